This design comes from an exercise in tuning for small area, a short achievable clock period and few clock cycles per item on the open sky130 flow, not from production work.
At most, simulation tests tie the RTL to the original design; equivalence was not proved.
Order is by start time. A run may have started before the one above it ended, and the first run may already hold edits.
The series may have gaps, and a smaller design here may also do less where the tests do not look.
Only the layout flow was run in runs 2 to 6, 8, 9, 13, 16, 23, 25 and 28 to 31; the RTL was not checked for function there.
No activity file was given, so power comes from the tool's default toggle rates.

<file path="design/flow/design.v">
`timescale 1ns/100ps
typedef logic [31:0]                        DATA;
typedef logic [$clog2(((32) + 32))-1:0]       PHYS_REG_IDX;
typedef logic [4-1:0]           B_MASK;
typedef enum logic [2:0] {
    M_MUL,
    M_MULH,
    M_MULHSU,
    M_MULHU
} MULT_FUNC;
typedef struct packed {
    logic           valid;
    DATA            source_reg_1;
    DATA            source_reg_2;
    PHYS_REG_IDX    dest_reg_idx;
    B_MASK          bm;
    MULT_FUNC       mult_func;
} MULT_PACKET;
typedef struct packed {
    logic            valid;
    logic [63:0]     prev_sum;
    logic [63:0]     mplier;
    logic [63:0]     mcand;
    PHYS_REG_IDX     dest_reg_idx;
    B_MASK           bm;
    MULT_FUNC        func;
} INTERNAL_MULT_PACKET;
typedef struct packed {
    DATA          result;
    PHYS_REG_IDX  completing_reg;
    logic         valid;
} CDB_REG_PACKET;
module mult_stage (
    input logic clock,
    input logic reset, 
    input logic is_last_stage,
    input logic next_stage_free,
    input INTERNAL_MULT_PACKET internal_mult_packet_in,
    input logic b_mm_mispred,
    input B_MASK b_mm_resolve,
    output logic current_stage_free,
    output INTERNAL_MULT_PACKET internal_mult_packet_out
);
    parameter SHIFT = 64/8;
    INTERNAL_MULT_PACKET internal_mult_packet;
    logic [63:0] cur_prev_sum, cur_mplier, cur_mcand;
    assign cur_prev_sum = internal_mult_packet.prev_sum;
    assign cur_mplier   = internal_mult_packet.mplier;
    assign cur_mcand    = internal_mult_packet.mcand;
    always_comb begin
        internal_mult_packet_out.valid        = internal_mult_packet.valid;
        internal_mult_packet_out.prev_sum     = cur_prev_sum + (cur_mplier[SHIFT-1:0] * cur_mcand);
        internal_mult_packet_out.mplier       = {{SHIFT{1'b0}}, cur_mplier[63:SHIFT]};
        internal_mult_packet_out.mcand        = {cur_mcand[63-SHIFT:0], {SHIFT{1'b0}}};
        internal_mult_packet_out.dest_reg_idx = internal_mult_packet.dest_reg_idx;
        internal_mult_packet_out.bm           = internal_mult_packet.bm;
        internal_mult_packet_out.func         = internal_mult_packet.func;
        if (|(b_mm_resolve & internal_mult_packet.bm)) begin
            internal_mult_packet_out.bm = internal_mult_packet_out.bm & ~(b_mm_resolve);
            if (b_mm_mispred) begin
                internal_mult_packet_out = '0;
            end
        end
    end
    assign current_stage_free = next_stage_free || (~internal_mult_packet_out.valid && ~is_last_stage);  
    always_ff @(posedge clock) begin
        if (reset) begin
            internal_mult_packet <= '0;         
        end else if (current_stage_free) begin
            internal_mult_packet <= internal_mult_packet_in;
        end else if (|(b_mm_resolve & internal_mult_packet.bm)) begin
            internal_mult_packet.bm <= internal_mult_packet.bm & ~(b_mm_resolve);
            if (b_mm_mispred) begin
                internal_mult_packet.valid <= 1'b0;
            end
        end
    end
endmodule  
module mult # (
) (
    input logic         clock,
    input logic         reset, 
    input MULT_PACKET   mult_packet_in,
    input logic         cdb_gnt,
    input B_MASK        b_mm_resolve,
    input logic         b_mm_mispred,
    output logic                  fu_free,  
    output logic                  cdb_valid,  
    output CDB_REG_PACKET         mult_result
);
    INTERNAL_MULT_PACKET internal_mult_packet_in, internal_mult_packet_out;
    localparam PW = $bits(internal_mult_packet_in);
    logic [(8-1)*PW-1:0] internal_mult_packets;
    logic [8-2:0] internal_free;
    INTERNAL_MULT_PACKET cdb_req_packet;
    assign cdb_req_packet = internal_mult_packets[(8-2)*PW +: PW];
    assign cdb_valid = cdb_req_packet.valid;
    assign internal_mult_packet_in.valid        = mult_packet_in.valid;
    assign internal_mult_packet_in.prev_sum     = 64'h0;
    assign internal_mult_packet_in.dest_reg_idx = mult_packet_in.dest_reg_idx;
    assign internal_mult_packet_in.bm           = mult_packet_in.bm;
    assign internal_mult_packet_in.func         = mult_packet_in.mult_func;
    DATA         in_rs1, in_rs2;
    logic [63:0] in_mcand, in_mplier;
    assign in_rs1 = mult_packet_in.source_reg_1;
    assign in_rs2 = mult_packet_in.source_reg_2;
    always_comb begin
        case (mult_packet_in.mult_func)
            M_MUL, M_MULH, M_MULHSU: in_mcand = {{(32){in_rs1[31]}}, in_rs1};
            default:                 in_mcand = {32'b0, in_rs1};
        endcase
        case (mult_packet_in.mult_func)
            M_MUL, M_MULH: in_mplier = {{(32){in_rs2[31]}}, in_rs2};
            default:       in_mplier = {32'b0, in_rs2};
        endcase
    end
    assign internal_mult_packet_in.mcand  = in_mcand;
    assign internal_mult_packet_in.mplier = in_mplier;
    logic [8*PW-1:0] stage_in_packets;
    logic [8*PW-1:0] stage_out_packets;
    logic [8-1:0] stage_next_free;
    logic [8-1:0] stage_free;
    assign stage_in_packets  = {internal_mult_packets, internal_mult_packet_in};
    assign {internal_mult_packet_out, internal_mult_packets} = stage_out_packets;
    assign stage_next_free   = {cdb_gnt, internal_free};
    assign {internal_free, fu_free} = stage_free;
    genvar g;
    generate
        for (g = 0; g < 8; g++) begin : mstage
            mult_stage u_stage (
                .clock (clock),
                .reset (reset),
                .is_last_stage ((g == 8-1) ? 1'b1 : 1'b0),
                .next_stage_free (stage_next_free[g]),
                .internal_mult_packet_in (stage_in_packets[g*PW +: PW]),
                .b_mm_mispred (b_mm_mispred),
                .b_mm_resolve (b_mm_resolve),
                .current_stage_free (stage_free[g]),
                .internal_mult_packet_out (stage_out_packets[g*PW +: PW])
            );
        end
    endgenerate
    logic [63:0] out_sum;
    assign out_sum = internal_mult_packet_out.prev_sum;
    assign mult_result.result = (internal_mult_packet_out.func == M_MUL) ? out_sum[31:0] : out_sum[63:32];
    assign mult_result.completing_reg = internal_mult_packet_out.dest_reg_idx;
    assign mult_result.valid = internal_mult_packet_out.valid;
endmodule  
module mult_top (
    input  logic        clock,
    input  logic        reset,
    input  logic        in_valid,
    input  logic [31:0] in_rs1,
    input  logic [31:0] in_rs2,
    input  logic [5:0]  in_dest,
    input  logic [3:0]  in_bm,
    input  logic [2:0]  in_func,
    output logic        fu_free,
    input  logic [3:0]  b_mm_resolve,
    input  logic        b_mm_mispred,
    input  logic        cdb_gnt,
    output logic        out_valid,
    output logic [31:0] out_result,
    output logic [5:0]  out_dest
);
    MULT_PACKET    mult_packet_in;
    CDB_REG_PACKET mult_result;
    logic          cdb_valid_unused;
    assign mult_packet_in.valid        = in_valid;
    assign mult_packet_in.source_reg_1 = in_rs1;
    assign mult_packet_in.source_reg_2 = in_rs2;
    assign mult_packet_in.dest_reg_idx = in_dest;
    assign mult_packet_in.bm           = in_bm;
    assign mult_packet_in.mult_func    = MULT_FUNC'(in_func);
    mult u_mult (
        .clock          (clock),
        .reset          (reset),
        .mult_packet_in (mult_packet_in),
        .cdb_gnt        (cdb_gnt),
        .b_mm_resolve   (b_mm_resolve),
        .b_mm_mispred   (b_mm_mispred),
        .fu_free        (fu_free),
        .cdb_valid      (cdb_valid_unused),
        .mult_result    (mult_result)
    );
    assign out_valid  = mult_result.valid;
    assign out_result = mult_result.result;
    assign out_dest   = mult_result.completing_reg;
endmodule
</file>
<file path="design/flow/run.sh">
#!/bin/bash
# synth_recipe.tcl (not shown) runs the flow's synth.tcl, then flattens the netlist and writes it again
# the make line also repeats each setting of config.mk as NAME=value (left out here)
make -C /OpenROAD-flow-scripts/flow DESIGN_CONFIG=/design/flow/config.mk WORK_HOME=/design/flow/orfs CLKGATE_MAP_FILE= SYNTH_SCRIPT=/design/flow/synth_recipe.tcl finish
</file>
<file path="design/flow/config.mk">
export PLATFORM = sky130hd
export DESIGN_NAME = mult_top
export DESIGN_NICKNAME = mult_top
export VERILOG_FILES = /design/flow/design.v
export SDC_FILE = /design/flow/constraint.sdc
export NUM_CORES = 4
export LEC_CHECK = 0
export CAP_MARGIN = 20
export CORE_MARGIN = 2
export CORE_UTILIZATION = 40
export PLACE_DENSITY = 0.6
export SLEW_MARGIN = 20
</file>
<file path="design/flow/constraint.sdc">
create_clock -name core_clock -period 6.5 [get_ports {clock}]
set_input_delay 1.3000 -clock core_clock [delete_from_list [all_inputs] [get_ports {clock}]]
set_output_delay 1.3000 -clock core_clock [all_outputs]
set_load 0.01 [all_outputs]
</file>
==> run_results.csv, run 1 <==
group,metric,value,unit
status,status,"finished clean",
min_path,whs_path_depth,2,
clock_tree,clk_path_buf_depth,3,
detailed_routing,num_vias,60900,
sta,max_freq,0.162,GHz
clock_tree,cts_buffers,97,
synthesis,synth_area_per_cell,8.96,sq um
power,power.leakage,44.3,nW
sta,finClkSkew,55.1,ps
layout,finalNetCount,11000,
clock_tree,clkSinkCount,860,
die,die_x,462,um
synthesis,synth_area_leaders,"fa_1, dfxtp_1, inv_1",
setup_path,path_max_fanout,9,
grt,grt_max_degree,152,
synthesis,syn_inst,9369,
placed_design,pre_cts_slack,128,ps
setup_path,r2r_setup_slack,430,ps
setup_path,r2r_cells,18,
setup_path,cp.depth,17,
synthesis,synth.top_cell.area_share,33.2,%
setup_path,worst_ep_required_time,5200,ps
synthesis,synth_flop_cell,"dfxtp_1",
detailed_routing,drt-total-wl,206000,um
clock_tree,ctsHoldBuffers,0,
clock_tree,path_clk_slew,60,ps
setup_path,endpoint_kind,"output port",
sta,min_period_over_period,95.2,%
sta,hold_viol_final,0,
clock_tree,cts_root_buffer,"clkbuf_16",
min_path,holdCritPathClass,"register to register",
layout,reg.largest.list,"u_mult.mstage.u_stage.internal_mult_packet: 860 flops",
placed_design,hpwlAfterDp,165000,um
synthesis,synth.yosys.seq_area_share,20.5,%
setup_path,endpoint,"out_result[31]",
die,die_y,462,um
grt,gr-total-overflow,0,
synthesis,ys_warn_count,2,
sta,finalCriticalPeriod,6190,ps
die,io_pins,126,
die,rows,168,
die,initial_core_util,40.1,%
job,drv_cap,0,
setup_path,cp-start-kind,"register",
clock_tree,cts_tree,"done",
sta,grt_setup_unrepaired,"false",
sta,finalSetupViolations,0,
setup_path,cp_num_buf_inv,5,
power,cellPowerDensity,149,nW/um^2
clock_tree,htree_levels,3,
clock_tree,clk_latency,760,ps
grt,grt_pass1_wl,343000,um
setup_path,cpPeakStageDelay,510,ps
detailed_routing,avgViaCountPerCell,5.02,
layout,drive_above_1_share,4.10,%
die,die_area,214000,sq um
layout,top_register,"u_mult.mstage.u_stage.internal_mult_packet",
grt,grt_use_total,19.7,%
sta,max_slew.worst_pin.slew,1070,ps
grt,antenna_found_initial,3,
synthesis,postSynth.asyncResetShare,0,%
sta,setup_tns,0,ps
synthesis,ys_ff_latch,860,
synthesis,synth_edf_count,0,
grt,grt_pass1_vias,64100,
setup_path,crit_chain,"and2_4 > fa_1 > inv_1 > fa_1 > inv_1 > ha_1 > inv_1 > fa_1 > inv_1 > fa_1 > a21o_1 > a21oi_1 > xnor2_1 > xnor2_1 > nand2_1 > a21oi_2 > dlygate4sd2_1",
detailed_routing,drtAntennaViolNets,0,
placed_design,portBuffers,125,
setup_path,critPathTopFamily,"adder cells",
synthesis,syn_area,83900,sq um
sta,maxSlewViolCount,0,
layout,largest_reg_flops,860,
synthesis,synth_cell_types,74,
setup_path,path_class,"register to output port",
layout,areaGrowthSynthToFinish,9.12,%
placed_design,place.gp.congestion,0.876,
sta,maxSlewHeadroom,28.5,%
detailed_routing,drt_iter0_drc,3388,
detailed_routing,wire_per_inst,17.0,um
synthesis,synth_top_cell_by_area,"fa_1",
detailed_routing,dr.pass1.iters,6,
sta,fin_ws,311,ps
die,coreArea,209000,sq um
detailed_routing,drc,0,
setup_path,cp_slowest_cell,"fa_1",
power,peakVddDrop,232,uV
setup_path,arrival,4890,ps
layout make-up:
class                      instances  area, sq um
tap                             2805         3510
inverter                        1686         6330
timing repair buffer             288         2640
clock buffer                     123         2640
clock inverter                    58          753
multi-input combinational       6291        58500
fill                           20300       118000
sequential                       860        17200
antenna                            1         2.50
through the flow:
step / instance area, sq um / utilization (%) / hold slack, ps / power (mW) / cells
2_1_floorplan: 83900 / - / 425 / 7.33 / 9369
3_3_place_gp: 88200 / 42.2 / 438 / 7.95 / 11900
3_5_place_dp: 88200 / 42.2 / 443 / 8.00 / 11900
4_1_cts: 91600 / 43.8 / 451 / 13.8 / 12100
5_1_grt: 91600 / 43.8 / 465 / 14.4 / 12100
6_report: 91600 / 43.8 / 451 / 13.7 / 12100
power breakdown:
group	internal, mW	switching, mW	leakage, nW	total, mW
combinational	0.866	1.29	35.7	2.16
sequential	5.47	0.242	6.99	5.72
clock	3.29	2.51	1.62	5.80
total	9.63	4.04	44.3	13.7
Yosys cell counts, types with 7 or more instances:
cell      instances
a22o_1           58
or3_1            18
a21o_1          167
nand2_1         721
nand3_1         131
o21bai_1         43
o211ai_1         25
dfxtp_1         860
o31ai_1          10
or2_2             8
xnor2_1         190
and2_1          862
o21ai_0         156
and4_1            7
buf_2            19
nand4_1          28
and3_1           25
nor3_1           36
buf_1            34
inv_1          1685
a211o_1           9
nor2b_1         103
nand2b_1         25
a31oi_1          31
nand3b_1         27
a21boi_0          8
ha_1            345
nor2_1          651
a21oi_1         512
a22oi_1         477
fa_1           1393
clkbuf_1        477
a211oi_1         23
xor2_1           87
o21a_1           20
worst min-delay path by stage:
stage              from  endpoint  slack, ps
6_report       register  register        450
5_1_grt        register  register        460
4_1_cts        register  register        450
3_5_place_dp   register  register        440
3_3_place_gp   register  register        440
2_1_floorplan  register  register        430
layer usage:
| layer | GRT usage [%] | up-vias | share of wire [%] |
|---|---|---|---|
| met4 | 4.02 | 0 | 1.9 |
| met1 | 27.4 | 30600 | 48 |
| met2 | 33.1 | 983 | 47 |
| met5 | 0 | - | 0 |
| li1 | - | 29000 | - |
| met3 | 2.06 | 218 | 3.3 |
cells in the final DEF, fill, tap and decap left out, types with 190 or more instances in the layout:
master   instances
a21oi_1        508
a22oi_1        477
and2_1         856
dfxtp_1        853
fa_1          1393
ha_1           345
inv_1         1685
nand2_1        721
nor2_1         644
xnor2_1        190
worst register-to-register path, delay by kind of cell, from the launching register on:
kind                     cells  cell delay (ps)
buffers and inverters        3              440
AND/OR/NAND/NOR              3              640
flip-flops                   1              760
AO/OA/AOI/OAI                6             1730
XOR/XNOR                     1               90
adder cells (fa/ha/maj)      5             2300
cells by family (layout without fill, tap and decap cells):
| family | after synthesis | count (layout) | synth area share (%) |
|---|---|---|---|
| multiplexers | 3 | 3 | 0.0358 |
| other | 0 | 1 | 0 |
| AND/OR/NAND/NOR | 2660 | 2660 | 15.6 |
| flip-flops | 860 | 860 | 20.5 |
| XOR/XNOR | 277 | 277 | 2.89 |
| adder cells (fa/ha/maj) | 1738 | 1738 | 38.4 |
| buffers and inverters | 2218 | 2155 | 9.95 |
| AO/OA/AOI/OAI | 1613 | 1613 | 12.7 |
what timing repair did:
item	4_1_cts	5_1_grt
setup buffers	0	0
setup endpoints to repair	1	14
cloned	0	0
resized for setup	6	9
Testbench counts, summed over its fixed seeds: cycles 14,910, items 4,800.
## Run 2: large edit since run 1, in outline
design/flow/design.v: 189 -> 2605 lines; modules unchanged: 0
  mult_fa: new, 4 lines
  mult_fac: new, 4 lines
  mult_ha: new, 4 lines
  mult_bsel: new, 3 lines
  mult_bseln: new, 3 lines
  mult_benc: new, 4 lines
  mult_pre: new, 2169 lines, shown in part
  mult_post: new, 374 lines, not shown
  mult_top: edited, 41 -> 39 lines
  removed: mult_stage, mult
  code outside the modules changed too, not shown
==> module mult_fa as of run 2 <==
module mult_fa (input logic a, b, ci, output logic s, co);
    assign s  = a ^ b ^ ci;
    assign co = (a & b) | (a & ci) | (b & ci);
endmodule
==> module mult_fac as of run 2 <==
module mult_fac (input logic a, b, output logic s, co);
    assign s  = ~(a ^ b);
    assign co = a | b;
endmodule
==> module mult_ha as of run 2 <==
module mult_ha (input logic a, b, output logic s, co);
    assign s  = a ^ b;
    assign co = a & b;
endmodule
==> module mult_bsel as of run 2 <==
module mult_bsel (input logic one, two, neg, aj, aj1, output logic p);
    assign p = ((one & aj) | (two & aj1)) ^ neg;
endmodule
==> module mult_bseln as of run 2 <==
module mult_bseln (input logic one, two, neg, aj, aj1, output logic p);
    assign p = ~(((one & aj) | (two & aj1)) ^ neg);
endmodule
==> module mult_benc as of run 2 <==
module mult_benc (input logic b2, b1, b0, output logic one, two);
    assign one = b1 ^ b0;
    assign two = (b2 & ~b1 & ~b0) | (~b2 & b1 & b0);
endmodule
==> module mult_pre as of run 2, first 29 of 2169 lines <==
module mult_pre (
    input  logic [31:0] rs1,
    input  logic [31:0] rs2,
    input  logic [1:0]  func,    
    output logic [241:0] t
);
    logic [34:0] ax, bx;
    logic sa, sb;
    assign sa = ~(func[1] & func[0]) & rs1[31];
    assign sb = ~func[1] & rs2[31];
    assign ax = {sa, sa, rs1, 1'b0};
    assign bx = {sb, sb, rs2, 1'b0};
    logic [16:0] one, two;
    mult_benc e0 (.b2(bx[2]), .b1(bx[1]), .b0(bx[0]), .one(one[0]), .two(two[0]));
    mult_benc e1 (.b2(bx[4]), .b1(bx[3]), .b0(bx[2]), .one(one[1]), .two(two[1]));
    mult_benc e2 (.b2(bx[6]), .b1(bx[5]), .b0(bx[4]), .one(one[2]), .two(two[2]));
    mult_benc e3 (.b2(bx[8]), .b1(bx[7]), .b0(bx[6]), .one(one[3]), .two(two[3]));
    mult_benc e4 (.b2(bx[10]), .b1(bx[9]), .b0(bx[8]), .one(one[4]), .two(two[4]));
    mult_benc e5 (.b2(bx[12]), .b1(bx[11]), .b0(bx[10]), .one(one[5]), .two(two[5]));
    mult_benc e6 (.b2(bx[14]), .b1(bx[13]), .b0(bx[12]), .one(one[6]), .two(two[6]));
    mult_benc e7 (.b2(bx[16]), .b1(bx[15]), .b0(bx[14]), .one(one[7]), .two(two[7]));
    mult_benc e8 (.b2(bx[18]), .b1(bx[17]), .b0(bx[16]), .one(one[8]), .two(two[8]));
    mult_benc e9 (.b2(bx[20]), .b1(bx[19]), .b0(bx[18]), .one(one[9]), .two(two[9]));
    mult_benc e10 (.b2(bx[22]), .b1(bx[21]), .b0(bx[20]), .one(one[10]), .two(two[10]));
    mult_benc e11 (.b2(bx[24]), .b1(bx[23]), .b0(bx[22]), .one(one[11]), .two(two[11]));
    mult_benc e12 (.b2(bx[26]), .b1(bx[25]), .b0(bx[24]), .one(one[12]), .two(two[12]));
    mult_benc e13 (.b2(bx[28]), .b1(bx[27]), .b0(bx[26]), .one(one[13]), .two(two[13]));
    mult_benc e14 (.b2(bx[30]), .b1(bx[29]), .b0(bx[28]), .one(one[14]), .two(two[14]));
    mult_benc e15 (.b2(bx[32]), .b1(bx[31]), .b0(bx[30]), .one(one[15]), .two(two[15]));
==> module mult_top as of run 2 <==
module mult_top (
    input  logic        clock,
    input  logic        reset,
    input  logic        in_valid,
    input  logic [31:0] in_rs1,
    input  logic [31:0] in_rs2,
    input  logic [5:0]  in_dest,
    input  logic [3:0]  in_bm,
    input  logic [2:0]  in_func,
    output logic        fu_free,
    input  logic [3:0]  b_mm_resolve,
    input  logic        b_mm_mispred,
    input  logic        cdb_gnt,
    output logic        out_valid,
    output logic [31:0] out_result,
    output logic [5:0]  out_dest
);
    logic [242-1:0] t_in, t_q;
    logic                v_q, hi_q, kill;
    logic [3:0]          bm_q;
    mult_pre  u_pre  (.rs1(in_rs1), .rs2(in_rs2), .func(in_func[1:0]), .t(t_in));
    mult_post u_post (.r(t_q), .hi(hi_q), .res(out_result));
    assign kill      = b_mm_mispred & |(b_mm_resolve & bm_q);
    assign fu_free   = ~v_q | cdb_gnt;
    assign out_valid = v_q & ~kill;
    always_ff @(posedge clock) begin
        if (reset)        v_q <= 1'b0;
        else if (fu_free) v_q <= in_valid;
        else if (kill)    v_q <= 1'b0;
        if (fu_free) begin
            bm_q     <= in_bm;
            out_dest <= in_dest;
            hi_q     <= |in_func[1:0];
            t_q      <= t_in;
        end else begin
            bm_q     <= bm_q & ~b_mm_resolve;
        end
    end
endmodule
--- a/design/flow/config.mk
+++ b/design/flow/config.mk
@@ -10,3 +10,5 @@
 export CORE_UTILIZATION = 40
 export PLACE_DENSITY = 0.6
 export SLEW_MARGIN = 20
+export SYNTH_HIERARCHICAL = 1
+export SYNTH_MINIMUM_KEEP_SIZE = 0
==> run 2 against run 1 <==
Global-route usage grew 7.7 points. Via count down 58%. Sequential share of layout area down 0.13 points. Hold slack improved by 44 ps. Now fails the layout checks on setup timing.
==> run_results.csv, run 2 <==
group,metric,value,unit
detailed_routing,dr.pass1.iters,5,
synthesis,syn_area,34800,sq um
die,io_pins,126,
detailed_routing,drc,0,
setup_path,path_max_fanout,3,
synthesis,netlist_top_cells_count,"xnor2_1, a22oi_2, fa_1, edfxtp_1, ha_1",
status,status,"failed layout checks",
synthesis,synth.top_cell.area_share,26.8,%
detailed_routing,drt_iter0_drc,2384,
die,initial_core_util,40.2,%
clock_tree,clk_path_buf_depth,3,
sta,finalCriticalPeriod,6560,ps
clock_tree,clkSinkCount,254,
layout,reg.largest.list,"t_q: 242 flops, out_dest: 6 flops, bm_q: 4 flops",
setup_path,endpoint,"out_result[31]",
die,die_x,299,um
synthesis,synth_cell_types,73,
die,die_y,299,um
detailed_routing,wire_per_inst,29.7,um
layout,final_cells,4176,
placed_design,place_inst,4100,
setup_path,arrival,5260,ps
clock_tree,cts_root_buffer,"clkbuf_16",
layout,finalNetCount,3672,
layout,top_register,"t_q",
synthesis,synth_area_per_cell,13.1,sq um
clock_tree,htree_levels,1,
clock_tree,cts_buffers,30,
placed_design,hpwlAfterDp,91100,um
die,rows,108,
sta,grt_setup_unrepaired,"true",
clock_tree,clk_latency,590,ps
die,die_area,89300,sq um
placed_design,portBuffers,124,
sta,fin_ws,-59.6,ps
layout,areaGrowthSynthToFinish,16.7,%
status,so.violations,"setup timing",
setup_path,worstReg2RegEnd,"t_q[70]",
setup_path,path_class,"register to output port",
setup_path,r2r-start,"v_q",
synthesis,synth_top_cell_by_area,"fa_1",
grt,grt_max_degree,79,
detailed_routing,avgViaCountPerCell,6.11,
synthesis,synth.yosys.seq_area_share,21.8,%
synthesis,ys_warn_count,7,
clock_tree,cts_tree,"done",
sta,maxSlewViolCount,0,
min_path,holdCritPathClass,"register to register",
grt,grt_use_total,27.4,%
grt,gr-total-overflow,0,
grt,antenna_found_initial,2,
setup_path,cp-start-kind,"register",
synthesis,synth_most_common_cell,"xnor2_1",
clock_tree,ctsHoldBuffers,0,
synthesis,syn_inst,2662,
layout,drive_above_1_share,33.5,%
sta,max_slew.worst_pin.slew,1200,ps
detailed_routing,num_vias,25500,
clock_tree,path_clk_slew,70,ps
grt,grt_pass1_vias,27600,
sta,hold_viol_final,0,
setup_path,r2r_cells,4,
detailed_routing,drtAntennaViolNets,0,
setup_path,crit_start,"t_q[15]",
placed_design,place.gp.congestion,0.910,
grt,grt_pass1_wl,183000,um
setup_path,r2r_setup_slack,3630,ps
synthesis,synth_area_leaders,"fa_1, edfxtp_1, a22oi_2",
synthesis,ys_ff_latch,254,
setup_path,endpoint_kind,"output port",
detailed_routing,drt-total-wl,124000,um
sta,finClkSkew,31.7,ps
layout,final_cell_mix,"xnor2_1, a22oi_2, fa_1",
layout,final_common_cell,"xnor2_1",
sta,min_period_over_period,101,%
die,coreArea,86500,sq um
synthesis,synth_flop_cell,"edfxtp_1",
synthesis,postSynth.asyncResetShare,0,%
sta,maxSlewHeadroom,19.7,%
layout,largest_reg_flops,242,
job,drv_cap,0,
synthesis,synth_edf_count,249,
sta,finalSetupViolations,1,
setup_path,worst_ep_required_time,5200,ps
sta,max_freq,0.152,GHz
==> run 2: changes by cell type in the layout (fill, tap and decap cells not counted), moves of 401 or more <==
cell,delta
a21oi_1,-442
nor2_1,-605
xnor2_1,+401
fa_1,-935
a22oi_1,-476
and2_1,-851
inv_1,-1603
a22oi_2,+578
dfxtp_1,-848
nand2_1,-656
==> run 2: how the worst min path moves through the flow <==
stage	slack [ps]	start	depth (start not counted)	endpoint
finish	500	bm_q[3]	2	bm_q[3]
global route	510	bm_q[3]	2	bm_q[3]
CTS	500	bm_q[0]	2	bm_q[0]
detailed placement	490	bm_q[0]	2	bm_q[0]
global placement	470	bm_q[0]	2	bm_q[0]
floorplan	460	bm_q[3]	2	bm_q[3]
==> run 2: per-module statistics from Yosys (local to each module, per instance) <==
module	cells	cell area (sq um)	times used
mult_fac	5	27.5	16
mult_ha	1	12.5	46
mult_post	568	3870	1
mult_fa	1	20.0	465
mult_benc	4	31.3	17
mult_bsel	2	21.3	560
mult_bseln	2	21.3	16
mult_top	275	7710	1
mult_pre	8	58.8	1
==> run 2: cells by family after synthesis <==
group,share of synthesized area (%)
xor gates and xnor gates,16.4
muxes,0.392
adders and majority gates,31.3
buffers and inverters,1.23
DFF,21.8
and+or+nand+nor,3.02
other,0.0108
AOI/OAI and AO/OA,25.8
==> run 2: routing by layer <==
| metal | routed length [um] | vias up | global-route usage [%] |
|---|---|---|---|
| met5 | 0 | - | 0 |
| li1 | - | 10600 | - |
| met1 | 51800 | 13500 | 37.1 |
| met2 | 57800 | 1187 | 44.0 |
| met3 | 8830 | 273 | 4.06 |
| met4 | 5580 | 0 | 11.5 |
==> run 2: stage by stage <==
stage | hold slack, ps | TNS (ps) | area [sq um] | utilization (%) | worst slack (ps)
floorplan | 459 | 0 | 34800 | - | 237
global placement | 468 | -18.1 | 38900 | 44.9 | -18.1
detailed placement | 491 | -44.7 | 38900 | 44.9 | -44.7
CTS | 502 | -321 | 40300 | 46.6 | -212
global route | 514 | -662 | 40600 | 46.9 | -182
finish | 495 | -59.6 | 40600 | 46.9 | -59.6
==> run 2: critical path, stage by stage, from the launching register on <==
cell and delay [ps]:
edfxtp_1 400, fa_1 570, fa_1 470, ha_4 320, nand2_4 50, a221oi_4 240
a21oi_2 130, o31ai_4 310, a41oi_4 180, nor3_4 270, a41oi_2 230, o21a_2 280
buf_6 120, o41ai_4 300, buf_4 170, a211oi_2 60, a211o_1 380, buf_2 180
==> run 2: layout make-up <==
type	count	area, sq um
Clock buffer	33	783
Antenna cell	1	2.50
Timing Repair Buffer	308	2350
Clock inverter	23	254
Fill cell	7800	45900
Inverter	83	319
Multi-Input combinational cell	2319	27800
Tap cell	1155	1450
Sequential cell	254	7580
==> run 2: timing repair <==
action,4_1_cts,5_1_grt
gates resized for setup,93,65
buffers inserted,15,4
hold endpoints to repair,0,0
gates cloned,0,0
pin swaps,38,37
endpoints found under the setup margin,26,24
Power of run 2 is not shown: default switching activity piles up to over one toggle a cycle in this logic, so the estimate is an artifact.
==> inputs of run 3 (changes only) <==
--- a/design/flow/config.mk
+++ b/design/flow/config.mk
@@ -7,8 +7,9 @@
 export LEC_CHECK = 0
 export CAP_MARGIN = 20
 export CORE_MARGIN = 2
-export CORE_UTILIZATION = 40
-export PLACE_DENSITY = 0.6
+export CORE_UTILIZATION = 65
+export PLACE_DENSITY = 0.75
+export SETUP_SLACK_MARGIN = 2.0
 export SLEW_MARGIN = 20
 export SYNTH_HIERARCHICAL = 1
 export SYNTH_MINIMUM_KEEP_SIZE = 0
==> run 3 against run 2 <==
The run now finishes clean. Critical path depth is 1 lower. Synthesized cell count is the same. Hold slack better by 13 ps. Highest routed layer is now met5. First-iteration DRC count rose by 25%. Sequential share of layout area decreased by 0.72 points.
==> run_results.csv, run 3 <==
group,metric,value,unit
status,status,"finished clean",
setup_path,arrival,4910,ps
clock_tree,cts_tree,"done",
grt,grt_use_total,42.7,%
layout,regArea,7580,sq um
synthesis,ys_warn_count,7,
layout,top_register,"t_q",
grt,gr-total-overflow,0,
sta,maxSlewViolCount,0,
setup_path,cp-start-kind,"register",
setup_path,endpoint,"out_result[26]",
synthesis,synth.top_cell.area_share,26.8,%
detailed_routing,wire_per_inst,31.2,um
layout,final_common_cell,"a22oi_2",
layout,areaGrowthSynthToFinish,21.4,%
setup_path,worstReg2RegEnd,"t_q[79]",
detailed_routing,drc,0,
sta,max_slew.worst_pin.slew,1020,ps
setup_path,r2r_cells,4,
synthesis,synth_cell_types,73,
placed_design,place.gp.congestion,0.960,
setup_path,path_class,"register to output port",
sta,hold_viol_final,0,
synthesis,synth_flop_cell,"edfxtp_1",
setup_path,endpoint_kind,"output port",
setup_path,crit_start,"t_q[83]",
setup_path,r2r_setup_slack,3770,ps
synthesis,ys_ff_latch,254,
clock_tree,htree_levels,1,
detailed_routing,num_vias,27000,
sta,setup_tns,0,ps
synthesis,syn_inst,2662,
sta,finalCriticalPeriod,6210,ps
synthesis,synth_area_per_cell,13.1,sq um
die,coreArea,52800,sq um
synthesis,synth_area_leaders,"fa_1, edfxtp_1, a22oi_2",
die,die_area,55300,sq um
layout,multi_input_area,28900,sq um
clock_tree,clk_path_buf_depth,3,
synthesis,postSynth.asyncResetShare,0,%
sta,finalSetupViolations,0,
grt,grt_pass1_wl,177000,um
layout,drive_above_1_share,42.5,%
die,die_x,235,um
setup_path,r2r-start,"v_q",
detailed_routing,drtAntennaViolNets,0,
grt,grt_max_degree,77,
job,drv_cap,0,
clock_tree,ctsHoldBuffers,0,
clock_tree,cts_buffers,26,
setup_path,worst_ep_required_time,5200,ps
die,die_y,235,um
synthesis,syn_area,34800,sq um
die,io_pins,126,
setup_path,path_max_fanout,3,
synthesis,synth.yosys.seq_area_share,21.8,%
layout,largest_reg_flops,242,
detailed_routing,drt_iter0_drc,2975,
clock_tree,cts_root_buffer,"clkbuf_16",
layout,reg.largest.list,"t_q: 242 flops, out_dest: 6 flops, bm_q: 4 flops",
detailed_routing,avgViaCountPerCell,7.08,
layout,final_cell_mix,"a22oi_2, xnor2_1, fa_1",
layout,fillers,3127,
die,rows,84,
grt,antenna_found_initial,8,
detailed_routing,drt-total-wl,119000,um
detailed_routing,dr.pass1.iters,5,
clock_tree,clkSinkCount,254,
sta,min_period_over_period,95.5,%
clock_tree,clk_latency,560,ps
synthesis,netlist_top_cells_count,"xnor2_1, a22oi_2, fa_1, edfxtp_1, ha_1",
die,initial_core_util,65.9,%
sta,maxSlewHeadroom,31.7,%
min_path,holdCritPathClass,"register to register",
sta,finClkSkew,9.93,ps
grt,grt_pass1_vias,28700,
synthesis,synth_edf_count,249,
synthesis,synth_most_common_cell,"xnor2_1",
placed_design,portBuffers,124,
sta,grt_setup_unrepaired,"true",
placed_design,hpwlAfterDp,83100,um
clock_tree,path_clk_slew,60,ps
sta,max_freq,0.161,GHz
synthesis,synth_top_cell_by_area,"fa_1",
layout,finalNetCount,3780,
[run 3: cell counts after synthesis]
Identical to the previous run, type by type.
[run 3: cell families (layout without fill, tap and decap cells)]
kind of cell | after synthesis | count (layout) | share of synthesized area, %
mux | 13 | 13 | 0.392
fa+ha+maj | 590 | 590 | 31.3
compound gates | 834 | 834 | 25.8
simple gates | 211 | 211 | 3.02
buf+inv | 108 | 549 | 1.23
other cells | 1 | 24 | 0.0108
flops | 254 | 254 | 21.8
xor+xnor | 651 | 651 | 16.4
[run 3: modules after synthesis, one instance, submodules excluded]
| module | copies in the design | cell area [sq um] | cells inside |
|---|---|---|---|
| mult_top | 1 | 7710 | 275 |
| mult_post | 1 | 3870 | 568 |
| mult_pre | 1 | 58.8 | 8 |
| mult_benc | 17 | 31.3 | 4 |
| mult_fac | 16 | 27.5 | 5 |
| mult_bsel | 560 | 21.3 | 2 |
| mult_bseln | 16 | 21.3 | 2 |
| mult_fa | 465 | 20.0 | 1 |
| mult_ha | 46 | 12.5 | 1 |
[run 3: timing repair]
action / 4_1_cts / 5_1_grt
gates resized for setup: 241 / 115
pin swaps: 97 / 86
setup buffers: 131 / 42
endpoints found under the setup margin: 173 / 53
endpoints found under the hold margin: 0 / 0
[run 3: final cells by class]
type,instances,area share (%)
Multi-Input combinational cell,2319,68.5
Sequential cell,254,18.0
Timing Repair Buffer,420,8.75
Tap cell,688,2.04
Clock buffer,29,1.62
Inverter,83,0.756
Clock inverter,17,0.380
Antenna cell,4,0.0237
[run 3: stage by stage]
step / cells / hold WS (ps) / setup WS (ps) / area [sq um] / util, %
2_1_floorplan: 2681 / 459 / 1220 / 36100 / -
3_3_place_gp: 3591 / 471 / 339 / 38700 / 73.4
3_5_place_dp: 3591 / 498 / 296 / 38700 / 73.4
4_1_cts: 3768 / 509 / 187 / 41400 / 78.5
5_1_grt: 3813 / 533 / 164 / 42200 / 80.0
6_report: 3814 / 508 / 294 / 42200 / 80.0
[run 3: worst min-delay path by stage]
stage	from	end	slack [ps]	depth (start not counted)
after floorplan	bm_q[3]	bm_q[3]	460	2
after detailed placement	bm_q[0]	bm_q[0]	500	2
after global routing	bm_q[3]	bm_q[3]	530	2
after global placement	bm_q[3]	bm_q[3]	470	2
final	bm_q[0]	bm_q[0]	510	2
after CTS	bm_q[0]	bm_q[0]	510	2
[run 3: worst max-delay path: stages, from the launching register on]
cell and delay [ps]:
edfxtp_1 420, fa_2 640, fa_1 470, ha_4 320, nand2_4 60, nor2_4 130
nand3_2 90, o211ai_1 380, a221oi_4 130, a2111oi_4 460, o21ai_2 110, buf_4 150
o41a_1 360, o21ai_2 180, xnor2_2 150, mux2i_1 110, buf_2 180
[run 3: per-layer routing]
| layer | vias to the layer above | part of all wire (%) | global-route usage (%) |
|---|---|---|---|
| li1 | 10800 | - | - |
| met2 | 2089 | 45 | 65.6 |
| met3 | 457 | 12 | 11.6 |
| met1 | 13700 | 38 | 56.6 |
| met4 | 4 | 4.9 | 20.2 |
| met5 | - | 0.019 | 0 |
Power of run 3 is left out for the same reason.
==> inputs of run 4 (changes only) <==
--- a/design/flow/design.v
+++ b/design/flow/design.v
@@ -25,7 +25,7 @@
     input  logic [31:0] rs1,
     input  logic [31:0] rs2,
     input  logic [1:0]  func,    
-    output logic [241:0] t
+    output logic [186:0] t
 );
     logic [34:0] ax, bx;
     logic sa, sb;
@@ -51,6 +51,8 @@
     mult_benc e14 (.b2(bx[30]), .b1(bx[29]), .b0(bx[28]), .one(one[14]), .two(two[14]));
     mult_benc e15 (.b2(bx[32]), .b1(bx[31]), .b0(bx[30]), .one(one[15]), .two(two[15]));
     mult_benc e16 (.b2(bx[34]), .b1(bx[33]), .b0(bx[32]), .one(one[16]), .two(two[16]));
+    logic n5;
+    logic n6;
     logic n7;
     logic n8;
     logic n9;
@@ -79,6 +81,8 @@
     logic n32;
     logic n33;
     logic n34;
+    logic n37;
+    logic n38;
     logic n39;
     logic n40;
     logic n41;
@@ -109,6 +113,8 @@
     logic n66;
     logic n67;
     logic n68;
+    logic n71;
+    logic n72;
     logic n73;
     logic n74;
     logic n75;
@@ -139,6 +145,8 @@
     logic n100;
     logic n101;
     logic n102;
+    logic n103;
+    logic n104;
     logic n105;
     logic n106;
     logic n107;
@@ -544,6 +552,7 @@
     logic n507;
     logic n508;
     logic n509;
+    logic n510;
     logic n511;
     logic n512;
     logic n513;
@@ -575,6 +584,8 @@
     logic n539;
     logic n540;
     logic n541;
+    logic n542;
+    logic n543;
     logic n545;
     logic n546;
     logic n547;
@@ -602,6 +613,10 @@
     logic n569;
     logic n570;
     logic n571;
+    logic n572;
+    logic n573;
+    logic n574;
+    logic n575;
     logic n577;
     logic n578;
     logic n579;
@@ -1202,12 +1217,168 @@
     logic n1174;
     logic n1175;
     logic n1176;
+    logic n1179;
+    logic n1181;
+    logic n1182;
+    logic n1183;
+    logic n1185;
+    logic n1186;
+    logic n1187;
+    logic n1189;
+    logic n1190;
+    logic n1191;
+    logic n1193;
+    logic n1194;
+    logic n1195;
+    logic n1197;
+    logic n1198;
+    logic n1199;
+    logic n1201;
+    logic n1202;
+    logic n1203;
+    logic n1205;
+    logic n1206;
+    logic n1207;
+    logic n1209;
+    logic n1210;
+    logic n1211;
+    logic n1213;
+    logic n1214;
+    logic n1215;
+    logic n1217;
+    logic n1218;
+    logic n1219;
+    logic n1221;
+    logic n1222;
+    logic n1223;
+    logic n1225;
+    logic n1226;
+    logic n1227;
+    logic n1229;
+    logic n1230;
+    logic n1231;
+    logic n1233;
+    logic n1234;
+    logic n1235;
+    logic n1237;
+    logic n1238;
+    logic n1239;
+    logic n1241;
+    logic n1242;
+    logic n1243;
+    logic n1245;
+    logic n1246;
+    logic n1247;
+    logic n1249;
+    logic n1250;
+    logic n1251;
+    logic n1253;
+    logic n1254;
+    logic n1255;
+    logic n1257;
+    logic n1258;
+    logic n1259;
+    logic n1261;
+    logic n1262;
+    logic n1263;
+    logic n1265;
+    logic n1266;
+    logic n1267;
+    logic n1269;
+    logic n1270;
+    logic n1271;
+    logic n1273;
+    logic n1274;
+    logic n1275;
+    logic n1277;
+    logic n1278;
+    logic n1279;
+    logic n1281;
+    logic n1282;
+    logic n1283;
+    logic n1285;
+    logic n1286;
+    logic n1287;
+    logic n1289;
+    logic n1290;
+    logic n1291;
+    logic n1293;
+    logic n1294;
+    logic n1295;
+    logic n1297;
+    logic n1298;
+    logic n1299;
+    logic n1301;
+    logic n1302;
+    logic n1303;
+    logic n1305;
+    logic n1306;
+    logic n1307;
+    logic n1309;
+    logic n1310;
+    logic n1311;
+    logic n1313;
+    logic n1314;
+    logic n1315;
+    logic n1317;
+    logic n1318;
+    logic n1319;
+    logic n1321;
+    logic n1322;
+    logic n1323;
+    logic n1325;
+    logic n1326;
+    logic n1327;
+    logic n1329;
+    logic n1330;
+    logic n1331;
+    logic n1333;
+    logic n1334;
+    logic n1335;
+    logic n1337;
+    logic n1338;
+    logic n1339;
+    logic n1341;
+    logic n1342;
+    logic n1343;
+    logic n1345;
+    logic n1346;
+    logic n1347;
+    logic n1349;
+    logic n1350;
+    logic n1351;
+    logic n1353;
+    logic n1354;
+    logic n1355;
+    logic n1357;
+    logic n1358;
+    logic n1359;
+    logic n1361;
+    logic n1362;
+    logic n1363;
+    logic n1365;
+    logic n1366;
+    logic n1367;
+    logic n1369;
+    logic n1370;
+    logic n1371;
+    logic n1373;
+    logic n1374;
+    logic n1375;
+    logic n1377;
+    logic n1378;
+    logic n1379;
+    logic n1381;
+    logic n1382;
+    logic n1383;
+    logic n1385;
+    logic n1387;
     mult_bsel u0 (.one(one[0]), .two(two[0]), .neg(bx[2]), .aj(ax[1]), .aj1(ax[0]), .p(t[0]));
     mult_bsel u1 (.one(one[0]), .two(two[0]), .neg(bx[2]), .aj(ax[2]), .aj1(ax[1]), .p(t[2]));
     mult_bsel u2 (.one(one[0]), .two(two[0]), .neg(bx[2]), .aj(ax[3]), .aj1(ax[2]), .p(t[3]));
     mult_bsel u3 (.one(one[0]), .two(two[0]), .neg(bx[2]), .aj(ax[4]), .aj1(ax[3]), .p(t[6]));
-    mult_bsel u4 (.one(one[0]), .two(two[0]), .neg(bx[2]), .aj(ax[5]), .aj1(ax[4]), .p(t[8]));
-    mult_bsel u5 (.one(one[0]), .two(two[0]), .neg(bx[2]), .aj(ax[6]), .aj1(ax[5]), .p(t[12]));
+    mult_bsel u4 (.one(one[0]), .two(two[0]), .neg(bx[2]), .aj(ax[5]), .aj1(ax[4]), .p(n5));
+    mult_bsel u5 (.one(one[0]), .two(two[0]), .neg(bx[2]), .aj(ax[6]), .aj1(ax[5]), .p(n6));
     mult_bsel u6 (.one(one[0]), .two(two[0]), .neg(bx[2]), .aj(ax[7]), .aj1(ax[6]), .p(n7));
     mult_bsel u7 (.one(one[0]), .two(two[0]), .neg(bx[2]), .aj(ax[8]), .aj1(ax[7]), .p(n8));
     mult_bsel u8 (.one(one[0]), .two(two[0]), .neg(bx[2]), .aj(ax[9]), .aj1(ax[8]), .p(n9));
@@ -1238,8 +1409,8 @@
     mult_bseln u33 (.one(one[0]), .two(two[0]), .neg(bx[2]), .aj(ax[34]), .aj1(ax[33]), .p(n34));
     mult_bsel u34 (.one(one[1]), .two(two[1]), .neg(bx[4]), .aj(ax[1]), .aj1(ax[0]), .p(t[4]));
     mult_bsel u35 (.one(one[1]), .two(two[1]), .neg(bx[4]), .aj(ax[2]), .aj1(ax[1]), .p(t[7]));
-    mult_bsel u36 (.one(one[1]), .two(two[1]), .neg(bx[4]), .aj(ax[3]), .aj1(ax[2]), .p(t[9]));
-    mult_bsel u37 (.one(one[1]), .two(two[1]), .neg(bx[4]), .aj(ax[4]), .aj1(ax[3]), .p(t[13]));
+    mult_bsel u36 (.one(one[1]), .two(two[1]), .neg(bx[4]), .aj(ax[3]), .aj1(ax[2]), .p(n37));
+    mult_bsel u37 (.one(one[1]), .two(two[1]), .neg(bx[4]), .aj(ax[4]), .aj1(ax[3]), .p(n38));
     mult_bsel u38 (.one(one[1]), .two(two[1]), .neg(bx[4]), .aj(ax[5]), .aj1(ax[4]), .p(n39));
     mult_bsel u39 (.one(one[1]), .two(two[1]), .neg(bx[4]), .aj(ax[6]), .aj1(ax[5]), .p(n40));
     mult_bsel u40 (.one(one[1]), .two(two[1]), .neg(bx[4]), .aj(ax[7]), .aj1(ax[6]), .p(n41));
@@ -1270,10 +1441,10 @@
     mult_bsel u65 (.one(one[1]), .two(two[1]), .neg(bx[4]), .aj(ax[32]), .aj1(ax[31]), .p(n66));
     mult_bsel u66 (.one(one[1]), .two(two[1]), .neg(bx[4]), .aj(ax[33]), .aj1(ax[32]), .p(n67));
     mult_bseln u67 (.one(one[1]), .two(two[1]), .neg(bx[4]), .aj(ax[34]), .aj1(ax[33]), .p(n68));
-    mult_bsel u68 (.one(one[2]), .two(two[2]), .neg(bx[6]), .aj(ax[1]), .aj1(ax[0]), .p(t[10]));
-    mult_bsel u69 (.one(one[2]), .two(two[2]), .neg(bx[6]), .aj(ax[2]), .aj1(ax[1]), .p(t[14]));
-    mult_bsel u70 (.one(one[2]), .two(two[2]), .neg(bx[6]), .aj(ax[3]), .aj1(ax[2]), .p(t[15]));
-    mult_bsel u71 (.one(one[2]), .two(two[2]), .neg(bx[6]), .aj(ax[4]), .aj1(ax[3]), .p(t[19]));
+    mult_bsel u68 (.one(one[2]), .two(two[2]), .neg(bx[6]), .aj(ax[1]), .aj1(ax[0]), .p(t[8]));
+    mult_bsel u69 (.one(one[2]), .two(two[2]), .neg(bx[6]), .aj(ax[2]), .aj1(ax[1]), .p(t[11]));
+    mult_bsel u70 (.one(one[2]), .two(two[2]), .neg(bx[6]), .aj(ax[3]), .aj1(ax[2]), .p(n71));
+    mult_bsel u71 (.one(one[2]), .two(two[2]), .neg(bx[6]), .aj(ax[4]), .aj1(ax[3]), .p(n72));
     mult_bsel u72 (.one(one[2]), .two(two[2]), .neg(bx[6]), .aj(ax[5]), .aj1(ax[4]), .p(n73));
     mult_bsel u73 (.one(one[2]), .two(two[2]), .neg(bx[6]), .aj(ax[6]), .aj1(ax[5]), .p(n74));
     mult_bsel u74 (.one(one[2]), .two(two[2]), .neg(bx[6]), .aj(ax[7]), .aj1(ax[6]), .p(n75));
@@ -1304,8 +1475,8 @@
     mult_bsel u99 (.one(one[2]), .two(two[2]), .neg(bx[6]), .aj(ax[32]), .aj1(ax[31]), .p(n100));
     mult_bsel u100 (.one(one[2]), .two(two[2]), .neg(bx[6]), .aj(ax[33]), .aj1(ax[32]), .p(n101));
     mult_bseln u101 (.one(one[2]), .two(two[2]), .neg(bx[6]), .aj(ax[34]), .aj1(ax[33]), .p(n102));
-    mult_bsel u102 (.one(one[3]), .two(two[3]), .neg(bx[8]), .aj(ax[1]), .aj1(ax[0]), .p(t[16]));
-    mult_bsel u103 (.one(one[3]), .two(two[3]), .neg(bx[8]), .aj(ax[2]), .aj1(ax[1]), .p(t[20]));
+    mult_bsel u102 (.one(one[3]), .two(two[3]), .neg(bx[8]), .aj(ax[1]), .aj1(ax[0]), .p(n103));
+    mult_bsel u103 (.one(one[3]), .two(two[3]), .neg(bx[8]), .aj(ax[2]), .aj1(ax[1]), .p(n104));
     mult_bsel u104 (.one(one[3]), .two(two[3]), .neg(bx[8]), .aj(ax[3]), .aj1(ax[2]), .p(n105));
     mult_bsel u105 (.one(one[3]), .two(two[3]), .neg(bx[8]), .aj(ax[4]), .aj1(ax[3]), .p(n106));
     mult_bsel u106 (.one(one[3]), .two(two[3]), .neg(bx[8]), .aj(ax[5]), .aj1(ax[4]), .p(n107));
@@ -1711,7 +1882,7 @@
     mult_bsel u506 (.one(one[14]), .two(two[14]), .neg(bx[30]), .aj(ax[31]), .aj1(ax[30]), .p(n507));
     mult_bsel u507 (.one(one[14]), .two(two[14]), .neg(bx[30]), .aj(ax[32]), .aj1(ax[31]), .p(n508));
     mult_bsel u508 (.one(one[14]), .two(two[14]), .neg(bx[30]), .aj(ax[33]), .aj1(ax[32]), .p(n509));
-    mult_bseln u509 (.one(one[14]), .two(two[14]), .neg(bx[30]), .aj(ax[34]), .aj1(ax[33]), .p(t[234]));
+    mult_bseln u509 (.one(one[14]), .two(two[14]), .neg(bx[30]), .aj(ax[34]), .aj1(ax[33]), .p(n510));
     mult_bsel u510 (.one(one[15]), .two(two[15]), .neg(bx[32]), .aj(ax[1]), .aj1(ax[0]), .p(n511));
     mult_bsel u511 (.one(one[15]), .two(two[15]), .neg(bx[32]), .aj(ax[2]), .aj1(ax[1]), .p(n512));
     mult_bsel u512 (.one(one[15]), .two(two[15]), .neg(bx[32]), .aj(ax[3]), .aj1(ax[2]), .p(n513));
@@ -1743,9 +1914,9 @@
     mult_bsel u538 (.one(one[15]), .two(two[15]), .neg(bx[32]), .aj(ax[29]), .aj1(ax[28]), .p(n539));
     mult_bsel u539 (.one(one[15]), .two(two[15]), .neg(bx[32]), .aj(ax[30]), .aj1(ax[29]), .p(n540));
     mult_bsel u540 (.one(one[15]), .two(two[15]), .neg(bx[32]), .aj(ax[31]), .aj1(ax[30]), .p(n541));
-    mult_bsel u541 (.one(one[15]), .two(two[15]), .neg(bx[32]), .aj(ax[32]), .aj1(ax[31]), .p(t[235]));
-    mult_bsel u542 (.one(one[15]), .two(two[15]), .neg(bx[32]), .aj(ax[33]), .aj1(ax[32]), .p(t[238]));
-    mult_bseln u543 (.one(one[15]), .two(two[15]), .neg(bx[32]), .aj(ax[34]), .aj1(ax[33]), .p(t[240]));
+    mult_bsel u541 (.one(one[15]), .two(two[15]), .neg(bx[32]), .aj(ax[32]), .aj1(ax[31]), .p(n542));
+    mult_bsel u542 (.one(one[15]), .two(two[15]), .neg(bx[32]), .aj(ax[33]), .aj1(ax[32]), .p(n543));
+    mult_bseln u543 (.one(one[15]), .two(two[15]), .neg(bx[32]), .aj(ax[34]), .aj1(ax[33]), .p(t[184]));
     mult_bsel u544 (.one(one[16]), .two(two[16]), .neg(bx[34]), .aj(ax[1]), .aj1(ax[0]), .p(n545));
     mult_bsel u545 (.one(one[16]), .two(two[16]), .neg(bx[34]), .aj(ax[2]), .aj1(ax[1]), .p(n546));
     mult_bsel u546 (.one(one[16]), .two(two[16]), .neg(bx[34]), .aj(ax[3]), .aj1(ax[2]), .p(n547));
@@ -1773,11 +1944,11 @@
     mult_bsel u568 (.one(one[16]), .two(two[16]), .neg(bx[34]), .aj(ax[25]), .aj1(ax[24]), .p(n569));
     mult_bsel u569 (.one(one[16]), .two(two[16]), .neg(bx[34]), .aj(ax[26]), .aj1(ax[25]), .p(n570));
     mult_bsel u570 (.one(one[16]), .two(two[16]), .neg(bx[34]), .aj(ax[27]), .aj1(ax[26]), .p(n571));
-    mult_bsel u571 (.one(one[16]), .two(two[16]), .neg(bx[34]), .aj(ax[28]), .aj1(ax[27]), .p(t[227]));
-    mult_bsel u572 (.one(one[16]), .two(two[16]), .neg(bx[34]), .aj(ax[29]), .aj1(ax[28]), .p(t[231]));
-    mult_bsel u573 (.one(one[16]), .two(two[16]), .neg(bx[34]), .aj(ax[30]), .aj1(ax[29]), .p(t[236]));
-    mult_bsel u574 (.one(one[16]), .two(two[16]), .neg(bx[34]), .aj(ax[31]), .aj1(ax[30]), .p(t[239]));
-    mult_bsel u575 (.one(one[16]), .two(two[16]), .neg(bx[34]), .aj(ax[32]), .aj1(ax[31]), .p(t[241]));
+    mult_bsel u571 (.one(one[16]), .two(two[16]), .neg(bx[34]), .aj(ax[28]), .aj1(ax[27]), .p(n572));
+    mult_bsel u572 (.one(one[16]), .two(two[16]), .neg(bx[34]), .aj(ax[29]), .aj1(ax[28]), .p(n573));
+    mult_bsel u573 (.one(one[16]), .two(two[16]), .neg(bx[34]), .aj(ax[30]), .aj1(ax[29]), .p(n574));
+    mult_bsel u574 (.one(one[16]), .two(two[16]), .neg(bx[34]), .aj(ax[31]), .aj1(ax[30]), .p(n575));
+    mult_bsel u575 (.one(one[16]), .two(two[16]), .neg(bx[34]), .aj(ax[32]), .aj1(ax[31]), .p(t[185]));
     mult_ha u576 (.a(n25), .b(n57), .s(n577), .co(n578));
     mult_ha u577 (.a(n26), .b(n58), .s(n579), .co(n580));
     mult_fa u578 (.a(n27), .b(n59), .ci(n91), .s(n581), .co(n582));
@@ -2078,241 +2249,180 @@
     mult_ha u873 (.a(n471), .b(n503), .s(n1171), .co(n1172));
     mult_fa u874 (.a(n408), .b(n440), .ci(n472), .s(n1173), .co(n1174));
     mult_ha u875 (.a(n441), .b(n473), .s(n1175), .co(n1176));
-    mult_ha u876 (.a(n7), .b(n39), .s(t[18]), .co(t[22]));
-    mult_ha u877 (.a(n8), .b(n40), .s(t[21]), .co(t[26]));
-    mult_fa u878 (.a(n9), .b(n41), .ci(n73), .s(t[24]), .co(t[29]));
-    mult_ha u879 (.a(n105), .b(n137), .s(t[25]), .co(t[30]));
-    mult_fa u880 (.a(n10), .b(n42), .ci(n74), .s(t[27]), .co(t[33]));
-    mult_ha u881 (.a(n106), .b(n138), .s(t[28]), .co(t[34]));
-    mult_fa u882 (.a(n75), .b(n107), .ci(n139), .s(t[31]), .co(t[37]));
-    mult_fa u883 (.a(n171), .b(bx[12]), .ci(n919), .s(t[32]), .co(t[38]));
-    mult_fa u884 (.a(n76), .b(n108), .ci(n140), .s(t[35]), .co(t[41]));
-    mult_fa u885 (.a(n172), .b(n921), .ci(n920), .s(t[36]), .co(t[42]));
-    mult_fa u886 (.a(n173), .b(n205), .ci(bx[14]), .s(t[39]), .co(t[45]));
-    mult_fa u887 (.a(n923), .b(n925), .ci(n922), .s(t[40]), .co(t[46]));
-    mult_fa u888 (.a(n174), .b(n206), .ci(n927), .s(t[43]), .co(t[49]));
-    mult_fa u889 (.a(n929), .b(n924), .ci(n926), .s(t[44]), .co(t[50]));
-    mult_fa u890 (.a(bx[16]), .b(n931), .ci(n933), .s(t[47]), .co(t[53]));
-    mult_fa u891 (.a(n935), .b(n928), .ci(n930), .s(t[48]), .co(t[54]));
-    mult_fa u892 (.a(n937), .b(n939), .ci(n941), .s(t[51]), .co(t[57]));
-    mult_fa u893 (.a(n932), .b(n934), .ci(n936), .s(t[52]), .co(t[58]));
-    mult_fa u894 (.a(n943), .b(n945), .ci(n947), .s(t[55]), .co(t[61]));
-    mult_fa u895 (.a(n938), .b(n940), .ci(n942), .s(t[56]), .co(t[62]));
-    mult_fa u896 (.a(n949), .b(n951), .ci(n953), .s(t[59]), .co(t[65]));
-    mult_fa u897 (.a(n944), .b(n946), .ci(n948), .s(t[60]), .co(t[66]));
-    mult_fa u898 (.a(n955), .b(n957), .ci(n959), .s(t[63]), .co(t[69]));
-    mult_fa u899 (.a(n950), .b(n952), .ci(n954), .s(t[64]), .co(t[70]));
-    mult_fa u900 (.a(n961), .b(n963), .ci(n965), .s(t[67]), .co(t[73]));
-    mult_fa u901 (.a(n956), .b(n958), .ci(n960), .s(t[68]), .co(t[74]));
-    mult_fa u902 (.a(n967), .b(n969), .ci(n971), .s(t[71]), .co(t[77]));
-    mult_fa u903 (.a(n962), .b(n964), .ci(n966), .s(t[72]), .co(t[78]));
-    mult_fa u904 (.a(n973), .b(n975), .ci(n977), .s(t[75]), .co(t[81]));
-    mult_fa u905 (.a(n968), .b(n970), .ci(n972), .s(t[76]), .co(t[82]));
-    mult_fa u906 (.a(n979), .b(n981), .ci(n983), .s(t[79]), .co(t[85]));
-    mult_fa u907 (.a(n974), .b(n976), .ci(n978), .s(t[80]), .co(t[86]));
-    mult_fa u908 (.a(n985), .b(n987), .ci(n989), .s(t[83]), .co(t[89]));
-    mult_fa u909 (.a(n980), .b(n982), .ci(n984), .s(t[84]), .co(t[90]));
-    mult_fa u910 (.a(n991), .b(n993), .ci(n995), .s(t[87]), .co(t[93]));
-    mult_fa u911 (.a(n986), .b(n988), .ci(n990), .s(t[88]), .co(t[94]));
-    mult_fa u912 (.a(n997), .b(n999), .ci(n1001), .s(t[91]), .co(t[97]));
-    mult_fa u913 (.a(n992), .b(n994), .ci(n996), .s(t[92]), .co(t[98]));
-    mult_fa u914 (.a(n1003), .b(n1005), .ci(n1007), .s(t[95]), .co(t[101]));
-    mult_fa u915 (.a(n998), .b(n1000), .ci(n1002), .s(t[96]), .co(t[102]));
-    mult_fa u916 (.a(n1009), .b(n1011), .ci(n1013), .s(t[99]), .co(t[105]));
-    mult_fa u917 (.a(n1004), .b(n1006), .ci(n1008), .s(t[100]), .co(t[106]));
-    mult_fa u918 (.a(n1015), .b(n1017), .ci(n1019), .s(t[103]), .co(t[109]));
-    mult_fa u919 (.a(n1010), .b(n1012), .ci(n1014), .s(t[104]), .co(t[110]));
-    mult_fa u920 (.a(n1021), .b(n1023), .ci(n1025), .s(t[107]), .co(t[113]));
-    mult_fa u921 (.a(n1016), .b(n1018), .ci(n1020), .s(t[108]), .co(t[114]));
-    mult_fa u922 (.a(n1027), .b(n1029), .ci(n1031), .s(t[111]), .co(t[117]));
-    mult_fa u923 (.a(n1022), .b(n1024), .ci(n1026), .s(t[112]), .co(t[118]));
-    mult_fa u924 (.a(n1033), .b(n1035), .ci(n1037), .s(t[115]), .co(t[121]));
-    mult_fa u925 (.a(n1028), .b(n1030), .ci(n1032), .s(t[116]), .co(t[122]));
-    mult_fa u926 (.a(n1039), .b(n1041), .ci(n1043), .s(t[119]), .co(t[125]));
-    mult_fa u927 (.a(n1034), .b(n1036), .ci(n1038), .s(t[120]), .co(t[126]));
-    mult_fa u928 (.a(n1045), .b(n1047), .ci(n1049), .s(t[123]), .co(t[129]));
-    mult_fa u929 (.a(n1040), .b(n1042), .ci(n1044), .s(t[124]), .co(t[130]));
-    mult_fa u930 (.a(n1051), .b(n1053), .ci(n1055), .s(t[127]), .co(t[133]));
-    mult_fa u931 (.a(n1046), .b(n1048), .ci(n1050), .s(t[128]), .co(t[134]));
-    mult_fa u932 (.a(n1057), .b(n1059), .ci(n1061), .s(t[131]), .co(t[137]));
-    mult_fa u933 (.a(n1052), .b(n1054), .ci(n1056), .s(t[132]), .co(t[138]));
-    mult_fa u934 (.a(n1063), .b(n1065), .ci(n1067), .s(t[135]), .co(t[141]));
-    mult_fa u935 (.a(n1058), .b(n1060), .ci(n1062), .s(t[136]), .co(t[142]));
-    mult_fa u936 (.a(n1069), .b(n1071), .ci(n1073), .s(t[139]), .co(t[145]));
-    mult_fa u937 (.a(n1064), .b(n1066), .ci(n1068), .s(t[140]), .co(t[146]));
-    mult_fa u938 (.a(n1075), .b(n1077), .ci(n1079), .s(t[143]), .co(t[149]));
-    mult_fa u939 (.a(n1070), .b(n1072), .ci(n1074), .s(t[144]), .co(t[150]));
-    mult_fa u940 (.a(n1081), .b(n1083), .ci(n1085), .s(t[147]), .co(t[153]));
-    mult_fa u941 (.a(n1076), .b(n1078), .ci(n1080), .s(t[148]), .co(t[154]));
-    mult_fa u942 (.a(n1087), .b(n1089), .ci(n1091), .s(t[151]), .co(t[157]));
-    mult_fa u943 (.a(n1082), .b(n1084), .ci(n1086), .s(t[152]), .co(t[158]));
-    mult_fa u944 (.a(n1093), .b(n1095), .ci(n1097), .s(t[155]), .co(t[161]));
-    mult_fa u945 (.a(n1088), .b(n1090), .ci(n1092), .s(t[156]), .co(t[162]));
-    mult_fa u946 (.a(n1099), .b(n1101), .ci(n1103), .s(t[159]), .co(t[165]));
-    mult_fa u947 (.a(n1094), .b(n1096), .ci(n1098), .s(t[160]), .co(t[166]));
-    mult_fa u948 (.a(n1105), .b(n1107), .ci(n1109), .s(t[163]), .co(t[169]));
-    mult_fa u949 (.a(n1100), .b(n1102), .ci(n1104), .s(t[164]), .co(t[170]));
-    mult_fa u950 (.a(n1111), .b(n1113), .ci(n1115), .s(t[167]), .co(t[173]));
-    mult_fa u951 (.a(n1106), .b(n1108), .ci(n1110), .s(t[168]), .co(t[174]));
-    mult_fa u952 (.a(n1117), .b(n1119), .ci(n1121), .s(t[171]), .co(t[177]));
-    mult_fa u953 (.a(n1112), .b(n1114), .ci(n1116), .s(t[172]), .co(t[178]));
-    mult_fa u954 (.a(n1123), .b(n1125), .ci(n1127), .s(t[175]), .co(t[181]));
-    mult_fa u955 (.a(n1118), .b(n1120), .ci(n1122), .s(t[176]), .co(t[182]));
-    mult_fa u956 (.a(n1129), .b(n1131), .ci(n1133), .s(t[179]), .co(t[185]));
-    mult_fa u957 (.a(n1124), .b(n1126), .ci(n1128), .s(t[180]), .co(t[186]));
-    mult_fa u958 (.a(n1135), .b(n1137), .ci(n1139), .s(t[183]), .co(t[189]));
-    mult_fa u959 (.a(n1130), .b(n1132), .ci(n1134), .s(t[184]), .co(t[190]));
-    mult_fa u960 (.a(n1141), .b(n1143), .ci(n1145), .s(t[187]), .co(t[193]));
-    mult_fa u961 (.a(n1136), .b(n1138), .ci(n1140), .s(t[188]), .co(t[194]));
-    mult_fa u962 (.a(n1147), .b(n1149), .ci(n1151), .s(t[191]), .co(t[197]));
-    mult_fa u963 (.a(n1142), .b(n1144), .ci(n1146), .s(t[192]), .co(t[198]));
-    mult_fa u964 (.a(n1153), .b(n1155), .ci(n1157), .s(t[195]), .co(t[201]));
-    mult_fa u965 (.a(n1148), .b(n1150), .ci(n1152), .s(t[196]), .co(t[202]));
-    mult_fa u966 (.a(n1159), .b(n1161), .ci(n1163), .s(t[199]), .co(t[205]));
-    mult_fa u967 (.a(n1154), .b(n1156), .ci(n1158), .s(t[200]), .co(t[206]));
-    mult_fa u968 (.a(n566), .b(n1165), .ci(n1167), .s(t[203]), .co(t[209]));
-    mult_fa u969 (.a(n1160), .b(n1162), .ci(n1164), .s(t[204]), .co(t[210]));
-    mult_fa u970 (.a(n535), .b(n567), .ci(n1169), .s(t[207]), .co(t[213]));
-    mult_fa u971 (.a(n1171), .b(n1166), .ci(n1168), .s(t[208]), .co(t[214]));
-    mult_fa u972 (.a(n504), .b(n536), .ci(n568), .s(t[211]), .co(t[217]));
-    mult_fa u973 (.a(n1173), .b(n1170), .ci(n1172), .s(t[212]), .co(t[218]));
-    mult_fa u974 (.a(n505), .b(n537), .ci(n569), .s(t[215]), .co(t[221]));
-    mult_fac u975 (.a(n1175), .b(n1174), .s(t[216]), .co(t[222]));
-    mult_fa u976 (.a(n442), .b(n474), .ci(n506), .s(t[219]), .co(t[225]));
-    mult_fa u977 (.a(n538), .b(n570), .ci(n1176), .s(t[220]), .co(t[226]));
-    mult_fac u978 (.a(n475), .b(n507), .s(t[223]), .co(t[229]));
-    mult_ha u979 (.a(n539), .b(n571), .s(t[224]), .co(t[230]));
-    mult_fa u980 (.a(n476), .b(n508), .ci(n540), .s(t[228]), .co(t[233]));
-    mult_ha u981 (.a(n509), .b(n541), .s(t[232]), .co(t[237]));
+    mult_ha u876 (.a(n7), .b(n39), .s(t[14]), .co(t[17]));
+    mult_ha u877 (.a(n8), .b(n40), .s(n1179), .co(t[20]));
+    mult_fa u878 (.a(n9), .b(n41), .ci(n73), .s(n1181), .co(n1182));
+    mult_ha u879 (.a(n105), .b(n137), .s(n1183), .co(t[23]));
+    mult_fa u880 (.a(n10), .b(n42), .ci(n74), .s(n1185), .co(n1186));
+    mult_ha u881 (.a(n106), .b(n138), .s(n1187), .co(t[26]));
+    mult_fa u882 (.a(n75), .b(n107), .ci(n139), .s(n1189), .co(n1190));
+    mult_fa u883 (.a(n171), .b(bx[12]), .ci(n919), .s(n1191), .co(t[29]));
+    mult_fa u884 (.a(n76), .b(n108), .ci(n140), .s(n1193), .co(n1194));
+    mult_fa u885 (.a(n172), .b(n921), .ci(n920), .s(n1195), .co(t[32]));
+    mult_fa u886 (.a(n173), .b(n205), .ci(bx[14]), .s(n1197), .co(n1198));
+    mult_fa u887 (.a(n923), .b(n925), .ci(n922), .s(n1199), .co(t[35]));
+    mult_fa u888 (.a(n174), .b(n206), .ci(n927), .s(n1201), .co(n1202));
+    mult_fa u889 (.a(n929), .b(n924), .ci(n926), .s(n1203), .co(t[38]));
+    mult_fa u890 (.a(bx[16]), .b(n931), .ci(n933), .s(n1205), .co(n1206));
+    mult_fa u891 (.a(n935), .b(n928), .ci(n930), .s(n1207), .co(t[41]));
+    mult_fa u892 (.a(n937), .b(n939), .ci(n941), .s(n1209), .co(n1210));
+    mult_fa u893 (.a(n932), .b(n934), .ci(n936), .s(n1211), .co(t[44]));
+    mult_fa u894 (.a(n943), .b(n945), .ci(n947), .s(n1213), .co(n1214));
+    mult_fa u895 (.a(n938), .b(n940), .ci(n942), .s(n1215), .co(t[47]));
+    mult_fa u896 (.a(n949), .b(n951), .ci(n953), .s(n1217), .co(n1218));
+    mult_fa u897 (.a(n944), .b(n946), .ci(n948), .s(n1219), .co(t[50]));
+    mult_fa u898 (.a(n955), .b(n957), .ci(n959), .s(n1221), .co(n1222));
+    mult_fa u899 (.a(n950), .b(n952), .ci(n954), .s(n1223), .co(t[53]));
+    mult_fa u900 (.a(n961), .b(n963), .ci(n965), .s(n1225), .co(n1226));
+    mult_fa u901 (.a(n956), .b(n958), .ci(n960), .s(n1227), .co(t[56]));
+    mult_fa u902 (.a(n967), .b(n969), .ci(n971), .s(n1229), .co(n1230));
+    mult_fa u903 (.a(n962), .b(n964), .ci(n966), .s(n1231), .co(t[59]));
+    mult_fa u904 (.a(n973), .b(n975), .ci(n977), .s(n1233), .co(n1234));
+    mult_fa u905 (.a(n968), .b(n970), .ci(n972), .s(n1235), .co(t[62]));
+    mult_fa u906 (.a(n979), .b(n981), .ci(n983), .s(n1237), .co(n1238));
+    mult_fa u907 (.a(n974), .b(n976), .ci(n978), .s(n1239), .co(t[65]));
+    mult_fa u908 (.a(n985), .b(n987), .ci(n989), .s(n1241), .co(n1242));
+    mult_fa u909 (.a(n980), .b(n982), .ci(n984), .s(n1243), .co(t[68]));
+    mult_fa u910 (.a(n991), .b(n993), .ci(n995), .s(n1245), .co(n1246));
+    mult_fa u911 (.a(n986), .b(n988), .ci(n990), .s(n1247), .co(t[71]));
+    mult_fa u912 (.a(n997), .b(n999), .ci(n1001), .s(n1249), .co(n1250));
+    mult_fa u913 (.a(n992), .b(n994), .ci(n996), .s(n1251), .co(t[74]));
+    mult_fa u914 (.a(n1003), .b(n1005), .ci(n1007), .s(n1253), .co(n1254));
+    mult_fa u915 (.a(n998), .b(n1000), .ci(n1002), .s(n1255), .co(t[77]));
+    mult_fa u916 (.a(n1009), .b(n1011), .ci(n1013), .s(n1257), .co(n1258));
+    mult_fa u917 (.a(n1004), .b(n1006), .ci(n1008), .s(n1259), .co(t[80]));
+    mult_fa u918 (.a(n1015), .b(n1017), .ci(n1019), .s(n1261), .co(n1262));
+    mult_fa u919 (.a(n1010), .b(n1012), .ci(n1014), .s(n1263), .co(t[83]));
+    mult_fa u920 (.a(n1021), .b(n1023), .ci(n1025), .s(n1265), .co(n1266));
+    mult_fa u921 (.a(n1016), .b(n1018), .ci(n1020), .s(n1267), .co(t[86]));
+    mult_fa u922 (.a(n1027), .b(n1029), .ci(n1031), .s(n1269), .co(n1270));
+    mult_fa u923 (.a(n1022), .b(n1024), .ci(n1026), .s(n1271), .co(t[89]));
+    mult_fa u924 (.a(n1033), .b(n1035), .ci(n1037), .s(n1273), .co(n1274));
+    mult_fa u925 (.a(n1028), .b(n1030), .ci(n1032), .s(n1275), .co(t[92]));
+    mult_fa u926 (.a(n1039), .b(n1041), .ci(n1043), .s(n1277), .co(n1278));
+    mult_fa u927 (.a(n1034), .b(n1036), .ci(n1038), .s(n1279), .co(t[95]));
+    mult_fa u928 (.a(n1045), .b(n1047), .ci(n1049), .s(n1281), .co(n1282));
+    mult_fa u929 (.a(n1040), .b(n1042), .ci(n1044), .s(n1283), .co(t[98]));
+    mult_fa u930 (.a(n1051), .b(n1053), .ci(n1055), .s(n1285), .co(n1286));
+    mult_fa u931 (.a(n1046), .b(n1048), .ci(n1050), .s(n1287), .co(t[101]));
+    mult_fa u932 (.a(n1057), .b(n1059), .ci(n1061), .s(n1289), .co(n1290));
+    mult_fa u933 (.a(n1052), .b(n1054), .ci(n1056), .s(n1291), .co(t[104]));
+    mult_fa u934 (.a(n1063), .b(n1065), .ci(n1067), .s(n1293), .co(n1294));
+    mult_fa u935 (.a(n1058), .b(n1060), .ci(n1062), .s(n1295), .co(t[107]));
+    mult_fa u936 (.a(n1069), .b(n1071), .ci(n1073), .s(n1297), .co(n1298));
+    mult_fa u937 (.a(n1064), .b(n1066), .ci(n1068), .s(n1299), .co(t[110]));
+    mult_fa u938 (.a(n1075), .b(n1077), .ci(n1079), .s(n1301), .co(n1302));
+    mult_fa u939 (.a(n1070), .b(n1072), .ci(n1074), .s(n1303), .co(t[113]));
+    mult_fa u940 (.a(n1081), .b(n1083), .ci(n1085), .s(n1305), .co(n1306));
+    mult_fa u941 (.a(n1076), .b(n1078), .ci(n1080), .s(n1307), .co(t[116]));
+    mult_fa u942 (.a(n1087), .b(n1089), .ci(n1091), .s(n1309), .co(n1310));
+    mult_fa u943 (.a(n1082), .b(n1084), .ci(n1086), .s(n1311), .co(t[119]));
+    mult_fa u944 (.a(n1093), .b(n1095), .ci(n1097), .s(n1313), .co(n1314));
+    mult_fa u945 (.a(n1088), .b(n1090), .ci(n1092), .s(n1315), .co(t[122]));
+    mult_fa u946 (.a(n1099), .b(n1101), .ci(n1103), .s(n1317), .co(n1318));
+    mult_fa u947 (.a(n1094), .b(n1096), .ci(n1098), .s(n1319), .co(t[125]));
+    mult_fa u948 (.a(n1105), .b(n1107), .ci(n1109), .s(n1321), .co(n1322));
+    mult_fa u949 (.a(n1100), .b(n1102), .ci(n1104), .s(n1323), .co(t[128]));
+    mult_fa u950 (.a(n1111), .b(n1113), .ci(n1115), .s(n1325), .co(n1326));
+    mult_fa u951 (.a(n1106), .b(n1108), .ci(n1110), .s(n1327), .co(t[131]));
+    mult_fa u952 (.a(n1117), .b(n1119), .ci(n1121), .s(n1329), .co(n1330));
+    mult_fa u953 (.a(n1112), .b(n1114), .ci(n1116), .s(n1331), .co(t[134]));
+    mult_fa u954 (.a(n1123), .b(n1125), .ci(n1127), .s(n1333), .co(n1334));
+    mult_fa u955 (.a(n1118), .b(n1120), .ci(n1122), .s(n1335), .co(t[137]));
+    mult_fa u956 (.a(n1129), .b(n1131), .ci(n1133), .s(n1337), .co(n1338));
+    mult_fa u957 (.a(n1124), .b(n1126), .ci(n1128), .s(n1339), .co(t[140]));
+    mult_fa u958 (.a(n1135), .b(n1137), .ci(n1139), .s(n1341), .co(n1342));
+    mult_fa u959 (.a(n1130), .b(n1132), .ci(n1134), .s(n1343), .co(t[143]));
+    mult_fa u960 (.a(n1141), .b(n1143), .ci(n1145), .s(n1345), .co(n1346));
+    mult_fa u961 (.a(n1136), .b(n1138), .ci(n1140), .s(n1347), .co(t[146]));
+    mult_fa u962 (.a(n1147), .b(n1149), .ci(n1151), .s(n1349), .co(n1350));
+    mult_fa u963 (.a(n1142), .b(n1144), .ci(n1146), .s(n1351), .co(t[149]));
+    mult_fa u964 (.a(n1153), .b(n1155), .ci(n1157), .s(n1353), .co(n1354));
+    mult_fa u965 (.a(n1148), .b(n1150), .ci(n1152), .s(n1355), .co(t[152]));
+    mult_fa u966 (.a(n1159), .b(n1161), .ci(n1163), .s(n1357), .co(n1358));
+    mult_fa u967 (.a(n1154), .b(n1156), .ci(n1158), .s(n1359), .co(t[155]));
+    mult_fa u968 (.a(n566), .b(n1165), .ci(n1167), .s(n1361), .co(n1362));
+    mult_fa u969 (.a(n1160), .b(n1162), .ci(n1164), .s(n1363), .co(t[158]));
+    mult_fa u970 (.a(n535), .b(n567), .ci(n1169), .s(n1365), .co(n1366));
+    mult_fa u971 (.a(n1171), .b(n1166), .ci(n1168), .s(n1367), .co(t[161]));
+    mult_fa u972 (.a(n504), .b(n536), .ci(n568), .s(n1369), .co(n1370));
+    mult_fa u973 (.a(n1173), .b(n1170), .ci(n1172), .s(n1371), .co(t[164]));
+    mult_fa u974 (.a(n505), .b(n537), .ci(n569), .s(n1373), .co(n1374));
+    mult_fac u975 (.a(n1175), .b(n1174), .s(n1375), .co(t[167]));
+    mult_fa u976 (.a(n442), .b(n474), .ci(n506), .s(n1377), .co(n1378));
+    mult_fa u977 (.a(n538), .b(n570), .ci(n1176), .s(n1379), .co(t[170]));
+    mult_fac u978 (.a(n475), .b(n507), .s(n1381), .co(n1382));
+    mult_ha u979 (.a(n539), .b(n571), .s(n1383), .co(t[173]));
+    mult_fa u980 (.a(n476), .b(n508), .ci(n540), .s(n1385), .co(t[176]));
+    mult_ha u981 (.a(n509), .b(n541), .s(n1387), .co(t[179]));
+    mult_ha u982 (.a(n5), .b(n37), .s(t[10]), .co(t[13]));
+    mult_ha u983 (.a(n6), .b(n38), .s(t[12]), .co(t[16]));
+    mult_fa u984 (.a(n71), .b(n103), .ci(bx[8]), .s(t[15]), .co(t[19]));
+    mult_fa u985 (.a(n72), .b(n104), .ci(n1179), .s(t[18]), .co(t[22]));
+    mult_fa u986 (.a(bx[10]), .b(n1181), .ci(n1183), .s(t[21]), .co(t[25]));
+    mult_fa u987 (.a(n1185), .b(n1187), .ci(n1182), .s(t[24]), .co(t[28]));
+    mult_fa u988 (.a(n1189), .b(n1191), .ci(n1186), .s(t[27]), .co(t[31]));
+    mult_fa u989 (.a(n1193), .b(n1195), .ci(n1190), .s(t[30]), .co(t[34]));
+    mult_fa u990 (.a(n1197), .b(n1199), .ci(n1194), .s(t[33]), .co(t[37]));
+    mult_fa u991 (.a(n1201), .b(n1203), .ci(n1198), .s(t[36]), .co(t[40]));
+    mult_fa u992 (.a(n1205), .b(n1207), .ci(n1202), .s(t[39]), .co(t[43]));
+    mult_fa u993 (.a(n1209), .b(n1211), .ci(n1206), .s(t[42]), .co(t[46]));
+    mult_fa u994 (.a(n1213), .b(n1215), .ci(n1210), .s(t[45]), .co(t[49]));
+    mult_fa u995 (.a(n1217), .b(n1219), .ci(n1214), .s(t[48]), .co(t[52]));
+    mult_fa u996 (.a(n1221), .b(n1223), .ci(n1218), .s(t[51]), .co(t[55]));
+    mult_fa u997 (.a(n1225), .b(n1227), .ci(n1222), .s(t[54]), .co(t[58]));
+    mult_fa u998 (.a(n1229), .b(n1231), .ci(n1226), .s(t[57]), .co(t[61]));
+    mult_fa u999 (.a(n1233), .b(n1235), .ci(n1230), .s(t[60]), .co(t[64]));
+    mult_fa u1000 (.a(n1237), .b(n1239), .ci(n1234), .s(t[63]), .co(t[67]));
+    mult_fa u1001 (.a(n1241), .b(n1243), .ci(n1238), .s(t[66]), .co(t[70]));
+    mult_fa u1002 (.a(n1245), .b(n1247), .ci(n1242), .s(t[69]), .co(t[73]));
+    mult_fa u1003 (.a(n1249), .b(n1251), .ci(n1246), .s(t[72]), .co(t[76]));
+    mult_fa u1004 (.a(n1253), .b(n1255), .ci(n1250), .s(t[75]), .co(t[79]));
+    mult_fa u1005 (.a(n1257), .b(n1259), .ci(n1254), .s(t[78]), .co(t[82]));
+    mult_fa u1006 (.a(n1261), .b(n1263), .ci(n1258), .s(t[81]), .co(t[85]));
+    mult_fa u1007 (.a(n1265), .b(n1267), .ci(n1262), .s(t[84]), .co(t[88]));
+    mult_fa u1008 (.a(n1269), .b(n1271), .ci(n1266), .s(t[87]), .co(t[91]));
+    mult_fa u1009 (.a(n1273), .b(n1275), .ci(n1270), .s(t[90]), .co(t[94]));
+    mult_fa u1010 (.a(n1277), .b(n1279), .ci(n1274), .s(t[93]), .co(t[97]));
+    mult_fa u1011 (.a(n1281), .b(n1283), .ci(n1278), .s(t[96]), .co(t[100]));
+    mult_fa u1012 (.a(n1285), .b(n1287), .ci(n1282), .s(t[99]), .co(t[103]));
+    mult_fa u1013 (.a(n1289), .b(n1291), .ci(n1286), .s(t[102]), .co(t[106]));
+    mult_fa u1014 (.a(n1293), .b(n1295), .ci(n1290), .s(t[105]), .co(t[109]));
+    mult_fa u1015 (.a(n1297), .b(n1299), .ci(n1294), .s(t[108]), .co(t[112]));
+    mult_fa u1016 (.a(n1301), .b(n1303), .ci(n1298), .s(t[111]), .co(t[115]));
+    mult_fa u1017 (.a(n1305), .b(n1307), .ci(n1302), .s(t[114]), .co(t[118]));
+    mult_fa u1018 (.a(n1309), .b(n1311), .ci(n1306), .s(t[117]), .co(t[121]));
+    mult_fa u1019 (.a(n1313), .b(n1315), .ci(n1310), .s(t[120]), .co(t[124]));
+    mult_fa u1020 (.a(n1317), .b(n1319), .ci(n1314), .s(t[123]), .co(t[127]));
+    mult_fa u1021 (.a(n1321), .b(n1323), .ci(n1318), .s(t[126]), .co(t[130]));
+    mult_fa u1022 (.a(n1325), .b(n1327), .ci(n1322), .s(t[129]), .co(t[133]));
+    mult_fa u1023 (.a(n1329), .b(n1331), .ci(n1326), .s(t[132]), .co(t[136]));
+    mult_fa u1024 (.a(n1333), .b(n1335), .ci(n1330), .s(t[135]), .co(t[139]));
+    mult_fa u1025 (.a(n1337), .b(n1339), .ci(n1334), .s(t[138]), .co(t[142]));
+    mult_fa u1026 (.a(n1341), .b(n1343), .ci(n1338), .s(t[141]), .co(t[145]));
+    mult_fa u1027 (.a(n1345), .b(n1347), .ci(n1342), .s(t[144]), .co(t[148]));
+    mult_fa u1028 (.a(n1349), .b(n1351), .ci(n1346), .s(t[147]), .co(t[151]));
+    mult_fa u1029 (.a(n1353), .b(n1355), .ci(n1350), .s(t[150]), .co(t[154]));
+    mult_fa u1030 (.a(n1357), .b(n1359), .ci(n1354), .s(t[153]), .co(t[157]));
+    mult_fa u1031 (.a(n1361), .b(n1363), .ci(n1358), .s(t[156]), .co(t[160]));
+    mult_fa u1032 (.a(n1365), .b(n1367), .ci(n1362), .s(t[159]), .co(t[163]));
+    mult_fa u1033 (.a(n1369), .b(n1371), .ci(n1366), .s(t[162]), .co(t[166]));
+    mult_fa u1034 (.a(n1373), .b(n1375), .ci(n1370), .s(t[165]), .co(t[169]));
+    mult_fa u1035 (.a(n1377), .b(n1379), .ci(n1374), .s(t[168]), .co(t[172]));
+    mult_fa u1036 (.a(n1381), .b(n1383), .ci(n1378), .s(t[171]), .co(t[175]));
+    mult_fa u1037 (.a(n572), .b(n1385), .ci(n1382), .s(t[174]), .co(t[178]));
+    mult_fac u1038 (.a(n573), .b(n1387), .s(t[177]), .co(t[181]));
+    mult_fa u1039 (.a(n510), .b(n542), .ci(n574), .s(t[180]), .co(t[183]));
+    mult_ha u1040 (.a(n543), .b(n575), .s(t[182]), .co(t[186]));
     assign t[1] = bx[2];
     assign t[5] = bx[4];
-    assign t[11] = bx[6];
-    assign t[17] = bx[8];
-    assign t[23] = bx[10];
+    assign t[9] = bx[6];
 endmodule
 module mult_post (
-    input  logic [241:0] r,
+    input  logic [186:0] r,
     input  logic        hi,      
     output logic [31:0] res
 );
-    logic n1389;
-    logic n1390;
-    logic n1391;
-    logic n1392;
-    logic n1393;
-    logic n1394;
-    logic n1395;
-    logic n1396;
-    logic n1397;
-    logic n1398;
-    logic n1399;
-    logic n1400;
-    logic n1401;
-    logic n1402;
-    logic n1403;
-    logic n1404;
-    logic n1405;
-    logic n1406;
-    logic n1407;
-    logic n1408;
-    logic n1409;
-    logic n1410;
-    logic n1411;
-    logic n1412;
-    logic n1413;
-    logic n1414;
-    logic n1415;
-    logic n1416;
-    logic n1417;
-    logic n1418;
-    logic n1419;
-    logic n1420;
-    logic n1421;
-    logic n1422;
-    logic n1423;
-    logic n1424;
-    logic n1425;
-    logic n1426;
-    logic n1427;
-    logic n1428;
-    logic n1429;
-    logic n1430;
-    logic n1431;
-    logic n1432;
-    logic n1433;
-    logic n1434;
-    logic n1435;
-    logic n1436;
-    logic n1437;
-    logic n1438;
-    logic n1439;
-    logic n1440;
-    logic n1441;
-    logic n1442;
-    logic n1443;
-    logic n1444;
-    logic n1445;
-    logic n1446;
-    logic n1447;
-    logic n1448;
-    logic n1449;
-    logic n1450;
-    logic n1451;
-    logic n1452;
-    logic n1453;
-    logic n1454;
-    logic n1455;
-    logic n1456;
-    logic n1457;
-    logic n1458;
-    logic n1459;
-    logic n1460;
-    logic n1461;
-    logic n1462;
-    logic n1463;
-    logic n1464;
-    logic n1465;
-    logic n1466;
-    logic n1467;
-    logic n1468;
-    logic n1469;
-    logic n1470;
-    logic n1471;
-    logic n1472;
-    logic n1473;
-    logic n1474;
-    logic n1475;
-    logic n1476;
-    logic n1477;
-    logic n1478;
-    logic n1479;
-    logic n1480;
-    logic n1481;
-    logic n1482;
-    logic n1483;
-    logic n1484;
-    logic n1485;
-    logic n1486;
-    logic n1487;
-    logic n1488;
-    logic n1489;
-    logic n1490;
-    logic n1491;
-    logic n1492;
-    logic n1493;
-    logic n1494;
-    logic n1495;
-    logic n1496;
-    logic n1497;
-    logic n1498;
-    logic n1499;
-    logic n1500;
-    logic n1501;
-    logic n1502;
-    logic n1503;
-    logic n1504;
-    logic n1505;
-    logic n1506;
     logic n1507;
     logic n1508;
     logic n1509;
@@ -2437,127 +2547,68 @@
     logic n1628;
     logic n1629;
     logic n1630;
-    mult_ha u982 (.a(r[8]), .b(r[9]), .s(n1389), .co(n1390));
-    mult_ha u983 (.a(r[12]), .b(r[13]), .s(n1391), .co(n1392));
-    mult_fa u984 (.a(r[15]), .b(r[16]), .ci(r[17]), .s(n1393), .co(n1394));
-    mult_fa u985 (.a(r[19]), .b(r[20]), .ci(r[21]), .s(n1395), .co(n1396));
-    mult_fa u986 (.a(r[23]), .b(r[24]), .ci(r[25]), .s(n1397), .co(n1398));
-    mult_fa u987 (.a(r[27]), .b(r[28]), .ci(r[29]), .s(n1399), .co(n1400));
-    mult_fa u988 (.a(r[31]), .b(r[32]), .ci(r[33]), .s(n1401), .co(n1402));
-    mult_fa u989 (.a(r[35]), .b(r[36]), .ci(r[37]), .s(n1403), .co(n1404));
-    mult_fa u990 (.a(r[39]), .b(r[40]), .ci(r[41]), .s(n1405), .co(n1406));
-    mult_fa u991 (.a(r[43]), .b(r[44]), .ci(r[45]), .s(n1407), .co(n1408));
-    mult_fa u992 (.a(r[47]), .b(r[48]), .ci(r[49]), .s(n1409), .co(n1410));
-    mult_fa u993 (.a(r[51]), .b(r[52]), .ci(r[53]), .s(n1411), .co(n1412));
-    mult_fa u994 (.a(r[55]), .b(r[56]), .ci(r[57]), .s(n1413), .co(n1414));
-    mult_fa u995 (.a(r[59]), .b(r[60]), .ci(r[61]), .s(n1415), .co(n1416));
-    mult_fa u996 (.a(r[63]), .b(r[64]), .ci(r[65]), .s(n1417), .co(n1418));
-    mult_fa u997 (.a(r[67]), .b(r[68]), .ci(r[69]), .s(n1419), .co(n1420));
-    mult_fa u998 (.a(r[71]), .b(r[72]), .ci(r[73]), .s(n1421), .co(n1422));
-    mult_fa u999 (.a(r[75]), .b(r[76]), .ci(r[77]), .s(n1423), .co(n1424));
-    mult_fa u1000 (.a(r[79]), .b(r[80]), .ci(r[81]), .s(n1425), .co(n1426));
-    mult_fa u1001 (.a(r[83]), .b(r[84]), .ci(r[85]), .s(n1427), .co(n1428));
-    mult_fa u1002 (.a(r[87]), .b(r[88]), .ci(r[89]), .s(n1429), .co(n1430));
-    mult_fa u1003 (.a(r[91]), .b(r[92]), .ci(r[93]), .s(n1431), .co(n1432));
-    mult_fa u1004 (.a(r[95]), .b(r[96]), .ci(r[97]), .s(n1433), .co(n1434));
-    mult_fa u1005 (.a(r[99]), .b(r[100]), .ci(r[101]), .s(n1435), .co(n1436));
-    mult_fa u1006 (.a(r[103]), .b(r[104]), .ci(r[105]), .s(n1437), .co(n1438));
-    mult_fa u1007 (.a(r[107]), .b(r[108]), .ci(r[109]), .s(n1439), .co(n1440));
-    mult_fa u1008 (.a(r[111]), .b(r[112]), .ci(r[113]), .s(n1441), .co(n1442));
-    mult_fa u1009 (.a(r[115]), .b(r[116]), .ci(r[117]), .s(n1443), .co(n1444));
-    mult_fa u1010 (.a(r[119]), .b(r[120]), .ci(r[121]), .s(n1445), .co(n1446));
-    mult_fa u1011 (.a(r[123]), .b(r[124]), .ci(r[125]), .s(n1447), .co(n1448));
-    mult_fa u1012 (.a(r[127]), .b(r[128]), .ci(r[129]), .s(n1449), .co(n1450));
-    mult_fa u1013 (.a(r[131]), .b(r[132]), .ci(r[133]), .s(n1451), .co(n1452));
-    mult_fa u1014 (.a(r[135]), .b(r[136]), .ci(r[137]), .s(n1453), .co(n1454));
-    mult_fa u1015 (.a(r[139]), .b(r[140]), .ci(r[141]), .s(n1455), .co(n1456));
-    mult_fa u1016 (.a(r[143]), .b(r[144]), .ci(r[145]), .s(n1457), .co(n1458));
-    mult_fa u1017 (.a(r[147]), .b(r[148]), .ci(r[149]), .s(n1459), .co(n1460));
-    mult_fa u1018 (.a(r[151]), .b(r[152]), .ci(r[153]), .s(n1461), .co(n1462));
-    mult_fa u1019 (.a(r[155]), .b(r[156]), .ci(r[157]), .s(n1463), .co(n1464));
-    mult_fa u1020 (.a(r[159]), .b(r[160]), .ci(r[161]), .s(n1465), .co(n1466));
-    mult_fa u1021 (.a(r[163]), .b(r[164]), .ci(r[165]), .s(n1467), .co(n1468));
-    mult_fa u1022 (.a(r[167]), .b(r[168]), .ci(r[169]), .s(n1469), .co(n1470));
-    mult_fa u1023 (.a(r[171]), .b(r[172]), .ci(r[173]), .s(n1471), .co(n1472));
-    mult_fa u1024 (.a(r[175]), .b(r[176]), .ci(r[177]), .s(n1473), .co(n1474));
-    mult_fa u1025 (.a(r[179]), .b(r[180]), .ci(r[181]), .s(n1475), .co(n1476));
-    mult_fa u1026 (.a(r[183]), .b(r[184]), .ci(r[185]), .s(n1477), .co(n1478));
-    mult_fa u1027 (.a(r[187]), .b(r[188]), .ci(r[189]), .s(n1479), .co(n1480));
-    mult_fa u1028 (.a(r[191]), .b(r[192]), .ci(r[193]), .s(n1481), .co(n1482));
-    mult_fa u1029 (.a(r[195]), .b(r[196]), .ci(r[197]), .s(n1483), .co(n1484));
-    mult_fa u1030 (.a(r[199]), .b(r[200]), .ci(r[201]), .s(n1485), .co(n1486));
-    mult_fa u1031 (.a(r[203]), .b(r[204]), .ci(r[205]), .s(n1487), .co(n1488));
-    mult_fa u1032 (.a(r[207]), .b(r[208]), .ci(r[209]), .s(n1489), .co(n1490));
-    mult_fa u1033 (.a(r[211]), .b(r[212]), .ci(r[213]), .s(n1491), .co(n1492));
-    mult_fa u1034 (.a(r[215]), .b(r[216]), .ci(r[217]), .s(n1493), .co(n1494));
-    mult_fa u1035 (.a(r[219]), .b(r[220]), .ci(r[221]), .s(n1495), .co(n1496));
-    mult_fa u1036 (.a(r[223]), .b(r[224]), .ci(r[225]), .s(n1497), .co(n1498));
-    mult_fa u1037 (.a(r[227]), .b(r[228]), .ci(r[229]), .s(n1499), .co(n1500));
-    mult_fac u1038 (.a(r[231]), .b(r[232]), .s(n1501), .co(n1502));
-    mult_fa u1039 (.a(r[234]), .b(r[235]), .ci(r[236]), .s(n1503), .co(n1504));
-    mult_ha u1040 (.a(r[238]), .b(r[239]), .s(n1505), .co(n1506));
     mult_ha u1041 (.a(r[3]), .b(r[4]), .s(n1507), .co(n1508));
     mult_ha u1042 (.a(r[6]), .b(r[7]), .s(n1509), .co(n1510));
-    mult_fa u1043 (.a(r[10]), .b(r[11]), .ci(n1389), .s(n1511), .co(n1512));
-    mult_fa u1044 (.a(r[14]), .b(n1391), .ci(n1390), .s(n1513), .co(n1514));
-    mult_fa u1045 (.a(r[18]), .b(n1393), .ci(n1392), .s(n1515), .co(n1516));
-    mult_fa u1046 (.a(r[22]), .b(n1395), .ci(n1394), .s(n1517), .co(n1518));
-    mult_fa u1047 (.a(r[26]), .b(n1397), .ci(n1396), .s(n1519), .co(n1520));
-    mult_fa u1048 (.a(r[30]), .b(n1399), .ci(n1398), .s(n1521), .co(n1522));
-    mult_fa u1049 (.a(r[34]), .b(n1401), .ci(n1400), .s(n1523), .co(n1524));
-    mult_fa u1050 (.a(r[38]), .b(n1403), .ci(n1402), .s(n1525), .co(n1526));
-    mult_fa u1051 (.a(r[42]), .b(n1405), .ci(n1404), .s(n1527), .co(n1528));
-    mult_fa u1052 (.a(r[46]), .b(n1407), .ci(n1406), .s(n1529), .co(n1530));
-    mult_fa u1053 (.a(r[50]), .b(n1409), .ci(n1408), .s(n1531), .co(n1532));
-    mult_fa u1054 (.a(r[54]), .b(n1411), .ci(n1410), .s(n1533), .co(n1534));
-    mult_fa u1055 (.a(r[58]), .b(n1413), .ci(n1412), .s(n1535), .co(n1536));
-    mult_fa u1056 (.a(r[62]), .b(n1415), .ci(n1414), .s(n1537), .co(n1538));
-    mult_fa u1057 (.a(r[66]), .b(n1417), .ci(n1416), .s(n1539), .co(n1540));
-    mult_fa u1058 (.a(r[70]), .b(n1419), .ci(n1418), .s(n1541), .co(n1542));
-    mult_fa u1059 (.a(r[74]), .b(n1421), .ci(n1420), .s(n1543), .co(n1544));
-    mult_fa u1060 (.a(r[78]), .b(n1423), .ci(n1422), .s(n1545), .co(n1546));
-    mult_fa u1061 (.a(r[82]), .b(n1425), .ci(n1424), .s(n1547), .co(n1548));
-    mult_fa u1062 (.a(r[86]), .b(n1427), .ci(n1426), .s(n1549), .co(n1550));
-    mult_fa u1063 (.a(r[90]), .b(n1429), .ci(n1428), .s(n1551), .co(n1552));
-    mult_fa u1064 (.a(r[94]), .b(n1431), .ci(n1430), .s(n1553), .co(n1554));
-    mult_fa u1065 (.a(r[98]), .b(n1433), .ci(n1432), .s(n1555), .co(n1556));
-    mult_fa u1066 (.a(r[102]), .b(n1435), .ci(n1434), .s(n1557), .co(n1558));
-    mult_fa u1067 (.a(r[106]), .b(n1437), .ci(n1436), .s(n1559), .co(n1560));
-    mult_fa u1068 (.a(r[110]), .b(n1439), .ci(n1438), .s(n1561), .co(n1562));
-    mult_fa u1069 (.a(r[114]), .b(n1441), .ci(n1440), .s(n1563), .co(n1564));
-    mult_fa u1070 (.a(r[118]), .b(n1443), .ci(n1442), .s(n1565), .co(n1566));
-    mult_fa u1071 (.a(r[122]), .b(n1445), .ci(n1444), .s(n1567), .co(n1568));
-    mult_fa u1072 (.a(r[126]), .b(n1447), .ci(n1446), .s(n1569), .co(n1570));
-    mult_fa u1073 (.a(r[130]), .b(n1449), .ci(n1448), .s(n1571), .co(n1572));
-    mult_fa u1074 (.a(r[134]), .b(n1451), .ci(n1450), .s(n1573), .co(n1574));
-    mult_fa u1075 (.a(r[138]), .b(n1453), .ci(n1452), .s(n1575), .co(n1576));
-    mult_fa u1076 (.a(r[142]), .b(n1455), .ci(n1454), .s(n1577), .co(n1578));
-    mult_fa u1077 (.a(r[146]), .b(n1457), .ci(n1456), .s(n1579), .co(n1580));
-    mult_fa u1078 (.a(r[150]), .b(n1459), .ci(n1458), .s(n1581), .co(n1582));
-    mult_fa u1079 (.a(r[154]), .b(n1461), .ci(n1460), .s(n1583), .co(n1584));
-    mult_fa u1080 (.a(r[158]), .b(n1463), .ci(n1462), .s(n1585), .co(n1586));
-    mult_fa u1081 (.a(r[162]), .b(n1465), .ci(n1464), .s(n1587), .co(n1588));
-    mult_fa u1082 (.a(r[166]), .b(n1467), .ci(n1466), .s(n1589), .co(n1590));
-    mult_fa u1083 (.a(r[170]), .b(n1469), .ci(n1468), .s(n1591), .co(n1592));
-    mult_fa u1084 (.a(r[174]), .b(n1471), .ci(n1470), .s(n1593), .co(n1594));
-    mult_fa u1085 (.a(r[178]), .b(n1473), .ci(n1472), .s(n1595), .co(n1596));
-    mult_fa u1086 (.a(r[182]), .b(n1475), .ci(n1474), .s(n1597), .co(n1598));
-    mult_fa u1087 (.a(r[186]), .b(n1477), .ci(n1476), .s(n1599), .co(n1600));
-    mult_fa u1088 (.a(r[190]), .b(n1479), .ci(n1478), .s(n1601), .co(n1602));
-    mult_fa u1089 (.a(r[194]), .b(n1481), .ci(n1480), .s(n1603), .co(n1604));
-    mult_fa u1090 (.a(r[198]), .b(n1483), .ci(n1482), .s(n1605), .co(n1606));
-    mult_fa u1091 (.a(r[202]), .b(n1485), .ci(n1484), .s(n1607), .co(n1608));
-    mult_fa u1092 (.a(r[206]), .b(n1487), .ci(n1486), .s(n1609), .co(n1610));
-    mult_fa u1093 (.a(r[210]), .b(n1489), .ci(n1488), .s(n1611), .co(n1612));
-    mult_fa u1094 (.a(r[214]), .b(n1491), .ci(n1490), .s(n1613), .co(n1614));
-    mult_fa u1095 (.a(r[218]), .b(n1493), .ci(n1492), .s(n1615), .co(n1616));
-    mult_fa u1096 (.a(r[222]), .b(n1495), .ci(n1494), .s(n1617), .co(n1618));
-    mult_fa u1097 (.a(r[226]), .b(n1497), .ci(n1496), .s(n1619), .co(n1620));
-    mult_fa u1098 (.a(r[230]), .b(n1499), .ci(n1498), .s(n1621), .co(n1622));
-    mult_fa u1099 (.a(r[233]), .b(n1501), .ci(n1500), .s(n1623), .co(n1624));
-    mult_fa u1100 (.a(r[237]), .b(n1503), .ci(n1502), .s(n1625), .co(n1626));
-    mult_fac u1101 (.a(n1505), .b(n1504), .s(n1627), .co(n1628));
-    mult_fa u1102 (.a(r[240]), .b(r[241]), .ci(n1506), .s(n1629), .co(n1630));
+    mult_fa u1043 (.a(r[8]), .b(r[9]), .ci(r[10]), .s(n1511), .co(n1512));
+    mult_fa u1044 (.a(r[11]), .b(r[12]), .ci(r[13]), .s(n1513), .co(n1514));
+    mult_fa u1045 (.a(r[14]), .b(r[15]), .ci(r[16]), .s(n1515), .co(n1516));
+    mult_fa u1046 (.a(r[17]), .b(r[18]), .ci(r[19]), .s(n1517), .co(n1518));
+    mult_fa u1047 (.a(r[20]), .b(r[21]), .ci(r[22]), .s(n1519), .co(n1520));
+    mult_fa u1048 (.a(r[23]), .b(r[24]), .ci(r[25]), .s(n1521), .co(n1522));
+    mult_fa u1049 (.a(r[26]), .b(r[27]), .ci(r[28]), .s(n1523), .co(n1524));
+    mult_fa u1050 (.a(r[29]), .b(r[30]), .ci(r[31]), .s(n1525), .co(n1526));
+    mult_fa u1051 (.a(r[32]), .b(r[33]), .ci(r[34]), .s(n1527), .co(n1528));
+    mult_fa u1052 (.a(r[35]), .b(r[36]), .ci(r[37]), .s(n1529), .co(n1530));
+    mult_fa u1053 (.a(r[38]), .b(r[39]), .ci(r[40]), .s(n1531), .co(n1532));
+    mult_fa u1054 (.a(r[41]), .b(r[42]), .ci(r[43]), .s(n1533), .co(n1534));
+    mult_fa u1055 (.a(r[44]), .b(r[45]), .ci(r[46]), .s(n1535), .co(n1536));
+    mult_fa u1056 (.a(r[47]), .b(r[48]), .ci(r[49]), .s(n1537), .co(n1538));
+    mult_fa u1057 (.a(r[50]), .b(r[51]), .ci(r[52]), .s(n1539), .co(n1540));
+    mult_fa u1058 (.a(r[53]), .b(r[54]), .ci(r[55]), .s(n1541), .co(n1542));
+    mult_fa u1059 (.a(r[56]), .b(r[57]), .ci(r[58]), .s(n1543), .co(n1544));
+    mult_fa u1060 (.a(r[59]), .b(r[60]), .ci(r[61]), .s(n1545), .co(n1546));
+    mult_fa u1061 (.a(r[62]), .b(r[63]), .ci(r[64]), .s(n1547), .co(n1548));
+    mult_fa u1062 (.a(r[65]), .b(r[66]), .ci(r[67]), .s(n1549), .co(n1550));
+    mult_fa u1063 (.a(r[68]), .b(r[69]), .ci(r[70]), .s(n1551), .co(n1552));
+    mult_fa u1064 (.a(r[71]), .b(r[72]), .ci(r[73]), .s(n1553), .co(n1554));
+    mult_fa u1065 (.a(r[74]), .b(r[75]), .ci(r[76]), .s(n1555), .co(n1556));
+    mult_fa u1066 (.a(r[77]), .b(r[78]), .ci(r[79]), .s(n1557), .co(n1558));
+    mult_fa u1067 (.a(r[80]), .b(r[81]), .ci(r[82]), .s(n1559), .co(n1560));
+    mult_fa u1068 (.a(r[83]), .b(r[84]), .ci(r[85]), .s(n1561), .co(n1562));
+    mult_fa u1069 (.a(r[86]), .b(r[87]), .ci(r[88]), .s(n1563), .co(n1564));
+    mult_fa u1070 (.a(r[89]), .b(r[90]), .ci(r[91]), .s(n1565), .co(n1566));
+    mult_fa u1071 (.a(r[92]), .b(r[93]), .ci(r[94]), .s(n1567), .co(n1568));
+    mult_fa u1072 (.a(r[95]), .b(r[96]), .ci(r[97]), .s(n1569), .co(n1570));
+    mult_fa u1073 (.a(r[98]), .b(r[99]), .ci(r[100]), .s(n1571), .co(n1572));
+    mult_fa u1074 (.a(r[101]), .b(r[102]), .ci(r[103]), .s(n1573), .co(n1574));
+    mult_fa u1075 (.a(r[104]), .b(r[105]), .ci(r[106]), .s(n1575), .co(n1576));
+    mult_fa u1076 (.a(r[107]), .b(r[108]), .ci(r[109]), .s(n1577), .co(n1578));
+    mult_fa u1077 (.a(r[110]), .b(r[111]), .ci(r[112]), .s(n1579), .co(n1580));
+    mult_fa u1078 (.a(r[113]), .b(r[114]), .ci(r[115]), .s(n1581), .co(n1582));
+    mult_fa u1079 (.a(r[116]), .b(r[117]), .ci(r[118]), .s(n1583), .co(n1584));
+    mult_fa u1080 (.a(r[119]), .b(r[120]), .ci(r[121]), .s(n1585), .co(n1586));
+    mult_fa u1081 (.a(r[122]), .b(r[123]), .ci(r[124]), .s(n1587), .co(n1588));
+    mult_fa u1082 (.a(r[125]), .b(r[126]), .ci(r[127]), .s(n1589), .co(n1590));
+    mult_fa u1083 (.a(r[128]), .b(r[129]), .ci(r[130]), .s(n1591), .co(n1592));
+    mult_fa u1084 (.a(r[131]), .b(r[132]), .ci(r[133]), .s(n1593), .co(n1594));
+    mult_fa u1085 (.a(r[134]), .b(r[135]), .ci(r[136]), .s(n1595), .co(n1596));
+    mult_fa u1086 (.a(r[137]), .b(r[138]), .ci(r[139]), .s(n1597), .co(n1598));
+    mult_fa u1087 (.a(r[140]), .b(r[141]), .ci(r[142]), .s(n1599), .co(n1600));
+    mult_fa u1088 (.a(r[143]), .b(r[144]), .ci(r[145]), .s(n1601), .co(n1602));
+    mult_fa u1089 (.a(r[146]), .b(r[147]), .ci(r[148]), .s(n1603), .co(n1604));
+    mult_fa u1090 (.a(r[149]), .b(r[150]), .ci(r[151]), .s(n1605), .co(n1606));
+    mult_fa u1091 (.a(r[152]), .b(r[153]), .ci(r[154]), .s(n1607), .co(n1608));
+    mult_fa u1092 (.a(r[155]), .b(r[156]), .ci(r[157]), .s(n1609), .co(n1610));
+    mult_fa u1093 (.a(r[158]), .b(r[159]), .ci(r[160]), .s(n1611), .co(n1612));
+    mult_fa u1094 (.a(r[161]), .b(r[162]), .ci(r[163]), .s(n1613), .co(n1614));
+    mult_fa u1095 (.a(r[164]), .b(r[165]), .ci(r[166]), .s(n1615), .co(n1616));
+    mult_fa u1096 (.a(r[167]), .b(r[168]), .ci(r[169]), .s(n1617), .co(n1618));
+    mult_fa u1097 (.a(r[170]), .b(r[171]), .ci(r[172]), .s(n1619), .co(n1620));
+    mult_fa u1098 (.a(r[173]), .b(r[174]), .ci(r[175]), .s(n1621), .co(n1622));
+    mult_fa u1099 (.a(r[176]), .b(r[177]), .ci(r[178]), .s(n1623), .co(n1624));
+    mult_fa u1100 (.a(r[179]), .b(r[180]), .ci(r[181]), .s(n1625), .co(n1626));
+    mult_fac u1101 (.a(r[182]), .b(r[183]), .s(n1627), .co(n1628));
+    mult_fa u1102 (.a(r[184]), .b(r[185]), .ci(r[186]), .s(n1629), .co(n1630));
     logic [63:0] ra, rb, p;
     assign ra = {n1629, n1627, n1625, n1623, n1621, n1619, n1617, n1615, n1613, n1611, n1609, n1607, n1605, n1603, n1601, n1599, n1597, n1595, n1593, n1591, n1589, n1587, n1585, n1583, n1581, n1579, n1577, n1575, n1573, n1571, n1569, n1567, n1565, n1563, n1561, n1559, n1557, n1555, n1553, n1551, n1549, n1547, n1545, n1543, n1541, n1539, n1537, n1535, n1533, n1531, n1529, n1527, n1525, n1523, n1521, n1519, n1517, n1515, n1513, n1511, n1509, r[5], r[2], r[0]};
     assign rb = {n1628, n1626, n1624, n1622, n1620, n1618, n1616, n1614, n1612, n1610, n1608, n1606, n1604, n1602, n1600, n1598, n1596, n1594, n1592, n1590, n1588, n1586, n1584, n1582, n1580, n1578, n1576, n1574, n1572, n1570, n1568, n1566, n1564, n1562, n1560, n1558, n1556, n1554, n1552, n1550, n1548, n1546, n1544, n1542, n1540, n1538, n1536, n1534, n1532, n1530, n1528, n1526, n1524, n1522, n1520, n1518, n1516, n1514, n1512, n1510, n1508, n1507, 1'b0, r[1]};
@@ -2581,7 +2632,7 @@
     output logic [31:0] out_result,
     output logic [5:0]  out_dest
 );
-    logic [242-1:0] t_in, t_q;
+    logic [187-1:0] t_in, t_q;
     logic                v_q, hi_q, kill;
     logic [3:0]          bm_q;
     mult_pre  u_pre  (.rs1(in_rs1), .rs2(in_rs2), .func(in_func[1:0]), .t(t_in));
--- a/design/flow/config.mk
+++ b/design/flow/config.mk
@@ -5,6 +5,7 @@
 export SDC_FILE = /design/flow/constraint.sdc
 export NUM_CORES = 4
 export LEC_CHECK = 0
+export ABC_CLOCK_PERIOD_IN_PS = 3000
 export CAP_MARGIN = 20
 export CORE_MARGIN = 2
 export CORE_UTILIZATION = 65
==> run 4 against run 3 <==
Die area fell by 4.7%. Critical path depth shrank 1. Via count up 6.9%. Count of clock-buffer cells in the layout shrank 10. Maximum frequency up 8.8%. First-iteration DRC count up 52%. Synthesized cell count decreased by 2.1%. Routed wire length up 13%. Global-route usage grew 4.1 points. Final cell count about the same. Design area is 1.5% higher. Highest routed layer unchanged.
==> run_results.csv, run 4 <==
group,metric,value,unit
setup_path,cp-start-kind,"register",
die,rows,82,
setup_path,arrival,4410,ps
clock_tree,clkSinkCount,199,
status,status,"finished clean",
layout,final_cell_mix,"a22oi_2, xnor2_1, fa_1",
detailed_routing,drtAntennaViolNets,0,
synthesis,synth_area_per_cell,12.7,sq um
grt,gr-total-overflow,0,
die,initial_core_util,65.9,%
placed_design,portBuffers,124,
sta,grt_setup_unrepaired,"true",
die,io_pins,126,
layout,regArea,5930,sq um
layout,largest_reg_flops,187,
detailed_routing,dr.pass1.iters,10,
die,die_area,52700,sq um
sta,fin_ws,795,ps
sta,max_freq,0.175,GHz
detailed_routing,drc,0,
layout,drive_above_1_share,49.5,%
clock_tree,path_clk_slew,80,ps
sta,finalSetupViolations,0,
die,die_x,230,um
die,coreArea,50200,sq um
clock_tree,clk_latency,450,ps
setup_path,crit_chain,"fa_2 > ha_4 > a21oi_1 > o21ai_2 > a21o_1 > a21oi_1 > o21ai_1 > a221o_1 > a41oi_2 > buf_4 > o211ai_1 > a31oi_1 > mux2_2 > o211ai_1 > buf_2",
synthesis,synth.top_cell.area_share,28.1,%
synthesis,netlist_top_cells_count,"xnor2_1, a22oi_2, fa_1, edfxtp_1, ha_1",
sta,setup_tns,0,ps
grt,grt_max_degree,80,
clock_tree,cts_buffers,17,
synthesis,synth_edf_count,194,
clock_tree,htree_levels,4,
sta,finalCriticalPeriod,5710,ps
setup_path,worst_ep_required_time,5200,ps
layout,areaGrowthSynthToFinish,29.4,%
placed_design,place.gp.congestion,0.970,
detailed_routing,wire_per_inst,35.2,um
sta,hold_slack,500,ps
layout,final_common_cell,"a22oi_2",
sta,finClkSkew,20.1,ps
synthesis,synth_most_common_cell,"xnor2_1",
layout,fillers,2298,
clock_tree,clk_path_buf_depth,2,
setup_path,cpPeakStageDelay,660,ps
sta,max_slew.worst_pin.slew,991,ps
synthesis,postSynth.asyncResetShare,0,%
clock_tree,cts_root_buffer,"clkbuf_16",
detailed_routing,avgViaCountPerCell,7.56,
min_path,holdCritPathClass,"register to register",
setup_path,endpoint_kind,"output port",
detailed_routing,drt-total-wl,134000,um
synthesis,synth_area_leaders,"fa_1, a22oi_2, edfxtp_1",
detailed_routing,drt_iter0_drc,4515,
placed_design,pre_cts_slack,449,ps
synthesis,synth_cell_types,73,
job,drv_cap,0,
synthesis,synth_flop_cell,"edfxtp_1",
clock_tree,cts_tree,"done",
setup_path,path_max_fanout,4,
grt,antenna_found_initial,9,
setup_path,cp_num_buf_inv,2,
synthesis,ys_warn_count,7,
sta,maxSlewViolCount,0,
setup_path,path_class,"register to output port",
layout,finalNetCount,3805,
sta,min_period_over_period,87.8,%
layout,top_register,"t_q",
synthesis,synth.yosys.seq_area_share,17.9,%
grt,grt_use_total,46.8,%
synthesis,synth_top_cell_by_area,"fa_1",
setup_path,cp_slowest_cell,"fa_2",
synthesis,syn_area,33100,sq um
die,die_y,230,um
grt,grt_pass1_vias,29400,
setup_path,critPathTopFamily,"compound AO/OA/AOI/OAI gates",
sta,hold_viol_final,0,
grt,grt_pass1_wl,183000,um
sta,maxSlewHeadroom,33.9,%
synthesis,syn_inst,2605,
placed_design,hpwlAfterDp,79600,um
layout,reg.largest.list,"t_q: 187 flops, out_dest: 6 flops, bm_q: 4 flops",
layout,multi_input_area,29600,sq um
detailed_routing,num_vias,28900,
synthesis,ys_ff_latch,199,
-- run 4: changes by cell type after synthesis --
| cell | change |
|---|---|
| buf_4 | -2 |
| edfxtp_1 | -55 |
-- run 4: worst paths after layout --
| path | to | startpoint | slack, ps | cells after the start |
|---|---|---|---|---|
| max | out_result[25] | t_q[88] | 790 | 15 |
| min | bm_q[0] | bm_q[0] | 500 | 2 |
| max reg2reg | t_q[90] | v_q | 4310 | 3 |
| min reg2reg | bm_q[0] | bm_q[0] | 500 | 2 |
-- run 4: what timing repair did --
| item | in CTS | in global routing |
|---|---|---|
| pin swaps | 267 | 208 |
| hold buffers | 0 | 0 |
| setup buffers | 195 | 56 |
| gates resized for setup | 578 | 251 |
| cloned | 9 | 3 |
| setup endpoints to repair | 154 | 94 |
-- run 4: worst reg2reg max path: cells and delay by family (launching register included) --
family                 cells  cell delay [ps]
buffers and inverters      2             1180
DFF                        1              310
and+or+nand+nor            1              240
-- run 4: kinds of logic after synthesis --
logic type,count (synthesis),share of synthesized area (%)
xor gates and xnor gates,651,17.2
adders and majority gates,590,32.9
buffers and inverters,106,1.25
muxes,13,0.412
other,1,0.0113
AOI/OAI and AO/OA,834,27.2
and+or+nand+nor,211,3.17
DFF,199,17.9
-- run 4: Yosys stat by module, one instance, submodules excluded --
module / times used / flip-flops and latches
mult_post: 1 / 0
mult_bsel: 560 / 0
mult_benc: 17 / 0
mult_top: 1 / 199
mult_ha: 46 / 0
mult_bseln: 16 / 0
mult_pre: 1 / 0
mult_fa: 465 / 0
mult_fac: 16 / 0
-- run 4: routing by layer --
layer,vias to the layer above,share of wire [%],GRT usage (%)
met4,12,8.7,28.2
met5,-,0.22,0
met1,14200,34,59.0
met3,936,15,15.6
li1,10700,-,-
met2,2952,42,70.2
-- run 4: cell type report --
type	count	share of cell area [%]
clock inverter	13	0.269
inverter	83	0.745
multi-input combinational	2319	69.2
timing repair buffer	509	13.0
sequential	199	13.8
clock buffer	19	1.03
tap	672	1.96
antenna	3	0.0175
-- run 4: metrics by stage --
| stage | cells | utilization, % | instance area (sq um) |
|---|---|---|---|
| global route | 3815 | 85.4 | 42800 |
| finish | 3817 | 85.4 | 42800 |
| global placement | 3519 | 73.3 | 36800 |
| detailed placement | 3519 | 73.3 | 36800 |
| CTS | 3755 | 81.9 | 41100 |
| floorplan | 2624 | - | 34100 |
Power of run 4 is not shown: the default activity estimate is doubtful for this run.
==> inputs of run 5 (changes only) <==
==> design/flow/design.v: back to that of run 2 <==
==> run 5 against run 4 <==
Utilization is 5.4 points lower. First-iteration DRC count shrank 34%. Clock skew shrank 10 ps. Maximum frequency shrank 8.1%. Critical path type unchanged. Largest cell class unchanged.
==> run_results.csv, run 5 <==
group,metric,value,unit
status,status,"finished clean",
detailed_routing,num_vias,27000,
sta,hold_slack,508,ps
sta,hold_viol_final,0,
detailed_routing,top_layer_used,"met5",
placed_design,hpwlAfterDp,83100,um
synthesis,synth_area_leaders,"fa_1, edfxtp_1, a22oi_2",
sta,maxSlewViolCount,0,
layout,regArea,7580,sq um
sta,grt_setup_unrepaired,"true",
layout,top_register,"t_q",
layout,areaGrowthSynthToFinish,21.4,%
setup_path,arrival,4910,ps
synthesis,synth_edf_count,249,
clock_tree,ctsHoldBuffers,0,
grt,gr-total-overflow,0,
synthesis,netlist_top_cells_count,"xnor2_1, a22oi_2, fa_1, edfxtp_1, ha_1",
setup_path,path_max_fanout,3,
setup_path,r2r_setup_slack,3770,ps
synthesis,synth_most_common_cell,"xnor2_1",
setup_path,worstReg2RegEnd,"t_q[79]",
clock_tree,htree_levels,1,
clock_tree,clk_path_buf_depth,3,
die,io_pins,126,
synthesis,syn_inst,2662,
die,die_y,235,um
synthesis,ys_ff_latch,254,
detailed_routing,wire_per_inst,31.2,um
die,rows,84,
sta,finalCriticalPeriod,6210,ps
detailed_routing,drtAntennaViolNets,0,
detailed_routing,met1_length,45000,um
sta,finClkSkew,9.93,ps
detailed_routing,routed-wl-met3,14800,um
detailed_routing,drt_iter0_drc,2975,
die,die_area,55300,sq um
detailed_routing,wl_met2,53500,um
layout,fillers,3127,
setup_path,path_class,"register to output port",
sta,finalSetupViolations,0,
clock_tree,path_clk_slew,60,ps
detailed_routing,drt-total-wl,119000,um
clock_tree,clk_latency,560,ps
detailed_routing,drc,0,
clock_tree,cts_root_buffer,"clkbuf_16",
sta,maxSlewHeadroom,31.7,%
synthesis,synth_top_cell_by_area,"fa_1",
layout,final_common_cell,"a22oi_2",
detailed_routing,dr.pass1.iters,5,
sta,max_slew.worst_pin.slew,1020,ps
synthesis,synth.yosys.seq_area_share,21.8,%
die,coreArea,52800,sq um
grt,antenna_found_initial,8,
setup_path,crit_start,"t_q[83]",
synthesis,synth_cell_types,73,
synthesis,synth_area_per_cell,13.1,sq um
setup_path,endpoint,"out_result[26]",
synthesis,synth_flop_cell,"edfxtp_1",
sta,min_period_over_period,95.5,%
layout,reg.largest.list,"t_q: 242 flops, out_dest: 6 flops, bm_q: 4 flops",
clock_tree,cts_buffers,26,
synthesis,ys_warn_count,7,
placed_design,portBuffers,124,
layout,multi_input_area,28900,sq um
clock_tree,cts_tree,"done",
setup_path,r2r_cells,4,
layout,final_cell_mix,"a22oi_2, xnor2_1, fa_1",
synthesis,synth.top_cell.area_share,26.8,%
grt,grt_use_total,42.7,%
die,initial_core_util,65.9,%
detailed_routing,avgViaCountPerCell,7.08,
placed_design,place.gp.congestion,0.960,
synthesis,syn_area,34800,sq um
layout,finalNetCount,3780,
synthesis,postSynth.asyncResetShare,0,%
job,drv_cap,0,
grt,grt_max_degree,77,
sta,setup_tns,0,ps
grt,grt_pass1_wl,177000,um
setup_path,endpoint_kind,"output port",
die,die_x,235,um
clock_tree,clkSinkCount,254,
setup_path,r2r-start,"v_q",
layout,largest_reg_flops,242,
grt,grt_pass1_vias,28700,
setup_path,worst_ep_required_time,5200,ps
layout,drive_above_1_share,42.5,%
sta,max_freq,0.161,GHz
min_path,holdCritPathClass,"register to register",
setup_path,cp-start-kind,"register",
[run 5: changes by cell type in the layout (fill, tap and decap cells not counted), sizes merged, moves of 4 or more]
cell | before | now
buf | 468 | 369
edfxtp | 194 | 249
clkbuf | 23 | 37
clkinv | 5 | 13
dlygate4sd2 | 3 | 11
clkdlybuf4s50 | 26 | 30
inv | 88 | 84
[run 5: worst max-delay path, stage by stage, from the launching register on]
cell       delay, ps
edfxtp_1         420
fa_2             640
fa_1             470
ha_4             320
nand2_4           60
nor2_4           130
nand3_2           90
o211ai_1         380
a221oi_4         130
a2111oi_4        460
o21ai_2          110
buf_4            150
o41a_1           360
o21ai_2          180
xnor2_2          150
mux2i_1          110
buf_2            180
[run 5: cells by family (layout without fill, tap and decap cells)]
logic type / after synthesis / count (layout) / synth area share, %
DFF: 254 / 254 / 21.8
other: 1 / 24 / 0.0108
and+or+nand+nor: 211 / 211 / 3.02
xor gates and xnor gates: 651 / 651 / 16.4
adders and majority gates: 590 / 590 / 31.3
muxes: 13 / 13 / 0.392
AOI/OAI and AO/OA: 834 / 834 / 25.8
buffers and inverters: 108 / 549 / 1.23
[run 5: worst min path at each step]
stage	slack, ps	end	startpoint	cells past startpoint
2_1_floorplan	460	bm_q[3]	bm_q[3]	2
3_3_place_gp	470	bm_q[3]	bm_q[3]	2
3_5_place_dp	500	bm_q[0]	bm_q[0]	2
4_1_cts	510	bm_q[0]	bm_q[0]	2
5_1_grt	530	bm_q[3]	bm_q[3]	2
6_report	510	bm_q[0]	bm_q[0]	2
[run 5: Yosys stat by module (local to each module, per instance)]
module	cells	flip-flops and latches
mult_bseln	2	0
mult_benc	4	0
mult_fa	1	0
mult_bsel	2	0
mult_post	568	0
mult_fac	5	0
mult_top	275	254
mult_ha	1	0
mult_pre	8	0
[run 5: stage by stage]
step	setup slack (ps)	area (sq um)	util [%]	cells
6_report	294	42200	80.0	3814
5_1_grt	164	42200	80.0	3813
4_1_cts	187	41400	78.5	3768
3_5_place_dp	296	38700	73.4	3591
3_3_place_gp	339	38700	73.4	3591
2_1_floorplan	1220	36100	-	2681
[run 5: what timing repair did]
item,CTS,global route
pin swaps,97,86
gates resized for setup,241,115
setup buffers,131,42
gates cloned,0,0
endpoints found under the setup margin,173,53
[run 5: cell type report]
cell class,instances,area share (%)
diodes,4,0.0237
clock buffers,29,1.62
clock inverters,17,0.380
inverters,83,0.756
multi-input cells,2319,68.5
flip-flops and latches,254,18.0
well taps,688,2.04
repair buffers,420,8.75
[run 5: routing by layer]
layer,vias up,global-route usage (%)
met5,-,0
met4,4,20.2
met3,457,11.6
met2,2089,65.6
met1,13700,56.6
li1,10800,-
Power of run 5 is not shown: default switching activity piles up to over one toggle a cycle in this logic, so the estimate is an artifact.
==> inputs of run 6 (changes only) <==
--- a/design/flow/design.v
+++ b/design/flow/design.v
@@ -3,24 +3,48 @@
     assign s  = a ^ b ^ ci;
     assign co = (a & b) | (a & ci) | (b & ci);
 endmodule
-module mult_fac (input logic a, b, output logic s, co);
-    assign s  = ~(a ^ b);
-    assign co = a | b;
-endmodule
 module mult_ha (input logic a, b, output logic s, co);
     assign s  = a ^ b;
     assign co = a & b;
 endmodule
+module mult_xnor (input logic a, b, output logic y);
+    assign y = ~(a ^ b);
+endmodule
+module mult_fac (input logic a, b, output logic s, co);
+    mult_xnor u_x (.a(a), .b(b), .y(s));
+    assign co = a | b;
+endmodule
+module mult_ao22 (input logic a, b, c, d, output logic y);
+    assign y = (a & b) | (c & d);
+endmodule
 module mult_bsel (input logic one, two, neg, aj, aj1, output logic p);
-    assign p = ((one & aj) | (two & aj1)) ^ neg;
+    logic m;
+    mult_ao22 u_m (.a(one), .b(aj), .c(two), .d(aj1), .y(m));
+    assign p = m ^ neg;
 endmodule
 module mult_bseln (input logic one, two, neg, aj, aj1, output logic p);
-    assign p = ~(((one & aj) | (two & aj1)) ^ neg);
+    logic m;
+    mult_ao22 u_m (.a(one), .b(aj), .c(two), .d(aj1), .y(m));
+    mult_xnor u_x (.a(m), .b(neg), .y(p));
 endmodule
 module mult_benc (input logic b2, b1, b0, output logic one, two);
     assign one = b1 ^ b0;
     assign two = (b2 & ~b1 & ~b0) | (~b2 & b1 & b0);
 endmodule
+module mult_gpn (input logic g1, p1, g0, p0, output logic g, p);
+    assign g = ~(g1 | (p1 & g0));
+    assign p = ~(p1 & p0);
+endmodule
+module mult_gn (input logic g1, p1, g0, output logic g);
+    assign g = ~(g1 | (p1 & g0));
+endmodule
+module mult_gpi (input logic g1, p1, g0, p0, output logic g, p);
+    assign g = ~(g1 & (p1 | g0));
+    assign p = ~(p1 | p0);
+endmodule
+module mult_gi (input logic g1, p1, g0, output logic g);
+    assign g = ~(g1 & (p1 | g0));
+endmodule
 module mult_pre (
     input  logic [31:0] rs1,
     input  logic [31:0] rs2,
@@ -2558,11 +2582,1259 @@
     mult_fa u1100 (.a(r[237]), .b(n1503), .ci(n1502), .s(n1625), .co(n1626));
     mult_fac u1101 (.a(n1505), .b(n1504), .s(n1627), .co(n1628));
     mult_fa u1102 (.a(r[240]), .b(r[241]), .ci(n1506), .s(n1629), .co(n1630));
-    logic [63:0] ra, rb, p;
-    assign ra = {n1629, n1627, n1625, n1623, n1621, n1619, n1617, n1615, n1613, n1611, n1609, n1607, n1605, n1603, n1601, n1599, n1597, n1595, n1593, n1591, n1589, n1587, n1585, n1583, n1581, n1579, n1577, n1575, n1573, n1571, n1569, n1567, n1565, n1563, n1561, n1559, n1557, n1555, n1553, n1551, n1549, n1547, n1545, n1543, n1541, n1539, n1537, n1535, n1533, n1531, n1529, n1527, n1525, n1523, n1521, n1519, n1517, n1515, n1513, n1511, n1509, r[5], r[2], r[0]};
-    assign rb = {n1628, n1626, n1624, n1622, n1620, n1618, n1616, n1614, n1612, n1610, n1608, n1606, n1604, n1602, n1600, n1598, n1596, n1594, n1592, n1590, n1588, n1586, n1584, n1582, n1580, n1578, n1576, n1574, n1572, n1570, n1568, n1566, n1564, n1562, n1560, n1558, n1556, n1554, n1552, n1550, n1548, n1546, n1544, n1542, n1540, n1538, n1536, n1534, n1532, n1530, n1528, n1526, n1524, n1522, n1520, n1518, n1516, n1514, n1512, n1510, n1508, n1507, 1'b0, r[1]};
-    assign p = ra + rb;
-    assign res = hi ? p[63:32] : p[31:0];
+    logic g1;
+    logic p2;
+    logic g3;
+    logic p4;
+    logic g5;
+    logic p6;
+    logic g7;
+    logic p8;
+    logic g9;
+    logic p10;
+    logic g11;
+    logic p12;
+    logic g13;
+    logic p14;
+    logic g15;
+    logic p16;
+    logic g17;
+    logic p18;
+    logic g19;
+    logic p20;
+    logic g21;
+    logic p22;
+    logic g23;
+    logic p24;
+    logic g25;
+    logic p26;
+    logic g27;
+    logic p28;
+    logic g29;
+    logic p30;
+    logic g31;
+    logic p32;
+    logic g33;
+    logic p34;
+    logic g35;
+    logic p36;
+    logic g37;
+    logic p38;
+    logic g39;
+    logic p40;
+    logic g41;
+    logic p42;
+    logic g43;
+    logic p44;
+    logic g45;
+    logic p46;
+    logic g47;
+    logic p48;
+    logic g49;
+    logic p50;
+    logic g51;
+    logic p52;
+    logic g53;
+    logic p54;
+    logic g55;
+    logic p56;
+    logic g57;
+    logic p58;
+    logic g59;
+    logic p60;
+    logic g61;
+    logic p62;
+    logic g63;
+    logic p64;
+    logic g65;
+    logic p66;
+    logic g67;
+    logic p68;
+    logic g69;
+    logic p70;
+    logic g71;
+    logic p72;
+    logic g73;
+    logic p74;
+    logic g75;
+    logic p76;
+    logic g77;
+    logic p78;
+    logic g79;
+    logic p80;
+    logic g81;
+    logic p82;
+    logic g83;
+    logic p84;
+    logic g85;
+    logic p86;
+    logic g87;
+    logic p88;
+    logic g89;
+    logic p90;
+    logic g91;
+    logic p92;
+    logic g93;
+    logic p94;
+    logic g95;
+    logic p96;
+    logic g97;
+    logic p98;
+    logic g99;
+    logic p100;
+    logic g101;
+    logic p102;
+    logic g103;
+    logic p104;
+    logic g105;
+    logic p106;
+    logic g107;
+    logic p108;
+    logic g109;
+    logic p110;
+    logic g111;
+    logic p112;
+    logic g113;
+    logic p114;
+    logic g115;
+    logic p116;
+    logic g117;
+    logic p118;
+    logic g119;
+    logic p120;
+    logic g121;
+    logic p122;
+    logic g123;
+    logic p124;
+    logic g125;
+    logic p126;
+    logic x127;
+    logic x128;
+    logic g129;
+    logic p130;
+    logic g131;
+    logic p132;
+    logic g133;
+    logic p134;
+    logic g135;
+    logic p136;
+    logic g137;
+    logic p138;
+    logic g139;
+    logic p140;
+    logic g141;
+    logic p142;
+    logic g143;
+    logic p144;
+    logic g145;
+    logic p146;
+    logic g147;
+    logic p148;
+    logic g149;
+    logic p150;
+    logic g151;
+    logic p152;
+    logic g153;
+    logic p154;
+    logic g155;
+    logic p156;
+    logic g157;
+    logic p158;
+    logic g159;
+    logic p160;
+    logic g161;
+    logic p162;
+    logic g163;
+    logic p164;
+    logic g165;
+    logic p166;
+    logic g167;
+    logic p168;
+    logic g169;
+    logic p170;
+    logic g171;
+    logic p172;
+    logic g173;
+    logic p174;
+    logic g175;
+    logic p176;
+    logic g177;
+    logic p178;
+    logic g179;
+    logic p180;
+    logic g181;
+    logic p182;
+    logic g183;
+    logic p184;
+    logic g185;
+    logic p186;
+    logic g187;
+    logic p188;
+    logic g189;
+    logic p190;
+    logic g191;
+    logic p192;
+    logic g193;
+    logic p194;
+    logic g195;
+    logic p196;
+    logic g197;
+    logic p198;
+    logic g199;
+    logic p200;
+    logic g201;
+    logic p202;
+    logic g203;
+    logic p204;
+    logic g205;
+    logic p206;
+    logic g207;
+    logic p208;
+    logic g209;
+    logic p210;
+    logic g211;
+    logic p212;
+    logic g213;
+    logic p214;
+    logic g215;
+    logic p216;
+    logic g217;
+    logic p218;
+    logic g219;
+    logic p220;
+    logic g221;
+    logic p222;
+    logic g223;
+    logic p224;
+    logic g225;
+    logic p226;
+    logic g227;
+    logic p228;
+    logic g229;
+    logic p230;
+    logic g231;
+    logic p232;
+    logic g233;
+    logic p234;
+    logic g235;
+    logic p236;
+    logic g237;
+    logic p238;
+    logic g239;
+    logic p240;
+    logic g241;
+    logic p242;
+    logic g243;
+    logic p244;
+    logic g245;
+    logic p246;
+    logic g247;
+    logic p248;
+    logic g249;
+    logic p250;
+    logic g251;
+    logic iv252;
+    logic g253;
+    logic iv254;
+    logic g255;
+    logic iv256;
+    logic p257;
+    logic g258;
+    logic p259;
+    logic g260;
+    logic p261;
+    logic g262;
+    logic p263;
+    logic g264;
+    logic p265;
+    logic g266;
+    logic p267;
+    logic g268;
+    logic p269;
+    logic g270;
+    logic p271;
+    logic g272;
+    logic p273;
+    logic g274;
+    logic p275;
+    logic g276;
+    logic p277;
+    logic g278;
+    logic p279;
+    logic g280;
+    logic p281;
+    logic g282;
+    logic p283;
+    logic g284;
+    logic p285;
+    logic g286;
+    logic p287;
+    logic g288;
+    logic p289;
+    logic g290;
+    logic p291;
+    logic g292;
+    logic p293;
+    logic g294;
+    logic p295;
+    logic g296;
+    logic p297;
+    logic g298;
+    logic p299;
+    logic g300;
+    logic p301;
+    logic g302;
+    logic p303;
+    logic g304;
+    logic p305;
+    logic g306;
+    logic p307;
+    logic g308;
+    logic p309;
+    logic g310;
+    logic p311;
+    logic g312;
+    logic p313;
+    logic g314;
+    logic p315;
+    logic g316;
+    logic p317;
+    logic g318;
+    logic p319;
+    logic g320;
+    logic p321;
+    logic g322;
+    logic p323;
+    logic g324;
+    logic p325;
+    logic g326;
+    logic p327;
+    logic g328;
+    logic p329;
+    logic g330;
+    logic p331;
+    logic g332;
+    logic p333;
+    logic g334;
+    logic p335;
+    logic g336;
+    logic p337;
+    logic g338;
+    logic p339;
+    logic g340;
+    logic p341;
+    logic g342;
+    logic p343;
+    logic g344;
+    logic p345;
+    logic g346;
+    logic p347;
+    logic g348;
+    logic p349;
+    logic g350;
+    logic p351;
+    logic g352;
+    logic p353;
+    logic g354;
+    logic p355;
+    logic g356;
+    logic p357;
+    logic g358;
+    logic p359;
+    logic g360;
+    logic p361;
+    logic g362;
+    logic p363;
+    logic g364;
+    logic p365;
+    logic g366;
+    logic p367;
+    logic g368;
+    logic p369;
+    logic g370;
+    logic p371;
+    logic g372;
+    logic p373;
+    logic g374;
+    logic p375;
+    logic g376;
+    logic g377;
+    logic iv378;
+    logic g379;
+    logic g380;
+    logic g381;
+    logic p382;
+    logic g383;
+    logic p384;
+    logic g385;
+    logic p386;
+    logic g387;
+    logic p388;
+    logic g389;
+    logic p390;
+    logic g391;
+    logic p392;
+    logic g393;
+    logic p394;
+    logic g395;
+    logic p396;
+    logic g397;
+    logic p398;
+    logic g399;
+    logic p400;
+    logic g401;
+    logic p402;
+    logic g403;
+    logic p404;
+    logic g405;
+    logic p406;
+    logic g407;
+    logic p408;
+    logic g409;
+    logic p410;
+    logic g411;
+    logic p412;
+    logic g413;
+    logic p414;
+    logic g415;
+    logic p416;
+    logic g417;
+    logic p418;
+    logic g419;
+    logic p420;
+    logic g421;
+    logic p422;
+    logic g423;
+    logic p424;
+    logic g425;
+    logic p426;
+    logic g427;
+    logic p428;
+    logic g429;
+    logic p430;
+    logic g431;
+    logic p432;
+    logic g433;
+    logic p434;
+    logic g435;
+    logic p436;
+    logic g437;
+    logic p438;
+    logic g439;
+    logic p440;
+    logic g441;
+    logic p442;
+    logic g443;
+    logic p444;
+    logic g445;
+    logic p446;
+    logic g447;
+    logic p448;
+    logic g449;
+    logic p450;
+    logic g451;
+    logic p452;
+    logic g453;
+    logic p454;
+    logic g455;
+    logic p456;
+    logic g457;
+    logic p458;
+    logic g459;
+    logic p460;
+    logic g461;
+    logic p462;
+    logic g463;
+    logic p464;
+    logic g465;
+    logic p466;
+    logic g467;
+    logic p468;
+    logic g469;
+    logic p470;
+    logic g471;
+    logic p472;
+    logic g473;
+    logic p474;
+    logic g475;
+    logic p476;
+    logic g477;
+    logic p478;
+    logic g479;
+    logic p480;
+    logic g481;
+    logic p482;
+    logic g483;
+    logic p484;
+    logic g485;
+    logic p486;
+    logic g487;
+    logic p488;
+    logic g489;
+    logic p490;
+    logic g491;
+    logic p492;
+    logic iv493;
+    logic g494;
+    logic g495;
+    logic g496;
+    logic iv497;
+    logic g498;
+    logic g499;
+    logic g500;
+    logic g501;
+    logic g502;
+    logic g503;
+    logic p504;
+    logic g505;
+    logic p506;
+    logic g507;
+    logic p508;
+    logic g509;
+    logic p510;
+    logic g511;
+    logic p512;
+    logic g513;
+    logic p514;
+    logic g515;
+    logic p516;
+    logic g517;
+    logic p518;
+    logic g519;
+    logic p520;
+    logic g521;
+    logic p522;
+    logic g523;
+    logic p524;
+    logic g525;
+    logic p526;
+    logic g527;
+    logic p528;
+    logic g529;
+    logic p530;
+    logic g531;
+    logic p532;
+    logic g533;
+    logic p534;
+    logic g535;
+    logic p536;
+    logic g537;
+    logic p538;
+    logic g539;
+    logic p540;
+    logic g541;
+    logic p542;
+    logic g543;
+    logic p544;
+    logic g545;
+    logic p546;
+    logic g547;
+    logic p548;
+    logic g549;
+    logic p550;
+    logic g551;
+    logic p552;
+    logic g553;
+    logic p554;
+    logic g555;
+    logic p556;
+    logic g557;
+    logic p558;
+    logic g559;
+    logic p560;
+    logic g561;
+    logic p562;
+    logic g563;
+    logic p564;
+    logic g565;
+    logic p566;
+    logic g567;
+    logic p568;
+    logic g569;
+    logic p570;
+    logic g571;
+    logic p572;
+    logic g573;
+    logic p574;
+    logic g575;
+    logic p576;
+    logic g577;
+    logic p578;
+    logic g579;
+    logic p580;
+    logic g581;
+    logic p582;
+    logic g583;
+    logic p584;
+    logic g585;
+    logic p586;
+    logic g587;
+    logic p588;
+    logic g589;
+    logic p590;
+    logic g591;
+    logic p592;
+    logic g593;
+    logic p594;
+    logic g595;
+    logic p596;
+    logic g597;
+    logic p598;
+    logic g599;
+    logic g600;
+    logic g601;
+    logic g602;
+    logic iv603;
+    logic g604;
+    logic iv605;
+    logic g606;
+    logic iv607;
+    logic g608;
+    logic iv609;
+    logic g610;
+    logic g611;
+    logic g612;
+    logic g613;
+    logic g614;
+    logic g615;
+    logic g616;
+    logic g617;
+    logic g618;
+    logic g619;
+    logic p620;
+    logic g621;
+    logic p622;
+    logic g623;
+    logic p624;
+    logic g625;
+    logic p626;
+    logic g627;
+    logic p628;
+    logic g629;
+    logic p630;
+    logic g631;
+    logic p632;
+    logic g633;
+    logic p634;
+    logic g635;
+    logic p636;
+    logic g637;
+    logic p638;
+    logic g639;
+    logic p640;
+    logic g641;
+    logic p642;
+    logic g643;
+    logic p644;
+    logic g645;
+    logic p646;
+    logic g647;
+    logic p648;
+    logic g649;
+    logic p650;
+    logic g651;
+    logic p652;
+    logic g653;
+    logic p654;
+    logic g655;
+    logic p656;
+    logic g657;
+    logic p658;
+    logic g659;
+    logic p660;
+    logic g661;
+    logic p662;
+    logic g663;
+    logic p664;
+    logic g665;
+    logic p666;
+    logic g667;
+    logic p668;
+    logic g669;
+    logic p670;
+    logic g671;
+    logic p672;
+    logic g673;
+    logic p674;
+    logic g675;
+    logic p676;
+    logic g677;
+    logic p678;
+    logic g679;
+    logic p680;
+    logic g681;
+    logic p682;
+    logic g683;
+    logic g684;
+    logic g685;
+    logic g686;
+    logic g687;
+    logic g688;
+    logic g689;
+    logic g690;
+    logic iv691;
+    logic g692;
+    logic iv693;
+    logic g694;
+    logic iv695;
+    logic g696;
+    logic iv697;
+    logic g698;
+    logic iv699;
+    logic g700;
+    logic iv701;
+    logic g702;
+    logic iv703;
+    logic g704;
+    logic iv705;
+    logic g706;
+    logic g707;
+    logic g708;
+    logic g709;
+    logic g710;
+    logic g711;
+    logic g712;
+    logic g713;
+    logic g714;
+    logic g715;
+    logic g716;
+    logic g717;
+    logic g718;
+    logic g719;
+    logic g720;
+    logic g721;
+    logic g722;
+    assign p2 = r[0] ^ r[1];
+    assign g1 = r[0] & r[1];
+    assign p4 = r[5] ^ n1507;
+    assign g3 = r[5] & n1507;
+    assign p6 = n1509 ^ n1508;
+    assign g5 = n1509 & n1508;
+    assign p8 = n1511 ^ n1510;
+    assign g7 = n1511 & n1510;
+    assign p10 = n1513 ^ n1512;
+    assign g9 = n1513 & n1512;
+    assign p12 = n1515 ^ n1514;
+    assign g11 = n1515 & n1514;
+    assign p14 = n1517 ^ n1516;
+    assign g13 = n1517 & n1516;
+    assign p16 = n1519 ^ n1518;
+    assign g15 = n1519 & n1518;
+    assign p18 = n1521 ^ n1520;
+    assign g17 = n1521 & n1520;
+    assign p20 = n1523 ^ n1522;
+    assign g19 = n1523 & n1522;
+    assign p22 = n1525 ^ n1524;
+    assign g21 = n1525 & n1524;
+    assign p24 = n1527 ^ n1526;
+    assign g23 = n1527 & n1526;
+    assign p26 = n1529 ^ n1528;
+    assign g25 = n1529 & n1528;
+    assign p28 = n1531 ^ n1530;
+    assign g27 = n1531 & n1530;
+    assign p30 = n1533 ^ n1532;
+    assign g29 = n1533 & n1532;
+    assign p32 = n1535 ^ n1534;
+    assign g31 = n1535 & n1534;
+    assign p34 = n1537 ^ n1536;
+    assign g33 = n1537 & n1536;
+    assign p36 = n1539 ^ n1538;
+    assign g35 = n1539 & n1538;
+    assign p38 = n1541 ^ n1540;
+    assign g37 = n1541 & n1540;
+    assign p40 = n1543 ^ n1542;
+    assign g39 = n1543 & n1542;
+    assign p42 = n1545 ^ n1544;
+    assign g41 = n1545 & n1544;
+    assign p44 = n1547 ^ n1546;
+    assign g43 = n1547 & n1546;
+    assign p46 = n1549 ^ n1548;
+    assign g45 = n1549 & n1548;
+    assign p48 = n1551 ^ n1550;
+    assign g47 = n1551 & n1550;
+    assign p50 = n1553 ^ n1552;
+    assign g49 = n1553 & n1552;
+    assign p52 = n1555 ^ n1554;
+    assign g51 = n1555 & n1554;
+    assign p54 = n1557 ^ n1556;
+    assign g53 = n1557 & n1556;
+    assign p56 = n1559 ^ n1558;
+    assign g55 = n1559 & n1558;
+    assign p58 = n1561 ^ n1560;
+    assign g57 = n1561 & n1560;
+    assign p60 = n1563 ^ n1562;
+    assign g59 = n1563 & n1562;
+    assign p62 = n1565 ^ n1564;
+    assign g61 = n1565 & n1564;
+    assign p64 = n1567 ^ n1566;
+    assign g63 = n1567 & n1566;
+    assign p66 = n1569 ^ n1568;
+    assign g65 = n1569 & n1568;
+    assign p68 = n1571 ^ n1570;
+    assign g67 = n1571 & n1570;
+    assign p70 = n1573 ^ n1572;
+    assign g69 = n1573 & n1572;
+    assign p72 = n1575 ^ n1574;
+    assign g71 = n1575 & n1574;
+    assign p74 = n1577 ^ n1576;
+    assign g73 = n1577 & n1576;
+    assign p76 = n1579 ^ n1578;
+    assign g75 = n1579 & n1578;
+    assign p78 = n1581 ^ n1580;
+    assign g77 = n1581 & n1580;
+    assign p80 = n1583 ^ n1582;
+    assign g79 = n1583 & n1582;
+    assign p82 = n1585 ^ n1584;
+    assign g81 = n1585 & n1584;
+    assign p84 = n1587 ^ n1586;
+    assign g83 = n1587 & n1586;
+    assign p86 = n1589 ^ n1588;
+    assign g85 = n1589 & n1588;
+    assign p88 = n1591 ^ n1590;
+    assign g87 = n1591 & n1590;
+    assign p90 = n1593 ^ n1592;
+    assign g89 = n1593 & n1592;
+    assign p92 = n1595 ^ n1594;
+    assign g91 = n1595 & n1594;
+    assign p94 = n1597 ^ n1596;
+    assign g93 = n1597 & n1596;
+    assign p96 = n1599 ^ n1598;
+    assign g95 = n1599 & n1598;
+    assign p98 = n1601 ^ n1600;
+    assign g97 = n1601 & n1600;
+    assign p100 = n1603 ^ n1602;
+    assign g99 = n1603 & n1602;
+    assign p102 = n1605 ^ n1604;
+    assign g101 = n1605 & n1604;
+    assign p104 = n1607 ^ n1606;
+    assign g103 = n1607 & n1606;
+    assign p106 = n1609 ^ n1608;
+    assign g105 = n1609 & n1608;
+    assign p108 = n1611 ^ n1610;
+    assign g107 = n1611 & n1610;
+    assign p110 = n1613 ^ n1612;
+    assign g109 = n1613 & n1612;
+    assign p112 = n1615 ^ n1614;
+    assign g111 = n1615 & n1614;
+    assign p114 = n1617 ^ n1616;
+    assign g113 = n1617 & n1616;
+    assign p116 = n1619 ^ n1618;
+    assign g115 = n1619 & n1618;
+    assign p118 = n1621 ^ n1620;
+    assign g117 = n1621 & n1620;
+    assign p120 = n1623 ^ n1622;
+    assign g119 = n1623 & n1622;
+    assign p122 = n1625 ^ n1624;
+    assign g121 = n1625 & n1624;
+    assign p124 = n1627 ^ n1626;
+    assign g123 = n1627 & n1626;
+    assign p126 = n1629 ^ n1628;
+    assign g125 = n1629 & n1628;
+    assign x127 = r[2] & g1;
+    assign x128 = p4 & r[2];
+    mult_gpn u_g129 (.g1(g5), .p1(p6), .g0(g3), .p0(p4), .g(g129), .p(p130));
+    mult_gpn u_g131 (.g1(g7), .p1(p8), .g0(g5), .p0(p6), .g(g131), .p(p132));
+    mult_gpn u_g133 (.g1(g9), .p1(p10), .g0(g7), .p0(p8), .g(g133), .p(p134));
+    mult_gpn u_g135 (.g1(g11), .p1(p12), .g0(g9), .p0(p10), .g(g135), .p(p136));
+    mult_gpn u_g137 (.g1(g13), .p1(p14), .g0(g11), .p0(p12), .g(g137), .p(p138));
+    mult_gpn u_g139 (.g1(g15), .p1(p16), .g0(g13), .p0(p14), .g(g139), .p(p140));
+    mult_gpn u_g141 (.g1(g17), .p1(p18), .g0(g15), .p0(p16), .g(g141), .p(p142));
+    mult_gpn u_g143 (.g1(g19), .p1(p20), .g0(g17), .p0(p18), .g(g143), .p(p144));
+    mult_gpn u_g145 (.g1(g21), .p1(p22), .g0(g19), .p0(p20), .g(g145), .p(p146));
+    mult_gpn u_g147 (.g1(g23), .p1(p24), .g0(g21), .p0(p22), .g(g147), .p(p148));
+    mult_gpn u_g149 (.g1(g25), .p1(p26), .g0(g23), .p0(p24), .g(g149), .p(p150));
+    mult_gpn u_g151 (.g1(g27), .p1(p28), .g0(g25), .p0(p26), .g(g151), .p(p152));
+    mult_gpn u_g153 (.g1(g29), .p1(p30), .g0(g27), .p0(p28), .g(g153), .p(p154));
+    mult_gpn u_g155 (.g1(g31), .p1(p32), .g0(g29), .p0(p30), .g(g155), .p(p156));
+    mult_gpn u_g157 (.g1(g33), .p1(p34), .g0(g31), .p0(p32), .g(g157), .p(p158));
+    mult_gpn u_g159 (.g1(g35), .p1(p36), .g0(g33), .p0(p34), .g(g159), .p(p160));
+    mult_gpn u_g161 (.g1(g37), .p1(p38), .g0(g35), .p0(p36), .g(g161), .p(p162));
+    mult_gpn u_g163 (.g1(g39), .p1(p40), .g0(g37), .p0(p38), .g(g163), .p(p164));
+    mult_gpn u_g165 (.g1(g41), .p1(p42), .g0(g39), .p0(p40), .g(g165), .p(p166));
+    mult_gpn u_g167 (.g1(g43), .p1(p44), .g0(g41), .p0(p42), .g(g167), .p(p168));
+    mult_gpn u_g169 (.g1(g45), .p1(p46), .g0(g43), .p0(p44), .g(g169), .p(p170));
+    mult_gpn u_g171 (.g1(g47), .p1(p48), .g0(g45), .p0(p46), .g(g171), .p(p172));
+    mult_gpn u_g173 (.g1(g49), .p1(p50), .g0(g47), .p0(p48), .g(g173), .p(p174));
+    mult_gpn u_g175 (.g1(g51), .p1(p52), .g0(g49), .p0(p50), .g(g175), .p(p176));
+    mult_gpn u_g177 (.g1(g53), .p1(p54), .g0(g51), .p0(p52), .g(g177), .p(p178));
+    mult_gpn u_g179 (.g1(g55), .p1(p56), .g0(g53), .p0(p54), .g(g179), .p(p180));
+    mult_gpn u_g181 (.g1(g57), .p1(p58), .g0(g55), .p0(p56), .g(g181), .p(p182));
+    mult_gpn u_g183 (.g1(g59), .p1(p60), .g0(g57), .p0(p58), .g(g183), .p(p184));
+    mult_gpn u_g185 (.g1(g61), .p1(p62), .g0(g59), .p0(p60), .g(g185), .p(p186));
+    mult_gpn u_g187 (.g1(g63), .p1(p64), .g0(g61), .p0(p62), .g(g187), .p(p188));
+    mult_gpn u_g189 (.g1(g65), .p1(p66), .g0(g63), .p0(p64), .g(g189), .p(p190));
+    mult_gpn u_g191 (.g1(g67), .p1(p68), .g0(g65), .p0(p66), .g(g191), .p(p192));
+    mult_gpn u_g193 (.g1(g69), .p1(p70), .g0(g67), .p0(p68), .g(g193), .p(p194));
+    mult_gpn u_g195 (.g1(g71), .p1(p72), .g0(g69), .p0(p70), .g(g195), .p(p196));
+    mult_gpn u_g197 (.g1(g73), .p1(p74), .g0(g71), .p0(p72), .g(g197), .p(p198));
+    mult_gpn u_g199 (.g1(g75), .p1(p76), .g0(g73), .p0(p74), .g(g199), .p(p200));
+    mult_gpn u_g201 (.g1(g77), .p1(p78), .g0(g75), .p0(p76), .g(g201), .p(p202));
+    mult_gpn u_g203 (.g1(g79), .p1(p80), .g0(g77), .p0(p78), .g(g203), .p(p204));
+    mult_gpn u_g205 (.g1(g81), .p1(p82), .g0(g79), .p0(p80), .g(g205), .p(p206));
+    mult_gpn u_g207 (.g1(g83), .p1(p84), .g0(g81), .p0(p82), .g(g207), .p(p208));
+    mult_gpn u_g209 (.g1(g85), .p1(p86), .g0(g83), .p0(p84), .g(g209), .p(p210));
+    mult_gpn u_g211 (.g1(g87), .p1(p88), .g0(g85), .p0(p86), .g(g211), .p(p212));
+    mult_gpn u_g213 (.g1(g89), .p1(p90), .g0(g87), .p0(p88), .g(g213), .p(p214));
+    mult_gpn u_g215 (.g1(g91), .p1(p92), .g0(g89), .p0(p90), .g(g215), .p(p216));
+    mult_gpn u_g217 (.g1(g93), .p1(p94), .g0(g91), .p0(p92), .g(g217), .p(p218));
+    mult_gpn u_g219 (.g1(g95), .p1(p96), .g0(g93), .p0(p94), .g(g219), .p(p220));
+    mult_gpn u_g221 (.g1(g97), .p1(p98), .g0(g95), .p0(p96), .g(g221), .p(p222));
+    mult_gpn u_g223 (.g1(g99), .p1(p100), .g0(g97), .p0(p98), .g(g223), .p(p224));
+    mult_gpn u_g225 (.g1(g101), .p1(p102), .g0(g99), .p0(p100), .g(g225), .p(p226));
+    mult_gpn u_g227 (.g1(g103), .p1(p104), .g0(g101), .p0(p102), .g(g227), .p(p228));
+    mult_gpn u_g229 (.g1(g105), .p1(p106), .g0(g103), .p0(p104), .g(g229), .p(p230));
+    mult_gpn u_g231 (.g1(g107), .p1(p108), .g0(g105), .p0(p106), .g(g231), .p(p232));
+    mult_gpn u_g233 (.g1(g109), .p1(p110), .g0(g107), .p0(p108), .g(g233), .p(p234));
+    mult_gpn u_g235 (.g1(g111), .p1(p112), .g0(g109), .p0(p110), .g(g235), .p(p236));
+    mult_gpn u_g237 (.g1(g113), .p1(p114), .g0(g111), .p0(p112), .g(g237), .p(p238));
+    mult_gpn u_g239 (.g1(g115), .p1(p116), .g0(g113), .p0(p114), .g(g239), .p(p240));
+    mult_gpn u_g241 (.g1(g117), .p1(p118), .g0(g115), .p0(p116), .g(g241), .p(p242));
+    mult_gpn u_g243 (.g1(g119), .p1(p120), .g0(g117), .p0(p118), .g(g243), .p(p244));
+    mult_gpn u_g245 (.g1(g121), .p1(p122), .g0(g119), .p0(p120), .g(g245), .p(p246));
+    mult_gpn u_g247 (.g1(g123), .p1(p124), .g0(g121), .p0(p122), .g(g247), .p(p248));
+    mult_gpn u_g249 (.g1(g125), .p1(p126), .g0(g123), .p0(p124), .g(g249), .p(p250));
+    mult_gn u_g251 (.g1(g3), .p1(x128), .g0(g1), .g(g251));
+    assign iv252 = ~x127;
+    mult_gi u_g253 (.g1(g129), .p1(p130), .g0(iv252), .g(g253));
+    assign iv254 = ~g3;
+    assign iv256 = ~x128;
+    mult_gpi u_g255 (.g1(g131), .p1(p132), .g0(iv254), .p0(iv256), .g(g255), .p(p257));
+    mult_gpi u_g258 (.g1(g133), .p1(p134), .g0(g129), .p0(p130), .g(g258), .p(p259));
+    mult_gpi u_g260 (.g1(g135), .p1(p136), .g0(g131), .p0(p132), .g(g260), .p(p261));
+    mult_gpi u_g262 (.g1(g137), .p1(p138), .g0(g133), .p0(p134), .g(g262), .p(p263));
+    mult_gpi u_g264 (.g1(g139), .p1(p140), .g0(g135), .p0(p136), .g(g264), .p(p265));
+    mult_gpi u_g266 (.g1(g141), .p1(p142), .g0(g137), .p0(p138), .g(g266), .p(p267));
+    mult_gpi u_g268 (.g1(g143), .p1(p144), .g0(g139), .p0(p140), .g(g268), .p(p269));
+    mult_gpi u_g270 (.g1(g145), .p1(p146), .g0(g141), .p0(p142), .g(g270), .p(p271));
+    mult_gpi u_g272 (.g1(g147), .p1(p148), .g0(g143), .p0(p144), .g(g272), .p(p273));
+    mult_gpi u_g274 (.g1(g149), .p1(p150), .g0(g145), .p0(p146), .g(g274), .p(p275));
+    mult_gpi u_g276 (.g1(g151), .p1(p152), .g0(g147), .p0(p148), .g(g276), .p(p277));
+    mult_gpi u_g278 (.g1(g153), .p1(p154), .g0(g149), .p0(p150), .g(g278), .p(p279));
+    mult_gpi u_g280 (.g1(g155), .p1(p156), .g0(g151), .p0(p152), .g(g280), .p(p281));
+    mult_gpi u_g282 (.g1(g157), .p1(p158), .g0(g153), .p0(p154), .g(g282), .p(p283));
+    mult_gpi u_g284 (.g1(g159), .p1(p160), .g0(g155), .p0(p156), .g(g284), .p(p285));
+    mult_gpi u_g286 (.g1(g161), .p1(p162), .g0(g157), .p0(p158), .g(g286), .p(p287));
+    mult_gpi u_g288 (.g1(g163), .p1(p164), .g0(g159), .p0(p160), .g(g288), .p(p289));
+    mult_gpi u_g290 (.g1(g165), .p1(p166), .g0(g161), .p0(p162), .g(g290), .p(p291));
+    mult_gpi u_g292 (.g1(g167), .p1(p168), .g0(g163), .p0(p164), .g(g292), .p(p293));
+    mult_gpi u_g294 (.g1(g169), .p1(p170), .g0(g165), .p0(p166), .g(g294), .p(p295));
+    mult_gpi u_g296 (.g1(g171), .p1(p172), .g0(g167), .p0(p168), .g(g296), .p(p297));
+    mult_gpi u_g298 (.g1(g173), .p1(p174), .g0(g169), .p0(p170), .g(g298), .p(p299));
+    mult_gpi u_g300 (.g1(g175), .p1(p176), .g0(g171), .p0(p172), .g(g300), .p(p301));
+    mult_gpi u_g302 (.g1(g177), .p1(p178), .g0(g173), .p0(p174), .g(g302), .p(p303));
+    mult_gpi u_g304 (.g1(g179), .p1(p180), .g0(g175), .p0(p176), .g(g304), .p(p305));
+    mult_gpi u_g306 (.g1(g181), .p1(p182), .g0(g177), .p0(p178), .g(g306), .p(p307));
+    mult_gpi u_g308 (.g1(g183), .p1(p184), .g0(g179), .p0(p180), .g(g308), .p(p309));
+    mult_gpi u_g310 (.g1(g185), .p1(p186), .g0(g181), .p0(p182), .g(g310), .p(p311));
+    mult_gpi u_g312 (.g1(g187), .p1(p188), .g0(g183), .p0(p184), .g(g312), .p(p313));
+    mult_gpi u_g314 (.g1(g189), .p1(p190), .g0(g185), .p0(p186), .g(g314), .p(p315));
+    mult_gpi u_g316 (.g1(g191), .p1(p192), .g0(g187), .p0(p188), .g(g316), .p(p317));
+    mult_gpi u_g318 (.g1(g193), .p1(p194), .g0(g189), .p0(p190), .g(g318), .p(p319));
+    mult_gpi u_g320 (.g1(g195), .p1(p196), .g0(g191), .p0(p192), .g(g320), .p(p321));
+    mult_gpi u_g322 (.g1(g197), .p1(p198), .g0(g193), .p0(p194), .g(g322), .p(p323));
+    mult_gpi u_g324 (.g1(g199), .p1(p200), .g0(g195), .p0(p196), .g(g324), .p(p325));
+    mult_gpi u_g326 (.g1(g201), .p1(p202), .g0(g197), .p0(p198), .g(g326), .p(p327));
+    mult_gpi u_g328 (.g1(g203), .p1(p204), .g0(g199), .p0(p200), .g(g328), .p(p329));
+    mult_gpi u_g330 (.g1(g205), .p1(p206), .g0(g201), .p0(p202), .g(g330), .p(p331));
+    mult_gpi u_g332 (.g1(g207), .p1(p208), .g0(g203), .p0(p204), .g(g332), .p(p333));
+    mult_gpi u_g334 (.g1(g209), .p1(p210), .g0(g205), .p0(p206), .g(g334), .p(p335));
+    mult_gpi u_g336 (.g1(g211), .p1(p212), .g0(g207), .p0(p208), .g(g336), .p(p337));
+    mult_gpi u_g338 (.g1(g213), .p1(p214), .g0(g209), .p0(p210), .g(g338), .p(p339));
+    mult_gpi u_g340 (.g1(g215), .p1(p216), .g0(g211), .p0(p212), .g(g340), .p(p341));
+    mult_gpi u_g342 (.g1(g217), .p1(p218), .g0(g213), .p0(p214), .g(g342), .p(p343));
+    mult_gpi u_g344 (.g1(g219), .p1(p220), .g0(g215), .p0(p216), .g(g344), .p(p345));
+    mult_gpi u_g346 (.g1(g221), .p1(p222), .g0(g217), .p0(p218), .g(g346), .p(p347));
+    mult_gpi u_g348 (.g1(g223), .p1(p224), .g0(g219), .p0(p220), .g(g348), .p(p349));
+    mult_gpi u_g350 (.g1(g225), .p1(p226), .g0(g221), .p0(p222), .g(g350), .p(p351));
+    mult_gpi u_g352 (.g1(g227), .p1(p228), .g0(g223), .p0(p224), .g(g352), .p(p353));
+    mult_gpi u_g354 (.g1(g229), .p1(p230), .g0(g225), .p0(p226), .g(g354), .p(p355));
+    mult_gpi u_g356 (.g1(g231), .p1(p232), .g0(g227), .p0(p228), .g(g356), .p(p357));
+    mult_gpi u_g358 (.g1(g233), .p1(p234), .g0(g229), .p0(p230), .g(g358), .p(p359));
+    mult_gpi u_g360 (.g1(g235), .p1(p236), .g0(g231), .p0(p232), .g(g360), .p(p361));
+    mult_gpi u_g362 (.g1(g237), .p1(p238), .g0(g233), .p0(p234), .g(g362), .p(p363));
+    mult_gpi u_g364 (.g1(g239), .p1(p240), .g0(g235), .p0(p236), .g(g364), .p(p365));
+    mult_gpi u_g366 (.g1(g241), .p1(p242), .g0(g237), .p0(p238), .g(g366), .p(p367));
+    mult_gpi u_g368 (.g1(g243), .p1(p244), .g0(g239), .p0(p240), .g(g368), .p(p369));
+    mult_gpi u_g370 (.g1(g245), .p1(p246), .g0(g241), .p0(p242), .g(g370), .p(p371));
+    mult_gpi u_g372 (.g1(g247), .p1(p248), .g0(g243), .p0(p244), .g(g372), .p(p373));
+    mult_gpi u_g374 (.g1(g249), .p1(p250), .g0(g245), .p0(p246), .g(g374), .p(p375));
+    mult_gn u_g376 (.g1(g255), .p1(p257), .g0(g1), .g(g376));
+    mult_gn u_g377 (.g1(g258), .p1(p259), .g0(x127), .g(g377));
+    assign iv378 = ~g251;
+    mult_gn u_g379 (.g1(g260), .p1(p261), .g0(iv378), .g(g379));
+    mult_gn u_g380 (.g1(g262), .p1(p263), .g0(g253), .g(g380));
+    mult_gpn u_g381 (.g1(g264), .p1(p265), .g0(g255), .p0(p257), .g(g381), .p(p382));
+    mult_gpn u_g383 (.g1(g266), .p1(p267), .g0(g258), .p0(p259), .g(g383), .p(p384));
+    mult_gpn u_g385 (.g1(g268), .p1(p269), .g0(g260), .p0(p261), .g(g385), .p(p386));
+    mult_gpn u_g387 (.g1(g270), .p1(p271), .g0(g262), .p0(p263), .g(g387), .p(p388));
+    mult_gpn u_g389 (.g1(g272), .p1(p273), .g0(g264), .p0(p265), .g(g389), .p(p390));
+    mult_gpn u_g391 (.g1(g274), .p1(p275), .g0(g266), .p0(p267), .g(g391), .p(p392));
+    mult_gpn u_g393 (.g1(g276), .p1(p277), .g0(g268), .p0(p269), .g(g393), .p(p394));
+    mult_gpn u_g395 (.g1(g278), .p1(p279), .g0(g270), .p0(p271), .g(g395), .p(p396));
+    mult_gpn u_g397 (.g1(g280), .p1(p281), .g0(g272), .p0(p273), .g(g397), .p(p398));
+    mult_gpn u_g399 (.g1(g282), .p1(p283), .g0(g274), .p0(p275), .g(g399), .p(p400));
+    mult_gpn u_g401 (.g1(g284), .p1(p285), .g0(g276), .p0(p277), .g(g401), .p(p402));
+    mult_gpn u_g403 (.g1(g286), .p1(p287), .g0(g278), .p0(p279), .g(g403), .p(p404));
+    mult_gpn u_g405 (.g1(g288), .p1(p289), .g0(g280), .p0(p281), .g(g405), .p(p406));
+    mult_gpn u_g407 (.g1(g290), .p1(p291), .g0(g282), .p0(p283), .g(g407), .p(p408));
+    mult_gpn u_g409 (.g1(g292), .p1(p293), .g0(g284), .p0(p285), .g(g409), .p(p410));
+    mult_gpn u_g411 (.g1(g294), .p1(p295), .g0(g286), .p0(p287), .g(g411), .p(p412));
+    mult_gpn u_g413 (.g1(g296), .p1(p297), .g0(g288), .p0(p289), .g(g413), .p(p414));
+    mult_gpn u_g415 (.g1(g298), .p1(p299), .g0(g290), .p0(p291), .g(g415), .p(p416));
+    mult_gpn u_g417 (.g1(g300), .p1(p301), .g0(g292), .p0(p293), .g(g417), .p(p418));
+    mult_gpn u_g419 (.g1(g302), .p1(p303), .g0(g294), .p0(p295), .g(g419), .p(p420));
+    mult_gpn u_g421 (.g1(g304), .p1(p305), .g0(g296), .p0(p297), .g(g421), .p(p422));
+    mult_gpn u_g423 (.g1(g306), .p1(p307), .g0(g298), .p0(p299), .g(g423), .p(p424));
+    mult_gpn u_g425 (.g1(g308), .p1(p309), .g0(g300), .p0(p301), .g(g425), .p(p426));
+    mult_gpn u_g427 (.g1(g310), .p1(p311), .g0(g302), .p0(p303), .g(g427), .p(p428));
+    mult_gpn u_g429 (.g1(g312), .p1(p313), .g0(g304), .p0(p305), .g(g429), .p(p430));
+    mult_gpn u_g431 (.g1(g314), .p1(p315), .g0(g306), .p0(p307), .g(g431), .p(p432));
+    mult_gpn u_g433 (.g1(g316), .p1(p317), .g0(g308), .p0(p309), .g(g433), .p(p434));
+    mult_gpn u_g435 (.g1(g318), .p1(p319), .g0(g310), .p0(p311), .g(g435), .p(p436));
+    mult_gpn u_g437 (.g1(g320), .p1(p321), .g0(g312), .p0(p313), .g(g437), .p(p438));
+    mult_gpn u_g439 (.g1(g322), .p1(p323), .g0(g314), .p0(p315), .g(g439), .p(p440));
+    mult_gpn u_g441 (.g1(g324), .p1(p325), .g0(g316), .p0(p317), .g(g441), .p(p442));
+    mult_gpn u_g443 (.g1(g326), .p1(p327), .g0(g318), .p0(p319), .g(g443), .p(p444));
+    mult_gpn u_g445 (.g1(g328), .p1(p329), .g0(g320), .p0(p321), .g(g445), .p(p446));
+    mult_gpn u_g447 (.g1(g330), .p1(p331), .g0(g322), .p0(p323), .g(g447), .p(p448));
+    mult_gpn u_g449 (.g1(g332), .p1(p333), .g0(g324), .p0(p325), .g(g449), .p(p450));
+    mult_gpn u_g451 (.g1(g334), .p1(p335), .g0(g326), .p0(p327), .g(g451), .p(p452));
+    mult_gpn u_g453 (.g1(g336), .p1(p337), .g0(g328), .p0(p329), .g(g453), .p(p454));
+    mult_gpn u_g455 (.g1(g338), .p1(p339), .g0(g330), .p0(p331), .g(g455), .p(p456));
+    mult_gpn u_g457 (.g1(g340), .p1(p341), .g0(g332), .p0(p333), .g(g457), .p(p458));
+    mult_gpn u_g459 (.g1(g342), .p1(p343), .g0(g334), .p0(p335), .g(g459), .p(p460));
+    mult_gpn u_g461 (.g1(g344), .p1(p345), .g0(g336), .p0(p337), .g(g461), .p(p462));
+    mult_gpn u_g463 (.g1(g346), .p1(p347), .g0(g338), .p0(p339), .g(g463), .p(p464));
+    mult_gpn u_g465 (.g1(g348), .p1(p349), .g0(g340), .p0(p341), .g(g465), .p(p466));
+    mult_gpn u_g467 (.g1(g350), .p1(p351), .g0(g342), .p0(p343), .g(g467), .p(p468));
+    mult_gpn u_g469 (.g1(g352), .p1(p353), .g0(g344), .p0(p345), .g(g469), .p(p470));
+    mult_gpn u_g471 (.g1(g354), .p1(p355), .g0(g346), .p0(p347), .g(g471), .p(p472));
+    mult_gpn u_g473 (.g1(g356), .p1(p357), .g0(g348), .p0(p349), .g(g473), .p(p474));
+    mult_gpn u_g475 (.g1(g358), .p1(p359), .g0(g350), .p0(p351), .g(g475), .p(p476));
+    mult_gpn u_g477 (.g1(g360), .p1(p361), .g0(g352), .p0(p353), .g(g477), .p(p478));
+    mult_gpn u_g479 (.g1(g362), .p1(p363), .g0(g354), .p0(p355), .g(g479), .p(p480));
+    mult_gpn u_g481 (.g1(g364), .p1(p365), .g0(g356), .p0(p357), .g(g481), .p(p482));
+    mult_gpn u_g483 (.g1(g366), .p1(p367), .g0(g358), .p0(p359), .g(g483), .p(p484));
+    mult_gpn u_g485 (.g1(g368), .p1(p369), .g0(g360), .p0(p361), .g(g485), .p(p486));
+    mult_gpn u_g487 (.g1(g370), .p1(p371), .g0(g362), .p0(p363), .g(g487), .p(p488));
+    mult_gpn u_g489 (.g1(g372), .p1(p373), .g0(g364), .p0(p365), .g(g489), .p(p490));
+    mult_gpn u_g491 (.g1(g374), .p1(p375), .g0(g366), .p0(p367), .g(g491), .p(p492));
+    assign iv493 = ~g1;
+    mult_gi u_g494 (.g1(g381), .p1(p382), .g0(iv493), .g(g494));
+    mult_gi u_g495 (.g1(g383), .p1(p384), .g0(iv252), .g(g495));
+    mult_gi u_g496 (.g1(g385), .p1(p386), .g0(g251), .g(g496));
+    assign iv497 = ~g253;
+    mult_gi u_g498 (.g1(g387), .p1(p388), .g0(iv497), .g(g498));
+    mult_gi u_g499 (.g1(g389), .p1(p390), .g0(g376), .g(g499));
+    mult_gi u_g500 (.g1(g391), .p1(p392), .g0(g377), .g(g500));
+    mult_gi u_g501 (.g1(g393), .p1(p394), .g0(g379), .g(g501));
+    mult_gi u_g502 (.g1(g395), .p1(p396), .g0(g380), .g(g502));
+    mult_gpi u_g503 (.g1(g397), .p1(p398), .g0(g381), .p0(p382), .g(g503), .p(p504));
+    mult_gpi u_g505 (.g1(g399), .p1(p400), .g0(g383), .p0(p384), .g(g505), .p(p506));
+    mult_gpi u_g507 (.g1(g401), .p1(p402), .g0(g385), .p0(p386), .g(g507), .p(p508));
+    mult_gpi u_g509 (.g1(g403), .p1(p404), .g0(g387), .p0(p388), .g(g509), .p(p510));
+    mult_gpi u_g511 (.g1(g405), .p1(p406), .g0(g389), .p0(p390), .g(g511), .p(p512));
+    mult_gpi u_g513 (.g1(g407), .p1(p408), .g0(g391), .p0(p392), .g(g513), .p(p514));
+    mult_gpi u_g515 (.g1(g409), .p1(p410), .g0(g393), .p0(p394), .g(g515), .p(p516));
+    mult_gpi u_g517 (.g1(g411), .p1(p412), .g0(g395), .p0(p396), .g(g517), .p(p518));
+    mult_gpi u_g519 (.g1(g413), .p1(p414), .g0(g397), .p0(p398), .g(g519), .p(p520));
+    mult_gpi u_g521 (.g1(g415), .p1(p416), .g0(g399), .p0(p400), .g(g521), .p(p522));
+    mult_gpi u_g523 (.g1(g417), .p1(p418), .g0(g401), .p0(p402), .g(g523), .p(p524));
+    mult_gpi u_g525 (.g1(g419), .p1(p420), .g0(g403), .p0(p404), .g(g525), .p(p526));
+    mult_gpi u_g527 (.g1(g421), .p1(p422), .g0(g405), .p0(p406), .g(g527), .p(p528));
+    mult_gpi u_g529 (.g1(g423), .p1(p424), .g0(g407), .p0(p408), .g(g529), .p(p530));
+    mult_gpi u_g531 (.g1(g425), .p1(p426), .g0(g409), .p0(p410), .g(g531), .p(p532));
+    mult_gpi u_g533 (.g1(g427), .p1(p428), .g0(g411), .p0(p412), .g(g533), .p(p534));
+    mult_gpi u_g535 (.g1(g429), .p1(p430), .g0(g413), .p0(p414), .g(g535), .p(p536));
+    mult_gpi u_g537 (.g1(g431), .p1(p432), .g0(g415), .p0(p416), .g(g537), .p(p538));
+    mult_gpi u_g539 (.g1(g433), .p1(p434), .g0(g417), .p0(p418), .g(g539), .p(p540));
+    mult_gpi u_g541 (.g1(g435), .p1(p436), .g0(g419), .p0(p420), .g(g541), .p(p542));
+    mult_gpi u_g543 (.g1(g437), .p1(p438), .g0(g421), .p0(p422), .g(g543), .p(p544));
+    mult_gpi u_g545 (.g1(g439), .p1(p440), .g0(g423), .p0(p424), .g(g545), .p(p546));
+    mult_gpi u_g547 (.g1(g441), .p1(p442), .g0(g425), .p0(p426), .g(g547), .p(p548));
+    mult_gpi u_g549 (.g1(g443), .p1(p444), .g0(g427), .p0(p428), .g(g549), .p(p550));
+    mult_gpi u_g551 (.g1(g445), .p1(p446), .g0(g429), .p0(p430), .g(g551), .p(p552));
+    mult_gpi u_g553 (.g1(g447), .p1(p448), .g0(g431), .p0(p432), .g(g553), .p(p554));
+    mult_gpi u_g555 (.g1(g449), .p1(p450), .g0(g433), .p0(p434), .g(g555), .p(p556));
+    mult_gpi u_g557 (.g1(g451), .p1(p452), .g0(g435), .p0(p436), .g(g557), .p(p558));
+    mult_gpi u_g559 (.g1(g453), .p1(p454), .g0(g437), .p0(p438), .g(g559), .p(p560));
+    mult_gpi u_g561 (.g1(g455), .p1(p456), .g0(g439), .p0(p440), .g(g561), .p(p562));
+    mult_gpi u_g563 (.g1(g457), .p1(p458), .g0(g441), .p0(p442), .g(g563), .p(p564));
+    mult_gpi u_g565 (.g1(g459), .p1(p460), .g0(g443), .p0(p444), .g(g565), .p(p566));
+    mult_gpi u_g567 (.g1(g461), .p1(p462), .g0(g445), .p0(p446), .g(g567), .p(p568));
+    mult_gpi u_g569 (.g1(g463), .p1(p464), .g0(g447), .p0(p448), .g(g569), .p(p570));
+    mult_gpi u_g571 (.g1(g465), .p1(p466), .g0(g449), .p0(p450), .g(g571), .p(p572));
+    mult_gpi u_g573 (.g1(g467), .p1(p468), .g0(g451), .p0(p452), .g(g573), .p(p574));
+    mult_gpi u_g575 (.g1(g469), .p1(p470), .g0(g453), .p0(p454), .g(g575), .p(p576));
+    mult_gpi u_g577 (.g1(g471), .p1(p472), .g0(g455), .p0(p456), .g(g577), .p(p578));
+    mult_gpi u_g579 (.g1(g473), .p1(p474), .g0(g457), .p0(p458), .g(g579), .p(p580));
+    mult_gpi u_g581 (.g1(g475), .p1(p476), .g0(g459), .p0(p460), .g(g581), .p(p582));
+    mult_gpi u_g583 (.g1(g477), .p1(p478), .g0(g461), .p0(p462), .g(g583), .p(p584));
+    mult_gpi u_g585 (.g1(g479), .p1(p480), .g0(g463), .p0(p464), .g(g585), .p(p586));
+    mult_gpi u_g587 (.g1(g481), .p1(p482), .g0(g465), .p0(p466), .g(g587), .p(p588));
+    mult_gpi u_g589 (.g1(g483), .p1(p484), .g0(g467), .p0(p468), .g(g589), .p(p590));
+    mult_gpi u_g591 (.g1(g485), .p1(p486), .g0(g469), .p0(p470), .g(g591), .p(p592));
+    mult_gpi u_g593 (.g1(g487), .p1(p488), .g0(g471), .p0(p472), .g(g593), .p(p594));
+    mult_gpi u_g595 (.g1(g489), .p1(p490), .g0(g473), .p0(p474), .g(g595), .p(p596));
+    mult_gpi u_g597 (.g1(g491), .p1(p492), .g0(g475), .p0(p476), .g(g597), .p(p598));
+    mult_gn u_g599 (.g1(g503), .p1(p504), .g0(g1), .g(g599));
+    mult_gn u_g600 (.g1(g505), .p1(p506), .g0(x127), .g(g600));
+    mult_gn u_g601 (.g1(g507), .p1(p508), .g0(iv378), .g(g601));
+    mult_gn u_g602 (.g1(g509), .p1(p510), .g0(g253), .g(g602));
+    assign iv603 = ~g376;
+    mult_gn u_g604 (.g1(g511), .p1(p512), .g0(iv603), .g(g604));
+    assign iv605 = ~g377;
+    mult_gn u_g606 (.g1(g513), .p1(p514), .g0(iv605), .g(g606));
+    assign iv607 = ~g379;
+    mult_gn u_g608 (.g1(g515), .p1(p516), .g0(iv607), .g(g608));
+    assign iv609 = ~g380;
+    mult_gn u_g610 (.g1(g517), .p1(p518), .g0(iv609), .g(g610));
+    mult_gn u_g611 (.g1(g519), .p1(p520), .g0(g494), .g(g611));
+    mult_gn u_g612 (.g1(g521), .p1(p522), .g0(g495), .g(g612));
+    mult_gn u_g613 (.g1(g523), .p1(p524), .g0(g496), .g(g613));
+    mult_gn u_g614 (.g1(g525), .p1(p526), .g0(g498), .g(g614));
+    mult_gn u_g615 (.g1(g527), .p1(p528), .g0(g499), .g(g615));
+    mult_gn u_g616 (.g1(g529), .p1(p530), .g0(g500), .g(g616));
+    mult_gn u_g617 (.g1(g531), .p1(p532), .g0(g501), .g(g617));
+    mult_gn u_g618 (.g1(g533), .p1(p534), .g0(g502), .g(g618));
+    mult_gpn u_g619 (.g1(g535), .p1(p536), .g0(g503), .p0(p504), .g(g619), .p(p620));
+    mult_gpn u_g621 (.g1(g537), .p1(p538), .g0(g505), .p0(p506), .g(g621), .p(p622));
+    mult_gpn u_g623 (.g1(g539), .p1(p540), .g0(g507), .p0(p508), .g(g623), .p(p624));
+    mult_gpn u_g625 (.g1(g541), .p1(p542), .g0(g509), .p0(p510), .g(g625), .p(p626));
+    mult_gpn u_g627 (.g1(g543), .p1(p544), .g0(g511), .p0(p512), .g(g627), .p(p628));
+    mult_gpn u_g629 (.g1(g545), .p1(p546), .g0(g513), .p0(p514), .g(g629), .p(p630));
+    mult_gpn u_g631 (.g1(g547), .p1(p548), .g0(g515), .p0(p516), .g(g631), .p(p632));
+    mult_gpn u_g633 (.g1(g549), .p1(p550), .g0(g517), .p0(p518), .g(g633), .p(p634));
+    mult_gpn u_g635 (.g1(g551), .p1(p552), .g0(g519), .p0(p520), .g(g635), .p(p636));
+    mult_gpn u_g637 (.g1(g553), .p1(p554), .g0(g521), .p0(p522), .g(g637), .p(p638));
+    mult_gpn u_g639 (.g1(g555), .p1(p556), .g0(g523), .p0(p524), .g(g639), .p(p640));
+    mult_gpn u_g641 (.g1(g557), .p1(p558), .g0(g525), .p0(p526), .g(g641), .p(p642));
+    mult_gpn u_g643 (.g1(g559), .p1(p560), .g0(g527), .p0(p528), .g(g643), .p(p644));
+    mult_gpn u_g645 (.g1(g561), .p1(p562), .g0(g529), .p0(p530), .g(g645), .p(p646));
+    mult_gpn u_g647 (.g1(g563), .p1(p564), .g0(g531), .p0(p532), .g(g647), .p(p648));
+    mult_gpn u_g649 (.g1(g565), .p1(p566), .g0(g533), .p0(p534), .g(g649), .p(p650));
+    mult_gpn u_g651 (.g1(g567), .p1(p568), .g0(g535), .p0(p536), .g(g651), .p(p652));
+    mult_gpn u_g653 (.g1(g569), .p1(p570), .g0(g537), .p0(p538), .g(g653), .p(p654));
+    mult_gpn u_g655 (.g1(g571), .p1(p572), .g0(g539), .p0(p540), .g(g655), .p(p656));
+    mult_gpn u_g657 (.g1(g573), .p1(p574), .g0(g541), .p0(p542), .g(g657), .p(p658));
+    mult_gpn u_g659 (.g1(g575), .p1(p576), .g0(g543), .p0(p544), .g(g659), .p(p660));
+    mult_gpn u_g661 (.g1(g577), .p1(p578), .g0(g545), .p0(p546), .g(g661), .p(p662));
+    mult_gpn u_g663 (.g1(g579), .p1(p580), .g0(g547), .p0(p548), .g(g663), .p(p664));
+    mult_gpn u_g665 (.g1(g581), .p1(p582), .g0(g549), .p0(p550), .g(g665), .p(p666));
+    mult_gpn u_g667 (.g1(g583), .p1(p584), .g0(g551), .p0(p552), .g(g667), .p(p668));
+    mult_gpn u_g669 (.g1(g585), .p1(p586), .g0(g553), .p0(p554), .g(g669), .p(p670));
+    mult_gpn u_g671 (.g1(g587), .p1(p588), .g0(g555), .p0(p556), .g(g671), .p(p672));
+    mult_gpn u_g673 (.g1(g589), .p1(p590), .g0(g557), .p0(p558), .g(g673), .p(p674));
+    mult_gpn u_g675 (.g1(g591), .p1(p592), .g0(g559), .p0(p560), .g(g675), .p(p676));
+    mult_gpn u_g677 (.g1(g593), .p1(p594), .g0(g561), .p0(p562), .g(g677), .p(p678));
+    mult_gpn u_g679 (.g1(g595), .p1(p596), .g0(g563), .p0(p564), .g(g679), .p(p680));
+    mult_gpn u_g681 (.g1(g597), .p1(p598), .g0(g565), .p0(p566), .g(g681), .p(p682));
+    mult_gi u_g683 (.g1(g619), .p1(p620), .g0(iv493), .g(g683));
+    mult_gi u_g684 (.g1(g621), .p1(p622), .g0(iv252), .g(g684));
+    mult_gi u_g685 (.g1(g623), .p1(p624), .g0(g251), .g(g685));
+    mult_gi u_g686 (.g1(g625), .p1(p626), .g0(iv497), .g(g686));
+    mult_gi u_g687 (.g1(g627), .p1(p628), .g0(g376), .g(g687));
+    mult_gi u_g688 (.g1(g629), .p1(p630), .g0(g377), .g(g688));
+    mult_gi u_g689 (.g1(g631), .p1(p632), .g0(g379), .g(g689));
+    mult_gi u_g690 (.g1(g633), .p1(p634), .g0(g380), .g(g690));
+    assign iv691 = ~g494;
+    mult_gi u_g692 (.g1(g635), .p1(p636), .g0(iv691), .g(g692));
+    assign iv693 = ~g495;
+    mult_gi u_g694 (.g1(g637), .p1(p638), .g0(iv693), .g(g694));
+    assign iv695 = ~g496;
+    mult_gi u_g696 (.g1(g639), .p1(p640), .g0(iv695), .g(g696));
+    assign iv697 = ~g498;
+    mult_gi u_g698 (.g1(g641), .p1(p642), .g0(iv697), .g(g698));
+    assign iv699 = ~g499;
+    mult_gi u_g700 (.g1(g643), .p1(p644), .g0(iv699), .g(g700));
+    assign iv701 = ~g500;
+    mult_gi u_g702 (.g1(g645), .p1(p646), .g0(iv701), .g(g702));
+    assign iv703 = ~g501;
+    mult_gi u_g704 (.g1(g647), .p1(p648), .g0(iv703), .g(g704));
+    assign iv705 = ~g502;
+    mult_gi u_g706 (.g1(g649), .p1(p650), .g0(iv705), .g(g706));
+    mult_gi u_g707 (.g1(g651), .p1(p652), .g0(g599), .g(g707));
+    mult_gi u_g708 (.g1(g653), .p1(p654), .g0(g600), .g(g708));
+    mult_gi u_g709 (.g1(g655), .p1(p656), .g0(g601), .g(g709));
+    mult_gi u_g710 (.g1(g657), .p1(p658), .g0(g602), .g(g710));
+    mult_gi u_g711 (.g1(g659), .p1(p660), .g0(g604), .g(g711));
+    mult_gi u_g712 (.g1(g661), .p1(p662), .g0(g606), .g(g712));
+    mult_gi u_g713 (.g1(g663), .p1(p664), .g0(g608), .g(g713));
+    mult_gi u_g714 (.g1(g665), .p1(p666), .g0(g610), .g(g714));
+    mult_gi u_g715 (.g1(g667), .p1(p668), .g0(g611), .g(g715));
+    mult_gi u_g716 (.g1(g669), .p1(p670), .g0(g612), .g(g716));
+    mult_gi u_g717 (.g1(g671), .p1(p672), .g0(g613), .g(g717));
+    mult_gi u_g718 (.g1(g673), .p1(p674), .g0(g614), .g(g718));
+    mult_gi u_g719 (.g1(g675), .p1(p676), .g0(g615), .g(g719));
+    mult_gi u_g720 (.g1(g677), .p1(p678), .g0(g616), .g(g720));
+    mult_gi u_g721 (.g1(g679), .p1(p680), .g0(g617), .g(g721));
+    mult_gi u_g722 (.g1(g681), .p1(p682), .g0(g618), .g(g722));
+    logic [63:0] s;
+    assign s[0] = p2;
+    assign s[1] = r[2] ^ g1;
+    assign s[2] = p4 ^ x127;
+    assign s[3] = p6 ^ ~g251;
+    assign s[4] = p8 ^ g253;
+    assign s[5] = p10 ^ ~g376;
+    assign s[6] = p12 ^ ~g377;
+    assign s[7] = p14 ^ ~g379;
+    assign s[8] = p16 ^ ~g380;
+    assign s[9] = p18 ^ g494;
+    assign s[10] = p20 ^ g495;
+    assign s[11] = p22 ^ g496;
+    assign s[12] = p24 ^ g498;
+    assign s[13] = p26 ^ g499;
+    assign s[14] = p28 ^ g500;
+    assign s[15] = p30 ^ g501;
+    assign s[16] = p32 ^ g502;
+    assign s[17] = p34 ^ ~g599;
+    assign s[18] = p36 ^ ~g600;
+    assign s[19] = p38 ^ ~g601;
+    assign s[20] = p40 ^ ~g602;
+    assign s[21] = p42 ^ ~g604;
+    assign s[22] = p44 ^ ~g606;
+    assign s[23] = p46 ^ ~g608;
+    assign s[24] = p48 ^ ~g610;
+    assign s[25] = p50 ^ ~g611;
+    assign s[26] = p52 ^ ~g612;
+    assign s[27] = p54 ^ ~g613;
+    assign s[28] = p56 ^ ~g614;
+    assign s[29] = p58 ^ ~g615;
+    assign s[30] = p60 ^ ~g616;
+    assign s[31] = p62 ^ ~g617;
+    assign s[32] = p64 ^ ~g618;
+    assign s[33] = p66 ^ g683;
+    assign s[34] = p68 ^ g684;
+    assign s[35] = p70 ^ g685;
+    assign s[36] = p72 ^ g686;
+    assign s[37] = p74 ^ g687;
+    assign s[38] = p76 ^ g688;
+    assign s[39] = p78 ^ g689;
+    assign s[40] = p80 ^ g690;
+    assign s[41] = p82 ^ g692;
+    assign s[42] = p84 ^ g694;
+    assign s[43] = p86 ^ g696;
+    assign s[44] = p88 ^ g698;
+    assign s[45] = p90 ^ g700;
+    assign s[46] = p92 ^ g702;
+    assign s[47] = p94 ^ g704;
+    assign s[48] = p96 ^ g706;
+    assign s[49] = p98 ^ g707;
+    assign s[50] = p100 ^ g708;
+    assign s[51] = p102 ^ g709;
+    assign s[52] = p104 ^ g710;
+    assign s[53] = p106 ^ g711;
+    assign s[54] = p108 ^ g712;
+    assign s[55] = p110 ^ g713;
+    assign s[56] = p112 ^ g714;
+    assign s[57] = p114 ^ g715;
+    assign s[58] = p116 ^ g716;
+    assign s[59] = p118 ^ g717;
+    assign s[60] = p120 ^ g718;
+    assign s[61] = p122 ^ g719;
+    assign s[62] = p124 ^ g720;
+    assign s[63] = p126 ^ g721;
+    assign res = hi ? s[63:32] : s[31:0];
 endmodule
 module mult_top (
     input  logic        clock,
--- a/design/flow/config.mk
+++ b/design/flow/config.mk
@@ -5,7 +5,6 @@
 export SDC_FILE = /design/flow/constraint.sdc
 export NUM_CORES = 4
 export LEC_CHECK = 0
-export ABC_CLOCK_PERIOD_IN_PS = 3000
 export CAP_MARGIN = 20
 export CORE_MARGIN = 2
 export CORE_UTILIZATION = 65
==> run 6 against run 5 <==
Area after synthesis shrank 2.7%. Final cell count grew 3.4%. Hold slack lost 10 ps. Die area shrank 2.6%. Critical path type unchanged.
==> run_results.csv, run 6 <==
group,metric,value,unit
status,status,"finished clean",
synthesis,synth_top_cell_by_area,"fa_1",
setup_path,arrival,4150,ps
sta,maxSlewHeadroom,16.8,%
synthesis,synth.top_cell.area_share,27.5,%
clock_tree,clk_path_buf_depth,3,
synthesis,ys_ff_latch,254,
grt,grt_pass1_wl,195000,um
synthesis,yosys.area_share.simple,4.17,%
detailed_routing,drc,0,
synthesis,synth_area_per_cell,12.0,sq um
synthesis,synth_xor_area_share,17.4,%
synthesis,synth-compound-area-share,23.9,%
sta,finalSetupViolations,0,
synthesis,syn_inst,2828,
setup_path,path_max_fanout,4,
detailed_routing,wire_per_inst,34.3,um
synthesis,synth.yosys.seq_area_share,22.4,%
clock_tree,htree_levels,1,
min_path,holdCritPathClass,"register to register",
detailed_routing,drt_iter0_drc,4465,
setup_path,critPathTopFamily,"adder cells",
sta,hold_viol_final,0,
setup_path,cpPeakStageDelay,620,ps
synthesis,synth_cell_types,32,
die,coreArea,51400,sq um
detailed_routing,drt-total-wl,135000,um
synthesis,postSynth.asyncResetShare,0,%
detailed_routing,routed-wl-met3,20900,um
die,die_area,53900,sq um
detailed_routing,top_layer_used,"met5",
synthesis,synth_mux_area_share,0.0333,%
grt,grt_use_total,49.4,%
layout,areaGrowthSynthToFinish,24.1,%
detailed_routing,drtAntennaViolNets,0,
setup_path,r2r-start,"v_q",
setup_path,r2r_setup_slack,3780,ps
clock_tree,ctsHoldBuffers,0,
detailed_routing,avgViaCountPerCell,7.50,
grt,grt_max_degree,86,
synthesis,synth_flop_cell,"edfxtp_1",
min_path,hp-start,"bm_q[3]",
sta,max_freq,0.184,GHz
setup_path,r2r_cells,4,
layout,drive_above_1_share,30.5,%
die,initial_core_util,65.8,%
placed_design,hpwlAfterDp,86700,um
layout,multi_input_area,29200,sq um
setup_path,cp_num_buf_inv,1,
clock_tree,clkSinkCount,254,
die,die_x,232,um
grt,grt_pass1_vias,31200,
sta,max_slew.worst_pin.slew,1250,ps
layout,largest_reg_flops,242,
clock_tree,path_clk_slew,60,ps
sta,maxSlewViolCount,0,
clock_tree,cts_buffers,31,
detailed_routing,num_vias,29600,
die,rows,83,
clock_tree,cts_root_buffer,"clkbuf_16",
placed_design,portBuffers,124,
setup_path,worstReg2RegEnd,"out_dest[5]",
setup_path,cp-start-kind,"register",
layout,fillers,2941,
sta,finClkSkew,24.6,ps
setup_path,crit_chain,"fa_1 > fa_1 > ha_4 > nand2_2 > nor2_4 > nand2_4 > nor2_4 > nand2_1 > o21ai_1 > xor2_1 > nand2_1 > o21ai_2 > buf_2",
job,drv_cap,0,
layout,top_register,"t_q",
sta,min_period_over_period,83.8,%
detailed_routing,wl_met2,58700,um
min_path,whs_endpoint,"bm_q[3]",
synthesis,synth_area_leaders,"fa_1, edfxtp_1, xor2_1",
layout,final_common_cell,"a22o_1",
placed_design,place.gp.congestion,1.03,
sta,setup_tns,0,ps
setup_path,cp_slowest_cell,"fa_1",
die,die_y,232,um
detailed_routing,met1_length,44500,um
clock_tree,cts_tree,"done",
sta,grt_setup_unrepaired,"true",
synthesis,netlist_top_cells_count,"xor2_1, a22o_1, fa_1, edfxtp_1, nand2_1",
setup_path,worst_ep_required_time,5200,ps
setup_path,endpoint_kind,"output port",
synthesis,synth_top_family_by_area,"adder cells",
synthesis,synth_most_common_cell,"xor2_1",
synthesis,syn_area,33800,sq um
setup_path,path_class,"register to output port",
synthesis,ys_warn_count,7,
min_path,whs_path_depth,2,
placed_design,pre_cts_slack,918,ps
grt,antenna_found_initial,4,
sta,fin_ws,1050,ps
sta,finalCriticalPeriod,5450,ps
layout,finalNetCount,3897,
clock_tree,clk_latency,630,ps
synthesis,synth_edf_count,249,
die,io_pins,126,
layout,final_cell_mix,"a22o_1, xor2_1, fa_1",
synthesis,synthAdderAreaFrac,31.6,%
detailed_routing,dr.pass1.iters,8,
sta,hold_slack,498,ps
layout,fin_util,81.6,%
layout,reg.largest.list,"t_q: 242 flops, out_dest: 6 flops, bm_q: 4 flops",
layout,regArea,7580,sq um
grt,gr-total-overflow,0,
==> run 6: cell families after synthesis <==
kind of cell	after synthesis
buffers and inverters	31
muxes	1
AOI/OAI and AO/OA	946
other	1
DFF	254
adders and majority gates	574
xor gates and xnor gates	673
and+or+nand+nor	348
==> run 6: per-module statistics from Yosys (local to each module, per instance), excerpt <==
module     flip-flops and latches  cells  area, sq um  copies in the design
mult_ao22                       0      1         8.76                   576
mult_post                       0    217         1770                     1
mult_fa                         0      1         20.0                   465
mult_gn                         0      1         8.76                    21
mult_benc                       0      4         31.3                    17
mult_gi                         0      1         5.00                    40
mult_fac                        0      1         6.26                    16
mult_pre                        0      8         58.8                     1
==> run 6: routing by layer <==
metal	global-route usage, %	vias to the layer above
met4	32.0	4
met5	0	-
li1	-	11300
met3	19.1	879
met1	59.5	14500
met2	74.2	2944
==> run 6: metrics by stage <==
step	instances	area [sq um]
finish	3942	42000
floorplan	2847	34400
detailed placement	3760	37200
CTS	3931	41400
global placement	3760	37200
global route	3942	42000
==> run 6: timing repair <==
item / CTS / global route
setup endpoints to repair: 138 / 94
cloned: 4 / 1
setup buffers: 110 / 8
gates resized for setup: 636 / 120
pin swaps: 230 / 70
==> run 6: area by class of cell <==
class	count	area share [%]
Inverter	19	0.233
Multi-Input combinational cell	2566	69.7
Timing Repair inverter	1	0.0209
Tap cell	680	2.03
Antenna cell	1	0.00596
Clock buffer	34	1.88
Clock inverter	23	0.510
Timing Repair Buffer	364	7.61
Sequential cell	254	18.1
==> run 6: tightest hold or removal path, cell delays in order, from the launching register on <==
cell	delay, ps
dfxtp_1	320
nand2b_1	60
o21ai_0	70
==> run 6: how the worst max path moves through the flow <==
stage / from / endpoint / slack (ps) / cells past startpoint
2_1_floorplan: in_rs2[31] / t_q[151] / 1540 / 8
6_report: t_q[107] / out_result[12] / 1050 / 13
4_1_cts: t_q[145] / out_result[11] / 1260 / 14
3_5_place_dp: t_q[139] / out_result[14] / 920 / 13
3_3_place_gp: t_q[139] / out_result[14] / 940 / 13
5_1_grt: t_q[107] / out_result[12] / 1040 / 13
Power of run 6 is left out for the same reason.
## Run 7: large edit since run 6, in outline
design/flow/design.v: 3877 -> 4018 lines; modules unchanged: 12
  mult_pre: edited, 2169 -> 2453 lines, shown in part
  mult_post: edited, 1622 -> 1479 lines, not shown
  mult_top: edited, 39 -> 39 lines
==> module mult_pre, changes in run 7, first 90 of 1649 lines <==
@@ -2,7 +2,7 @@
     input  logic [31:0] rs1,
     input  logic [31:0] rs2,
     input  logic [1:0]  func,    
-    output logic [241:0] t
+    output logic [138:0] t
 );
     logic [34:0] ax, bx;
     logic sa, sb;
@@ -28,6 +28,10 @@
     mult_benc e14 (.b2(bx[30]), .b1(bx[29]), .b0(bx[28]), .one(one[14]), .two(two[14]));
     mult_benc e15 (.b2(bx[32]), .b1(bx[31]), .b0(bx[30]), .one(one[15]), .two(two[15]));
     mult_benc e16 (.b2(bx[34]), .b1(bx[33]), .b0(bx[32]), .one(one[16]), .two(two[16]));
+    logic n3;
+    logic n4;
+    logic n5;
+    logic n6;
     logic n7;
     logic n8;
     logic n9;
@@ -56,6 +60,10 @@
     logic n32;
     logic n33;
     logic n34;
+    logic n35;
+    logic n36;
+    logic n37;
+    logic n38;
     logic n39;
     logic n40;
     logic n41;
@@ -86,6 +94,10 @@
     logic n66;
     logic n67;
     logic n68;
+    logic n69;
+    logic n70;
+    logic n71;
+    logic n72;
     logic n73;
     logic n74;
     logic n75;
@@ -116,6 +128,8 @@
     logic n100;
     logic n101;
     logic n102;
+    logic n103;
+    logic n104;
     logic n105;
     logic n106;
     logic n107;
@@ -521,6 +535,7 @@
     logic n507;
     logic n508;
     logic n509;
+    logic n510;
     logic n511;
     logic n512;
     logic n513;
@@ -552,6 +567,9 @@
     logic n539;
     logic n540;
     logic n541;
+    logic n542;
+    logic n543;
+    logic n544;
     logic n545;
     logic n546;
     logic n547;
@@ -579,58 +597,47 @@
     logic n569;
     logic n570;
     logic n571;
-    logic n577;
+    logic n572;
+    logic n573;
+    logic n574;
+    logic n575;
+    logic n576;
     logic n578;
-    logic n579;
     logic n580;
     logic n581;
     logic n582;
-    logic n583;
     logic n584;
     logic n585;
     logic n586;
-    logic n587;
     logic n588;
==> module mult_top, changes in run 7 <==
@@ -15,7 +15,7 @@
     output logic [31:0] out_result,
     output logic [5:0]  out_dest
 );
-    logic [242-1:0] t_in, t_q;
+    logic [139-1:0] t_in, t_q;
     logic                v_q, hi_q, kill;
     logic [3:0]          bm_q;
     mult_pre  u_pre  (.rs1(in_rs1), .rs2(in_rs2), .func(in_func[1:0]), .t(t_in));
==> run 7 against run 6 <==
The flow now stops in global routing (5_1_grt). Synthesized cell count shrank 3.0%. Area after synthesis shrank 9.2%.
==> run_results.csv, run 7 <==
group,metric,value,unit
clock_tree,ctsHoldBuffers,0,
placed_design,place.gp.congestion,1.06,
clock_tree,clkSinkCount,151,
synthesis,synth_top_cell_by_area,"fa_1",
placed_design,hpwlAfterDp,83500,um
synthesis,synth_most_common_cell,"xor2_1",
status,error_line,"[ERROR GRT-0232] Routing congestion too high. Check the congestion heatmap in the GUI.",
synthesis,synth_area_per_cell,11.2,sq um
clock_tree,cts_root_buffer,"clkbuf_16",
die,die_y,221,um
clock_tree,cts_buffers,17,
clock_tree,htree_levels,4,
synthesis,postSynth.asyncResetShare,0,%
synthesis,syn_area,30700,sq um
die,die_x,221,um
synthesis,synth_flop_cell,"edfxtp_1",
synthesis,synth.yosys.seq_area_share,14.6,%
grt,grt_max_degree,80,
synthesis,syn_inst,2744,
synthesis,synth_area_leaders,"fa_1, xor2_1, a22o_1",
synthesis,ys_ff_latch,151,
clock_tree,clk_path_buf_depth,2,
synthesis,ys_warn_count,7,
die,rows,79,
placed_design,portBuffers,124,
status,lastStage,"global routing (5_1_grt)",
die,io_pins,126,
synthesis,synth_edf_count,146,
synthesis,synth_cell_types,41,
placed_design,pre_cts_slack,559,ps
die,initial_core_util,66.0,%
status,status,"stopped before the end",
synthesis,synth.top_cell.area_share,30.9,%
synthesis,netlist_top_cells_count,"xor2_1, a22o_1, fa_1, nand2_1, a21oi_2",
## run 7: worst max path at each step
stage / cells after the start / slack, ps / endpoint
2_1_floorplan: 10 / 830 / t_q[117]
3_3_place_gp: 12 / 630 / t_q[37]
3_5_place_dp: 12 / 560 / t_q[37]
4_1_cts: 13 / 1370 / out_result[6]
## run 7: cells by family after synthesis
group / share of synthesized area [%]
other: 0.0122
and+or+nand+nor: 4.99
muxes: 0.0367
buffers and inverters: 0.921
DFF: 14.6
AOI/OAI and AO/OA: 25.7
xor gates and xnor gates: 19.0
adders and majority gates: 34.6
## run 7: what timing repair did
item | in CTS
gates cloned | 28
pin swaps | 203
buffers inserted | 191
endpoints found under the hold margin | 0
gates resized for setup | 805
setup endpoints to repair | 157
## run 7: through the flow
stage	std cells	instance area [sq um]	util, %
3_5_place_dp	3629	34700	74.5
3_3_place_gp	3629	34700	74.5
4_1_cts	3880	39800	85.6
2_1_floorplan	2763	31700	-
## run 7: modules after synthesis (local to each module, per instance), a selection
module | flip-flops and latches | times used
mult_xnor | 0 | 32
mult_top | 151 | 1
mult_post | 0 | 1
mult_gpn | 0 | 131
mult_gpi | 0 | 100
mult_ha | 0 | 37
mult_bsel | 0 | 560
mult_pre | 0 | 1
mult_benc | 0 | 17
mult_ao22 | 0 | 576
mult_fa | 0 | 474
mult_gi | 0 | 31
Testbench counts for the RTL of run 7, summed over its fixed seeds: cycles 6,414, items 4,800.
==> inputs of run 8 (changes only) <==
==> design/flow/design.v: back to that of run 6 <==
--- a/design/flow/config.mk
+++ b/design/flow/config.mk
@@ -8,8 +8,8 @@
 export CAP_MARGIN = 20
 export CORE_MARGIN = 2
 export CORE_UTILIZATION = 65
+export CTS_BUF_LIST = sky130_fd_sc_hd__clkbuf_4 sky130_fd_sc_hd__clkbuf_8
 export PLACE_DENSITY = 0.75
-export SETUP_SLACK_MARGIN = 2.0
 export SLEW_MARGIN = 20
 export SYNTH_HIERARCHICAL = 1
 export SYNTH_MINIMUM_KEEP_SIZE = 0
==> run 8 against run 7 <==
Area after synthesis grew 10%. Synthesized cell count up 3.1%. The run now finishes clean.
==> run_results.csv, run 8 <==
group,metric,value,unit
layout,largest_reg_flops,242,
layout,top_register,"t_q",
detailed_routing,dr.pass1.iters,6,
sta,finalCriticalPeriod,6300,ps
layout,reg.largest.list,"t_q: 242 flops, out_dest: 6 flops, bm_q: 4 flops",
job,drv_cap,0,
sta,finClkSkew,38.9,ps
placed_design,hpwlAfterDp,85300,um
die,coreArea,51400,sq um
detailed_routing,drt-total-wl,122000,um
die,die_x,232,um
detailed_routing,drc,0,
layout,areaGrowthSynthToFinish,12.2,%
setup_path,path_class,"register to output port",
sta,hold_viol_final,0,
sta,max_freq,0.159,GHz
die,rows,83,
setup_path,cp-start-kind,"register",
synthesis,syn_inst,2828,
clock_tree,clk_latency,660,ps
placed_design,portBuffers,124,
setup_path,arrival,5000,ps
sta,fin_ws,200,ps
placed_design,pre_cts_slack,850,ps
sta,min_period_over_period,96.9,%
layout,finalNetCount,3794,
synthesis,synth_edf_count,249,
placed_design,place.gp.congestion,0.993,
status,status,"finished clean",
grt,grt_use_total,45.6,%
synthesis,synth_top_cell_by_area,"fa_1",
synthesis,synth_most_common_cell,"xor2_1",
clock_tree,clk_path_buf_depth,3,
die,initial_core_util,65.8,%
setup_path,path_max_fanout,4,
sta,grt_setup_unrepaired,"false",
synthesis,ys_ff_latch,254,
clock_tree,cts_root_buffer,"clkbuf_8",
synthesis,syn_area,33800,sq um
setup_path,endpoint_kind,"output port",
grt,grt_pass1_wl,179000,um
die,io_pins,126,
synthesis,synth_cell_types,32,
min_path,holdCritPathClass,"register to register",
clock_tree,htree_levels,2,
synthesis,synth_area_per_cell,12.0,sq um
synthesis,postSynth.asyncResetShare,0,%
detailed_routing,wire_per_inst,31.7,um
sta,finalSetupViolations,0,
grt,grt_pass1_vias,29100,
synthesis,synth.top_cell.area_share,27.5,%
synthesis,synth_flop_cell,"edfxtp_1",
detailed_routing,num_vias,27900,
clock_tree,clkSinkCount,254,
grt,antenna_found_initial,4,
grt,grt_max_degree,150,
grt,gr-total-overflow,0,
setup_path,worst_ep_required_time,5200,ps
clock_tree,cts_buffers,47,
detailed_routing,avgViaCountPerCell,7.26,
detailed_routing,drtAntennaViolNets,0,
layout,final_cell_mix,"a22o_1, xor2_1, fa_1",
clock_tree,path_clk_slew,70,ps
die,die_y,232,um
detailed_routing,drt_iter0_drc,3772,
synthesis,synth.yosys.seq_area_share,22.4,%
clock_tree,cts_tree,"done",
clock_tree,post_cts_buffers,0,
layout,final_common_cell,"a22o_1",
sta,max_slew.worst_pin.slew,1230,ps
sta,maxSlewViolCount,0,
sta,hold_slack,490,ps
sta,setup_tns,0,ps
synthesis,netlist_top_cells_count,"xor2_1, a22o_1, fa_1, edfxtp_1, nand2_1",
layout,drive_above_1_share,17.0,%
sta,maxSlewHeadroom,17.5,%
synthesis,synth_area_leaders,"fa_1, edfxtp_1, xor2_1",
die,die_area,53900,sq um
synthesis,ys_warn_count,7,
[run 8: path summary, 6_finish.rpt]
kind	startpoint	endpoint	slack, ps	depth (start not counted)
hold / removal	bm_q[3]	bm_q[3]	490	2
setup reg to reg	v_q	t_q[186]	4420	3
setup / recovery	t_q[131]	out_result[12]	200	13
hold reg to reg	bm_q[3]	bm_q[3]	490	2
[run 8: metal layers]
| layer | wire length [um] | GRT usage [%] | share of wire [%] | vias to the layer above |
|---|---|---|---|---|
| met3 | 17800 | 17.1 | 15 | 623 |
| met5 | 41 | 0 | 0.034 | - |
| li1 | - | - | - | 11000 |
| met4 | 8410 | 27.3 | 6.9 | 6 |
| met2 | 53300 | 67.7 | 44 | 2559 |
| met1 | 42600 | 56.9 | 35 | 13700 |
[run 8: cell families (layout without fill, tap and decap cells)]
group,Yosys count,count (layout),share of synthesized area [%]
compound gates,946,946,23.9
mux,1,1,0.0333
buf+inv,31,351,0.485
xor+xnor,673,673,17.4
fa+ha+maj,574,574,31.6
other cells,1,22,0.0111
simple gates,348,348,4.17
flops,254,254,22.4
[run 8: cell type report]
type	count	area, sq um
inverters	19	78.8
diodes	2	5.00
multi-input cells	2562	26300
flip-flops and latches	254	7580
fillers	3491	13500
clock inverters	22	208
repair buffers	250	2160
clock buffers	60	751
well taps	680	851
[run 8: worst max-delay path, stage by stage (launching register included)]
cell             delay (ps)
edfxtp_1                400
fa_1                    600
fa_1                    540
ha_1                    610
nand2_1                 180
nor2_1                  230
nand2_1                 150
nor2_1                  270
nand2_1                  80
o21ai_1                 150
xor2_1                  260
nand2_1                  80
o21ai_0                 170
clkdlybuf4s50_1         610
[run 8: timing repair]
| action | in CTS | in global routing |
|---|---|---|
| setup endpoints to repair | 0 | 1 |
| hold buffers | 0 | 0 |
| resized for setup | 0 | 1 |
[run 8: per-stage QoR]
| step | util [%] | cell area [sq um] | instances |
|---|---|---|---|
| finish | 73.8 | 37900 | 3849 |
| global route | 73.8 | 37900 | 3848 |
| CTS | 73.7 | 37900 | 3846 |
| detailed placement | 71.9 | 36900 | 3764 |
| global placement | 71.9 | 36900 | 3764 |
| floorplan | - | 33900 | 2847 |
[run 8: modules after synthesis (local to each module, per instance), excerpt]
| module | cells inside | flops+latches |
|---|---|---|
| mult_top | 275 | 254 |
| mult_gpn | 2 | 0 |
| mult_post | 217 | 0 |
| mult_gi | 1 | 0 |
| mult_fa | 1 | 0 |
| mult_pre | 8 | 0 |
| mult_ao22 | 1 | 0 |
| mult_gn | 1 | 0 |
| mult_ha | 1 | 0 |
| mult_xnor | 1 | 0 |
Power of run 8 is left out for the same reason.
==> inputs of run 9 (changes only) <==
--- a/design/flow/config.mk
+++ b/design/flow/config.mk
@@ -7,9 +7,10 @@
 export LEC_CHECK = 0
 export CAP_MARGIN = 20
 export CORE_MARGIN = 2
-export CORE_UTILIZATION = 65
+export CORE_UTILIZATION = 55
 export CTS_BUF_LIST = sky130_fd_sc_hd__clkbuf_4 sky130_fd_sc_hd__clkbuf_8
-export PLACE_DENSITY = 0.75
+export PLACE_DENSITY = 0.7
+export SETUP_SLACK_MARGIN = 1.2
 export SLEW_MARGIN = 20
 export SYNTH_HIERARCHICAL = 1
 export SYNTH_MINIMUM_KEEP_SIZE = 0
==> run 9 against run 8 <==
Still clean on timing, DRC and antenna. Setup slack improved by 820 ps. Count of clock-buffer cells in the layout stayed put. Utilization down 7.1 points. Flip-flop and latch count is the same. Synthesized cell count unchanged. Die area up 18%. Hold slack improved by 9.1 ps. Routed wire length up 6.1%. Clock skew fell by 5.4 ps. Final cell count grew 3.9%. Register-to-register slack lost 140 ps. Critical path type unchanged. Largest cell class unchanged.
==> run_results.csv, run 9 <==
group,metric,value,unit
detailed_routing,met1_length,48000,um
setup_path,worst_ep_required_time,5200,ps
clock_tree,htree_levels,2,
die,die_x,252,um
grt,antenna_found_initial,3,
grt,grt_pass1_wl,188000,um
clock_tree,ctsHoldBuffers,0,
sta,finalSetupViolations,0,
detailed_routing,drtAntennaViolNets,0,
setup_path,cpPeakStageDelay,590,ps
synthesis,synth_area_leaders,"fa_1, edfxtp_1, xor2_1",
synthesis,synth.yosys.seq_area_share,22.4,%
detailed_routing,dr.pass1.iters,6,
detailed_routing,wire_per_inst,32.4,um
sta,finClkSkew,33.6,ps
sta,max_slew.worst_pin.slew,1330,ps
grt,gr-total-overflow,0,
setup_path,critPathTopFamily,"adder cells",
detailed_routing,num_vias,27900,
setup_path,cp-start-kind,"register",
job,drv_cap,0,
synthesis,syn_area,33800,sq um
layout,fillers,4574,
detailed_routing,routed-wl-met3,16300,um
clock_tree,cts_buffers,49,
synthesis,ys_ff_latch,254,
placed_design,hpwlAfterDp,87200,um
die,initial_core_util,55.8,%
sta,min_period_over_period,84.3,%
setup_path,cp.depth,13,
grt,grt_use_total,40.4,%
setup_path,crit_start,"t_q[61]",
die,die_y,252,um
min_path,holdCritPathClass,"register to register",
detailed_routing,drc,0,
synthesis,postSynth.asyncResetShare,0,%
layout,drive_above_1_share,27.1,%
sta,max_freq,0.182,GHz
detailed_routing,drt-total-wl,130000,um
synthesis,synth_area_per_cell,12.0,sq um
sta,hold_viol_final,0,
min_path,whs_path_depth,2,
min_path,hp-start,"bm_q[3]",
die,coreArea,60600,sq um
clock_tree,clkSinkCount,254,
layout,finalNetCount,3837,
layout,final_cell_mix,"a22o_1, xor2_1, fa_1",
synthesis,synth_most_common_cell,"xor2_1",
layout,regArea,7580,sq um
layout,largest_reg_flops,242,
setup_path,path_class,"register to output port",
clock_tree,clk_latency,660,ps
synthesis,synth_flop_cell,"edfxtp_1",
grt,grt_pass1_vias,29100,
status,status,"finished clean",
clock_tree,clk_path_buf_depth,3,
setup_path,arrival,4180,ps
grt,grt_max_degree,151,
layout,top_register,"t_q",
sta,setup_tns,0,ps
placed_design,place.gp.congestion,0.995,
synthesis,synth_top_cell_by_area,"fa_1",
setup_path,crit_path_frequent_cell,"a21oi_4",
die,io_pins,126,
layout,areaGrowthSynthToFinish,19.5,%
synthesis,netlist_top_cells_count,"xor2_1, a22o_1, fa_1, edfxtp_1, nand2_1",
setup_path,crit_chain,"fa_2 > fa_2 > ha_4 > a21oi_4 > o21ai_4 > buf_6 > a21oi_4 > o21ai_4 > a21oi_4 > xnor2_1 > nor2_1 > a21oi_1 > dlygate4sd2_1",
layout,final_common_cell,"a22o_1",
setup_path,path_max_fanout,4,
detailed_routing,drt_iter0_drc,3670,
clock_tree,cts_tree,"done",
setup_path,cp_slowest_cell,"fa_2",
die,rows,90,
synthesis,synth_cell_types,32,
sta,maxSlewViolCount,0,
die,die_area,63500,sq um
setup_path,r2r-start,"v_q",
placed_design,portBuffers,124,
synthesis,syn_inst,2828,
sta,finalCriticalPeriod,5480,ps
placed_design,pre_cts_slack,837,ps
detailed_routing,wl_met2,57400,um
sta,grt_setup_unrepaired,"true",
setup_path,endpoint_kind,"output port",
sta,maxSlewHeadroom,11.1,%
detailed_routing,top_layer_used,"met5",
layout,reg.largest.list,"t_q: 242 flops, out_dest: 6 flops, bm_q: 4 flops",
sta,fin_ws,1020,ps
setup_path,r2r_cells,3,
sta,hold_slack,499,ps
setup_path,cp_num_buf_inv,2,
clock_tree,cts_root_buffer,"clkbuf_8",
synthesis,synth_edf_count,249,
synthesis,ys_warn_count,7,
layout,multi_input_area,28400,sq um
detailed_routing,avgViaCountPerCell,6.97,
synthesis,synth.top_cell.area_share,27.5,%
clock_tree,path_clk_slew,60,ps
run 9: cell type report:
| class | count | area share [%] |
|---|---|---|
| flip-flops and latches | 254 | 18.8 |
| repair buffers | 291 | 5.86 |
| clock inverters | 30 | 0.560 |
| well taps | 782 | 2.42 |
| clock buffers | 60 | 1.87 |
| inverters | 19 | 0.207 |
| multi-input cells | 2562 | 70.3 |
| diodes | 2 | 0.0124 |
run 9: through the flow:
stage / utilization [%] / std cells / instance area (sq um)
finish: 66.7 / 4000 / 40400
CTS: 66.0 / 3985 / 40000
global route: 66.7 / 4000 / 40400
floorplan: - / 2847 / 33900
global placement: 61.1 / 3857 / 37000
detailed placement: 61.1 / 3857 / 37000
run 9: final timing paths:
path                                  endpoint  slack (ps)
worst min register to register         bm_q[3]         500
worst max-delay path            out_result[28]        1020
worst min-delay path                   bm_q[3]         500
worst max register to register         t_q[22]        4280
run 9: worst register-to-register path, cell delays in order (launching register included):
cell	delay, ps
dfxtp_1	310
and2b_1	240
clkinv_8	420
buf_12	700
run 9: cell families after synthesis:
family / synth area share (%)
xor+xnor: 17.4
flops: 22.4
fa+ha+maj: 31.6
other cells: 0.0111
compound gates: 23.9
mux: 0.0333
simple gates: 4.17
buf+inv: 0.485
run 9: modules after synthesis (local to each module, per instance), a selection:
module | copies in the design | cells inside
mult_gn | 21 | 1
mult_fac | 16 | 1
mult_ha | 46 | 1
mult_fa | 465 | 1
mult_gpi | 106 | 2
mult_post | 1 | 217
mult_benc | 17 | 4
run 9: routing by layer:
layer	vias to the layer above	GRT usage, %
li1	11100	-
met1	14000	52.5
met2	2242	61.4
met3	536	11.6
met4	2	21.4
met5	-	0
run 9: timing repair:
item                       in CTS  in global routing
pin swaps                      87                 57
setup buffers                  38                 13
gates resized for setup       464                111
setup endpoints to repair      32                 32
Power of run 9 is left out for the same reason.
==> inputs of run 10 (changes only) <==
==> design/flow/design.v: back to that of run 7 <==
--- a/design/flow/config.mk
+++ b/design/flow/config.mk
@@ -7,10 +7,10 @@
 export LEC_CHECK = 0
 export CAP_MARGIN = 20
 export CORE_MARGIN = 2
-export CORE_UTILIZATION = 55
+export CORE_UTILIZATION = 50
 export CTS_BUF_LIST = sky130_fd_sc_hd__clkbuf_4 sky130_fd_sc_hd__clkbuf_8
-export PLACE_DENSITY = 0.7
-export SETUP_SLACK_MARGIN = 1.2
+export PLACE_DENSITY = 0.65
+export SETUP_SLACK_MARGIN = 1.5
 export SLEW_MARGIN = 20
 export SYNTH_HIERARCHICAL = 1
 export SYNTH_MINIMUM_KEEP_SIZE = 0
==> run 10 against run 9 <==
Non-clock buffer count up 91. Sequential share of layout area down 6.7 points. Critical endpoint is now out_result[6]. Count of clock-buffer cells in the layout down 41. Via count down 6.5%. Synthesized cell count down 3.0%.
==> run_results.csv, run 10 <==
group,metric,value,unit
status,status,"finished clean",
synthesis,synth_area_leaders,"fa_1, xor2_1, a22o_1",
layout,drive_above_1_share,26.6,%
synthesis,postSynth.asyncResetShare,0,%
die,die_y,252,um
clock_tree,clk_latency,480,ps
sta,maxSlewViolCount,0,
grt,grt_max_degree,81,
min_path,holdCritPathClass,"register to register",
sta,grt_setup_unrepaired,"true",
placed_design,place_inst,3813,
sta,finalCriticalPeriod,5120,ps
synthesis,synth.yosys.seq_area_share,14.6,%
grt,grt_pass1_wl,170000,um
synthesis,synth_flop_cell,"edfxtp_1",
grt,antenna_found_initial,4,
layout,final_cell_mix,"xor2_1, a22o_1, fa_1",
setup_path,worst_ep_required_time,5200,ps
synthesis,synth_cell_types,41,
layout,largest_reg_flops,139,
sta,max_freq,0.195,GHz
detailed_routing,dr.pass1.iters,5,
sta,hold_viol_final,0,
clock_tree,cts_tree,"done",
setup_path,cp-start-kind,"register",
detailed_routing,drt_iter0_drc,2711,
die,die_x,252,um
grt,grt_pass1_vias,27500,
die,coreArea,60600,sq um
synthesis,synth_area_per_cell,11.2,sq um
detailed_routing,avgViaCountPerCell,6.60,
detailed_routing,wire_per_inst,28.8,um
clock_tree,clk_path_buf_depth,2,
synthesis,synth_top_cell_by_area,"fa_1",
die,die_area,63400,sq um
layout,finalNetCount,3808,
detailed_routing,drtAntennaViolNets,0,
layout,reg.largest.list,"t_q: 139 flops, out_dest: 6 flops, bm_q: 4 flops",
sta,maxSlewHeadroom,35.4,%
clock_tree,cts_buffers,17,
setup_path,endpoint_kind,"output port",
setup_path,cp_num_buf_inv,1,
setup_path,arrival,3820,ps
layout,areaGrowthSynthToFinish,21.5,%
detailed_routing,drc,0,
clock_tree,htree_levels,4,
sta,min_period_over_period,78.8,%
setup_path,path_class,"register to output port",
die,io_pins,126,
layout,top_register,"t_q",
layout,final_cells,3952,
synthesis,synth_edf_count,146,
synthesis,synth_most_common_cell,"xor2_1",
placed_design,hpwlAfterDp,82900,um
layout,final_common_cell,"xor2_1",
placed_design,portBuffers,124,
grt,grt_use_total,35.6,%
clock_tree,clkSinkCount,151,
setup_path,cpPeakStageDelay,610,ps
die,initial_core_util,50.7,%
sta,finalSetupViolations,0,
setup_path,path_max_fanout,4,
clock_tree,path_clk_slew,80,ps
synthesis,synth.top_cell.area_share,30.9,%
synthesis,ys_ff_latch,151,
detailed_routing,drt-total-wl,114000,um
die,rows,90,
synthesis,netlist_top_cells_count,"xor2_1, a22o_1, fa_1, nand2_1, a21oi_2",
sta,finClkSkew,13.2,ps
sta,hold_slack,497,ps
placed_design,place.gp.congestion,1.01,
synthesis,syn_area,30700,sq um
detailed_routing,num_vias,26100,
synthesis,syn_inst,2744,
sta,setup_tns,0,ps
clock_tree,cts_root_buffer,"clkbuf_8",
sta,max_slew.worst_pin.slew,969,ps
setup_path,cp_slowest_cell,"fa_2",
synthesis,ys_warn_count,7,
grt,gr-total-overflow,0,
setup_path,critPathTopFamily,"adder cells",
setup_path,crit_chain,"fa_2 > fa_2 > ha_4 > nand2_8 > nor2_4 > nand2_4 > nor2_4 > nand2_1 > o21ai_2 > xor2_1 > nor2_1 > a31oi_2 > buf_2",
job,drv_cap,0,
run 10: worst register-to-register path, delay by kind of cell (launching register included):
family        cells  cell delay, ps
flops             1             320
buf+inv           3            1640
simple gates      1             220
run 10: final timing paths:
path            from            end  slack, ps  depth (start not counted)
min          bm_q[0]        bm_q[0]        500                          2
max reg2reg      v_q        t_q[25]       3870                          4
max          t_q[73]  out_result[6]       1380                         13
min reg2reg  bm_q[0]        bm_q[0]        500                          2
run 10: logic make-up after synthesis:
group | share of synthesized area [%]
AO/OA/AOI/OAI | 25.7
XOR/XNOR | 19.0
adder cells (fa/ha/maj) | 34.6
AND/OR/NAND/NOR | 4.99
flip-flops | 14.6
buffers and inverters | 0.921
other | 0.0122
multiplexers | 0.0367
run 10: Yosys stat by module, one instance, submodules excluded, a selection:
| module | cells | flip-flops and latches | area, sq um | times used |
|---|---|---|---|---|
| mult_fa | 1 | 0 | 20.0 | 474 |
| mult_benc | 4 | 0 | 31.3 | 17 |
| mult_gpn | 2 | 0 | 12.5 | 131 |
| mult_top | 172 | 151 | 4620 | 1 |
| mult_post | 288 | 0 | 2000 | 1 |
| mult_gn | 1 | 0 | 8.76 | 24 |
| mult_xnor | 1 | 0 | 8.76 | 32 |
| mult_gi | 1 | 0 | 5.00 | 31 |
run 10: metrics by stage:
stage / area [sq um] / setup WS [ps] / utilization, %
after floorplan: 31300 / 832 / -
after global placement: 34700 / 533 / 57.3
after detailed placement: 34700 / 499 / 57.3
after CTS: 36800 / 1240 / 60.7
after global routing: 37300 / 1240 / 61.6
final: 37300 / 1380 / 61.6
run 10: final cells by class:
cell class / instances / area, sq um
well taps: 782 / 978
diodes: 1 / 2.50
multi-input cells: 2542 / 27700
inverters: 62 / 238
clock buffers: 19 / 249
flip-flops and latches: 151 / 4480
fillers: 5043 / 23300
repair buffers: 382 / 3590
clock inverters: 13 / 98.8
run 10: per-layer routing:
layer  global-route usage, %  vias up  part of all wire [%]
met2                    56.1     1746                    46
met3                    7.38      308                    10
met5                       0        -                     0
met1                    48.5    13200                    40
li1                        -    10800                     -
met4                    13.8        0                   3.9
run 10: repair_timing:
action,4_1_cts,5_1_grt
setup buffers,89,11
resized for setup,292,146
hold endpoints to repair,0,0
hold buffers,0,0
cloned,4,2
setup endpoints to repair,100,74
pin swaps,67,56
Testbench counts for the RTL of run 10, summed over its fixed seeds: cycles 6,414, items 4,800.
Power of run 10 is not shown: the default activity estimate is doubtful for this run.
==> inputs of run 11 (changes only) <==
==> design/flow/flow/run.sh (new file) <==
#!/bin/bash
# The standard layout (standard.sh) with two changes to how it is made:
# the input and output ports get plain buf_2 buffers (buffer_ports would
# otherwise pick a delay cell), and clock-tree synthesis inserts no dummy
# loads.  The full make output goes to standard.log in the work folder.
set -euo pipefail
export BUFFER_PORTS_ARGS="-buffer_cell sky130_fd_sc_hd__buf_2"
export CTS_ARGS="-sink_clustering_enable -repair_clock_nets -dont_use_dummy_load -buf_list {sky130_fd_sc_hd__clkbuf_4 sky130_fd_sc_hd__clkbuf_8}"
bash standard.sh > standard.log 2>&1
==> design/flow/standard.sh (new file) <==
#!/bin/bash
# synth_recipe.tcl (not shown) runs the flow's synth.tcl, then flattens the netlist and writes it again
# the make line also repeats each setting of config.mk as NAME=value (left out here)
make -C /OpenROAD-flow-scripts/flow DESIGN_CONFIG=/design/flow/config.mk WORK_HOME=/design/flow/orfs CLKGATE_MAP_FILE= SYNTH_SCRIPT=/design/flow/synth_recipe.tcl "${@:-finish}"
removed: design/flow/run.sh
==> run 11 against run 10 <==
Non-clock buffer count shrank 81. Register-to-register slack gained 520 ps. Final cell count shrank 2.1%. Via count grew 1.5%.
==> run_results.csv, run 11 <==
group,metric,value,unit
setup_path,worst_ep_required_time,5200,ps
layout,final_cell_mix,"xor2_1, a22o_1, fa_1",
synthesis,syn_inst,2744,
layout,multi_input_area,27700,sq um
setup_path,r2r_setup_slack,4390,ps
min_path,whs_path_depth,2,
detailed_routing,wire_per_inst,31.3,um
clock_tree,clk_path_buf_depth,2,
grt,gr-total-overflow,0,
grt,grt_max_degree,61,
clock_tree,cts_buffers,17,
clock_tree,path_clk_slew,90,ps
synthesis,netlist_top_cells_count,"xor2_1, a22o_1, fa_1, nand2_1, a21oi_2",
die,die_y,252,um
sta,max_freq,0.198,GHz
layout,finalNetCount,3738,
setup_path,r2r_cells,3,
clock_tree,cts_root_buffer,"clkbuf_8",
sta,min_period_over_period,77.9,%
synthesis,synth_top_cell_by_area,"fa_1",
placed_design,place.gp.congestion,0.981,
sta,finClkSkew,37.0,ps
die,initial_core_util,50.7,%
setup_path,worstReg2RegEnd,"t_q[0]",
setup_path,path_class,"register to output port",
die,die_area,63400,sq um
grt,grt_pass1_wl,175000,um
placed_design,portBuffers,124,
layout,largest_reg_flops,139,
die,die_x,252,um
sta,max_slew.worst_pin.slew,1120,ps
detailed_routing,num_vias,26500,
layout,reg.largest.list,"t_q: 139 flops, out_dest: 6 flops, bm_q: 4 flops",
detailed_routing,dr.pass1.iters,7,
clock_tree,clkSinkCount,151,
setup_path,path_max_fanout,4,
setup_path,cp-start-kind,"register",
placed_design,hpwlAfterDp,82500,um
detailed_routing,drc,0,
synthesis,syn_area,30700,sq um
layout,top_register,"t_q",
grt,grt_pass1_vias,27500,
synthesis,ys_ff_latch,151,
synthesis,synth.top_cell.area_share,30.9,%
sta,hold_slack,496,ps
synthesis,synth_edf_count,146,
sta,grt_setup_unrepaired,"true",
synthesis,ys_warn_count,7,
synthesis,synth_cell_types,41,
synthesis,synth_area_leaders,"fa_1, xor2_1, a22o_1",
setup_path,r2r-start,"v_q",
min_path,whs_endpoint,"bm_q[1]",
sta,maxSlewHeadroom,25.3,%
synthesis,synth_area_per_cell,11.2,sq um
layout,regArea,4480,sq um
setup_path,arrival,3760,ps
setup_path,endpoint_kind,"output port",
detailed_routing,drtAntennaViolNets,0,
synthesis,synth_flop_cell,"edfxtp_1",
sta,maxSlewViolCount,0,
die,io_pins,126,
min_path,hp-start,"bm_q[1]",
sta,hold_viol_final,0,
sta,setup_tns,0,ps
layout,fillers,5128,
die,coreArea,60600,sq um
sta,finalSetupViolations,0,
clock_tree,htree_levels,4,
detailed_routing,drt_iter0_drc,3109,
detailed_routing,avgViaCountPerCell,6.84,
detailed_routing,drt-total-wl,121000,um
clock_tree,clk_latency,490,ps
status,status,"finished clean",
min_path,holdCritPathClass,"register to register",
layout,areaGrowthSynthToFinish,16.9,%
synthesis,postSynth.asyncResetShare,0,%
layout,final_common_cell,"xor2_1",
synthesis,synth.yosys.seq_area_share,14.6,%
grt,grt_use_total,37.5,%
sta,finalCriticalPeriod,5060,ps
synthesis,synth_most_common_cell,"xor2_1",
grt,antenna_found_initial,3,
layout,drive_above_1_share,26.6,%
clock_tree,cts_tree,"done",
die,rows,90,
job,drv_cap,0,
-- run 11: cell counts after synthesis --
Identical to the previous run, type by type.
-- run 11: area by class of cell --
cell class                      count  share of cell area [%]
Antenna cell                        2                  0.0139
Clock buffer                       17                   0.652
Inverter                           62                   0.662
Multi-Input combinational cell   2553                    77.2
Sequential cell                   151                    12.5
Tap cell                          782                    2.73
Timing Repair Buffer              301                    6.23
-- run 11: critical path, cell delays in order (launching register included) --
cell	delay [ps]
edfxtp_1	400
fa_1	590
fa_2	460
ha_4	370
nand2_4	100
nor2_4	190
nand2_4	110
nor2_4	140
buf_4	130
a21oi_2	50
o21ai_2	90
xor2_2	280
nor2_1	70
a31oi_1	140
buf_2	150
-- run 11: modules after synthesis (local to each module, per instance), excerpt --
module     cells inside  area, sq um  copies in the design
mult_xnor             1         8.76                    32
mult_ao22             1         8.76                   576
mult_post           288         2000                     1
mult_bsel             1         8.76                   560
mult_benc             4         31.3                    17
mult_top            172         4620                     1
mult_fa               1         20.0                   474
mult_gn               1         8.76                    24
-- run 11: repair_timing --
action                     CTS  global route
setup endpoints to repair   72            68
setup buffers               38            34
pin swaps                   36            47
cloned                       9             4
hold buffers                 0             0
resized for setup          119           111
-- run 11: worst max path at each step --
| stage | start | endpoint | slack (ps) | cells past startpoint |
|---|---|---|---|---|
| after floorplan | in_rs2[31] | t_q[117] | 830 | 10 |
| after global placement | in_rs2[23] | t_q[117] | 760 | 12 |
| after detailed placement | in_rs2[23] | t_q[117] | 700 | 12 |
| after CTS | t_q[68] | out_result[6] | 1370 | 13 |
| after global routing | t_q[68] | out_result[19] | 1300 | 14 |
| final | t_q[82] | out_result[7] | 1440 | 14 |
-- run 11: kinds of logic after synthesis --
kind of cell	Yosys count	share of synthesized area [%]
xor gates and xnor gates	668	19.0
AOI/OAI and AO/OA	922	25.7
and+or+nand+nor	363	4.99
other	1	0.0122
DFF	151	14.6
adders and majority gates	566	34.6
buffers and inverters	72	0.921
muxes	1	0.0367
-- run 11: metal layers --
layer | global-route usage, % | vias up | part of all wire, %
met5 | 0 | - | 0.015
li1 | - | 10700 | -
met3 | 9.01 | 508 | 11
met4 | 19.9 | 2 | 6.2
met2 | 58.9 | 1927 | 45
met1 | 48.1 | 13300 | 38
-- run 11: stage by stage --
step / setup WS, ps / std cells / utilization, % / cell area [sq um]
after floorplan: 832 / 2763 / - / 31300
after CTS: 1370 / 3828 / 57.7 / 35000
final: 1440 / 3868 / 59.2 / 35900
after global routing: 1300 / 3867 / 59.2 / 35900
after detailed placement: 704 / 3764 / 55.6 / 33700
after global placement: 756 / 3764 / 55.6 / 33700
Power of run 11 is not shown: the default activity estimate is doubtful for this run.
==> inputs of run 12 (changes only) <==
--- a/design/flow/config.mk
+++ b/design/flow/config.mk
@@ -10,7 +10,7 @@
 export CORE_UTILIZATION = 50
 export CTS_BUF_LIST = sky130_fd_sc_hd__clkbuf_4 sky130_fd_sc_hd__clkbuf_8
 export PLACE_DENSITY = 0.65
-export SETUP_SLACK_MARGIN = 1.5
+export SETUP_SLACK_MARGIN = 2.0
 export SLEW_MARGIN = 20
 export SYNTH_HIERARCHICAL = 1
 export SYNTH_MINIMUM_KEEP_SIZE = 0
==> run 12 against run 11 <==
Still clean on timing, DRC and antenna. Synthesized cell count is the same. Hold slack improved by 5.0 ps. Maximum frequency increased by 0.18%. Global-route usage is 0.89 points lower. Utilization is 5.5 points higher. Setup slack better by 9.1 ps. Via count is 0.75% higher. First-iteration DRC count up 7.8%. Clock skew about the same. Final cell count up 3.6%. Critical path type unchanged. Critical endpoint is now out_result[29].
==> run_results.csv, run 12 <==
group,metric,value,unit
setup_path,r2r_setup_slack,4440,ps
layout,areaGrowthSynthToFinish,27.7,%
sta,hold_slack,501,ps
placed_design,portBuffers,124,
placed_design,hpwlAfterDp,83600,um
grt,grt_pass1_wl,173000,um
setup_path,crit_start,"t_q[66]",
clock_tree,cts_buffers,17,
setup_path,cp-start-kind,"register",
grt,grt_max_degree,68,
setup_path,crit_chain,"fa_1 > fa_1 > ha_4 > buf_6 > nand2_8 > nor2_4 > buf_4 > a21oi_4 > o21ai_2 > inv_1 > o21ai_2 > a21oi_2 > xnor2_1 > nor2_1 > a21oi_1 > buf_2",
grt,antenna_found_initial,3,
grt,gr-total-overflow,0,
synthesis,synth_edf_count,146,
detailed_routing,drtAntennaViolNets,0,
layout,finalNetCount,3880,
grt,grt_pass1_vias,27400,
sta,maxSlewViolCount,0,
clock_tree,cts_tree,"done",
min_path,whs_path_depth,2,
synthesis,synth_area_leaders,"fa_1, xor2_1, a22o_1",
detailed_routing,wire_per_inst,29.7,um
sta,max_freq,0.198,GHz
setup_path,endpoint,"out_result[29]",
die,rows,90,
grt,grt_use_total,36.6,%
min_path,hp-start,"bm_q[0]",
detailed_routing,dr.pass1.iters,7,
sta,hold_viol_final,0,
synthesis,synth_most_common_cell,"xor2_1",
synthesis,synth_area_per_cell,11.2,sq um
die,die_x,252,um
die,die_y,252,um
layout,drive_above_1_share,36.8,%
layout,top_register,"t_q",
layout,final_cell_mix,"a22o_1, xor2_1, fa_1",
sta,maxSlewHeadroom,52.2,%
sta,max_slew.worst_pin.slew,717,ps
die,initial_core_util,50.7,%
job,drv_cap,0,
sta,finalCriticalPeriod,5050,ps
clock_tree,clk_latency,480,ps
min_path,holdCritPathClass,"register to register",
layout,postLayoutCellArea,39200,sq um
setup_path,cp_slowest_cell,"fa_1",
synthesis,synth_top_cell_by_area,"fa_1",
layout,largest_reg_flops,139,
layout,fin_util,64.7,%
sta,grt_setup_unrepaired,"true",
setup_path,worstReg2RegEnd,"t_q[69]",
die,io_pins,126,
detailed_routing,drc,0,
status,status,"finished clean",
sta,min_period_over_period,77.7,%
synthesis,syn_inst,2744,
setup_path,r2r-start,"v_q",
setup_path,r2r_cells,3,
setup_path,worst_ep_required_time,5200,ps
clock_tree,clk_path_buf_depth,2,
setup_path,endpoint_kind,"output port",
layout,reg.largest.list,"t_q: 139 flops, out_dest: 6 flops, bm_q: 4 flops",
placed_design,place.gp.congestion,1.05,
placed_design,placed_cell_area,34100,sq um
clock_tree,clkSinkCount,151,
synthesis,postSynth.asyncResetShare,0,%
clock_tree,path_clk_slew,80,ps
detailed_routing,avgViaCountPerCell,6.65,
synthesis,ys_ff_latch,151,
synthesis,ys_warn_count,7,
detailed_routing,drt-total-wl,119000,um
sta,finClkSkew,36.6,ps
synthesis,synth_flop_cell,"edfxtp_1",
layout,final_common_cell,"a22o_1",
clock_tree,cts_root_buffer,"clkbuf_8",
setup_path,path_class,"register to output port",
clock_tree,htree_levels,4,
sta,setup_tns,0,ps
synthesis,syn_area,30700,sq um
sta,finalSetupViolations,0,
synthesis,synth_cell_types,41,
detailed_routing,drt_iter0_drc,3350,
synthesis,synth.top_cell.area_share,30.9,%
die,die_area,63400,sq um
setup_path,cpPeakStageDelay,570,ps
setup_path,arrival,3750,ps
synthesis,synth.yosys.seq_area_share,14.6,%
detailed_routing,num_vias,26700,
setup_path,path_max_fanout,4,
synthesis,netlist_top_cells_count,"xor2_1, a22o_1, fa_1, nand2_1, a21oi_2",
die,coreArea,60600,sq um
[run 12: changes by cell type in the layout (fill, tap and decap cells not counted), moves of 40 or more]
cell	previous run	this run
fa_2	71	212
xor2_2	6	64
fa_1	403	262
buf_12	17	66
buf_6	10	50
buf_4	152	221
xor2_1	597	537
[run 12: Yosys stat by module, one instance, submodules excluded, excerpt]
| module | cell area, sq um | cells inside |
|---|---|---|
| mult_pre | 28.8 | 4 |
| mult_gpi | 12.5 | 2 |
| mult_bsel | 8.76 | 1 |
| mult_ha | 12.5 | 1 |
| mult_ao22 | 8.76 | 1 |
| mult_xnor | 8.76 | 1 |
| mult_top | 4620 | 172 |
| mult_post | 2000 | 288 |
| mult_fac | 6.26 | 1 |
| mult_gi | 5.00 | 1 |
| mult_gn | 8.76 | 1 |
| mult_benc | 31.3 | 4 |
| mult_fa | 20.0 | 1 |
[run 12: how the worst min path moves through the flow]
stage                     endpoint  slack (ps)
after floorplan            bm_q[3]         460
after global placement     bm_q[3]         470
after detailed placement   bm_q[1]         490
after CTS                  bm_q[1]         510
after global routing       bm_q[1]         530
final                      bm_q[0]         500
[run 12: final cells by class]
cell class | instances | area (sq um)
clock buffers | 17 | 234
inverters | 62 | 238
fillers | 4719 | 21400
well taps | 782 | 978
flip-flops and latches | 151 | 4480
diodes | 1 | 2.50
multi-input cells | 2545 | 28600
repair buffers | 451 | 4630
[run 12: kinds of logic after synthesis]
kind of cell               after synthesis  share of synthesized area, %
muxes                                    1                        0.0367
and+or+nand+nor                        363                          4.99
DFF                                    151                          14.6
adders and majority gates              566                          34.6
other                                    1                        0.0122
buffers and inverters                   72                         0.921
xor gates and xnor gates               668                          19.0
AOI/OAI and AO/OA                      922                          25.7
[run 12: routing by layer]
layer / GRT usage [%] / routed length, um
met1: 49.0 / 46500
met2: 57.2 / 54100
met3: 7.81 / 12200
met4: 16.7 / 6330
met5: 0 / 13
[run 12: critical path, delay by kind of cell (launching register included)]
kind | cells | cell delay, ps
buf+inv | 4 | 500
compound gates | 5 | 570
xor+xnor | 1 | 150
fa+ha+maj | 3 | 1390
flops | 1 | 390
simple gates | 3 | 260
[run 12: per-stage QoR]
step                      setup slack [ps]  cells
after floorplan                        832   2763
after global placement                 896   3778
after detailed placement               828   3778
after CTS                             1360   3971
after global routing                  1250   4009
final                                 1450   4009
[run 12: repair_timing]
item,4_1_cts,5_1_grt
pin swaps,102,107
gates resized for setup,307,239
setup buffers,162,33
setup endpoints to repair,134,69
hold buffers,0,0
cloned,14,4
Power of run 12 is not shown: the default activity estimate is doubtful for this run.
## Run 13: large edit since run 12, in outline
design/flow/design.v: 4018 -> 4083 lines; modules unchanged: 12
  mult_pre: edited, 2453 -> 2531 lines, shown in part
  mult_post: edited, 1479 -> 1466 lines, not shown
  mult_top: edited, 39 -> 39 lines
==> module mult_pre as of run 13, first 29 of 2531 lines <==
module mult_pre (
    input  logic [31:0] rs1,
    input  logic [31:0] rs2,
    input  logic [1:0]  func,    
    output logic [123:0] t
);
    logic [34:0] ax, bx;
    logic sa, sb;
    assign sa = ~(func[1] & func[0]) & rs1[31];
    assign sb = ~func[1] & rs2[31];
    assign ax = {sa, sa, rs1, 1'b0};
    assign bx = {sb, sb, rs2, 1'b0};
    logic [16:0] one0, two0;
    logic [16:0] one1, two1;
    mult_benc e0_0 (.b2(bx[2]), .b1(bx[1]), .b0(bx[0]), .one(one0[0]), .two(two0[0]));
    mult_benc e0_1 (.b2(bx[2]), .b1(bx[1]), .b0(bx[0]), .one(one1[0]), .two(two1[0]));
    mult_benc e1_0 (.b2(bx[4]), .b1(bx[3]), .b0(bx[2]), .one(one0[1]), .two(two0[1]));
    mult_benc e1_1 (.b2(bx[4]), .b1(bx[3]), .b0(bx[2]), .one(one1[1]), .two(two1[1]));
    mult_benc e2_0 (.b2(bx[6]), .b1(bx[5]), .b0(bx[4]), .one(one0[2]), .two(two0[2]));
    mult_benc e2_1 (.b2(bx[6]), .b1(bx[5]), .b0(bx[4]), .one(one1[2]), .two(two1[2]));
    mult_benc e3_0 (.b2(bx[8]), .b1(bx[7]), .b0(bx[6]), .one(one0[3]), .two(two0[3]));
    mult_benc e3_1 (.b2(bx[8]), .b1(bx[7]), .b0(bx[6]), .one(one1[3]), .two(two1[3]));
    mult_benc e4_0 (.b2(bx[10]), .b1(bx[9]), .b0(bx[8]), .one(one0[4]), .two(two0[4]));
    mult_benc e4_1 (.b2(bx[10]), .b1(bx[9]), .b0(bx[8]), .one(one1[4]), .two(two1[4]));
    mult_benc e5_0 (.b2(bx[12]), .b1(bx[11]), .b0(bx[10]), .one(one0[5]), .two(two0[5]));
    mult_benc e5_1 (.b2(bx[12]), .b1(bx[11]), .b0(bx[10]), .one(one1[5]), .two(two1[5]));
    mult_benc e6_0 (.b2(bx[14]), .b1(bx[13]), .b0(bx[12]), .one(one0[6]), .two(two0[6]));
    mult_benc e6_1 (.b2(bx[14]), .b1(bx[13]), .b0(bx[12]), .one(one1[6]), .two(two1[6]));
    mult_benc e7_0 (.b2(bx[16]), .b1(bx[15]), .b0(bx[14]), .one(one0[7]), .two(two0[7]));
==> module mult_top, changes in run 13 <==
@@ -15,7 +15,7 @@
     output logic [31:0] out_result,
     output logic [5:0]  out_dest
 );
-    logic [139-1:0] t_in, t_q;
+    logic [124-1:0] t_in, t_q;
     logic                v_q, hi_q, kill;
     logic [3:0]          bm_q;
     mult_pre  u_pre  (.rs1(in_rs1), .rs2(in_rs2), .func(in_func[1:0]), .t(t_in));
--- a/design/flow/config.mk
+++ b/design/flow/config.mk
@@ -10,7 +10,7 @@
 export CORE_UTILIZATION = 50
 export CTS_BUF_LIST = sky130_fd_sc_hd__clkbuf_4 sky130_fd_sc_hd__clkbuf_8
 export PLACE_DENSITY = 0.65
-export SETUP_SLACK_MARGIN = 2.0
+export SETUP_SLACK_MARGIN = 1.5
 export SLEW_MARGIN = 20
 export SYNTH_HIERARCHICAL = 1
 export SYNTH_MINIMUM_KEEP_SIZE = 0
==> run 13 against run 12 <==
First-iteration DRC count fell by 18%. Non-clock buffer count fell by 78. Routed wire length fell by 7.2%. Area after synthesis rose by 0.51%. Critical path depth fell by 4. Die area rose by 0.50%. Register-to-register slack got worse by 130 ps. Maximum frequency rose by 0.92%. Utilization fell by 5.5 points. Via count fell by 2.6%. Sequential share of layout area fell by 0.35 points. Count of clock-buffer cells in the layout did not move. Largest cell class unchanged. Highest routed layer unchanged.
==> run_results.csv, run 13 <==
group,metric,value,unit
die,die_y,252,um
sta,max_freq,0.200,GHz
sta,hold_viol_final,0,
clock_tree,path_clk_slew,80,ps
min_path,hp-start,"bm_q[1]",
setup_path,crit_chain,"buf_2 > nand2b_4 > o22ai_4 > buf_4 > a22o_1 > xor2_2 > or2_1 > fa_1 > fa_1 > fa_2 > fa_2 > fa_2",
placed_design,place.gp.congestion,0.965,
clock_tree,cts_tree,"done",
detailed_routing,dr.pass1.iters,6,
clock_tree,ctsHoldBuffers,0,
sta,max_slew.worst_pin.slew,944,ps
synthesis,netlist_top_cells_count,"xor2_1, a22o_1, fa_1, nand2_1, a21oi_2",
setup_path,worst_ep_required_time,6680,ps
grt,antenna_found_initial,2,
setup_path,cp_slowest_cell,"fa_2",
synthesis,synth.top_cell.area_share,30.9,%
clock_tree,cts_buffers,17,
synthesis,synth_top_cell_by_area,"fa_1",
layout,fillers,5212,
detailed_routing,avgViaCountPerCell,6.48,
sta,grt_setup_unrepaired,"true",
detailed_routing,drc,0,
die,initial_core_util,50.3,%
synthesis,synth_area_per_cell,11.0,sq um
detailed_routing,drt_iter0_drc,2738,
placed_design,placed_cell_area,33900,sq um
synthesis,synth_edf_count,131,
layout,multi_input_area,27700,sq um
clock_tree,cts_root_buffer,"clkbuf_8",
setup_path,cp-start-kind,"input port",
sta,maxSlewHeadroom,37.0,%
detailed_routing,drt-total-wl,111000,um
setup_path,arrival,5190,ps
layout,n_antenna_cell,0,
synthesis,syn_area,30900,sq um
grt,grt_max_degree,81,
die,die_x,252,um
die,die_area,63700,sq um
detailed_routing,num_vias,26000,
die,coreArea,61400,sq um
synthesis,synth_flop_cell,"edfxtp_1",
synthesis,postSynth.asyncResetShare,0,%
grt,grt_use_total,34.4,%
synthesis,ys_warn_count,7,
setup_path,crit_path_frequent_cell,"fa_2",
min_path,holdCritPathClass,"register to register",
setup_path,path_class,"input port to register",
status,status,"finished clean",
placed_design,portBuffers,124,
setup_path,crit_start,"in_rs2[6]",
synthesis,synth_cell_types,42,
synthesis,ys_ff_latch,136,
synthesis,synth_most_common_cell,"xor2_1",
grt,gr-total-overflow,0,
layout,finalNetCount,3870,
setup_path,endpoint_kind,"register",
detailed_routing,wire_per_inst,27.6,um
setup_path,r2r-start,"v_q",
layout,reg.largest.list,"t_q: 124 flops, out_dest: 6 flops, bm_q: 4 flops",
layout,top_register,"t_q",
placed_design,hpwlAfterDp,83700,um
layout,regArea,4030,sq um
setup_path,cpPeakStageDelay,580,ps
clock_tree,clk_path_buf_depth,2,
synthesis,syn_inst,2814,
synthesis,synth_area_leaders,"fa_1, xor2_1, a22o_1",
clock_tree,htree_levels,4,
layout,largest_reg_flops,124,
detailed_routing,drtAntennaViolNets,0,
synthesis,synth.yosys.seq_area_share,13.1,%
setup_path,path_max_fanout,6,
grt,grt_pass1_wl,166000,um
sta,setup_tns,0,ps
layout,final_common_cell,"xor2_1",
sta,min_period_over_period,77.0,%
die,io_pins,126,
layout,areaGrowthSynthToFinish,17.8,%
sta,maxSlewViolCount,0,
clock_tree,clk_latency,440,ps
layout,final_cell_mix,"xor2_1, a22o_1, fa_1",
layout,postLayoutCellArea,36400,sq um
sta,finalCriticalPeriod,5010,ps
job,drv_cap,0,
sta,finalSetupViolations,0,
clock_tree,clkSinkCount,136,
sta,finClkSkew,22.9,ps
grt,grt_pass1_vias,27100,
die,rows,91,
layout,drive_above_1_share,26.7,%
## run 13: cell types whose count changed after synthesis, sizes merged, moves of 9 or more
cell / before / now
inv: 62 / 85
nand2b: 20 / 37
o22ai: 17 / 34
edfxtp: 146 / 131
xor2: 617 / 630
nand2: 170 / 181
and2: 11 / 20
## run 13: cell type report
| type | count | share of cell area (%) |
|---|---|---|
| Clock buffer | 17 | 0.643 |
| Inverter | 86 | 0.901 |
| Multi-Input combinational cell | 2607 | 76.1 |
| Sequential cell | 136 | 11.1 |
| Tap cell | 790 | 2.72 |
| Timing Repair Buffer | 373 | 8.59 |
## run 13: path summary, 6_finish.rpt
path / cells after the start / endpoint / slack [ps]
worst max register to register: 3 / t_q[65] / 4310
worst min register to register: 2 / bm_q[1] / 500
worst min-delay path: 2 / bm_q[1] / 500
worst max-delay path: 12 / t_q[82] / 1490
## run 13: per-module statistics from Yosys (local to each module, per instance), a selection
module / times used / cells / flip-flops and latches
mult_xnor: 32 / 1 / 0
mult_post: 1 / 317 / 0
mult_benc: 34 / 4 / 0
mult_pre: 1 / 4 / 0
mult_gpi: 100 / 2 / 0
mult_fac: 16 / 1 / 0
## run 13: critical path, delay by kind of cell
kind / cells / cell delay, ps
xor+xnor: 1 / 100
compound gates: 2 / 520
fa+ha+maj: 5 / 2410
simple gates: 2 / 480
buf+inv: 2 / 360
## run 13: repair_timing
action	4_1_cts	5_1_grt
setup buffers	74	39
resized for setup	86	135
cloned	3	3
endpoints found under the setup margin	86	70
pin swaps	23	26
## run 13: layer usage
layer	track usage [%]	up-vias	share of wire [%]
li1	-	11000	-
met1	46.9	13200	40
met2	55.3	1559	47
met3	6.40	231	9.5
met4	11.6	2	3.3
met5	0	-	0.012
## run 13: through the flow
| step | hold WS [ps] | util, % | setup WS, ps | cells |
|---|---|---|---|---|
| 2_1_floorplan | 459 | - | 637 | 2836 |
| 3_3_place_gp | 471 | 55.3 | 581 | 3873 |
| 3_5_place_dp | 488 | 55.3 | 537 | 3873 |
| 4_1_cts | 501 | 57.7 | 1470 | 3967 |
| 5_1_grt | 538 | 59.3 | 1430 | 4009 |
| 6_report | 496 | 59.3 | 1490 | 4009 |
## run 13: cell families (layout without fill, tap and decap cells)
kind of cell	Yosys count	count (layout)	share of synthesized area [%]
multiplexers	1	1	0.0365
flip-flops	136	136	13.1
other	1	23	0.0121
AND/OR/NAND/NOR	400	400	5.63
buffers and inverters	95	476	1.20
XOR/XNOR	685	685	19.4
adder cells (fa/ha/maj)	563	563	34.4
AO/OA/AOI/OAI	933	935	26.2
Power of run 13 is not shown: the default activity estimate is doubtful for this run.
==> run 14: too many edits to list; what changed since run 13 <==
design/flow/design.v: 4083 -> 4065 lines; modules unchanged: 14
  mult_pre: edited, 2531 -> 2513 lines, shown in part
==> module mult_pre as of run 14, first 29 of 2513 lines <==
module mult_pre (
    input  logic [31:0] rs1,
    input  logic [31:0] rs2,
    input  logic [1:0]  func,    
    output logic [123:0] t
);
    logic [34:0] ax, bx;
    logic sa, sb;
    assign sa = ~(func[1] & func[0]) & rs1[31];
    assign sb = ~func[1] & rs2[31];
    assign ax = {sa, sa, rs1, 1'b0};
    assign bx = {sb, sb, rs2, 1'b0};
    logic [16:0] one, two;
    mult_benc e0 (.b2(bx[2]), .b1(bx[1]), .b0(bx[0]), .one(one[0]), .two(two[0]));
    mult_benc e1 (.b2(bx[4]), .b1(bx[3]), .b0(bx[2]), .one(one[1]), .two(two[1]));
    mult_benc e2 (.b2(bx[6]), .b1(bx[5]), .b0(bx[4]), .one(one[2]), .two(two[2]));
    mult_benc e3 (.b2(bx[8]), .b1(bx[7]), .b0(bx[6]), .one(one[3]), .two(two[3]));
    mult_benc e4 (.b2(bx[10]), .b1(bx[9]), .b0(bx[8]), .one(one[4]), .two(two[4]));
    mult_benc e5 (.b2(bx[12]), .b1(bx[11]), .b0(bx[10]), .one(one[5]), .two(two[5]));
    mult_benc e6 (.b2(bx[14]), .b1(bx[13]), .b0(bx[12]), .one(one[6]), .two(two[6]));
    mult_benc e7 (.b2(bx[16]), .b1(bx[15]), .b0(bx[14]), .one(one[7]), .two(two[7]));
    mult_benc e8 (.b2(bx[18]), .b1(bx[17]), .b0(bx[16]), .one(one[8]), .two(two[8]));
    mult_benc e9 (.b2(bx[20]), .b1(bx[19]), .b0(bx[18]), .one(one[9]), .two(two[9]));
    mult_benc e10 (.b2(bx[22]), .b1(bx[21]), .b0(bx[20]), .one(one[10]), .two(two[10]));
    mult_benc e11 (.b2(bx[24]), .b1(bx[23]), .b0(bx[22]), .one(one[11]), .two(two[11]));
    mult_benc e12 (.b2(bx[26]), .b1(bx[25]), .b0(bx[24]), .one(one[12]), .two(two[12]));
    mult_benc e13 (.b2(bx[28]), .b1(bx[27]), .b0(bx[26]), .one(one[13]), .two(two[13]));
    mult_benc e14 (.b2(bx[30]), .b1(bx[29]), .b0(bx[28]), .one(one[14]), .two(two[14]));
    mult_benc e15 (.b2(bx[32]), .b1(bx[31]), .b0(bx[30]), .one(one[15]), .two(two[15]));
--- a/design/flow/config.mk
+++ b/design/flow/config.mk
@@ -10,7 +10,7 @@
 export CORE_UTILIZATION = 50
 export CTS_BUF_LIST = sky130_fd_sc_hd__clkbuf_4 sky130_fd_sc_hd__clkbuf_8
 export PLACE_DENSITY = 0.65
-export SETUP_SLACK_MARGIN = 1.5
+export SETUP_SLACK_MARGIN = 1.2
 export SLEW_MARGIN = 20
 export SYNTH_HIERARCHICAL = 1
 export SYNTH_MINIMUM_KEEP_SIZE = 0
==> run 14 against run 13 <==
Die area is 1.7% lower. Maximum frequency is 5.5% lower. Synthesized cell count is 2.4% lower. Routed wire length is 0.76% lower. Utilization is 2.3 points lower. Area after synthesis is 1.7% lower. Register-to-register slack worse by 140 ps. Global-route usage is 0.39 points higher. Flip-flop and latch count stayed put.
==> run_results.csv, run 14 <==
group,metric,value,unit
detailed_routing,avgViaCountPerCell,6.54,
layout,largest_reg_flops,124,
setup_path,crit_start,"in_rs2[9]",
grt,grt_pass1_vias,26600,
sta,finClkSkew,32.1,ps
sta,grt_setup_unrepaired,"true",
die,coreArea,60100,sq um
layout,final_common_cell,"xor2_1",
sta,hold_slack,492,ps
status,status,"finished clean",
detailed_routing,drt_iter0_drc,2751,
synthesis,syn_area,30300,sq um
clock_tree,clk_path_buf_depth,2,
die,die_x,250,um
clock_tree,htree_levels,4,
min_path,holdCritPathClass,"register to register",
synthesis,synth.top_cell.area_share,31.5,%
detailed_routing,dr.pass1.iters,5,
synthesis,synth_cell_types,42,
setup_path,endpoint,"t_q[77]",
layout,areaGrowthSynthToFinish,12.8,%
layout,finalNetCount,3710,
synthesis,postSynth.asyncResetShare,0,%
clock_tree,cts_root_buffer,"clkbuf_8",
layout,fillers,5260,
die,die_area,62700,sq um
synthesis,synth_most_common_cell,"xor2_1",
layout,multi_input_area,26700,sq um
die,rows,90,
min_path,whs_path_depth,2,
grt,grt_max_degree,74,
detailed_routing,drc,0,
layout,reg.largest.list,"t_q: 124 flops, out_dest: 6 flops, bm_q: 4 flops",
sta,finalSetupViolations,0,
synthesis,synth_top_cell_by_area,"fa_1",
clock_tree,clk_latency,470,ps
sta,max_freq,0.189,GHz
placed_design,place.gp.congestion,0.975,
detailed_routing,wire_per_inst,28.6,um
die,die_y,250,um
setup_path,endpoint_kind,"register",
setup_path,r2r_cells,3,
die,io_pins,126,
setup_path,r2r-start,"v_q",
setup_path,path_max_fanout,8,
placed_design,portBuffers,124,
synthesis,synth_area_per_cell,11.0,sq um
sta,min_period_over_period,81.5,%
placed_design,hpwlAfterDp,83400,um
layout,top_register,"t_q",
detailed_routing,drt-total-wl,110000,um
grt,antenna_found_initial,9,
setup_path,path_class,"input port to register",
layout,final_cell_mix,"xor2_1, a22o_1, fa_1",
grt,grt_use_total,34.8,%
detailed_routing,drtAntennaViolNets,0,
sta,maxSlewViolCount,0,
synthesis,synth_flop_cell,"edfxtp_1",
setup_path,worst_ep_required_time,6680,ps
synthesis,synth_area_leaders,"fa_1, xor2_1, a22o_1",
synthesis,syn_inst,2746,
sta,hold_viol_final,0,
clock_tree,path_clk_slew,70,ps
job,drv_cap,0,
synthesis,ys_ff_latch,136,
setup_path,r2r_setup_slack,4170,ps
sta,maxSlewHeadroom,40.1,%
synthesis,netlist_top_cells_count,"xor2_1, a22o_1, fa_1, nand2_1, a21oi_2",
layout,drive_above_1_share,21.9,%
setup_path,arrival,5480,ps
layout,regArea,4030,sq um
grt,grt_pass1_wl,165000,um
clock_tree,clkSinkCount,136,
clock_tree,cts_buffers,17,
sta,max_slew.worst_pin.slew,899,ps
setup_path,worstReg2RegEnd,"t_q[105]",
clock_tree,cts_tree,"done",
grt,gr-total-overflow,0,
die,initial_core_util,50.5,%
synthesis,synth.yosys.seq_area_share,13.3,%
sta,finalCriticalPeriod,5300,ps
sta,setup_tns,0,ps
synthesis,synth_edf_count,131,
detailed_routing,num_vias,25100,
synthesis,ys_warn_count,7,
setup_path,cp-start-kind,"input port",
-- run 14: final cells by class --
class,count,area share [%]
Multi-Input combinational cell,2536,77.9
Sequential cell,136,11.8
Timing Repair Buffer,284,5.86
Inverter,86,0.958
Antenna cell,1,0.00731
Tap cell,782,2.86
Clock buffer,17,0.684
-- run 14: worst min-delay path by stage --
stage | end | slack (ps) | from
after floorplan | bm_q[3] | 460 | bm_q[3]
after global placement | bm_q[0] | 480 | bm_q[0]
after detailed placement | bm_q[3] | 490 | bm_q[3]
after CTS | bm_q[3] | 500 | bm_q[3]
after global routing | bm_q[3] | 530 | bm_q[3]
final | bm_q[3] | 490 | bm_q[3]
-- run 14: per-module statistics from Yosys, one instance, submodules excluded, a selection --
module | cell area [sq um] | cells | flip-flops and latches
mult_gpn | 12.5 | 2 | 0
mult_ao22 | 8.76 | 1 | 0
mult_xnor | 8.76 | 1 | 0
mult_ha | 12.5 | 1 | 0
mult_fa | 20.0 | 1 | 0
mult_top | 4170 | 157 | 136
mult_gpi | 12.5 | 2 | 0
mult_benc | 31.3 | 4 | 0
mult_fac | 6.26 | 1 | 0
-- run 14: metal layers --
layer	GRT usage, %	share of wire [%]	up-vias
li1	-	-	10600
met1	47.6	41	12700
met2	55.8	47	1547
met3	6.56	8.8	278
met4	11.7	3.8	2
met5	0	0.014	-
-- run 14: kinds of logic (layout without fill, tap and decap cells) --
logic type                 count (synthesis)  after routing  synth area share, %
AOI/OAI and AO/OA                        916            917                 26.0
xor gates and xnor gates                 668            669                 19.3
adders and majority gates                563            563                 35.0
and+or+nand+nor                          366            366                 5.16
DFF                                      136            136                 13.3
buffers and inverters                     95            387                 1.22
other                                      1             21               0.0124
muxes                                      1              1               0.0371
-- run 14: through the flow --
step	setup WS, ps	area [sq um]	std cells	utilization [%]
5_1_grt	1180	34200	3842	56.9
2_1_floorplan	533	30900	2765	-
6_report	1200	34200	3842	56.9
4_1_cts	1210	33900	3816	56.3
3_3_place_gp	680	33500	3792	55.7
3_5_place_dp	655	33500	3792	55.7
-- run 14: what timing repair did --
item,4_1_cts,5_1_grt
gates cloned,0,2
setup buffers,7,23
hold buffers,0,0
setup endpoints to repair,6,19
resized for setup,7,19
pin swaps,2,10
-- run 14: worst max-delay path, stage by stage --
cell,delay (ps)
buf_2,320
nand2_1,290
o22ai_4,250
buf_12,170
a22o_1,150
xor2_1,210
fa_1,480
fa_1,460
fa_1,440
fa_1,390
fa_1,520
fa_2,480
Testbench counts for the RTL of run 14, summed over its fixed seeds: cycles 6,414, items 4,800.
Power of run 14 is not shown: the default activity estimate is doubtful for this run.
==> inputs of run 15 (changes only) <==
--- a/design/flow/config.mk
+++ b/design/flow/config.mk
@@ -10,7 +10,7 @@
 export CORE_UTILIZATION = 50
 export CTS_BUF_LIST = sky130_fd_sc_hd__clkbuf_4 sky130_fd_sc_hd__clkbuf_8
 export PLACE_DENSITY = 0.65
-export SETUP_SLACK_MARGIN = 1.2
+export SETUP_SLACK_MARGIN = 1.7
 export SLEW_MARGIN = 20
 export SYNTH_HIERARCHICAL = 1
 export SYNTH_MINIMUM_KEEP_SIZE = 0
==> run 15 against run 14 <==
Still clean. Non-clock buffer count grew 109. Setup slack improved by 370 ps. Final cell count up 2.9%. Sequential share of layout area is 1.0 points lower. Critical path depth grew 1. Synthesized cell count did not move. Count of clock-buffer cells in the layout unchanged. Die area is the same. Routed wire length up 4.7%. Via count is 3.6% higher. Largest cell class unchanged.
==> run_results.csv, run 15 <==
group,metric,value,unit
setup_path,r2r_cells,3,
synthesis,synth_edf_count,131,
sta,setup_tns,0,ps
synthesis,syn_inst,2746,
synthesis,synth_area_per_cell,11.0,sq um
setup_path,cpPeakStageDelay,540,ps
setup_path,r2r-start,"v_q",
detailed_routing,avgViaCountPerCell,6.58,
min_path,whs_endpoint,"bm_q[3]",
setup_path,worst_ep_required_time,6680,ps
setup_path,path_max_fanout,5,
setup_path,cp_num_buf_inv,3,
synthesis,synth_most_common_cell,"xor2_1",
sta,maxSlewViolCount,0,
sta,finalCriticalPeriod,4930,ps
synthesis,synth_area_leaders,"fa_1, xor2_1, a22o_1",
synthesis,synth_top_cell_by_area,"fa_1",
layout,reg.largest.list,"t_q: 124 flops, out_dest: 6 flops, bm_q: 4 flops",
clock_tree,ctsHoldBuffers,0,
die,initial_core_util,50.5,%
clock_tree,path_clk_slew,100,ps
detailed_routing,drtAntennaViolNets,0,
layout,final_cell_mix,"a22o_1, xor2_1, fa_1",
grt,grt_use_total,35.8,%
setup_path,critPathTopFamily,"adder cells",
detailed_routing,num_vias,26000,
layout,drive_above_1_share,33.0,%
layout,top_register,"t_q",
synthesis,ys_warn_count,7,
synthesis,netlist_top_cells_count,"xor2_1, a22o_1, fa_1, nand2_1, a21oi_2",
clock_tree,cts_root_buffer,"clkbuf_8",
grt,gr-total-overflow,0,
detailed_routing,wire_per_inst,29.1,um
setup_path,path_class,"input port to register",
grt,antenna_found_initial,4,
synthesis,synth_cell_types,42,
placed_design,hpwlAfterDp,83500,um
setup_path,arrival,5110,ps
setup_path,cp-start-kind,"input port",
sta,grt_setup_unrepaired,"true",
die,rows,90,
setup_path,crit_path_frequent_cell,"fa_2",
grt,grt_pass1_vias,27300,
detailed_routing,dr.pass1.iters,5,
synthesis,synth.top_cell.area_share,31.5,%
grt,met2_usage,57.6,%
layout,largest_reg_flops,124,
sta,finClkSkew,39.9,ps
min_path,holdCritPathClass,"register to register",
detailed_routing,drt-total-wl,115000,um
clock_tree,cts_buffers,17,
clock_tree,htree_levels,4,
layout,finalNetCount,3819,
die,die_y,250,um
synthesis,ys_ff_latch,136,
die,coreArea,60100,sq um
grt,met3_usage,7.30,%
clock_tree,cts_tree,"done",
setup_path,r2r_setup_slack,4360,ps
synthesis,postSynth.asyncResetShare,0,%
setup_path,endpoint_kind,"register",
die,die_area,62700,sq um
setup_path,crit_chain,"clkbuf_4 > nand2b_4 > o22ai_4 > buf_4 > buf_12 > a22o_1 > xor2_2 > fa_1 > fa_2 > fa_2 > fa_2 > fa_1 > fa_2",
sta,max_slew.worst_pin.slew,958,ps
clock_tree,clkSinkCount,136,
placed_design,portBuffers,124,
sta,min_period_over_period,75.8,%
clock_tree,clk_latency,480,ps
sta,finalSetupViolations,0,
grt,grt_max_degree,72,
synthesis,syn_area,30300,sq um
placed_design,place.gp.congestion,0.992,
job,drv_cap,0,
status,status,"finished clean",
synthesis,synth.yosys.seq_area_share,13.3,%
clock_tree,clk_path_buf_depth,2,
placed_design,place_inst,3771,
setup_path,worstReg2RegEnd,"t_q[50]",
grt,grt_use_met1,46.8,%
synthesis,synth_flop_cell,"edfxtp_1",
layout,areaGrowthSynthToFinish,23.8,%
die,io_pins,126,
min_path,hp-start,"bm_q[3]",
sta,maxSlewHeadroom,36.1,%
min_path,whs_path_depth,2,
detailed_routing,drc,0,
layout,final_cells,3952,
layout,final_common_cell,"a22o_1",
sta,hold_viol_final,0,
sta,max_freq,0.203,GHz
grt,busiest_layer,"met2",
sta,hold_slack,493,ps
detailed_routing,drt_iter0_drc,2725,
setup_path,cp_slowest_cell,"fa_1",
die,die_x,250,um
grt,grt_pass1_wl,168000,um
run 15: cell counts after synthesis:
No cell type changed its count.
run 15: worst max-delay path by stage:
| stage | start | endpoint | cells past startpoint |
|---|---|---|---|
| floorplan | in_rs2[31] | t_q[106] | 11 |
| global placement | in_rs2[15] | t_q[67] | 12 |
| detailed placement | in_rs2[15] | t_q[67] | 12 |
| CTS | t_q[55] | out_result[8] | 13 |
| global route | t_q[62] | out_result[31] | 14 |
| finish | in_rs2[12] | t_q[53] | 13 |
run 15: final cells by class:
| cell class | count | area, sq um |
|---|---|---|
| sequential | 136 | 4030 |
| antenna | 2 | 5.00 |
| timing repair buffer | 393 | 3830 |
| fill | 4953 | 22600 |
| tap | 782 | 978 |
| multi-input combinational | 2536 | 28100 |
| clock buffer | 17 | 234 |
| inverter | 86 | 328 |
run 15: Yosys stat by module, one instance, submodules excluded, excerpt:
module | cells inside | copies in the design | flip-flops and latches | cell area [sq um]
mult_benc | 4 | 17 | 0 | 31.3
mult_bsel | 1 | 560 | 0 | 8.76
mult_fa | 1 | 477 | 0 | 20.0
mult_fac | 1 | 16 | 0 | 6.26
mult_gn | 1 | 30 | 0 | 8.76
mult_gpi | 2 | 100 | 0 | 12.5
mult_ha | 1 | 34 | 0 | 12.5
mult_post | 317 | 1 | 0 | 2100
mult_top | 157 | 1 | 136 | 4170
mult_xnor | 1 | 32 | 0 | 8.76
run 15: metal layers:
| layer | up-vias | part of all wire (%) |
|---|---|---|
| met4 | 0 | 5.1 |
| li1 | 10700 | - |
| met1 | 13200 | 40 |
| met3 | 365 | 9.4 |
| met5 | - | 0 |
| met2 | 1684 | 46 |
run 15: stage by stage:
step,worst slack [ps],utilization (%),instance area [sq um]
3_3_place_gp,581,55.8,33600
6_report,1570,62.5,37600
4_1_cts,1650,59.3,35600
5_1_grt,1520,62.4,37600
3_5_place_dp,550,55.8,33600
2_1_floorplan,533,-,31100
run 15: repair_timing:
action | CTS | global route
pin swaps | 68 | 114
setup buffers | 106 | 46
resized for setup | 192 | 281
setup endpoints to repair | 103 | 64
endpoints found under the hold margin | 0 | 0
cloned | 2 | 8
run 15: kinds of logic (layout without fill, tap and decap cells):
kind of cell    Yosys count  count (layout)  synth area share, %
buf+inv                  95             496                 1.22
simple gates            366             366                 5.16
fa+ha+maj               563             563                 35.0
xor+xnor                668             670                 19.3
flops                   136             136                 13.3
mux                       1               1               0.0371
other cells               1              22               0.0124
compound gates          916             916                 26.0
run 15: worst register-to-register path, stage by stage (launching register included):
cell and delay (ps):
dfxtp_1 320, and2b_1 220, inv_6 360, buf_4 790
Power of run 15 is not shown: the default activity estimate is doubtful for this run.
## Run 16: large edit since run 15, in outline
design/flow/design.v: 4065 -> 4020 lines; modules unchanged: 12
  mult_pre: edited, 2513 -> 2461 lines, shown in part
  mult_post: edited, 1466 -> 1473 lines, not shown
  mult_top: edited, 39 -> 39 lines
==> module mult_pre, changes in run 16, first 98 of 1111 lines <==
@@ -2,7 +2,7 @@
     input  logic [31:0] rs1,
     input  logic [31:0] rs2,
     input  logic [1:0]  func,    
-    output logic [123:0] t
+    output logic [136:0] t
 );
     logic [34:0] ax, bx;
     logic sa, sb;
@@ -877,7 +877,6 @@
     logic n895;
     logic n896;
     logic n897;
-    logic n898;
     logic n901;
     logic n902;
     logic n903;
@@ -898,10 +897,9 @@
     logic n918;
     logic n919;
     logic n920;
-    logic n921;
     logic n922;
-    logic n923;
-    logic n924;
+    logic n925;
+    logic n926;
     logic n927;
     logic n928;
     logic n929;
@@ -920,11 +918,11 @@
     logic n942;
     logic n943;
     logic n944;
-    logic n945;
     logic n946;
-    logic n947;
-    logic n948;
     logic n949;
+    logic n950;
+    logic n951;
+    logic n952;
     logic n953;
     logic n954;
     logic n955;
@@ -943,11 +941,11 @@
     logic n968;
     logic n969;
     logic n970;
-    logic n971;
     logic n972;
-    logic n973;
-    logic n974;
+    logic n975;
     logic n976;
+    logic n977;
+    logic n978;
     logic n979;
     logic n980;
     logic n981;
@@ -966,11 +964,11 @@
     logic n994;
     logic n995;
     logic n996;
-    logic n997;
     logic n998;
-    logic n999;
-    logic n1000;
+    logic n1001;
     logic n1002;
+    logic n1003;
+    logic n1004;
     logic n1005;
     logic n1006;
     logic n1007;
@@ -991,11 +989,10 @@
     logic n1022;
     logic n1023;
     logic n1024;
-    logic n1025;
-    logic n1026;
-    logic n1027;
-    logic n1028;
+    logic n1029;
     logic n1030;
+    logic n1031;
+    logic n1032;
     logic n1033;
     logic n1034;
     logic n1035;
@@ -1016,14 +1013,13 @@
     logic n1050;
     logic n1051;
     logic n1052;
-    logic n1053;
     logic n1054;
-    logic n1055;
-    logic n1056;
==> module mult_top, changes in run 16 <==
@@ -15,7 +15,7 @@
     output logic [31:0] out_result,
     output logic [5:0]  out_dest
 );
-    logic [124-1:0] t_in, t_q;
+    logic [137-1:0] t_in, t_q;
     logic                v_q, hi_q, kill;
     logic [3:0]          bm_q;
     mult_pre  u_pre  (.rs1(in_rs1), .rs2(in_rs2), .func(in_func[1:0]), .t(t_in));
--- a/design/flow/config.mk
+++ b/design/flow/config.mk
@@ -10,7 +10,7 @@
 export CORE_UTILIZATION = 50
 export CTS_BUF_LIST = sky130_fd_sc_hd__clkbuf_4 sky130_fd_sc_hd__clkbuf_8
 export PLACE_DENSITY = 0.65
-export SETUP_SLACK_MARGIN = 1.7
+export SETUP_SLACK_MARGIN = 1.5
 export SLEW_MARGIN = 20
 export SYNTH_HIERARCHICAL = 1
 export SYNTH_MINIMUM_KEEP_SIZE = 0
==> run 16 against run 15 <==
Sequential share of layout area rose by 1.7 points. Flip-flop and latch count rose by 13. Count of clock-buffer cells in the layout did not move. Critical path depth did not move. Critical endpoint is now out_result[8].
==> run_results.csv, run 16 <==
group,metric,value,unit
status,status,"finished clean",
layout,postLayoutCellArea,35500,sq um
setup_path,crit_start,"t_q[68]",
synthesis,synth.top_cell.area_share,31.0,%
setup_path,r2r_cells,3,
clock_tree,cts_root_buffer,"clkbuf_8",
clock_tree,clk_path_buf_depth,2,
sta,maxSlewViolCount,0,
layout,areaGrowthSynthToFinish,15.8,%
synthesis,synth_top_family_by_area,"adder cells",
sta,max_slew.worst_pin.slew,1080,ps
setup_path,arrival,3750,ps
detailed_routing,dr.pass1.iters,6,
grt,grt_max_degree,106,
clock_tree,clk_latency,480,ps
clock_tree,clkSinkCount,149,
layout,final_cells,3853,
synthesis,postSynth.asyncResetShare,0,%
placed_design,place_inst,3760,
synthesis,synthAdderAreaFrac,34.7,%
layout,top_register,"t_q",
synthesis,synth_area_leaders,"fa_1, xor2_1, a22o_1",
setup_path,endpoint,"out_result[8]",
layout,multi_input_area,27400,sq um
layout,reg.largest.list,"t_q: 137 flops, out_dest: 6 flops, bm_q: 4 flops",
sta,finClkSkew,21.7,ps
die,io_pins,126,
detailed_routing,drt_iter0_drc,2914,
sta,hold_slack,485,ps
job,drv_cap,0,
placed_design,place.gp.congestion,0.996,
setup_path,endpoint_kind,"output port",
synthesis,ys_warn_count,7,
grt,antenna_found_initial,4,
detailed_routing,num_vias,25800,
synthesis,synth_top_cell_by_area,"fa_1",
sta,hold_viol_final,0,
die,die_y,252,um
synthesis,syn_area,30700,sq um
layout,largest_reg_flops,137,
sta,grt_setup_unrepaired,"true",
clock_tree,htree_levels,4,
clock_tree,cts_buffers,17,
synthesis,synth-compound-area-share,25.8,%
setup_path,cp-start-kind,"register",
setup_path,worst_ep_required_time,5200,ps
sta,min_period_over_period,77.7,%
grt,grt_use_total,35.9,%
clock_tree,ctsHoldBuffers,0,
clock_tree,cts_tree,"done",
synthesis,synth_edf_count,144,
min_path,holdCritPathClass,"register to register",
synthesis,synth_cell_types,41,
die,die_x,252,um
sta,setup_tns,0,ps
synthesis,ys_ff_latch,149,
setup_path,path_class,"register to output port",
detailed_routing,drt-total-wl,113000,um
detailed_routing,wire_per_inst,29.4,um
synthesis,synth_mux_area_share,0.0367,%
synthesis,synth_area_per_cell,11.2,sq um
placed_design,placed_cell_area,33700,sq um
detailed_routing,drtAntennaViolNets,0,
synthesis,synth_flop_cell,"edfxtp_1",
synthesis,netlist_top_cells_count,"xor2_1, a22o_1, fa_1, nand2_1, a21oi_2",
placed_design,hpwlAfterDp,82000,um
placed_design,portBuffers,124,
grt,gr-total-overflow,0,
setup_path,r2r-start,"v_q",
die,die_area,63300,sq um
synthesis,yosys.area_share.simple,5.00,%
layout,regArea,4420,sq um
grt,grt_pass1_vias,27200,
sta,maxSlewHeadroom,27.9,%
synthesis,syn_inst,2742,
synthesis,synth_xor_area_share,19.1,%
setup_path,path_max_fanout,4,
die,initial_core_util,50.7,%
detailed_routing,avgViaCountPerCell,6.70,
sta,finalSetupViolations,0,
die,rows,90,
layout,fillers,5219,
clock_tree,path_clk_slew,70,ps
grt,grt_pass1_wl,169000,um
layout,drive_above_1_share,25.7,%
sta,finalCriticalPeriod,5050,ps
sta,max_freq,0.198,GHz
synthesis,synth_most_common_cell,"xor2_1",
setup_path,r2r_setup_slack,4570,ps
detailed_routing,drc,0,
setup_path,worstReg2RegEnd,"t_q[115]",
layout,final_cell_mix,"xor2_1, a22o_1, fa_1",
layout,finalNetCount,3724,
synthesis,synth.yosys.seq_area_share,14.4,%
die,coreArea,60500,sq um
layout,final_common_cell,"xor2_1",
[run 16: how the worst min path moves through the flow]
stage / start / to / slack [ps] / cells after the start
2_1_floorplan: bm_q[3] / bm_q[3] / 460 / 2
3_3_place_gp: bm_q[0] / bm_q[0] / 470 / 2
3_5_place_dp: bm_q[0] / bm_q[0] / 470 / 2
4_1_cts: bm_q[0] / bm_q[0] / 490 / 2
5_1_grt: bm_q[0] / bm_q[0] / 510 / 2
6_report: bm_q[0] / bm_q[0] / 480 / 2
[run 16: logic make-up after synthesis]
logic type      count (synthesis)
buf+inv                        72
compound gates                922
xor+xnor                      668
other cells                     1
mux                             1
flops                         149
simple gates                  363
fa+ha+maj                     566
[run 16: layout make-up]
cell class              instances  share of cell area (%)
diodes                          1                 0.00705
clock buffers                  17                   0.659
inverters                      62                   0.669
multi-input cells            2547                    77.1
flip-flops and latches        149                    12.5
well taps                     782                    2.76
repair buffers                295                    6.33
[run 16: timing repair]
action	in CTS	in global routing
gates resized for setup	90	88
pin swaps	28	35
setup buffers	30	38
setup endpoints to repair	65	67
cloned	7	0
[run 16: through the flow]
stage | setup slack (ps) | utilization, %
4_1_cts | 1370 | 57.4
2_1_floorplan | 814 | -
6_report | 1450 | 58.7
5_1_grt | 1310 | 58.7
3_5_place_dp | 594 | 55.7
3_3_place_gp | 662 | 55.7
[run 16: worst max-delay path: stages, from the launching register on]
cell and delay (ps):
edfxtp_1 410, fa_1 570, fa_1 450, ha_4 370, nand2_4 100, nor2_4 180
nand2_4 100, nor2_4 120, nand2_1 80, o21ai_2 130, xor2_1 230, nor2_1 100
a31oi_2 260, buf_2 180
[run 16: modules after synthesis (local to each module, per instance), a selection]
module | cells | copies in the design
mult_gn | 1 | 24
mult_benc | 4 | 17
mult_xnor | 1 | 32
mult_ha | 1 | 37
mult_top | 170 | 1
mult_gi | 1 | 31
mult_pre | 4 | 1
mult_gpn | 2 | 131
mult_gpi | 2 | 100
mult_ao22 | 1 | 576
[run 16: routing by layer]
layer	wire length (um)	track usage [%]	share of wire [%]	up-vias
met5	0	0	0	-
met4	5340	16.1	4.7	0
met3	11400	7.96	10	353
met2	51400	55.8	45	1691
met1	45200	48.1	40	13200
li1	-	-	-	10600
Power of run 16 is not shown: the default activity estimate is doubtful for this run.
==> inputs of run 17 (changes only) <==
==> design/flow/design.v: back to that of run 14 <==
==> run 17 against run 16 <==
Utilization rose by 0.34 points. Hold slack improved by 9.3 ps. Area after synthesis fell by 1.0%. Global-route usage fell by 0.39 points. Still clean on timing, DRC and antenna. Die area fell by 1.0%. Register-to-register slack got worse by 390 ps. Final cell count rose by 1.1%. Count of clock-buffer cells in the layout did not move. Maximum frequency rose by 0.96%. Critical path type is now input port to register. Non-clock buffer count rose by 41.
==> run_results.csv, run 17 <==
group,metric,value,unit
detailed_routing,dr.pass1.iters,5,
detailed_routing,avgViaCountPerCell,6.58,
layout,final_cell_mix,"xor2_1, a22o_1, fa_1",
layout,fin_util,59.1,%
sta,setup_tns,0,ps
setup_path,r2r_cells,3,
setup_path,cp_num_buf_inv,2,
synthesis,synth.yosys.seq_area_share,13.3,%
setup_path,worst_ep_required_time,6680,ps
setup_path,cp.depth,12,
sta,finalSetupViolations,0,
sta,min_period_over_period,77.0,%
setup_path,endpoint_kind,"register",
placed_design,place_inst,3783,
clock_tree,ctsHoldBuffers,0,
die,coreArea,60100,sq um
layout,areaGrowthSynthToFinish,17.1,%
synthesis,ys_warn_count,7,
synthesis,synth_cell_types,42,
placed_design,pre_cts_slack,649,ps
layout,largest_reg_flops,124,
grt,grt_pass1_vias,26900,
setup_path,path_max_fanout,6,
synthesis,syn_inst,2746,
setup_path,critPathTopFamily,"adder cells",
clock_tree,clk_latency,470,ps
die,initial_core_util,50.5,%
grt,antenna_found_initial,6,
detailed_routing,drt-total-wl,112000,um
sta,max_slew.worst_pin.slew,956,ps
sta,fin_ws,1500,ps
setup_path,crit_path_frequent_cell,"fa_2",
detailed_routing,wire_per_inst,28.8,um
synthesis,synth_flop_cell,"edfxtp_1",
layout,top_register,"t_q",
clock_tree,cts_root_buffer,"clkbuf_8",
status,status,"finished clean",
die,rows,90,
synthesis,synth_most_common_cell,"xor2_1",
placed_design,place.gp.congestion,1.00,
clock_tree,cts_tree,"done",
layout,finalNetCount,3764,
detailed_routing,drtAntennaViolNets,0,
clock_tree,path_clk_slew,90,ps
die,die_x,250,um
setup_path,cp-start-kind,"input port",
sta,finClkSkew,23.1,ps
sta,grt_setup_unrepaired,"true",
clock_tree,clk_path_buf_depth,2,
synthesis,synth_area_per_cell,11.0,sq um
sta,max_freq,0.200,GHz
synthesis,netlist_top_cells_count,"xor2_1, a22o_1, fa_1, nand2_1, a21oi_2",
placed_design,portBuffers,124,
synthesis,syn_area,30300,sq um
setup_path,arrival,5190,ps
clock_tree,clkSinkCount,136,
die,die_y,250,um
layout,drive_above_1_share,26.0,%
detailed_routing,drc,0,
die,io_pins,126,
sta,hold_viol_final,0,
sta,finalCriticalPeriod,5000,ps
min_path,whs_path_depth,2,
layout,final_cells,3897,
grt,gr-total-overflow,0,
placed_design,hpwlAfterDp,83600,um
job,drv_cap,0,
sta,maxSlewViolCount,0,
die,die_area,62700,sq um
setup_path,cp_slowest_cell,"fa_2",
detailed_routing,drt_iter0_drc,2854,
layout,final_common_cell,"xor2_1",
grt,grt_use_total,35.5,%
synthesis,synth_edf_count,131,
layout,reg.largest.list,"t_q: 124 flops, out_dest: 6 flops, bm_q: 4 flops",
synthesis,synth.top_cell.area_share,31.5,%
setup_path,crit_chain,"clkbuf_4 > nand2b_1 > o22ai_4 > buf_12 > a22o_1 > xor2_2 > fa_1 > fa_1 > fa_2 > fa_2 > fa_2 > fa_2",
setup_path,path_class,"input port to register",
synthesis,ys_ff_latch,136,
setup_path,cpPeakStageDelay,550,ps
grt,grt_pass1_wl,167000,um
sta,maxSlewHeadroom,36.2,%
synthesis,synth_top_cell_by_area,"fa_1",
clock_tree,htree_levels,4,
synthesis,postSynth.asyncResetShare,0,%
grt,grt_max_degree,77,
synthesis,synth_area_leaders,"fa_1, xor2_1, a22o_1",
min_path,holdCritPathClass,"register to register",
detailed_routing,num_vias,25700,
clock_tree,cts_buffers,17,
==> run 17: changes by cell type in the layout (fill, tap and decap cells not counted), moves of 12 or more <==
| cell | delta |
|---|---|
| fa_2 | +14 |
| buf_2 | -15 |
| buf_4 | +17 |
| inv_1 | +23 |
| clkbuf_4 | +13 |
| o21ai_2 | -12 |
| edfxtp_1 | -13 |
| buf_6 | +15 |
==> run 17: kinds of logic (layout without fill, tap and decap cells) <==
family	count (synthesis)	after routing	share of synthesized area, %
flops	136	136	13.3
mux	1	1	0.0371
xor+xnor	668	670	19.3
fa+ha+maj	563	563	35.0
compound gates	916	918	26.0
buf+inv	95	439	1.22
other cells	1	22	0.0124
simple gates	366	366	5.16
==> run 17: modules after synthesis, one instance, submodules excluded, a selection <==
module	copies in the design	cells	flip-flops and latches	area (sq um)
mult_top	1	157	136	4170
mult_post	1	317	0	2100
mult_pre	1	4	0	28.8
mult_fa	477	1	0	20.0
mult_fac	16	1	0	6.26
mult_gi	25	1	0	5.00
==> run 17: tightest hold or removal path: cells and delay by family (launching register included) <==
| kind | cells | cell delay (ps) |
|---|---|---|
| DFF | 1 | 330 |
| and+or+nand+nor | 1 | 60 |
| AOI/OAI and AO/OA | 1 | 60 |
==> run 17: metal layers <==
metal	track usage [%]	wire [um]	up-vias	share of wire, %
met5	0	0	-	0
met4	14.0	4140	0	3.7
met3	7.24	11200	304	10
met2	55.4	51400	1687	46
met1	48.6	45400	13000	41
li1	-	-	10700	-
==> run 17: through the flow <==
stage | hold slack (ps) | instance area (sq um)
2_1_floorplan | 459 | 31000
3_3_place_gp | 472 | 33500
3_5_place_dp | 476 | 33500
4_1_cts | 492 | 34800
5_1_grt | 540 | 35500
6_report | 494 | 35500
==> run 17: path summary, 6_finish.rpt <==
kind	start	to	slack, ps
max	in_rs2[20]	t_q[93]	1500
min	bm_q[3]	bm_q[3]	490
max reg2reg	v_q	t_q[34]	4180
min reg2reg	bm_q[3]	bm_q[3]	490
==> run 17: area by class of cell <==
cell class | instances | area (sq um)
timing repair buffer | 336 | 2790
antenna | 2 | 5.00
fill | 5116 | 24600
multi-input combinational | 2538 | 27100
inverter | 86 | 328
sequential | 136 | 4030
clock buffer | 17 | 234
tap | 782 | 978
==> run 17: timing repair <==
| item | CTS | global route |
|---|---|---|
| endpoints found under the setup margin | 78 | 59 |
| pin swaps | 24 | 13 |
| gates resized for setup | 49 | 121 |
| buffers inserted | 73 | 17 |
| gates cloned | 4 | 1 |
Testbench counts for the RTL of run 17, summed over its fixed seeds: cycles 6,414, items 4,800.
Power of run 17 is not shown: the default activity estimate is doubtful for this run.
==> inputs of run 18 (changes only) <==
--- a/design/flow/config.mk
+++ b/design/flow/config.mk
@@ -7,9 +7,9 @@
 export LEC_CHECK = 0
 export CAP_MARGIN = 20
 export CORE_MARGIN = 2
-export CORE_UTILIZATION = 50
+export CORE_UTILIZATION = 58
 export CTS_BUF_LIST = sky130_fd_sc_hd__clkbuf_4 sky130_fd_sc_hd__clkbuf_8
-export PLACE_DENSITY = 0.65
+export PLACE_DENSITY = 0.72
 export SETUP_SLACK_MARGIN = 1.5
 export SLEW_MARGIN = 20
 export SYNTH_HIERARCHICAL = 1
==> run 18 against run 17 <==
Still clean on timing, DRC and antenna. Critical path depth grew 1. Register-to-register slack worse by 250 ps. Utilization up 9.5 points. Non-clock buffer count up 2. Synthesized cell count unchanged. Setup slack lost 38 ps. Design area fell by 0.55%. Flip-flop and latch count did not move. Area after synthesis did not move. Die area is 14% lower. Sequential share of layout area rose by 0.062 points. Hold slack got worse by 2.8 ps.
==> run_results.csv, run 18 <==
group,metric,value,unit
sta,maxSlewHeadroom,37.6,%
sta,hold_viol_final,0,
sta,max_freq,0.198,GHz
setup_path,path_class,"input port to register",
placed_design,portBuffers,124,
sta,min_period_over_period,77.6,%
synthesis,syn_area,30300,sq um
grt,grt_pass1_wl,165000,um
sta,grt_setup_unrepaired,"true",
min_path,whs_path_depth,2,
synthesis,synth_most_common_cell,"xor2_1",
layout,drive_above_1_share,25.9,%
detailed_routing,drc,0,
grt,grt_use_total,41.1,%
synthesis,synth_flop_cell,"edfxtp_1",
min_path,hp-start,"bm_q[0]",
layout,final_cell_mix,"xor2_1, a22o_1, fa_1",
detailed_routing,drtAntennaViolNets,0,
die,die_x,233,um
placed_design,hpwlAfterDp,82900,um
clock_tree,cts_root_buffer,"clkbuf_8",
setup_path,r2r_setup_slack,3930,ps
clock_tree,ctsHoldBuffers,0,
sta,finalSetupViolations,0,
detailed_routing,dr.pass1.iters,6,
sta,maxSlewViolCount,0,
die,die_area,54200,sq um
clock_tree,cts_buffers,17,
grt,grt_pass1_vias,26800,
min_path,whs_endpoint,"bm_q[0]",
clock_tree,path_clk_slew,70,ps
layout,final_common_cell,"xor2_1",
detailed_routing,drt-total-wl,112000,um
die,io_pins,126,
setup_path,worstReg2RegEnd,"t_q[16]",
setup_path,endpoint_kind,"register",
synthesis,synth_cell_types,42,
sta,setup_tns,0,ps
job,drv_cap,0,
sta,max_slew.worst_pin.slew,936,ps
placed_design,place.gp.congestion,1.01,
setup_path,cp-start-kind,"input port",
layout,largest_reg_flops,124,
setup_path,r2r-start,"v_q",
die,rows,83,
setup_path,r2r_cells,4,
grt,grt_max_degree,71,
setup_path,path_max_fanout,20,
clock_tree,clk_latency,460,ps
sta,hold_slack,491,ps
detailed_routing,avgViaCountPerCell,6.89,
layout,top_register,"t_q",
synthesis,ys_warn_count,7,
die,die_y,233,um
clock_tree,htree_levels,4,
detailed_routing,drt_iter0_drc,3209,
layout,reg.largest.list,"t_q: 124 flops, out_dest: 6 flops, bm_q: 4 flops",
synthesis,synth_edf_count,131,
synthesis,netlist_top_cells_count,"xor2_1, a22o_1, fa_1, nand2_1, a21oi_2",
synthesis,synth_area_per_cell,11.0,sq um
layout,finalNetCount,3765,
clock_tree,cts_tree,"done",
min_path,holdCritPathClass,"register to register",
synthesis,synth.top_cell.area_share,31.5,%
setup_path,worst_ep_required_time,6700,ps
clock_tree,clkSinkCount,136,
sta,finalCriticalPeriod,5040,ps
die,coreArea,51500,sq um
setup_path,arrival,5240,ps
synthesis,synth.yosys.seq_area_share,13.3,%
synthesis,ys_ff_latch,136,
synthesis,synth_area_leaders,"fa_1, xor2_1, a22o_1",
sta,finClkSkew,23.5,ps
detailed_routing,wire_per_inst,29.4,um
clock_tree,clk_path_buf_depth,2,
grt,gr-total-overflow,0,
synthesis,synth_top_cell_by_area,"fa_1",
synthesis,syn_inst,2746,
layout,areaGrowthSynthToFinish,16.4,%
status,status,"finished clean",
die,initial_core_util,58.9,%
grt,antenna_found_initial,5,
synthesis,postSynth.asyncResetShare,0,%
detailed_routing,num_vias,26200,
-- run 18: timing repair --
action,4_1_cts,5_1_grt
setup endpoints to repair,76,55
gates cloned,3,0
pin swaps,27,21
buffers inserted,72,20
gates resized for setup,43,113
-- run 18: worst max path at each step --
stage | start | endpoint | cells after the start
floorplan | in_rs2[31] | t_q[106] | 11
global placement | in_rs2[13] | t_q[77] | 11
detailed placement | in_rs2[13] | t_q[77] | 11
CTS | in_rs2[17] | t_q[77] | 12
global route | t_q[61] | out_result[31] | 14
finish | in_rs2[27] | t_q[106] | 13
-- run 18: layout make-up --
type	instances	area, sq um
Inverter	86	328
Tap cell	680	851
Multi-Input combinational cell	2537	27100
Timing Repair Buffer	338	2780
Sequential cell	136	4030
Antenna cell	5	12.5
Clock buffer	17	234
Fill cell	4012	16200
-- run 18: logic make-up after synthesis --
logic type	Yosys count	share of synthesized area, %
AO/OA/AOI/OAI	916	26.0
XOR/XNOR	668	19.3
adder cells (fa/ha/maj)	563	35.0
buffers and inverters	95	1.22
flip-flops	136	13.3
multiplexers	1	0.0371
other	1	0.0124
AND/OR/NAND/NOR	366	5.16
-- run 18: per-module statistics from Yosys (local to each module, per instance), excerpt --
module / flops+latches / copies in the design / cells inside
mult_bsel: 0 / 560 / 1
mult_fa: 0 / 477 / 1
mult_ha: 0 / 34 / 1
mult_post: 0 / 1 / 317
mult_pre: 0 / 1 / 4
mult_top: 136 / 1 / 157
mult_xnor: 0 / 32 / 1
-- run 18: metal layers --
layer | global-route usage [%] | part of all wire [%] | vias to the layer above
met5 | 0 | 0.034 | -
met4 | 17.9 | 5.2 | 4
met3 | 10.6 | 12 | 431
met2 | 63.7 | 45 | 2017
met1 | 54.6 | 38 | 13000
li1 | - | - | 10700
-- run 18: metrics by stage --
stage | utilization [%] | setup WS (ps) | cells | cell area (sq um)
floorplan | - | 533 | 2765 | 31000
global placement | 64.8 | 656 | 3682 | 33400
detailed placement | 64.8 | 572 | 3682 | 33400
CTS | 67.3 | 1480 | 3774 | 34700
global route | 68.6 | 1420 | 3797 | 35300
finish | 68.6 | 1460 | 3799 | 35300
-- run 18: worst max-delay path, cell delays in order --
cell,delay (ps)
clkbuf_4,260
buf_12,250
o22ai_4,130
buf_4,180
buf_4,180
a22o_1,220
xor2_1,160
fa_1,440
fa_1,440
fa_2,430
fa_1,490
fa_2,360
fa_2,410
Power of run 18 is not shown: the default activity estimate is doubtful for this run.
==> run 19: too many edits to list; what changed since run 18 <==
design/flow/design.v: 4065 -> 3564 lines; modules unchanged: 13
  mult_and: new, 3 lines
  mult_pre: edited, 2513 -> 2479 lines, shown in part
  mult_post: edited, 1466 -> 996 lines, not shown
==> module mult_and as of run 19 <==
module mult_and (input logic a, b, output logic y);
    assign y = a & b;
endmodule
==> module mult_pre, changes in run 19, first 69 of 951 lines <==
@@ -10,7 +10,9 @@
     assign sb = ~func[1] & rs2[31];
     assign ax = {sa, sa, rs1, 1'b0};
     assign bx = {sb, sb, rs2, 1'b0};
-    logic [16:0] one, two;
+    logic u;         
+    assign u = func[1] & rs2[31];
+    logic [15:0] one, two;
     mult_benc e0 (.b2(bx[2]), .b1(bx[1]), .b0(bx[0]), .one(one[0]), .two(two[0]));
     mult_benc e1 (.b2(bx[4]), .b1(bx[3]), .b0(bx[2]), .one(one[1]), .two(two[1]));
     mult_benc e2 (.b2(bx[6]), .b1(bx[5]), .b0(bx[4]), .one(one[2]), .two(two[2]));
@@ -27,7 +29,6 @@
     mult_benc e13 (.b2(bx[28]), .b1(bx[27]), .b0(bx[26]), .one(one[13]), .two(two[13]));
     mult_benc e14 (.b2(bx[30]), .b1(bx[29]), .b0(bx[28]), .one(one[14]), .two(two[14]));
     mult_benc e15 (.b2(bx[32]), .b1(bx[31]), .b0(bx[30]), .one(one[15]), .two(two[15]));
-    mult_benc e16 (.b2(bx[34]), .b1(bx[33]), .b0(bx[32]), .one(one[16]), .two(two[16]));
     logic n3;
     logic n4;
     logic n5;
@@ -570,38 +571,6 @@
     logic n542;
     logic n543;
     logic n544;
-    logic n545;
-    logic n546;
-    logic n547;
-    logic n548;
-    logic n549;
-    logic n550;
-    logic n551;
-    logic n552;
-    logic n553;
-    logic n554;
-    logic n555;
-    logic n556;
-    logic n557;
-    logic n558;
-    logic n559;
-    logic n560;
-    logic n561;
-    logic n562;
-    logic n563;
-    logic n564;
-    logic n565;
-    logic n566;
-    logic n567;
-    logic n568;
-    logic n569;
-    logic n570;
-    logic n571;
-    logic n572;
-    logic n573;
-    logic n574;
-    logic n575;
-    logic n576;
     logic n578;
     logic n580;
     logic n581;
@@ -995,6 +964,7 @@
     logic n1026;
     logic n1027;
     logic n1028;
+    logic n1029;
     logic n1030;
     logic n1033;
     logic n1034;
@@ -1023,7 +993,6 @@
     logic n1057;
     logic n1058;
--- a/design/flow/config.mk
+++ b/design/flow/config.mk
@@ -7,9 +7,9 @@
 export LEC_CHECK = 0
 export CAP_MARGIN = 20
 export CORE_MARGIN = 2
-export CORE_UTILIZATION = 58
+export CORE_UTILIZATION = 50
 export CTS_BUF_LIST = sky130_fd_sc_hd__clkbuf_4 sky130_fd_sc_hd__clkbuf_8
-export PLACE_DENSITY = 0.72
+export PLACE_DENSITY = 0.65
 export SETUP_SLACK_MARGIN = 1.5
 export SLEW_MARGIN = 20
 export SYNTH_HIERARCHICAL = 1
==> run 19 against run 18 <==
Die area rose by 7.8%. Utilization fell by 9.3 points. Sequential share of layout area rose by 0.71 points. Synthesized cell count fell by 12%. Critical path type is now register to output port. Largest cell class unchanged.
==> run_results.csv, run 19 <==
group,metric,value,unit
sta,setup_tns,0,ps
sta,finClkSkew,24.3,ps
placed_design,place.gp.congestion,0.975,
synthesis,synth.top_cell.area_share,33.8,%
setup_path,path_class,"register to output port",
grt,grt_max_degree,76,
synthesis,syn_area,28200,sq um
clock_tree,clk_latency,480,ps
grt,grt_pass1_vias,25000,
layout,largest_reg_flops,124,
sta,finalCriticalPeriod,5090,ps
job,drv_cap,0,
synthesis,netlist_top_cells_count,"xor2_1, a22o_1, fa_1, edfxtp_1, nand2_1",
die,coreArea,56100,sq um
grt,grt_use_total,35.8,%
detailed_routing,dr.pass1.iters,5,
synthesis,synth_area_per_cell,11.7,sq um
sta,hold_viol_final,0,
die,die_y,242,um
synthesis,syn_inst,2411,
sta,max_freq,0.196,GHz
detailed_routing,wl_met2,48200,um
layout,finalNetCount,3387,
die,initial_core_util,50.3,%
synthesis,synth_most_common_cell,"xor2_1",
detailed_routing,drtAntennaViolNets,0,
layout,areaGrowthSynthToFinish,17.8,%
sta,min_period_over_period,78.3,%
detailed_routing,top_layer_used,"met5",
clock_tree,path_clk_slew,80,ps
layout,drive_above_1_share,24.1,%
placed_design,portBuffers,124,
setup_path,path_max_fanout,3,
synthesis,synth_cell_types,40,
layout,final_common_cell,"xor2_1",
clock_tree,clkSinkCount,136,
grt,grt_pass1_wl,157000,um
setup_path,cp-start-kind,"register",
detailed_routing,num_vias,23400,
clock_tree,cts_buffers,17,
clock_tree,cts_tree,"done",
synthesis,synth.yosys.seq_area_share,14.3,%
synthesis,ys_warn_count,39,
setup_path,endpoint_kind,"output port",
status,status,"finished clean",
die,die_x,242,um
setup_path,worst_ep_required_time,5200,ps
die,rows,87,
clock_tree,htree_levels,4,
layout,reg.largest.list,"t_q: 124 flops, out_dest: 6 flops, bm_q: 4 flops",
grt,gr-total-overflow,0,
detailed_routing,wire_per_inst,30.5,um
die,io_pins,126,
synthesis,synth_area_leaders,"fa_1, xor2_1, a22o_1",
die,die_area,58400,sq um
sta,maxSlewViolCount,0,
clock_tree,cts_root_buffer,"clkbuf_8",
layout,fillers,4618,
sta,maxSlewHeadroom,27.1,%
detailed_routing,drc,0,
placed_design,hpwlAfterDp,73400,um
synthesis,ys_ff_latch,136,
sta,max_slew.worst_pin.slew,1090,ps
detailed_routing,drt_iter0_drc,2760,
synthesis,synth_flop_cell,"edfxtp_1",
sta,grt_setup_unrepaired,"true",
detailed_routing,drt-total-wl,106000,um
setup_path,arrival,3790,ps
min_path,holdCritPathClass,"register to register",
grt,antenna_found_initial,4,
detailed_routing,avgViaCountPerCell,6.70,
detailed_routing,routed-wl-met3,11500,um
clock_tree,clk_path_buf_depth,2,
detailed_routing,met1_length,41100,um
sta,finalSetupViolations,0,
layout,final_cell_mix,"xor2_1, a22o_1, fa_1",
layout,top_register,"t_q",
synthesis,postSynth.asyncResetShare,0,%
synthesis,synth_top_cell_by_area,"fa_1",
synthesis,synth_edf_count,131,
run 19: changes by cell type after synthesis, moves of 6 or more:
| cell | previous run | this run |
|---|---|---|
| nand2_1 | 164 | 101 |
| nor2_1 | 127 | 69 |
| a21oi_2 | 155 | 98 |
| o21ai_2 | 100 | 49 |
| inv_1 | 83 | 47 |
| xor2_1 | 613 | 580 |
| a22o_1 | 576 | 544 |
| and2_1 | 20 | 40 |
| o21ai_1 | 25 | 13 |
| ha_1 | 86 | 92 |
run 19: worst paths after layout:
kind	from	endpoint	slack, ps	cells after the start
max reg2reg	v_q	t_q[90]	4240	3
min reg2reg	bm_q[0]	bm_q[0]	490	2
max	t_q[58]	out_result[16]	1410	15
min	bm_q[0]	bm_q[0]	490	2
run 19: what timing repair did:
item,CTS,global route
cloned,4,3
endpoints found under the setup margin,76,78
pin swaps,49,27
hold buffers,0,0
resized for setup,123,65
setup buffers,33,20
run 19: per-layer routing:
metal | vias up | global-route usage [%]
li1 | 9400 | -
met1 | 11900 | 47.4
met2 | 1685 | 55.6
met3 | 371 | 8.00
met4 | 2 | 18.1
met5 | - | 0
run 19: final cells by class:
class	instances	area [sq um]	area share, %
Multi-Input combinational cell	2241	25400	76.4
Sequential cell	136	4030	12.1
Timing Repair Buffer	288	2430	7.32
Tap cell	756	946	2.84
Clock buffer	17	234	0.704
Inverter	49	189	0.568
Antenna cell	1	2.50	0.00753
run 19: cells by family (layout without fill, tap and decap cells):
group | after synthesis | after routing | share of synthesized area [%]
AOI/OAI and AO/OA | 761 | 763 | 23.3
xor gates and xnor gates | 630 | 632 | 19.6
adders and majority gates | 568 | 568 | 37.8
and+or+nand+nor | 257 | 257 | 4.21
DFF | 136 | 136 | 14.3
buffers and inverters | 56 | 354 | 0.758
muxes | 2 | 2 | 0.0798
other | 1 | 20 | 0.0133
run 19: critical path: stages (launching register included):
cell	delay, ps
edfxtp_1	380
ha_1	320
fa_2	570
ha_4	230
a21oi_4	200
buf_6	120
o21ai_4	70
a21oi_4	200
o21ai_4	110
a21oi_2	150
o21ai_2	90
buf_4	140
xor2_1	180
nand2_1	110
o21ai_0	220
buf_2	200
run 19: modules after synthesis, one instance, submodules excluded, a selection:
module,cells inside,times used
mult_post,253,1
mult_pre,4,1
mult_fa,1,476
mult_ha,1,34
mult_gpi,2,49
mult_and,1,32
mult_bsel,1,528
mult_gi,1,13
mult_gn,1,36
mult_fac,1,16
mult_benc,4,16
mult_ao22,1,544
mult_top,157,1
mult_xnor,1,32
mult_gpn,2,62
run 19: stage by stage:
stage	area [sq um]	std cells	hold slack (ps)	setup WS (ps)	util, %
2_1_floorplan	28900	2429	459	1410	-
3_3_place_gp	31400	3410	475	779	56.0
3_5_place_dp	31400	3410	476	699	56.0
4_1_cts	32700	3464	490	1360	58.3
5_1_grt	33200	3487	505	1250	59.3
6_report	33200	3488	488	1410	59.3
Testbench counts for the RTL of run 19, summed over its fixed seeds: cycles 6,414, items 4,800.
Power of run 19 is not shown: the default activity estimate is doubtful for this run.
==> inputs of run 20 (changes only) <==
==> design/flow/flow/run.sh (replaced) <==
#!/bin/bash
# The standard layout (standard.sh) with two changes to how it is made:
# the input and output ports get plain buf_4 buffers (buffer_ports would
# otherwise pick a delay cell), and clock-tree synthesis inserts no dummy
# loads.  The full make output goes to standard.log in the work folder.
set -euo pipefail
export BUFFER_PORTS_ARGS="-buffer_cell sky130_fd_sc_hd__buf_4"
export CTS_ARGS="-sink_clustering_enable -repair_clock_nets -dont_use_dummy_load -buf_list {sky130_fd_sc_hd__clkbuf_4 sky130_fd_sc_hd__clkbuf_8}"
bash standard.sh > standard.log 2>&1
==> run 20 against run 19 <==
Die area did not move. Maximum frequency up 0.98%. Final cell count down 0.37%. Global-route usage is 0.084 points higher. First-iteration DRC count rose by 2.2%. Register-to-register slack barely moved. Count of clock-buffer cells in the layout did not move. Highest routed layer unchanged.
==> run_results.csv, run 20 <==
group,metric,value,unit
status,status,"finished clean",
setup_path,cp-start-kind,"register",
layout,drive_above_1_share,24.1,%
sta,finalSetupViolations,0,
setup_path,path_class,"register to output port",
placed_design,portBuffers,124,
detailed_routing,drt_iter0_drc,2821,
clock_tree,cts_buffers,17,
die,io_pins,126,
die,rows,87,
synthesis,synth_top_cell_by_area,"fa_1",
sta,setup_tns,0,ps
setup_path,crit_chain,"ha_4 > fa_2 > ha_4 > nand2_4 > nor2_4 > nand2_2 > nor2_2 > nand2_1 > o21ai_2 > a21oi_2 > xnor2_2 > nor2_1 > a21oi_2 > buf_4",
synthesis,synth_area_per_cell,11.7,sq um
clock_tree,path_clk_slew,80,ps
layout,finalNetCount,3374,
layout,largest_reg_flops,124,
setup_path,path_max_fanout,3,
detailed_routing,drtAntennaViolNets,0,
sta,maxSlewViolCount,0,
grt,grt_pass1_vias,24700,
die,die_x,242,um
clock_tree,clk_latency,480,ps
setup_path,cp_slowest_cell,"fa_2",
sta,maxSlewHeadroom,30.1,%
layout,final_common_cell,"xor2_1",
layout,final_cell_mix,"xor2_1, a22o_1, fa_1",
layout,reg.largest.list,"t_q: 124 flops, out_dest: 6 flops, bm_q: 4 flops",
layout,fillers,4641,
clock_tree,htree_levels,4,
detailed_routing,avgViaCountPerCell,6.73,
sta,hold_viol_final,0,
synthesis,synth_area_leaders,"fa_1, xor2_1, a22o_1",
detailed_routing,drt-total-wl,107000,um
job,drv_cap,0,
detailed_routing,dr.pass1.iters,6,
synthesis,ys_ff_latch,136,
setup_path,worst_ep_required_time,5200,ps
setup_path,cpPeakStageDelay,460,ps
layout,top_register,"t_q",
synthesis,postSynth.asyncResetShare,0,%
grt,gr-total-overflow,0,
setup_path,cp_num_buf_inv,1,
layout,areaGrowthSynthToFinish,19.2,%
clock_tree,clk_path_buf_depth,2,
die,coreArea,56100,sq um
detailed_routing,num_vias,23400,
sta,finalCriticalPeriod,5040,ps
placed_design,place.gp.congestion,0.973,
synthesis,syn_inst,2411,
synthesis,syn_area,28200,sq um
synthesis,synth.top_cell.area_share,33.8,%
synthesis,synth.yosys.seq_area_share,14.3,%
grt,antenna_found_initial,2,
clock_tree,ctsHoldBuffers,0,
clock_tree,cts_root_buffer,"clkbuf_8",
detailed_routing,drc,0,
clock_tree,clkSinkCount,136,
placed_design,hpwlAfterDp,72000,um
sta,max_freq,0.198,GHz
synthesis,synth_cell_types,40,
setup_path,arrival,3740,ps
sta,grt_setup_unrepaired,"true",
die,die_y,242,um
synthesis,synth_edf_count,131,
sta,finClkSkew,25.8,ps
synthesis,synth_flop_cell,"edfxtp_1",
sta,max_slew.worst_pin.slew,1050,ps
grt,grt_max_degree,75,
min_path,holdCritPathClass,"register to register",
sta,min_period_over_period,77.6,%
synthesis,ys_warn_count,39,
setup_path,critPathTopFamily,"adder cells",
die,initial_core_util,50.3,%
detailed_routing,wire_per_inst,30.8,um
grt,grt_pass1_wl,156000,um
clock_tree,cts_tree,"done",
grt,grt_use_total,35.9,%
die,die_area,58400,sq um
synthesis,synth_most_common_cell,"xor2_1",
setup_path,endpoint_kind,"output port",
synthesis,netlist_top_cells_count,"xor2_1, a22o_1, fa_1, edfxtp_1, nand2_1",
run 20: cell counts after synthesis:
No cell type changed its count.
run 20: through the flow:
stage	instance area (sq um)	hold slack [ps]	cells	util (%)	setup slack (ps)
3_3_place_gp	31400	476	3375	56.0	623
2_1_floorplan	28900	459	2429	-	1410
3_5_place_dp	31400	484	3375	56.0	578
6_report	33600	489	3475	60.0	1460
4_1_cts	32800	498	3446	58.5	1390
5_1_grt	33600	520	3474	60.0	1320
run 20: final timing paths:
path,from,endpoint,slack (ps),depth (start not counted)
min,bm_q[0],bm_q[0],490,2
max,t_q[54],out_result[17],1460,14
max reg2reg,v_q,t_q[88],4250,3
min reg2reg,bm_q[0],bm_q[0],490,2
run 20: cells by family after synthesis:
| group | after synthesis | share of synthesized area, % |
|---|---|---|
| and+or+nand+nor | 257 | 4.21 |
| adders and majority gates | 568 | 37.8 |
| xor gates and xnor gates | 630 | 19.6 |
| AOI/OAI and AO/OA | 761 | 23.3 |
| other | 1 | 0.0133 |
| muxes | 2 | 0.0798 |
| DFF | 136 | 14.3 |
| buffers and inverters | 56 | 0.758 |
run 20: what timing repair did:
| action | in CTS | in global routing |
|---|---|---|
| pin swaps | 41 | 47 |
| setup endpoints to repair | 95 | 66 |
| cloned | 7 | 2 |
| setup buffers | 47 | 26 |
| resized for setup | 108 | 109 |
run 20: layout make-up:
cell class,count,area [sq um],share of cell area [%]
Antenna cell,1,2.50,0.00744
Clock buffer,17,234,0.696
Inverter,49,189,0.562
Multi-Input combinational cell,2242,25600,76.0
Sequential cell,136,4030,12.0
Tap cell,756,946,2.81
Timing Repair Buffer,274,2670,7.93
run 20: worst min-delay path: cells and delay by family (launching register included):
family / cells / cell delay (ps)
flops: 1 / 320
compound gates: 1 / 60
simple gates: 1 / 60
run 20: modules after synthesis, one instance, submodules excluded, a selection:
module	copies in the design	area (sq um)
mult_ao22	544	8.76
mult_benc	16	31.3
mult_and	32	6.26
mult_gi	13	5.00
mult_top	1	4170
mult_xnor	32	8.76
mult_ha	34	12.5
mult_post	1	1840
mult_pre	1	25.0
mult_bsel	528	8.76
mult_gn	36	8.76
mult_fa	476	20.0
mult_gpn	62	12.5
mult_fac	16	6.26
mult_gpi	49	12.5
run 20: metal layers:
layer	GRT usage, %	vias up	share of wire [%]
met2	55.1	1704	45
met4	19.4	2	5.9
met1	46.3	11900	38
met5	0	-	0.012
li1	-	9369	-
met3	9.76	418	11
Power of run 20 is not shown: the default activity estimate is doubtful for this run.
==> inputs of run 21 (changes only) <==
==> design/flow/flow/run.sh (replaced) <==
#!/bin/bash
# The standard layout (standard.sh) with two changes to how it is made:
# the input and output ports get plain buf_2 buffers (buffer_ports would
# otherwise pick a delay cell), and clock-tree synthesis inserts no dummy
# loads.  The full make output goes to standard.log in the work folder.
set -euo pipefail
export BUFFER_PORTS_ARGS="-buffer_cell sky130_fd_sc_hd__buf_2"
export CTS_ARGS="-sink_clustering_enable -repair_clock_nets -dont_use_dummy_load -buf_list {sky130_fd_sc_hd__clkbuf_4 sky130_fd_sc_hd__clkbuf_8}"
bash standard.sh > standard.log 2>&1
--- a/design/flow/config.mk
+++ b/design/flow/config.mk
@@ -14,3 +14,4 @@
 export SLEW_MARGIN = 20
 export SYNTH_HIERARCHICAL = 1
 export SYNTH_MINIMUM_KEEP_SIZE = 0
+export TNS_END_PERCENT = 0
==> run 21 against run 20 <==
Synthesized cell count unchanged. Global-route usage increased by 0.16 points. Flip-flop and latch count unchanged. Non-clock buffer count decreased by 13.
==> run_results.csv, run 21 <==
group,metric,value,unit
status,status,"finished clean",
synthesis,postSynth.asyncResetShare,0,%
layout,top_register,"t_q",
synthesis,synth_flop_cell,"edfxtp_1",
detailed_routing,num_vias,23300,
setup_path,path_class,"input port to register",
synthesis,synth_most_common_cell,"xor2_1",
detailed_routing,dr.pass1.iters,6,
job,drv_cap,0,
placed_design,hpwlAfterDp,72600,um
grt,antenna_found_initial,5,
clock_tree,ctsHoldBuffers,0,
synthesis,ys_ff_latch,136,
layout,final_cell_mix,"xor2_1, a22o_1, fa_1",
detailed_routing,drc,0,
setup_path,endpoint,"t_q[77]",
setup_path,crit_chain,"buf_2 > nand2_1 > o22ai_4 > buf_12 > a22o_1 > xor2_1 > fa_1 > fa_2 > fa_2 > fa_2 > fa_1 > fa_1",
die,initial_core_util,50.3,%
synthesis,ys_warn_count,39,
setup_path,r2r_cells,3,
synthesis,synth_area_per_cell,11.7,sq um
die,die_x,242,um
detailed_routing,wire_per_inst,30.6,um
setup_path,worst_ep_required_time,6680,ps
layout,drive_above_1_share,22.2,%
die,rows,87,
detailed_routing,drt-total-wl,106000,um
sta,finClkSkew,19.0,ps
sta,max_freq,0.194,GHz
sta,min_period_over_period,79.5,%
sta,finalSetupViolations,0,
layout,finalNetCount,3360,
setup_path,cp-start-kind,"input port",
layout,fin_util,58.2,%
grt,gr-total-overflow,0,
setup_path,arrival,5350,ps
sta,maxSlewViolCount,0,
sta,maxSlewHeadroom,24.7,%
placed_design,place.gp.congestion,0.987,
grt,grt_use_total,36.1,%
layout,postLayoutCellArea,32600,sq um
clock_tree,htree_levels,4,
clock_tree,clk_path_buf_depth,2,
placed_design,portBuffers,124,
layout,largest_reg_flops,124,
synthesis,synth_area_leaders,"fa_1, xor2_1, a22o_1",
synthesis,synth_top_cell_by_area,"fa_1",
detailed_routing,drtAntennaViolNets,0,
placed_design,pre_cts_slack,663,ps
detailed_routing,avgViaCountPerCell,6.74,
detailed_routing,drt_iter0_drc,2899,
sta,fin_ws,1340,ps
synthesis,syn_area,28200,sq um
sta,grt_setup_unrepaired,"true",
synthesis,synth_edf_count,131,
grt,grt_pass1_wl,158000,um
setup_path,path_max_fanout,8,
die,io_pins,126,
synthesis,synth.top_cell.area_share,33.8,%
synthesis,syn_inst,2411,
clock_tree,clk_latency,460,ps
grt,grt_max_degree,74,
layout,reg.largest.list,"t_q: 124 flops, out_dest: 6 flops, bm_q: 4 flops",
synthesis,netlist_top_cells_count,"xor2_1, a22o_1, fa_1, edfxtp_1, nand2_1",
setup_path,crit_start,"in_rs2[9]",
setup_path,worstReg2RegEnd,"t_q[30]",
layout,areaGrowthSynthToFinish,15.6,%
sta,max_slew.worst_pin.slew,1130,ps
sta,hold_viol_final,0,
synthesis,synth.yosys.seq_area_share,14.3,%
layout,final_common_cell,"xor2_1",
clock_tree,clkSinkCount,136,
min_path,holdCritPathClass,"register to register",
setup_path,endpoint_kind,"register",
die,die_area,58400,sq um
layout,fillers,4680,
clock_tree,cts_tree,"done",
clock_tree,cts_root_buffer,"clkbuf_8",
die,die_y,242,um
clock_tree,path_clk_slew,70,ps
setup_path,cpPeakStageDelay,520,ps
sta,finalCriticalPeriod,5160,ps
die,coreArea,56100,sq um
synthesis,synth_cell_types,40,
setup_path,r2r-start,"v_q",
sta,setup_tns,0,ps
setup_path,cp_slowest_cell,"fa_1",
clock_tree,cts_buffers,17,
placed_design,placed_cell_area,31100,sq um
setup_path,r2r_setup_slack,4200,ps
grt,grt_pass1_vias,25000,
-- run 21: layout make-up --
type	count	area (sq um)	share of cell area [%]
tap	756	946	2.90
sequential	136	4030	12.4
timing repair buffer	261	2010	6.17
antenna	1	2.50	0.00767
clock buffer	17	234	0.717
inverter	49	189	0.579
multi-input combinational	2241	25200	77.3
-- run 21: cell families after synthesis --
group	synth area share [%]
AOI/OAI and AO/OA	23.3
xor gates and xnor gates	19.6
adders and majority gates	37.8
and+or+nand+nor	4.21
DFF	14.3
buffers and inverters	0.758
muxes	0.0798
other	0.0133
-- run 21: worst max-delay path, delay by kind of cell --
family          cells  cell delay (ps)
fa+ha+maj           6             2610
buf+inv             2              490
compound gates      2              400
simple gates        1              310
xor+xnor            1              220
-- run 21: modules after synthesis (local to each module, per instance), excerpt --
module,flops+latches,cell area [sq um],times used,cells inside
mult_and,0,6.26,32,1
mult_ao22,0,8.76,544,1
mult_benc,0,31.3,16,4
mult_fa,0,20.0,476,1
mult_gn,0,8.76,36,1
mult_gpi,0,12.5,49,2
mult_gpn,0,12.5,62,2
mult_pre,0,25.0,1,4
mult_top,136,4170,1,157
-- run 21: what timing repair did --
item                       4_1_cts  5_1_grt
hold endpoints to repair         0        0
resized for setup              106       36
gates cloned                     4        0
pin swaps                       38        8
setup buffers                   41        4
setup endpoints to repair       87       74
-- run 21: per-layer routing --
layer	vias to the layer above	share of wire [%]	GRT usage, %	wire (um)
li1	9337	-	-	-
met1	11900	38	47.0	40500
met2	1741	46	56.7	48300
met3	369	11	9.10	11900
met4	6	4.8	16.6	5120
met5	-	0.033	0	35
-- run 21: how the worst min path moves through the flow --
stage	from	to	slack [ps]	cells past startpoint
after floorplan	bm_q[3]	bm_q[3]	460	2
after global placement	bm_q[3]	bm_q[3]	480	2
after detailed placement	bm_q[1]	bm_q[1]	490	2
after CTS	bm_q[1]	bm_q[1]	510	2
after global routing	bm_q[0]	bm_q[0]	510	2
final	bm_q[3]	bm_q[3]	500	2
-- run 21: stage by stage --
step,hold slack (ps),std cells
6_report,500,3461
5_1_grt,514,3460
4_1_cts,509,3456
2_1_floorplan,459,2429
3_5_place_dp,490,3394
3_3_place_gp,476,3394
Power of run 21 is not shown: the default activity estimate is doubtful for this run.
==> inputs of run 22 (changes only) <==
--- a/design/flow/config.mk
+++ b/design/flow/config.mk
@@ -10,7 +10,7 @@
 export CORE_UTILIZATION = 50
 export CTS_BUF_LIST = sky130_fd_sc_hd__clkbuf_4 sky130_fd_sc_hd__clkbuf_8
 export PLACE_DENSITY = 0.65
-export SETUP_SLACK_MARGIN = 1.5
+export SETUP_SLACK_MARGIN = 1.8
 export SLEW_MARGIN = 20
 export SYNTH_HIERARCHICAL = 1
 export SYNTH_MINIMUM_KEEP_SIZE = 0
==> run 22 against run 21 <==
Largest cell class unchanged. Count of clock-buffer cells in the layout unchanged. Synthesized cell count unchanged. Flip-flop and latch count unchanged. Non-clock buffer count unchanged. Via count unchanged. Maximum frequency unchanged. Die area unchanged. First-iteration DRC count unchanged. Routed wire length unchanged. Final cell count unchanged.
==> run_results.csv, run 22 <==
group,metric,value,unit
status,status,"finished clean",
synthesis,netlist_top_cells_count,"xor2_1, a22o_1, fa_1, edfxtp_1, nand2_1",
clock_tree,path_clk_slew,70,ps
layout,finalNetCount,3360,
placed_design,hpwlAfterDp,72600,um
synthesis,synth.top_cell.area_share,33.8,%
sta,finClkSkew,19.0,ps
setup_path,path_class,"input port to register",
layout,final_common_cell,"xor2_1",
grt,grt_pass1_wl,158000,um
sta,hold_viol_final,0,
layout,fillers,4680,
synthesis,ys_ff_latch,136,
job,drv_cap,0,
synthesis,synth_edf_count,131,
grt,grt_use_total,36.1,%
layout,multi_input_area,25200,sq um
synthesis,synth_top_cell_by_area,"fa_1",
setup_path,endpoint_kind,"register",
grt,gr-total-overflow,0,
detailed_routing,num_vias,23300,
synthesis,synth_flop_cell,"edfxtp_1",
synthesis,synth_most_common_cell,"xor2_1",
synthesis,synth_area_leaders,"fa_1, xor2_1, a22o_1",
clock_tree,clk_path_buf_depth,2,
synthesis,synth_area_per_cell,11.7,sq um
synthesis,syn_area,28200,sq um
detailed_routing,drc,0,
clock_tree,htree_levels,4,
layout,areaGrowthSynthToFinish,15.6,%
grt,grt_max_degree,74,
setup_path,arrival,5350,ps
sta,setup_tns,0,ps
synthesis,ys_warn_count,39,
layout,top_register,"t_q",
die,io_pins,126,
synthesis,synth_cell_types,40,
placed_design,portBuffers,124,
detailed_routing,drtAntennaViolNets,0,
die,die_x,242,um
synthesis,syn_inst,2411,
synthesis,synth.yosys.seq_area_share,14.3,%
clock_tree,cts_tree,"done",
layout,drive_above_1_share,22.2,%
clock_tree,cts_buffers,17,
setup_path,worst_ep_required_time,6680,ps
sta,max_freq,0.194,GHz
detailed_routing,avgViaCountPerCell,6.74,
detailed_routing,drt-total-wl,106000,um
min_path,holdCritPathClass,"register to register",
sta,maxSlewViolCount,0,
die,die_area,58400,sq um
grt,antenna_found_initial,5,
sta,finalSetupViolations,0,
clock_tree,clk_latency,460,ps
sta,maxSlewHeadroom,24.7,%
detailed_routing,drt_iter0_drc,2899,
layout,largest_reg_flops,124,
layout,regArea,4030,sq um
sta,min_period_over_period,79.5,%
synthesis,postSynth.asyncResetShare,0,%
sta,grt_setup_unrepaired,"true",
sta,max_slew.worst_pin.slew,1130,ps
grt,grt_pass1_vias,25000,
clock_tree,cts_root_buffer,"clkbuf_8",
detailed_routing,wire_per_inst,30.6,um
die,coreArea,56100,sq um
die,initial_core_util,50.3,%
die,die_y,242,um
setup_path,path_max_fanout,8,
detailed_routing,dr.pass1.iters,6,
clock_tree,clkSinkCount,136,
setup_path,cp-start-kind,"input port",
die,rows,87,
layout,final_cell_mix,"xor2_1, a22o_1, fa_1",
placed_design,place.gp.congestion,0.987,
sta,finalCriticalPeriod,5160,ps
layout,reg.largest.list,"t_q: 124 flops, out_dest: 6 flops, bm_q: 4 flops",
==> run 22: cell counts after synthesis <==
No cell type changed its count.
==> run 22: per-module statistics from Yosys (local to each module, per instance), a selection <==
module	area (sq um)	flops+latches	times used	cells
mult_gn	8.76	0	36	1
mult_ha	12.5	0	34	1
mult_gpn	12.5	0	62	2
mult_xnor	8.76	0	32	1
mult_and	6.26	0	32	1
mult_bsel	8.76	0	528	1
mult_fac	6.26	0	16	1
==> run 22: worst max-delay path: stages <==
cell and delay (ps):
buf_2 310, nand2_1 310, o22ai_4 230, buf_12 180, a22o_1 170, xor2_1 220, fa_1 510, fa_2 390
fa_2 350, fa_2 340, fa_1 520, fa_1 500
==> run 22: area by class of cell <==
cell class | instances | share of cell area [%]
multi-input cells | 2241 | 77.3
diodes | 1 | 0.00767
repair buffers | 261 | 6.17
well taps | 756 | 2.90
inverters | 49 | 0.579
clock buffers | 17 | 0.717
flip-flops and latches | 136 | 12.4
==> run 22: final timing paths <==
check        slack, ps      end       from  depth (start not counted)
max               1340  t_q[77]  in_rs2[9]                         12
min                500  bm_q[3]    bm_q[3]                          2
max reg2reg       4200  t_q[30]        v_q                          3
min reg2reg        500  bm_q[3]    bm_q[3]                          2
==> run 22: cells by family (layout without fill, tap and decap cells) <==
kind of cell | count (synthesis) | after routing | synth area share (%)
buffers and inverters | 56 | 327 | 0.758
multiplexers | 2 | 2 | 0.0798
AO/OA/AOI/OAI | 761 | 763 | 23.3
adder cells (fa/ha/maj) | 568 | 568 | 37.8
other | 1 | 20 | 0.0133
flip-flops | 136 | 136 | 14.3
XOR/XNOR | 630 | 632 | 19.6
AND/OR/NAND/NOR | 257 | 257 | 4.21
==> run 22: metrics by stage <==
stage	worst slack [ps]	instances	hold WS, ps	cell area (sq um)	util (%)
2_1_floorplan	1400	2429	459	28800	-
3_3_place_gp	751	3394	476	31100	55.5
3_5_place_dp	663	3394	490	31100	55.5
4_1_cts	1460	3456	509	32400	57.9
5_1_grt	1350	3460	514	32600	58.2
6_report	1340	3461	500	32600	58.2
==> run 22: per-layer routing <==
layer	track usage, %	wire (um)	vias up	share of wire [%]
met3	9.10	11900	369	11
met4	16.6	5120	6	4.8
met5	0	35	-	0.033
met1	47.0	40500	11900	38
li1	-	-	9337	-
met2	56.7	48300	1741	46
==> run 22: what timing repair did <==
item,in CTS,in global routing
gates cloned,4,0
hold buffers,0,0
resized for setup,106,36
pin swaps,38,8
setup buffers,41,4
setup endpoints to repair,110,108
Power of run 22 is not shown: the default activity estimate is doubtful for this run.
==> inputs of run 23 (changes only) <==
--- a/design/flow/design.v
+++ b/design/flow/design.v
@@ -48,6 +48,9 @@
 module mult_and (input logic a, b, output logic y);
     assign y = a & b;
 endmodule
+module mult_sgn (input logic [1:0] f, input logic s, output logic y);
+    assign y = ~(f[1] & f[0]) & s;
+endmodule
 module mult_pre (
     input  logic [31:0] rs1,
     input  logic [31:0] rs2,
@@ -55,10 +58,11 @@
     output logic [123:0] t
 );
     logic [34:0] ax, bx;
-    logic sa, sb;
-    assign sa = ~(func[1] & func[0]) & rs1[31];
+    logic sa0, sa1, sb;
+    mult_sgn g_sa0 (.f(func), .s(rs1[31]), .y(sa0));
+    mult_sgn g_sa1 (.f(func), .s(rs1[31]), .y(sa1));
     assign sb = ~func[1] & rs2[31];
-    assign ax = {sa, sa, rs1, 1'b0};
+    assign ax = {sa1, sa0, rs1, 1'b0};
     assign bx = {sb, sb, rs2, 1'b0};
     logic u;         
     assign u = func[1] & rs2[31];
--- a/design/flow/config.mk
+++ b/design/flow/config.mk
@@ -10,7 +10,7 @@
 export CORE_UTILIZATION = 50
 export CTS_BUF_LIST = sky130_fd_sc_hd__clkbuf_4 sky130_fd_sc_hd__clkbuf_8
 export PLACE_DENSITY = 0.65
-export SETUP_SLACK_MARGIN = 1.8
+export SETUP_SLACK_MARGIN = 1.5
 export SLEW_MARGIN = 20
 export SYNTH_HIERARCHICAL = 1
 export SYNTH_MINIMUM_KEEP_SIZE = 0
==> run 23 against run 22 <==
Still clean on timing, DRC and antenna. Count of clock-buffer cells in the layout unchanged. Sequential share of layout area shrank 0.13 points. Critical path depth decreased by 2. Area after synthesis barely moved. Synthesized cell count hardly changed. Flip-flop and latch count stayed put. Via count up 0.81%. Hold slack got worse by 10 ps. Clock skew increased by 19 ps. Final cell count is 0.98% higher. Design area rose by 1.0%. Critical endpoint is now t_q[97]. Highest routed layer unchanged.
==> run_results.csv, run 23 <==
group,metric,value,unit
die,die_y,242,um
synthesis,synth.yosys.seq_area_share,14.3,%
detailed_routing,avgViaCountPerCell,6.73,
clock_tree,ctsHoldBuffers,0,
synthesis,synth_edf_count,131,
sta,min_period_over_period,80.3,%
setup_path,path_class,"input port to register",
sta,hold_viol_final,0,
synthesis,synth_flop_cell,"edfxtp_1",
layout,final_common_cell,"xor2_1",
sta,finalCriticalPeriod,5220,ps
clock_tree,htree_levels,4,
placed_design,placed_cell_area,31300,sq um
job,drv_cap,0,
synthesis,synth_top_cell_by_area,"fa_1",
sta,maxSlewViolCount,0,
clock_tree,clkSinkCount,136,
synthesis,synth_cell_types,40,
layout,finalNetCount,3395,
die,die_area,58400,sq um
die,initial_core_util,50.4,%
synthesis,postSynth.asyncResetShare,0,%
synthesis,ys_warn_count,39,
setup_path,worst_ep_required_time,6680,ps
layout,top_register,"t_q",
layout,drive_above_1_share,22.9,%
clock_tree,cts_tree,"done",
sta,fin_ws,1280,ps
clock_tree,cts_root_buffer,"clkbuf_8",
clock_tree,clk_latency,480,ps
detailed_routing,drc,0,
synthesis,netlist_top_cells_count,"xor2_1, a22o_1, fa_1, edfxtp_1, nand2_1",
sta,grt_setup_unrepaired,"true",
layout,largest_reg_flops,124,
synthesis,synth_most_common_cell,"xor2_1",
detailed_routing,wire_per_inst,30.5,um
detailed_routing,num_vias,23500,
clock_tree,path_clk_slew,90,ps
synthesis,syn_inst,2412,
sta,maxSlewHeadroom,29.3,%
sta,max_freq,0.192,GHz
detailed_routing,drtAntennaViolNets,0,
grt,grt_use_total,35.9,%
setup_path,endpoint_kind,"register",
synthesis,syn_area,28200,sq um
synthesis,synth.top_cell.area_share,33.7,%
layout,regArea,4030,sq um
grt,grt_pass1_vias,24500,
die,die_x,242,um
grt,grt_pass1_wl,157000,um
layout,final_cell_mix,"xor2_1, a22o_1, fa_1",
detailed_routing,drt-total-wl,106000,um
detailed_routing,drt_iter0_drc,2866,
detailed_routing,dr.pass1.iters,7,
sta,max_slew.worst_pin.slew,1060,ps
setup_path,path_max_fanout,12,
synthesis,synth_area_per_cell,11.7,sq um
layout,reg.largest.list,"t_q: 124 flops, out_dest: 6 flops, bm_q: 4 flops",
placed_design,pre_cts_slack,678,ps
status,status,"finished clean",
placed_design,portBuffers,124,
die,rows,87,
grt,grt_max_degree,78,
layout,n_antenna_cell,0,
layout,areaGrowthSynthToFinish,16.8,%
synthesis,ys_ff_latch,136,
setup_path,arrival,5400,ps
sta,finalSetupViolations,0,
grt,antenna_found_initial,9,
sta,setup_tns,0,ps
clock_tree,clk_path_buf_depth,2,
layout,multi_input_area,25300,sq um
layout,fillers,4644,
synthesis,synth_area_leaders,"fa_1, xor2_1, a22o_1",
die,io_pins,126,
placed_design,hpwlAfterDp,74300,um
layout,fin_util,58.8,%
min_path,holdCritPathClass,"register to register",
setup_path,cp-start-kind,"input port",
placed_design,place.gp.congestion,0.989,
grt,gr-total-overflow,0,
sta,finClkSkew,37.5,ps
layout,postLayoutCellArea,33000,sq um
clock_tree,cts_buffers,17,
die,coreArea,56100,sq um
==> run 23: cell type report <==
| type | count | share of cell area (%) |
|---|---|---|
| Tap cell | 756 | 2.87 |
| Clock buffer | 17 | 0.710 |
| Timing Repair Buffer | 291 | 6.79 |
| Inverter | 49 | 0.573 |
| Multi-Input combinational cell | 2246 | 76.8 |
| Sequential cell | 136 | 12.2 |
==> run 23: critical path, cell delays in order <==
cell,delay [ps]
buf_2,300
xor2_4,630
a22o_1,270
xor2_1,250
fa_1,460
fa_1,410
fa_1,440
fa_1,490
fa_2,360
fa_1,490
==> run 23: per-layer routing <==
| layer | up-vias | track usage (%) | share of wire (%) |
|---|---|---|---|
| met4 | 10 | 17.1 | 5.4 |
| met2 | 1729 | 54.7 | 45 |
| met3 | 415 | 8.73 | 11 |
| li1 | 9423 | - | - |
| met5 | - | 0 | 0.083 |
| met1 | 11900 | 48.1 | 39 |
==> run 23: cells by family after synthesis <==
group / Yosys count / synth area share [%]
and+or+nand+nor: 257 / 4.21
adders and majority gates: 568 / 37.8
other: 1 / 0.0133
DFF: 136 / 14.3
muxes: 2 / 0.0798
buffers and inverters: 56 / 0.758
AOI/OAI and AO/OA: 762 / 23.3
xor gates and xnor gates: 630 / 19.5
==> run 23: per-module statistics from Yosys (local to each module, per instance), excerpt <==
module,cell area [sq um],flip-flops and latches,times used,cells
mult_benc,31.3,0,16,4
mult_gpi,12.5,0,49,2
mult_ha,12.5,0,34,1
mult_bsel,8.76,0,528,1
mult_xnor,8.76,0,32,1
mult_gn,8.76,0,36,1
mult_and,6.26,0,32,1
==> run 23: per-stage QoR <==
stage	hold WS, ps	cells
after CTS	489	3466
after floorplan	459	2430
final	490	3495
after detailed placement	474	3415
after global routing	517	3495
after global placement	477	3415
==> run 23: timing repair <==
action                                  4_1_cts  5_1_grt
buffers inserted                             26       26
resized for setup                            69       69
gates cloned                                  8        2
endpoints found under the setup margin       78       91
pin swaps                                    25       32
==> run 23: path summary, 6_finish.rpt <==
kind / from / depth (start not counted) / slack [ps] / endpoint
worst max-delay path: in_rs2[16] / 10 / 1280 / t_q[97]
worst min-delay path: bm_q[0] / 2 / 490 / bm_q[0]
worst max register to register: v_q / 3 / 4250 / t_q[85]
worst min register to register: bm_q[0] / 2 / 490 / bm_q[0]
Power of run 23 is not shown: the default activity estimate is doubtful for this run.
==> inputs of run 24 (changes only) <==
--- a/design/flow/design.v
+++ b/design/flow/design.v
@@ -48,9 +48,6 @@
 module mult_and (input logic a, b, output logic y);
     assign y = a & b;
 endmodule
-module mult_sgn (input logic [1:0] f, input logic s, output logic y);
-    assign y = ~(f[1] & f[0]) & s;
-endmodule
 module mult_pre (
     input  logic [31:0] rs1,
     input  logic [31:0] rs2,
@@ -58,11 +55,10 @@
     output logic [123:0] t
 );
     logic [34:0] ax, bx;
-    logic sa0, sa1, sb;
-    mult_sgn g_sa0 (.f(func), .s(rs1[31]), .y(sa0));
-    mult_sgn g_sa1 (.f(func), .s(rs1[31]), .y(sa1));
+    logic sa, sb;
+    assign sa = ~(func[1] & func[0]) & rs1[31];
     assign sb = ~func[1] & rs2[31];
-    assign ax = {sa1, sa0, rs1, 1'b0};
+    assign ax = {sa, sa, rs1, 1'b0};
     assign bx = {sb, sb, rs2, 1'b0};
     logic u;         
     assign u = func[1] & rs2[31];
--- a/design/flow/config.mk
+++ b/design/flow/config.mk
@@ -14,4 +14,4 @@
 export SLEW_MARGIN = 20
 export SYNTH_HIERARCHICAL = 1
 export SYNTH_MINIMUM_KEEP_SIZE = 0
-export TNS_END_PERCENT = 0
+export TNS_END_PERCENT = 30
==> run 24 against run 23 <==
Still clean. Clock skew down 18 ps. Via count fell by 0.20%. Hold slack better by 4.8 ps. Flip-flop and latch count unchanged. Non-clock buffer count rose by 15. Design area up 1.5%. First-iteration DRC count down 2.3%. Area after synthesis hardly changed. Final cell count rose by 0.29%. Count of clock-buffer cells in the layout stayed put. Routed wire length is 2.6% higher. Critical path type is now register to output port. Largest cell class unchanged. Highest routed layer unchanged.
==> run_results.csv, run 24 <==
group,metric,value,unit
grt,grt_pass1_vias,24700,
clock_tree,htree_levels,4,
synthesis,synth_top_cell_by_area,"fa_1",
grt,grt_pass1_wl,158000,um
layout,largest_reg_flops,124,
synthesis,synth_area_leaders,"fa_1, xor2_1, a22o_1",
grt,gr-total-overflow,0,
synthesis,synth-compound-area-share,23.3,%
setup_path,path_max_fanout,3,
layout,areaGrowthSynthToFinish,18.6,%
synthesis,synth_mux_area_share,0.0798,%
clock_tree,clkSinkCount,136,
layout,reg.largest.list,"t_q: 124 flops, out_dest: 6 flops, bm_q: 4 flops",
grt,grt_max_degree,69,
clock_tree,cts_root_buffer,"clkbuf_8",
clock_tree,cts_buffers,17,
synthesis,synth_xor_area_share,19.6,%
synthesis,synthAdderAreaFrac,37.8,%
die,die_area,58400,sq um
synthesis,yosys.area_share.simple,4.21,%
setup_path,cp-start-kind,"register",
layout,final_cell_mix,"xor2_1, a22o_1, fa_1",
synthesis,ys_warn_count,39,
detailed_routing,dr.pass1.iters,5,
sta,min_period_over_period,77.8,%
sta,max_freq,0.198,GHz
detailed_routing,drt_iter0_drc,2799,
synthesis,synth.yosys.seq_area_share,14.3,%
die,coreArea,56100,sq um
detailed_routing,num_vias,23500,
synthesis,synth_most_common_cell,"xor2_1",
layout,finalNetCount,3404,
sta,finClkSkew,19.1,ps
die,die_y,242,um
synthesis,synth_top_family_by_area,"adder cells",
sta,finalSetupViolations,0,
clock_tree,cts_tree,"done",
clock_tree,clk_latency,460,ps
synthesis,synth_edf_count,131,
job,drv_cap,0,
detailed_routing,drt-total-wl,109000,um
synthesis,netlist_top_cells_count,"xor2_1, a22o_1, fa_1, edfxtp_1, nand2_1",
sta,hold_viol_final,0,
synthesis,synth_area_per_cell,11.7,sq um
setup_path,arrival,3760,ps
layout,top_register,"t_q",
status,status,"finished clean",
layout,final_common_cell,"xor2_1",
synthesis,synth_flop_cell,"edfxtp_1",
layout,drive_above_1_share,25.1,%
detailed_routing,wire_per_inst,31.2,um
setup_path,path_class,"register to output port",
sta,finalCriticalPeriod,5060,ps
grt,antenna_found_initial,3,
sta,setup_tns,0,ps
min_path,holdCritPathClass,"register to register",
synthesis,synth.top_cell.area_share,33.8,%
synthesis,synth_cell_types,40,
setup_path,worst_ep_required_time,5200,ps
placed_design,place.gp.congestion,0.966,
detailed_routing,drc,0,
die,io_pins,126,
detailed_routing,avgViaCountPerCell,6.69,
sta,grt_setup_unrepaired,"true",
grt,grt_use_total,36.4,%
clock_tree,clk_path_buf_depth,2,
sta,maxSlewHeadroom,28.5,%
synthesis,postSynth.asyncResetShare,0,%
setup_path,endpoint_kind,"output port",
die,initial_core_util,50.3,%
sta,max_slew.worst_pin.slew,1070,ps
placed_design,hpwlAfterDp,74500,um
clock_tree,path_clk_slew,70,ps
placed_design,portBuffers,124,
synthesis,syn_area,28200,sq um
die,die_x,242,um
synthesis,syn_inst,2411,
sta,maxSlewViolCount,0,
die,rows,87,
detailed_routing,drtAntennaViolNets,0,
synthesis,ys_ff_latch,136,
run 24: cell count changes in the layout (fill, tap and decap cells not counted), moves of 7 or more:
cell	previous run	this run
nor2_2	8	15
fa_2	36	57
buf_6	3	14
buf_12	22	32
ha_1	81	70
clkbuf_4	1	11
ha_2	5	14
buf_4	140	131
fa_1	440	419
nor2_1	49	41
buf_2	119	110
run 24: worst paths after layout:
| check | start | to | slack, ps | cells past startpoint |
|---|---|---|---|---|
| worst max-delay path | t_q[65] | out_result[19] | 1440 | 14 |
| worst min register to register | bm_q[3] | bm_q[3] | 500 | 2 |
| worst max register to register | v_q | t_q[28] | 4550 | 3 |
| worst min-delay path | bm_q[3] | bm_q[3] | 500 | 2 |
run 24: what timing repair did:
action,CTS,global route
setup buffers,36,27
cloned,6,5
resized for setup,104,88
hold buffers,0,0
setup endpoints to repair,84,72
pin swaps,45,40
run 24: final cells by class:
cell class	instances	area, sq um
Antenna cell	1	2.50
Clock buffer	17	234
Multi-Input combinational cell	2240	25400
Timing Repair Buffer	306	2630
Tap cell	756	946
Sequential cell	136	4030
Inverter	49	189
Fill cell	4605	22600
run 24: kinds of logic (layout without fill, tap and decap cells):
logic type               after synthesis  after routing
AND/OR/NAND/NOR                      257            257
other                                  1             20
flip-flops                           136            136
multiplexers                           2              2
adder cells (fa/ha/maj)              568            568
XOR/XNOR                             630            632
buffers and inverters                 56            372
AO/OA/AOI/OAI                        761            762
run 24: Yosys stat by module, one instance, submodules excluded, excerpt:
module	copies in the design	flip-flops and latches	cells
mult_and	32	0	1
mult_ao22	544	0	1
mult_benc	16	0	4
mult_bsel	528	0	1
mult_fac	16	0	1
mult_gi	13	0	1
mult_gn	36	0	1
mult_gpi	49	0	2
mult_gpn	62	0	2
mult_ha	34	0	1
mult_post	1	0	253
mult_pre	1	0	4
mult_top	1	136	157
mult_xnor	32	0	1
run 24: critical path, stage by stage, from the launching register on:
cell,delay [ps]
edfxtp_1,370
ha_1,320
fa_1,490
ha_4,310
nand2_4,80
nor2_4,170
nand2_1,180
nor2_2,160
nand2_1,100
o21ai_4,210
a21oi_2,100
xnor2_2,280
nor2_1,100
a21oi_2,250
buf_2,180
run 24: per-stage QoR:
step	worst slack [ps]	hold slack [ps]	cell area, sq um	instances	util [%]
final	1440	495	33500	3505	59.7
after detailed placement	659	487	31400	3413	56.0
after global routing	1350	514	33500	3504	59.7
after floorplan	1410	459	28900	2429	-
after CTS	1430	498	32700	3472	58.3
after global placement	706	477	31400	3413	56.0
run 24: layer usage:
layer / routed length (um) / GRT usage [%]
met5: 144 / 0
met1: 41700 / 48.1
met2: 49300 / 56.9
met4: 5890 / 17.3
met3: 12200 / 8.40
Testbench counts for the RTL of run 24, summed over its fixed seeds: cycles 6,414, items 4,800.
Power of run 24 is not shown: the default activity estimate is doubtful for this run.
--- run 25: outline of the changes from run 24 ---
design/flow/design.v: 3564 -> 3572 lines; modules unchanged: 13
  mult_sgn: new, 3 lines
  mult_pre: edited, 2479 -> 2496 lines, shown in part
  mult_post: edited, 996 -> 984 lines, not shown
  mult_top: edited, 39 -> 39 lines
==> module mult_sgn as of run 25 <==
module mult_sgn (input logic [1:0] f, input logic s, output logic y);
    assign y = ~(f[1] & f[0]) & s;
endmodule
==> module mult_pre, changes in run 25, first 84 of 1045 lines <==
@@ -2,13 +2,14 @@
     input  logic [31:0] rs1,
     input  logic [31:0] rs2,
     input  logic [1:0]  func,    
-    output logic [123:0] t
+    output logic [119:0] t
 );
     logic [34:0] ax, bx;
-    logic sa, sb;
-    assign sa = ~(func[1] & func[0]) & rs1[31];
+    logic sa0, sa1, sb;
+    mult_sgn g_sa0 (.f(func), .s(rs1[31]), .y(sa0));
+    mult_sgn g_sa1 (.f(func), .s(rs1[31]), .y(sa1));
     assign sb = ~func[1] & rs2[31];
-    assign ax = {sa, sa, rs1, 1'b0};
+    assign ax = {sa1, sa0, rs1, 1'b0};
     assign bx = {sb, sb, rs2, 1'b0};
     logic u;         
     assign u = func[1] & rs2[31];
@@ -894,6 +895,7 @@
     logic n947;
     logic n948;
     logic n949;
+    logic n950;
     logic n953;
     logic n954;
     logic n955;
@@ -916,9 +918,10 @@
     logic n972;
     logic n973;
     logic n974;
+    logic n975;
     logic n976;
-    logic n979;
-    logic n980;
+    logic n977;
+    logic n978;
     logic n981;
     logic n982;
     logic n983;
@@ -939,11 +942,11 @@
     logic n998;
     logic n999;
     logic n1000;
+    logic n1001;
     logic n1002;
+    logic n1003;
+    logic n1004;
     logic n1005;
-    logic n1006;
-    logic n1007;
-    logic n1008;
     logic n1009;
     logic n1010;
     logic n1011;
@@ -966,10 +969,10 @@
     logic n1028;
     logic n1029;
     logic n1030;
+    logic n1031;
+    logic n1032;
     logic n1033;
     logic n1034;
-    logic n1035;
-    logic n1036;
     logic n1037;
     logic n1038;
     logic n1039;
@@ -993,10 +996,11 @@
     logic n1057;
     logic n1058;
     logic n1059;
+    logic n1060;
+    logic n1061;
+    logic n1062;
     logic n1063;
     logic n1064;
-    logic n1065;
-    logic n1066;
     logic n1067;
     logic n1068;
     logic n1069;
@@ -1017,13 +1021,13 @@
     logic n1084;
==> module mult_top, changes in run 25 <==
@@ -15,7 +15,7 @@
     output logic [31:0] out_result,
     output logic [5:0]  out_dest
 );
-    logic [124-1:0] t_in, t_q;
+    logic [120-1:0] t_in, t_q;
     logic                v_q, hi_q, kill;
     logic [3:0]          bm_q;
     mult_pre  u_pre  (.rs1(in_rs1), .rs2(in_rs2), .func(in_func[1:0]), .t(t_in));
--- a/design/flow/config.mk
+++ b/design/flow/config.mk
@@ -14,4 +14,4 @@
 export SLEW_MARGIN = 20
 export SYNTH_HIERARCHICAL = 1
 export SYNTH_MINIMUM_KEEP_SIZE = 0
-export TNS_END_PERCENT = 30
+export TNS_END_PERCENT = 0
==> run 25 against run 24 <==
Critical path depth shrank 5. Die area shrank 0.37%. Setup slack lost 27 ps. Synthesized cell count shrank 0.12%. Sequential share of layout area shrank 0.22 points. Final cell count grew 0.11%. Count of clock-buffer cells in the layout is the same. Area after synthesis shrank 0.37%. Non-clock buffer count grew 18. Utilization grew 0.085 points. Register-to-register slack lost 300 ps. Critical path type is now input port to register. Still clean on timing, DRC and antenna.
==> run_results.csv, run 25 <==
group,metric,value,unit
grt,met3_usage,8.27,%
sta,finClkSkew,21.1,ps
die,die_area,58100,sq um
setup_path,worstReg2RegEnd,"t_q[20]",
sta,grt_setup_unrepaired,"true",
synthesis,synth_top_cell_by_area,"fa_1",
grt,antenna_found_initial,5,
min_path,whs_endpoint,"bm_q[3]",
setup_path,path_max_fanout,26,
grt,busiest_layer,"met2",
layout,largest_reg_flops,120,
synthesis,netlist_top_cells_count,"xor2_1, a22o_1, fa_1, edfxtp_1, nand2_1",
clock_tree,clk_path_buf_depth,2,
die,rows,86,
synthesis,ys_warn_count,39,
sta,hold_viol_final,0,
grt,grt_max_degree,74,
setup_path,r2r_cells,3,
setup_path,r2r-start,"v_q",
layout,final_common_cell,"xor2_1",
synthesis,synth_most_common_cell,"xor2_1",
placed_design,portBuffers,124,
setup_path,critPathTopFamily,"adder cells",
detailed_routing,avgViaCountPerCell,6.69,
detailed_routing,drc,0,
clock_tree,path_clk_slew,70,ps
synthesis,synth_flop_cell,"edfxtp_1",
sta,max_slew.worst_pin.slew,1090,ps
die,initial_core_util,50.8,%
layout,top_register,"t_q",
min_path,holdCritPathClass,"register to register",
setup_path,endpoint_kind,"register",
min_path,hp-start,"bm_q[3]",
synthesis,syn_area,28100,sq um
layout,drive_above_1_share,22.6,%
setup_path,cp_slowest_cell,"buf_2",
grt,met2_usage,56.3,%
sta,maxSlewHeadroom,27.1,%
clock_tree,cts_root_buffer,"clkbuf_8",
synthesis,ys_ff_latch,132,
sta,min_period_over_period,78.2,%
synthesis,synth.yosys.seq_area_share,13.9,%
synthesis,syn_inst,2408,
synthesis,synth_area_leaders,"fa_1, xor2_1, a22o_1",
placed_design,place.gp.congestion,0.955,
clock_tree,clk_latency,460,ps
sta,finalSetupViolations,0,
setup_path,crit_start,"in_rs1[10]",
synthesis,synth_top_family_by_area,"adder cells",
synthesis,synth-compound-area-share,23.4,%
synthesis,synth_cell_types,40,
sta,hold_slack,496,ps
layout,finalNetCount,3416,
detailed_routing,wire_per_inst,30.1,um
synthesis,synth.top_cell.area_share,33.9,%
sta,maxSlewViolCount,0,
detailed_routing,drt_iter0_drc,2704,
die,coreArea,55300,sq um
grt,grt_use_met1,47.4,%
setup_path,crit_path_frequent_cell,"fa_1",
sta,max_freq,0.197,GHz
setup_path,path_class,"input port to register",
setup_path,cpPeakStageDelay,640,ps
grt,grt_pass1_vias,24800,
placed_design,hpwlAfterDp,73700,um
clock_tree,htree_levels,4,
layout,final_cell_mix,"xor2_1, a22o_1, fa_1",
grt,gr-total-overflow,0,
status,status,"finished clean",
layout,areaGrowthSynthToFinish,17.6,%
job,drv_cap,0,
die,io_pins,126,
detailed_routing,drtAntennaViolNets,0,
detailed_routing,dr.pass1.iters,5,
detailed_routing,num_vias,23500,
synthesis,yosys.area_share.simple,4.22,%
setup_path,r2r_setup_slack,4250,ps
setup_path,cp_num_buf_inv,1,
sta,finalCriticalPeriod,5090,ps
clock_tree,cts_buffers,17,
clock_tree,cts_tree,"done",
synthesis,synth_mux_area_share,0.0801,%
detailed_routing,drt-total-wl,106000,um
clock_tree,ctsHoldBuffers,0,
setup_path,worst_ep_required_time,6670,ps
grt,grt_use_total,35.7,%
layout,reg.largest.list,"t_q: 120 flops, out_dest: 6 flops, bm_q: 4 flops",
setup_path,crit_chain,"buf_2 > a22o_1 > xor2_1 > fa_1 > fa_2 > fa_1 > fa_2 > fa_1 > fa_1",
setup_path,cp-start-kind,"input port",
synthesis,synth_area_per_cell,11.7,sq um
sta,setup_tns,0,ps
grt,grt_pass1_wl,153000,um
min_path,whs_path_depth,2,
synthesis,postSynth.asyncResetShare,0,%
synthesis,synthAdderAreaFrac,38.0,%
clock_tree,clkSinkCount,132,
die,die_x,241,um
setup_path,arrival,5250,ps
synthesis,synth_xor_area_share,19.6,%
die,die_y,241,um
synthesis,synth_edf_count,127,
-- run 25: cell count changes in the layout (fill, tap and decap cells not counted), sizes merged, moves of 2 or more --
cell    before  now
bufbuf       2    0
clkbuf      33   44
buf        288  297
edfxtp     131  127
xor2       582  580
-- run 25: worst max-delay path by stage --
stage	endpoint	depth (start not counted)
2_1_floorplan	t_q[85]	10
3_3_place_gp	t_q[74]	12
3_5_place_dp	t_q[51]	12
4_1_cts	t_q[57]	12
5_1_grt	t_q[74]	13
6_report	t_q[85]	9
-- run 25: cells by family (layout without fill, tap and decap cells) --
group,after synthesis,after routing
XOR/XNOR,630,630
AND/OR/NAND/NOR,257,257
adder cells (fa/ha/maj),568,568
multiplexers,2,2
flip-flops,132,132
AO/OA/AOI/OAI,762,762
other,1,20
buffers and inverters,56,390
-- run 25: repair_timing --
item | CTS | global route
resized for setup | 32 | 115
endpoints found under the setup margin | 70 | 69
pin swaps | 18 | 19
setup buffers | 51 | 26
gates cloned | 0 | 7
-- run 25: layer usage --
| layer | vias up | share of wire (%) |
|---|---|---|
| met5 | - | 0.047 |
| met4 | 8 | 4.7 |
| met3 | 382 | 11 |
| met2 | 1714 | 46 |
| met1 | 11900 | 39 |
| li1 | 9437 | - |
-- run 25: tightest hold or removal path, stage by stage (launching register included) --
cell	delay [ps]
dfxtp_1	320
nand2b_1	70
o21ai_0	60
-- run 25: cell type report --
cell class | instances | area [sq um]
flip-flops and latches | 132 | 3910
fillers | 4633 | 22300
well taps | 748 | 936
clock buffers | 17 | 234
inverters | 49 | 189
repair buffers | 324 | 2900
diodes | 1 | 2.50
multi-input cells | 2238 | 24900
-- run 25: through the flow --
step / area (sq um) / instances / worst slack, ps / utilization (%)
6_report: 33100 / 3509 / 1410 / 59.8
5_1_grt: 33100 / 3508 / 1390 / 59.8
4_1_cts: 32100 / 3475 / 1410 / 58.1
3_5_place_dp: 31200 / 3407 / 628 / 56.4
3_3_place_gp: 31200 / 3407 / 634 / 56.4
2_1_floorplan: 28700 / 2426 / 1260 / -
-- run 25: Yosys stat by module, one instance, submodules excluded, a selection --
module     copies in the design  cells  area, sq um
mult_fa                     476      1         20.0
mult_pre                      1      3         17.5
mult_gpi                     49      2         12.5
mult_bsel                   528      1         8.76
mult_and                     32      1         6.26
mult_gi                      13      1         5.00
Power of run 25 is not shown: the default activity estimate is doubtful for this run.
==> inputs of run 26 (changes only) <==
==> design/flow/design.v: back to that of run 19 <==
==> design/flow/config.mk (replaced) <==
export PLATFORM = sky130hd
export DESIGN_NAME = mult_top
export DESIGN_NICKNAME = mult_top
export VERILOG_FILES = /design/flow/design.v
export SDC_FILE = /design/flow/constraint.sdc
export NUM_CORES = 4
export LEC_CHECK = 0
export CAP_MARGIN = 0
export CORE_MARGIN = 2
export CORE_UTILIZATION = 50
export CTS_BUF_LIST = sky130_fd_sc_hd__clkbuf_4 sky130_fd_sc_hd__clkbuf_8
export PLACE_DENSITY = 0.65
export SETUP_SLACK_MARGIN = 1.5
export SLEW_MARGIN = 0
export SYNTH_HIERARCHICAL = 1
export SYNTH_MINIMUM_KEEP_SIZE = 0
export TNS_END_PERCENT = 0
==> run 26 against run 25 <==
Die area is 0.37% higher. Largest cell class unchanged. Critical path depth is 3 higher. Routed wire length is 0.27% higher. Synthesized cell count is 0.12% higher.
==> run_results.csv, run 26 <==
group,metric,value,unit
status,status,"finished clean",
synthesis,synth_mux_area_share,0.0798,%
clock_tree,clkSinkCount,136,
sta,setup_tns,0,ps
setup_path,worst_ep_required_time,6680,ps
clock_tree,htree_levels,4,
clock_tree,clk_path_buf_depth,2,
detailed_routing,top_layer_used,"met5",
sta,maxSlewHeadroom,24.7,%
grt,grt_max_degree,74,
synthesis,ys_ff_latch,136,
synthesis,synth_xor_area_share,19.6,%
layout,finalNetCount,3360,
synthesis,synth_area_leaders,"fa_1, xor2_1, a22o_1",
die,initial_core_util,50.3,%
setup_path,arrival,5350,ps
setup_path,r2r-start,"v_q",
setup_path,cpPeakStageDelay,520,ps
synthesis,synth-compound-area-share,23.3,%
die,io_pins,126,
layout,final_cell_mix,"xor2_1, a22o_1, fa_1",
setup_path,path_max_fanout,8,
synthesis,syn_inst,2411,
clock_tree,path_clk_slew,70,ps
synthesis,yosys.area_share.simple,4.21,%
sta,max_slew.worst_pin.slew,1130,ps
sta,finalSetupViolations,0,
synthesis,synth_area_per_cell,11.7,sq um
synthesis,synth_top_family_by_area,"adder cells",
grt,grt_use_total,36.1,%
sta,finalCriticalPeriod,5160,ps
detailed_routing,drt-total-wl,106000,um
synthesis,synth_most_common_cell,"xor2_1",
layout,postLayoutCellArea,32600,sq um
die,coreArea,56100,sq um
sta,finClkSkew,19.0,ps
detailed_routing,wl_met2,48300,um
die,rows,87,
placed_design,place.gp.congestion,0.987,
synthesis,synth_edf_count,131,
setup_path,worstReg2RegEnd,"t_q[30]",
synthesis,synth_flop_cell,"edfxtp_1",
detailed_routing,num_vias,23300,
min_path,holdCritPathClass,"register to register",
layout,top_register,"t_q",
layout,drive_above_1_share,22.2,%
layout,final_cells,3461,
detailed_routing,routed-wl-met3,11900,um
die,die_y,242,um
detailed_routing,dr.pass1.iters,6,
synthesis,synth.top_cell.area_share,33.8,%
synthesis,synth_top_cell_by_area,"fa_1",
setup_path,crit_chain,"buf_2 > nand2_1 > o22ai_4 > buf_12 > a22o_1 > xor2_1 > fa_1 > fa_2 > fa_2 > fa_2 > fa_1 > fa_1",
synthesis,ys_warn_count,39,
clock_tree,ctsHoldBuffers,0,
detailed_routing,met1_length,40500,um
setup_path,cp_slowest_cell,"fa_1",
setup_path,cp-start-kind,"input port",
synthesis,netlist_top_cells_count,"xor2_1, a22o_1, fa_1, edfxtp_1, nand2_1",
layout,areaGrowthSynthToFinish,15.6,%
detailed_routing,avgViaCountPerCell,6.74,
detailed_routing,drtAntennaViolNets,0,
setup_path,endpoint_kind,"register",
die,die_x,242,um
sta,grt_setup_unrepaired,"true",
sta,min_period_over_period,79.5,%
synthesis,synthAdderAreaFrac,37.8,%
die,die_area,58400,sq um
grt,grt_pass1_wl,158000,um
detailed_routing,wire_per_inst,30.6,um
sta,max_freq,0.194,GHz
grt,gr-total-overflow,0,
layout,largest_reg_flops,124,
detailed_routing,drc,0,
setup_path,path_class,"input port to register",
sta,maxSlewViolCount,0,
placed_design,portBuffers,124,
layout,final_common_cell,"xor2_1",
grt,grt_pass1_vias,25000,
setup_path,r2r_setup_slack,4200,ps
clock_tree,clk_latency,460,ps
clock_tree,cts_tree,"done",
synthesis,synth.yosys.seq_area_share,14.3,%
synthesis,postSynth.asyncResetShare,0,%
setup_path,crit_start,"in_rs2[9]",
detailed_routing,drt_iter0_drc,2899,
clock_tree,cts_root_buffer,"clkbuf_8",
placed_design,placed_cell_area,31100,sq um
synthesis,syn_area,28200,sq um
job,drv_cap,0,
sta,hold_viol_final,0,
synthesis,synth_cell_types,40,
grt,antenna_found_initial,5,
placed_design,hpwlAfterDp,72600,um
layout,reg.largest.list,"t_q: 124 flops, out_dest: 6 flops, bm_q: 4 flops",
clock_tree,cts_buffers,17,
setup_path,endpoint,"t_q[77]",
placed_design,place_inst,3394,
setup_path,r2r_cells,3,
[run 26: worst max-delay path, delay by kind of cell]
family | cells | cell delay [ps]
simple gates | 1 | 310
buf+inv | 2 | 490
fa+ha+maj | 6 | 2610
compound gates | 2 | 400
xor+xnor | 1 | 220
[run 26: repair_timing]
action / in CTS / in global routing
buffers inserted: 41 / 4
resized for setup: 106 / 36
pin swaps: 38 / 8
cloned: 4 / 0
setup endpoints to repair: 87 / 74
[run 26: stage by stage]
step | util [%] | hold WS (ps) | worst slack, ps
after floorplan | - | 459 | 1400
after global placement | 55.5 | 476 | 751
after detailed placement | 55.5 | 490 | 663
after CTS | 57.9 | 509 | 1460
after global routing | 58.2 | 514 | 1350
final | 58.2 | 500 | 1340
[run 26: worst min-delay path by stage]
| stage | end | cells past startpoint | start | slack [ps] |
|---|---|---|---|---|
| final | bm_q[3] | 2 | bm_q[3] | 500 |
| after detailed placement | bm_q[1] | 2 | bm_q[1] | 490 |
| after global placement | bm_q[3] | 2 | bm_q[3] | 480 |
| after CTS | bm_q[1] | 2 | bm_q[1] | 510 |
| after floorplan | bm_q[3] | 2 | bm_q[3] | 460 |
| after global routing | bm_q[0] | 2 | bm_q[0] | 510 |
[run 26: layout make-up]
cell class / instances / area, sq um
Tap cell: 756 / 946
Sequential cell: 136 / 4030
Inverter: 49 / 189
Fill cell: 4680 / 23400
Antenna cell: 1 / 2.50
Timing Repair Buffer: 261 / 2010
Multi-Input combinational cell: 2241 / 25200
Clock buffer: 17 / 234
[run 26: kinds of logic (layout without fill, tap and decap cells)]
| group | count (synthesis) | count (layout) |
|---|---|---|
| flops | 136 | 136 |
| compound gates | 761 | 763 |
| xor+xnor | 630 | 632 |
| fa+ha+maj | 568 | 568 |
| buf+inv | 56 | 327 |
| simple gates | 257 | 257 |
| other cells | 1 | 20 |
| mux | 2 | 2 |
[run 26: modules after synthesis, one instance, submodules excluded, excerpt]
module | area, sq um | flip-flops and latches
mult_and | 6.26 | 0
mult_ao22 | 8.76 | 0
mult_benc | 31.3 | 0
mult_bsel | 8.76 | 0
mult_fa | 20.0 | 0
mult_fac | 6.26 | 0
mult_gi | 5.00 | 0
mult_gn | 8.76 | 0
mult_gpi | 12.5 | 0
mult_gpn | 12.5 | 0
mult_ha | 12.5 | 0
mult_post | 1840 | 0
mult_pre | 25.0 | 0
mult_top | 4170 | 136
mult_xnor | 8.76 | 0
[run 26: routing by layer]
| layer | track usage (%) | vias up |
|---|---|---|
| met1 | 47.0 | 11900 |
| met2 | 56.7 | 1741 |
| met3 | 9.10 | 369 |
| met5 | 0 | - |
| met4 | 16.6 | 6 |
| li1 | - | 9337 |
Testbench counts for the RTL of run 26, summed over its fixed seeds: cycles 6,414, items 4,800.
Power of run 26 is not shown: the default activity estimate is doubtful for this run.
==> inputs of run 27 (changes only) <==
==> design/flow/config.mk (replaced) <==
export PLATFORM = sky130hd
export DESIGN_NAME = mult_top
export DESIGN_NICKNAME = mult_top
export VERILOG_FILES = /design/flow/design.v
export SDC_FILE = /design/flow/constraint.sdc
export NUM_CORES = 4
export LEC_CHECK = 0
export CAP_MARGIN = 20
export CORE_MARGIN = 2
export CORE_UTILIZATION = 50
export CTS_BUF_LIST = sky130_fd_sc_hd__clkbuf_4 sky130_fd_sc_hd__clkbuf_8
export PLACE_DENSITY = 0.75
export SETUP_SLACK_MARGIN = 1.5
export SLEW_MARGIN = 20
export SYNTH_HIERARCHICAL = 1
export SYNTH_MINIMUM_KEEP_SIZE = 0
export TNS_END_PERCENT = 0
==> run 27 against run 26 <==
Routed wire length decreased by 2.5%. Setup slack worse by 1.6 ps. Critical path type unchanged. Via count up 1.3%. Still clean. Design area is 0.25% higher. Largest cell class unchanged.
==> run_results.csv, run 27 <==
group,metric,value,unit
synthesis,synth_cell_types,40,
clock_tree,cts_root_buffer,"clkbuf_8",
clock_tree,clkSinkCount,136,
detailed_routing,drtAntennaViolNets,0,
setup_path,crit_path_frequent_cell,"fa_1",
setup_path,endpoint,"t_q[77]",
setup_path,r2r_setup_slack,4190,ps
die,io_pins,126,
sta,grt_setup_unrepaired,"true",
clock_tree,ctsHoldBuffers,0,
sta,finalSetupViolations,0,
placed_design,portBuffers,124,
grt,antenna_found_initial,7,
grt,gr-total-overflow,0,
synthesis,netlist_top_cells_count,"xor2_1, a22o_1, fa_1, edfxtp_1, nand2_1",
setup_path,path_max_fanout,11,
layout,fillers,4653,
die,die_x,242,um
detailed_routing,drc,0,
setup_path,crit_start,"in_rs2[13]",
grt,grt_pass1_vias,25100,
detailed_routing,drt-total-wl,103000,um
sta,hold_viol_final,0,
status,status,"finished clean",
clock_tree,cts_tree,"done",
placed_design,hpwlAfterDp,70500,um
detailed_routing,num_vias,23600,
sta,max_slew.worst_pin.slew,1110,ps
die,initial_core_util,50.3,%
detailed_routing,avgViaCountPerCell,6.82,
clock_tree,clk_latency,480,ps
setup_path,cpPeakStageDelay,590,ps
layout,largest_reg_flops,124,
layout,final_cell_mix,"xor2_1, a22o_1, fa_1",
synthesis,synth_top_cell_by_area,"fa_1",
layout,top_register,"t_q",
synthesis,synth_most_common_cell,"xor2_1",
die,rows,87,
synthesis,synth_area_per_cell,11.7,sq um
layout,final_common_cell,"xor2_1",
setup_path,path_class,"input port to register",
synthesis,ys_ff_latch,136,
sta,maxSlewViolCount,0,
min_path,holdCritPathClass,"register to register",
synthesis,synth.yosys.seq_area_share,14.3,%
setup_path,worstReg2RegEnd,"t_q[37]",
synthesis,syn_inst,2411,
setup_path,critPathTopFamily,"adder cells",
layout,drive_above_1_share,22.8,%
synthesis,synth_flop_cell,"edfxtp_1",
die,coreArea,56100,sq um
sta,max_freq,0.194,GHz
detailed_routing,dr.pass1.iters,7,
setup_path,cp.depth,10,
layout,reg.largest.list,"t_q: 124 flops, out_dest: 6 flops, bm_q: 4 flops",
layout,areaGrowthSynthToFinish,15.9,%
sta,maxSlewHeadroom,25.8,%
synthesis,syn_area,28200,sq um
setup_path,r2r_cells,3,
layout,finalNetCount,3364,
die,die_y,242,um
synthesis,synth.top_cell.area_share,33.8,%
sta,finClkSkew,26.8,ps
sta,setup_tns,0,ps
sta,min_period_over_period,79.5,%
setup_path,cp_num_buf_inv,2,
die,die_area,58400,sq um
clock_tree,cts_buffers,17,
synthesis,postSynth.asyncResetShare,0,%
grt,grt_use_total,35.0,%
clock_tree,path_clk_slew,70,ps
setup_path,crit_chain,"buf_4 > xor2_4 > buf_4 > a22o_1 > xor2_1 > fa_1 > fa_1 > fa_1 > fa_1 > fa_1",
grt,grt_pass1_wl,154000,um
clock_tree,clk_path_buf_depth,2,
placed_design,place.gp.congestion,0.985,
setup_path,arrival,5350,ps
setup_path,cp-start-kind,"input port",
clock_tree,htree_levels,4,
setup_path,cp_slowest_cell,"xor2_4",
detailed_routing,drt_iter0_drc,2783,
setup_path,worst_ep_required_time,6680,ps
setup_path,r2r-start,"v_q",
sta,finalCriticalPeriod,5170,ps
synthesis,ys_warn_count,39,
job,drv_cap,0,
grt,grt_max_degree,76,
detailed_routing,wire_per_inst,29.8,um
synthesis,synth_edf_count,131,
setup_path,endpoint_kind,"register",
synthesis,synth_area_leaders,"fa_1, xor2_1, a22o_1",
run 27: worst min-delay path by stage:
stage | end | startpoint | depth (start not counted) | slack, ps
floorplan | bm_q[3] | bm_q[3] | 2 | 460
global placement | bm_q[0] | bm_q[0] | 2 | 470
detailed placement | bm_q[3] | bm_q[3] | 2 | 480
CTS | bm_q[3] | bm_q[3] | 2 | 490
global route | bm_q[3] | bm_q[3] | 2 | 520
finish | bm_q[3] | bm_q[3] | 2 | 490
run 27: stage by stage:
| stage | hold slack, ps | instances | worst slack (ps) | instance area [sq um] | utilization (%) |
|---|---|---|---|---|---|
| after floorplan | 459 | 2429 | 1400 | 28800 | - |
| after global placement | 473 | 3392 | 789 | 31100 | 55.5 |
| after detailed placement | 480 | 3392 | 711 | 31100 | 55.5 |
| after CTS | 491 | 3460 | 1450 | 32500 | 57.9 |
| after global routing | 523 | 3465 | 1360 | 32700 | 58.4 |
| final | 487 | 3465 | 1330 | 32700 | 58.4 |
run 27: worst register-to-register path: stages, from the launching register on:
cell	delay, ps
dfxtp_1	330
and2b_1	230
inv_6	430
buf_4	900
run 27: per-module statistics from Yosys, one instance, submodules excluded, excerpt:
module	cells	area, sq um	times used	flip-flops and latches
mult_and	1	6.26	32	0
mult_ao22	1	8.76	544	0
mult_gi	1	5.00	13	0
mult_gpi	2	12.5	49	0
mult_gpn	2	12.5	62	0
mult_ha	1	12.5	34	0
mult_pre	4	25.0	1	0
mult_top	157	4170	1	136
mult_xnor	1	8.76	32	0
run 27: per-layer routing:
layer	up-vias	GRT usage, %	routed length [um]
met3	500	9.54	11800
met4	6	19.6	6350
li1	9344	-	-
met1	11900	44.4	38400
met2	1914	54.2	46500
met5	-	0	35
run 27: timing repair:
action	4_1_cts	5_1_grt
cloned	4	0
pin swaps	44	15
endpoints found under the setup margin	81	70
resized for setup	117	47
buffers inserted	47	4
run 27: final cells by class:
type	count	area [sq um]	share of cell area (%)
multi-input combinational	2241	25400	77.5
sequential	136	4030	12.3
timing repair buffer	265	1950	5.97
tap	756	946	2.89
clock buffer	17	234	0.715
inverter	49	189	0.577
antenna	1	2.50	0.00765
run 27: logic make-up after synthesis:
kind of cell	synth area share, %
muxes	0.0798
adders and majority gates	37.8
and+or+nand+nor	4.21
buffers and inverters	0.758
other	0.0133
DFF	14.3
xor gates and xnor gates	19.6
AOI/OAI and AO/OA	23.3
Power of run 27 is not shown: the default activity estimate is doubtful for this run.
==> run 28: too many edits to list; what changed since run 27 <==
design/flow/design.v: 3564 -> 3551 lines; modules unchanged: 13
  mult_pre: edited, 2479 -> 2431 lines, shown in part
  mult_post: edited, 996 -> 1031 lines, not shown
  mult_top: edited, 39 -> 39 lines
==> module mult_pre, changes in run 28, first 98 of 1106 lines <==
@@ -2,7 +2,7 @@
     input  logic [31:0] rs1,
     input  logic [31:0] rs2,
     input  logic [1:0]  func,    
-    output logic [123:0] t
+    output logic [135:0] t
 );
     logic [34:0] ax, bx;
     logic sa, sb;
@@ -846,7 +846,6 @@
     logic n895;
     logic n896;
     logic n897;
-    logic n898;
     logic n901;
     logic n902;
     logic n903;
@@ -867,10 +866,9 @@
     logic n918;
     logic n919;
     logic n920;
-    logic n921;
     logic n922;
-    logic n923;
-    logic n924;
+    logic n925;
+    logic n926;
     logic n927;
     logic n928;
     logic n929;
@@ -889,11 +887,11 @@
     logic n942;
     logic n943;
     logic n944;
-    logic n945;
     logic n946;
-    logic n947;
-    logic n948;
     logic n949;
+    logic n950;
+    logic n951;
+    logic n952;
     logic n953;
     logic n954;
     logic n955;
@@ -912,11 +910,11 @@
     logic n968;
     logic n969;
     logic n970;
-    logic n971;
     logic n972;
-    logic n973;
-    logic n974;
+    logic n975;
     logic n976;
+    logic n977;
+    logic n978;
     logic n979;
     logic n980;
     logic n981;
@@ -935,11 +933,11 @@
     logic n994;
     logic n995;
     logic n996;
-    logic n997;
     logic n998;
-    logic n999;
-    logic n1000;
+    logic n1001;
     logic n1002;
+    logic n1003;
+    logic n1004;
     logic n1005;
     logic n1006;
     logic n1007;
@@ -961,11 +959,10 @@
     logic n1023;
     logic n1024;
     logic n1025;
-    logic n1026;
-    logic n1027;
-    logic n1028;
     logic n1029;
     logic n1030;
+    logic n1031;
+    logic n1032;
     logic n1033;
     logic n1034;
     logic n1035;
@@ -986,13 +983,13 @@
     logic n1050;
     logic n1051;
     logic n1052;
-    logic n1053;
     logic n1054;
-    logic n1055;
-    logic n1056;
     logic n1057;
==> module mult_top, changes in run 28 <==
@@ -15,7 +15,7 @@
     output logic [31:0] out_result,
     output logic [5:0]  out_dest
 );
-    logic [124-1:0] t_in, t_q;
+    logic [136-1:0] t_in, t_q;
     logic                v_q, hi_q, kill;
     logic [3:0]          bm_q;
     mult_pre  u_pre  (.rs1(in_rs1), .rs2(in_rs2), .func(in_func[1:0]), .t(t_in));
--- a/design/flow/config.mk
+++ b/design/flow/config.mk
@@ -9,7 +9,7 @@
 export CORE_MARGIN = 2
 export CORE_UTILIZATION = 50
 export CTS_BUF_LIST = sky130_fd_sc_hd__clkbuf_4 sky130_fd_sc_hd__clkbuf_8
-export PLACE_DENSITY = 0.75
+export PLACE_DENSITY = 0.65
 export SETUP_SLACK_MARGIN = 1.5
 export SLEW_MARGIN = 20
 export SYNTH_HIERARCHICAL = 1
==> run 28 against run 27 <==
Maximum frequency down 2.8%. Count of clock-buffer cells in the layout unchanged. Flip-flop and latch count up 12. Setup slack worse by 150 ps. Register-to-register slack worse by 100 ps. Sequential share of layout area up 1.4 points. Synthesized cell count up 0.37%. Die area up 1.2%. Global-route usage down 0.055 points. Still clean. Design area down 2.2%. Non-clock buffer count down 35. Utilization down 1.7 points.
==> run_results.csv, run 28 <==
group,metric,value,unit
status,status,"finished clean",
synthesis,synth-compound-area-share,23.1,%
synthesis,synth_top_family_by_area,"adder cells",
synthesis,yosys.area_share.simple,4.13,%
synthesis,synth_flop_cell,"edfxtp_1",
clock_tree,ctsHoldBuffers,0,
clock_tree,cts_buffers,17,
die,rows,87,
grt,grt_use_total,34.9,%
grt,grt_pass1_wl,155000,um
detailed_routing,drtAntennaViolNets,0,
synthesis,ys_warn_count,39,
sta,maxSlewHeadroom,19.1,%
synthesis,synth_xor_area_share,19.4,%
die,io_pins,126,
synthesis,syn_inst,2420,
synthesis,postSynth.asyncResetShare,0,%
layout,top_register,"t_q",
layout,largest_reg_flops,136,
clock_tree,cts_tree,"done",
synthesis,synth_edf_count,143,
layout,final_common_cell,"xor2_1",
sta,hold_slack,485,ps
grt,grt_max_degree,84,
layout,fillers,4764,
die,coreArea,56500,sq um
sta,max_freq,0.188,GHz
detailed_routing,num_vias,23300,
layout,final_cells,3434,
setup_path,endpoint_kind,"register",
min_path,holdCritPathClass,"register to register",
grt,gr-total-overflow,0,
sta,finClkSkew,24.1,ps
synthesis,synth_cell_types,42,
placed_design,place_inst,3402,
die,die_x,243,um
synthesis,synth_area_leaders,"fa_1, xor2_1, a22o_1",
detailed_routing,wire_per_inst,30.3,um
placed_design,portBuffers,124,
sta,max_slew.worst_pin.slew,1210,ps
synthesis,synth.yosys.seq_area_share,15.4,%
synthesis,synth.top_cell.area_share,33.1,%
layout,drive_above_1_share,18.4,%
sta,maxSlewViolCount,0,
detailed_routing,avgViaCountPerCell,6.78,
synthesis,syn_area,28600,sq um
placed_design,hpwlAfterDp,72100,um
setup_path,arrival,5530,ps
clock_tree,cts_root_buffer,"clkbuf_8",
synthesis,ys_ff_latch,148,
placed_design,pre_cts_slack,742,ps
detailed_routing,drt_iter0_drc,2372,
synthesis,synthAdderAreaFrac,37.3,%
detailed_routing,dr.pass1.iters,6,
clock_tree,clk_path_buf_depth,2,
layout,multi_input_area,24800,sq um
setup_path,path_max_fanout,36,
placed_design,place.gp.congestion,0.980,
layout,areaGrowthSynthToFinish,11.9,%
die,die_area,59100,sq um
grt,grt_pass1_vias,24800,
synthesis,netlist_top_cells_count,"xor2_1, a22o_1, fa_1, edfxtp_1",
sta,fin_ws,1180,ps
job,drv_cap,0,
layout,finalNetCount,3333,
clock_tree,clkSinkCount,148,
detailed_routing,drc,0,
layout,reg.largest.list,"t_q: 136 flops, out_dest: 6 flops, bm_q: 4 flops",
grt,antenna_found_initial,2,
setup_path,path_class,"input port to register",
synthesis,synth_mux_area_share,0.0788,%
clock_tree,htree_levels,4,
sta,min_period_over_period,81.8,%
synthesis,synth_most_common_cell,"xor2_1",
synthesis,synth_top_cell_by_area,"fa_1",
sta,finalCriticalPeriod,5320,ps
detailed_routing,drt-total-wl,104000,um
sta,hold_viol_final,0,
die,initial_core_util,50.6,%
clock_tree,path_clk_slew,80,ps
setup_path,cp-start-kind,"input port",
sta,grt_setup_unrepaired,"true",
layout,regArea,4390,sq um
setup_path,worst_ep_required_time,6720,ps
die,die_y,243,um
sta,finalSetupViolations,0,
sta,setup_tns,0,ps
clock_tree,clk_latency,500,ps
synthesis,synth_area_per_cell,11.8,sq um
layout,final_cell_mix,"xor2_1, a22o_1, fa_1",
==> run 28: repair_timing <==
| item | 4_1_cts | 5_1_grt |
|---|---|---|
| cloned | 0 | 0 |
| setup endpoints to repair | 71 | 96 |
| endpoints found under the hold margin | 0 | 0 |
| buffers inserted | 10 | 4 |
| resized for setup | 69 | 1 |
| pin swaps | 23 | 6 |
==> run 28: worst max-delay path, cell delays in order <==
cell,delay [ps]
buf_2,120
buf_4,600
and2_1,820
buf_4,410
and2_1,180
fa_1,460
fa_1,530
fa_1,600
fa_1,450
==> run 28: through the flow <==
step | util [%] | cell area [sq um]
3_5_place_dp | 55.4 | 31300
6_report | 56.6 | 32000
3_3_place_gp | 55.4 | 31300
4_1_cts | 56.5 | 31900
2_1_floorplan | - | 29000
5_1_grt | 56.6 | 32000
==> run 28: metal layers <==
layer | up-vias | GRT usage [%] | routed length, um
li1 | 9333 | - | -
met1 | 11900 | 46.2 | 40800
met2 | 1634 | 55.2 | 47400
met3 | 355 | 8.23 | 11300
met4 | 2 | 14.8 | 4610
met5 | - | 0 | 13
==> run 28: layout make-up <==
| type | count | area share (%) |
|---|---|---|
| sequential | 148 | 13.7 |
| tap | 756 | 2.96 |
| inverter | 36 | 0.438 |
| timing repair buffer | 230 | 4.63 |
| antenna | 1 | 0.00782 |
| multi-input combinational | 2246 | 77.5 |
| clock buffer | 17 | 0.731 |
==> run 28: kinds of logic after synthesis <==
group | Yosys count
and+or+nand+nor | 257
muxes | 2
DFF | 148
AOI/OAI and AO/OA | 767
xor gates and xnor gates | 633
buffers and inverters | 44
other | 1
adders and majority gates | 568
==> run 28: per-module statistics from Yosys, one instance, submodules excluded, excerpt <==
module     cells inside  cell area [sq um]  times used
mult_gn               1               8.76          36
mult_ha               1               12.5          37
mult_top            169               4530           1
mult_benc             4               31.3          16
mult_ao22             1               8.76         544
mult_and              1               6.26          32
mult_xnor             1               8.76          32
mult_gpn              2               12.5          65
mult_gi               1               5.00          16
mult_fac              1               6.26          16
mult_pre              4               25.0           1
mult_fa               1               20.0         473
==> run 28: final timing paths <==
path / from / to / slack, ps / cells after the start
hold reg to reg: bm_q[0] / bm_q[0] / 490 / 2
setup / recovery: in_rs2[31] / t_q[80] / 1180 / 9
setup reg to reg: v_q / t_q[68] / 4090 / 3
hold / removal: bm_q[0] / bm_q[0] / 490 / 2
Power of run 28 is not shown: the default activity estimate is doubtful for this run.
==> run 29: too many edits to list; what changed since run 28 <==
design/flow/design.v: 3551 -> 3555 lines; modules unchanged: 13
  mult_pre: edited, 2431 -> 2423 lines, shown in part
  mult_post: edited, 1031 -> 1043 lines, not shown
  mult_top: edited, 39 -> 39 lines
==> module mult_pre, changes in run 29, first 101 of 1545 lines <==
@@ -2,7 +2,7 @@
     input  logic [31:0] rs1,
     input  logic [31:0] rs2,
     input  logic [1:0]  func,    
-    output logic [135:0] t
+    output logic [137:0] t
 );
     logic [34:0] ax, bx;
     logic sa, sb;
@@ -582,47 +582,46 @@
     logic n589;
     logic n590;
     logic n591;
-    logic n592;
-    logic n594;
     logic n595;
     logic n596;
-    logic n597;
+    logic n599;
+    logic n600;
     logic n601;
     logic n602;
-    logic n603;
     logic n604;
+    logic n605;
     logic n606;
-    logic n607;
     logic n608;
-    logic n610;
+    logic n611;
+    logic n612;
     logic n613;
     logic n614;
     logic n615;
     logic n616;
-    logic n617;
-    logic n618;
+    logic n619;
+    logic n620;
     logic n621;
     logic n622;
     logic n623;
     logic n624;
-    logic n625;
-    logic n626;
+    logic n627;
+    logic n628;
     logic n629;
     logic n630;
     logic n631;
     logic n632;
     logic n633;
     logic n634;
-    logic n635;
-    logic n636;
+    logic n637;
+    logic n638;
     logic n639;
     logic n640;
     logic n641;
     logic n642;
     logic n643;
     logic n644;
-    logic n645;
-    logic n646;
+    logic n647;
+    logic n648;
     logic n649;
     logic n650;
     logic n651;
@@ -631,8 +630,8 @@
     logic n654;
     logic n655;
     logic n656;
-    logic n657;
-    logic n658;
+    logic n659;
+    logic n660;
     logic n661;
     logic n662;
     logic n663;
@@ -641,8 +640,8 @@
     logic n666;
     logic n667;
     logic n668;
-    logic n669;
-    logic n670;
+    logic n671;
+    logic n672;
     logic n673;
     logic n674;
     logic n675;
@@ -653,8 +652,8 @@
     logic n680;
     logic n681;
     logic n682;
-    logic n683;
-    logic n684;
+    logic n685;
+    logic n686;
     logic n687;
==> module mult_top, changes in run 29 <==
@@ -15,7 +15,7 @@
     output logic [31:0] out_result,
     output logic [5:0]  out_dest
 );
-    logic [136-1:0] t_in, t_q;
+    logic [138-1:0] t_in, t_q;
     logic                v_q, hi_q, kill;
     logic [3:0]          bm_q;
     mult_pre  u_pre  (.rs1(in_rs1), .rs2(in_rs2), .func(in_func[1:0]), .t(t_in));
==> run 29 against run 28 <==
First-iteration DRC count fell by 0.17%. Global-route usage rose by 0.26 points. Highest routed layer unchanged. Synthesized cell count barely moved. Flip-flop and latch count rose by 2. Maximum frequency rose by 0.54%. Critical path type unchanged. Setup slack improved by 29 ps. Sequential share of layout area rose by 0.13 points.
==> run_results.csv, run 29 <==
group,metric,value,unit
status,status,"finished clean",
layout,final_common_cell,"xor2_1",
clock_tree,clk_latency,500,ps
detailed_routing,dr.pass1.iters,6,
sta,max_freq,0.189,GHz
synthesis,syn_area,28700,sq um
sta,hold_viol_final,0,
synthesis,synth_cell_types,44,
clock_tree,cts_tree,"done",
synthesis,netlist_top_cells_count,"xor2_1, a22o_1, fa_1, edfxtp_1, a21oi_2",
synthesis,synth_area_per_cell,11.8,sq um
detailed_routing,drt-total-wl,105000,um
sta,maxSlewHeadroom,22.4,%
clock_tree,htree_levels,4,
grt,grt_pass1_wl,155000,um
die,coreArea,56500,sq um
clock_tree,ctsHoldBuffers,0,
grt,antenna_found_initial,5,
setup_path,path_class,"input port to register",
synthesis,ys_ff_latch,150,
grt,grt_pass1_vias,24700,
die,die_y,243,um
sta,finalSetupViolations,0,
clock_tree,path_clk_slew,90,ps
sta,grt_setup_unrepaired,"true",
synthesis,ys_warn_count,39,
clock_tree,clkSinkCount,150,
layout,drive_above_1_share,18.6,%
clock_tree,cts_buffers,17,
synthesis,synth_top_cell_by_area,"fa_1",
grt,gr-total-overflow,0,
synthesis,synth_edf_count,145,
synthesis,postSynth.asyncResetShare,0,%
sta,maxSlewViolCount,0,
layout,areaGrowthSynthToFinish,12.1,%
detailed_routing,drtAntennaViolNets,0,
detailed_routing,drc,0,
synthesis,synth_most_common_cell,"xor2_1",
detailed_routing,num_vias,23100,
setup_path,endpoint_kind,"register",
job,drv_cap,0,
layout,reg.largest.list,"t_q: 138 flops, out_dest: 6 flops, bm_q: 4 flops",
die,die_area,59300,sq um
detailed_routing,wire_per_inst,30.4,um
sta,setup_tns,0,ps
layout,top_register,"t_q",
min_path,hp-start,"bm_q[0]",
detailed_routing,drt_iter0_drc,2368,
setup_path,path_max_fanout,21,
detailed_routing,avgViaCountPerCell,6.73,
clock_tree,cts_root_buffer,"clkbuf_8",
synthesis,syn_inst,2421,
die,initial_core_util,50.7,%
sta,min_period_over_period,81.3,%
synthesis,synth.yosys.seq_area_share,15.5,%
setup_path,worst_ep_required_time,6700,ps
placed_design,portBuffers,124,
clock_tree,clk_path_buf_depth,2,
sta,finClkSkew,37.4,ps
sta,finalCriticalPeriod,5290,ps
die,die_x,243,um
sta,max_slew.worst_pin.slew,1160,ps
die,rows,87,
setup_path,r2r-start,"v_q",
die,io_pins,126,
layout,finalNetCount,3335,
layout,largest_reg_flops,138,
setup_path,arrival,5490,ps
placed_design,place.gp.congestion,0.963,
layout,final_cell_mix,"xor2_1, a22o_1, fa_1",
synthesis,synth_flop_cell,"edfxtp_1",
synthesis,synth.top_cell.area_share,33.0,%
setup_path,cp-start-kind,"input port",
grt,grt_use_total,35.2,%
placed_design,hpwlAfterDp,72900,um
synthesis,synth_area_leaders,"fa_1, xor2_1, a22o_1",
min_path,holdCritPathClass,"register to register",
setup_path,crit_start,"in_rs2[5]",
grt,grt_max_degree,85,
==> run 29: area by class of cell <==
cell class | instances | area (sq um)
multi-input combinational | 2244 | 24900
antenna | 1 | 2.50
fill | 4832 | 24400
sequential | 150 | 4450
clock buffer | 17 | 234
inverter | 37 | 149
tap | 756 | 946
timing repair buffer | 230 | 1470
==> run 29: worst paths after layout <==
| kind | slack (ps) | end | cells after the start |
|---|---|---|---|
| max reg2reg | 4260 | t_q[117] | 3 |
| max | 1210 | t_q[69] | 10 |
| min | 490 | bm_q[0] | 2 |
| min reg2reg | 490 | bm_q[0] | 2 |
==> run 29: per-stage QoR <==
stage | hold slack, ps | instance area, sq um | utilization (%) | worst slack (ps) | cells
floorplan | 459 | 29100 | - | 1470 | 2439
global placement | 473 | 31400 | 55.6 | 663 | 3405
detailed placement | 480 | 31400 | 55.6 | 593 | 3405
CTS | 495 | 32100 | 56.7 | 1310 | 3434
global route | 522 | 32100 | 56.9 | 1100 | 3435
finish | 491 | 32100 | 56.9 | 1210 | 3435
==> run 29: cells by family (layout without fill, tap and decap cells) <==
kind of cell | count (synthesis) | after routing | synth area share, %
xor gates and xnor gates | 633 | 633 | 19.3
and+or+nand+nor | 251 | 251 | 4.07
muxes | 2 | 2 | 0.0785
DFF | 150 | 150 | 15.5
other | 1 | 20 | 0.0131
adders and majority gates | 569 | 569 | 37.2
buffers and inverters | 46 | 284 | 0.668
AOI/OAI and AO/OA | 769 | 770 | 23.1
==> run 29: repair_timing <==
action	4_1_cts	5_1_grt
pin swaps	14	12
buffers inserted	11	0
endpoints found under the setup margin	88	85
gates cloned	1	0
resized for setup	66	15
==> run 29: routing by layer <==
layer / GRT usage [%] / routed length [um]
met4: 15.9 / 5120
met5: 0 / 27
met3: 10.2 / 11900
met2: 54.1 / 46600
met1: 46.1 / 40900
==> run 29: critical path: stages <==
cell	delay, ps
buf_2	270
nand2_1	140
o22ai_4	840
a22o_1	280
xor2_1	240
fa_1	470
fa_1	480
fa_1	450
fa_1	510
fa_1	490
==> run 29: Yosys stat by module, one instance, submodules excluded, a selection <==
module | area [sq um] | flops+latches
mult_post | 1810 | 0
mult_benc | 31.3 | 0
mult_fa | 20.0 | 0
mult_gpi | 12.5 | 0
mult_gpn | 12.5 | 0
mult_ha | 12.5 | 0
mult_xnor | 8.76 | 0
mult_and | 6.26 | 0
mult_fac | 6.26 | 0
mult_gi | 5.00 | 0
Power of run 29 is not shown: the default activity estimate is doubtful for this run.
## Run 30: large edit since run 29, in outline
design/flow/design.v: 3555 -> 3581 lines; modules unchanged: 13
  mult_pre: edited, 2423 -> 2496 lines, shown in part
  mult_post: edited, 1043 -> 996 lines, not shown
  mult_top: edited, 39 -> 39 lines
==> module mult_pre as of run 30, first 31 of 2496 lines <==
module mult_pre (
    input  logic [31:0] rs1,
    input  logic [31:0] rs2,
    input  logic [1:0]  func,    
    output logic [123:0] t
);
    logic [34:0] ax, bx;
    logic sa, sb;
    assign sa = ~(func[1] & func[0]) & rs1[31];
    assign sb = ~func[1] & rs2[31];
    assign ax = {sa, sa, rs1, 1'b0};
    assign bx = {sb, sb, rs2, 1'b0};
    logic u;         
    assign u = func[1] & rs2[31];
    logic [15:0] one0, two0;
    logic [15:0] one1, two1;
    mult_benc e0_0 (.b2(bx[2]), .b1(bx[1]), .b0(bx[0]), .one(one0[0]), .two(two0[0]));
    mult_benc e0_1 (.b2(bx[2]), .b1(bx[1]), .b0(bx[0]), .one(one1[0]), .two(two1[0]));
    mult_benc e1_0 (.b2(bx[4]), .b1(bx[3]), .b0(bx[2]), .one(one0[1]), .two(two0[1]));
    mult_benc e1_1 (.b2(bx[4]), .b1(bx[3]), .b0(bx[2]), .one(one1[1]), .two(two1[1]));
    mult_benc e2_0 (.b2(bx[6]), .b1(bx[5]), .b0(bx[4]), .one(one0[2]), .two(two0[2]));
    mult_benc e2_1 (.b2(bx[6]), .b1(bx[5]), .b0(bx[4]), .one(one1[2]), .two(two1[2]));
    mult_benc e3_0 (.b2(bx[8]), .b1(bx[7]), .b0(bx[6]), .one(one0[3]), .two(two0[3]));
    mult_benc e3_1 (.b2(bx[8]), .b1(bx[7]), .b0(bx[6]), .one(one1[3]), .two(two1[3]));
    mult_benc e4_0 (.b2(bx[10]), .b1(bx[9]), .b0(bx[8]), .one(one0[4]), .two(two0[4]));
    mult_benc e4_1 (.b2(bx[10]), .b1(bx[9]), .b0(bx[8]), .one(one1[4]), .two(two1[4]));
    mult_benc e5_0 (.b2(bx[12]), .b1(bx[11]), .b0(bx[10]), .one(one0[5]), .two(two0[5]));
    mult_benc e5_1 (.b2(bx[12]), .b1(bx[11]), .b0(bx[10]), .one(one1[5]), .two(two1[5]));
    mult_benc e6_0 (.b2(bx[14]), .b1(bx[13]), .b0(bx[12]), .one(one0[6]), .two(two0[6]));
    mult_benc e6_1 (.b2(bx[14]), .b1(bx[13]), .b0(bx[12]), .one(one1[6]), .two(two1[6]));
    mult_benc e7_0 (.b2(bx[16]), .b1(bx[15]), .b0(bx[14]), .one(one0[7]), .two(two0[7]));
==> module mult_top, changes in run 30 <==
@@ -15,7 +15,7 @@
     output logic [31:0] out_result,
     output logic [5:0]  out_dest
 );
-    logic [138-1:0] t_in, t_q;
+    logic [124-1:0] t_in, t_q;
     logic                v_q, hi_q, kill;
     logic [3:0]          bm_q;
     mult_pre  u_pre  (.rs1(in_rs1), .rs2(in_rs2), .func(in_func[1:0]), .t(t_in));
==> run 30 against run 29 <==
Critical path depth fell by 1. Non-clock buffer count rose by 91. Still clean. Critical endpoint is now t_q[51]. Highest routed layer unchanged. Area after synthesis rose by 0.18%.
==> run_results.csv, run 30 <==
group,metric,value,unit
status,status,"finished clean",
detailed_routing,num_vias,22900,
synthesis,synth_area_per_cell,11.6,sq um
sta,setup_tns,0,ps
synthesis,synth_most_common_cell,"xor2_1",
setup_path,arrival,5330,ps
grt,grt_use_total,32.9,%
detailed_routing,wire_per_inst,27.4,um
layout,n_antenna_cell,0,
sta,grt_setup_unrepaired,"true",
detailed_routing,drt_iter0_drc,2056,
clock_tree,cts_buffers,17,
die,die_x,244,um
synthesis,synth.yosys.seq_area_share,14.0,%
die,die_y,244,um
synthesis,synth_top_cell_by_area,"fa_1",
die,io_pins,126,
clock_tree,ctsHoldBuffers,0,
sta,finalCriticalPeriod,5160,ps
job,drv_cap,0,
synthesis,synth_cell_types,40,
detailed_routing,avgViaCountPerCell,6.39,
synthesis,postSynth.asyncResetShare,0,%
layout,regArea,4030,sq um
grt,gr-total-overflow,0,
sta,hold_viol_final,0,
layout,reg.largest.list,"t_q: 124 flops, out_dest: 6 flops, bm_q: 4 flops",
grt,antenna_found_initial,1,
layout,final_common_cell,"xor2_1",
setup_path,cp-start-kind,"input port",
detailed_routing,dr.pass1.iters,6,
synthesis,syn_inst,2475,
placed_design,hpwlAfterDp,76600,um
layout,drive_above_1_share,22.5,%
clock_tree,path_clk_slew,80,ps
synthesis,netlist_top_cells_count,"xor2_1, a22o_1, fa_1, edfxtp_1, nand2_1",
layout,fillers,4707,
synthesis,synth_area_leaders,"fa_1, xor2_1, a22o_1",
sta,max_slew.worst_pin.slew,1050,ps
layout,top_register,"t_q",
die,die_area,59400,sq um
die,coreArea,56600,sq um
clock_tree,clk_latency,450,ps
clock_tree,clkSinkCount,136,
clock_tree,cts_tree,"done",
layout,finalNetCount,3483,
synthesis,synth_edf_count,131,
sta,max_freq,0.194,GHz
setup_path,path_max_fanout,27,
detailed_routing,drtAntennaViolNets,0,
setup_path,endpoint_kind,"register",
layout,final_cells,3583,
sta,min_period_over_period,79.3,%
synthesis,synth_flop_cell,"edfxtp_1",
detailed_routing,drt-total-wl,98300,um
placed_design,place_inst,3487,
synthesis,ys_warn_count,39,
die,initial_core_util,50.7,%
synthesis,ys_ff_latch,136,
clock_tree,clk_path_buf_depth,2,
grt,grt_pass1_vias,24100,
clock_tree,htree_levels,4,
setup_path,path_class,"input port to register",
clock_tree,cts_root_buffer,"clkbuf_8",
sta,finalSetupViolations,0,
placed_design,place.gp.congestion,0.941,
setup_path,r2r_setup_slack,4240,ps
sta,finClkSkew,24.8,ps
sta,maxSlewViolCount,0,
setup_path,worst_ep_required_time,6670,ps
layout,final_cell_mix,"xor2_1, a22o_1, fa_1",
sta,maxSlewHeadroom,29.8,%
layout,areaGrowthSynthToFinish,16.8,%
grt,grt_pass1_wl,149000,um
placed_design,portBuffers,124,
detailed_routing,drc,0,
synthesis,syn_area,28700,sq um
min_path,holdCritPathClass,"register to register",
die,rows,87,
synthesis,synth.top_cell.area_share,33.2,%
layout,largest_reg_flops,124,
layout,multi_input_area,25600,sq um
grt,grt_max_degree,80,
## run 30: layout make-up
| cell class | instances | area share [%] |
|---|---|---|
| Sequential cell | 136 | 12.0 |
| Timing Repair Buffer | 321 | 7.57 |
| Inverter | 49 | 0.563 |
| Tap cell | 756 | 2.82 |
| Multi-Input combinational cell | 2304 | 76.3 |
| Clock buffer | 17 | 0.697 |
## run 30: worst paths after layout
kind / from / to / cells past startpoint
worst max-delay path: in_rs1[16] / t_q[51] / 9
worst min-delay path: bm_q[3] / bm_q[3] / 2
worst max register to register: v_q / t_q[101] / 3
worst min register to register: bm_q[3] / bm_q[3] / 2
## run 30: per-module statistics from Yosys (local to each module, per instance), a selection
module / copies in the design / area, sq um / flip-flops and latches / cells inside
mult_and: 32 / 6.26 / 0 / 1
mult_pre: 1 / 25.0 / 0 / 4
mult_ao22: 544 / 8.76 / 0 / 1
mult_post: 1 / 1840 / 0 / 253
mult_gi: 13 / 5.00 / 0 / 1
mult_top: 1 / 4170 / 136 / 157
mult_gpi: 49 / 12.5 / 0 / 2
mult_gpn: 62 / 12.5 / 0 / 2
mult_bsel: 528 / 8.76 / 0 / 1
## run 30: logic make-up (layout without fill, tap and decap cells)
| logic type | count (synthesis) | in the layout | synth area share, % |
|---|---|---|---|
| fa+ha+maj | 568 | 568 | 37.2 |
| compound gates | 777 | 777 | 23.5 |
| mux | 2 | 2 | 0.0784 |
| simple gates | 289 | 289 | 4.69 |
| buf+inv | 56 | 387 | 0.745 |
| xor+xnor | 646 | 646 | 19.7 |
| other cells | 1 | 22 | 0.0131 |
| flops | 136 | 136 | 14.0 |
## run 30: per-layer routing
metal / routed length (um) / global-route usage (%)
met5: 13 / 0
met4: 1850 / 7.34
met3: 10100 / 7.99
met2: 44900 / 51.3
met1: 41500 / 46.7
## run 30: timing repair
item / 4_1_cts / 5_1_grt
endpoints found under the setup margin: 92 / 86
buffers inserted: 61 / 18
pin swaps: 25 / 21
resized for setup: 61 / 84
## run 30: critical path, stage by stage
cell and delay [ps]:
buf_2 720, a22o_1 270, xor2_1 240, fa_1 500, fa_1 450, fa_1 400, fa_1 400, fa_1 540
fa_1 490
## run 30: metrics by stage
step | util [%] | area, sq um | hold slack, ps | setup WS, ps
detailed placement | 56.0 | 31700 | 486 | 539
global route | 59.3 | 33500 | 533 | 1320
global placement | 56.0 | 31700 | 472 | 571
finish | 59.3 | 33500 | 491 | 1340
CTS | 58.2 | 32900 | 493 | 1320
floorplan | - | 29300 | 459 | 1450
Power of run 30 is not shown: the default activity estimate is doubtful for this run.
--- run 31: outline of the changes from run 30 ---
design/flow/design.v: 3581 -> 3585 lines; modules unchanged: 13
  mult_pre: edited, 2496 -> 2512 lines, shown in part
  mult_post: edited, 996 -> 984 lines, not shown
  mult_top: edited, 39 -> 39 lines
==> module mult_pre, changes in run 31, first 96 of 1035 lines <==
@@ -2,7 +2,7 @@
     input  logic [31:0] rs1,
     input  logic [31:0] rs2,
     input  logic [1:0]  func,    
-    output logic [123:0] t
+    output logic [119:0] t
 );
     logic [34:0] ax, bx;
     logic sa, sb;
@@ -911,6 +911,7 @@
     logic n947;
     logic n948;
     logic n949;
+    logic n950;
     logic n953;
     logic n954;
     logic n955;
@@ -933,9 +934,10 @@
     logic n972;
     logic n973;
     logic n974;
+    logic n975;
     logic n976;
-    logic n979;
-    logic n980;
+    logic n977;
+    logic n978;
     logic n981;
     logic n982;
     logic n983;
@@ -956,11 +958,11 @@
     logic n998;
     logic n999;
     logic n1000;
+    logic n1001;
     logic n1002;
+    logic n1003;
+    logic n1004;
     logic n1005;
-    logic n1006;
-    logic n1007;
-    logic n1008;
     logic n1009;
     logic n1010;
     logic n1011;
@@ -983,10 +985,10 @@
     logic n1028;
     logic n1029;
     logic n1030;
+    logic n1031;
+    logic n1032;
     logic n1033;
     logic n1034;
-    logic n1035;
-    logic n1036;
     logic n1037;
     logic n1038;
     logic n1039;
@@ -1010,10 +1012,11 @@
     logic n1057;
     logic n1058;
     logic n1059;
+    logic n1060;
+    logic n1061;
+    logic n1062;
     logic n1063;
     logic n1064;
-    logic n1065;
-    logic n1066;
     logic n1067;
     logic n1068;
     logic n1069;
@@ -1034,13 +1037,13 @@
     logic n1084;
     logic n1085;
     logic n1086;
+    logic n1087;
     logic n1088;
+    logic n1089;
+    logic n1090;
     logic n1091;
     logic n1092;
     logic n1093;
-    logic n1094;
-    logic n1095;
-    logic n1096;
     logic n1097;
     logic n1098;
     logic n1099;
@@ -1061,12 +1064,12 @@
     logic n1114;
     logic n1115;
     logic n1116;
+    logic n1117;
+    logic n1118;
     logic n1119;
==> module mult_top, changes in run 31 <==
@@ -15,7 +15,7 @@
     output logic [31:0] out_result,
     output logic [5:0]  out_dest
 );
-    logic [124-1:0] t_in, t_q;
+    logic [120-1:0] t_in, t_q;
     logic                v_q, hi_q, kill;
     logic [3:0]          bm_q;
     mult_pre  u_pre  (.rs1(in_rs1), .rs2(in_rs2), .func(in_func[1:0]), .t(t_in));
==> run 31 against run 30 <==
Critical path depth increased by 4. Die area fell by 0.41%. Still clean on timing, DRC and antenna. Largest cell class unchanged. Highest routed layer is now met4. Setup slack better by 58 ps. Critical path type unchanged. Synthesized cell count shrank 0.16%. Critical endpoint is now t_q[62]. Register-to-register slack got worse by 80 ps. Final cell count decreased by 0.31%. Global-route usage is 0.14 points lower.
==> run_results.csv, run 31 <==
group,metric,value,unit
status,status,"finished clean",
setup_path,worst_ep_required_time,6690,ps
synthesis,postSynth.asyncResetShare,0,%
setup_path,path_max_fanout,9,
synthesis,synth_area_leaders,"fa_1, xor2_1, a22o_1",
grt,grt_pass1_vias,23900,
detailed_routing,top_layer_used,"met4",
clock_tree,htree_levels,4,
die,die_y,243,um
setup_path,endpoint_kind,"register",
synthesis,ys_ff_latch,132,
synthesis,synth_most_common_cell,"xor2_1",
sta,maxSlewHeadroom,38.0,%
synthesis,syn_inst,2471,
detailed_routing,drc,0,
sta,grt_setup_unrepaired,"true",
detailed_routing,met1_length,42100,um
die,io_pins,126,
setup_path,cp-start-kind,"input port",
die,die_x,243,um
clock_tree,clk_latency,450,ps
layout,areaGrowthSynthToFinish,16.6,%
sta,finalCriticalPeriod,5100,ps
synthesis,synth_cell_types,40,
detailed_routing,avgViaCountPerCell,6.41,
clock_tree,clk_path_buf_depth,2,
sta,finClkSkew,32.1,ps
die,die_area,59100,sq um
clock_tree,cts_root_buffer,"clkbuf_8",
die,initial_core_util,50.6,%
sta,max_slew.worst_pin.slew,929,ps
layout,n_antenna_cell,0,
min_path,holdCritPathClass,"register to register",
synthesis,synth.yosys.seq_area_share,13.7,%
grt,grt_pass1_wl,148000,um
sta,hold_viol_final,0,
synthesis,syn_area,28600,sq um
synthesis,synth.top_cell.area_share,33.3,%
sta,max_freq,0.196,GHz
setup_path,arrival,5290,ps
clock_tree,cts_tree,"done",
synthesis,ys_warn_count,39,
detailed_routing,drt-total-wl,99300,um
die,coreArea,56500,sq um
detailed_routing,num_vias,22900,
grt,gr-total-overflow,0,
detailed_routing,drt_iter0_drc,2244,
grt,grt_use_total,32.8,%
die,rows,87,
detailed_routing,routed-wl-met3,8720,um
placed_design,portBuffers,124,
layout,final_cell_mix,"xor2_1, a22o_1, fa_1",
sta,min_period_over_period,78.5,%
sta,setup_tns,0,ps
grt,grt_max_degree,71,
synthesis,synth_top_cell_by_area,"fa_1",
sta,hold_slack,486,ps
layout,reg.largest.list,"t_q: 120 flops, out_dest: 6 flops, bm_q: 4 flops",
detailed_routing,wl_met2,45300,um
placed_design,place.gp.congestion,0.916,
setup_path,path_class,"input port to register",
synthesis,netlist_top_cells_count,"xor2_1, a22o_1, fa_1, edfxtp_1, nand2_1",
layout,top_register,"t_q",
synthesis,synth_area_per_cell,11.6,sq um
job,drv_cap,0,
layout,finalNetCount,3472,
sta,finalSetupViolations,0,
clock_tree,cts_buffers,17,
detailed_routing,wire_per_inst,27.8,um
placed_design,hpwlAfterDp,75400,um
detailed_routing,drtAntennaViolNets,0,
layout,final_common_cell,"xor2_1",
sta,maxSlewViolCount,0,
layout,drive_above_1_share,23.3,%
grt,antenna_found_initial,1,
synthesis,synth_edf_count,127,
clock_tree,ctsHoldBuffers,0,
synthesis,synth_flop_cell,"edfxtp_1",
clock_tree,clkSinkCount,132,
detailed_routing,dr.pass1.iters,7,
clock_tree,path_clk_slew,90,ps
layout,largest_reg_flops,120,
==> run 31: kinds of logic after synthesis <==
family	after synthesis	synth area share, %
flip-flops	132	13.7
multiplexers	2	0.0787
AO/OA/AOI/OAI	777	23.6
XOR/XNOR	646	19.8
AND/OR/NAND/NOR	289	4.71
other	1	0.0131
buffers and inverters	56	0.748
adder cells (fa/ha/maj)	568	37.3
==> run 31: cell type report <==
type / instances / area [sq um]
timing repair buffer: 314 / 2550
sequential: 132 / 3910
tap: 756 / 946
inverter: 49 / 186
multi-input combinational: 2304 / 25500
clock buffer: 17 / 234
fill: 4732 / 23100
==> run 31: what timing repair did <==
item,CTS,global route
pin swaps,8,34
setup endpoints to repair,80,70
setup buffers,17,34
cloned,1,5
gates resized for setup,57,188
==> run 31: worst max-delay path, cell delays in order <==
cell and delay, ps:
buf_6 130, buf_12 130, buf_12 140, o22ai_4 240
buf_8 210, a22o_1 200, xor2_2 200, fa_1 450
fa_1 480, fa_1 410, fa_1 410, fa_1 520
fa_1 460
==> run 31: stage by stage <==
step                      worst slack (ps)  cells  instance area [sq um]  utilization (%)
after floorplan                       1330   2492                  28900                -
after global placement                 542   3498                  31400             55.7
after detailed placement               496   3498                  31400             55.7
after CTS                             1420   3533                  32200             57.1
after global routing                  1410   3572                  33400             59.0
final                                 1400   3572                  33400             59.0
==> run 31: worst paths after layout <==
kind	slack, ps	cells after the start	start	end
hold reg to reg	490	2	bm_q[0]	bm_q[0]
setup reg to reg	4160	3	v_q	t_q[66]
setup / recovery	1400	13	in_rs2[13]	t_q[62]
hold / removal	490	2	bm_q[0]	bm_q[0]
==> run 31: per-module statistics from Yosys (local to each module, per instance), excerpt <==
| module | cells inside | area [sq um] | times used | flops+latches |
|---|---|---|---|---|
| mult_top | 153 | 4050 | 1 | 132 |
| mult_ao22 | 1 | 8.76 | 544 | 0 |
| mult_bsel | 1 | 8.76 | 528 | 0 |
| mult_gi | 1 | 5.00 | 13 | 0 |
| mult_benc | 4 | 31.3 | 32 | 0 |
| mult_gn | 1 | 8.76 | 36 | 0 |
| mult_gpi | 2 | 12.5 | 49 | 0 |
| mult_gpn | 2 | 12.5 | 62 | 0 |
==> run 31: metal layers <==
layer  global-route usage, %  up-vias
li1                        -     9621
met1                    46.4    11800
met2                    51.7     1292
met3                    6.31      233
met4                    8.84        0
met5                       0        -
Power of run 31 is not shown: the default activity estimate is doubtful for this run.

[port drivers added, routing unchanged]
The results above use ideal ports. As a check the final layouts listed here were re-extracted and re-timed, cells and wires unchanged.
Step 1 assumes that a clkbuf_16 drives the clock port and a buf_2 every other input.
Step 2, shift: input delay + t, output delay - t, t = (earliest + latest rising clock arrival at the registers) / 2. This alone moves slack from input paths to output paths.
Three values: ideal, step 1, step 2; two values: the first two.
run | shift t [ns] | setup WS [ns] | worst setup path at the end
run 1 | 0.814 | 0.311 / 0.230 / 0.394 | input to output
run 2 | 0.635 | -0.060 / -0.118 / 0.517 | register to output
run 3 | 0.617 | 0.294 / 0.228 / 0.845 | register to output
run 4 | 0.498 | 0.795 / 0.743 / 0.595 | input to register
run 5 | 0.617 | 0.294 / 0.228 / 0.845 | register to output
run 6 | 0.675 | 1.051 / 0.996 / 1.299 | input to register
run 8 | 0.694 | 0.200 / 0.147 / 0.641 | input to register
run 9 | 0.698 | 1.019 / 0.956 / 0.681 | input to register
run 10 | 0.531 | 1.381 / 1.324 / 0.960 | input to register
run 11 | 0.526 | 1.439 / 1.385 / 0.945 | input to register
run 12 | 0.516 | 1.448 / 1.391 / 1.306 | input to register
run 13 | 0.479 | 1.494 / 1.495 / 1.017 | input to register
run 14 | 0.514 | 1.202 / 1.189 / 0.675 | input to register
run 15 | 0.514 | 1.571 / 1.543 / 1.029 | input to register
run 16 | 0.532 | 1.447 / 1.391 / 0.941 | input to register
run 17 | 0.518 | 1.495 / 1.496 / 0.978 | input to register
run 18 | 0.501 | 1.457 / 1.396 / 0.895 | input to register
run 19 | 0.516 | 1.408 / 1.361 / 0.890 | input to register
run 20 | 0.520 | 1.458 / 1.409 / 0.944 | input to register
run 21 | 0.505 | 1.335 / 1.250 / 0.745 | input to register
run 22 | 0.505 | 1.335 / 1.250 / 0.745 | input to register
run 23 | 0.512 | 1.281 / 1.231 / 0.718 | input to register
run 24 | 0.508 | 1.442 / 1.393 / 0.906 | input to register
run 25 | 0.511 | 1.415 / 1.416 / 0.905 | input to register
run 26 | 0.505 | 1.335 / 1.250 / 0.745 | input to register
run 27 | 0.514 | 1.334 / 1.358 / 0.844 | input to register
run 28 | 0.530 | 1.185 / 1.173 / 0.683 | input to register
run 29 | 0.540 | 1.214 / 1.244 / 0.704 | input to register
run 30 | 0.473 | 1.343 / 1.354 / 0.881 | input to register
run 31 | 0.472 | 1.401 / 1.306 / 0.834 | input to register
